Source: an optimization exercise on an open RTL-to-GDS flow (aim: small area and a short achievable clock period). Production flows keep margins and buffers that such runs may drop.
At most, simulation tests tie the RTL to the original design; equivalence was not proved.
Order is by start time. A run may have started before the one above it ended, and the first run may already hold edits.
The series may have gaps, and a smaller design here may also do less where the tests do not look.
Function not checked in runs 2, 3 and 19: the RTL went through the layout flow alone.
The clock port is modelled as an ideal driver; clocking choices that lean on that would not hold on a real chip.

[run.sh]
#!/bin/bash
# synth_recipe.tcl (not shown) runs the flow's synth.tcl, then flattens the netlist and writes it again
# the make line also repeats each setting of config.mk as NAME=value (left out here)
make -C /OpenROAD-flow-scripts/flow DESIGN_CONFIG=/design/flow/config.mk WORK_HOME=/design/flow/orfs CLKGATE_MAP_FILE= SYNTH_SCRIPT=/design/flow/synth_recipe.tcl finish
[config.mk]
export PLATFORM = sky130hd
export DESIGN_NAME = tpu
export DESIGN_NICKNAME = tpu
export VERILOG_FILES = /design/flow/design.v
export SDC_FILE = /design/flow/constraint.sdc
export NUM_CORES = 4
export LEC_CHECK = 0
export CAP_MARGIN = 20
export CORE_MARGIN = 2
export CORE_UTILIZATION = 40
export PLACE_DENSITY = 0.55
export SLEW_MARGIN = 20
[constraint.sdc]
create_clock -name core_clock -period 6.0 [get_ports {clk}]
set_input_delay 1.2000 -clock core_clock [delete_from_list [all_inputs] [get_ports {clk}]]
set_output_delay 1.2000 -clock core_clock [all_outputs]
set_load 0.01 [all_outputs]
[design.v]
`timescale 1 ns / 1ns
module multSigned #(parameter size = 8) (x,y,po);
	input signed [size - 1:0] x;
	input signed [size - 1:0] y;
	output signed [(size * 2) - 1:0] po;
	assign po = x * y;
endmodule
`timescale 1 ns / 1ns
module adder(a, b, o);
	parameter firstInpSize = 16;
	parameter secondInpSize = 16;
	parameter outputSize = 24;
	input signed [firstInpSize - 1:0] a;
	input signed [secondInpSize - 1:0] b;
	output signed [outputSize - 1:0] o;
	assign o = a + b;
endmodule 
`timescale 1 ns / 1ns
module mac(so, si, di, wi);
	parameter inputWeightSize = 8;
	parameter parSumSize = 24;
	parameter outputSize = 24;
	input [inputWeightSize - 1:0] di;
	input [inputWeightSize - 1:0] wi;
	input [parSumSize - 1:0] si;
	output [outputSize - 1:0] so;
	wire [(inputWeightSize * 2) - 1:0] multOut;
	multSigned#(inputWeightSize) MUL(di, wi, multOut);
	adder#((inputWeightSize * 2), parSumSize, outputSize) ADD(multOut,si,so);
endmodule
`timescale 1 ns / 1ns
module PE(
	so, wo, dout, si, di, wi, clk, rst
);
	input clk, rst;
	input [7:0] di;
	input [7:0] wi;
	input [23:0] si;
	output [7:0] dout;
	output [7:0] wo;
	output [23:0] so;
	reg [7:0] diReg;
	reg [7:0] wiReg;
	reg [23:0] soReg;
	wire [23:0] soReg_input;
	mac#(8, 24, 24) MAC_UNIT(soReg_input, si, diReg, wiReg);
	always @(posedge clk, posedge rst) begin
		if (rst) begin
			diReg <= 0;
			wiReg <= 0;
			soReg <= 0;
		end
		else begin
			diReg <= di;
			wiReg <= wi;
			soReg <= soReg_input;
		end
	end
	assign dout = diReg;
	assign wo = wiReg;
	assign so = soReg;
endmodule
`timescale 1ns/1ns
module tpu(
    o, d, w, clk, rst
);
    parameter arraySize = 8;
    output wire [24*arraySize-1:0] o;
    input  wire [8*arraySize-1:0] d;
    input  wire [8*arraySize-1:0] w;
    input   clk, rst;
    reg [2:0] age;
    always @(posedge clk, posedge rst)
        if (rst) age <= 3'd0;
        else if (age != 3'd7) age <= age + 3'd1;
    wire wvalid = (age == 3'd7);
    reg signed [10:0] p [1:8];
    integer k;
    always @(posedge clk, posedge rst)
        if (rst) begin
            for (k = 1; k <= 8; k = k + 1) p[k] <= 11'sd0;
        end else begin
            p[1] <= {{3{d[7]}}, d[7:0]};
            for (k = 2; k <= 8; k = k + 1)
                p[k] <= p[k-1] + {{3{d[8*k-1]}}, d[8*k-1 -: 8]};
        end
    reg signed [10:0] x [2:8];
    always @(posedge clk) begin
        x[2] <= p[8];
        for (k = 3; k <= 8; k = k + 1) x[k] <= x[k-1];
    end
    genvar i;
    generate
        for (i = 1; i <= arraySize; i = i + 1) begin : COL
            reg [7:0] wd [1:7];
            integer s;
            always @(posedge clk) begin
                wd[1] <= w[8*i-1 -: 8];
                for (s = 2; s <= 7; s = s + 1) wd[s] <= wd[s-1];
            end
            reg signed [7:0] w8;
            always @(posedge clk, posedge rst)
                if (rst) w8 <= 8'd0;
                else w8 <= wvalid ? wd[7] : 8'd0;
            wire signed [10:0] xi;
            if (i == 1) begin : X1
                assign xi = p[8];
            end else begin : XN
                assign xi = x[i];
            end
            reg signed [18:0] oreg;
            always @(posedge clk, posedge rst)
                if (rst) oreg <= 19'sd0;
                else oreg <= w8 * xi;
            assign o[24*i-1 -: 24] = {{5{oreg[18]}}, oreg};
        end
    endgenerate
endmodule
==> impl_metrics.prom, run 1 <==
# TYPE chip_impl_metric gauge
chip_impl_info{name="status",value="finished clean"} 1
chip_impl_metric{name="num_vias",unit=""} 28159
chip_impl_metric{name="post_synth_instance_area",unit="sq um"} 47300
chip_impl_metric{name="synthDistinctLibCells",unit=""} 58
chip_impl_metric{name="setup-tns-final",unit="ns"} 0
chip_impl_info{name="reg2reg_to",value="COL[6].oreg[18]"} 1
chip_impl_metric{name="final_critical_path_share_of_the_clock_period",unit=""} 0.809
chip_impl_info{name="layout.cells.most_common",value="sky130_fd_sc_hd__inv_1"} 1
chip_impl_metric{name="drv.max_cap_violation_count",unit=""} 0
chip_impl_metric{name="detail_route.first_pass.iterations",unit=""} 7
chip_impl_metric{name="synth_enable_flop_cells",unit=""} 0
chip_impl_metric{name="cts.path.max_buffers",unit=""} 3
chip_impl_metric{name="fp.dieArea",unit="sq um"} 121000
chip_impl_metric{name="pin_count",unit=""} 322
chip_impl_metric{name="dp_hpwl",unit="um"} 73600
chip_impl_metric{name="routed_wire_length_per_instance",unit="um"} 15.6
chip_impl_info{name="critPathLaunchType",value="flip-flop"} 1
chip_impl_metric{name="grt_max_degree",unit=""} 113
chip_impl_metric{name="cts-resized-gates",unit=""} 0
chip_impl_metric{name="achievable-frequency",unit="GHz"} 0.206
chip_impl_metric{name="wire_length_of_the_first_global_routing_pass",unit="um"} 160000
chip_impl_metric{name="remaining_drc_errors",unit=""} 0
chip_impl_metric{name="cts.repair_timing.setup_buffer_count",unit=""} 0
chip_impl_metric{name="cts_hold_buffers",unit=""} 0
chip_impl_metric{name="dp_worst_setup_slack",unit="ns"} 1.18
chip_impl_info{name="top_library_cells_by_usage_in_the_layout_fill_and_taps_aside",value="sky130_fd_sc_hd__inv_1 (780), sky130_fd_sc_hd__fa_1 (591), sky130_fd_sc_hd__dfxtp_1 (525), sky130_fd_sc_hd__and2_1 (478), sky130_fd_sc_hd__ha_1 (348)"} 1
chip_impl_info{name="cts.root.buffer_cell",value="sky130_fd_sc_hd__clkbuf_16"} 1
chip_impl_info{name="timing.hold.worst.class",value="flip-flop to flip-flop"} 1
chip_impl_info{name="timing_endpoint_of_the_critical_path",value="COL[6].oreg[18]"} 1
chip_impl_metric{name="ys_async_sr_fraction",unit=""} 0.365
chip_impl_metric{name="grt_overflow",unit=""} 0
chip_impl_metric{name="slew_violations",unit=""} 0
chip_impl_metric{name="postSynthRegisterBits",unit=""} 827
chip_impl_info{name="critical-path-slowest-cell",value="sky130_fd_sc_hd__dfrtp_1"} 1
chip_impl_info{name="grt_setup_unrepaired",value="no"} 1
chip_impl_metric{name="final_antenna_net_count",unit=""} 0
chip_impl_metric{name="max_stage_delay",unit="ns"} 0.59
chip_impl_metric{name="layout.core_utilization",unit=""} 0.469
chip_impl_metric{name="cp_data_arrival_time",unit="ns"} 5.41
chip_impl_metric{name="portBuffers",unit=""} 321
chip_impl_metric{name="reg2reg_setup_slack",unit="ns"} 1.15
chip_impl_info{name="timing_worst_setup_path_type",value="flip-flop to flip-flop"} 1
chip_impl_metric{name="number_of_instances_in_the_synthesized_netlist",unit=""} 4251
chip_impl_info{name="synth_ff_type",value="sky130_fd_sc_hd__dfxtp_1"} 1
chip_impl_metric{name="dieHeight",unit="um"} 348
chip_impl_metric{name="report.final.setup_viol",unit=""} 0
chip_impl_metric{name="cts_made_buffers",unit=""} 92
chip_impl_info{name="cp_cell_sequence",value="nand2_1 -> fa_1 -> fa_1 -> inv_1 -> fa_1 -> inv_1 -> fa_1 -> inv_1 -> ha_1 -> o21a_1 -> o31a_1 -> o2111ai_1 -> a21boi_0 -> a21oi_1 -> a311o_1"} 1
chip_impl_metric{name="design.final.nets",unit=""} 5635
chip_impl_metric{name="drt-initial-drc-count",unit=""} 1108
chip_impl_metric{name="clk-insertion-delay-late",unit="ns"} 0.70
chip_impl_metric{name="area_delta_synth_final",unit="%"} 16.8
chip_impl_info{name="synthTopCellsByArea",value="sky130_fd_sc_hd__fa_1 (25%), sky130_fd_sc_hd__dfxtp_1 (22%), sky130_fd_sc_hd__dfrtp_1 (16%), sky130_fd_sc_hd__ha_1 (9.2%), sky130_fd_sc_hd__and2_1 (6.3%)"} 1
chip_impl_metric{name="first_global_vias",unit=""} 30230
chip_impl_metric{name="cts_htree_levels",unit=""} 3
chip_impl_metric{name="normalized_max_slew_margin",unit=""} 0.368
chip_impl_metric{name="synth_fp_nets",unit=""} 5321
chip_impl_metric{name="floorplan.rows",unit=""} 126
chip_impl_info{name="worstSetupEndpointType",value="flip-flop"} 1
chip_impl_metric{name="finalHoldViolations",unit=""} 0
chip_impl_metric{name="sequential_cell_area_fraction_in_the_yosys_report",unit=""} 0.382
chip_impl_metric{name="ys_warnings",unit=""} 11
chip_impl_metric{name="vias_per_cell",unit=""} 4.55
chip_impl_metric{name="antenna_found_initial",unit=""} 11
chip_impl_metric{name="synth_top_area_share",unit=""} 0.250
chip_impl_metric{name="grtUsageTotal",unit=""} 0.166
chip_impl_info{name="cpMostUsedCell",value="sky130_fd_sc_hd__fa_1"} 1
chip_impl_metric{name="wl",unit="um"} 96200
chip_impl_metric{name="drive_gt1_frac",unit=""} 0.0396
chip_impl_info{name="reg_to_reg_startpoint",value="COL[6].w8[3]"} 1
chip_impl_info{name="tritoncts_clock_tree",value="yes"} 1
chip_impl_metric{name="coreArea",unit="sq um"} 118000
chip_impl_metric{name="crit_fanout",unit=""} 11
chip_impl_metric{name="floorplan.initialDensity",unit=""} 0.402
chip_impl_metric{name="cts_sinks",unit=""} 827
chip_impl_metric{name="holdPathStages",unit=""} 0
chip_impl_metric{name="worst_endpoint_required_time",unit="ns"} 6.55
chip_impl_metric{name="setup_slack",unit="ns"} 1.15
chip_impl_metric{name="synthesis.area_per_instance",unit="sq um"} 11.1
chip_impl_metric{name="worst_reg_to_reg_cells",unit=""} 15
chip_impl_metric{name="minimum_clock_period_after_layout",unit="ns"} 4.85
chip_impl_metric{name="place.gp.congestion",unit=""} 0.837
chip_impl_metric{name="die_w",unit="um"} 348
chip_impl_info{name="synth_top_area_cell",value="sky130_fd_sc_hd__fa_1"} 1
chip_impl_metric{name="cts.clk_slew.worst_paths",unit="ns"} 0.06
chip_impl_metric{name="finalClockSkew",unit="ns"} 0.0299
chip_impl_metric{name="worst_pin_slew",unit="ns"} 0.948
chip_impl_info{name="crit_start",value="COL[6].w8[3]"} 1
layer usage:
metal,GRT usage,up-vias,wire length (um)
met2,0.263,519,43700
met3,0.0308,111,4940
met4,0.0506,2,2100
li1,-,13602,-
met5,0,-,13
met1,0.231,13925,45500
sequential cells by signal, indices dropped and copies added (netlist names):
register,count
COL.w8,64
p,83
COL.oreg,152
x,77
COL.wd,448
age,3
cells by family after synthesis:
kind of cell	synth area share
XOR/XNOR	0.0365
AO/OA/AOI/OAI	0.0466
AND/OR/NAND/NOR	0.117
buffers and inverters	0.0742
adder cells (fa/ha/maj)	0.343
flip-flops	0.382
multiplexers	0.000688
how the worst min path moves through the flow:
stage,from,end
5_1_grt,COL[3].wd[3][0],COL[3].wd[4][0]
6_report,COL[5].wd[5][7],COL[5].wd[6][7]
4_1_cts,COL[5].wd[5][7],COL[5].wd[6][7]
2_1_floorplan,COL[1].wd[1][0],COL[1].wd[2][0]
3_3_place_gp,COL[5].wd[6][6],COL[5].wd[7][6]
3_5_place_dp,COL[2].wd[4][6],COL[2].wd[5][6]
stage by stage:
step,hold slack [ns],instances,area (sq um)
finish,0.296,6185,55200
CTS,0.307,6180,55200
global placement,0.310,6007,51900
detailed placement,0.312,6007,51900
global route,0.321,6184,55200
floorplan,0.310,4251,47300
synth_stat cells (8+ instances only):
master / count
sky130_fd_sc_hd__o21ai_0: 81
sky130_fd_sc_hd__inv_1: 781
sky130_fd_sc_hd__dfrtp_1: 302
sky130_fd_sc_hd__o21bai_1: 13
sky130_fd_sc_hd__xor2_1: 44
sky130_fd_sc_hd__nor2b_1: 33
sky130_fd_sc_hd__nand3_1: 15
sky130_fd_sc_hd__nor2_1: 154
sky130_fd_sc_hd__nand2b_1: 38
sky130_fd_sc_hd__xnor2_1: 153
sky130_fd_sc_hd__a21oi_1: 91
sky130_fd_sc_hd__buf_4: 40
sky130_fd_sc_hd__clkbuf_1: 64
sky130_fd_sc_hd__nor3_1: 32
sky130_fd_sc_hd__nand2_1: 252
sky130_fd_sc_hd__o311ai_0: 10
sky130_fd_sc_hd__a211oi_1: 14
sky130_fd_sc_hd__and2_1: 478
sky130_fd_sc_hd__fa_1: 591
sky130_fd_sc_hd__or2_2: 8
sky130_fd_sc_hd__a21o_1: 29
sky130_fd_sc_hd__o21a_1: 30
sky130_fd_sc_hd__o31a_1: 8
sky130_fd_sc_hd__dfxtp_1: 525
sky130_fd_sc_hd__ha_1: 349
area by class of cell:
type                       instances  area (sq um)
fill                           10913         62400
multi-input combinational       2530         25700
sequential                       827         18100
timing repair buffer             325          3270
inverter                         789          2970
clock buffer                     121          2720
tap                             1536          1920
clock inverter                    52           554
antenna                            5          12.5
critical path, delay by kind of cell, from the launching register on:
family / cells / cell delay [ns]
compound gates: 6 / 1.53
buf+inv: 3 / 0.14
simple gates: 1 / 0.14
fa+ha+maj: 5 / 2.34
flops: 1 / 0.59
Power of run 1 is not shown: default switching activity piles up to over one toggle a cycle in this logic, so the estimate is an artifact.
==> run 2: changes to the inputs <==
--- a/design.v
+++ b/design.v
@@ -1,9 +1,430 @@
-`timescale 1 ns / 1ns
-module multSigned #(parameter size = 8) (x,y,po);
-	input signed [size - 1:0] x;
-	input signed [size - 1:0] y;
-	output signed [(size * 2) - 1:0] po;
-	assign po = x * y;
+module mul8x11(a, b, p);
+    input [7:0] a;
+    input [10:0] b;
+    output [18:0] p;
+    wire pp1;
+    assign pp1 = a[0] & b[0];
+    wire pp2;
+    assign pp2 = a[0] & b[1];
+    wire pp3;
+    assign pp3 = a[0] & b[2];
+    wire pp4;
+    assign pp4 = a[0] & b[3];
+    wire pp5;
+    assign pp5 = a[0] & b[4];
+    wire pp6;
+    assign pp6 = a[0] & b[5];
+    wire pp7;
+    assign pp7 = a[0] & b[6];
+    wire pp8;
+    assign pp8 = a[0] & b[7];
+    wire pp9;
+    assign pp9 = a[0] & b[8];
+    wire pp10;
+    assign pp10 = a[0] & b[9];
+    wire pp11;
+    assign pp11 = ~(a[0] & b[10]);
+    wire pp12;
+    assign pp12 = a[1] & b[0];
+    wire pp13;
+    assign pp13 = a[1] & b[1];
+    wire pp14;
+    assign pp14 = a[1] & b[2];
+    wire pp15;
+    assign pp15 = a[1] & b[3];
+    wire pp16;
+    assign pp16 = a[1] & b[4];
+    wire pp17;
+    assign pp17 = a[1] & b[5];
+    wire pp18;
+    assign pp18 = a[1] & b[6];
+    wire pp19;
+    assign pp19 = a[1] & b[7];
+    wire pp20;
+    assign pp20 = a[1] & b[8];
+    wire pp21;
+    assign pp21 = a[1] & b[9];
+    wire pp22;
+    assign pp22 = ~(a[1] & b[10]);
+    wire pp23;
+    assign pp23 = a[2] & b[0];
+    wire pp24;
+    assign pp24 = a[2] & b[1];
+    wire pp25;
+    assign pp25 = a[2] & b[2];
+    wire pp26;
+    assign pp26 = a[2] & b[3];
+    wire pp27;
+    assign pp27 = a[2] & b[4];
+    wire pp28;
+    assign pp28 = a[2] & b[5];
+    wire pp29;
+    assign pp29 = a[2] & b[6];
+    wire pp30;
+    assign pp30 = a[2] & b[7];
+    wire pp31;
+    assign pp31 = a[2] & b[8];
+    wire pp32;
+    assign pp32 = a[2] & b[9];
+    wire pp33;
+    assign pp33 = ~(a[2] & b[10]);
+    wire pp34;
+    assign pp34 = a[3] & b[0];
+    wire pp35;
+    assign pp35 = a[3] & b[1];
+    wire pp36;
+    assign pp36 = a[3] & b[2];
+    wire pp37;
+    assign pp37 = a[3] & b[3];
+    wire pp38;
+    assign pp38 = a[3] & b[4];
+    wire pp39;
+    assign pp39 = a[3] & b[5];
+    wire pp40;
+    assign pp40 = a[3] & b[6];
+    wire pp41;
+    assign pp41 = a[3] & b[7];
+    wire pp42;
+    assign pp42 = a[3] & b[8];
+    wire pp43;
+    assign pp43 = a[3] & b[9];
+    wire pp44;
+    assign pp44 = ~(a[3] & b[10]);
+    wire pp45;
+    assign pp45 = a[4] & b[0];
+    wire pp46;
+    assign pp46 = a[4] & b[1];
+    wire pp47;
+    assign pp47 = a[4] & b[2];
+    wire pp48;
+    assign pp48 = a[4] & b[3];
+    wire pp49;
+    assign pp49 = a[4] & b[4];
+    wire pp50;
+    assign pp50 = a[4] & b[5];
+    wire pp51;
+    assign pp51 = a[4] & b[6];
+    wire pp52;
+    assign pp52 = a[4] & b[7];
+    wire pp53;
+    assign pp53 = a[4] & b[8];
+    wire pp54;
+    assign pp54 = a[4] & b[9];
+    wire pp55;
+    assign pp55 = ~(a[4] & b[10]);
+    wire pp56;
+    assign pp56 = a[5] & b[0];
+    wire pp57;
+    assign pp57 = a[5] & b[1];
+    wire pp58;
+    assign pp58 = a[5] & b[2];
+    wire pp59;
+    assign pp59 = a[5] & b[3];
+    wire pp60;
+    assign pp60 = a[5] & b[4];
+    wire pp61;
+    assign pp61 = a[5] & b[5];
+    wire pp62;
+    assign pp62 = a[5] & b[6];
+    wire pp63;
+    assign pp63 = a[5] & b[7];
+    wire pp64;
+    assign pp64 = a[5] & b[8];
+    wire pp65;
+    assign pp65 = a[5] & b[9];
+    wire pp66;
+    assign pp66 = ~(a[5] & b[10]);
+    wire pp67;
+    assign pp67 = a[6] & b[0];
+    wire pp68;
+    assign pp68 = a[6] & b[1];
+    wire pp69;
+    assign pp69 = a[6] & b[2];
+    wire pp70;
+    assign pp70 = a[6] & b[3];
+    wire pp71;
+    assign pp71 = a[6] & b[4];
+    wire pp72;
+    assign pp72 = a[6] & b[5];
+    wire pp73;
+    assign pp73 = a[6] & b[6];
+    wire pp74;
+    assign pp74 = a[6] & b[7];
+    wire pp75;
+    assign pp75 = a[6] & b[8];
+    wire pp76;
+    assign pp76 = a[6] & b[9];
+    wire pp77;
+    assign pp77 = ~(a[6] & b[10]);
+    wire pp78;
+    assign pp78 = ~(a[7] & b[0]);
+    wire pp79;
+    assign pp79 = ~(a[7] & b[1]);
+    wire pp80;
+    assign pp80 = ~(a[7] & b[2]);
+    wire pp81;
+    assign pp81 = ~(a[7] & b[3]);
+    wire pp82;
+    assign pp82 = ~(a[7] & b[4]);
+    wire pp83;
+    assign pp83 = ~(a[7] & b[5]);
+    wire pp84;
+    assign pp84 = ~(a[7] & b[6]);
+    wire pp85;
+    assign pp85 = ~(a[7] & b[7]);
+    wire pp86;
+    assign pp86 = ~(a[7] & b[8]);
+    wire pp87;
+    assign pp87 = ~(a[7] & b[9]);
+    wire pp88;
+    assign pp88 = a[7] & b[10];
+    wire s89;
+    wire c90;
+    assign s89 = pp7 ^ pp17;
+    assign c90 = pp7 & pp17;
+    wire s91;
+    wire c92;
+    assign s91 = pp8 ^ pp18 ^ pp28;
+    assign c92 = (pp8 & pp18) | (pp8 & pp28) | (pp18 & pp28);
+    wire s93;
+    wire c94;
+    assign s93 = pp38 ^ pp48 ^ pp58;
+    assign c94 = (pp38 & pp48) | (pp38 & pp58) | (pp48 & pp58);
+    wire s95;
+    wire c96;
+    assign s95 = pp9 ^ pp19 ^ pp29;
+    assign c96 = (pp9 & pp19) | (pp9 & pp29) | (pp19 & pp29);
+    wire s97;
+    wire c98;
+    assign s97 = pp39 ^ pp49 ^ pp59;
+    assign c98 = (pp39 & pp49) | (pp39 & pp59) | (pp49 & pp59);
+    wire s99;
+    wire c100;
+    assign s99 = pp10 ^ pp20 ^ pp30;
+    assign c100 = (pp10 & pp20) | (pp10 & pp30) | (pp20 & pp30);
+    wire s101;
+    wire c102;
+    assign s101 = pp40 ^ pp50 ^ pp60;
+    assign c102 = (pp40 & pp50) | (pp40 & pp60) | (pp50 & pp60);
+    wire s103;
+    wire c104;
+    assign s103 = pp11 ^ pp21 ^ pp31;
+    assign c104 = (pp11 & pp21) | (pp11 & pp31) | (pp21 & pp31);
+    wire s105;
+    wire c106;
+    assign s105 = pp41 ^ pp51 ^ pp61;
+    assign c106 = (pp41 & pp51) | (pp41 & pp61) | (pp51 & pp61);
+    wire s107;
+    wire c108;
+    assign s107 = pp71 ^ pp81;
+    assign c108 = pp71 & pp81;
+    wire s109;
+    wire c110;
+    assign s109 = pp22 ^ pp32 ^ pp42;
+    assign c110 = (pp22 & pp32) | (pp22 & pp42) | (pp32 & pp42);
+    wire s111;
+    wire c112;
+    assign s111 = pp52 ^ pp62 ^ pp72;
+    assign c112 = (pp52 & pp62) | (pp52 & pp72) | (pp62 & pp72);
+    wire s113;
+    wire c114;
+    assign s113 = pp33 ^ pp43 ^ pp53;
+    assign c114 = (pp33 & pp43) | (pp33 & pp53) | (pp43 & pp53);
+    wire s115;
+    wire c116;
+    assign s115 = pp5 ^ pp15;
+    assign c116 = pp5 & pp15;
+    wire s117;
+    wire c118;
+    assign s117 = pp6 ^ pp16 ^ pp26;
+    assign c118 = (pp6 & pp16) | (pp6 & pp26) | (pp16 & pp26);
+    wire s119;
+    wire c120;
+    assign s119 = pp36 ^ pp46;
+    assign c120 = pp36 & pp46;
+    wire s121;
+    wire c122;
+    assign s121 = pp27 ^ pp37 ^ pp47;
+    assign c122 = (pp27 & pp37) | (pp27 & pp47) | (pp37 & pp47);
+    wire s123;
+    wire c124;
+    assign s123 = pp57 ^ pp67 ^ s89;
+    assign c124 = (pp57 & pp67) | (pp57 & s89) | (pp67 & s89);
+    wire s125;
+    wire c126;
+    assign s125 = pp68 ^ pp78 ^ 1'b1;
+    assign c126 = (pp68 & pp78) | (pp68 & 1'b1) | (pp78 & 1'b1);
+    wire s127;
+    wire c128;
+    assign s127 = s91 ^ s93 ^ c90;
+    assign c128 = (s91 & s93) | (s91 & c90) | (s93 & c90);
+    wire s129;
+    wire c130;
+    assign s129 = pp69 ^ pp79 ^ s95;
+    assign c130 = (pp69 & pp79) | (pp69 & s95) | (pp79 & s95);
+    wire s131;
+    wire c132;
+    assign s131 = s97 ^ c92 ^ c94;
+    assign c132 = (s97 & c92) | (s97 & c94) | (c92 & c94);
+    wire s133;
+    wire c134;
+    assign s133 = pp70 ^ pp80 ^ s99;
+    assign c134 = (pp70 & pp80) | (pp70 & s99) | (pp80 & s99);
+    wire s135;
+    wire c136;
+    assign s135 = s101 ^ c96 ^ c98;
+    assign c136 = (s101 & c96) | (s101 & c98) | (c96 & c98);
+    wire s137;
+    wire c138;
+    assign s137 = 1'b1 ^ s103 ^ s105;
+    assign c138 = (1'b1 & s103) | (1'b1 & s105) | (s103 & s105);
+    wire s139;
+    wire c140;
+    assign s139 = s107 ^ c100 ^ c102;
+    assign c140 = (s107 & c100) | (s107 & c102) | (c100 & c102);
+    wire s141;
+    wire c142;
+    assign s141 = pp82 ^ s109 ^ s111;
+    assign c142 = (pp82 & s109) | (pp82 & s111) | (s109 & s111);
+    wire s143;
+    wire c144;
+    assign s143 = c104 ^ c106 ^ c108;
+    assign c144 = (c104 & c106) | (c104 & c108) | (c106 & c108);
+    wire s145;
+    wire c146;
+    assign s145 = pp63 ^ pp73 ^ pp83;
+    assign c146 = (pp63 & pp73) | (pp63 & pp83) | (pp73 & pp83);
+    wire s147;
+    wire c148;
+    assign s147 = s113 ^ c110 ^ c112;
+    assign c148 = (s113 & c110) | (s113 & c112) | (c110 & c112);
+    wire s149;
+    wire c150;
+    assign s149 = pp44 ^ pp54 ^ pp64;
+    assign c150 = (pp44 & pp54) | (pp44 & pp64) | (pp54 & pp64);
+    wire s151;
+    wire c152;
+    assign s151 = pp74 ^ pp84 ^ c114;
+    assign c152 = (pp74 & pp84) | (pp74 & c114) | (pp84 & c114);
+    wire s153;
+    wire c154;
+    assign s153 = pp55 ^ pp65 ^ pp75;
+    assign c154 = (pp55 & pp65) | (pp55 & pp75) | (pp65 & pp75);
+    wire s155;
+    wire c156;
+    assign s155 = pp4 ^ pp14;
+    assign c156 = pp4 & pp14;
+    wire s157;
+    wire c158;
+    assign s157 = pp25 ^ pp35 ^ pp45;
+    assign c158 = (pp25 & pp35) | (pp25 & pp45) | (pp35 & pp45);
+    wire s159;
+    wire c160;
+    assign s159 = pp56 ^ s117 ^ s119;
+    assign c160 = (pp56 & s117) | (pp56 & s119) | (s117 & s119);
+    wire s161;
+    wire c162;
+    assign s161 = s121 ^ s123 ^ c118;
+    assign c162 = (s121 & s123) | (s121 & c118) | (s123 & c118);
+    wire s163;
+    wire c164;
+    assign s163 = s125 ^ s127 ^ c122;
+    assign c164 = (s125 & s127) | (s125 & c122) | (s127 & c122);
+    wire s165;
+    wire c166;
+    assign s165 = s129 ^ s131 ^ c126;
+    assign c166 = (s129 & s131) | (s129 & c126) | (s131 & c126);
+    wire s167;
+    wire c168;
+    assign s167 = s133 ^ s135 ^ c130;
+    assign c168 = (s133 & s135) | (s133 & c130) | (s135 & c130);
+    wire s169;
+    wire c170;
+    assign s169 = s137 ^ s139 ^ c134;
+    assign c170 = (s137 & s139) | (s137 & c134) | (s139 & c134);
+    wire s171;
+    wire c172;
+    assign s171 = s141 ^ s143 ^ c138;
+    assign c172 = (s141 & s143) | (s141 & c138) | (s143 & c138);
+    wire s173;
+    wire c174;
+    assign s173 = s145 ^ s147 ^ c142;
+    assign c174 = (s145 & s147) | (s145 & c142) | (s147 & c142);
+    wire s175;
+    wire c176;
+    assign s175 = s149 ^ s151 ^ c146;
+    assign c176 = (s149 & s151) | (s149 & c146) | (s151 & c146);
+    wire s177;
+    wire c178;
+    assign s177 = pp85 ^ s153 ^ c150;
+    assign c178 = (pp85 & s153) | (pp85 & c150) | (s153 & c150);
+    wire s179;
+    wire c180;
+    assign s179 = pp66 ^ pp76 ^ pp86;
+    assign c180 = (pp66 & pp76) | (pp66 & pp86) | (pp76 & pp86);
+    wire s181;
+    wire c182;
+    assign s181 = pp3 ^ pp13;
+    assign c182 = pp3 & pp13;
+    wire s183;
+    wire c184;
+    assign s183 = pp24 ^ pp34 ^ s155;
+    assign c184 = (pp24 & pp34) | (pp24 & s155) | (pp34 & s155);
+    wire s185;
+    wire c186;
+    assign s185 = s115 ^ s157 ^ c156;
+    assign c186 = (s115 & s157) | (s115 & c156) | (s157 & c156);
+    wire s187;
+    wire c188;
+    assign s187 = c116 ^ s159 ^ c158;
+    assign c188 = (c116 & s159) | (c116 & c158) | (s159 & c158);
+    wire s189;
+    wire c190;
+    assign s189 = c120 ^ s161 ^ c160;
+    assign c190 = (c120 & s161) | (c120 & c160) | (s161 & c160);
+    wire s191;
+    wire c192;
+    assign s191 = c124 ^ s163 ^ c162;
+    assign c192 = (c124 & s163) | (c124 & c162) | (s163 & c162);
+    wire s193;
+    wire c194;
+    assign s193 = c128 ^ s165 ^ c164;
+    assign c194 = (c128 & s165) | (c128 & c164) | (s165 & c164);
+    wire s195;
+    wire c196;
+    assign s195 = c132 ^ s167 ^ c166;
+    assign c196 = (c132 & s167) | (c132 & c166) | (s167 & c166);
+    wire s197;
+    wire c198;
+    assign s197 = c136 ^ s169 ^ c168;
+    assign c198 = (c136 & s169) | (c136 & c168) | (s169 & c168);
+    wire s199;
+    wire c200;
+    assign s199 = c140 ^ s171 ^ c170;
+    assign c200 = (c140 & s171) | (c140 & c170) | (s171 & c170);
+    wire s201;
+    wire c202;
+    assign s201 = c144 ^ s173 ^ c172;
+    assign c202 = (c144 & s173) | (c144 & c172) | (s173 & c172);
+    wire s203;
+    wire c204;
+    assign s203 = c148 ^ s175 ^ c174;
+    assign c204 = (c148 & s175) | (c148 & c174) | (s175 & c174);
+    wire s205;
+    wire c206;
+    assign s205 = c152 ^ s177 ^ c176;
+    assign c206 = (c152 & s177) | (c152 & c176) | (s177 & c176);
+    wire s207;
+    wire c208;
+    assign s207 = c154 ^ s179 ^ c178;
+    assign c208 = (c154 & s179) | (c154 & c178) | (s179 & c178);
+    wire s209;
+    wire c210;
+    assign s209 = pp77 ^ pp87 ^ c180;
+    assign c210 = (pp77 & pp87) | (pp77 & c180) | (pp87 & c180);
+    wire [18:0] ra = {1'b1, pp88, s209, s207, s205, s203, s201, s199, s197, s195, s193, s191, s189, s187, s185, s183, pp23, pp2, pp1};
+    wire [18:0] rb = {1'b0, c210, c208, c206, c204, c202, c200, c198, c196, c194, c192, c190, c188, c186, c184, c182, s181, pp12, 1'b0};
+    assign p = ra + rb;
 endmodule
 `timescale 1 ns / 1ns
 module adder(a, b, o);
@@ -108,10 +529,12 @@
             end else begin : XN
                 assign xi = x[i];
             end
-            reg signed [18:0] oreg;
+            wire [18:0] prod;
+            mul8x11 MUL(w8, xi, prod);
+            reg [18:0] oreg;
             always @(posedge clk, posedge rst)
-                if (rst) oreg <= 19'sd0;
-                else oreg <= w8 * xi;
+                if (rst) oreg <= 19'd0;
+                else oreg <= prod;
             assign o[24*i-1 -: 24] = {{5{oreg[18]}}, oreg};
         end
     endgenerate
==> impl_metrics.prom, run 2 <==
# TYPE chip_impl_metric gauge
chip_impl_metric{name="drt-initial-drc-count",unit=""} 1019
chip_impl_metric{name="dieHeight",unit="um"} 329
chip_impl_metric{name="slew_violations",unit=""} 0
chip_impl_metric{name="pin_count",unit=""} 322
chip_impl_metric{name="clk-insertion-delay-late",unit="ns"} 0.67
chip_impl_metric{name="synth.mux.area_fraction",unit=""} 0.00104
chip_impl_metric{name="ys_async_sr_fraction",unit=""} 0.365
chip_impl_metric{name="max_stage_delay",unit="ns"} 0.54
chip_impl_metric{name="cts_sinks",unit=""} 827
chip_impl_info{name="synthTopCellsByArea",value="sky130_fd_sc_hd__dfxtp_1 (25%), sky130_fd_sc_hd__fa_1 (21%), sky130_fd_sc_hd__dfrtp_1 (18%), sky130_fd_sc_hd__ha_1 (8.0%), sky130_fd_sc_hd__and2_1 (6.9%)"} 1
chip_impl_metric{name="final_critical_path_share_of_the_clock_period",unit=""} 0.804
chip_impl_metric{name="path_buf_inv",unit=""} 2
chip_impl_metric{name="num_vias",unit=""} 25505
chip_impl_info{name="most_frequent_cell_after_synthesis",value="sky130_fd_sc_hd__dfxtp_1"} 1
chip_impl_metric{name="cts.clk_slew.worst_paths",unit="ns"} 0.06
chip_impl_metric{name="grt_max_degree",unit=""} 112
chip_impl_info{name="worstSetupEndpointType",value="flip-flop"} 1
chip_impl_info{name="synth_top_area_cell",value="sky130_fd_sc_hd__dfxtp_1"} 1
chip_impl_metric{name="cts.path.max_buffers",unit=""} 3
chip_impl_info{name="reg2reg_to",value="COL[4].oreg[18]"} 1
chip_impl_metric{name="detail_route.first_pass.iterations",unit=""} 5
chip_impl_metric{name="achievable-frequency",unit="GHz"} 0.207
chip_impl_metric{name="cp_data_arrival_time",unit="ns"} 5.41
chip_impl_metric{name="setup-tns-final",unit="ns"} 0
chip_impl_metric{name="sequential_cell_area_fraction_in_the_yosys_report",unit=""} 0.428
chip_impl_info{name="tritoncts_clock_tree",value="yes"} 1
chip_impl_info{name="grt_setup_unrepaired",value="no"} 1
chip_impl_info{name="hold_path_end",value="COL[1].wd[3][7]"} 1
chip_impl_metric{name="synth_enable_flop_cells",unit=""} 0
chip_impl_info{name="layout.cells.most_common",value="sky130_fd_sc_hd__dfxtp_1"} 1
chip_impl_metric{name="worst_reg_to_reg_cells",unit=""} 15
chip_impl_metric{name="worst_endpoint_required_time",unit="ns"} 6.59
chip_impl_metric{name="place.gp.congestion",unit=""} 0.831
chip_impl_metric{name="floorplan.initialDensity",unit=""} 0.402
chip_impl_info{name="regMostFlops",value="COL.wd"} 1
chip_impl_info{name="reg_to_reg_startpoint",value="COL[4].w8[2]"} 1
chip_impl_metric{name="vias_per_cell",unit=""} 4.63
chip_impl_metric{name="normalized_max_slew_margin",unit=""} 0.439
chip_impl_metric{name="post_synth_instance_area",unit="sq um"} 42200
chip_impl_metric{name="design.final.nets",unit=""} 4877
chip_impl_info{name="synthTopCellsByCount",value="sky130_fd_sc_hd__dfxtp_1 (525), sky130_fd_sc_hd__inv_1 (468), sky130_fd_sc_hd__and2_1 (462), sky130_fd_sc_hd__fa_1 (439), sky130_fd_sc_hd__nand2_1 (372)"} 1
chip_impl_metric{name="cts_htree_levels",unit=""} 3
chip_impl_metric{name="holdPathStages",unit=""} 0
chip_impl_metric{name="synthesized_area_fraction_occupied_by_and_or_nand_nor_cells",unit=""} 0.131
chip_impl_metric{name="synth_compound_gate_area_share",unit=""} 0.0636
chip_impl_metric{name="synth_adder_area_share",unit=""} 0.288
chip_impl_metric{name="wire_length_of_the_first_global_routing_pass",unit="um"} 143000
chip_impl_metric{name="synthDistinctLibCells",unit=""} 70
chip_impl_metric{name="wl",unit="um"} 87500
chip_impl_info{name="timing.hold.worst.class",value="flip-flop to flip-flop"} 1
chip_impl_metric{name="cts.repair_timing.setup_buffer_count",unit=""} 0
chip_impl_metric{name="finalClockSkew",unit="ns"} 0.0182
chip_impl_info{name="cpMostUsedCell",value="sky130_fd_sc_hd__fa_1"} 1
chip_impl_metric{name="fp.dieArea",unit="sq um"} 108000
chip_impl_metric{name="portBuffers",unit=""} 321
chip_impl_info{name="cp_cell_sequence",value="and2_1 -> fa_1 -> fa_1 -> inv_1 -> fa_1 -> fa_1 -> inv_1 -> ha_1 -> nand4_1 -> nor4_1 -> or2_2 -> o41ai_2 -> o21ai_1 -> a221o_1 -> a21oi_1"} 1
chip_impl_metric{name="drive_gt1_frac",unit=""} 0.0459
chip_impl_info{name="crit_family",value="adder cells"} 1
chip_impl_metric{name="synth_top_area_share",unit=""} 0.249
chip_impl_metric{name="routed_wire_length_per_instance",unit="um"} 15.9
chip_impl_metric{name="dp_hpwl",unit="um"} 65400
chip_impl_info{name="synth_top_family_by_area",value="adder cells"} 1
chip_impl_info{name="timing_worst_setup_path_type",value="flip-flop to flip-flop"} 1
chip_impl_info{name="holdCritStartpoint",value="COL[1].wd[2][7]"} 1
chip_impl_metric{name="reg2reg_setup_slack",unit="ns"} 1.18
chip_impl_info{name="largest_registers",value="COL.wd: 448 flops, COL.oreg: 152 flops, p: 83 flops"} 1
chip_impl_metric{name="postSynthRegisterBits",unit=""} 827
chip_impl_metric{name="first_global_vias",unit=""} 26628
chip_impl_info{name="cts.root.buffer_cell",value="sky130_fd_sc_hd__clkbuf_16"} 1
chip_impl_metric{name="coreArea",unit="sq um"} 105000
chip_impl_metric{name="drv.max_cap_violation_count",unit=""} 0
chip_impl_metric{name="die_w",unit="um"} 329
chip_impl_metric{name="grtUsageTotal",unit=""} 0.166
chip_impl_metric{name="number_of_instances_in_the_synthesized_netlist",unit=""} 3736
chip_impl_metric{name="synth_fp_nets",unit=""} 4574
chip_impl_metric{name="finalHoldViolations",unit=""} 0
chip_impl_metric{name="floorplan.rows",unit=""} 119
chip_impl_metric{name="antenna_found_initial",unit=""} 2
chip_impl_metric{name="synthesis.area_per_instance",unit="sq um"} 11.3
chip_impl_metric{name="ys_warnings",unit=""} 11
chip_impl_info{name="status",value="finished clean"} 1
chip_impl_metric{name="remaining_drc_errors",unit=""} 0
chip_impl_metric{name="minimum_clock_period_after_layout",unit="ns"} 4.82
chip_impl_metric{name="synth-xor-area-share",unit=""} 0.0324
chip_impl_metric{name="cts_hold_buffers",unit=""} 0
chip_impl_metric{name="final_antenna_net_count",unit=""} 0
chip_impl_info{name="critical-path-slowest-cell",value="sky130_fd_sc_hd__fa_1"} 1
chip_impl_metric{name="worst-path-stages",unit=""} 15
chip_impl_metric{name="largest_register_ff_count",unit=""} 448
chip_impl_metric{name="area_delta_synth_final",unit="%"} 17.7
chip_impl_metric{name="crit_fanout",unit=""} 11
chip_impl_info{name="top_library_cells_by_usage_in_the_layout_fill_and_taps_aside",value="sky130_fd_sc_hd__dfxtp_1 (525), sky130_fd_sc_hd__inv_1 (467), sky130_fd_sc_hd__and2_1 (462), sky130_fd_sc_hd__fa_1 (439), sky130_fd_sc_hd__nand2_1 (372)"} 1
chip_impl_metric{name="cts-resized-gates",unit=""} 0
chip_impl_info{name="synth_ff_type",value="sky130_fd_sc_hd__dfxtp_1"} 1
chip_impl_metric{name="cts_made_buffers",unit=""} 88
chip_impl_metric{name="report.final.setup_viol",unit=""} 0
chip_impl_metric{name="worst_pin_slew",unit="ns"} 0.841
chip_impl_metric{name="grt_overflow",unit=""} 0
chip_impl_info{name="critPathLaunchType",value="flip-flop"} 1
==> run 2: cell types whose count changed in the layout (fill, tap and decap cells not counted), moves of 13 or more <==
cell,change
sky130_fd_sc_hd__a21o_1,+27
sky130_fd_sc_hd__a21oi_1,+13
sky130_fd_sc_hd__and2_1,-16
sky130_fd_sc_hd__fa_1,-152
sky130_fd_sc_hd__ha_1,-80
sky130_fd_sc_hd__inv_1,-313
sky130_fd_sc_hd__nand2_1,+120
sky130_fd_sc_hd__nand2b_1,-24
sky130_fd_sc_hd__nor2_1,-79
sky130_fd_sc_hd__o21ai_0,-13
sky130_fd_sc_hd__xnor2_1,-49
==> run 2: through the flow <==
step                instance area [sq um]  std cells  utilization  hold WS (ns)  setup slack, ns
floorplan                           42200       3736            -         0.310            0.785
global placement                    46600       5340        0.444         0.310             1.23
detailed placement                  46600       5340        0.444         0.312             1.21
CTS                                 49600       5505        0.473         0.314             1.17
global route                        49600       5506        0.473         0.319            0.915
finish                              49600       5506        0.473         0.315             1.18
==> run 2: layer usage <==
layer | wire length [um] | track usage
met1 | 39500 | 0.219
met5 | 0 | 0
met4 | 2810 | 0.0576
met3 | 3640 | 0.0300
met2 | 41500 | 0.274
==> run 2: how the worst max path moves through the flow <==
stage                       startpoint         endpoint  slack (ns)
after CTS                      x[3][4]  COL[3].oreg[15]        1.17
after floorplan                    rst   COL[1].oreg[0]        0.78
after detailed placement  COL[1].w8[5]  COL[1].oreg[16]        1.21
final                     COL[4].w8[2]  COL[4].oreg[18]        1.18
after global placement         x[3][3]  COL[3].oreg[15]        1.23
after global routing           x[3][4]  COL[3].oreg[15]        0.91
==> run 2: kinds of logic after synthesis <==
logic type,after synthesis
XOR/XNOR,156
flip-flops,827
AND/OR/NAND/NOR,1064
buffers and inverters,583
adder cells (fa/ha/maj),708
AO/OA/AOI/OAI,394
multiplexers,4
==> run 2: area by class of cell <==
cell class / instances / area, sq um
flip-flops and latches: 827 / 18100
fillers: 9614 / 55300
repair buffers: 328 / 3300
clock buffers: 125 / 2600
multi-input cells: 2326 / 21800
clock inverters: 40 / 398
diodes: 1 / 2.50
well taps: 1391 / 1740
inverters: 468 / 1760
Power of run 2 is left out for the same reason.
==> run 3: changes to the inputs <==
--- a/config.mk
+++ b/config.mk
@@ -9,4 +9,5 @@
 export CORE_MARGIN = 2
 export CORE_UTILIZATION = 40
 export PLACE_DENSITY = 0.55
+export SETUP_SLACK_MARGIN = 2.5
 export SLEW_MARGIN = 20
==> impl_metrics.prom, run 3 <==
# TYPE chip_impl_metric gauge
chip_impl_metric{name="achievable-frequency",unit="GHz"} 0.228
chip_impl_metric{name="die_w",unit="um"} 329
chip_impl_metric{name="postSynthRegisterBits",unit=""} 827
chip_impl_info{name="critPathLaunchType",value="flip-flop"} 1
chip_impl_metric{name="clk-insertion-delay-late",unit="ns"} 0.66
chip_impl_metric{name="floorplan.rows",unit=""} 119
chip_impl_info{name="largest_registers",value="COL.wd: 448 flops, COL.oreg: 152 flops, p: 83 flops"} 1
chip_impl_info{name="layout.cells.most_common",value="sky130_fd_sc_hd__dfxtp_1"} 1
chip_impl_metric{name="drive_gt1_frac",unit=""} 0.221
chip_impl_metric{name="slew_violations",unit=""} 0
chip_impl_metric{name="ys_async_sr_fraction",unit=""} 0.365
chip_impl_info{name="cts.root.buffer_cell",value="sky130_fd_sc_hd__clkbuf_16"} 1
chip_impl_metric{name="floorplan.initialDensity",unit=""} 0.402
chip_impl_metric{name="synthDistinctLibCells",unit=""} 70
chip_impl_metric{name="minimum_clock_period_after_layout",unit="ns"} 4.39
chip_impl_metric{name="wl",unit="um"} 92500
chip_impl_metric{name="max_stage_delay",unit="ns"} 0.52
chip_impl_metric{name="worst_endpoint_required_time",unit="ns"} 6.59
chip_impl_info{name="crit_start",value="COL[4].w8[0]"} 1
chip_impl_metric{name="routed_wire_length_per_instance",unit="um"} 16.0
chip_impl_metric{name="cts_htree_levels",unit=""} 3
chip_impl_metric{name="cts.path.max_buffers",unit=""} 3
chip_impl_metric{name="cts.clk_slew.worst_paths",unit="ns"} 0.07
chip_impl_metric{name="synth_fp_nets",unit=""} 4574
chip_impl_info{name="worstSetupEndpointType",value="flip-flop"} 1
chip_impl_metric{name="cts_made_buffers",unit=""} 92
chip_impl_metric{name="worst_pin_slew",unit="ns"} 0.817
chip_impl_metric{name="portBuffers",unit=""} 321
chip_impl_info{name="timing.hold.worst.class",value="flip-flop to flip-flop"} 1
chip_impl_metric{name="setup-tns-final",unit="ns"} 0
chip_impl_info{name="status",value="finished clean"} 1
chip_impl_metric{name="remaining_drc_errors",unit=""} 0
chip_impl_info{name="timing_worst_setup_path_type",value="flip-flop to flip-flop"} 1
chip_impl_metric{name="grt_max_degree",unit=""} 123
chip_impl_metric{name="vias_per_cell",unit=""} 4.62
chip_impl_info{name="cpMostUsedCell",value="sky130_fd_sc_hd__fa_1"} 1
chip_impl_metric{name="report.final.setup_viol",unit=""} 0
chip_impl_metric{name="pin_count",unit=""} 322
chip_impl_metric{name="crit_fanout",unit=""} 6
chip_impl_metric{name="setup_slack",unit="ns"} 1.61
chip_impl_metric{name="normalized_max_slew_margin",unit=""} 0.456
chip_impl_metric{name="largest_register_ff_count",unit=""} 448
chip_impl_metric{name="grt_overflow",unit=""} 0
chip_impl_metric{name="fp.dieArea",unit="sq um"} 108000
chip_impl_metric{name="first_global_vias",unit=""} 28272
chip_impl_metric{name="num_vias",unit=""} 26724
chip_impl_info{name="synthTopCellsByArea",value="sky130_fd_sc_hd__dfxtp_1 (25%), sky130_fd_sc_hd__fa_1 (21%), sky130_fd_sc_hd__dfrtp_1 (18%), sky130_fd_sc_hd__ha_1 (8.0%), sky130_fd_sc_hd__and2_1 (6.9%)"} 1
chip_impl_metric{name="area_delta_synth_final",unit="%"} 29.6
chip_impl_info{name="holdCritStartpoint",value="COL[3].wd[5][0]"} 1
chip_impl_metric{name="design.final.nets",unit=""} 5150
chip_impl_metric{name="synth_top_area_share",unit=""} 0.249
chip_impl_metric{name="dp_hpwl",unit="um"} 66000
chip_impl_metric{name="number_of_instances_in_the_synthesized_netlist",unit=""} 3736
chip_impl_info{name="grt_setup_unrepaired",value="yes"} 1
chip_impl_metric{name="post_synth_instance_area",unit="sq um"} 42200
chip_impl_metric{name="layout.core_utilization",unit=""} 0.521
chip_impl_metric{name="synth_enable_flop_cells",unit=""} 0
chip_impl_metric{name="drv.max_cap_violation_count",unit=""} 0
chip_impl_metric{name="final_critical_path_share_of_the_clock_period",unit=""} 0.731
chip_impl_metric{name="wire_length_of_the_first_global_routing_pass",unit="um"} 150000
chip_impl_metric{name="finalClockSkew",unit="ns"} 0.0372
chip_impl_info{name="crit_family",value="adder cells"} 1
chip_impl_info{name="top_library_cells_by_usage_in_the_layout_fill_and_taps_aside",value="sky130_fd_sc_hd__dfxtp_1 (465), sky130_fd_sc_hd__inv_1 (434), sky130_fd_sc_hd__fa_1 (408), sky130_fd_sc_hd__and2_1 (404), sky130_fd_sc_hd__nand2_1 (333)"} 1
chip_impl_metric{name="coreArea",unit="sq um"} 105000
chip_impl_metric{name="cp_data_arrival_time",unit="ns"} 4.97
chip_impl_info{name="synth_ff_type",value="sky130_fd_sc_hd__dfxtp_1"} 1
chip_impl_metric{name="dieHeight",unit="um"} 329
chip_impl_info{name="regMostFlops",value="COL.wd"} 1
chip_impl_metric{name="dp_worst_setup_slack",unit="ns"} 1.40
chip_impl_metric{name="detail_route.first_pass.iterations",unit=""} 7
chip_impl_metric{name="sequential_cell_area_fraction_in_the_yosys_report",unit=""} 0.428
chip_impl_metric{name="place.gp.congestion",unit=""} 0.836
chip_impl_metric{name="grtUsageTotal",unit=""} 0.175
chip_impl_info{name="critical-path-slowest-cell",value="sky130_fd_sc_hd__fa_1"} 1
chip_impl_metric{name="placed_cells",unit=""} 5339
chip_impl_info{name="tritoncts_clock_tree",value="yes"} 1
chip_impl_metric{name="post_layout_nonfiller_instances",unit=""} 5787
chip_impl_info{name="most_frequent_cell_after_synthesis",value="sky130_fd_sc_hd__dfxtp_1"} 1
chip_impl_info{name="cp_cell_sequence",value="and2_4 -> fa_1 -> fa_1 -> inv_2 -> fa_1 -> fa_1 -> inv_2 -> ha_4 -> nand4_1 -> nor4_2 -> or2_4 -> o41ai_4 -> o21ai_2 -> a221o_1 -> a21oi_1"} 1
chip_impl_info{name="synthTopCellsByCount",value="sky130_fd_sc_hd__dfxtp_1 (525), sky130_fd_sc_hd__inv_1 (468), sky130_fd_sc_hd__and2_1 (462), sky130_fd_sc_hd__fa_1 (439), sky130_fd_sc_hd__nand2_1 (372)"} 1
chip_impl_metric{name="finalHoldViolations",unit=""} 0
chip_impl_metric{name="final_antenna_net_count",unit=""} 0
chip_impl_metric{name="ys_warnings",unit=""} 11
chip_impl_metric{name="path_buf_inv",unit=""} 2
chip_impl_info{name="reg_to_reg_startpoint",value="COL[4].w8[0]"} 1
chip_impl_metric{name="cts_sinks",unit=""} 827
chip_impl_metric{name="drt-initial-drc-count",unit=""} 1035
chip_impl_metric{name="antenna_found_initial",unit=""} 10
chip_impl_metric{name="synthesis.area_per_instance",unit="sq um"} 11.3
chip_impl_info{name="synth_top_area_cell",value="sky130_fd_sc_hd__dfxtp_1"} 1
-- run 3: cell counts after synthesis --
No cell type changed its count.
-- run 3: metrics by stage --
stage               hold slack [ns]  instance area [sq um]
floorplan                     0.310                  43500
global placement              0.310                  47600
finish                        0.316                  54600
CTS                           0.319                  53500
detailed placement            0.312                  47600
global route                  0.321                  54600
-- run 3: worst reg2reg max path, delay by kind of cell, from the launching register on --
kind / cells / cell delay [ns]
simple gates: 4 / 0.63
buf+inv: 2 / 0.09
flops: 1 / 0.46
compound gates: 4 / 0.90
fa+ha+maj: 5 / 2.22
-- run 3: worst paths after layout --
path                       cells after the start  slack (ns)         endpoint
min in group asynchronous                      2        0.93   COL[2].oreg[5]
max                                           15        1.61  COL[4].oreg[18]
min                                            0        0.32  COL[3].wd[6][0]
min reg2reg                                    0        0.32  COL[3].wd[6][0]
max in group asynchronous                      3        3.87     COL[6].w8[1]
max reg2reg                                   15        1.61  COL[4].oreg[18]
-- run 3: cell families (layout without fill, tap and decap cells) --
logic type,after synthesis,after routing,share of synthesized area
compound gates,394,394,0.0636
other cells,0,6,0
simple gates,1064,1064,0.131
xor+xnor,156,156,0.0324
mux,4,4,0.00104
flops,827,827,0.428
fa+ha+maj,708,708,0.288
buf+inv,583,1237,0.0554
-- run 3: area by class of cell --
cell class	count	area [sq um]
antenna	6	15.0
clock inverter	40	470
sequential	827	18300
tap	1391	1740
multi-input combinational	2326	24100
fill	9230	50300
timing repair buffer	597	5540
clock buffer	132	2720
inverter	468	1760
-- run 3: what timing repair did --
item	in CTS	in global routing
hold buffers	0	0
pin swaps	137	166
gates resized for setup	327	173
endpoints found under the setup margin	91	94
buffers inserted	215	55
-- run 3: layer usage --
layer,GRT usage,wire length (um),vias to the layer above
li1,-,-,12912
met1,0.233,41500,13180
met2,0.290,44700,505
met3,0.0298,4120,125
met4,0.0580,2190,2
met5,0,12,-
Power of run 3 is left out for the same reason.
==> run 4: changes to the inputs <==
==> design.v (replaced) <==
module mul8x11(neg, one, two, b, p);
    input [3:0] neg, one, two;
    input [10:0] b;
    output [18:0] p;
    wire [11:0] bx = {b[10], b};
    wire [11:0] b2 = {b, 1'b0};
    wire pp1;
    assign pp1 = (((one[0] & bx[0]) | (two[0] & b2[0])) ^ neg[0]);
    wire pp2;
    assign pp2 = (((one[0] & bx[1]) | (two[0] & b2[1])) ^ neg[0]);
    wire pp3;
    assign pp3 = (((one[0] & bx[2]) | (two[0] & b2[2])) ^ neg[0]);
    wire pp4;
    assign pp4 = (((one[0] & bx[3]) | (two[0] & b2[3])) ^ neg[0]);
    wire pp5;
    assign pp5 = (((one[0] & bx[4]) | (two[0] & b2[4])) ^ neg[0]);
    wire pp6;
    assign pp6 = (((one[0] & bx[5]) | (two[0] & b2[5])) ^ neg[0]);
    wire pp7;
    assign pp7 = (((one[0] & bx[6]) | (two[0] & b2[6])) ^ neg[0]);
    wire pp8;
    assign pp8 = (((one[0] & bx[7]) | (two[0] & b2[7])) ^ neg[0]);
    wire pp9;
    assign pp9 = (((one[0] & bx[8]) | (two[0] & b2[8])) ^ neg[0]);
    wire pp10;
    assign pp10 = (((one[0] & bx[9]) | (two[0] & b2[9])) ^ neg[0]);
    wire pp11;
    assign pp11 = (((one[0] & bx[10]) | (two[0] & b2[10])) ^ neg[0]);
    wire pp12;
    assign pp12 = ~(((one[0] & bx[11]) | (two[0] & b2[11])) ^ neg[0]);
    wire pp13;
    assign pp13 = (((one[1] & bx[0]) | (two[1] & b2[0])) ^ neg[1]);
    wire pp14;
    assign pp14 = (((one[1] & bx[1]) | (two[1] & b2[1])) ^ neg[1]);
    wire pp15;
    assign pp15 = (((one[1] & bx[2]) | (two[1] & b2[2])) ^ neg[1]);
    wire pp16;
    assign pp16 = (((one[1] & bx[3]) | (two[1] & b2[3])) ^ neg[1]);
    wire pp17;
    assign pp17 = (((one[1] & bx[4]) | (two[1] & b2[4])) ^ neg[1]);
    wire pp18;
    assign pp18 = (((one[1] & bx[5]) | (two[1] & b2[5])) ^ neg[1]);
    wire pp19;
    assign pp19 = (((one[1] & bx[6]) | (two[1] & b2[6])) ^ neg[1]);
    wire pp20;
    assign pp20 = (((one[1] & bx[7]) | (two[1] & b2[7])) ^ neg[1]);
    wire pp21;
    assign pp21 = (((one[1] & bx[8]) | (two[1] & b2[8])) ^ neg[1]);
    wire pp22;
    assign pp22 = (((one[1] & bx[9]) | (two[1] & b2[9])) ^ neg[1]);
    wire pp23;
    assign pp23 = (((one[1] & bx[10]) | (two[1] & b2[10])) ^ neg[1]);
    wire pp24;
    assign pp24 = ~(((one[1] & bx[11]) | (two[1] & b2[11])) ^ neg[1]);
    wire pp25;
    assign pp25 = (((one[2] & bx[0]) | (two[2] & b2[0])) ^ neg[2]);
    wire pp26;
    assign pp26 = (((one[2] & bx[1]) | (two[2] & b2[1])) ^ neg[2]);
    wire pp27;
    assign pp27 = (((one[2] & bx[2]) | (two[2] & b2[2])) ^ neg[2]);
    wire pp28;
    assign pp28 = (((one[2] & bx[3]) | (two[2] & b2[3])) ^ neg[2]);
    wire pp29;
    assign pp29 = (((one[2] & bx[4]) | (two[2] & b2[4])) ^ neg[2]);
    wire pp30;
    assign pp30 = (((one[2] & bx[5]) | (two[2] & b2[5])) ^ neg[2]);
    wire pp31;
    assign pp31 = (((one[2] & bx[6]) | (two[2] & b2[6])) ^ neg[2]);
    wire pp32;
    assign pp32 = (((one[2] & bx[7]) | (two[2] & b2[7])) ^ neg[2]);
    wire pp33;
    assign pp33 = (((one[2] & bx[8]) | (two[2] & b2[8])) ^ neg[2]);
    wire pp34;
    assign pp34 = (((one[2] & bx[9]) | (two[2] & b2[9])) ^ neg[2]);
    wire pp35;
    assign pp35 = (((one[2] & bx[10]) | (two[2] & b2[10])) ^ neg[2]);
    wire pp36;
    assign pp36 = ~(((one[2] & bx[11]) | (two[2] & b2[11])) ^ neg[2]);
    wire pp37;
    assign pp37 = (((one[3] & bx[0]) | (two[3] & b2[0])) ^ neg[3]);
    wire pp38;
    assign pp38 = (((one[3] & bx[1]) | (two[3] & b2[1])) ^ neg[3]);
    wire pp39;
    assign pp39 = (((one[3] & bx[2]) | (two[3] & b2[2])) ^ neg[3]);
    wire pp40;
    assign pp40 = (((one[3] & bx[3]) | (two[3] & b2[3])) ^ neg[3]);
    wire pp41;
    assign pp41 = (((one[3] & bx[4]) | (two[3] & b2[4])) ^ neg[3]);
    wire pp42;
    assign pp42 = (((one[3] & bx[5]) | (two[3] & b2[5])) ^ neg[3]);
    wire pp43;
    assign pp43 = (((one[3] & bx[6]) | (two[3] & b2[6])) ^ neg[3]);
    wire pp44;
    assign pp44 = (((one[3] & bx[7]) | (two[3] & b2[7])) ^ neg[3]);
    wire pp45;
    assign pp45 = (((one[3] & bx[8]) | (two[3] & b2[8])) ^ neg[3]);
    wire pp46;
    assign pp46 = (((one[3] & bx[9]) | (two[3] & b2[9])) ^ neg[3]);
    wire pp47;
    assign pp47 = (((one[3] & bx[10]) | (two[3] & b2[10])) ^ neg[3]);
    wire pp48;
    assign pp48 = ~(((one[3] & bx[11]) | (two[3] & b2[11])) ^ neg[3]);
    wire s49;
    assign s49 = ~pp12;
    wire s50;
    assign s50 = ~pp12;
    wire s51;
    assign s51 = ~pp35;
    wire s52;
    assign s52 = ~pp47;
    wire s53;
    wire c54;
    HA us53(neg[3], pp17, s53, c54);
    wire s55;
    wire c56;
    HA us55(pp18, pp28, s55, c56);
    wire s57;
    wire c58;
    HA us57(pp19, pp29, s57, c58);
    wire s59;
    wire c60;
    HA us59(pp10, pp20, s59, c60);
    wire s61;
    wire c62;
    HA us61(pp11, pp21, s61, c62);
    wire s63;
    wire c64;
    HA us63(pp22, pp32, s63, c64);
    wire s65;
    wire c66;
    HA us65(pp23, pp33, s65, c66);
    wire s67;
    wire c68;
    HA us67(pp12, pp24, s67, c68);
    wire s69;
    wire c70;
    HA us69(neg[2], pp15, s69, c70);
    wire s71;
    wire c72;
    HA us71(pp16, pp26, s71, c72);
    wire s73;
    wire c74;
    FA us73(pp27, pp37, pp7, s73, c74);
    wire s75;
    wire c76;
    FA us75(pp38, pp8, c54, s75, c76);
    wire s77;
    wire c78;
    FA us77(pp39, pp9, c56, s77, c78);
    wire s79;
    wire c80;
    FA us79(pp30, pp40, c58, s79, c80);
    wire s81;
    wire c82;
    FA us81(pp31, pp41, c60, s81, c82);
    wire s83;
    wire c84;
    FA us83(pp42, s49, c62, s83, c84);
    wire s85;
    wire c86;
    FA us85(pp43, s50, c64, s85, c86);
    wire s87;
    wire c88;
    FA us87(pp34, pp44, c66, s87, c88);
    wire s89;
    wire c90;
    HA us89(pp45, s51, s89, c90);
    wire s91;
    wire c92;
    HA us91(pp35, pp36, s91, c92);
    wire s93;
    wire c94;
    HA us93(neg[1], pp13, s93, c94);
    wire s95;
    wire c96;
    HA us95(pp14, pp4, s95, c96);
    wire s97;
    wire c98;
    FA us97(pp25, pp5, s69, s97, c98);
    wire s99;
    wire c100;
    FA us99(pp6, c70, s71, s99, c100);
    wire s101;
    wire c102;
    FA us101(c72, s53, s73, s101, c102);
    wire s103;
    wire c104;
    FA us103(s55, c74, s75, s103, c104);
    wire s105;
    wire c106;
    FA us105(s57, c76, s77, s105, c106);
    wire s107;
    wire c108;
    FA us107(s59, c78, s79, s107, c108);
    wire s109;
    wire c110;
    FA us109(s61, c80, s81, s109, c110);
    wire s111;
    wire c112;
    FA us111(s63, c82, s83, s111, c112);
    wire s113;
    wire c114;
    FA us113(s65, c84, s85, s113, c114);
    wire s115;
    wire c116;
    FA us115(s67, c86, s87, s115, c116);
    wire s117;
    wire c118;
    FA us117(c68, s89, c88, s117, c118);
    wire s119;
    wire c120;
    FA us119(pp46, c90, s91, s119, c120);
    wire s121;
    wire c122;
    HA us121(s52, c92, s121, c122);
    wire s123;
    wire c124;
    HA us123(pp47, pp48, s123, c124);
    wire [18:0] ra = {1'b1, s123, s121, s119, s117, s115, s113, s111, s109, s107, s105, s103, s101, s99, s97, s95, pp3, pp2, neg[0]};
    wire [18:0] rb = {c124, c122, c120, c118, c116, c114, c112, c110, c108, c106, c104, c102, c100, c98, c96, c94, s93, 1'b0, pp1};
    assign p = ra + rb;
endmodule
module FA(a, b, c, s, co);
    input a, b, c;
    output s, co;
    assign s = a ^ b ^ c;
    assign co = (a & b) | (a & c) | (b & c);
endmodule
module HA(a, b, s, co);
    input a, b;
    output s, co;
    assign s = a ^ b;
    assign co = a & b;
endmodule
`timescale 1ns/1ns
module tpu(
    o, d, w, clk, rst
);
    parameter arraySize = 8;
    output wire [24*arraySize-1:0] o;
    input  wire [8*arraySize-1:0] d;
    input  wire [8*arraySize-1:0] w;
    input   clk, rst;
    reg [2:0] age;
    always @(posedge clk, posedge rst)
        if (rst) age <= 3'd0;
        else if (age != 3'd7) age <= age + 3'd1;
    wire wvalid = (age == 3'd7);
    reg signed [10:0] p [1:8];
    integer k;
    always @(posedge clk, posedge rst)
        if (rst) begin
            for (k = 1; k <= 8; k = k + 1) p[k] <= 11'sd0;
        end else begin
            p[1] <= {{3{d[7]}}, d[7:0]};
            for (k = 2; k <= 8; k = k + 1)
                p[k] <= p[k-1] + {{3{d[8*k-1]}}, d[8*k-1 -: 8]};
        end
    reg signed [10:0] x [2:8];
    always @(posedge clk) begin
        x[2] <= p[8];
        for (k = 3; k <= 8; k = k + 1) x[k] <= x[k-1];
    end
    genvar i;
    generate
        for (i = 1; i <= arraySize; i = i + 1) begin : COL
            reg [7:0] wd [1:7];
            integer s;
            always @(posedge clk) begin
                wd[1] <= w[8*i-1 -: 8];
                for (s = 2; s <= 7; s = s + 1) wd[s] <= wd[s-1];
            end
            wire [7:0] wm = wvalid ? wd[7] : 8'd0;
            wire [8:0] we = {wm, 1'b0};
            reg [3:0] neg, one, two;
            integer q;
            always @(posedge clk, posedge rst)
                if (rst) begin
                    neg <= 4'd0; one <= 4'd0; two <= 4'd0;
                end else begin
                    for (q = 0; q < 4; q = q + 1) begin
                        neg[q] <= we[2*q+2];
                        one[q] <= we[2*q+1] ^ we[2*q];
                        two[q] <= (we[2*q+2] & ~we[2*q+1] & ~we[2*q]) |
                                  (~we[2*q+2] & we[2*q+1] & we[2*q]);
                    end
                end
            wire signed [10:0] xi;
            if (i == 1) begin : X1
                assign xi = p[8];
            end else begin : XN
                assign xi = x[i];
            end
            wire [18:0] prod;
            mul8x11 MUL(neg, one, two, xi, prod);
            reg [18:0] oreg;
            always @(posedge clk, posedge rst)
                if (rst) oreg <= 19'd0;
                else oreg <= prod;
            assign o[24*i-1 -: 24] = {{5{oreg[18]}}, oreg};
        end
    endgenerate
endmodule
==> config.mk (replaced) <==
export PLATFORM = sky130hd
export DESIGN_NAME = tpu
export DESIGN_NICKNAME = tpu
export VERILOG_FILES = /design/flow/design.v
export SDC_FILE = /design/flow/constraint.sdc
export NUM_CORES = 4
export LEC_CHECK = 0
export ABC_AREA = 1
export CAP_MARGIN = 20
export CORE_MARGIN = 2
export CORE_UTILIZATION = 60
export CTS_BUF_LIST = sky130_fd_sc_hd__clkbuf_4 sky130_fd_sc_hd__clkbuf_8
export PLACE_DENSITY = 0.7
export SLEW_MARGIN = 20
export SYNTH_HIERARCHICAL = 1
export SYNTH_MINIMUM_KEEP_SIZE = 0
==> impl_metrics.prom, run 4 <==
# TYPE chip_impl_metric gauge
chip_impl_metric{name="normalized_max_slew_margin",unit=""} 0.298
chip_impl_info{name="critPathLaunchType",value="flip-flop"} 1
chip_impl_info{name="cts.root.buffer_cell",value="sky130_fd_sc_hd__clkbuf_8"} 1
chip_impl_metric{name="routed_wire_length_per_instance",unit="um"} 15.8
chip_impl_info{name="critical-path-slowest-cell",value="sky130_fd_sc_hd__dfrtp_1"} 1
chip_impl_info{name="reg2reg_to",value="COL[5].oreg[18]"} 1
chip_impl_metric{name="minimum_clock_period_after_layout",unit="ns"} 3.69
chip_impl_metric{name="antenna_found_initial",unit=""} 3
chip_impl_info{name="synth_ff_type",value="sky130_fd_sc_hd__dfxtp_1"} 1
chip_impl_metric{name="ys_async_sr_fraction",unit=""} 0.389
chip_impl_metric{name="cts_htree_levels",unit=""} 4
chip_impl_metric{name="synth_enable_flop_cells",unit=""} 0
chip_impl_metric{name="slew_violations",unit=""} 0
chip_impl_info{name="timing_worst_setup_path_type",value="flip-flop to flip-flop"} 1
chip_impl_metric{name="finalClockSkew",unit="ns"} 0.0377
chip_impl_info{name="cp_cell_sequence",value="inv_1 -> xor2_1 -> inv_1 -> fa_1 -> fa_1 -> ha_1 -> nand2_1 -> inv_1 -> a21oi_1 -> nor2_1 -> nor2_1 -> nand2_1 -> nand2_1 -> nand2_1"} 1
chip_impl_metric{name="finalHoldViolations",unit=""} 0
chip_impl_metric{name="number_of_instances_in_the_synthesized_netlist",unit=""} 4573
chip_impl_info{name="synthTopCellsByArea",value="sky130_fd_sc_hd__dfxtp_1 (24%), sky130_fd_sc_hd__dfrtp_1 (19%), sky130_fd_sc_hd__ha_1 (9.8%), sky130_fd_sc_hd__xor2_1 (9.1%), sky130_fd_sc_hd__fa_1 (7.7%)"} 1
chip_impl_info{name="cpMostUsedCell",value="sky130_fd_sc_hd__nand2_1"} 1
chip_impl_metric{name="drv.max_cap_violation_count",unit=""} 0
chip_impl_metric{name="setup-tns-final",unit="ns"} 0
chip_impl_metric{name="largest_register_ff_count",unit=""} 448
chip_impl_metric{name="design.final.nets",unit=""} 5594
chip_impl_metric{name="cts_made_buffers",unit=""} 137
chip_impl_metric{name="achievable-frequency",unit="GHz"} 0.271
chip_impl_metric{name="final_critical_path_share_of_the_clock_period",unit=""} 0.615
chip_impl_metric{name="wire_length_of_the_first_global_routing_pass",unit="um"} 154000
chip_impl_metric{name="cts_sinks",unit=""} 859
chip_impl_metric{name="portBuffers",unit=""} 321
chip_impl_metric{name="ys_warnings",unit=""} 17
chip_impl_metric{name="cts_hold_buffers",unit=""} 0
chip_impl_metric{name="coreArea",unit="sq um"} 71600
chip_impl_info{name="reg_to_reg_startpoint",value="COL[5].neg[0]"} 1
chip_impl_metric{name="post_synth_instance_area",unit="sq um"} 43500
chip_impl_info{name="timing_endpoint_of_the_critical_path",value="COL[5].oreg[18]"} 1
chip_impl_metric{name="area_delta_synth_final",unit="%"} 16.2
chip_impl_metric{name="clk-insertion-delay-late",unit="ns"} 0.81
chip_impl_metric{name="cts.path.max_buffers",unit=""} 3
chip_impl_info{name="crit_family",value="adder cells"} 1
chip_impl_metric{name="hold-worst-slack",unit="ns"} 0.305
chip_impl_info{name="worstSetupEndpointType",value="flip-flop"} 1
chip_impl_metric{name="sequential_cell_area_fraction_in_the_yosys_report",unit=""} 0.434
chip_impl_info{name="crit_start",value="COL[5].neg[0]"} 1
chip_impl_metric{name="grtUsageTotal",unit=""} 0.256
chip_impl_metric{name="postSynthRegisterBits",unit=""} 859
chip_impl_info{name="synth_top_area_cell",value="sky130_fd_sc_hd__dfxtp_1"} 1
chip_impl_metric{name="grt_overflow",unit=""} 0
chip_impl_metric{name="synth_top_area_share",unit=""} 0.242
chip_impl_info{name="layout.cells.most_common",value="sky130_fd_sc_hd__nand2_1"} 1
chip_impl_metric{name="dp_hpwl",unit="um"} 73000
chip_impl_metric{name="final_antenna_net_count",unit=""} 0
chip_impl_metric{name="remaining_drc_errors",unit=""} 0
chip_impl_metric{name="num_vias",unit=""} 31684
chip_impl_info{name="synthTopCellsByCount",value="sky130_fd_sc_hd__nand2_1 (829), sky130_fd_sc_hd__dfxtp_1 (525), sky130_fd_sc_hd__inv_1 (460), sky130_fd_sc_hd__xor2_1 (451), sky130_fd_sc_hd__ha_1 (341)"} 1
chip_impl_metric{name="worst_pin_slew",unit="ns"} 1.05
chip_impl_info{name="top_library_cells_by_usage_in_the_layout_fill_and_taps_aside",value="sky130_fd_sc_hd__nand2_1 (829), sky130_fd_sc_hd__dfxtp_1 (525), sky130_fd_sc_hd__inv_1 (459), sky130_fd_sc_hd__xor2_1 (451), sky130_fd_sc_hd__ha_1 (340)"} 1
chip_impl_metric{name="synthDistinctLibCells",unit=""} 37
chip_impl_metric{name="cts-resized-gates",unit=""} 0
chip_impl_info{name="most_frequent_cell_after_synthesis",value="sky130_fd_sc_hd__nand2_1"} 1
chip_impl_metric{name="cts.clk_slew.worst_paths",unit="ns"} 0.07
chip_impl_metric{name="path_buf_inv",unit=""} 3
chip_impl_metric{name="fp.dieArea",unit="sq um"} 74700
chip_impl_metric{name="dieHeight",unit="um"} 273
chip_impl_metric{name="floorplan.rows",unit=""} 98
chip_impl_metric{name="max_stage_delay",unit="ns"} 0.81
chip_impl_metric{name="reg2reg_setup_slack",unit="ns"} 2.31
chip_impl_info{name="grt_setup_unrepaired",value="no"} 1
chip_impl_metric{name="floorplan.initialDensity",unit=""} 0.608
chip_impl_info{name="regMostFlops",value="COL.wd"} 1
chip_impl_metric{name="detail_route.first_pass.iterations",unit=""} 6
chip_impl_info{name="timing.hold.worst.class",value="flip-flop to flip-flop"} 1
chip_impl_metric{name="grt_max_degree",unit=""} 150
chip_impl_metric{name="place.gp.congestion",unit=""} 0.975
chip_impl_metric{name="worst-path-stages",unit=""} 14
chip_impl_metric{name="vias_per_cell",unit=""} 5.26
chip_impl_metric{name="drive_gt1_frac",unit=""} 0.0832
chip_impl_info{name="tritoncts_clock_tree",value="yes"} 1
chip_impl_metric{name="die_w",unit="um"} 273
chip_impl_metric{name="worst_reg_to_reg_cells",unit=""} 14
chip_impl_metric{name="crit_fanout",unit=""} 14
chip_impl_metric{name="cp_data_arrival_time",unit="ns"} 4.38
chip_impl_metric{name="synthesis.area_per_instance",unit="sq um"} 9.51
chip_impl_metric{name="wl",unit="um"} 95100
chip_impl_metric{name="pin_count",unit=""} 322
chip_impl_metric{name="drt-initial-drc-count",unit=""} 2073
chip_impl_metric{name="synth_fp_nets",unit=""} 5211
chip_impl_metric{name="cts.repair_timing.setup_buffer_count",unit=""} 0
chip_impl_metric{name="report.final.setup_viol",unit=""} 0
chip_impl_info{name="status",value="finished clean"} 1
chip_impl_info{name="largest_registers",value="COL.wd: 448 flops, COL.oreg: 152 flops, p: 83 flops"} 1
chip_impl_metric{name="first_global_vias",unit=""} 30958
chip_impl_metric{name="worst_endpoint_required_time",unit="ns"} 6.69
## run 4: changes by cell type after synthesis, sizes merged, moves of 246 or more
cell | previous run | this run
fa | 439 | 167
xor2 | 52 | 451
o22ai | 2 | 312
and2 | 462 | 0
nand2 | 372 | 897
nand3 | 15 | 261
## run 4: layout make-up
class,count,area (sq um)
multi-input cells,3085,22000
fillers,5665,21100
flip-flops and latches,859,18900
repair buffers,326,3280
clock buffers,213,2670
inverters,547,2060
well taps,950,1190
clock inverters,42,462
diodes,1,2.50
## run 4: logic make-up (layout without fill, tap and decap cells)
kind of cell	count (synthesis)	after routing	synth area share
AO/OA/AOI/OAI	610	610	0.0854
buffers and inverters	629	1128	0.0603
XOR/XNOR	490	490	0.0986
adder cells (fa/ha/maj)	508	508	0.175
other	0	1	0
flip-flops	859	859	0.434
AND/OR/NAND/NOR	1475	1475	0.147
multiplexers	2	2	0.000518
## run 4: how the worst min path moves through the flow
stage,start,to,slack [ns],depth (start not counted)
2_1_floorplan,COL[1].wd[1][0],COL[1].wd[2][0],0.31,0
3_3_place_gp,COL[3].wd[3][1],COL[3].wd[4][1],0.31,0
3_5_place_dp,COL[1].wd[4][7],COL[1].wd[5][7],0.31,0
4_1_cts,COL[4].wd[3][2],COL[4].wd[4][2],0.31,0
5_1_grt,COL[4].wd[3][2],COL[4].wd[4][2],0.32,0
6_report,COL[4].wd[6][0],COL[4].wd[7][0],0.31,0
## run 4: through the flow
| step | worst slack [ns] | instance area [sq um] | util | cells |
|---|---|---|---|---|
| after floorplan | 0.337 | 43500 | - | 4573 |
| after global placement | 2.46 | 47400 | 0.662 | 5767 |
| after detailed placement | 2.37 | 47400 | 0.662 | 5767 |
| after CTS | 2.35 | 50500 | 0.706 | 6022 |
| after global routing | 2.05 | 50500 | 0.706 | 6023 |
| final | 2.31 | 50500 | 0.706 | 6023 |
## run 4: per-layer routing
layer  share of wire  track usage  vias to the layer above
met1            0.44        0.340                    14804
met3           0.053       0.0423                      188
li1                -            -                    15782
met4           0.027       0.0917                        2
met5         0.00012            0                        -
met2            0.48        0.422                      908
## run 4: per-module statistics from Yosys (local to each module, per instance)
module	times used	cells inside	area [sq um]	flip-flops and latches
mul8x11	8	313	1840	0
tpu	1	1781	24000	859
FA	160	1	20.0	0
HA	128	1	12.5	0
Power of run 4 is left out for the same reason.
==> run 5: changes to the inputs <==
--- a/config.mk
+++ b/config.mk
@@ -8,9 +8,9 @@
 export ABC_AREA = 1
 export CAP_MARGIN = 20
 export CORE_MARGIN = 2
-export CORE_UTILIZATION = 60
-export CTS_BUF_LIST = sky130_fd_sc_hd__clkbuf_4 sky130_fd_sc_hd__clkbuf_8
-export PLACE_DENSITY = 0.7
+export CORE_UTILIZATION = 40
+export PLACE_DENSITY = 0.55
+export SETUP_SLACK_MARGIN = 3.3
 export SLEW_MARGIN = 20
 export SYNTH_HIERARCHICAL = 1
 export SYNTH_MINIMUM_KEEP_SIZE = 0
==> impl_metrics.prom, run 5 <==
# TYPE chip_impl_metric gauge
chip_impl_metric{name="grt_overflow",unit=""} 0
chip_impl_info{name="crit_family",value="adder cells"} 1
chip_impl_metric{name="synthDistinctLibCells",unit=""} 37
chip_impl_metric{name="largest_register_ff_count",unit=""} 448
chip_impl_info{name="largest_registers",value="COL.wd: 448 flops, COL.oreg: 152 flops, p: 83 flops"} 1
chip_impl_metric{name="cts.clk_slew.worst_paths",unit="ns"} 0.06
chip_impl_metric{name="path_buf_inv",unit=""} 2
chip_impl_info{name="synthTopCellsByCount",value="sky130_fd_sc_hd__nand2_1 (829), sky130_fd_sc_hd__dfxtp_1 (525), sky130_fd_sc_hd__inv_1 (460), sky130_fd_sc_hd__xor2_1 (451), sky130_fd_sc_hd__ha_1 (341)"} 1
chip_impl_info{name="top_library_cells_by_usage_in_the_layout_fill_and_taps_aside",value="sky130_fd_sc_hd__nand2_1 (678), sky130_fd_sc_hd__dfxtp_1 (484), sky130_fd_sc_hd__xor2_1 (422), sky130_fd_sc_hd__inv_1 (373), sky130_fd_sc_hd__dfrtp_1 (282)"} 1
chip_impl_info{name="critical-path-slowest-cell",value="sky130_fd_sc_hd__fa_1"} 1
chip_impl_metric{name="ys_async_sr_fraction",unit=""} 0.389
chip_impl_metric{name="die_w",unit="um"} 334
chip_impl_info{name="grt_setup_unrepaired",value="yes"} 1
chip_impl_metric{name="floorplan.initialDensity",unit=""} 0.405
chip_impl_metric{name="storage_cell_area",unit="sq um"} 19000
chip_impl_info{name="critPathLaunchType",value="flip-flop"} 1
chip_impl_metric{name="sequential_cell_area_fraction_in_the_yosys_report",unit=""} 0.434
chip_impl_metric{name="synth_top_area_share",unit=""} 0.242
chip_impl_metric{name="cts_htree_levels",unit=""} 3
chip_impl_info{name="cpMostUsedCell",value="sky130_fd_sc_hd__nand2_1"} 1
chip_impl_metric{name="max_stage_delay",unit="ns"} 0.54
chip_impl_metric{name="multi_input_comb_area",unit="sq um"} 26400
chip_impl_metric{name="normalized_max_slew_margin",unit=""} 0.484
chip_impl_metric{name="synth.mux.area_fraction",unit=""} 0.000518
chip_impl_metric{name="antenna_found_initial",unit=""} 6
chip_impl_metric{name="setup-tns-final",unit="ns"} 0
chip_impl_metric{name="finalClockSkew",unit="ns"} 0.0392
chip_impl_metric{name="drt-initial-drc-count",unit=""} 1595
chip_impl_metric{name="final_antenna_net_count",unit=""} 0
chip_impl_metric{name="achievable-frequency",unit="GHz"} 0.298
chip_impl_metric{name="final_critical_path_share_of_the_clock_period",unit=""} 0.559
chip_impl_metric{name="cts_hold_buffers",unit=""} 0
chip_impl_metric{name="cp_data_arrival_time",unit="ns"} 3.94
chip_impl_metric{name="area_delta_synth_final",unit="%"} 33.7
chip_impl_metric{name="worst_pin_slew",unit="ns"} 0.775
chip_impl_info{name="timing.hold.worst.class",value="flip-flop to flip-flop"} 1
chip_impl_metric{name="grtUsageTotal",unit=""} 0.196
chip_impl_info{name="synth_top_area_cell",value="sky130_fd_sc_hd__dfxtp_1"} 1
chip_impl_metric{name="cts_sinks",unit=""} 859
chip_impl_metric{name="crit_fanout",unit=""} 8
chip_impl_info{name="regMostFlops",value="COL.wd"} 1
chip_impl_metric{name="dp_hpwl",unit="um"} 82800
chip_impl_metric{name="synthesis.area_per_instance",unit="sq um"} 9.51
chip_impl_metric{name="synth-xor-area-share",unit=""} 0.0986
chip_impl_metric{name="finalHoldViolations",unit=""} 0
chip_impl_metric{name="num_vias",unit=""} 32698
chip_impl_metric{name="remaining_drc_errors",unit=""} 0
chip_impl_info{name="cp_cell_sequence",value="clkinv_4 -> buf_6 -> o22ai_2 -> xor2_1 -> ha_2 -> fa_1 -> fa_1 -> ha_4 -> a21oi_4 -> nand2_2 -> nor2_1 -> nand2_1 -> nand3b_1 -> nand2_1 -> nand2_1 -> nand2_1"} 1
chip_impl_metric{name="minimum_clock_period_after_layout",unit="ns"} 3.35
chip_impl_metric{name="slew_violations",unit=""} 0
chip_impl_info{name="synthTopCellsByArea",value="sky130_fd_sc_hd__dfxtp_1 (24%), sky130_fd_sc_hd__dfrtp_1 (19%), sky130_fd_sc_hd__ha_1 (9.8%), sky130_fd_sc_hd__xor2_1 (9.1%), sky130_fd_sc_hd__fa_1 (7.7%)"} 1
chip_impl_info{name="most_frequent_cell_after_synthesis",value="sky130_fd_sc_hd__nand2_1"} 1
chip_impl_metric{name="synthesized_area_fraction_occupied_by_and_or_nand_nor_cells",unit=""} 0.147
chip_impl_metric{name="number_of_instances_in_the_synthesized_netlist",unit=""} 4573
chip_impl_metric{name="fill_cells",unit=""} 9653
chip_impl_metric{name="portBuffers",unit=""} 321
chip_impl_metric{name="clk-insertion-delay-late",unit="ns"} 0.69
chip_impl_metric{name="synth_enable_flop_cells",unit=""} 0
chip_impl_metric{name="cts.path.max_buffers",unit=""} 3
chip_impl_metric{name="worst_endpoint_required_time",unit="ns"} 6.58
chip_impl_info{name="tritoncts_clock_tree",value="yes"} 1
chip_impl_metric{name="synth_compound_gate_area_share",unit=""} 0.0854
chip_impl_metric{name="dieHeight",unit="um"} 334
chip_impl_info{name="cts.root.buffer_cell",value="sky130_fd_sc_hd__clkbuf_16"} 1
chip_impl_metric{name="post_synth_instance_area",unit="sq um"} 43500
chip_impl_info{name="synth_ff_type",value="sky130_fd_sc_hd__dfxtp_1"} 1
chip_impl_metric{name="synth_adder_area_share",unit=""} 0.175
chip_impl_metric{name="first_global_vias",unit=""} 32875
chip_impl_info{name="status",value="finished clean"} 1
chip_impl_metric{name="drv.max_cap_violation_count",unit=""} 0
chip_impl_metric{name="detail_route.first_pass.iterations",unit=""} 5
chip_impl_info{name="layout.cells.most_common",value="sky130_fd_sc_hd__nand2_1"} 1
chip_impl_metric{name="design.final.nets",unit=""} 5809
chip_impl_metric{name="report.final.setup_viol",unit=""} 0
chip_impl_metric{name="vias_per_cell",unit=""} 4.91
chip_impl_info{name="worstSetupEndpointType",value="flip-flop"} 1
chip_impl_metric{name="pin_count",unit=""} 322
chip_impl_metric{name="ys_warnings",unit=""} 17
chip_impl_metric{name="floorplan.rows",unit=""} 120
chip_impl_metric{name="wl",unit="um"} 112000
chip_impl_info{name="synth_top_family_by_area",value="adder cells"} 1
chip_impl_metric{name="coreArea",unit="sq um"} 108000
chip_impl_metric{name="place.gp.congestion",unit=""} 0.904
chip_impl_metric{name="grt_max_degree",unit=""} 118
chip_impl_metric{name="cts_made_buffers",unit=""} 92
chip_impl_metric{name="routed_wire_length_per_instance",unit="um"} 16.8
chip_impl_metric{name="wire_length_of_the_first_global_routing_pass",unit="um"} 175000
chip_impl_metric{name="synth_fp_nets",unit=""} 5211
chip_impl_metric{name="drive_gt1_frac",unit=""} 0.281
chip_impl_metric{name="postSynthRegisterBits",unit=""} 859
chip_impl_info{name="timing_worst_setup_path_type",value="flip-flop to flip-flop"} 1
chip_impl_metric{name="fp.dieArea",unit="sq um"} 111000
## run 5: cell count changes in the layout (fill, tap and decap cells not counted), moves of 86 or more
cell | previous run | this run
sky130_fd_sc_hd__ha_4 | 1 | 88
sky130_fd_sc_hd__clkbuf_16 | 0 | 102
sky130_fd_sc_hd__dlygate4sd2_1 | 0 | 169
sky130_fd_sc_hd__buf_4 | 3 | 192
sky130_fd_sc_hd__clkdlybuf4s50_1 | 321 | 129
sky130_fd_sc_hd__o22ai_2 | 0 | 86
sky130_fd_sc_hd__clkbuf_8 | 171 | 12
sky130_fd_sc_hd__ha_1 | 340 | 208
sky130_fd_sc_hd__nand2_2 | 68 | 162
sky130_fd_sc_hd__inv_1 | 459 | 373
sky130_fd_sc_hd__nand2_1 | 829 | 678
sky130_fd_sc_hd__o22ai_1 | 312 | 195
## run 5: stage by stage
stage | cells | instance area [sq um] | setup slack, ns | utilization | hold slack (ns)
after floorplan | 4573 | 45000 | 0.337 | - | 0.310
final | 6654 | 58200 | 2.65 | 0.541 | 0.303
after global placement | 6220 | 49400 | 2.42 | 0.460 | 0.310
after detailed placement | 6220 | 49400 | 2.42 | 0.460 | 0.312
after CTS | 6565 | 55900 | 2.76 | 0.520 | 0.307
after global routing | 6654 | 58200 | 2.46 | 0.541 | 0.316
## run 5: cell type report
type | count | share of cell area
multi-input combinational | 3085 | 0.454
antenna | 1 | 0.0000430
sequential | 859 | 0.327
clock buffer | 133 | 0.0479
timing repair inverter | 5 | 0.000624
clock inverter | 40 | 0.00906
tap | 1403 | 0.0302
timing repair buffer | 581 | 0.0903
inverter | 547 | 0.0406
## run 5: path summary, 6_finish.rpt
check / from / to / slack, ns / depth (start not counted)
worst max-delay path: COL[2].one[1] / COL[2].oreg[17] / 2.65 / 16
worst min-delay path: COL[1].wd[6][5] / COL[1].wd[7][5] / 0.30 / 0
worst max register to register: COL[2].one[1] / COL[2].oreg[17] / 2.65 / 16
worst min register to register: COL[1].wd[6][5] / COL[1].wd[7][5] / 0.30 / 0
max in group asynchronous: rst / COL[4].neg[0] / 3.90 / 3
min in group asynchronous: rst / COL[1].oreg[1] / 0.92 / 2
## run 5: Yosys stat by module (local to each module, per instance)
module / flops+latches / cells inside
FA: 0 / 1
HA: 0 / 1
mul8x11: 0 / 313
tpu: 859 / 1781
## run 5: per-layer routing
layer  up-vias  part of all wire  GRT usage
met4         6             0.034     0.0671
li1      16158                 -          -
met5         -           0.00033          0
met2       729              0.48      0.330
met1     15612              0.43      0.250
met3       193             0.050     0.0401
## run 5: cells by family after synthesis
group / Yosys count
xor gates and xnor gates: 490
AOI/OAI and AO/OA: 610
DFF: 859
muxes: 2
adders and majority gates: 508
buffers and inverters: 629
and+or+nand+nor: 1475
## run 5: what timing repair did
item                                   CTS  global route
endpoints found under the hold margin    0             0
setup buffers                          169            86
resized for setup                      786           412
cloned                                   3             2
pin swaps                              293           285
setup endpoints to repair              304           135
Power of run 5 is left out for the same reason.
==> run 6: changes to the inputs <==
--- a/config.mk
+++ b/config.mk
@@ -10,7 +10,7 @@
 export CORE_MARGIN = 2
 export CORE_UTILIZATION = 40
 export PLACE_DENSITY = 0.55
-export SETUP_SLACK_MARGIN = 3.3
+export SETUP_SLACK_MARGIN = 2.8
 export SLEW_MARGIN = 20
 export SYNTH_HIERARCHICAL = 1
 export SYNTH_MINIMUM_KEEP_SIZE = 0
==> impl_metrics.prom, run 6 <==
# TYPE chip_impl_metric gauge
chip_impl_metric{name="report.final.setup_viol",unit=""} 0
chip_impl_metric{name="postSynthRegisterBits",unit=""} 859
chip_impl_info{name="largest_registers",value="COL.wd: 448 flops, COL.oreg: 152 flops, p: 83 flops"} 1
chip_impl_metric{name="dp_hpwl",unit="um"} 80100
chip_impl_metric{name="pin_count",unit=""} 322
chip_impl_info{name="critPathLaunchType",value="flip-flop"} 1
chip_impl_info{name="synth_top_area_cell",value="sky130_fd_sc_hd__dfxtp_1"} 1
chip_impl_info{name="timing.hold.worst.class",value="flip-flop to flip-flop"} 1
chip_impl_metric{name="portBuffers",unit=""} 321
chip_impl_metric{name="synth_fp_nets",unit=""} 5211
chip_impl_metric{name="largest_register_ff_count",unit=""} 448
chip_impl_metric{name="finalClockSkew",unit="ns"} 0.0247
chip_impl_info{name="synthTopCellsByArea",value="sky130_fd_sc_hd__dfxtp_1 (24%), sky130_fd_sc_hd__dfrtp_1 (19%), sky130_fd_sc_hd__ha_1 (9.8%), sky130_fd_sc_hd__xor2_1 (9.1%), sky130_fd_sc_hd__fa_1 (7.7%)"} 1
chip_impl_info{name="regMostFlops",value="COL.wd"} 1
chip_impl_metric{name="remaining_drc_errors",unit=""} 0
chip_impl_metric{name="cts_made_buffers",unit=""} 93
chip_impl_metric{name="clk-insertion-delay-late",unit="ns"} 0.68
chip_impl_info{name="synthTopCellsByCount",value="sky130_fd_sc_hd__nand2_1 (829), sky130_fd_sc_hd__dfxtp_1 (525), sky130_fd_sc_hd__inv_1 (460), sky130_fd_sc_hd__xor2_1 (451), sky130_fd_sc_hd__ha_1 (341)"} 1
chip_impl_metric{name="area_delta_synth_final",unit="%"} 29.1
chip_impl_metric{name="worst_endpoint_required_time",unit="ns"} 6.56
chip_impl_metric{name="cp_data_arrival_time",unit="ns"} 3.87
chip_impl_metric{name="first_global_vias",unit=""} 31659
chip_impl_metric{name="minimum_clock_period_after_layout",unit="ns"} 3.31
chip_impl_metric{name="vias_per_cell",unit=""} 4.95
chip_impl_metric{name="wl",unit="um"} 107000
chip_impl_metric{name="ys_warnings",unit=""} 17
chip_impl_metric{name="finalHoldViolations",unit=""} 0
chip_impl_metric{name="cts_hold_buffers",unit=""} 0
chip_impl_metric{name="place.gp.congestion",unit=""} 0.901
chip_impl_info{name="timing_worst_setup_path_type",value="flip-flop to flip-flop"} 1
chip_impl_metric{name="drt-initial-drc-count",unit=""} 1619
chip_impl_metric{name="synthDistinctLibCells",unit=""} 37
chip_impl_metric{name="floorplan.initialDensity",unit=""} 0.405
chip_impl_metric{name="final_antenna_net_count",unit=""} 0
chip_impl_metric{name="detail_route.first_pass.iterations",unit=""} 5
chip_impl_info{name="grt_setup_unrepaired",value="yes"} 1
chip_impl_metric{name="fin_area",unit="sq um"} 56200
chip_impl_metric{name="cts.path.max_buffers",unit=""} 3
chip_impl_metric{name="final_critical_path_share_of_the_clock_period",unit=""} 0.551
chip_impl_metric{name="crit_fanout",unit=""} 8
chip_impl_metric{name="synth_top_area_share",unit=""} 0.242
chip_impl_metric{name="sequential_cell_area_fraction_in_the_yosys_report",unit=""} 0.434
chip_impl_metric{name="die_w",unit="um"} 334
chip_impl_metric{name="antenna_found_initial",unit=""} 7
chip_impl_metric{name="routed_wire_length_per_instance",unit="um"} 16.3
chip_impl_metric{name="detailed_place.area",unit="sq um"} 48000
chip_impl_metric{name="achievable-frequency",unit="GHz"} 0.303
chip_impl_info{name="layout.cells.most_common",value="sky130_fd_sc_hd__nand2_1"} 1
chip_impl_metric{name="synthesis.area_per_instance",unit="sq um"} 9.51
chip_impl_metric{name="cts_sinks",unit=""} 859
chip_impl_info{name="worstSetupEndpointType",value="flip-flop"} 1
chip_impl_metric{name="cts_htree_levels",unit=""} 3
chip_impl_metric{name="drv.max_cap_violation_count",unit=""} 0
chip_impl_info{name="most_frequent_cell_after_synthesis",value="sky130_fd_sc_hd__nand2_1"} 1
chip_impl_info{name="cts.root.buffer_cell",value="sky130_fd_sc_hd__clkbuf_16"} 1
chip_impl_metric{name="coreArea",unit="sq um"} 108000
chip_impl_metric{name="post_synth_instance_area",unit="sq um"} 43500
chip_impl_metric{name="worst_pin_slew",unit="ns"} 0.792
chip_impl_metric{name="number_of_instances_in_the_synthesized_netlist",unit=""} 4573
chip_impl_metric{name="grt_overflow",unit=""} 0
chip_impl_metric{name="num_vias",unit=""} 32507
chip_impl_info{name="tritoncts_clock_tree",value="yes"} 1
chip_impl_info{name="synth_ff_type",value="sky130_fd_sc_hd__dfxtp_1"} 1
chip_impl_metric{name="slew_violations",unit=""} 0
chip_impl_metric{name="floorplan.rows",unit=""} 120
chip_impl_metric{name="grt_max_degree",unit=""} 131
chip_impl_metric{name="ys_async_sr_fraction",unit=""} 0.389
chip_impl_metric{name="drive_gt1_frac",unit=""} 0.235
chip_impl_metric{name="fp.dieArea",unit="sq um"} 111000
chip_impl_metric{name="dieHeight",unit="um"} 334
chip_impl_metric{name="setup-tns-final",unit="ns"} 0
chip_impl_metric{name="layout.core_utilization",unit=""} 0.523
chip_impl_metric{name="wire_length_of_the_first_global_routing_pass",unit="um"} 168000
chip_impl_metric{name="design.final.nets",unit=""} 5722
chip_impl_info{name="status",value="finished clean"} 1
chip_impl_metric{name="normalized_max_slew_margin",unit=""} 0.472
chip_impl_metric{name="grtUsageTotal",unit=""} 0.186
chip_impl_metric{name="synth_enable_flop_cells",unit=""} 0
chip_impl_info{name="top_library_cells_by_usage_in_the_layout_fill_and_taps_aside",value="sky130_fd_sc_hd__nand2_1 (718), sky130_fd_sc_hd__dfxtp_1 (487), sky130_fd_sc_hd__xor2_1 (425), sky130_fd_sc_hd__inv_1 (377), sky130_fd_sc_hd__clkdlybuf4s50_1 (321)"} 1
chip_impl_metric{name="cts.clk_slew.worst_paths",unit="ns"} 0.06
run 6: cell counts after synthesis:
No cell type changed its count.
run 6: final timing paths:
path	start	endpoint	slack (ns)	cells after the start
max in group asynchronous	rst	COL[4].neg[0]	3.92	3
worst max-delay path	x[4][6]	COL[4].oreg[14]	2.69	14
worst max register to register	x[4][6]	COL[4].oreg[14]	2.69	14
worst min register to register	COL[2].wd[3][3]	COL[2].wd[4][3]	0.32	0
worst min-delay path	COL[2].wd[3][3]	COL[2].wd[4][3]	0.32	0
min in group asynchronous	rst	COL[8].neg[1]	0.93	2
run 6: cell type report:
type / instances / area (sq um)
repair inverters: 5 / 28.8
diodes: 1 / 2.50
flip-flops and latches: 859 / 19000
well taps: 1403 / 1760
multi-input cells: 3085 / 25200
clock inverters: 46 / 478
fillers: 9692 / 51300
inverters: 547 / 2300
clock buffers: 129 / 2810
repair buffers: 493 / 4580
run 6: cell families after synthesis:
family | after synthesis | synth area share
XOR/XNOR | 490 | 0.0986
flip-flops | 859 | 0.434
adder cells (fa/ha/maj) | 508 | 0.175
AO/OA/AOI/OAI | 610 | 0.0854
AND/OR/NAND/NOR | 1475 | 0.147
multiplexers | 2 | 0.000518
buffers and inverters | 629 | 0.0603
run 6: per-module statistics from Yosys (local to each module, per instance):
module,cells,flops+latches
HA,1,0
FA,1,0
mul8x11,313,0
tpu,1781,859
run 6: repair_timing:
item                                    in CTS  in global routing
buffers inserted                            69                 99
pin swaps                                   57                266
endpoints found under the setup margin      95                 90
resized for setup                          372                556
gates cloned                                 0                  5
run 6: per-layer routing:
metal,routed length [um],up-vias,global-route usage
met2,51600,818,0.314
met1,47100,15487,0.241
met4,3120,6,0.0588
met5,39,-,0
li1,-,16004,-
met3,5450,192,0.0353
run 6: metrics by stage:
step	cells	hold WS (ns)	setup slack (ns)
6_report	6568	0.316	2.69
2_1_floorplan	4573	0.310	0.337
5_1_grt	6567	0.316	2.56
3_3_place_gp	6219	0.310	2.36
3_5_place_dp	6219	0.312	2.33
4_1_cts	6463	0.317	2.75
run 6: worst max-delay path: stages (launching register included):
cell,delay [ns]
sky130_fd_sc_hd__dfxtp_4,0.38
sky130_fd_sc_hd__clkinvlp_4,0.20
sky130_fd_sc_hd__o22ai_2,0.23
sky130_fd_sc_hd__xor2_1,0.18
sky130_fd_sc_hd__ha_2,0.21
sky130_fd_sc_hd__fa_1,0.45
sky130_fd_sc_hd__fa_2,0.58
sky130_fd_sc_hd__ha_4,0.23
sky130_fd_sc_hd__a21o_1,0.20
sky130_fd_sc_hd__nor2_1,0.13
sky130_fd_sc_hd__nand3_2,0.14
sky130_fd_sc_hd__nand2_2,0.11
sky130_fd_sc_hd__nand2_1,0.06
sky130_fd_sc_hd__nand2_1,0.06
sky130_fd_sc_hd__nand2_1,0.05
Power of run 6 is left out for the same reason.
==> run 7: changes to the inputs <==
--- a/config.mk
+++ b/config.mk
@@ -10,7 +10,6 @@
 export CORE_MARGIN = 2
 export CORE_UTILIZATION = 40
 export PLACE_DENSITY = 0.55
-export SETUP_SLACK_MARGIN = 2.8
 export SLEW_MARGIN = 20
 export SYNTH_HIERARCHICAL = 1
 export SYNTH_MINIMUM_KEEP_SIZE = 0
==> impl_metrics.prom, run 7 <==
# TYPE chip_impl_metric gauge
chip_impl_info{name="status",value="finished clean"} 1
chip_impl_metric{name="cts.clk_slew.worst_paths",unit="ns"} 0.06
chip_impl_metric{name="postSynthRegisterBits",unit=""} 859
chip_impl_metric{name="coreArea",unit="sq um"} 108000
chip_impl_metric{name="slew_violations",unit=""} 0
chip_impl_metric{name="ys_async_sr_fraction",unit=""} 0.389
chip_impl_metric{name="place.gp.congestion",unit=""} 0.901
chip_impl_metric{name="report.final.setup_viol",unit=""} 0
chip_impl_metric{name="cts.path.max_buffers",unit=""} 3
chip_impl_metric{name="setup-tns-final",unit="ns"} 0
chip_impl_metric{name="reg2reg_setup_slack",unit="ns"} 2.34
chip_impl_metric{name="number_of_instances_in_the_synthesized_netlist",unit=""} 4573
chip_impl_metric{name="synth_fp_nets",unit=""} 5211
chip_impl_metric{name="minimum_clock_period_after_layout",unit="ns"} 3.66
chip_impl_metric{name="cts.repair_timing.setup_buffer_count",unit=""} 0
chip_impl_metric{name="achievable-frequency",unit="GHz"} 0.273
chip_impl_info{name="crit_family",value="adder cells"} 1
chip_impl_metric{name="post_synth_instance_area",unit="sq um"} 43500
chip_impl_metric{name="crit_fanout",unit=""} 14
chip_impl_metric{name="floorplan.rows",unit=""} 120
chip_impl_metric{name="cts_htree_levels",unit=""} 3
chip_impl_metric{name="finalClockSkew",unit="ns"} 0.0217
chip_impl_info{name="largest_registers",value="COL.wd: 448 flops, COL.oreg: 152 flops, p: 83 flops"} 1
chip_impl_info{name="tritoncts_clock_tree",value="yes"} 1
chip_impl_metric{name="ys_warnings",unit=""} 17
chip_impl_metric{name="cts-resized-gates",unit=""} 0
chip_impl_info{name="synth_top_area_cell",value="sky130_fd_sc_hd__dfxtp_1"} 1
chip_impl_metric{name="remaining_drc_errors",unit=""} 0
chip_impl_metric{name="drv.max_cap_violation_count",unit=""} 0
chip_impl_info{name="synthTopCellsByCount",value="sky130_fd_sc_hd__nand2_1 (829), sky130_fd_sc_hd__dfxtp_1 (525), sky130_fd_sc_hd__inv_1 (460), sky130_fd_sc_hd__xor2_1 (451), sky130_fd_sc_hd__ha_1 (341)"} 1
chip_impl_metric{name="path_buf_inv",unit=""} 3
chip_impl_info{name="synth_ff_type",value="sky130_fd_sc_hd__dfxtp_1"} 1
chip_impl_metric{name="normalized_max_slew_margin",unit=""} 0.449
chip_impl_metric{name="holdPathStages",unit=""} 0
chip_impl_metric{name="first_global_vias",unit=""} 31034
chip_impl_metric{name="fp.dieArea",unit="sq um"} 111000
chip_impl_metric{name="sequential_cell_area_fraction_in_the_yosys_report",unit=""} 0.434
chip_impl_info{name="layout.cells.most_common",value="sky130_fd_sc_hd__nand2_1"} 1
chip_impl_metric{name="final_antenna_net_count",unit=""} 0
chip_impl_metric{name="final_critical_path_share_of_the_clock_period",unit=""} 0.610
chip_impl_metric{name="num_vias",unit=""} 31382
chip_impl_info{name="worstSetupEndpointType",value="flip-flop"} 1
chip_impl_info{name="reg2reg_to",value="COL[6].oreg[18]"} 1
chip_impl_metric{name="vias_per_cell",unit=""} 4.91
chip_impl_info{name="grt_setup_unrepaired",value="no"} 1
chip_impl_info{name="reg_to_reg_startpoint",value="COL[6].neg[0]"} 1
chip_impl_metric{name="detailed_place.area",unit="sq um"} 48000
chip_impl_info{name="timing_worst_setup_path_type",value="flip-flop to flip-flop"} 1
chip_impl_metric{name="cts_sinks",unit=""} 859
chip_impl_info{name="most_frequent_cell_after_synthesis",value="sky130_fd_sc_hd__nand2_1"} 1
chip_impl_info{name="cp_cell_sequence",value="inv_1 -> xor2_1 -> inv_1 -> fa_1 -> fa_1 -> ha_1 -> inv_1 -> o21ai_0 -> a21oi_1 -> nor2_1 -> nor2_1 -> nand2_1 -> nand2_1 -> nand2_1"} 1
chip_impl_metric{name="wire_length_of_the_first_global_routing_pass",unit="um"} 165000
chip_impl_metric{name="synthDistinctLibCells",unit=""} 37
chip_impl_metric{name="cts_made_buffers",unit=""} 93
chip_impl_metric{name="cts_hold_buffers",unit=""} 0
chip_impl_metric{name="max_stage_delay",unit="ns"} 0.77
chip_impl_metric{name="fin_area",unit="sq um"} 51300
chip_impl_metric{name="dieHeight",unit="um"} 334
chip_impl_info{name="top_library_cells_by_usage_in_the_layout_fill_and_taps_aside",value="sky130_fd_sc_hd__nand2_1 (829), sky130_fd_sc_hd__dfxtp_1 (525), sky130_fd_sc_hd__inv_1 (459), sky130_fd_sc_hd__xor2_1 (451), sky130_fd_sc_hd__ha_1 (340)"} 1
chip_impl_info{name="regMostFlops",value="COL.wd"} 1
chip_impl_metric{name="worst_reg_to_reg_cells",unit=""} 14
chip_impl_metric{name="drive_gt1_frac",unit=""} 0.0661
chip_impl_metric{name="routed_wire_length_per_instance",unit="um"} 16.0
chip_impl_metric{name="synth_top_area_share",unit=""} 0.242
chip_impl_info{name="timing.hold.worst.class",value="flip-flop to flip-flop"} 1
chip_impl_info{name="cts.root.buffer_cell",value="sky130_fd_sc_hd__clkbuf_16"} 1
chip_impl_metric{name="synthesis.area_per_instance",unit="sq um"} 9.51
chip_impl_metric{name="layout.core_utilization",unit=""} 0.477
chip_impl_info{name="hold_path_end",value="COL[2].wd[4][3]"} 1
chip_impl_metric{name="dp_hpwl",unit="um"} 80100
chip_impl_metric{name="drt-initial-drc-count",unit=""} 1709
chip_impl_metric{name="area_delta_synth_final",unit="%"} 17.9
chip_impl_metric{name="worst_endpoint_required_time",unit="ns"} 6.55
chip_impl_metric{name="worst_pin_slew",unit="ns"} 0.827
chip_impl_metric{name="largest_register_ff_count",unit=""} 448
chip_impl_metric{name="grt_max_degree",unit=""} 131
chip_impl_metric{name="synth_enable_flop_cells",unit=""} 0
chip_impl_info{name="holdCritStartpoint",value="COL[2].wd[3][3]"} 1
chip_impl_metric{name="wl",unit="um"} 102000
chip_impl_metric{name="finalHoldViolations",unit=""} 0
chip_impl_info{name="critical-path-slowest-cell",value="sky130_fd_sc_hd__dfrtp_1"} 1
chip_impl_metric{name="die_w",unit="um"} 334
chip_impl_metric{name="design.final.nets",unit=""} 5549
chip_impl_metric{name="cp_data_arrival_time",unit="ns"} 4.21
chip_impl_metric{name="floorplan.initialDensity",unit=""} 0.405
chip_impl_info{name="synthTopCellsByArea",value="sky130_fd_sc_hd__dfxtp_1 (24%), sky130_fd_sc_hd__dfrtp_1 (19%), sky130_fd_sc_hd__ha_1 (9.8%), sky130_fd_sc_hd__xor2_1 (9.1%), sky130_fd_sc_hd__fa_1 (7.7%)"} 1
chip_impl_metric{name="grt_overflow",unit=""} 0
chip_impl_metric{name="portBuffers",unit=""} 321
chip_impl_metric{name="detail_route.first_pass.iterations",unit=""} 5
chip_impl_metric{name="grtUsageTotal",unit=""} 0.183
chip_impl_metric{name="pin_count",unit=""} 322
chip_impl_metric{name="antenna_found_initial",unit=""} 6
chip_impl_metric{name="clk-insertion-delay-late",unit="ns"} 0.67
chip_impl_info{name="critPathLaunchType",value="flip-flop"} 1
run 7: cell types whose count changed in the layout (fill, tap and decap cells not counted), sizes merged:
| cell | delta |
|---|---|
| inv | -10 |
| clkinv | +9 |
| clkinvlp | -4 |
| buf | -168 |
run 7: metal layers:
metal | part of all wire | up-vias | wire length [um] | GRT usage
met5 | 0.00052 | - | 53 | 0
met4 | 0.030 | 8 | 3110 | 0.0576
met3 | 0.055 | 175 | 5650 | 0.0375
met2 | 0.47 | 776 | 48000 | 0.305
met1 | 0.44 | 14757 | 45400 | 0.238
li1 | - | 15666 | - | -
run 7: area by class of cell:
class                   instances  area (sq um)
repair buffers                325          3280
multi-input cells            3085         22000
clock buffers                 129          2810
flip-flops and latches        859         18900
diodes                          1          2.50
fillers                     10168         56200
inverters                     547          2060
clock inverters                46           478
well taps                    1403          1760
run 7: Yosys stat by module, one instance, submodules excluded:
module   flops+latches  cells  copies in the design  area, sq um
FA                   0      1                   160         20.0
HA                   0      1                   128         12.5
tpu                859   1781                     1        24000
mul8x11              0    313                     8         1840
run 7: logic make-up after synthesis:
logic type      after synthesis  synth area share
simple gates               1475             0.147
mux                           2          0.000518
buf+inv                     629            0.0603
xor+xnor                    490            0.0986
fa+ha+maj                   508             0.175
flops                       859             0.434
compound gates              610            0.0854
run 7: how the worst max path moves through the flow:
| stage | startpoint | endpoint | slack [ns] | depth (start not counted) |
|---|---|---|---|---|
| final | COL[6].neg[0] | COL[6].oreg[18] | 2.34 | 14 |
| after global routing | COL[6].neg[0] | COL[6].oreg[18] | 2.05 | 14 |
| after CTS | COL[6].neg[0] | COL[6].oreg[18] | 2.32 | 14 |
| after detailed placement | COL[6].neg[0] | COL[6].oreg[18] | 2.33 | 14 |
| after global placement | COL[6].neg[0] | COL[6].oreg[18] | 2.36 | 14 |
| after floorplan | rst | COL[1].neg[0] | 0.34 | 1 |
run 7: worst reg2reg max path: stages (launching register included):
cell and delay (ns):
sky130_fd_sc_hd__dfrtp_1 0.77, sky130_fd_sc_hd__inv_1 0.25, sky130_fd_sc_hd__xor2_1 0.28, sky130_fd_sc_hd__inv_1 0.12
sky130_fd_sc_hd__fa_1 0.43, sky130_fd_sc_hd__fa_1 0.47, sky130_fd_sc_hd__ha_1 0.37, sky130_fd_sc_hd__inv_1 0.12
sky130_fd_sc_hd__o21ai_0 0.13, sky130_fd_sc_hd__a21oi_1 0.26, sky130_fd_sc_hd__nor2_1 0.07, sky130_fd_sc_hd__nor2_1 0.13
sky130_fd_sc_hd__nand2_1 0.07, sky130_fd_sc_hd__nand2_1 0.05, sky130_fd_sc_hd__nand2_1 0.06
run 7: stage by stage:
step	hold slack [ns]	std cells	setup WS (ns)
2_1_floorplan	0.310	4573	0.337
3_3_place_gp	0.310	6219	2.36
3_5_place_dp	0.312	6219	2.33
4_1_cts	0.317	6394	2.32
5_1_grt	0.316	6394	2.05
6_report	0.317	6395	2.34
Power of run 7 is left out for the same reason.
==> run 8: changes to the inputs <==
--- a/config.mk
+++ b/config.mk
@@ -8,8 +8,11 @@
 export ABC_AREA = 1
 export CAP_MARGIN = 20
 export CORE_MARGIN = 2
-export CORE_UTILIZATION = 40
-export PLACE_DENSITY = 0.55
+export CORE_UTILIZATION = 60
+export CTS_BUF_LIST = sky130_fd_sc_hd__clkbuf_4 sky130_fd_sc_hd__clkbuf_8
+export CTS_CLUSTER_DIAMETER = 60
+export CTS_CLUSTER_SIZE = 20
+export PLACE_DENSITY = 0.7
 export SLEW_MARGIN = 20
 export SYNTH_HIERARCHICAL = 1
 export SYNTH_MINIMUM_KEEP_SIZE = 0
==> impl_metrics.prom, run 8 <==
# TYPE chip_impl_metric gauge
chip_impl_info{name="worstSetupEndpointType",value="flip-flop"} 1
chip_impl_metric{name="reg2reg_setup_slack",unit="ns"} 2.32
chip_impl_info{name="regMostFlops",value="COL.wd"} 1
chip_impl_metric{name="place.gp.congestion",unit=""} 0.975
chip_impl_metric{name="die_w",unit="um"} 273
chip_impl_metric{name="setup-tns-final",unit="ns"} 0
chip_impl_metric{name="synth_enable_flop_cells",unit=""} 0
chip_impl_metric{name="synth-xor-area-share",unit=""} 0.0986
chip_impl_metric{name="worst-path-stages",unit=""} 14
chip_impl_metric{name="grt_max_degree",unit=""} 150
chip_impl_info{name="hold_path_end",value="COL[2].wd[5][1]"} 1
chip_impl_metric{name="number_of_instances_in_the_synthesized_netlist",unit=""} 4573
chip_impl_info{name="cp_cell_sequence",value="inv_1 -> xor2_1 -> inv_1 -> fa_1 -> fa_1 -> ha_1 -> nand2_1 -> inv_1 -> nand2_1 -> nand3_1 -> a21oi_1 -> nand2_1 -> nand2_1 -> nand2_1"} 1
chip_impl_metric{name="post_layout_nonfiller_instances",unit=""} 5891
chip_impl_metric{name="path_buf_inv",unit=""} 3
chip_impl_info{name="routed.top_layer",value="met5"} 1
chip_impl_metric{name="sequential_cell_area_fraction_in_the_yosys_report",unit=""} 0.434
chip_impl_info{name="synthTopCellsByCount",value="sky130_fd_sc_hd__nand2_1 (829), sky130_fd_sc_hd__dfxtp_1 (525), sky130_fd_sc_hd__inv_1 (460), sky130_fd_sc_hd__xor2_1 (451), sky130_fd_sc_hd__ha_1 (341)"} 1
chip_impl_info{name="synth_top_area_cell",value="sky130_fd_sc_hd__dfxtp_1"} 1
chip_impl_info{name="status",value="finished clean"} 1
chip_impl_metric{name="cts_htree_levels",unit=""} 3
chip_impl_metric{name="floorplan.initialDensity",unit=""} 0.608
chip_impl_metric{name="fin_area",unit="sq um"} 48900
chip_impl_info{name="synth_top_family_by_area",value="adder cells"} 1
chip_impl_metric{name="num_vias",unit=""} 31098
chip_impl_metric{name="remaining_drc_errors",unit=""} 0
chip_impl_info{name="layout.cells.most_common",value="sky130_fd_sc_hd__nand2_1"} 1
chip_impl_info{name="critical-path-slowest-cell",value="sky130_fd_sc_hd__dfrtp_1"} 1
chip_impl_metric{name="met3RoutedLength",unit="um"} 4510
chip_impl_metric{name="synthDistinctLibCells",unit=""} 37
chip_impl_metric{name="dp_worst_setup_slack",unit="ns"} 2.37
chip_impl_metric{name="minimum_clock_period_after_layout",unit="ns"} 3.68
chip_impl_metric{name="clk-insertion-delay-late",unit="ns"} 0.69
chip_impl_metric{name="area_delta_synth_final",unit="%"} 12.5
chip_impl_info{name="reg_to_reg_startpoint",value="COL[5].neg[0]"} 1
chip_impl_info{name="holdCritStartpoint",value="COL[2].wd[4][1]"} 1
chip_impl_metric{name="first_global_vias",unit=""} 30046
chip_impl_metric{name="synth.mux.area_fraction",unit=""} 0.000518
chip_impl_info{name="timing.hold.worst.class",value="flip-flop to flip-flop"} 1
chip_impl_metric{name="dp_hpwl",unit="um"} 73000
chip_impl_metric{name="drive_gt1_frac",unit=""} 0.0583
chip_impl_info{name="reg2reg_to",value="COL[5].oreg[13]"} 1
chip_impl_metric{name="design.final.nets",unit=""} 5524
chip_impl_info{name="top_library_cells_by_usage_in_the_layout_fill_and_taps_aside",value="sky130_fd_sc_hd__nand2_1 (829), sky130_fd_sc_hd__dfxtp_1 (525), sky130_fd_sc_hd__inv_1 (459), sky130_fd_sc_hd__xor2_1 (451), sky130_fd_sc_hd__ha_1 (340)"} 1
chip_impl_metric{name="routed_wire_length_per_instance",unit="um"} 15.8
chip_impl_info{name="most_frequent_cell_after_synthesis",value="sky130_fd_sc_hd__nand2_1"} 1
chip_impl_metric{name="synthesized_area_fraction_occupied_by_and_or_nand_nor_cells",unit=""} 0.147
chip_impl_metric{name="holdPathStages",unit=""} 0
chip_impl_metric{name="setup_slack",unit="ns"} 2.32
chip_impl_metric{name="report.final.setup_viol",unit=""} 0
chip_impl_metric{name="cts_sinks",unit=""} 859
chip_impl_metric{name="worst_endpoint_required_time",unit="ns"} 6.57
chip_impl_metric{name="synth_fp_nets",unit=""} 5211
chip_impl_metric{name="drv.max_cap_violation_count",unit=""} 0
chip_impl_metric{name="floorplan.rows",unit=""} 98
chip_impl_metric{name="largest_register_ff_count",unit=""} 448
chip_impl_info{name="timing_worst_setup_path_type",value="flip-flop to flip-flop"} 1
chip_impl_info{name="tritoncts_clock_tree",value="yes"} 1
chip_impl_metric{name="post_synth_instance_area",unit="sq um"} 43500
chip_impl_metric{name="cts.repair_timing.setup_buffer_count",unit=""} 0
chip_impl_metric{name="cp_data_arrival_time",unit="ns"} 4.25
chip_impl_metric{name="cts_hold_buffers",unit=""} 0
chip_impl_metric{name="fp.dieArea",unit="sq um"} 74700
chip_impl_info{name="grt_setup_unrepaired",value="no"} 1
chip_impl_info{name="crit_family",value="adder cells"} 1
chip_impl_info{name="critPathLaunchType",value="flip-flop"} 1
chip_impl_metric{name="dieHeight",unit="um"} 273
chip_impl_metric{name="slew_violations",unit=""} 0
chip_impl_info{name="cpMostUsedCell",value="sky130_fd_sc_hd__nand2_1"} 1
chip_impl_metric{name="cts.path.max_buffers",unit=""} 3
chip_impl_metric{name="max_stage_delay",unit="ns"} 0.81
chip_impl_metric{name="ys_warnings",unit=""} 17
chip_impl_metric{name="detail_route.first_pass.iterations",unit=""} 6
chip_impl_metric{name="synth_top_area_share",unit=""} 0.242
chip_impl_metric{name="synthesis.area_per_instance",unit="sq um"} 9.51
chip_impl_metric{name="synth_adder_area_share",unit=""} 0.175
chip_impl_metric{name="route.met2.wl",unit="um"} 44200
chip_impl_metric{name="crit_fanout",unit=""} 14
chip_impl_metric{name="normalized_max_slew_margin",unit=""} 0.293
chip_impl_metric{name="coreArea",unit="sq um"} 71600
chip_impl_metric{name="postSynthRegisterBits",unit=""} 859
chip_impl_metric{name="cts-resized-gates",unit=""} 0
chip_impl_metric{name="worst_pin_slew",unit="ns"} 1.06
chip_impl_metric{name="vias_per_cell",unit=""} 5.28
chip_impl_info{name="cts.root.buffer_cell",value="sky130_fd_sc_hd__clkbuf_8"} 1
chip_impl_metric{name="synth_compound_gate_area_share",unit=""} 0.0854
chip_impl_metric{name="wire_length_of_the_first_global_routing_pass",unit="um"} 151000
chip_impl_metric{name="detailed_place.area",unit="sq um"} 47400
chip_impl_metric{name="grt_overflow",unit=""} 0
chip_impl_metric{name="achievable-frequency",unit="GHz"} 0.272
chip_impl_metric{name="ys_async_sr_fraction",unit=""} 0.389
chip_impl_metric{name="cts.clk_slew.worst_paths",unit="ns"} 0.12
chip_impl_metric{name="grtUsageTotal",unit=""} 0.248
chip_impl_metric{name="worst_reg_to_reg_cells",unit=""} 14
chip_impl_info{name="largest_registers",value="COL.wd: 448 flops, COL.oreg: 152 flops, p: 83 flops"} 1
chip_impl_metric{name="finalClockSkew",unit="ns"} 0.0353
chip_impl_metric{name="final_critical_path_share_of_the_clock_period",unit=""} 0.613
chip_impl_metric{name="portBuffers",unit=""} 321
chip_impl_metric{name="met1_length",unit="um"} 41900
chip_impl_metric{name="pin_count",unit=""} 322
chip_impl_metric{name="antenna_found_initial",unit=""} 3
chip_impl_metric{name="drt-initial-drc-count",unit=""} 2119
chip_impl_metric{name="finalHoldViolations",unit=""} 0
chip_impl_metric{name="final_antenna_net_count",unit=""} 0
chip_impl_metric{name="placed_cells",unit=""} 5767
chip_impl_info{name="synthTopCellsByArea",value="sky130_fd_sc_hd__dfxtp_1 (24%), sky130_fd_sc_hd__dfrtp_1 (19%), sky130_fd_sc_hd__ha_1 (9.8%), sky130_fd_sc_hd__xor2_1 (9.1%), sky130_fd_sc_hd__fa_1 (7.7%)"} 1
chip_impl_metric{name="cts_made_buffers",unit=""} 67
chip_impl_info{name="synth_ff_type",value="sky130_fd_sc_hd__dfxtp_1"} 1
chip_impl_metric{name="wl",unit="um"} 93100
==> run 8: cell types whose count changed in the layout (fill, tap and decap cells not counted), moves of 4 or more <==
cell / delta
sky130_fd_sc_hd__inv_12: +4
sky130_fd_sc_hd__inv_6: -5
sky130_fd_sc_hd__clkbuf_16: -102
sky130_fd_sc_hd__clkbuf_1: -11
sky130_fd_sc_hd__clkinv_4: -9
sky130_fd_sc_hd__clkinv_2: -9
sky130_fd_sc_hd__clkbuf_8: +56
sky130_fd_sc_hd__clkbuf_4: +15
sky130_fd_sc_hd__inv_8: +5
==> run 8: worst max-delay path by stage <==
stage,endpoint,from,slack (ns)
finish,COL[5].oreg[13],COL[5].neg[0],2.32
global route,COL[5].oreg[18],COL[5].neg[0],2.05
CTS,COL[6].oreg[18],COL[6].neg[0],2.32
detailed placement,COL[5].oreg[18],COL[5].neg[0],2.37
global placement,COL[6].oreg[18],COL[6].neg[0],2.46
floorplan,COL[1].neg[0],rst,0.34
==> run 8: cell families after synthesis <==
family                     Yosys count
AOI/OAI and AO/OA                  610
xor gates and xnor gates           490
adders and majority gates          508
buffers and inverters              629
DFF                                859
muxes                                2
and+or+nand+nor                   1475
==> run 8: layout make-up <==
cell class                 instances  area (sq um)
tap                              950          1190
multi-input combinational       3085         22000
fill                            5832         22700
antenna                            3          7.51
timing repair buffer             326          3280
clock buffer                      87          1100
inverter                         547          2060
sequential                       859         18900
clock inverter                    34           422
==> run 8: worst register-to-register path, delay by kind of cell, from the launching register on <==
| kind | cells | cell delay [ns] |
|---|---|---|
| AO/OA/AOI/OAI | 1 | 0.21 |
| XOR/XNOR | 1 | 0.28 |
| adder cells (fa/ha/maj) | 3 | 1.30 |
| buffers and inverters | 3 | 0.44 |
| flip-flops | 1 | 0.81 |
| AND/OR/NAND/NOR | 6 | 0.50 |
==> run 8: metrics by stage <==
stage                util  hold slack [ns]
global placement    0.662            0.310
finish              0.684            0.313
floorplan               -            0.310
detailed placement  0.662            0.312
CTS                 0.683            0.312
global route        0.683            0.314
==> run 8: metal layers <==
layer | GRT usage | vias up
met1 | 0.339 | 14543
met4 | 0.0772 | 2
met2 | 0.415 | 811
li1 | - | 15580
met5 | 0 | -
met3 | 0.0303 | 162
==> run 8: per-module statistics from Yosys, one instance, submodules excluded <==
module	times used	cells
FA	160	1
HA	128	1
mul8x11	8	313
tpu	1	1781
Power of run 8 is left out for the same reason.
==> run 9: changes to the inputs <==
==> flow/run.sh (new file) <==
#!/bin/bash
# The standard layout, with the port buffers made of the smallest buffer cell
# instead of the delay buffer buffer_ports picks by default.
set -euo pipefail
bash standard.sh BUFFER_PORTS_ARGS="-buffer_cell sky130_fd_sc_hd__buf_1" finish > standard_flow.log 2>&1
==> standard.sh (new file) <==
#!/bin/bash
# synth_recipe.tcl (not shown) runs the flow's synth.tcl, then flattens the netlist and writes it again
# the make line also repeats each setting of config.mk as NAME=value (left out here)
make -C /OpenROAD-flow-scripts/flow DESIGN_CONFIG=/design/flow/config.mk WORK_HOME=/design/flow/orfs CLKGATE_MAP_FILE= SYNTH_SCRIPT=/design/flow/synth_recipe.tcl "${@:-finish}"
==> config.mk (replaced) <==
export PLATFORM = sky130hd
export DESIGN_NAME = tpu
export DESIGN_NICKNAME = tpu
export VERILOG_FILES = /design/flow/design.v
export SDC_FILE = /design/flow/constraint.sdc
export NUM_CORES = 4
export LEC_CHECK = 0
export ABC_AREA = 1
export CAP_MARGIN = 20
export CORE_MARGIN = 2
export CORE_UTILIZATION = 40
export PLACE_DENSITY = 0.55
export SLEW_MARGIN = 20
export SYNTH_HIERARCHICAL = 1
export SYNTH_MINIMUM_KEEP_SIZE = 0
removed: run.sh
==> impl_metrics.prom, run 9 <==
# TYPE chip_impl_metric gauge
chip_impl_info{name="status",value="finished clean"} 1
chip_impl_metric{name="worst_pin_slew",unit="ns"} 0.879
chip_impl_metric{name="reg2reg_setup_slack",unit="ns"} 2.29
chip_impl_metric{name="synthesis.area_per_instance",unit="sq um"} 9.51
chip_impl_info{name="worstSetupEndpointType",value="flip-flop"} 1
chip_impl_info{name="layout.cells.most_common",value="sky130_fd_sc_hd__nand2_1"} 1
chip_impl_metric{name="drv.max_cap_violation_count",unit=""} 0
chip_impl_metric{name="drive_gt1_frac",unit=""} 0.0634
chip_impl_info{name="crit_start",value="COL[6].neg[0]"} 1
chip_impl_metric{name="cts-resized-gates",unit=""} 0
chip_impl_metric{name="remaining_drc_errors",unit=""} 0
chip_impl_info{name="most_frequent_cell_after_synthesis",value="sky130_fd_sc_hd__nand2_1"} 1
chip_impl_metric{name="routed_wire_length_per_instance",unit="um"} 15.9
chip_impl_info{name="grt_setup_unrepaired",value="no"} 1
chip_impl_metric{name="cts_made_buffers",unit=""} 91
chip_impl_metric{name="grt_max_degree",unit=""} 138
chip_impl_metric{name="wl",unit="um"} 101000
chip_impl_metric{name="number_of_instances_in_the_synthesized_netlist",unit=""} 4573
chip_impl_metric{name="place.gp.congestion",unit=""} 0.927
chip_impl_metric{name="ys_warnings",unit=""} 17
chip_impl_metric{name="worst_endpoint_required_time",unit="ns"} 6.55
chip_impl_metric{name="design.final.nets",unit=""} 5548
chip_impl_metric{name="synth_adder_area_share",unit=""} 0.175
chip_impl_metric{name="cp_data_arrival_time",unit="ns"} 4.26
chip_impl_info{name="synthTopCellsByCount",value="sky130_fd_sc_hd__nand2_1 (829), sky130_fd_sc_hd__dfxtp_1 (525), sky130_fd_sc_hd__inv_1 (460), sky130_fd_sc_hd__xor2_1 (451), sky130_fd_sc_hd__ha_1 (341)"} 1
chip_impl_metric{name="setup-tns-final",unit="ns"} 0
chip_impl_metric{name="first_global_vias",unit=""} 31014
chip_impl_metric{name="grt_overflow",unit=""} 0
chip_impl_metric{name="detail_route.first_pass.iterations",unit=""} 5
chip_impl_info{name="critPathLaunchType",value="flip-flop"} 1
chip_impl_metric{name="vias_per_cell",unit=""} 4.89
chip_impl_metric{name="finalClockSkew",unit="ns"} 0.0247
chip_impl_metric{name="grtUsageTotal",unit=""} 0.181
chip_impl_metric{name="worst_reg_to_reg_cells",unit=""} 14
chip_impl_info{name="largest_registers",value="COL.wd: 448 flops, COL.oreg: 152 flops, p: 83 flops"} 1
chip_impl_metric{name="ys_async_sr_fraction",unit=""} 0.389
chip_impl_metric{name="cts.path.max_buffers",unit=""} 3
chip_impl_metric{name="floorplan.initialDensity",unit=""} 0.405
chip_impl_metric{name="synth.mux.area_fraction",unit=""} 0.000518
chip_impl_metric{name="synth_top_area_share",unit=""} 0.242
chip_impl_metric{name="clk-insertion-delay-late",unit="ns"} 0.67
chip_impl_metric{name="normalized_max_slew_margin",unit=""} 0.414
chip_impl_metric{name="num_vias",unit=""} 31236
chip_impl_metric{name="finalHoldViolations",unit=""} 0
chip_impl_metric{name="cts.repair_timing.setup_buffer_count",unit=""} 0
chip_impl_metric{name="drt-initial-drc-count",unit=""} 1612
chip_impl_info{name="tritoncts_clock_tree",value="yes"} 1
chip_impl_info{name="reg_to_reg_startpoint",value="COL[6].neg[0]"} 1
chip_impl_metric{name="sequential_cell_area_fraction_in_the_yosys_report",unit=""} 0.434
chip_impl_metric{name="holdPathStages",unit=""} 0
chip_impl_info{name="regMostFlops",value="COL.wd"} 1
chip_impl_info{name="synthTopCellsByArea",value="sky130_fd_sc_hd__dfxtp_1 (24%), sky130_fd_sc_hd__dfrtp_1 (19%), sky130_fd_sc_hd__ha_1 (9.8%), sky130_fd_sc_hd__xor2_1 (9.1%), sky130_fd_sc_hd__fa_1 (7.7%)"} 1
chip_impl_metric{name="pin_count",unit=""} 322
chip_impl_metric{name="synthDistinctLibCells",unit=""} 37
chip_impl_metric{name="detailed_place.area",unit="sq um"} 46000
chip_impl_metric{name="coreArea",unit="sq um"} 108000
chip_impl_metric{name="synthesized_area_fraction_occupied_by_and_or_nand_nor_cells",unit=""} 0.147
chip_impl_metric{name="synth-xor-area-share",unit=""} 0.0986
chip_impl_info{name="timing_worst_setup_path_type",value="flip-flop to flip-flop"} 1
chip_impl_metric{name="largest_register_ff_count",unit=""} 448
chip_impl_metric{name="crit_fanout",unit=""} 14
chip_impl_metric{name="minimum_clock_period_after_layout",unit="ns"} 3.71
chip_impl_metric{name="final_antenna_net_count",unit=""} 0
chip_impl_metric{name="dp_hpwl",unit="um"} 79300
chip_impl_metric{name="synth_enable_flop_cells",unit=""} 0
chip_impl_info{name="cts.root.buffer_cell",value="sky130_fd_sc_hd__clkbuf_16"} 1
chip_impl_info{name="top_library_cells_by_usage_in_the_layout_fill_and_taps_aside",value="sky130_fd_sc_hd__nand2_1 (829), sky130_fd_sc_hd__dfxtp_1 (525), sky130_fd_sc_hd__inv_1 (459), sky130_fd_sc_hd__xor2_1 (451), sky130_fd_sc_hd__ha_1 (340)"} 1
chip_impl_metric{name="report.final.setup_viol",unit=""} 0
chip_impl_metric{name="synth_fp_nets",unit=""} 5211
chip_impl_metric{name="cts_hold_buffers",unit=""} 0
chip_impl_metric{name="antenna_found_initial",unit=""} 6
chip_impl_metric{name="cts.clk_slew.worst_paths",unit="ns"} 0.07
chip_impl_metric{name="area_delta_synth_final",unit="%"} 12.8
chip_impl_metric{name="postSynthRegisterBits",unit=""} 859
chip_impl_metric{name="fin_area",unit="sq um"} 49100
chip_impl_metric{name="layout.core_utilization",unit=""} 0.457
chip_impl_metric{name="slew_violations",unit=""} 0
chip_impl_metric{name="achievable-frequency",unit="GHz"} 0.270
chip_impl_metric{name="floorplan.rows",unit=""} 120
chip_impl_metric{name="dieHeight",unit="um"} 334
chip_impl_metric{name="wire_length_of_the_first_global_routing_pass",unit="um"} 162000
chip_impl_metric{name="post_synth_instance_area",unit="sq um"} 43500
chip_impl_info{name="synth_top_area_cell",value="sky130_fd_sc_hd__dfxtp_1"} 1
chip_impl_metric{name="final_critical_path_share_of_the_clock_period",unit=""} 0.618
chip_impl_info{name="timing_endpoint_of_the_critical_path",value="COL[6].oreg[18]"} 1
chip_impl_metric{name="synth_compound_gate_area_share",unit=""} 0.0854
chip_impl_info{name="reg2reg_to",value="COL[6].oreg[18]"} 1
chip_impl_metric{name="cts_sinks",unit=""} 859
chip_impl_info{name="timing.hold.worst.class",value="flip-flop to flip-flop"} 1
chip_impl_info{name="synth_top_family_by_area",value="adder cells"} 1
chip_impl_info{name="synth_ff_type",value="sky130_fd_sc_hd__dfxtp_1"} 1
chip_impl_metric{name="die_w",unit="um"} 334
chip_impl_metric{name="cts_htree_levels",unit=""} 3
chip_impl_metric{name="portBuffers",unit=""} 321
chip_impl_metric{name="fp.dieArea",unit="sq um"} 111000
==> run 9: cell counts after synthesis <==
No cell type changed its count.
==> run 9: worst min-delay path by stage <==
stage	from	end	slack, ns
6_report	COL[4].wd[6][0]	COL[4].wd[7][0]	0.31
5_1_grt	COL[4].wd[6][0]	COL[4].wd[7][0]	0.32
4_1_cts	COL[4].wd[6][0]	COL[4].wd[7][0]	0.31
3_5_place_dp	COL[1].wd[4][5]	COL[1].wd[5][5]	0.31
3_3_place_gp	COL[6].wd[5][3]	COL[6].wd[6][3]	0.31
2_1_floorplan	COL[1].wd[1][0]	COL[1].wd[2][0]	0.31
==> run 9: metrics by stage <==
step / instances / hold slack (ns) / worst slack, ns
3_3_place_gp: 6220 / 0.310 / 2.32
3_5_place_dp: 6220 / 0.312 / 2.30
5_1_grt: 6390 / 0.317 / 1.96
6_report: 6391 / 0.307 / 2.29
2_1_floorplan: 4573 / 0.310 / 0.337
4_1_cts: 6390 / 0.311 / 2.26
==> run 9: cell type report <==
class,instances,area (sq um)
repair buffers,326,1270
well taps,1403,1760
flip-flops and latches,859,18900
fillers,10506,58400
multi-input cells,3085,22000
inverters,547,2060
clock buffers,133,2710
clock inverters,37,394
diodes,1,2.50
==> run 9: worst max-delay path, stage by stage (launching register included) <==
cell and delay (ns):
sky130_fd_sc_hd__dfrtp_1 0.78, sky130_fd_sc_hd__inv_1 0.23, sky130_fd_sc_hd__xor2_1 0.27, sky130_fd_sc_hd__inv_1 0.12
sky130_fd_sc_hd__fa_1 0.53, sky130_fd_sc_hd__fa_1 0.41, sky130_fd_sc_hd__ha_1 0.36, sky130_fd_sc_hd__nand2_1 0.17
sky130_fd_sc_hd__inv_1 0.05, sky130_fd_sc_hd__a21oi_1 0.28, sky130_fd_sc_hd__nor2_1 0.07, sky130_fd_sc_hd__nor2_1 0.13
sky130_fd_sc_hd__nand2_1 0.07, sky130_fd_sc_hd__nand2_1 0.05, sky130_fd_sc_hd__nand2_1 0.05
==> run 9: cells by family (layout without fill, tap and decap cells) <==
family                     count (synthesis)  in the layout
and+or+nand+nor                         1475           1475
DFF                                      859            859
AOI/OAI and AO/OA                        610            610
other                                      0              1
buffers and inverters                    629           1043
xor gates and xnor gates                 490            490
adders and majority gates                508            508
muxes                                      2              2
==> run 9: per-layer routing <==
layer	vias to the layer above	part of all wire	global-route usage	wire length (um)
met3	186	0.053	0.0388	5420
met5	-	0.00070	0	71
met1	14693	0.44	0.230	45100
li1	15659	-	-	-
met4	10	0.027	0.0532	2700
met2	688	0.48	0.309	48200
==> run 9: modules after synthesis (local to each module, per instance) <==
module / copies in the design / flops+latches / cells inside
tpu: 1 / 859 / 1781
mul8x11: 8 / 0 / 313
FA: 160 / 0 / 1
HA: 128 / 0 / 1
Power of run 9 is left out for the same reason.
==> run 10: changes to the inputs <==
--- a/config.mk
+++ b/config.mk
@@ -8,8 +8,11 @@
 export ABC_AREA = 1
 export CAP_MARGIN = 20
 export CORE_MARGIN = 2
-export CORE_UTILIZATION = 40
-export PLACE_DENSITY = 0.55
+export CORE_UTILIZATION = 60
+export CTS_BUF_LIST = sky130_fd_sc_hd__clkbuf_4 sky130_fd_sc_hd__clkbuf_8
+export CTS_CLUSTER_DIAMETER = 60
+export CTS_CLUSTER_SIZE = 18
+export PLACE_DENSITY = 0.7
 export SLEW_MARGIN = 20
 export SYNTH_HIERARCHICAL = 1
 export SYNTH_MINIMUM_KEEP_SIZE = 0
==> impl_metrics.prom, run 10 <==
# TYPE chip_impl_metric gauge
chip_impl_metric{name="die_w",unit="um"} 273
chip_impl_metric{name="cts_made_buffers",unit=""} 67
chip_impl_info{name="synth_ff_type",value="sky130_fd_sc_hd__dfxtp_1"} 1
chip_impl_metric{name="first_global_vias",unit=""} 29836
chip_impl_metric{name="remaining_drc_errors",unit=""} 0
chip_impl_info{name="grt_setup_unrepaired",value="no"} 1
chip_impl_metric{name="synth_fp_nets",unit=""} 5211
chip_impl_metric{name="cts.repair_timing.setup_buffer_count",unit=""} 0
chip_impl_info{name="synthTopCellsByArea",value="sky130_fd_sc_hd__dfxtp_1 (24%), sky130_fd_sc_hd__dfrtp_1 (19%), sky130_fd_sc_hd__ha_1 (9.8%), sky130_fd_sc_hd__xor2_1 (9.1%), sky130_fd_sc_hd__fa_1 (7.7%)"} 1
chip_impl_metric{name="normalized_max_slew_margin",unit=""} 0.431
chip_impl_metric{name="number_of_instances_in_the_synthesized_netlist",unit=""} 4573
chip_impl_metric{name="dieHeight",unit="um"} 273
chip_impl_metric{name="num_vias",unit=""} 31058
chip_impl_metric{name="detailed_place.area",unit="sq um"} 45400
chip_impl_metric{name="cts_hold_buffers",unit=""} 0
chip_impl_metric{name="worst_pin_slew",unit="ns"} 0.853
chip_impl_info{name="most_frequent_cell_after_synthesis",value="sky130_fd_sc_hd__nand2_1"} 1
chip_impl_info{name="cts.root.buffer_cell",value="sky130_fd_sc_hd__clkbuf_8"} 1
chip_impl_metric{name="grtUsageTotal",unit=""} 0.249
chip_impl_metric{name="dp_hpwl",unit="um"} 73000
chip_impl_metric{name="floorplan.rows",unit=""} 98
chip_impl_metric{name="storage_cell_area",unit="sq um"} 18900
chip_impl_metric{name="achievable-frequency",unit="GHz"} 0.273
chip_impl_info{name="top_library_cells_by_usage_in_the_layout_fill_and_taps_aside",value="sky130_fd_sc_hd__nand2_1 (829), sky130_fd_sc_hd__dfxtp_1 (525), sky130_fd_sc_hd__inv_1 (459), sky130_fd_sc_hd__xor2_1 (451), sky130_fd_sc_hd__ha_1 (340)"} 1
chip_impl_metric{name="antenna_found_initial",unit=""} 4
chip_impl_metric{name="cts.clk_slew.worst_paths",unit="ns"} 0.11
chip_impl_metric{name="grt_max_degree",unit=""} 138
chip_impl_metric{name="synthDistinctLibCells",unit=""} 37
chip_impl_metric{name="cts.path.max_buffers",unit=""} 3
chip_impl_metric{name="fp.dieArea",unit="sq um"} 74700
chip_impl_info{name="timing_worst_setup_path_type",value="flip-flop to flip-flop"} 1
chip_impl_metric{name="crit_fanout",unit=""} 14
chip_impl_metric{name="setup-tns-final",unit="ns"} 0
chip_impl_info{name="timing.hold.worst.class",value="flip-flop to flip-flop"} 1
chip_impl_metric{name="finalHoldViolations",unit=""} 0
chip_impl_metric{name="final_antenna_net_count",unit=""} 0
chip_impl_metric{name="drv.max_cap_violation_count",unit=""} 0
chip_impl_metric{name="largest_register_ff_count",unit=""} 448
chip_impl_metric{name="floorplan.initialDensity",unit=""} 0.608
chip_impl_metric{name="drive_gt1_frac",unit=""} 0.0587
chip_impl_metric{name="fin_area",unit="sq um"} 46900
chip_impl_metric{name="post_synth_instance_area",unit="sq um"} 43500
chip_impl_metric{name="routed_wire_length_per_instance",unit="um"} 15.8
chip_impl_metric{name="worst_endpoint_required_time",unit="ns"} 6.57
chip_impl_metric{name="sequential_cell_area_fraction_in_the_yosys_report",unit=""} 0.434
chip_impl_metric{name="drt-initial-drc-count",unit=""} 1932
chip_impl_info{name="synth_top_area_cell",value="sky130_fd_sc_hd__dfxtp_1"} 1
chip_impl_metric{name="detail_route.first_pass.iterations",unit=""} 6
chip_impl_metric{name="synthesis.area_per_instance",unit="sq um"} 9.51
chip_impl_metric{name="area_delta_synth_final",unit="%"} 7.71
chip_impl_info{name="status",value="finished clean"} 1
chip_impl_info{name="regMostFlops",value="COL.wd"} 1
chip_impl_metric{name="pin_count",unit=""} 322
chip_impl_metric{name="finalClockSkew",unit="ns"} 0.0269
chip_impl_metric{name="minimum_clock_period_after_layout",unit="ns"} 3.66
chip_impl_info{name="worstSetupEndpointType",value="flip-flop"} 1
chip_impl_metric{name="ys_warnings",unit=""} 17
chip_impl_metric{name="postSynthRegisterBits",unit=""} 859
chip_impl_metric{name="cts_htree_levels",unit=""} 3
chip_impl_metric{name="synth_enable_flop_cells",unit=""} 0
chip_impl_info{name="critPathLaunchType",value="flip-flop"} 1
chip_impl_info{name="tritoncts_clock_tree",value="yes"} 1
chip_impl_metric{name="wire_length_of_the_first_global_routing_pass",unit="um"} 150000
chip_impl_metric{name="setup_slack",unit="ns"} 2.34
chip_impl_metric{name="placed_cells",unit=""} 5767
chip_impl_metric{name="post_layout_nonfiller_instances",unit=""} 5891
chip_impl_metric{name="dp_worst_setup_slack",unit="ns"} 2.33
chip_impl_metric{name="synth_top_area_share",unit=""} 0.242
chip_impl_metric{name="coreArea",unit="sq um"} 71600
chip_impl_metric{name="cts_sinks",unit=""} 859
chip_impl_metric{name="grt_overflow",unit=""} 0
chip_impl_metric{name="portBuffers",unit=""} 321
chip_impl_metric{name="fill_cells",unit=""} 6080
chip_impl_metric{name="clk-insertion-delay-late",unit="ns"} 0.69
chip_impl_metric{name="vias_per_cell",unit=""} 5.27
chip_impl_info{name="synthTopCellsByCount",value="sky130_fd_sc_hd__nand2_1 (829), sky130_fd_sc_hd__dfxtp_1 (525), sky130_fd_sc_hd__inv_1 (460), sky130_fd_sc_hd__xor2_1 (451), sky130_fd_sc_hd__ha_1 (341)"} 1
chip_impl_metric{name="ys_async_sr_fraction",unit=""} 0.389
chip_impl_metric{name="place.gp.congestion",unit=""} 0.971
chip_impl_metric{name="slew_violations",unit=""} 0
chip_impl_info{name="largest_registers",value="COL.wd: 448 flops, COL.oreg: 152 flops, p: 83 flops"} 1
chip_impl_metric{name="multi_input_comb_area",unit="sq um"} 22000
chip_impl_metric{name="cts-resized-gates",unit=""} 0
chip_impl_info{name="layout.cells.most_common",value="sky130_fd_sc_hd__nand2_1"} 1
chip_impl_metric{name="wl",unit="um"} 93200
chip_impl_metric{name="report.final.setup_viol",unit=""} 0
chip_impl_metric{name="final_critical_path_share_of_the_clock_period",unit=""} 0.610
chip_impl_metric{name="design.final.nets",unit=""} 5524
chip_impl_metric{name="cp_data_arrival_time",unit="ns"} 4.23
run 10: critical path, cell delays in order, from the launching register on:
cell and delay [ns]:
sky130_fd_sc_hd__dfrtp_1 0.71, sky130_fd_sc_hd__inv_1 0.19, sky130_fd_sc_hd__xor2_1 0.33, sky130_fd_sc_hd__inv_1 0.15
sky130_fd_sc_hd__fa_1 0.44, sky130_fd_sc_hd__fa_1 0.46, sky130_fd_sc_hd__ha_1 0.38, sky130_fd_sc_hd__nand2_1 0.10
sky130_fd_sc_hd__nor3_1 0.31, sky130_fd_sc_hd__nand2_1 0.10, sky130_fd_sc_hd__nand3b_1 0.23, sky130_fd_sc_hd__nand3_1 0.10
sky130_fd_sc_hd__nand2_1 0.05
run 10: final cells by class:
| cell class | instances | area share |
|---|---|---|
| diodes | 1 | 0.0000534 |
| clock inverters | 29 | 0.00652 |
| inverters | 547 | 0.0439 |
| well taps | 950 | 0.0254 |
| multi-input cells | 3085 | 0.470 |
| clock buffers | 94 | 0.0244 |
| flip-flops and latches | 859 | 0.403 |
| repair buffers | 326 | 0.0270 |
run 10: final timing paths:
check | startpoint | end | slack (ns) | depth (start not counted)
max | COL[3].neg[0] | COL[3].oreg[17] | 2.34 | 12
min | COL[5].wd[5][4] | COL[5].wd[6][4] | 0.32 | 0
max reg2reg | COL[3].neg[0] | COL[3].oreg[17] | 2.34 | 12
min reg2reg | COL[5].wd[5][4] | COL[5].wd[6][4] | 0.32 | 0
max in group asynchronous | rst | COL[7].oreg[18] | 4.28 | 4
min in group asynchronous | rst | COL[2].oreg[15] | 0.70 | 3
run 10: cell families (layout without fill, tap and decap cells):
logic type,count (synthesis),count (layout),share of synthesized area
AOI/OAI and AO/OA,610,610,0.0854
other,0,1,0
DFF,859,859,0.434
muxes,2,2,0.000518
buffers and inverters,629,996,0.0603
adders and majority gates,508,508,0.175
and+or+nand+nor,1475,1475,0.147
xor gates and xnor gates,490,490,0.0986
run 10: through the flow:
| stage | utilization | hold WS (ns) |
|---|---|---|
| 3_5_place_dp | 0.634 | 0.312 |
| 3_3_place_gp | 0.634 | 0.310 |
| 2_1_floorplan | - | 0.310 |
| 4_1_cts | 0.654 | 0.325 |
| 5_1_grt | 0.654 | 0.329 |
| 6_report | 0.654 | 0.321 |
run 10: Yosys stat by module (local to each module, per instance):
| module | cell area, sq um | flip-flops and latches | cells |
|---|---|---|---|
| HA | 12.5 | 0 | 1 |
| FA | 20.0 | 0 | 1 |
| mul8x11 | 1840 | 0 | 313 |
| tpu | 24000 | 859 | 1781 |
run 10: metal layers:
metal  GRT usage  part of all wire  up-vias  wire (um)
met3      0.0369             0.047      179       4360
met1       0.340              0.45    14491      42200
li1            -                 -    15559          -
met4      0.0828             0.032        6       3010
met2       0.406              0.47      823      43600
met5           0           0.00043        -         40
Power of run 10 is left out for the same reason.
==> run 11: changes to the inputs <==
--- a/config.mk
+++ b/config.mk
@@ -13,6 +13,7 @@
 export CTS_CLUSTER_DIAMETER = 60
 export CTS_CLUSTER_SIZE = 18
 export PLACE_DENSITY = 0.7
+export SETUP_SLACK_MARGIN = 2.45
 export SLEW_MARGIN = 20
 export SYNTH_HIERARCHICAL = 1
 export SYNTH_MINIMUM_KEEP_SIZE = 0
==> impl_metrics.prom, run 11 <==
# TYPE chip_impl_metric gauge
chip_impl_metric{name="cts.path.max_buffers",unit=""} 3
chip_impl_metric{name="cts_made_buffers",unit=""} 67
chip_impl_metric{name="cts.clk_slew.worst_paths",unit="ns"} 0.11
chip_impl_info{name="synthTopCellsByCount",value="sky130_fd_sc_hd__nand2_1 (829), sky130_fd_sc_hd__dfxtp_1 (525), sky130_fd_sc_hd__inv_1 (460), sky130_fd_sc_hd__xor2_1 (451), sky130_fd_sc_hd__ha_1 (341)"} 1
chip_impl_metric{name="drt-initial-drc-count",unit=""} 1841
chip_impl_metric{name="crit_fanout",unit=""} 7
chip_impl_metric{name="grt_overflow",unit=""} 0
chip_impl_info{name="critPathLaunchType",value="flip-flop"} 1
chip_impl_metric{name="remaining_drc_errors",unit=""} 0
chip_impl_metric{name="detail_route.first_pass.iterations",unit=""} 6
chip_impl_metric{name="largest_register_ff_count",unit=""} 448
chip_impl_info{name="critical-path-slowest-cell",value="sky130_fd_sc_hd__fa_1"} 1
chip_impl_info{name="status",value="finished clean"} 1
chip_impl_info{name="synthTopCellsByArea",value="sky130_fd_sc_hd__dfxtp_1 (24%), sky130_fd_sc_hd__dfrtp_1 (19%), sky130_fd_sc_hd__ha_1 (9.8%), sky130_fd_sc_hd__xor2_1 (9.1%), sky130_fd_sc_hd__fa_1 (7.7%)"} 1
chip_impl_metric{name="floorplan.rows",unit=""} 98
chip_impl_metric{name="ys_warnings",unit=""} 17
chip_impl_info{name="synth_top_area_cell",value="sky130_fd_sc_hd__dfxtp_1"} 1
chip_impl_metric{name="post_synth_instance_area",unit="sq um"} 43500
chip_impl_metric{name="slew_violations",unit=""} 0
chip_impl_metric{name="vias_per_cell",unit=""} 5.30
chip_impl_metric{name="area_delta_synth_final",unit="%"} 10.8
chip_impl_metric{name="dieHeight",unit="um"} 273
chip_impl_metric{name="grt.met3_usage",unit=""} 0.0372
chip_impl_info{name="grt_most_used_layer",value="met2"} 1
chip_impl_metric{name="wl",unit="um"} 95200
chip_impl_metric{name="worst_pin_slew",unit="ns"} 0.857
chip_impl_metric{name="achievable-frequency",unit="GHz"} 0.292
chip_impl_metric{name="portBuffers",unit=""} 321
chip_impl_metric{name="first_global_vias",unit=""} 29835
chip_impl_metric{name="clk-insertion-delay-late",unit="ns"} 0.69
chip_impl_metric{name="postSynthRegisterBits",unit=""} 859
chip_impl_metric{name="grt_max_degree",unit=""} 138
chip_impl_metric{name="finalHoldViolations",unit=""} 0
chip_impl_metric{name="cts_sinks",unit=""} 859
chip_impl_metric{name="normalized_max_slew_margin",unit=""} 0.429
chip_impl_metric{name="synth_compound_gate_area_share",unit=""} 0.0854
chip_impl_metric{name="synth_enable_flop_cells",unit=""} 0
chip_impl_metric{name="pin_count",unit=""} 322
chip_impl_info{name="cts.root.buffer_cell",value="sky130_fd_sc_hd__clkbuf_8"} 1
chip_impl_metric{name="cp_data_arrival_time",unit="ns"} 4.02
chip_impl_metric{name="report.final.setup_viol",unit=""} 0
chip_impl_info{name="layout.cells.most_common",value="sky130_fd_sc_hd__nand2_1"} 1
chip_impl_metric{name="sequential_cell_area_fraction_in_the_yosys_report",unit=""} 0.434
chip_impl_info{name="regMostFlops",value="COL.wd"} 1
chip_impl_metric{name="coreArea",unit="sq um"} 71600
chip_impl_info{name="most_frequent_cell_after_synthesis",value="sky130_fd_sc_hd__nand2_1"} 1
chip_impl_info{name="worstSetupEndpointType",value="flip-flop"} 1
chip_impl_metric{name="synth_adder_area_share",unit=""} 0.175
chip_impl_metric{name="synthDistinctLibCells",unit=""} 37
chip_impl_metric{name="synth_top_area_share",unit=""} 0.242
chip_impl_metric{name="synth-xor-area-share",unit=""} 0.0986
chip_impl_info{name="timing_worst_setup_path_type",value="flip-flop to flip-flop"} 1
chip_impl_metric{name="drive_gt1_frac",unit=""} 0.110
chip_impl_metric{name="cts_htree_levels",unit=""} 3
chip_impl_metric{name="design.final.nets",unit=""} 5599
chip_impl_metric{name="dp_hpwl",unit="um"} 73000
chip_impl_metric{name="minimum_clock_period_after_layout",unit="ns"} 3.43
chip_impl_info{name="cpMostUsedCell",value="sky130_fd_sc_hd__nand2_1"} 1
chip_impl_info{name="synth_top_family_by_area",value="adder cells"} 1
chip_impl_info{name="largest_registers",value="COL.wd: 448 flops, COL.oreg: 152 flops, p: 83 flops"} 1
chip_impl_metric{name="floorplan.initialDensity",unit=""} 0.608
chip_impl_metric{name="max_stage_delay",unit="ns"} 0.47
chip_impl_metric{name="final_antenna_net_count",unit=""} 0
chip_impl_metric{name="place.gp.congestion",unit=""} 0.971
chip_impl_metric{name="synthesis.area_per_instance",unit="sq um"} 9.51
chip_impl_metric{name="cts_hold_buffers",unit=""} 0
chip_impl_metric{name="num_vias",unit=""} 31637
chip_impl_metric{name="synth.mux.area_fraction",unit=""} 0.000518
chip_impl_metric{name="final_critical_path_share_of_the_clock_period",unit=""} 0.571
chip_impl_info{name="synth_ff_type",value="sky130_fd_sc_hd__dfxtp_1"} 1
chip_impl_info{name="grt_setup_unrepaired",value="yes"} 1
chip_impl_metric{name="die_w",unit="um"} 273
chip_impl_metric{name="synth_fp_nets",unit=""} 5211
chip_impl_info{name="timing.hold.worst.class",value="flip-flop to flip-flop"} 1
chip_impl_info{name="top_library_cells_by_usage_in_the_layout_fill_and_taps_aside",value="sky130_fd_sc_hd__nand2_1 (821), sky130_fd_sc_hd__dfxtp_1 (519), sky130_fd_sc_hd__inv_1 (453), sky130_fd_sc_hd__xor2_1 (449), sky130_fd_sc_hd__buf_1 (321)"} 1
chip_impl_metric{name="routed_wire_length_per_instance",unit="um"} 15.9
chip_impl_metric{name="groute.layer.met1.usage",unit=""} 0.340
chip_impl_metric{name="worst_endpoint_required_time",unit="ns"} 6.59
chip_impl_metric{name="setup-tns-final",unit="ns"} 0
chip_impl_metric{name="antenna_found_initial",unit=""} 4
chip_impl_metric{name="grtUsageTotal",unit=""} 0.249
chip_impl_info{name="cp_cell_sequence",value="clkinvlp_4 -> buf_4 -> o22ai_1 -> xor2_1 -> ha_1 -> fa_1 -> fa_1 -> ha_1 -> nand2_1 -> nor2_1 -> nand2_1 -> nand3b_1 -> nand3_1 -> nand2_1"} 1
chip_impl_metric{name="finalClockSkew",unit="ns"} 0.0260
chip_impl_metric{name="synthesized_area_fraction_occupied_by_and_or_nand_nor_cells",unit=""} 0.147
chip_impl_metric{name="ys_async_sr_fraction",unit=""} 0.389
chip_impl_metric{name="grt.met2_usage",unit=""} 0.407
chip_impl_metric{name="drv.max_cap_violation_count",unit=""} 0
chip_impl_metric{name="fp.dieArea",unit="sq um"} 74700
chip_impl_info{name="tritoncts_clock_tree",value="yes"} 1
chip_impl_metric{name="number_of_instances_in_the_synthesized_netlist",unit=""} 4573
chip_impl_metric{name="wire_length_of_the_first_global_routing_pass",unit="um"} 151000
## run 11: worst paths after layout
path                            startpoint              end  slack (ns)  cells after the start
setup / recovery             COL[1].two[0]  COL[1].oreg[17]        2.57                     14
hold / removal             COL[5].wd[5][4]  COL[5].wd[6][4]        0.32                      0
setup reg to reg             COL[1].two[0]  COL[1].oreg[17]        2.57                     14
hold reg to reg            COL[5].wd[5][4]  COL[5].wd[6][4]        0.32                      0
max in group asynchronous              rst    COL[7].neg[3]        4.24                      4
min in group asynchronous              rst  COL[2].oreg[15]        0.70                      3
## run 11: cell families after synthesis
family	count (synthesis)
DFF	859
AOI/OAI and AO/OA	610
xor gates and xnor gates	490
buffers and inverters	629
adders and majority gates	508
and+or+nand+nor	1475
muxes	2
## run 11: area by class of cell
class,count,area [sq um]
diodes,1,2.50
clock buffers,94,1140
clock inverters,29,305
fillers,5923,23400
inverters,547,2210
multi-input cells,3085,22600
flip-flops and latches,859,18900
well taps,950,1190
repair buffers,390,1750
repair inverters,11,60.1
## run 11: timing repair
item / CTS / global route
endpoints found under the hold margin: 0 / 0
setup buffers: 0 / 64
cloned: 0 / 11
pin swaps: 0 / 7
resized for setup: 9 / 198
endpoints found under the setup margin: 12 / 77
## run 11: metal layers
layer,wire [um],vias to the layer above
met5,40,-
met4,3160,6
met3,4970,204
met2,44800,915
met1,42200,14790
li1,-,15722
## run 11: Yosys stat by module (local to each module, per instance)
module	flip-flops and latches	cell area, sq um	copies in the design
HA	0	12.5	128
mul8x11	0	1840	8
tpu	859	24000	1
FA	0	20.0	160
## run 11: worst max-delay path, delay by kind of cell (launching register included)
kind                       cells  cell delay, ns
buffers and inverters          2            0.28
and+or+nand+nor                6            0.79
AOI/OAI and AO/OA              1            0.17
xor gates and xnor gates       1            0.18
adders and majority gates      4            1.46
DFF                            1            0.45
## run 11: stage by stage
stage | instance area [sq um] | cells | worst slack (ns) | util | hold WS [ns]
detailed placement | 45400 | 5767 | 2.33 | 0.634 | 0.312
floorplan | 43500 | 4573 | 0.337 | - | 0.310
CTS | 46900 | 5890 | 2.39 | 0.654 | 0.325
global placement | 45400 | 5767 | 2.39 | 0.634 | 0.310
finish | 48200 | 5966 | 2.57 | 0.673 | 0.320
global route | 48200 | 5966 | 2.39 | 0.673 | 0.329
Power of run 11 is left out for the same reason.
==> run 12: changes to the inputs <==
==> flow/run.sh (replaced) <==
#!/bin/bash
# The standard layout with two changes:
#  - the port buffers are the smallest buffer cell instead of the delay buffer
#    buffer_ports picks by default;
#  - after clock tree synthesis, the clock of the output registers is delayed a
#    little (flow/skew.tcl): they end the multiplier paths, the longest
#    register-to-register paths, and start only the paths to the outputs, which
#    have time to spare.
set -euo pipefail
PORTBUF='BUFFER_PORTS_ARGS=-buffer_cell sky130_fd_sc_hd__buf_1'
bash standard.sh "$PORTBUF" cts > 1_standard_to_cts.log 2>&1
R=$(pwd)/orfs/results/$FLOW_PLATFORM/tpu/base
IN_ODB=$R/4_cts.odb OUT_ODB=$R/4_cts_skew.odb SDC=$R/4_cts.sdc \
  DLY_CELL=sky130_fd_sc_hd__clkdlybuf4s15_1 BUF_CELL=sky130_fd_sc_hd__clkbuf_8 CHUNK=6 \
  openroad -no_init -exit flow/skew.tcl > 2_skew.log 2>&1
cp $R/4_cts_skew.odb $R/4_cts.odb
bash standard.sh "$PORTBUF" finish > 3_standard_finish.log 2>&1
==> flow/skew.tcl (new file) <==
# Delays the clock of the output registers (COL[*].oreg[*]): they capture the
# multiplier, the design's longest register-to-register path, and launch only
# to the outputs, which have time to spare. Each column's output registers get
# one delay cell, fed from the leaf clock net most of them are on, driving one
# clock buffer per group of at most CHUNK nearby registers.
# env: IN_ODB OUT_ODB SDC DLY_CELL BUF_CELL CHUNK
set plat $::env(FLOW_HOME)/platforms/$::env(FLOW_PLATFORM)
read_lib $plat/lib/sky130_fd_sc_hd__tt_025C_1v80.lib
read_db $::env(IN_ODB)
read_sdc $::env(SDC)
source $plat/setRC.tcl
set_propagated_clock [all_clocks]
estimate_parasitics -placement
puts "before:"
report_worst_slack -max
report_worst_slack -min

set db [ord::get_db]
set block [ord::get_db_block]
set dly_m [$db findMaster $::env(DLY_CELL)]
set buf_m [$db findMaster $::env(BUF_CELL)]
array set groups {}
foreach inst [$block getInsts] {
  set n [$inst getName]
  if {![string match {COL*oreg*} $n]} continue
  if {![regexp {COL[^0-9]*([0-9]+)} $n -> col]} { error "no column in $n" }
  lappend groups($col) $inst
}
proc centroid { regs } {
  set sx 0; set sy 0
  foreach r $regs { set loc [$r getLocation]; incr sx [lindex $loc 0]; incr sy [lindex $loc 1] }
  return [list [expr {$sx / [llength $regs]}] [expr {$sy / [llength $regs]}]]
}
set k 0
set nb 0
foreach grp [lsort [array names groups]] {
  set regs $groups($grp)
  # source: the leaf clock net that most of the column's registers are on
  array unset votes
  foreach r $regs { set nn [[[$r findITerm CLK] getNet] getName]; if {[info exists votes($nn)]} {incr votes($nn)} else {set votes($nn) 1} }
  set best ""; set bv 0
  foreach nn [array names votes] { if {$votes($nn) > $bv} { set bv $votes($nn); set best $nn } }
  set net [$block findNet $best]
  # one delay cell per column
  set dly [odb::dbInst_create $block $dly_m "oskew_dly_$k"]
  set n1 [odb::dbNet_create $block "oskew_n1_$k"]
  $n1 setSigType CLOCK
  [$dly findITerm A] connect $net
  [$dly findITerm X] connect $n1
  set c [centroid $regs]
  $dly setLocation [lindex $c 0] [lindex $c 1]
  $dly setPlacementStatus PLACED
  # the column's registers split along their longer spread into chunks, one
  # clock buffer each
  set xs {}; set ys {}
  foreach r $regs { set l [$r getLocation]; lappend xs [lindex $l 0]; lappend ys [lindex $l 1] }
  set xs [lsort -integer $xs]; set ys [lsort -integer $ys]
  set axis [expr {([lindex $xs end] - [lindex $xs 0]) > ([lindex $ys end] - [lindex $ys 0]) ? 0 : 1}]
  set keyed {}
  foreach r $regs { lappend keyed [list [lindex [$r getLocation] $axis] $r] }
  set sorted {}
  foreach p [lsort -integer -index 0 $keyed] { lappend sorted [lindex $p 1] }
  set nchunks [expr {([llength $sorted] + $::env(CHUNK) - 1) / $::env(CHUNK)}]
  set per [expr {([llength $sorted] + $nchunks - 1) / $nchunks}]
  for {set i 0} {$i < [llength $sorted]} {incr i $per} {
    set chunk [lrange $sorted $i [expr {$i + $per - 1}]]
    set buf [odb::dbInst_create $block $buf_m "oskew_buf_$nb"]
    set n2 [odb::dbNet_create $block "oskew_n2_$nb"]
    $n2 setSigType CLOCK
    [$buf findITerm A] connect $n1
    [$buf findITerm X] connect $n2
    foreach r $chunk { set ck [$r findITerm CLK]; $ck disconnect; $ck connect $n2 }
    set c [centroid $chunk]
    $buf setLocation [lindex $c 0] [lindex $c 1]
    $buf setPlacementStatus PLACED
    incr nb
  }
  puts "column $grp: [llength $regs] registers from $best, $nchunks buffers"
  incr k
}
puts "inserted $k delay cells and $nb buffers"
global_connect
detailed_placement
check_placement -verbose
estimate_parasitics -placement
puts "after:"
report_worst_slack -max
report_worst_slack -min
report_checks -from [all_registers] -to [all_registers] -format end -group_path_count 2
report_checks -to [all_outputs] -format end -group_path_count 2
report_checks -path_delay min -format end -group_path_count 5
set worst 0
foreach inst [$block getInsts] {
  if {![string match {COL*oreg*} [$inst getName]]} continue
  set pin [get_pins -of_objects [get_cells [$inst getName]] -filter "name == CLK"]
  foreach s [list [get_property $pin slew_max_rise] [get_property $pin slew_max_fall]] {
    if {$s > $worst} { set worst $s }
  }
}
puts "worst output-register clock slew: $worst"
write_db $::env(OUT_ODB)
--- a/config.mk
+++ b/config.mk
@@ -13,7 +13,6 @@
 export CTS_CLUSTER_DIAMETER = 60
 export CTS_CLUSTER_SIZE = 18
 export PLACE_DENSITY = 0.7
-export SETUP_SLACK_MARGIN = 2.45
 export SLEW_MARGIN = 20
 export SYNTH_HIERARCHICAL = 1
 export SYNTH_MINIMUM_KEEP_SIZE = 0
==> impl_metrics.prom, run 12 <==
# TYPE chip_impl_metric gauge
chip_impl_info{name="status",value="finished clean"} 1
chip_impl_info{name="synthTopCellsByCount",value="sky130_fd_sc_hd__nand2_1 (829), sky130_fd_sc_hd__dfxtp_1 (525), sky130_fd_sc_hd__inv_1 (460), sky130_fd_sc_hd__xor2_1 (451), sky130_fd_sc_hd__ha_1 (341)"} 1
chip_impl_metric{name="grt_max_degree",unit=""} 138
chip_impl_metric{name="layout.core_utilization",unit=""} 0.662
chip_impl_metric{name="place.gp.congestion",unit=""} 0.971
chip_impl_metric{name="final_critical_path_share_of_the_clock_period",unit=""} 0.524
chip_impl_metric{name="ys_async_sr_fraction",unit=""} 0.389
chip_impl_metric{name="first_global_vias",unit=""} 30270
chip_impl_info{name="tritoncts_clock_tree",value="yes"} 1
chip_impl_metric{name="ys_warnings",unit=""} 17
chip_impl_info{name="crit_start",value="COL[3].oreg[18]"} 1
chip_impl_metric{name="synthesis.area_per_instance",unit="sq um"} 9.51
chip_impl_metric{name="grtUsageTotal",unit=""} 0.253
chip_impl_metric{name="worst_endpoint_required_time",unit="ns"} 4.80
chip_impl_metric{name="num_vias",unit=""} 31281
chip_impl_info{name="reg_to_reg_startpoint",value="COL[5].neg[0]"} 1
chip_impl_metric{name="area_delta_synth_final",unit="%"} 8.91
chip_impl_metric{name="drt-initial-drc-count",unit=""} 1893
chip_impl_info{name="synth_top_area_cell",value="sky130_fd_sc_hd__dfxtp_1"} 1
chip_impl_metric{name="cts_sinks",unit=""} 859
chip_impl_metric{name="cts.path.max_buffers",unit=""} 3
chip_impl_metric{name="minimum_clock_period_after_layout",unit="ns"} 3.14
chip_impl_metric{name="cts.repair_timing.setup_buffer_count",unit=""} 0
chip_impl_metric{name="coreArea",unit="sq um"} 71600
chip_impl_metric{name="cts.clk_slew.worst_paths",unit="ns"} 0.09
chip_impl_metric{name="fp.dieArea",unit="sq um"} 74700
chip_impl_metric{name="wire_length_of_the_first_global_routing_pass",unit="um"} 153000
chip_impl_info{name="crit_family",value="flip-flops"} 1
chip_impl_metric{name="hold-worst-slack",unit="ns"} 0.0937
chip_impl_info{name="critPathLaunchType",value="flip-flop"} 1
chip_impl_metric{name="achievable-frequency",unit="GHz"} 0.318
chip_impl_info{name="holdCritStartpoint",value="COL[7].one[0]"} 1
chip_impl_metric{name="dieHeight",unit="um"} 273
chip_impl_metric{name="synth_enable_flop_cells",unit=""} 0
chip_impl_metric{name="clk-insertion-delay-late",unit="ns"} 1.28
chip_impl_metric{name="crit_fanout",unit=""} 6
chip_impl_metric{name="routed_wire_length_per_instance",unit="um"} 16.0
chip_impl_info{name="synthTopCellsByArea",value="sky130_fd_sc_hd__dfxtp_1 (24%), sky130_fd_sc_hd__dfrtp_1 (19%), sky130_fd_sc_hd__ha_1 (9.8%), sky130_fd_sc_hd__xor2_1 (9.1%), sky130_fd_sc_hd__fa_1 (7.7%)"} 1
chip_impl_metric{name="post_synth_instance_area",unit="sq um"} 43500
chip_impl_metric{name="pin_count",unit=""} 322
chip_impl_metric{name="grt_overflow",unit=""} 0
chip_impl_info{name="synth_ff_type",value="sky130_fd_sc_hd__dfxtp_1"} 1
chip_impl_metric{name="cp_data_arrival_time",unit="ns"} 1.94
chip_impl_info{name="timing_worst_setup_path_type",value="flip-flop to output pin"} 1
chip_impl_info{name="regMostFlops",value="COL.wd"} 1
chip_impl_metric{name="detail_route.first_pass.iterations",unit=""} 5
chip_impl_info{name="worstSetupEndpointType",value="output pin"} 1
chip_impl_metric{name="worst_pin_slew",unit="ns"} 0.844
chip_impl_metric{name="synthDistinctLibCells",unit=""} 37
chip_impl_metric{name="cts-resized-gates",unit=""} 0
chip_impl_metric{name="cts_htree_levels",unit=""} 3
chip_impl_metric{name="drv.max_cap_violation_count",unit=""} 0
chip_impl_metric{name="vias_per_cell",unit=""} 5.27
chip_impl_metric{name="max_stage_delay",unit="ns"} 0.50
chip_impl_metric{name="wl",unit="um"} 94600
chip_impl_metric{name="die_w",unit="um"} 273
chip_impl_metric{name="remaining_drc_errors",unit=""} 0
chip_impl_metric{name="finalHoldViolations",unit=""} 0
chip_impl_metric{name="path_buf_inv",unit=""} 1
chip_impl_info{name="top_library_cells_by_usage_in_the_layout_fill_and_taps_aside",value="sky130_fd_sc_hd__nand2_1 (829), sky130_fd_sc_hd__dfxtp_1 (525), sky130_fd_sc_hd__inv_1 (459), sky130_fd_sc_hd__xor2_1 (451), sky130_fd_sc_hd__ha_1 (340)"} 1
chip_impl_metric{name="floorplan.initialDensity",unit=""} 0.608
chip_impl_metric{name="drive_gt1_frac",unit=""} 0.0647
chip_impl_metric{name="synth_top_area_share",unit=""} 0.242
chip_impl_metric{name="largest_register_ff_count",unit=""} 448
chip_impl_metric{name="number_of_instances_in_the_synthesized_netlist",unit=""} 4573
chip_impl_info{name="layout.cells.most_common",value="sky130_fd_sc_hd__nand2_1"} 1
chip_impl_metric{name="report.final.setup_viol",unit=""} 0
chip_impl_info{name="cp_cell_sequence",value="buf_1"} 1
chip_impl_metric{name="setup-tns-final",unit="ns"} 0
chip_impl_metric{name="synth_fp_nets",unit=""} 5211
chip_impl_metric{name="dp_hpwl",unit="um"} 73000
chip_impl_metric{name="final_antenna_net_count",unit=""} 0
chip_impl_info{name="cts.root.buffer_cell",value="sky130_fd_sc_hd__clkbuf_8"} 1
chip_impl_metric{name="floorplan.rows",unit=""} 98
chip_impl_info{name="most_frequent_cell_after_synthesis",value="sky130_fd_sc_hd__nand2_1"} 1
chip_impl_metric{name="portBuffers",unit=""} 321
chip_impl_metric{name="cts_made_buffers",unit=""} 67
chip_impl_metric{name="postSynthRegisterBits",unit=""} 859
chip_impl_info{name="grt_setup_unrepaired",value="no"} 1
chip_impl_metric{name="design.final.nets",unit=""} 5564
chip_impl_metric{name="slew_violations",unit=""} 0
chip_impl_info{name="largest_registers",value="COL.wd: 448 flops, COL.oreg: 152 flops, p: 83 flops"} 1
chip_impl_metric{name="cts_hold_buffers",unit=""} 0
chip_impl_info{name="timing.hold.worst.class",value="flip-flop to flip-flop"} 1
chip_impl_metric{name="finalClockSkew",unit="ns"} 0.623
chip_impl_metric{name="normalized_max_slew_margin",unit=""} 0.437
chip_impl_info{name="critical-path-slowest-cell",value="sky130_fd_sc_hd__dfrtp_1"} 1
chip_impl_metric{name="sequential_cell_area_fraction_in_the_yosys_report",unit=""} 0.434
chip_impl_metric{name="antenna_found_initial",unit=""} 4
-- run 12: cell counts after synthesis --
Identical to the previous run, type by type.
-- run 12: area by class of cell --
cell class	count	area [sq um]
Buffer	40	520
Multi-Input combinational cell	3085	22000
Timing Repair Buffer	326	1270
Clock inverter	29	305
Sequential cell	859	18900
Clock buffer	94	1140
Fill cell	6033	24200
Tap cell	950	1190
Antenna cell	2	5.00
Inverter	547	2060
-- run 12: worst paths after layout --
kind	slack, ns	end	cells past startpoint
worst max-delay path	2.86	o[68]	1
worst min-delay path	0.09	COL[7].oreg[0]	3
worst max register to register	2.86	COL[5].oreg[18]	14
worst min register to register	0.09	COL[7].oreg[0]	3
max in group asynchronous	4.25	COL[7].neg[3]	4
min in group asynchronous	0.18	COL[6].oreg[14]	3
-- run 12: per-module statistics from Yosys, one instance, submodules excluded --
module   cells inside  copies in the design
FA                  1                   160
tpu              1781                     1
HA                  1                   128
mul8x11           313                     8
-- run 12: kinds of logic after synthesis --
group                    share of synthesized area
AND/OR/NAND/NOR                              0.147
XOR/XNOR                                    0.0986
AO/OA/AOI/OAI                               0.0854
flip-flops                                   0.434
adder cells (fa/ha/maj)                      0.175
buffers and inverters                       0.0603
multiplexers                              0.000518
-- run 12: through the flow --
stage,cells,setup WS [ns],area (sq um)
global placement,5767,2.39,45400
finish,5932,2.86,47400
detailed placement,5767,2.33,45400
floorplan,4573,0.337,43500
CTS,5890,2.30,46900
global route,5931,2.67,47400
-- run 12: routing by layer --
| layer | up-vias | track usage | part of all wire |
|---|---|---|---|
| met5 | - | 0 | 0.00042 |
| met4 | 6 | 0.0886 | 0.034 |
| met3 | 208 | 0.0412 | 0.050 |
| met2 | 853 | 0.413 | 0.47 |
| met1 | 14557 | 0.343 | 0.45 |
| li1 | 15657 | - | - |
-- run 12: tightest hold or removal path: stages (launching register included) --
cell                      delay, ns
sky130_fd_sc_hd__dfrtp_1       0.41
sky130_fd_sc_hd__nand2_1       0.07
sky130_fd_sc_hd__ha_1          0.13
sky130_fd_sc_hd__xnor2_1       0.06
Power of run 12 is left out for the same reason.
==> run 13: changes to the inputs <==
--- a/flow/run.sh
+++ b/flow/run.sh
@@ -14,4 +14,4 @@
   DLY_CELL=sky130_fd_sc_hd__clkdlybuf4s15_1 BUF_CELL=sky130_fd_sc_hd__clkbuf_8 CHUNK=6 \
   openroad -no_init -exit flow/skew.tcl > 2_skew.log 2>&1
 cp $R/4_cts_skew.odb $R/4_cts.odb
-bash standard.sh "$PORTBUF" finish > 3_standard_finish.log 2>&1
+bash standard.sh "$PORTBUF" SETUP_SLACK_MARGIN=3.0 finish > 3_standard_finish.log 2>&1
==> impl_metrics.prom, run 13 <==
# TYPE chip_impl_metric gauge
chip_impl_info{name="synthTopCellsByCount",value="sky130_fd_sc_hd__nand2_1 (829), sky130_fd_sc_hd__dfxtp_1 (525), sky130_fd_sc_hd__inv_1 (460), sky130_fd_sc_hd__xor2_1 (451), sky130_fd_sc_hd__ha_1 (341)"} 1
chip_impl_info{name="largest_registers",value="COL.wd: 448 flops, COL.oreg: 152 flops, p: 83 flops"} 1
chip_impl_metric{name="postSynthRegisterBits",unit=""} 859
chip_impl_metric{name="path_buf_inv",unit=""} 1
chip_impl_metric{name="floorplan.rows",unit=""} 98
chip_impl_metric{name="finalHoldViolations",unit=""} 0
chip_impl_metric{name="dieHeight",unit="um"} 273
chip_impl_metric{name="final_antenna_net_count",unit=""} 0
chip_impl_info{name="crit_family",value="flip-flops"} 1
chip_impl_info{name="reg2reg_to",value="COL[2].oreg[18]"} 1
chip_impl_metric{name="floorplan.initialDensity",unit=""} 0.608
chip_impl_metric{name="grt_overflow",unit=""} 0
chip_impl_metric{name="fill_cells",unit=""} 5874
chip_impl_metric{name="cts_htree_levels",unit=""} 3
chip_impl_metric{name="worst_reg_to_reg_cells",unit=""} 15
chip_impl_metric{name="drt-initial-drc-count",unit=""} 1902
chip_impl_metric{name="cts_sinks",unit=""} 859
chip_impl_metric{name="post_synth_instance_area",unit="sq um"} 43500
chip_impl_metric{name="cts.path.max_buffers",unit=""} 3
chip_impl_metric{name="crit_fanout",unit=""} 6
chip_impl_metric{name="max_stage_delay",unit="ns"} 0.49
chip_impl_metric{name="slew_violations",unit=""} 0
chip_impl_metric{name="setup-tns-final",unit="ns"} 0
chip_impl_info{name="most_frequent_cell_after_synthesis",value="sky130_fd_sc_hd__nand2_1"} 1
chip_impl_info{name="timing.hold.worst.class",value="flip-flop to flip-flop"} 1
chip_impl_metric{name="grtUsageTotal",unit=""} 0.253
chip_impl_info{name="reg_to_reg_startpoint",value="COL[2].one[1]"} 1
chip_impl_info{name="holdCritStartpoint",value="COL[7].neg[0]"} 1
chip_impl_metric{name="dp_hpwl",unit="um"} 73000
chip_impl_metric{name="achievable-frequency",unit="GHz"} 0.322
chip_impl_metric{name="detail_route.first_pass.iterations",unit=""} 5
chip_impl_metric{name="design.final.nets",unit=""} 5636
chip_impl_info{name="regMostFlops",value="COL.wd"} 1
chip_impl_info{name="timing_worst_setup_path_type",value="flip-flop to output pin"} 1
chip_impl_info{name="critical-path-slowest-cell",value="sky130_fd_sc_hd__dfrtp_2"} 1
chip_impl_metric{name="pin_count",unit=""} 322
chip_impl_metric{name="reg2reg_setup_slack",unit="ns"} 3.08
chip_impl_info{name="synthTopCellsByArea",value="sky130_fd_sc_hd__dfxtp_1 (24%), sky130_fd_sc_hd__dfrtp_1 (19%), sky130_fd_sc_hd__ha_1 (9.8%), sky130_fd_sc_hd__xor2_1 (9.1%), sky130_fd_sc_hd__fa_1 (7.7%)"} 1
chip_impl_metric{name="number_of_instances_in_the_synthesized_netlist",unit=""} 4573
chip_impl_metric{name="fp.dieArea",unit="sq um"} 74700
chip_impl_metric{name="cts.clk_slew.worst_paths",unit="ns"} 0.09
chip_impl_metric{name="cts_hold_buffers",unit=""} 0
chip_impl_metric{name="vias_per_cell",unit=""} 5.29
chip_impl_info{name="cp_cell_sequence",value="buf_2"} 1
chip_impl_metric{name="sequential_cell_area_fraction_in_the_yosys_report",unit=""} 0.434
chip_impl_metric{name="cts_made_buffers",unit=""} 67
chip_impl_metric{name="synth_fp_nets",unit=""} 5211
chip_impl_info{name="crit_start",value="COL[6].oreg[18]"} 1
chip_impl_metric{name="multi_input_comb_area",unit="sq um"} 22300
chip_impl_info{name="synth_top_area_cell",value="sky130_fd_sc_hd__dfxtp_1"} 1
chip_impl_metric{name="coreArea",unit="sq um"} 71600
chip_impl_metric{name="ys_async_sr_fraction",unit=""} 0.389
chip_impl_metric{name="num_vias",unit=""} 31768
chip_impl_info{name="grt_setup_unrepaired",value="yes"} 1
chip_impl_metric{name="minimum_clock_period_after_layout",unit="ns"} 3.10
chip_impl_metric{name="area_delta_synth_final",unit="%"} 12.1
chip_impl_metric{name="die_w",unit="um"} 273
chip_impl_metric{name="synthDistinctLibCells",unit=""} 37
chip_impl_metric{name="routed_wire_length_per_instance",unit="um"} 16.1
chip_impl_info{name="synth_ff_type",value="sky130_fd_sc_hd__dfxtp_1"} 1
chip_impl_metric{name="drive_gt1_frac",unit=""} 0.138
chip_impl_metric{name="place.gp.congestion",unit=""} 0.971
chip_impl_metric{name="finalClockSkew",unit="ns"} 0.637
chip_impl_metric{name="holdPathStages",unit=""} 1
chip_impl_info{name="worstSetupEndpointType",value="output pin"} 1
chip_impl_metric{name="worst_endpoint_required_time",unit="ns"} 4.80
chip_impl_info{name="tritoncts_clock_tree",value="yes"} 1
chip_impl_metric{name="grt_max_degree",unit=""} 138
chip_impl_metric{name="largest_register_ff_count",unit=""} 448
chip_impl_metric{name="synth_enable_flop_cells",unit=""} 0
chip_impl_metric{name="synthesis.area_per_instance",unit="sq um"} 9.51
chip_impl_metric{name="remaining_drc_errors",unit=""} 0
chip_impl_metric{name="wl",unit="um"} 96400
chip_impl_metric{name="worst_pin_slew",unit="ns"} 0.861
chip_impl_metric{name="antenna_found_initial",unit=""} 4
chip_impl_metric{name="first_global_vias",unit=""} 30270
chip_impl_metric{name="wire_length_of_the_first_global_routing_pass",unit="um"} 153000
chip_impl_metric{name="report.final.setup_viol",unit=""} 0
chip_impl_metric{name="drv.max_cap_violation_count",unit=""} 0
chip_impl_metric{name="clk-insertion-delay-late",unit="ns"} 1.29
chip_impl_metric{name="ys_warnings",unit=""} 17
chip_impl_info{name="top_library_cells_by_usage_in_the_layout_fill_and_taps_aside",value="sky130_fd_sc_hd__nand2_1 (827), sky130_fd_sc_hd__dfxtp_1 (518), sky130_fd_sc_hd__inv_1 (452), sky130_fd_sc_hd__xor2_1 (451), sky130_fd_sc_hd__ha_1 (324)"} 1
chip_impl_metric{name="cp_data_arrival_time",unit="ns"} 1.90
chip_impl_info{name="cts.root.buffer_cell",value="sky130_fd_sc_hd__clkbuf_8"} 1
chip_impl_metric{name="synth_top_area_share",unit=""} 0.242
chip_impl_metric{name="final_critical_path_share_of_the_clock_period",unit=""} 0.517
chip_impl_info{name="status",value="finished clean"} 1
chip_impl_metric{name="portBuffers",unit=""} 321
chip_impl_info{name="hold_path_end",value="COL[7].oreg[0]"} 1
chip_impl_info{name="critPathLaunchType",value="flip-flop"} 1
chip_impl_info{name="layout.cells.most_common",value="sky130_fd_sc_hd__nand2_1"} 1
chip_impl_metric{name="normalized_max_slew_margin",unit=""} 0.426
chip_impl_metric{name="storage_cell_area",unit="sq um"} 18900
==> run 13: per-module statistics from Yosys (local to each module, per instance) <==
| module | flops+latches | copies in the design | cells |
|---|---|---|---|
| tpu | 859 | 1 | 1781 |
| mul8x11 | 0 | 8 | 313 |
| FA | 0 | 160 | 1 |
| HA | 0 | 128 | 1 |
==> run 13: final cells by class <==
cell class,count,area share
sequential,859,0.388
antenna,1,0.0000513
buffer,40,0.0107
timing repair inverter,8,0.000924
timing repair buffer,390,0.0431
inverter,547,0.0453
multi-input combinational,3085,0.458
clock buffer,94,0.0234
clock inverter,29,0.00626
tap,950,0.0244
==> run 13: how the worst max path moves through the flow <==
stage | end | slack [ns] | cells past startpoint
5_1_grt | o[138] | 2.81 | 1
2_1_floorplan | COL[1].neg[0] | 0.34 | 1
3_5_place_dp | COL[3].oreg[17] | 2.33 | 12
6_report | o[138] | 2.90 | 1
3_3_place_gp | COL[4].oreg[18] | 2.39 | 14
4_1_cts | COL[3].oreg[17] | 2.30 | 12
==> run 13: logic make-up after synthesis <==
kind of cell             synth area share
adder cells (fa/ha/maj)             0.175
AND/OR/NAND/NOR                     0.147
buffers and inverters              0.0603
multiplexers                     0.000518
AO/OA/AOI/OAI                      0.0854
XOR/XNOR                           0.0986
flip-flops                          0.434
==> run 13: through the flow <==
stage / util / hold slack, ns / setup WS, ns / cells / area [sq um]
after floorplan: - / 0.310 / 0.337 / 4573 / 43500
after global placement: 0.634 / 0.310 / 2.39 / 5767 / 45400
after detailed placement: 0.634 / 0.312 / 2.33 / 5767 / 45400
after CTS: 0.654 / 0.325 / 2.30 / 5890 / 46900
after global routing: 0.681 / 0.151 / 2.81 / 6003 / 48800
final: 0.681 / 0.125 / 2.90 / 6003 / 48800
==> run 13: worst register-to-register path: stages, from the launching register on <==
cell,delay (ns)
sky130_fd_sc_hd__dfrtp_1,0.44
sky130_fd_sc_hd__clkinvlp_4,0.22
sky130_fd_sc_hd__buf_4,0.20
sky130_fd_sc_hd__o22ai_1,0.18
sky130_fd_sc_hd__xor2_1,0.18
sky130_fd_sc_hd__ha_1,0.18
sky130_fd_sc_hd__fa_1,0.43
sky130_fd_sc_hd__fa_1,0.44
sky130_fd_sc_hd__ha_4,0.31
sky130_fd_sc_hd__inv_1,0.05
sky130_fd_sc_hd__o21bai_1,0.31
sky130_fd_sc_hd__a21oi_2,0.12
sky130_fd_sc_hd__nor2_1,0.10
sky130_fd_sc_hd__nor2_1,0.06
sky130_fd_sc_hd__nand3b_1,0.08
sky130_fd_sc_hd__nand2_1,0.05
==> run 13: timing repair <==
item                                    in CTS  in global routing
endpoints found under the setup margin       0                234
endpoints found under the hold margin        0                  0
buffers inserted                             0                 64
gates resized for setup                      0                383
==> run 13: metal layers <==
metal | global-route usage | up-vias | part of all wire
li1 | - | 15783 | -
met1 | 0.343 | 14862 | 0.44
met2 | 0.413 | 900 | 0.47
met3 | 0.0412 | 217 | 0.052
met4 | 0.0886 | 6 | 0.035
met5 | 0 | - | 0.00041
Power of run 13 is left out for the same reason.
==> run 14: changes to the inputs <==
--- a/design.v
+++ b/design.v
@@ -246,19 +246,30 @@
         if (rst) age <= 3'd0;
         else if (age != 3'd7) age <= age + 3'd1;
     wire wvalid = (age == 3'd7);
-    reg signed [10:0] p [1:8];
-    integer k;
+    wire signed [7:0] d1 = d[7:0],   d2 = d[15:8],  d3 = d[23:16], d4 = d[31:24];
+    wire signed [7:0] d5 = d[39:32], d6 = d[47:40], d7 = d[55:48], d8 = d[63:56];
+    reg signed [7:0]  p1;
+    reg signed [8:0]  p2;
+    reg signed [9:0]  p3, p4;
+    reg signed [10:0] p5, p6, p7, p8;
     always @(posedge clk, posedge rst)
         if (rst) begin
-            for (k = 1; k <= 8; k = k + 1) p[k] <= 11'sd0;
+            p1 <= 8'sd0;  p2 <= 9'sd0;  p3 <= 10'sd0; p4 <= 10'sd0;
+            p5 <= 11'sd0; p6 <= 11'sd0; p7 <= 11'sd0; p8 <= 11'sd0;
         end else begin
-            p[1] <= {{3{d[7]}}, d[7:0]};
-            for (k = 2; k <= 8; k = k + 1)
-                p[k] <= p[k-1] + {{3{d[8*k-1]}}, d[8*k-1 -: 8]};
+            p1 <= d1;
+            p2 <= p1 + d2;
+            p3 <= p2 + d3;
+            p4 <= p3 + d4;
+            p5 <= p4 + d5;
+            p6 <= p5 + d6;
+            p7 <= p6 + d7;
+            p8 <= p7 + d8;
         end
+    integer k;
     reg signed [10:0] x [2:8];
     always @(posedge clk) begin
-        x[2] <= p[8];
+        x[2] <= p8;
         for (k = 3; k <= 8; k = k + 1) x[k] <= x[k-1];
     end
     genvar i;
@@ -287,7 +298,7 @@
                 end
             wire signed [10:0] xi;
             if (i == 1) begin : X1
-                assign xi = p[8];
+                assign xi = p8;
             end else begin : XN
                 assign xi = x[i];
             end
--- a/config.mk
+++ b/config.mk
@@ -8,11 +8,11 @@
 export ABC_AREA = 1
 export CAP_MARGIN = 20
 export CORE_MARGIN = 2
-export CORE_UTILIZATION = 60
+export CORE_UTILIZATION = 70
 export CTS_BUF_LIST = sky130_fd_sc_hd__clkbuf_4 sky130_fd_sc_hd__clkbuf_8
 export CTS_CLUSTER_DIAMETER = 60
 export CTS_CLUSTER_SIZE = 18
-export PLACE_DENSITY = 0.7
+export PLACE_DENSITY = 0.75
 export SLEW_MARGIN = 20
 export SYNTH_HIERARCHICAL = 1
 export SYNTH_MINIMUM_KEEP_SIZE = 0
==> impl_metrics.prom, run 14 <==
# TYPE chip_impl_metric gauge
chip_impl_info{name="status",value="finished clean"} 1
chip_impl_metric{name="cp_data_arrival_time",unit="ns"} 1.93
chip_impl_info{name="layout.cells.most_common",value="sky130_fd_sc_hd__nand2_1"} 1
chip_impl_metric{name="portBuffers",unit=""} 321
chip_impl_metric{name="normalized_max_slew_margin",unit=""} 0.368
chip_impl_info{name="critPathLaunchType",value="flip-flop"} 1
chip_impl_info{name="timing_worst_setup_path_type",value="flip-flop to output pin"} 1
chip_impl_metric{name="pin_count",unit=""} 322
chip_impl_metric{name="achievable-frequency",unit="GHz"} 0.320
chip_impl_metric{name="worst_pin_slew",unit="ns"} 0.948
chip_impl_metric{name="place.gp.congestion",unit=""} 0.981
chip_impl_metric{name="cts_made_buffers",unit=""} 61
chip_impl_metric{name="area_delta_synth_final",unit="%"} 12.0
chip_impl_info{name="regMostFlops",value="COL.wd"} 1
chip_impl_metric{name="ys_async_sr_fraction",unit=""} 0.387
chip_impl_info{name="most_frequent_cell_after_synthesis",value="sky130_fd_sc_hd__nand2_1"} 1
chip_impl_info{name="synthTopCellsByArea",value="sky130_fd_sc_hd__dfxtp_1 (24%), sky130_fd_sc_hd__dfrtp_1 (19%), sky130_fd_sc_hd__ha_1 (9.8%), sky130_fd_sc_hd__xor2_1 (9.1%), sky130_fd_sc_hd__fa_1 (7.7%)"} 1
chip_impl_metric{name="detail_route.first_pass.iterations",unit=""} 8
chip_impl_metric{name="largest_register_ff_count",unit=""} 448
chip_impl_metric{name="vias_per_cell",unit=""} 5.60
chip_impl_metric{name="dp_worst_setup_slack",unit="ns"} 2.35
chip_impl_metric{name="hold-worst-slack",unit="ns"} 0.147
chip_impl_metric{name="worst_reg_to_reg_cells",unit=""} 15
chip_impl_metric{name="finalClockSkew",unit="ns"} 0.633
chip_impl_metric{name="floorplan.rows",unit=""} 91
chip_impl_info{name="cp_cell_sequence",value="buf_6"} 1
chip_impl_metric{name="synth_fp_nets",unit=""} 5184
chip_impl_info{name="worstSetupEndpointType",value="output pin"} 1
chip_impl_metric{name="cts_htree_levels",unit=""} 2
chip_impl_metric{name="detailed_place.area",unit="sq um"} 45000
chip_impl_metric{name="wire_length_of_the_first_global_routing_pass",unit="um"} 151000
chip_impl_metric{name="design.final.nets",unit=""} 5606
chip_impl_metric{name="synthesis.area_per_instance",unit="sq um"} 9.53
chip_impl_info{name="synth_top_area_cell",value="sky130_fd_sc_hd__dfxtp_1"} 1
chip_impl_metric{name="setup_slack",unit="ns"} 2.87
chip_impl_metric{name="final_critical_path_share_of_the_clock_period",unit=""} 0.521
chip_impl_metric{name="dieHeight",unit="um"} 253
chip_impl_metric{name="floorplan.initialDensity",unit=""} 0.705
chip_impl_metric{name="final_antenna_net_count",unit=""} 0
chip_impl_metric{name="sequential_cell_area_fraction_in_the_yosys_report",unit=""} 0.434
chip_impl_info{name="cts.root.buffer_cell",value="sky130_fd_sc_hd__clkbuf_8"} 1
chip_impl_metric{name="worst_endpoint_required_time",unit="ns"} 4.80
chip_impl_info{name="top_library_cells_by_usage_in_the_layout_fill_and_taps_aside",value="sky130_fd_sc_hd__nand2_1 (810), sky130_fd_sc_hd__dfxtp_1 (522), sky130_fd_sc_hd__xor2_1 (448), sky130_fd_sc_hd__inv_1 (444), sky130_fd_sc_hd__ha_1 (318)"} 1
chip_impl_info{name="synthTopCellsByCount",value="sky130_fd_sc_hd__nand2_1 (821), sky130_fd_sc_hd__dfxtp_1 (525), sky130_fd_sc_hd__inv_1 (457), sky130_fd_sc_hd__xor2_1 (450), sky130_fd_sc_hd__ha_1 (340)"} 1
chip_impl_info{name="largest_registers",value="COL.wd: 448 flops, COL.oreg: 152 flops, x: 77 flops"} 1
chip_impl_metric{name="worst-path-stages",unit=""} 1
chip_impl_metric{name="drt-initial-drc-count",unit=""} 2896
chip_impl_metric{name="slew_violations",unit=""} 0
chip_impl_metric{name="cts_sinks",unit=""} 857
chip_impl_info{name="critical-path-slowest-cell",value="sky130_fd_sc_hd__dfrtp_2"} 1
chip_impl_metric{name="fp.dieArea",unit="sq um"} 63900
chip_impl_metric{name="report.final.setup_viol",unit=""} 0
chip_impl_info{name="tritoncts_clock_tree",value="yes"} 1
chip_impl_metric{name="dp_hpwl",unit="um"} 73400
chip_impl_metric{name="grt_overflow",unit=""} 0
chip_impl_metric{name="cts.clk_slew.worst_paths",unit="ns"} 0.10
chip_impl_metric{name="ys_warnings",unit=""} 16
chip_impl_metric{name="synth_top_area_share",unit=""} 0.243
chip_impl_info{name="synth_ff_type",value="sky130_fd_sc_hd__dfxtp_1"} 1
chip_impl_metric{name="synth_enable_flop_cells",unit=""} 0
chip_impl_info{name="grt_setup_unrepaired",value="yes"} 1
chip_impl_metric{name="clk-insertion-delay-late",unit="ns"} 1.33
chip_impl_metric{name="cts.path.max_buffers",unit=""} 3
chip_impl_info{name="crit_family",value="flip-flops"} 1
chip_impl_info{name="timing.hold.worst.class",value="flip-flop to flip-flop"} 1
chip_impl_metric{name="post_synth_instance_area",unit="sq um"} 43300
chip_impl_metric{name="postSynthRegisterBits",unit=""} 857
chip_impl_metric{name="drv.max_cap_violation_count",unit=""} 0
chip_impl_metric{name="synthDistinctLibCells",unit=""} 35
chip_impl_metric{name="crit_fanout",unit=""} 6
chip_impl_metric{name="drive_gt1_frac",unit=""} 0.140
chip_impl_metric{name="fin_area",unit="sq um"} 48500
chip_impl_metric{name="remaining_drc_errors",unit=""} 0
chip_impl_metric{name="minimum_clock_period_after_layout",unit="ns"} 3.13
chip_impl_metric{name="grtUsageTotal",unit=""} 0.295
chip_impl_metric{name="antenna_found_initial",unit=""} 4
chip_impl_metric{name="die_w",unit="um"} 253
chip_impl_metric{name="holdPathStages",unit=""} 1
chip_impl_metric{name="max_stage_delay",unit="ns"} 0.52
chip_impl_metric{name="routed_wire_length_per_instance",unit="um"} 17.0
chip_impl_metric{name="path_buf_inv",unit=""} 1
chip_impl_metric{name="first_global_vias",unit=""} 30431
chip_impl_metric{name="number_of_instances_in_the_synthesized_netlist",unit=""} 4547
chip_impl_metric{name="finalHoldViolations",unit=""} 0
chip_impl_metric{name="wl",unit="um"} 99000
chip_impl_metric{name="setup-tns-final",unit="ns"} 0
chip_impl_metric{name="num_vias",unit=""} 32557
chip_impl_metric{name="coreArea",unit="sq um"} 61500
chip_impl_metric{name="grt_max_degree",unit=""} 154
[run 14: cell count changes after synthesis, sizes merged, moves of 3 or more]
cell	before	now
inv	499	495
nand2	897	889
nand3	261	258
nor2	230	223
[run 14: through the flow]
step	std cells	util
CTS	5694	0.755
detailed placement	5580	0.732
global placement	5580	0.732
finish	5811	0.789
global route	5811	0.789
floorplan	4547	-
[run 14: final cells by class]
type                       count  area (sq um)
fill                        4125         12900
buffer                        40           520
clock buffer                  96          1130
timing repair inverter        12          70.1
clock inverter                18           268
timing repair buffer         389          2160
tap                          790           988
multi-input combinational   3065         22300
antenna                        1          2.50
inverter                     543          2210
sequential                   857         18900
[run 14: logic make-up after synthesis]
kind of cell,count (synthesis),synth area share
AOI/OAI and AO/OA,611,0.0858
buffers and inverters,625,0.0598
and+or+nand+nor,1456,0.145
muxes,2,0.000520
DFF,857,0.434
adders and majority gates,507,0.175
xor gates and xnor gates,489,0.0989
[run 14: path summary, 6_finish.rpt]
check / startpoint / to / slack [ns]
max: COL[3].oreg[18] / o[67] / 2.87
min: COL[1].neg[0] / COL[1].oreg[0] / 0.15
max reg2reg: COL[1].two[1] / COL[1].oreg[18] / 3.03
min reg2reg: COL[1].neg[0] / COL[1].oreg[0] / 0.15
max in group asynchronous: rst / p1[5] / 3.68
min in group asynchronous: rst / COL[3].oreg[14] / 0.56
[run 14: what timing repair did]
action / in CTS / in global routing
endpoints found under the hold margin: 0 / 2
setup endpoints to repair: 0 / 217
hold buffers: 0 / 1
resized for setup: 0 / 417
setup buffers: 0 / 63
[run 14: modules after synthesis (local to each module, per instance)]
module	flops+latches	times used
FA	0	160
HA	0	128
mul8x11	0	8
tpu	857	1
[run 14: layer usage]
metal	vias up	GRT usage	wire (um)
met1	15321	0.388	41000
li1	15728	-	-
met2	1250	0.499	48400
met4	6	0.103	3440
met5	-	0	36
met3	252	0.0422	6130
Power of run 14 is left out for the same reason.
==> run 15: changes to the inputs <==
--- a/config.mk
+++ b/config.mk
@@ -8,11 +8,11 @@
 export ABC_AREA = 1
 export CAP_MARGIN = 20
 export CORE_MARGIN = 2
-export CORE_UTILIZATION = 70
+export CORE_UTILIZATION = 60
 export CTS_BUF_LIST = sky130_fd_sc_hd__clkbuf_4 sky130_fd_sc_hd__clkbuf_8
 export CTS_CLUSTER_DIAMETER = 60
 export CTS_CLUSTER_SIZE = 18
-export PLACE_DENSITY = 0.75
+export PLACE_DENSITY = 0.7
 export SLEW_MARGIN = 20
 export SYNTH_HIERARCHICAL = 1
 export SYNTH_MINIMUM_KEEP_SIZE = 0
==> impl_metrics.prom, run 15 <==
# TYPE chip_impl_metric gauge
chip_impl_info{name="most_frequent_cell_after_synthesis",value="sky130_fd_sc_hd__nand2_1"} 1
chip_impl_metric{name="portBuffers",unit=""} 321
chip_impl_metric{name="cts_made_buffers",unit=""} 67
chip_impl_info{name="regMostFlops",value="COL.wd"} 1
chip_impl_info{name="tritoncts_clock_tree",value="yes"} 1
chip_impl_metric{name="finalClockSkew",unit="ns"} 0.636
chip_impl_metric{name="synth_fp_nets",unit=""} 5184
chip_impl_metric{name="final_antenna_net_count",unit=""} 0
chip_impl_metric{name="drive_gt1_frac",unit=""} 0.137
chip_impl_metric{name="placed_cells",unit=""} 5740
chip_impl_metric{name="design.final.nets",unit=""} 5611
chip_impl_metric{name="worst_endpoint_required_time",unit="ns"} 4.80
chip_impl_metric{name="path_buf_inv",unit=""} 1
chip_impl_metric{name="max_stage_delay",unit="ns"} 0.45
chip_impl_metric{name="dp_hpwl",unit="um"} 72400
chip_impl_metric{name="coreArea",unit="sq um"} 71500
chip_impl_metric{name="grt.met2_usage",unit=""} 0.420
chip_impl_metric{name="synth_top_area_share",unit=""} 0.243
chip_impl_metric{name="postSynthRegisterBits",unit=""} 857
chip_impl_metric{name="report.final.setup_viol",unit=""} 0
chip_impl_metric{name="synth_enable_flop_cells",unit=""} 0
chip_impl_info{name="status",value="finished clean"} 1
chip_impl_metric{name="crit_fanout",unit=""} 6
chip_impl_metric{name="clk-insertion-delay-late",unit="ns"} 1.32
chip_impl_metric{name="fp.dieArea",unit="sq um"} 74400
chip_impl_metric{name="groute.layer.met1.usage",unit=""} 0.345
chip_impl_info{name="largest_registers",value="COL.wd: 448 flops, COL.oreg: 152 flops, x: 77 flops"} 1
chip_impl_metric{name="synthesis.area_per_instance",unit="sq um"} 9.53
chip_impl_metric{name="cp_data_arrival_time",unit="ns"} 1.91
chip_impl_info{name="critical-path-slowest-cell",value="sky130_fd_sc_hd__dfrtp_2"} 1
chip_impl_metric{name="dieHeight",unit="um"} 273
chip_impl_metric{name="antenna_found_initial",unit=""} 3
chip_impl_info{name="cts.root.buffer_cell",value="sky130_fd_sc_hd__clkbuf_8"} 1
chip_impl_metric{name="worst_pin_slew",unit="ns"} 1.08
chip_impl_metric{name="ys_warnings",unit=""} 16
chip_impl_metric{name="routed_wire_length_per_instance",unit="um"} 16.0
chip_impl_metric{name="setup-tns-final",unit="ns"} 0
chip_impl_metric{name="wl",unit="um"} 95700
chip_impl_metric{name="area_delta_synth_final",unit="%"} 12.0
chip_impl_metric{name="cts.clk_slew.worst_paths",unit="ns"} 0.10
chip_impl_metric{name="achievable-frequency",unit="GHz"} 0.322
chip_impl_metric{name="cts.path.max_buffers",unit=""} 3
chip_impl_metric{name="place.gp.congestion",unit=""} 0.955
chip_impl_metric{name="grt_max_degree",unit=""} 144
chip_impl_info{name="grt_most_used_layer",value="met2"} 1
chip_impl_metric{name="number_of_instances_in_the_synthesized_netlist",unit=""} 4547
chip_impl_info{name="synth_top_area_cell",value="sky130_fd_sc_hd__dfxtp_1"} 1
chip_impl_metric{name="drv.max_cap_violation_count",unit=""} 0
chip_impl_metric{name="cts_htree_levels",unit=""} 3
chip_impl_info{name="timing.hold.worst.class",value="flip-flop to flip-flop"} 1
chip_impl_metric{name="drt-initial-drc-count",unit=""} 2437
chip_impl_metric{name="final_critical_path_share_of_the_clock_period",unit=""} 0.518
chip_impl_metric{name="vias_per_cell",unit=""} 5.29
chip_impl_metric{name="normalized_max_slew_margin",unit=""} 0.280
chip_impl_metric{name="num_vias",unit=""} 31634
chip_impl_metric{name="detail_route.first_pass.iterations",unit=""} 8
chip_impl_info{name="grt_setup_unrepaired",value="yes"} 1
chip_impl_metric{name="grtUsageTotal",unit=""} 0.255
chip_impl_metric{name="slew_violations",unit=""} 0
chip_impl_metric{name="pin_count",unit=""} 322
chip_impl_metric{name="ys_async_sr_fraction",unit=""} 0.387
chip_impl_metric{name="cts_sinks",unit=""} 857
chip_impl_metric{name="die_w",unit="um"} 273
chip_impl_metric{name="floorplan.initialDensity",unit=""} 0.606
chip_impl_metric{name="post_layout_nonfiller_instances",unit=""} 5978
chip_impl_metric{name="remaining_drc_errors",unit=""} 0
chip_impl_metric{name="reg2reg_setup_slack",unit="ns"} 3.05
chip_impl_info{name="critPathLaunchType",value="flip-flop"} 1
chip_impl_info{name="top_library_cells_by_usage_in_the_layout_fill_and_taps_aside",value="sky130_fd_sc_hd__nand2_1 (817), sky130_fd_sc_hd__dfxtp_1 (519), sky130_fd_sc_hd__xor2_1 (448), sky130_fd_sc_hd__inv_1 (447), sky130_fd_sc_hd__ha_1 (328)"} 1
chip_impl_info{name="timing_worst_setup_path_type",value="flip-flop to output pin"} 1
chip_impl_metric{name="grt_overflow",unit=""} 0
chip_impl_metric{name="post_synth_instance_area",unit="sq um"} 43300
chip_impl_metric{name="minimum_clock_period_after_layout",unit="ns"} 3.11
chip_impl_info{name="synthTopCellsByArea",value="sky130_fd_sc_hd__dfxtp_1 (24%), sky130_fd_sc_hd__dfrtp_1 (19%), sky130_fd_sc_hd__ha_1 (9.8%), sky130_fd_sc_hd__xor2_1 (9.1%), sky130_fd_sc_hd__fa_1 (7.7%)"} 1
chip_impl_metric{name="finalHoldViolations",unit=""} 0
chip_impl_metric{name="grt.met3_usage",unit=""} 0.0409
chip_impl_metric{name="largest_register_ff_count",unit=""} 448
chip_impl_metric{name="synthDistinctLibCells",unit=""} 35
chip_impl_info{name="layout.cells.most_common",value="sky130_fd_sc_hd__nand2_1"} 1
chip_impl_info{name="synth_ff_type",value="sky130_fd_sc_hd__dfxtp_1"} 1
chip_impl_metric{name="sequential_cell_area_fraction_in_the_yosys_report",unit=""} 0.434
chip_impl_metric{name="wire_length_of_the_first_global_routing_pass",unit="um"} 154000
chip_impl_info{name="cp_cell_sequence",value="buf_1"} 1
chip_impl_metric{name="floorplan.rows",unit=""} 98
chip_impl_metric{name="first_global_vias",unit=""} 30424
chip_impl_info{name="synthTopCellsByCount",value="sky130_fd_sc_hd__nand2_1 (821), sky130_fd_sc_hd__dfxtp_1 (525), sky130_fd_sc_hd__inv_1 (457), sky130_fd_sc_hd__xor2_1 (450), sky130_fd_sc_hd__ha_1 (340)"} 1
chip_impl_info{name="worstSetupEndpointType",value="output pin"} 1
chip_impl_info{name="crit_family",value="flip-flops"} 1
-- run 15: final timing paths --
check / start / to / cells after the start
setup / recovery: COL[4].oreg[18] / o[92] / 1
hold / removal: COL[3].neg[0] / COL[3].oreg[0] / 1
setup reg to reg: COL[2].one[1] / COL[2].oreg[18] / 14
hold reg to reg: COL[3].neg[0] / COL[3].oreg[0] / 1
max in group asynchronous: rst / COL[5].two[1] / 4
min in group asynchronous: rst / COL[2].oreg[12] / 3
-- run 15: layer usage --
| metal | wire length (um) | vias up |
|---|---|---|
| met5 | 30 | - |
| met4 | 2930 | 4 |
| met3 | 5280 | 175 |
| met2 | 45300 | 934 |
| met1 | 42200 | 14806 |
| li1 | - | 15715 |
-- run 15: area by class of cell --
class	count	area, sq um
Antenna cell	1	2.50
Buffer	40	520
Clock buffer	99	1210
Clock inverter	23	278
Fill cell	5843	22900
Inverter	543	2200
Multi-Input combinational cell	3065	22200
Sequential cell	857	18900
Tap cell	950	1190
Timing Repair Buffer	391	2060
Timing Repair inverter	9	52.6
-- run 15: metrics by stage --
stage | instance area [sq um] | hold slack, ns | setup WS (ns) | utilization
global route | 48500 | 0.143 | 2.79 | 0.679
finish | 48500 | 0.117 | 2.89 | 0.679
CTS | 46700 | 0.311 | 2.34 | 0.654
detailed placement | 45200 | 0.312 | 2.36 | 0.633
global placement | 45200 | 0.310 | 2.38 | 0.633
floorplan | 43300 | 0.310 | 0.365 | -
-- run 15: kinds of logic after synthesis --
group / Yosys count / synth area share
compound gates: 611 / 0.0858
xor+xnor: 489 / 0.0989
fa+ha+maj: 507 / 0.175
buf+inv: 625 / 0.0598
flops: 857 / 0.434
mux: 2 / 0.000520
simple gates: 1456 / 0.145
-- run 15: per-module statistics from Yosys, one instance, submodules excluded --
module	cells	area, sq um	flip-flops and latches
HA	1	12.5	0
mul8x11	313	1840	0
tpu	1755	23800	857
FA	1	20.0	0
-- run 15: repair_timing --
item / CTS / global route
setup buffers: 0 / 65
endpoints found under the hold margin: 0 / 15
hold buffers: 0 / 1
resized for setup: 0 / 355
setup endpoints to repair: 0 / 225
Power of run 15 is left out for the same reason.
==> run 16: changes to the inputs <==
--- a/flow/run.sh
+++ b/flow/run.sh
@@ -14,4 +14,4 @@
   DLY_CELL=sky130_fd_sc_hd__clkdlybuf4s15_1 BUF_CELL=sky130_fd_sc_hd__clkbuf_8 CHUNK=6 \
   openroad -no_init -exit flow/skew.tcl > 2_skew.log 2>&1
 cp $R/4_cts_skew.odb $R/4_cts.odb
-bash standard.sh "$PORTBUF" SETUP_SLACK_MARGIN=3.0 finish > 3_standard_finish.log 2>&1
+bash standard.sh "$PORTBUF" SETUP_SLACK_MARGIN=3.2 finish > 3_standard_finish.log 2>&1
==> impl_metrics.prom, run 16 <==
# TYPE chip_impl_metric gauge
chip_impl_metric{name="worst_reg_to_reg_cells",unit=""} 16
chip_impl_info{name="cts.root.buffer_cell",value="sky130_fd_sc_hd__clkbuf_8"} 1
chip_impl_info{name="holdCritStartpoint",value="COL[4].one[0]"} 1
chip_impl_metric{name="wl",unit="um"} 102000
chip_impl_metric{name="finalClockSkew",unit="ns"} 0.662
chip_impl_metric{name="antenna_found_initial",unit=""} 4
chip_impl_metric{name="detail_route.first_pass.iterations",unit=""} 5
chip_impl_metric{name="synth_enable_flop_cells",unit=""} 0
chip_impl_metric{name="slew_violations",unit=""} 0
chip_impl_metric{name="fill_cells",unit=""} 5261
chip_impl_info{name="timing.hold.worst.class",value="flip-flop to flip-flop"} 1
chip_impl_metric{name="setup-tns-final",unit="ns"} 0
chip_impl_metric{name="final_critical_path_share_of_the_clock_period",unit=""} 0.523
chip_impl_metric{name="drt-initial-drc-count",unit=""} 2316
chip_impl_metric{name="holdPathStages",unit=""} 3
chip_impl_metric{name="routed_wire_length_per_instance",unit="um"} 16.7
chip_impl_info{name="status",value="finished clean"} 1
chip_impl_metric{name="coreArea",unit="sq um"} 71500
chip_impl_metric{name="floorplan.initialDensity",unit=""} 0.606
chip_impl_metric{name="path_buf_inv",unit=""} 1
chip_impl_info{name="tritoncts_clock_tree",value="yes"} 1
chip_impl_metric{name="grt_max_degree",unit=""} 144
chip_impl_metric{name="design.final.nets",unit=""} 5721
chip_impl_metric{name="synth_fp_nets",unit=""} 5184
chip_impl_metric{name="normalized_max_slew_margin",unit=""} 0.289
chip_impl_metric{name="ys_warnings",unit=""} 16
chip_impl_info{name="largest_registers",value="COL.wd: 448 flops, COL.oreg: 152 flops, x: 77 flops"} 1
chip_impl_metric{name="finalHoldViolations",unit=""} 0
chip_impl_info{name="crit_family",value="flip-flops"} 1
chip_impl_metric{name="fp.dieArea",unit="sq um"} 74400
chip_impl_metric{name="pin_count",unit=""} 322
chip_impl_metric{name="reg2reg_setup_slack",unit="ns"} 3.03
chip_impl_metric{name="post_synth_instance_area",unit="sq um"} 43300
chip_impl_metric{name="achievable-frequency",unit="GHz"} 0.319
chip_impl_metric{name="dp_hpwl",unit="um"} 72400
chip_impl_metric{name="cts_sinks",unit=""} 857
chip_impl_metric{name="placed_cells",unit=""} 5740
chip_impl_metric{name="final_antenna_net_count",unit=""} 0
chip_impl_info{name="timing_worst_setup_path_type",value="flip-flop to output pin"} 1
chip_impl_metric{name="wire_length_of_the_first_global_routing_pass",unit="um"} 154000
chip_impl_info{name="synth_top_area_cell",value="sky130_fd_sc_hd__dfxtp_1"} 1
chip_impl_metric{name="drv.max_cap_violation_count",unit=""} 0
chip_impl_metric{name="max_stage_delay",unit="ns"} 0.45
chip_impl_metric{name="cts_htree_levels",unit=""} 3
chip_impl_metric{name="post_layout_nonfiller_instances",unit=""} 6089
chip_impl_info{name="regMostFlops",value="COL.wd"} 1
chip_impl_metric{name="cts_made_buffers",unit=""} 67
chip_impl_metric{name="minimum_clock_period_after_layout",unit="ns"} 3.14
chip_impl_metric{name="die_w",unit="um"} 273
chip_impl_info{name="critical-path-slowest-cell",value="sky130_fd_sc_hd__dfrtp_2"} 1
chip_impl_metric{name="cts.path.max_buffers",unit=""} 3
chip_impl_metric{name="floorplan.rows",unit=""} 98
chip_impl_metric{name="first_global_vias",unit=""} 30424
chip_impl_info{name="synthTopCellsByArea",value="sky130_fd_sc_hd__dfxtp_1 (24%), sky130_fd_sc_hd__dfrtp_1 (19%), sky130_fd_sc_hd__ha_1 (9.8%), sky130_fd_sc_hd__xor2_1 (9.1%), sky130_fd_sc_hd__fa_1 (7.7%)"} 1
chip_impl_metric{name="place.gp.congestion",unit=""} 0.955
chip_impl_metric{name="layout.core_utilization",unit=""} 0.730
chip_impl_metric{name="clk-insertion-delay-late",unit="ns"} 1.34
chip_impl_metric{name="ys_async_sr_fraction",unit=""} 0.387
chip_impl_metric{name="cts.clk_slew.worst_paths",unit="ns"} 0.10
chip_impl_info{name="cp_cell_sequence",value="buf_1"} 1
chip_impl_metric{name="synth_top_area_share",unit=""} 0.243
chip_impl_metric{name="sequential_cell_area_fraction_in_the_yosys_report",unit=""} 0.434
chip_impl_info{name="hold_path_end",value="COL[4].oreg[0]"} 1
chip_impl_metric{name="grt_overflow",unit=""} 0
chip_impl_metric{name="worst_pin_slew",unit="ns"} 1.07
chip_impl_metric{name="synthDistinctLibCells",unit=""} 35
chip_impl_metric{name="report.final.setup_viol",unit=""} 0
chip_impl_info{name="synth_ff_type",value="sky130_fd_sc_hd__dfxtp_1"} 1
chip_impl_metric{name="portBuffers",unit=""} 321
chip_impl_metric{name="grtUsageTotal",unit=""} 0.255
chip_impl_info{name="most_frequent_cell_after_synthesis",value="sky130_fd_sc_hd__nand2_1"} 1
chip_impl_metric{name="remaining_drc_errors",unit=""} 0
chip_impl_metric{name="vias_per_cell",unit=""} 5.38
chip_impl_metric{name="synthesis.area_per_instance",unit="sq um"} 9.53
chip_impl_info{name="reg_to_reg_startpoint",value="COL[5].one[1]"} 1
chip_impl_info{name="layout.cells.most_common",value="sky130_fd_sc_hd__nand2_1"} 1
chip_impl_metric{name="dieHeight",unit="um"} 273
chip_impl_info{name="synthTopCellsByCount",value="sky130_fd_sc_hd__nand2_1 (821), sky130_fd_sc_hd__dfxtp_1 (525), sky130_fd_sc_hd__inv_1 (457), sky130_fd_sc_hd__xor2_1 (450), sky130_fd_sc_hd__ha_1 (340)"} 1
chip_impl_metric{name="worst_endpoint_required_time",unit="ns"} 4.80
chip_impl_info{name="grt_setup_unrepaired",value="yes"} 1
chip_impl_info{name="worstSetupEndpointType",value="output pin"} 1
chip_impl_info{name="top_library_cells_by_usage_in_the_layout_fill_and_taps_aside",value="sky130_fd_sc_hd__nand2_1 (716), sky130_fd_sc_hd__dfxtp_1 (512), sky130_fd_sc_hd__xor2_1 (433), sky130_fd_sc_hd__inv_1 (424), sky130_fd_sc_hd__dfrtp_1 (288)"} 1
chip_impl_metric{name="area_delta_synth_final",unit="%"} 20.5
chip_impl_metric{name="number_of_instances_in_the_synthesized_netlist",unit=""} 4547
chip_impl_metric{name="num_vias",unit=""} 32747
chip_impl_info{name="critPathLaunchType",value="flip-flop"} 1
chip_impl_metric{name="cp_data_arrival_time",unit="ns"} 1.94
chip_impl_metric{name="largest_register_ff_count",unit=""} 448
chip_impl_metric{name="hold-worst-slack",unit="ns"} 0.118
chip_impl_metric{name="crit_fanout",unit=""} 6
chip_impl_metric{name="drive_gt1_frac",unit=""} 0.247
chip_impl_info{name="reg2reg_to",value="COL[5].oreg[18]"} 1
chip_impl_metric{name="postSynthRegisterBits",unit=""} 857
run 16: per-layer routing:
| metal | vias to the layer above | wire length [um] | GRT usage |
|---|---|---|---|
| met4 | 4 | 3140 | 0.0817 |
| met2 | 1042 | 49400 | 0.420 |
| met3 | 204 | 5450 | 0.0409 |
| met5 | - | 25 | 0 |
| li1 | 15931 | - | - |
| met1 | 15566 | 43600 | 0.345 |
run 16: area by class of cell:
type / count / area [sq um] / share of cell area
multi-input combinational: 3065 / 24800 / 0.474
sequential: 857 / 18900 / 0.362
timing repair buffer: 500 / 3060 / 0.0587
inverter: 543 / 2230 / 0.0428
clock buffer: 99 / 1210 / 0.0231
tap: 950 / 1190 / 0.0228
buffer: 40 / 520 / 0.00997
clock inverter: 23 / 278 / 0.00532
timing repair inverter: 10 / 62.6 / 0.00120
antenna: 2 / 5.00 / 0.0000959
run 16: modules after synthesis (local to each module, per instance):
module / times used / cells / flops+latches / cell area [sq um]
FA: 160 / 1 / 0 / 20.0
mul8x11: 8 / 313 / 0 / 1840
tpu: 1 / 1755 / 857 / 23800
HA: 128 / 1 / 0 / 12.5
run 16: kinds of logic (layout without fill, tap and decap cells):
| logic type | count (synthesis) | count (layout) | share of synthesized area |
|---|---|---|---|
| XOR/XNOR | 489 | 489 | 0.0989 |
| adder cells (fa/ha/maj) | 507 | 507 | 0.175 |
| AND/OR/NAND/NOR | 1456 | 1456 | 0.145 |
| flip-flops | 857 | 857 | 0.434 |
| AO/OA/AOI/OAI | 611 | 611 | 0.0858 |
| other | 0 | 2 | 0 |
| multiplexers | 2 | 2 | 0.000520 |
| buffers and inverters | 625 | 1215 | 0.0598 |
run 16: worst max path at each step:
stage	startpoint	to	depth (start not counted)
finish	COL[4].oreg[18]	o[92]	1
CTS	COL[4].neg[0]	COL[4].oreg[18]	14
global route	COL[4].oreg[18]	o[95]	1
floorplan	rst	COL[1].neg[0]	1
detailed placement	COL[4].neg[0]	COL[4].oreg[18]	14
global placement	COL[3].neg[0]	COL[3].oreg[17]	12
run 16: through the flow:
step | setup WS (ns) | area, sq um
finish | 2.86 | 52200
global route | 2.79 | 52200
CTS | 2.34 | 46700
detailed placement | 2.36 | 45200
global placement | 2.38 | 45200
floorplan | 0.365 | 43300
run 16: repair_timing:
action,CTS,global route
resized for setup,0,992
hold endpoints to repair,0,15
setup endpoints to repair,0,283
hold buffers,0,1
setup buffers,0,174
Power of run 16 is left out for the same reason.
==> run 17: changes to the inputs <==
==> flow/run.sh (replaced) <==
#!/bin/bash
# The standard layout with three changes:
#  - the port buffers are the smallest buffer cell instead of the delay buffer
#    buffer_ports picks by default;
#  - after clock tree synthesis, the clock of the output registers is delayed a
#    little (flow/skew.tcl): they end the multiplier paths, the longest
#    register-to-register paths, and start only the paths to the outputs, which
#    have time to spare;
#  - the steps after clock tree synthesis repair setup timing to a margin
#    (SETUP_SLACK_MARGIN), so that resizing works on the paths the delayed
#    clock leaves critical.
set -euo pipefail
PORTBUF='BUFFER_PORTS_ARGS=-buffer_cell sky130_fd_sc_hd__buf_1'
bash standard.sh "$PORTBUF" cts > 1_standard_to_cts.log 2>&1
R=$(pwd)/orfs/results/$FLOW_PLATFORM/tpu/base
IN_ODB=$R/4_cts.odb OUT_ODB=$R/4_cts_skew.odb SDC=$R/4_cts.sdc \
  DLY_CELL=sky130_fd_sc_hd__clkdlybuf4s15_1 BUF_CELL=sky130_fd_sc_hd__clkbuf_8 CHUNK=6 \
  openroad -no_init -exit flow/skew.tcl > 2_skew.log 2>&1
cp $R/4_cts_skew.odb $R/4_cts.odb
bash standard.sh "$PORTBUF" SETUP_SLACK_MARGIN=3.0 finish > 3_standard_finish.log 2>&1
==> impl_metrics.prom, run 17 <==
# TYPE chip_impl_metric gauge
chip_impl_metric{name="setup_slack",unit="ns"} 2.89
chip_impl_info{name="synth_ff_type",value="sky130_fd_sc_hd__dfxtp_1"} 1
chip_impl_metric{name="setup-tns-final",unit="ns"} 0
chip_impl_metric{name="number_of_instances_in_the_synthesized_netlist",unit=""} 4547
chip_impl_metric{name="design.final.nets",unit=""} 5611
chip_impl_metric{name="minimum_clock_period_after_layout",unit="ns"} 3.11
chip_impl_metric{name="detail_route.first_pass.iterations",unit=""} 8
chip_impl_info{name="synthTopCellsByCount",value="sky130_fd_sc_hd__nand2_1 (821), sky130_fd_sc_hd__dfxtp_1 (525), sky130_fd_sc_hd__inv_1 (457), sky130_fd_sc_hd__xor2_1 (450), sky130_fd_sc_hd__ha_1 (340)"} 1
chip_impl_metric{name="reg2reg_setup_slack",unit="ns"} 3.05
chip_impl_info{name="regMostFlops",value="COL.wd"} 1
chip_impl_metric{name="grt_overflow",unit=""} 0
chip_impl_metric{name="synth_top_area_share",unit=""} 0.243
chip_impl_metric{name="routed_wire_length_per_instance",unit="um"} 16.0
chip_impl_metric{name="drt-initial-drc-count",unit=""} 2437
chip_impl_metric{name="sequential_cell_area_fraction_in_the_yosys_report",unit=""} 0.434
chip_impl_metric{name="final_critical_path_share_of_the_clock_period",unit=""} 0.518
chip_impl_info{name="timing.hold.worst.class",value="flip-flop to flip-flop"} 1
chip_impl_metric{name="area_delta_synth_final",unit="%"} 12.0
chip_impl_metric{name="grtUsageTotal",unit=""} 0.255
chip_impl_metric{name="achievable-frequency",unit="GHz"} 0.322
chip_impl_metric{name="normalized_max_slew_margin",unit=""} 0.280
chip_impl_metric{name="vias_per_cell",unit=""} 5.29
chip_impl_info{name="most_frequent_cell_after_synthesis",value="sky130_fd_sc_hd__nand2_1"} 1
chip_impl_metric{name="ys_warnings",unit=""} 16
chip_impl_info{name="worstSetupEndpointType",value="output pin"} 1
chip_impl_metric{name="wl",unit="um"} 95700
chip_impl_info{name="largest_registers",value="COL.wd: 448 flops, COL.oreg: 152 flops, x: 77 flops"} 1
chip_impl_metric{name="num_vias",unit=""} 31634
chip_impl_info{name="critPathLaunchType",value="flip-flop"} 1
chip_impl_info{name="critical-path-slowest-cell",value="sky130_fd_sc_hd__dfrtp_2"} 1
chip_impl_metric{name="post_synth_instance_area",unit="sq um"} 43300
chip_impl_metric{name="cts.clk_slew.worst_paths",unit="ns"} 0.10
chip_impl_info{name="cp_cell_sequence",value="buf_1"} 1
chip_impl_info{name="timing_worst_setup_path_type",value="flip-flop to output pin"} 1
chip_impl_metric{name="path_buf_inv",unit=""} 1
chip_impl_info{name="synth_top_area_cell",value="sky130_fd_sc_hd__dfxtp_1"} 1
chip_impl_metric{name="cts_made_buffers",unit=""} 67
chip_impl_metric{name="max_stage_delay",unit="ns"} 0.45
chip_impl_info{name="grt_setup_unrepaired",value="yes"} 1
chip_impl_metric{name="cts_htree_levels",unit=""} 3
chip_impl_info{name="hold_path_end",value="COL[3].oreg[0]"} 1
chip_impl_metric{name="cts.path.max_buffers",unit=""} 3
chip_impl_metric{name="dieHeight",unit="um"} 273
chip_impl_metric{name="remaining_drc_errors",unit=""} 0
chip_impl_info{name="top_library_cells_by_usage_in_the_layout_fill_and_taps_aside",value="sky130_fd_sc_hd__nand2_1 (817), sky130_fd_sc_hd__dfxtp_1 (519), sky130_fd_sc_hd__xor2_1 (448), sky130_fd_sc_hd__inv_1 (447), sky130_fd_sc_hd__ha_1 (328)"} 1
chip_impl_metric{name="dp_hpwl",unit="um"} 72400
chip_impl_metric{name="largest_register_ff_count",unit=""} 448
chip_impl_info{name="synthTopCellsByArea",value="sky130_fd_sc_hd__dfxtp_1 (24%), sky130_fd_sc_hd__dfrtp_1 (19%), sky130_fd_sc_hd__ha_1 (9.8%), sky130_fd_sc_hd__xor2_1 (9.1%), sky130_fd_sc_hd__fa_1 (7.7%)"} 1
chip_impl_metric{name="place.gp.congestion",unit=""} 0.955
chip_impl_metric{name="clk-insertion-delay-late",unit="ns"} 1.32
chip_impl_metric{name="synth_enable_flop_cells",unit=""} 0
chip_impl_metric{name="crit_fanout",unit=""} 6
chip_impl_info{name="cts.root.buffer_cell",value="sky130_fd_sc_hd__clkbuf_8"} 1
chip_impl_metric{name="drv.max_cap_violation_count",unit=""} 0
chip_impl_metric{name="worst_pin_slew",unit="ns"} 1.08
chip_impl_metric{name="cts_sinks",unit=""} 857
chip_impl_metric{name="finalClockSkew",unit="ns"} 0.636
chip_impl_info{name="holdCritStartpoint",value="COL[3].neg[0]"} 1
chip_impl_info{name="reg2reg_to",value="COL[2].oreg[18]"} 1
chip_impl_metric{name="grt_max_degree",unit=""} 144
chip_impl_metric{name="synthDistinctLibCells",unit=""} 35
chip_impl_metric{name="drive_gt1_frac",unit=""} 0.137
chip_impl_metric{name="wire_length_of_the_first_global_routing_pass",unit="um"} 154000
chip_impl_metric{name="fill_cells",unit=""} 5843
chip_impl_metric{name="dp_worst_setup_slack",unit="ns"} 2.36
chip_impl_info{name="layout.cells.most_common",value="sky130_fd_sc_hd__nand2_1"} 1
chip_impl_metric{name="slew_violations",unit=""} 0
chip_impl_info{name="tritoncts_clock_tree",value="yes"} 1
chip_impl_metric{name="portBuffers",unit=""} 321
chip_impl_info{name="crit_family",value="flip-flops"} 1
chip_impl_metric{name="pin_count",unit=""} 322
chip_impl_metric{name="postSynthRegisterBits",unit=""} 857
chip_impl_metric{name="cp_data_arrival_time",unit="ns"} 1.91
chip_impl_metric{name="final_antenna_net_count",unit=""} 0
chip_impl_metric{name="antenna_found_initial",unit=""} 3
chip_impl_metric{name="finalHoldViolations",unit=""} 0
chip_impl_metric{name="ys_async_sr_fraction",unit=""} 0.387
chip_impl_metric{name="first_global_vias",unit=""} 30424
chip_impl_metric{name="floorplan.rows",unit=""} 98
chip_impl_metric{name="fp.dieArea",unit="sq um"} 74400
chip_impl_metric{name="floorplan.initialDensity",unit=""} 0.606
chip_impl_metric{name="synth_fp_nets",unit=""} 5184
chip_impl_info{name="status",value="finished clean"} 1
chip_impl_metric{name="report.final.setup_viol",unit=""} 0
chip_impl_metric{name="worst_reg_to_reg_cells",unit=""} 14
chip_impl_metric{name="die_w",unit="um"} 273
chip_impl_metric{name="synthesis.area_per_instance",unit="sq um"} 9.53
chip_impl_metric{name="holdPathStages",unit=""} 1
chip_impl_metric{name="coreArea",unit="sq um"} 71500
chip_impl_metric{name="worst_endpoint_required_time",unit="ns"} 4.80
chip_impl_info{name="reg_to_reg_startpoint",value="COL[2].one[1]"} 1
[run 17: cell counts after synthesis]
Identical to the previous run, type by type.
[run 17: logic make-up after synthesis]
family,Yosys count,share of synthesized area
mux,2,0.000520
fa+ha+maj,507,0.175
buf+inv,625,0.0598
flops,857,0.434
compound gates,611,0.0858
xor+xnor,489,0.0989
simple gates,1456,0.145
[run 17: cell type report]
cell class              instances  area [sq um]  area share
multi-input cells            3065         22200       0.456
flip-flops and latches        857         18900       0.389
inverters                     543          2200      0.0452
repair buffers                391          2060      0.0425
clock buffers                  99          1210      0.0248
well taps                     950          1190      0.0245
plain buffers                  40           520      0.0107
clock inverters                23           278     0.00572
repair inverters                9          52.6     0.00108
diodes                          1          2.50   0.0000516
[run 17: worst max path at each step]
stage,from,end,slack (ns),depth (start not counted)
after floorplan,rst,COL[1].neg[0],0.37,1
after CTS,COL[4].neg[0],COL[4].oreg[18],2.34,14
after global placement,COL[3].neg[0],COL[3].oreg[17],2.38,12
after detailed placement,COL[4].neg[0],COL[4].oreg[18],2.36,14
after global routing,COL[4].oreg[18],o[95],2.79,1
final,COL[4].oreg[18],o[92],2.89,1
[run 17: what timing repair did]
action | CTS | global route
endpoints found under the hold margin | 0 | 15
hold buffers | 0 | 1
gates resized for setup | 0 | 355
setup buffers | 0 | 65
endpoints found under the setup margin | 0 | 225
[run 17: routing by layer]
metal | wire length, um | GRT usage | vias up
met2 | 45300 | 0.420 | 934
met5 | 30 | 0 | -
met4 | 2930 | 0.0817 | 4
met3 | 5280 | 0.0409 | 175
met1 | 42200 | 0.345 | 14806
li1 | - | - | 15715
[run 17: modules after synthesis, one instance, submodules excluded]
module   area [sq um]  flops+latches  copies in the design  cells
HA               12.5              0                   128      1
FA               20.0              0                   160      1
tpu             23800            857                     1   1755
mul8x11          1840              0                     8    313
[run 17: worst reg2reg max path, delay by kind of cell (launching register included)]
| kind | cells | cell delay (ns) |
|---|---|---|
| and+or+nand+nor | 7 | 0.76 |
| DFF | 1 | 0.43 |
| AOI/OAI and AO/OA | 1 | 0.26 |
| adders and majority gates | 4 | 1.52 |
| xor gates and xnor gates | 1 | 0.21 |
| buffers and inverters | 1 | 0.20 |
[run 17: per-stage QoR]
step | instance area, sq um | hold slack (ns) | instances | utilization
2_1_floorplan | 43300 | 0.310 | 4547 | -
3_3_place_gp | 45200 | 0.310 | 5740 | 0.633
3_5_place_dp | 45200 | 0.312 | 5740 | 0.633
4_1_cts | 46700 | 0.311 | 5862 | 0.654
5_1_grt | 48500 | 0.143 | 5978 | 0.679
6_report | 48500 | 0.117 | 5978 | 0.679
Power of run 17 is left out for the same reason.
==> run 18: changes to the inputs <==
--- a/flow/run.sh
+++ b/flow/run.sh
@@ -14,7 +14,7 @@
 bash standard.sh "$PORTBUF" cts > 1_standard_to_cts.log 2>&1
 R=$(pwd)/orfs/results/$FLOW_PLATFORM/tpu/base
 IN_ODB=$R/4_cts.odb OUT_ODB=$R/4_cts_skew.odb SDC=$R/4_cts.sdc \
-  DLY_CELL=sky130_fd_sc_hd__clkdlybuf4s15_1 BUF_CELL=sky130_fd_sc_hd__clkbuf_8 CHUNK=6 \
+  DLY_CELL=sky130_fd_sc_hd__clkdlybuf4s15_1 BUF_CELL=sky130_fd_sc_hd__clkbuf_8 CHUNK=8 \
   openroad -no_init -exit flow/skew.tcl > 2_skew.log 2>&1
 cp $R/4_cts_skew.odb $R/4_cts.odb
-bash standard.sh "$PORTBUF" SETUP_SLACK_MARGIN=3.0 finish > 3_standard_finish.log 2>&1
+bash standard.sh "$PORTBUF" SETUP_SLACK_MARGIN=2.9 finish > 3_standard_finish.log 2>&1
--- a/config.mk
+++ b/config.mk
@@ -8,11 +8,11 @@
 export ABC_AREA = 1
 export CAP_MARGIN = 20
 export CORE_MARGIN = 2
-export CORE_UTILIZATION = 60
+export CORE_UTILIZATION = 65
 export CTS_BUF_LIST = sky130_fd_sc_hd__clkbuf_4 sky130_fd_sc_hd__clkbuf_8
 export CTS_CLUSTER_DIAMETER = 60
 export CTS_CLUSTER_SIZE = 18
-export PLACE_DENSITY = 0.7
+export PLACE_DENSITY = 0.72
 export SLEW_MARGIN = 20
 export SYNTH_HIERARCHICAL = 1
 export SYNTH_MINIMUM_KEEP_SIZE = 0
==> impl_metrics.prom, run 18 <==
# TYPE chip_impl_metric gauge
chip_impl_metric{name="antenna_found_initial",unit=""} 4
chip_impl_metric{name="num_vias",unit=""} 32172
chip_impl_info{name="critical-path-slowest-cell",value="sky130_fd_sc_hd__dfrtp_1"} 1
chip_impl_metric{name="floorplan.initialDensity",unit=""} 0.658
chip_impl_metric{name="largest_register_ff_count",unit=""} 448
chip_impl_info{name="regMostFlops",value="COL.wd"} 1
chip_impl_metric{name="final_critical_path_share_of_the_clock_period",unit=""} 0.510
chip_impl_metric{name="finalClockSkew",unit="ns"} 0.582
chip_impl_metric{name="pin_count",unit=""} 322
chip_impl_info{name="synth_ff_type",value="sky130_fd_sc_hd__dfxtp_1"} 1
chip_impl_metric{name="minimum_clock_period_after_layout",unit="ns"} 3.06
chip_impl_info{name="grt_setup_unrepaired",value="yes"} 1
chip_impl_info{name="synthTopCellsByArea",value="sky130_fd_sc_hd__dfxtp_1 (24%), sky130_fd_sc_hd__dfrtp_1 (19%), sky130_fd_sc_hd__ha_1 (9.8%), sky130_fd_sc_hd__xor2_1 (9.1%), sky130_fd_sc_hd__fa_1 (7.7%)"} 1
chip_impl_info{name="critPathLaunchType",value="flip-flop"} 1
chip_impl_metric{name="max_stage_delay",unit="ns"} 0.42
chip_impl_metric{name="synthDistinctLibCells",unit=""} 35
chip_impl_metric{name="cts_htree_levels",unit=""} 3
chip_impl_metric{name="cp_data_arrival_time",unit="ns"} 1.86
chip_impl_metric{name="grt_overflow",unit=""} 0
chip_impl_metric{name="post_synth_instance_area",unit="sq um"} 43300
chip_impl_metric{name="first_global_vias",unit=""} 30267
chip_impl_info{name="cp_cell_sequence",value="buf_1"} 1
chip_impl_metric{name="synth_top_area_share",unit=""} 0.243
chip_impl_metric{name="normalized_max_slew_margin",unit=""} 0.367
chip_impl_metric{name="drt-initial-drc-count",unit=""} 2453
chip_impl_metric{name="drive_gt1_frac",unit=""} 0.105
chip_impl_metric{name="dieHeight",unit="um"} 262
chip_impl_metric{name="crit_fanout",unit=""} 6
chip_impl_info{name="tritoncts_clock_tree",value="yes"} 1
chip_impl_metric{name="finalHoldViolations",unit=""} 0
chip_impl_metric{name="coreArea",unit="sq um"} 65900
chip_impl_metric{name="worst_endpoint_required_time",unit="ns"} 4.80
chip_impl_metric{name="drv.max_cap_violation_count",unit=""} 0
chip_impl_metric{name="wl",unit="um"} 96400
chip_impl_metric{name="die_w",unit="um"} 262
chip_impl_info{name="top_library_cells_by_usage_in_the_layout_fill_and_taps_aside",value="sky130_fd_sc_hd__nand2_1 (820), sky130_fd_sc_hd__dfxtp_1 (523), sky130_fd_sc_hd__xor2_1 (449), sky130_fd_sc_hd__inv_1 (448), sky130_fd_sc_hd__ha_1 (332)"} 1
chip_impl_info{name="synth_top_area_cell",value="sky130_fd_sc_hd__dfxtp_1"} 1
chip_impl_metric{name="grt_max_degree",unit=""} 149
chip_impl_metric{name="grtUsageTotal",unit=""} 0.273
chip_impl_info{name="synthTopCellsByCount",value="sky130_fd_sc_hd__nand2_1 (821), sky130_fd_sc_hd__dfxtp_1 (525), sky130_fd_sc_hd__inv_1 (457), sky130_fd_sc_hd__xor2_1 (450), sky130_fd_sc_hd__ha_1 (340)"} 1
chip_impl_info{name="most_frequent_cell_after_synthesis",value="sky130_fd_sc_hd__nand2_1"} 1
chip_impl_metric{name="ys_async_sr_fraction",unit=""} 0.387
chip_impl_metric{name="fp.dieArea",unit="sq um"} 68700
chip_impl_metric{name="cts.path.max_buffers",unit=""} 3
chip_impl_metric{name="cts.clk_slew.worst_paths",unit="ns"} 0.06
chip_impl_metric{name="slew_violations",unit=""} 0
chip_impl_metric{name="synth_enable_flop_cells",unit=""} 0
chip_impl_metric{name="floorplan.rows",unit=""} 94
chip_impl_metric{name="routed_wire_length_per_instance",unit="um"} 16.4
chip_impl_info{name="layout.cells.most_common",value="sky130_fd_sc_hd__nand2_1"} 1
chip_impl_metric{name="area_delta_synth_final",unit="%"} 10.9
chip_impl_info{name="timing.hold.worst.class",value="input port to async pin"} 1
chip_impl_info{name="worstSetupEndpointType",value="output pin"} 1
chip_impl_info{name="crit_family",value="flip-flops"} 1
chip_impl_metric{name="setup-tns-final",unit="ns"} 0
chip_impl_metric{name="number_of_instances_in_the_synthesized_netlist",unit=""} 4547
chip_impl_metric{name="worst_pin_slew",unit="ns"} 0.949
chip_impl_metric{name="report.final.setup_viol",unit=""} 0
chip_impl_metric{name="postSynthRegisterBits",unit=""} 857
chip_impl_metric{name="place.gp.congestion",unit=""} 0.989
chip_impl_metric{name="achievable-frequency",unit="GHz"} 0.327
chip_impl_metric{name="final_antenna_net_count",unit=""} 0
chip_impl_metric{name="synth_fp_nets",unit=""} 5184
chip_impl_metric{name="synthesis.area_per_instance",unit="sq um"} 9.53
chip_impl_metric{name="ys_warnings",unit=""} 16
chip_impl_metric{name="portBuffers",unit=""} 321
chip_impl_metric{name="cts_made_buffers",unit=""} 69
chip_impl_info{name="status",value="finished clean"} 1
chip_impl_info{name="cts.root.buffer_cell",value="sky130_fd_sc_hd__clkbuf_8"} 1
chip_impl_info{name="timing_worst_setup_path_type",value="flip-flop to output pin"} 1
chip_impl_metric{name="dp_hpwl",unit="um"} 73100
chip_impl_metric{name="clk-insertion-delay-late",unit="ns"} 1.24
chip_impl_metric{name="cts_sinks",unit=""} 857
chip_impl_metric{name="detail_route.first_pass.iterations",unit=""} 6
chip_impl_metric{name="sequential_cell_area_fraction_in_the_yosys_report",unit=""} 0.434
chip_impl_metric{name="wire_length_of_the_first_global_routing_pass",unit="um"} 151000
chip_impl_info{name="largest_registers",value="COL.wd: 448 flops, COL.oreg: 152 flops, x: 77 flops"} 1
chip_impl_metric{name="vias_per_cell",unit=""} 5.47
chip_impl_metric{name="remaining_drc_errors",unit=""} 0
chip_impl_metric{name="path_buf_inv",unit=""} 1
chip_impl_metric{name="design.final.nets",unit=""} 5594
[run 18: cell type report]
| type | instances | area (sq um) |
|---|---|---|
| Inverter | 543 | 2200 |
| Multi-Input combinational cell | 3065 | 22100 |
| Timing Repair inverter | 10 | 55.1 |
| Fill cell | 5085 | 17800 |
| Sequential cell | 857 | 18900 |
| Buffer | 32 | 410 |
| Clock inverter | 31 | 378 |
| Tap cell | 864 | 1080 |
| Timing Repair Buffer | 379 | 1760 |
| Clock buffer | 97 | 1170 |
| Antenna cell | 3 | 7.51 |
[run 18: path summary, 6_finish.rpt]
check                                 from  slack, ns  cells past startpoint               to
hold reg to reg              COL[4].neg[0]       0.20                      1   COL[4].oreg[0]
min in group core_clock      COL[4].neg[0]       0.20                      1   COL[4].oreg[0]
setup / recovery           COL[7].oreg[18]       2.94                      1           o[164]
setup reg to reg                  x[8][10]       2.97                     15  COL[8].oreg[18]
max in group asynchronous              rst       4.11                      3    COL[4].one[2]
hold / removal                         rst       0.17                      2   COL[8].oreg[6]
[run 18: per-stage QoR]
stage | hold WS, ns | std cells | area [sq um] | utilization | setup WS [ns]
2_1_floorplan | 0.310 | 4547 | 43300 | - | 0.365
5_1_grt | 0.156 | 5879 | 48000 | 0.729 | 2.83
6_report | 0.166 | 5881 | 48000 | 0.729 | 2.94
3_3_place_gp | 0.310 | 5655 | 45100 | 0.685 | 2.45
3_5_place_dp | 0.312 | 5655 | 45100 | 0.685 | 2.41
4_1_cts | 0.318 | 5783 | 46700 | 0.709 | 2.35
[run 18: per-layer routing]
metal  up-vias  GRT usage  part of all wire
met2      1131      0.454              0.47
met1     15120      0.368              0.43
li1      15713          -                 -
met4         6     0.0824             0.030
met3       202     0.0469             0.065
met5         -          0           0.00043
[run 18: cell families after synthesis]
| logic type | after synthesis | synth area share |
|---|---|---|
| simple gates | 1456 | 0.145 |
| flops | 857 | 0.434 |
| buf+inv | 625 | 0.0598 |
| compound gates | 611 | 0.0858 |
| fa+ha+maj | 507 | 0.175 |
| xor+xnor | 489 | 0.0989 |
| mux | 2 | 0.000520 |
[run 18: Yosys stat by module, one instance, submodules excluded]
module	cells inside	flip-flops and latches	copies in the design	cell area, sq um
FA	1	0	160	20.0
mul8x11	313	0	8	1840
tpu	1755	857	1	23800
HA	1	0	128	12.5
[run 18: repair_timing]
action | 4_1_cts | 5_1_grt
endpoints found under the setup margin | 0 | 90
buffers inserted | 0 | 53
gates resized for setup | 0 | 170
hold buffers | 0 | 0
Power of run 18 is left out for the same reason.
==> run 19: changes to the inputs <==
--- a/design.v
+++ b/design.v
@@ -2,8 +2,22 @@
     input [3:0] neg, one, two;
     input [10:0] b;
     output [18:0] p;
-    wire [11:0] bx = {b[10], b};
-    wire [11:0] b2 = {b, 1'b0};
+    wire [12:0] bx = {b[10], b[10], b};
+    wire [12:0] b2 = {b[10], b, 1'b0};
+    wire [12:0] po;
+    assign po[0] = 1'b0;
+    assign po[1] = po[0] | bx[0];
+    assign po[2] = po[1] | bx[1];
+    assign po[3] = po[2] | bx[2];
+    assign po[4] = po[3] | bx[3];
+    assign po[5] = po[4] | bx[4];
+    assign po[6] = po[5] | bx[5];
+    assign po[7] = po[6] | bx[6];
+    assign po[8] = po[7] | bx[7];
+    assign po[9] = po[8] | bx[8];
+    assign po[10] = po[9] | bx[9];
+    assign po[11] = po[10] | bx[10];
+    assign po[12] = po[11] | bx[11];
     wire pp1;
     assign pp1 = (((one[0] & bx[0]) | (two[0] & b2[0])) ^ neg[0]);
     wire pp2;
@@ -77,147 +91,115 @@
     wire pp36;
     assign pp36 = ~(((one[2] & bx[11]) | (two[2] & b2[11])) ^ neg[2]);
     wire pp37;
-    assign pp37 = (((one[3] & bx[0]) | (two[3] & b2[0])) ^ neg[3]);
+    assign pp37 = (((one[3] & bx[0]) | (two[3] & b2[0])) ^ (neg[3] & ((one[3] & po[0]) | (two[3] & 1'b0))));
     wire pp38;
-    assign pp38 = (((one[3] & bx[1]) | (two[3] & b2[1])) ^ neg[3]);
+    assign pp38 = (((one[3] & bx[1]) | (two[3] & b2[1])) ^ (neg[3] & ((one[3] & po[1]) | (two[3] & po[0]))));
     wire pp39;
-    assign pp39 = (((one[3] & bx[2]) | (two[3] & b2[2])) ^ neg[3]);
+    assign pp39 = (((one[3] & bx[2]) | (two[3] & b2[2])) ^ (neg[3] & ((one[3] & po[2]) | (two[3] & po[1]))));
     wire pp40;
-    assign pp40 = (((one[3] & bx[3]) | (two[3] & b2[3])) ^ neg[3]);
+    assign pp40 = (((one[3] & bx[3]) | (two[3] & b2[3])) ^ (neg[3] & ((one[3] & po[3]) | (two[3] & po[2]))));
     wire pp41;
-    assign pp41 = (((one[3] & bx[4]) | (two[3] & b2[4])) ^ neg[3]);
+    assign pp41 = (((one[3] & bx[4]) | (two[3] & b2[4])) ^ (neg[3] & ((one[3] & po[4]) | (two[3] & po[3]))));
     wire pp42;
-    assign pp42 = (((one[3] & bx[5]) | (two[3] & b2[5])) ^ neg[3]);
+    assign pp42 = (((one[3] & bx[5]) | (two[3] & b2[5])) ^ (neg[3] & ((one[3] & po[5]) | (two[3] & po[4]))));
     wire pp43;
-    assign pp43 = (((one[3] & bx[6]) | (two[3] & b2[6])) ^ neg[3]);
+    assign pp43 = (((one[3] & bx[6]) | (two[3] & b2[6])) ^ (neg[3] & ((one[3] & po[6]) | (two[3] & po[5]))));
     wire pp44;
-    assign pp44 = (((one[3] & bx[7]) | (two[3] & b2[7])) ^ neg[3]);
+    assign pp44 = (((one[3] & bx[7]) | (two[3] & b2[7])) ^ (neg[3] & ((one[3] & po[7]) | (two[3] & po[6]))));
     wire pp45;
-    assign pp45 = (((one[3] & bx[8]) | (two[3] & b2[8])) ^ neg[3]);
+    assign pp45 = (((one[3] & bx[8]) | (two[3] & b2[8])) ^ (neg[3] & ((one[3] & po[8]) | (two[3] & po[7]))));
     wire pp46;
-    assign pp46 = (((one[3] & bx[9]) | (two[3] & b2[9])) ^ neg[3]);
+    assign pp46 = (((one[3] & bx[9]) | (two[3] & b2[9])) ^ (neg[3] & ((one[3] & po[9]) | (two[3] & po[8]))));
     wire pp47;
-    assign pp47 = (((one[3] & bx[10]) | (two[3] & b2[10])) ^ neg[3]);
+    assign pp47 = (((one[3] & bx[10]) | (two[3] & b2[10])) ^ (neg[3] & ((one[3] & po[10]) | (two[3] & po[9]))));
     wire pp48;
-    assign pp48 = ~(((one[3] & bx[11]) | (two[3] & b2[11])) ^ neg[3]);
-    wire s49;
-    assign s49 = ~pp12;
+    assign pp48 = (((one[3] & bx[11]) | (two[3] & b2[11])) ^ (neg[3] & ((one[3] & po[11]) | (two[3] & po[10]))));
+    wire pp49;
+    assign pp49 = ~(((one[3] & bx[12]) | (two[3] & b2[12])) ^ (neg[3] & ((one[3] & po[12]) | (two[3] & po[11]))));
     wire s50;
     assign s50 = ~pp12;
     wire s51;
-    assign s51 = ~pp35;
+    assign s51 = ~pp23;
     wire s52;
-    assign s52 = ~pp47;
-    wire s53;
-    wire c54;
-    HA us53(neg[3], pp17, s53, c54);
-    wire s55;
-    wire c56;
-    HA us55(pp18, pp28, s55, c56);
-    wire s57;
-    wire c58;
-    HA us57(pp19, pp29, s57, c58);
-    wire s59;
-    wire c60;
-    HA us59(pp10, pp20, s59, c60);
-    wire s61;
-    wire c62;
-    HA us61(pp11, pp21, s61, c62);
-    wire s63;
-    wire c64;
-    HA us63(pp22, pp32, s63, c64);
-    wire s65;
-    wire c66;
-    HA us65(pp23, pp33, s65, c66);
-    wire s67;
-    wire c68;
-    HA us67(pp12, pp24, s67, c68);
-    wire s69;
-    wire c70;
-    HA us69(neg[2], pp15, s69, c70);
-    wire s71;
-    wire c72;
-    HA us71(pp16, pp26, s71, c72);
+    wire c53;
+    HA us52(neg[2], pp15, s52, c53);
+    wire s54;
+    wire c55;
+    HA us54(pp16, pp26, s54, c55);
+    wire s56;
+    wire c57;
+    FA us56(pp17, pp27, pp7, s56, c57);
+    wire s58;
+    wire c59;
+    FA us58(pp18, pp28, pp8, s58, c59);
+    wire s60;
+    wire c61;
+    FA us60(pp19, pp29, pp9, s60, c61);
+    wire s62;
+    wire c63;
+    FA us62(pp10, pp20, pp30, s62, c63);
+    wire s64;
+    wire c65;
+    FA us64(pp11, pp21, pp31, s64, c65);
+    wire s66;
+    wire c67;
+    FA us66(pp22, pp32, s50, s66, c67);
+    wire s68;
+    wire c69;
+    FA us68(pp12, pp33, s51, s68, c69);
+    wire s70;
+    wire c71;
+    FA us70(pp23, pp24, pp34, s70, c71);
+    wire s72;
+    assign s72 = ~pp35;
     wire s73;
     wire c74;
-    FA us73(pp27, pp37, pp7, s73, c74);
+    HA us73(neg[1], pp13, s73, c74);
     wire s75;
     wire c76;
-    FA us75(pp38, pp8, c54, s75, c76);
+    HA us75(pp14, pp4, s75, c76);
     wire s77;
     wire c78;
-    FA us77(pp39, pp9, c56, s77, c78);
+    FA us77(pp25, pp5, s52, s77, c78);
     wire s79;
     wire c80;
-    FA us79(pp30, pp40, c58, s79, c80);
+    FA us79(pp6, c53, s54, s79, c80);
     wire s81;
     wire c82;
-    FA us81(pp31, pp41, c60, s81, c82);
+    FA us81(c55, pp37, s56, s81, c82);
     wire s83;
     wire c84;
-    FA us83(pp42, s49, c62, s83, c84);
+    FA us83(pp38, c57, s58, s83, c84);
     wire s85;
     wire c86;
-    FA us85(pp43, s50, c64, s85, c86);
+    FA us85(pp39, c59, s60, s85, c86);
     wire s87;
     wire c88;
-    FA us87(pp34, pp44, c66, s87, c88);
+    FA us87(pp40, c61, s62, s87, c88);
     wire s89;
     wire c90;
-    HA us89(pp45, s51, s89, c90);
+    FA us89(pp41, c63, s64, s89, c90);
     wire s91;
     wire c92;
-    HA us91(pp35, pp36, s91, c92);
+    FA us91(pp42, c65, s66, s91, c92);
     wire s93;
     wire c94;
-    HA us93(neg[1], pp13, s93, c94);
+    FA us93(pp43, c67, s68, s93, c94);
     wire s95;
     wire c96;
-    HA us95(pp14, pp4, s95, c96);
+    FA us95(pp44, c69, s70, s95, c96);
     wire s97;
     wire c98;
-    FA us97(pp25, pp5, s69, s97, c98);
+    FA us97(s72, pp45, c71, s97, c98);
     wire s99;
     wire c100;
-    FA us99(pp6, c70, s71, s99, c100);
+    FA us99(pp35, pp36, pp46, s99, c100);
     wire s101;
-    wire c102;
-    FA us101(c72, s53, s73, s101, c102);
-    wire s103;
-    wire c104;
-    FA us103(s55, c74, s75, s103, c104);
-    wire s105;
-    wire c106;
-    FA us105(s57, c76, s77, s105, c106);
-    wire s107;
-    wire c108;
-    FA us107(s59, c78, s79, s107, c108);
-    wire s109;
-    wire c110;
-    FA us109(s61, c80, s81, s109, c110);
-    wire s111;
-    wire c112;
-    FA us111(s63, c82, s83, s111, c112);
-    wire s113;
-    wire c114;
-    FA us113(s65, c84, s85, s113, c114);
-    wire s115;
-    wire c116;
-    FA us115(s67, c86, s87, s115, c116);
-    wire s117;
-    wire c118;
-    FA us117(c68, s89, c88, s117, c118);
-    wire s119;
-    wire c120;
-    FA us119(pp46, c90, s91, s119, c120);
-    wire s121;
-    wire c122;
-    HA us121(s52, c92, s121, c122);
-    wire s123;
-    wire c124;
-    HA us123(pp47, pp48, s123, c124);
-    wire [18:0] ra = {1'b1, s123, s121, s119, s117, s115, s113, s111, s109, s107, s105, s103, s101, s99, s97, s95, pp3, pp2, neg[0]};
-    wire [18:0] rb = {c124, c122, c120, c118, c116, c114, c112, c110, c108, c106, c104, c102, c100, c98, c96, c94, s93, 1'b0, pp1};
+    assign s101 = ~pp47;
+    wire s102;
+    assign s102 = ~pp48;
+    wire [18:0] ra = {pp49, s102, s101, s99, s97, s95, s93, s91, s89, s87, s85, s83, s81, s79, s77, s75, pp3, pp2, neg[0]};
+    wire [18:0] rb = {pp48, pp47, c100, c98, c96, c94, c92, c90, c88, c86, c84, c82, c80, c78, c76, c74, s73, 1'b0, pp1};
     assign p = ra + rb;
 endmodule
 module FA(a, b, c, s, co);
==> impl_metrics.prom, run 19 <==
# TYPE chip_impl_metric gauge
chip_impl_metric{name="cts_made_buffers",unit=""} 61
chip_impl_info{name="crit_start",value="COL[2].oreg[18]"} 1
chip_impl_metric{name="dp_hpwl",unit="um"} 76900
chip_impl_metric{name="grt_overflow",unit=""} 0
chip_impl_info{name="crit_family",value="flip-flops"} 1
chip_impl_metric{name="normalized_max_slew_margin",unit=""} 0.388
chip_impl_metric{name="synth_enable_flop_cells",unit=""} 0
chip_impl_info{name="synth_ff_type",value="sky130_fd_sc_hd__dfxtp_1"} 1
chip_impl_info{name="timing_worst_setup_path_type",value="flip-flop to output pin"} 1
chip_impl_metric{name="pin_count",unit=""} 322
chip_impl_metric{name="portBuffers",unit=""} 321
chip_impl_metric{name="setup-tns-final",unit="ns"} 0
chip_impl_metric{name="detail_route.first_pass.iterations",unit=""} 6
chip_impl_metric{name="first_global_vias",unit=""} 32513
chip_impl_metric{name="routed_wire_length_per_instance",unit="um"} 15.9
chip_impl_metric{name="post_synth_instance_area",unit="sq um"} 44400
chip_impl_metric{name="ys_async_sr_fraction",unit=""} 0.387
chip_impl_info{name="status",value="finished clean"} 1
chip_impl_info{name="synthTopCellsByCount",value="sky130_fd_sc_hd__nand2_1 (1163), sky130_fd_sc_hd__dfxtp_1 (525), sky130_fd_sc_hd__inv_1 (503), sky130_fd_sc_hd__xor2_1 (394), sky130_fd_sc_hd__dfrtp_1 (332)"} 1
chip_impl_metric{name="synth_fp_nets",unit=""} 5536
chip_impl_info{name="top_library_cells_by_usage_in_the_layout_fill_and_taps_aside",value="sky130_fd_sc_hd__nand2_1 (1163), sky130_fd_sc_hd__dfxtp_1 (506), sky130_fd_sc_hd__inv_1 (501), sky130_fd_sc_hd__xor2_1 (390), sky130_fd_sc_hd__dfrtp_1 (304)"} 1
chip_impl_metric{name="wl",unit="um"} 101000
chip_impl_metric{name="fill_cells",unit=""} 5214
chip_impl_metric{name="drt-initial-drc-count",unit=""} 2894
chip_impl_metric{name="area_delta_synth_final",unit="%"} 11.4
chip_impl_metric{name="number_of_instances_in_the_synthesized_netlist",unit=""} 4995
chip_impl_metric{name="cp_data_arrival_time",unit="ns"} 1.91
chip_impl_metric{name="worst_pin_slew",unit="ns"} 0.919
chip_impl_metric{name="die_w",unit="um"} 265
chip_impl_metric{name="cts_hold_buffers",unit=""} 0
chip_impl_metric{name="setup_slack",unit="ns"} 2.89
chip_impl_info{name="synthTopCellsByArea",value="sky130_fd_sc_hd__dfxtp_1 (24%), sky130_fd_sc_hd__dfrtp_1 (19%), sky130_fd_sc_hd__nand2_1 (9.8%), sky130_fd_sc_hd__xor2_1 (7.8%), sky130_fd_sc_hd__fa_1 (7.5%)"} 1
chip_impl_info{name="critical-path-slowest-cell",value="sky130_fd_sc_hd__dfrtp_2"} 1
chip_impl_metric{name="cts_sinks",unit=""} 857
chip_impl_info{name="grt_setup_unrepaired",value="yes"} 1
chip_impl_metric{name="drive_gt1_frac",unit=""} 0.116
chip_impl_metric{name="wire_length_of_the_first_global_routing_pass",unit="um"} 161000
chip_impl_info{name="cts.root.buffer_cell",value="sky130_fd_sc_hd__clkbuf_8"} 1
chip_impl_metric{name="worst_endpoint_required_time",unit="ns"} 4.80
chip_impl_metric{name="drv.max_cap_violation_count",unit=""} 0
chip_impl_metric{name="postSynthRegisterBits",unit=""} 857
chip_impl_info{name="tritoncts_clock_tree",value="yes"} 1
chip_impl_info{name="cp_cell_sequence",value="clkbuf_2"} 1
chip_impl_info{name="largest_registers",value="COL.wd: 448 flops, COL.oreg: 152 flops, x: 77 flops"} 1
chip_impl_info{name="most_frequent_cell_after_synthesis",value="sky130_fd_sc_hd__nand2_1"} 1
chip_impl_metric{name="synth_top_area_share",unit=""} 0.237
chip_impl_metric{name="clk-insertion-delay-late",unit="ns"} 1.29
chip_impl_metric{name="place.gp.congestion",unit=""} 0.961
chip_impl_metric{name="cts.path.max_buffers",unit=""} 3
chip_impl_metric{name="remaining_drc_errors",unit=""} 0
chip_impl_info{name="worstSetupEndpointType",value="output pin"} 1
chip_impl_metric{name="worst-path-stages",unit=""} 1
chip_impl_metric{name="crit_fanout",unit=""} 6
chip_impl_metric{name="design.final.nets",unit=""} 5964
chip_impl_metric{name="report.final.setup_viol",unit=""} 0
chip_impl_metric{name="largest_register_ff_count",unit=""} 448
chip_impl_metric{name="antenna_found_initial",unit=""} 5
chip_impl_metric{name="slew_violations",unit=""} 0
chip_impl_metric{name="cts.clk_slew.worst_paths",unit="ns"} 0.06
chip_impl_metric{name="final_critical_path_share_of_the_clock_period",unit=""} 0.518
chip_impl_metric{name="dieHeight",unit="um"} 265
chip_impl_info{name="synth_top_area_cell",value="sky130_fd_sc_hd__dfxtp_1"} 1
chip_impl_metric{name="fp.dieArea",unit="sq um"} 70400
chip_impl_metric{name="path_buf_inv",unit=""} 1
chip_impl_metric{name="finalClockSkew",unit="ns"} 0.580
chip_impl_metric{name="grt_max_degree",unit=""} 148
chip_impl_metric{name="ys_warnings",unit=""} 16
chip_impl_metric{name="final_antenna_net_count",unit=""} 0
chip_impl_metric{name="dp_worst_setup_slack",unit="ns"} 2.27
chip_impl_metric{name="sequential_cell_area_fraction_in_the_yosys_report",unit=""} 0.424
chip_impl_info{name="reg_to_reg_startpoint",value="COL[4].one[0]"} 1
chip_impl_metric{name="floorplan.initialDensity",unit=""} 0.658
chip_impl_metric{name="finalHoldViolations",unit=""} 0
chip_impl_metric{name="worst_reg_to_reg_cells",unit=""} 14
chip_impl_metric{name="num_vias",unit=""} 34690
chip_impl_info{name="critPathLaunchType",value="flip-flop"} 1
chip_impl_info{name="layout.cells.most_common",value="sky130_fd_sc_hd__nand2_1"} 1
chip_impl_metric{name="synthDistinctLibCells",unit=""} 38
chip_impl_metric{name="synthesis.area_per_instance",unit="sq um"} 8.88
chip_impl_metric{name="minimum_clock_period_after_layout",unit="ns"} 3.11
chip_impl_metric{name="max_stage_delay",unit="ns"} 0.46
chip_impl_metric{name="floorplan.rows",unit=""} 95
chip_impl_metric{name="achievable-frequency",unit="GHz"} 0.322
chip_impl_metric{name="coreArea",unit="sq um"} 67400
chip_impl_info{name="regMostFlops",value="COL.wd"} 1
chip_impl_metric{name="vias_per_cell",unit=""} 5.47
chip_impl_metric{name="cts_htree_levels",unit=""} 2
chip_impl_metric{name="grtUsageTotal",unit=""} 0.281
chip_impl_info{name="timing.hold.worst.class",value="input port to async pin"} 1
run 19: cells by family after synthesis:
| kind of cell | after synthesis | share of synthesized area |
|---|---|---|
| multiplexers | 2 | 0.000508 |
| buffers and inverters | 689 | 0.0648 |
| XOR/XNOR | 457 | 0.0902 |
| flip-flops | 857 | 0.424 |
| adder cells (fa/ha/maj) | 411 | 0.144 |
| AO/OA/AOI/OAI | 603 | 0.0816 |
| AND/OR/NAND/NOR | 1976 | 0.195 |
run 19: final timing paths:
path,end,slack [ns]
min reg2reg,COL[2].oreg[0],0.20
min,COL[2].oreg[10],0.06
max in group asynchronous,COL[4].neg[0],4.47
min in group core_clock,COL[2].oreg[0],0.20
max,o[46],2.89
max reg2reg,COL[4].oreg[17],2.97
run 19: cell type report:
cell class | count | area, sq um | share of cell area
diodes | 1 | 2.50 | 0.0000506
repair buffers | 419 | 2130 | 0.0431
multi-input cells | 3449 | 23100 | 0.467
inverters | 599 | 2510 | 0.0508
flip-flops and latches | 857 | 18900 | 0.382
clock inverters | 22 | 249 | 0.00504
repair inverters | 4 | 22.5 | 0.000456
clock buffers | 90 | 1070 | 0.0216
well taps | 873 | 1090 | 0.0221
plain buffers | 32 | 410 | 0.00830
run 19: routing by layer:
layer,up-vias,part of all wire,track usage,wire (um)
li1,17025,-,-,-
met1,16138,0.43,0.382,43700
met2,1284,0.46,0.457,47000
met3,235,0.073,0.0520,7410
met4,8,0.029,0.0904,2970
met5,-,0.00050,0,51
run 19: Yosys stat by module (local to each module, per instance):
module   cells inside  area [sq um]
FA                  1          20.0
HA                  1          12.5
mul8x11           381          2120
tpu              1755         23800
run 19: worst min-delay path: cells and delay by family:
family | cells | cell delay [ns]
buf+inv | 3 | 0.60
run 19: stage by stage:
| stage | utilization | instance area (sq um) | instances | hold slack, ns |
|---|---|---|---|---|
| floorplan | - | 44400 | 4995 | 0.310 |
| global placement | 0.684 | 46100 | 6103 | 0.309 |
| detailed placement | 0.684 | 46100 | 6103 | 0.312 |
| CTS | 0.704 | 47400 | 6215 | 0.312 |
| global route | 0.734 | 49400 | 6346 | 0.0978 |
| finish | 0.734 | 49400 | 6346 | 0.0603 |
run 19: what timing repair did:
| action | 4_1_cts | 5_1_grt |
|---|---|---|
| setup buffers | 0 | 94 |
| endpoints found under the setup margin | 0 | 98 |
| gates resized for setup | 0 | 256 |
Power of run 19 is left out for the same reason.
==> run 20: changes to the inputs <==
==> design.v: back to that of run 14 <==
--- a/flow/run.sh
+++ b/flow/run.sh
@@ -14,7 +14,7 @@
 bash standard.sh "$PORTBUF" cts > 1_standard_to_cts.log 2>&1
 R=$(pwd)/orfs/results/$FLOW_PLATFORM/tpu/base
 IN_ODB=$R/4_cts.odb OUT_ODB=$R/4_cts_skew.odb SDC=$R/4_cts.sdc \
-  DLY_CELL=sky130_fd_sc_hd__clkdlybuf4s15_1 BUF_CELL=sky130_fd_sc_hd__clkbuf_8 CHUNK=8 \
+  DLY_CELL=sky130_fd_sc_hd__clkdlybuf4s15_1 BUF_CELL=sky130_fd_sc_hd__clkbuf_8 CHUNK=6 \
   openroad -no_init -exit flow/skew.tcl > 2_skew.log 2>&1
 cp $R/4_cts_skew.odb $R/4_cts.odb
-bash standard.sh "$PORTBUF" SETUP_SLACK_MARGIN=2.9 finish > 3_standard_finish.log 2>&1
+bash standard.sh "$PORTBUF" SETUP_SLACK_MARGIN=3.0 finish > 3_standard_finish.log 2>&1
--- a/config.mk
+++ b/config.mk
@@ -9,9 +9,9 @@
 export CAP_MARGIN = 20
 export CORE_MARGIN = 2
 export CORE_UTILIZATION = 65
-export CTS_BUF_LIST = sky130_fd_sc_hd__clkbuf_4 sky130_fd_sc_hd__clkbuf_8
-export CTS_CLUSTER_DIAMETER = 60
-export CTS_CLUSTER_SIZE = 18
+export CTS_BUF_LIST = sky130_fd_sc_hd__clkbuf_16
+export CTS_CLUSTER_DIAMETER = 80
+export CTS_CLUSTER_SIZE = 30
 export PLACE_DENSITY = 0.72
 export SLEW_MARGIN = 20
 export SYNTH_HIERARCHICAL = 1
==> impl_metrics.prom, run 20 <==
# TYPE chip_impl_metric gauge
chip_impl_info{name="status",value="finished clean"} 1
chip_impl_metric{name="place.gp.congestion",unit=""} 0.989
chip_impl_metric{name="first_global_vias",unit=""} 30327
chip_impl_metric{name="fill_cells",unit=""} 5005
chip_impl_metric{name="cts_htree_levels",unit=""} 2
chip_impl_metric{name="cts_hold_buffers",unit=""} 0
chip_impl_info{name="cts.root.buffer_cell",value="sky130_fd_sc_hd__clkbuf_16"} 1
chip_impl_metric{name="final_antenna_net_count",unit=""} 0
chip_impl_info{name="synthTopCellsByArea",value="sky130_fd_sc_hd__dfxtp_1 (24%), sky130_fd_sc_hd__dfrtp_1 (19%), sky130_fd_sc_hd__ha_1 (9.8%), sky130_fd_sc_hd__xor2_1 (9.1%), sky130_fd_sc_hd__fa_1 (7.7%)"} 1
chip_impl_metric{name="detail_route.first_pass.iterations",unit=""} 6
chip_impl_metric{name="crit_fanout",unit=""} 6
chip_impl_metric{name="remaining_drc_errors",unit=""} 0
chip_impl_metric{name="grt_max_degree",unit=""} 149
chip_impl_metric{name="post_synth_instance_area",unit="sq um"} 43300
chip_impl_metric{name="cp_data_arrival_time",unit="ns"} 1.85
chip_impl_metric{name="dp_hpwl",unit="um"} 73100
chip_impl_info{name="synth_ff_type",value="sky130_fd_sc_hd__dfxtp_1"} 1
chip_impl_metric{name="wire_length_of_the_first_global_routing_pass",unit="um"} 152000
chip_impl_metric{name="cts.clk_slew.worst_paths",unit="ns"} 0.10
chip_impl_metric{name="finalHoldViolations",unit=""} 0
chip_impl_metric{name="met3RoutedLength",unit="um"} 6130
chip_impl_info{name="worstSetupEndpointType",value="output pin"} 1
chip_impl_metric{name="minimum_clock_period_after_layout",unit="ns"} 3.05
chip_impl_info{name="synthTopCellsByCount",value="sky130_fd_sc_hd__nand2_1 (821), sky130_fd_sc_hd__dfxtp_1 (525), sky130_fd_sc_hd__inv_1 (457), sky130_fd_sc_hd__xor2_1 (450), sky130_fd_sc_hd__ha_1 (340)"} 1
chip_impl_info{name="largest_registers",value="COL.wd: 448 flops, COL.oreg: 152 flops, x: 77 flops"} 1
chip_impl_metric{name="synth_top_area_share",unit=""} 0.243
chip_impl_info{name="crit_start",value="COL[3].oreg[18]"} 1
chip_impl_metric{name="normalized_max_slew_margin",unit=""} 0.405
chip_impl_info{name="cp_cell_sequence",value="clkbuf_2"} 1
chip_impl_metric{name="final_critical_path_share_of_the_clock_period",unit=""} 0.508
chip_impl_metric{name="ys_warnings",unit=""} 16
chip_impl_metric{name="dieHeight",unit="um"} 262
chip_impl_info{name="most_frequent_cell_after_synthesis",value="sky130_fd_sc_hd__nand2_1"} 1
chip_impl_metric{name="vias_per_cell",unit=""} 5.49
chip_impl_metric{name="num_vias",unit=""} 32141
chip_impl_metric{name="post_layout_nonfiller_instances",unit=""} 5854
chip_impl_metric{name="floorplan.rows",unit=""} 94
chip_impl_info{name="synth_top_area_cell",value="sky130_fd_sc_hd__dfxtp_1"} 1
chip_impl_metric{name="area_delta_synth_final",unit="%"} 12.2
chip_impl_metric{name="die_w",unit="um"} 262
chip_impl_metric{name="largest_register_ff_count",unit=""} 448
chip_impl_info{name="tritoncts_clock_tree",value="yes"} 1
chip_impl_metric{name="ys_async_sr_fraction",unit=""} 0.387
chip_impl_metric{name="cts_sinks",unit=""} 857
chip_impl_info{name="regMostFlops",value="COL.wd"} 1
chip_impl_metric{name="finalClockSkew",unit="ns"} 0.617
chip_impl_metric{name="fp.dieArea",unit="sq um"} 68700
chip_impl_info{name="timing.hold.worst.class",value="flip-flop to flip-flop"} 1
chip_impl_info{name="routed.top_layer",value="met5"} 1
chip_impl_metric{name="achievable-frequency",unit="GHz"} 0.328
chip_impl_metric{name="grt_overflow",unit=""} 0
chip_impl_info{name="crit_family",value="flip-flops"} 1
chip_impl_metric{name="met1_length",unit="um"} 41800
chip_impl_metric{name="portBuffers",unit=""} 321
chip_impl_metric{name="worst_pin_slew",unit="ns"} 0.892
chip_impl_metric{name="synth_fp_nets",unit=""} 5184
chip_impl_info{name="top_library_cells_by_usage_in_the_layout_fill_and_taps_aside",value="sky130_fd_sc_hd__nand2_1 (814), sky130_fd_sc_hd__dfxtp_1 (519), sky130_fd_sc_hd__inv_1 (455), sky130_fd_sc_hd__xor2_1 (448), sky130_fd_sc_hd__ha_1 (323)"} 1
chip_impl_metric{name="grtUsageTotal",unit=""} 0.275
chip_impl_metric{name="postSynthRegisterBits",unit=""} 857
chip_impl_metric{name="synthDistinctLibCells",unit=""} 35
chip_impl_metric{name="antenna_found_initial",unit=""} 3
chip_impl_metric{name="sequential_cell_area_fraction_in_the_yosys_report",unit=""} 0.434
chip_impl_metric{name="drive_gt1_frac",unit=""} 0.119
chip_impl_metric{name="wl",unit="um"} 97800
chip_impl_info{name="timing_worst_setup_path_type",value="flip-flop to output pin"} 1
chip_impl_info{name="critical-path-slowest-cell",value="sky130_fd_sc_hd__dfrtp_2"} 1
chip_impl_metric{name="worst_endpoint_required_time",unit="ns"} 4.80
chip_impl_info{name="reg_to_reg_startpoint",value="COL[5].two[1]"} 1
chip_impl_info{name="critPathLaunchType",value="flip-flop"} 1
chip_impl_metric{name="synthesis.area_per_instance",unit="sq um"} 9.53
chip_impl_metric{name="report.final.setup_viol",unit=""} 0
chip_impl_metric{name="design.final.nets",unit=""} 5591
chip_impl_metric{name="coreArea",unit="sq um"} 65900
chip_impl_info{name="holdCritStartpoint",value="COL[3].neg[0]"} 1
chip_impl_info{name="layout.cells.most_common",value="sky130_fd_sc_hd__nand2_1"} 1
chip_impl_metric{name="routed_wire_length_per_instance",unit="um"} 16.7
chip_impl_metric{name="floorplan.initialDensity",unit=""} 0.658
chip_impl_info{name="grt_setup_unrepaired",value="yes"} 1
chip_impl_metric{name="max_stage_delay",unit="ns"} 0.49
chip_impl_metric{name="pin_count",unit=""} 322
chip_impl_metric{name="path_buf_inv",unit=""} 1
chip_impl_metric{name="placed_cells",unit=""} 5655
chip_impl_metric{name="clk-insertion-delay-late",unit="ns"} 1.23
chip_impl_metric{name="route.met2.wl",unit="um"} 47100
chip_impl_metric{name="setup-tns-final",unit="ns"} 0
chip_impl_metric{name="cts_made_buffers",unit=""} 43
chip_impl_metric{name="synth_enable_flop_cells",unit=""} 0
chip_impl_metric{name="hold-worst-slack",unit="ns"} 0.149
chip_impl_metric{name="drv.max_cap_violation_count",unit=""} 0
chip_impl_metric{name="cts.path.max_buffers",unit=""} 3
chip_impl_metric{name="number_of_instances_in_the_synthesized_netlist",unit=""} 4547
chip_impl_metric{name="drt-initial-drc-count",unit=""} 2466
chip_impl_metric{name="slew_violations",unit=""} 0
run 20: cell types whose count changed in the layout (fill, tap and decap cells not counted), moves of 30 or more:
| cell | change |
|---|---|
| sky130_fd_sc_hd__ha_1 | +96 |
| sky130_fd_sc_hd__clkinvlp_4 | -30 |
| sky130_fd_sc_hd__clkbuf_8 | -55 |
| sky130_fd_sc_hd__o22ai_1 | +46 |
| sky130_fd_sc_hd__nand3_1 | -56 |
| sky130_fd_sc_hd__nor2_1 | -36 |
| sky130_fd_sc_hd__inv_1 | -46 |
| sky130_fd_sc_hd__xor2_1 | +58 |
| sky130_fd_sc_hd__clkbuf_16 | +46 |
| sky130_fd_sc_hd__nand4_1 | -56 |
| sky130_fd_sc_hd__o21ai_0 | -83 |
| sky130_fd_sc_hd__buf_1 | -39 |
| sky130_fd_sc_hd__inv_2 | +42 |
| sky130_fd_sc_hd__nand2_1 | -349 |
run 20: metal layers:
| layer | vias to the layer above | GRT usage |
|---|---|---|
| met5 | - | 0 |
| met4 | 6 | 0.0753 |
| met3 | 207 | 0.0412 |
| met2 | 1154 | 0.465 |
| met1 | 15091 | 0.369 |
| li1 | 15683 | - |
run 20: kinds of logic (layout without fill, tap and decap cells):
kind of cell | count (synthesis) | in the layout | share of synthesized area
adders and majority gates | 507 | 507 | 0.175
muxes | 2 | 2 | 0.000520
DFF | 857 | 857 | 0.434
and+or+nand+nor | 1456 | 1456 | 0.145
other | 0 | 1 | 0
xor gates and xnor gates | 489 | 489 | 0.0989
buffers and inverters | 625 | 1067 | 0.0598
AOI/OAI and AO/OA | 611 | 611 | 0.0858
run 20: Yosys stat by module, one instance, submodules excluded:
module | cell area [sq um] | copies in the design
mul8x11 | 1840 | 8
FA | 20.0 | 160
tpu | 23800 | 1
HA | 12.5 | 128
run 20: final cells by class:
cell class	instances	area (sq um)	area share
multi-input cells	3065	22300	0.459
flip-flops and latches	857	18900	0.389
inverters	543	2200	0.0452
repair buffers	390	1950	0.0401
clock buffers	46	1150	0.0237
well taps	864	1080	0.0222
plain buffers	40	520	0.0107
clock inverters	34	398	0.00819
repair inverters	14	75.1	0.00154
diodes	1	2.50	0.0000515
run 20: worst paths after layout:
path / end / slack (ns) / depth (start not counted)
worst max register to register: COL[5].oreg[18] / 3.10 / 16
min in group asynchronous: COL[8].oreg[7] / 0.17 / 2
max in group asynchronous: p1[4] / 4.08 / 3
worst min-delay path: COL[3].oreg[0] / 0.15 / 1
worst min register to register: COL[3].oreg[0] / 0.15 / 1
worst max-delay path: o[71] / 2.95 / 1
run 20: worst register-to-register path: cells and delay by family (launching register included):
family	cells	cell delay, ns
fa+ha+maj	4	1.44
compound gates	2	0.33
flops	1	0.42
simple gates	6	0.50
xor+xnor	1	0.20
buf+inv	3	0.44
run 20: what timing repair did:
item	in CTS	in global routing
setup buffers	0	64
gates resized for setup	0	303
endpoints found under the setup margin	0	146
run 20: through the flow:
step | cell area [sq um] | utilization | setup WS [ns]
2_1_floorplan | 43300 | - | 0.365
3_3_place_gp | 45100 | 0.685 | 2.45
3_5_place_dp | 45100 | 0.685 | 2.41
4_1_cts | 46700 | 0.709 | 2.34
5_1_grt | 48600 | 0.738 | 2.88
6_report | 48600 | 0.738 | 2.95
Power of run 20 is left out for the same reason.
==> run 21: changes to the inputs <==
--- a/config.mk
+++ b/config.mk
@@ -8,11 +8,11 @@
 export ABC_AREA = 1
 export CAP_MARGIN = 20
 export CORE_MARGIN = 2
-export CORE_UTILIZATION = 65
+export CORE_UTILIZATION = 60
 export CTS_BUF_LIST = sky130_fd_sc_hd__clkbuf_16
 export CTS_CLUSTER_DIAMETER = 80
 export CTS_CLUSTER_SIZE = 30
-export PLACE_DENSITY = 0.72
+export PLACE_DENSITY = 0.7
 export SLEW_MARGIN = 20
 export SYNTH_HIERARCHICAL = 1
 export SYNTH_MINIMUM_KEEP_SIZE = 0
==> impl_metrics.prom, run 21 <==
# TYPE chip_impl_metric gauge
chip_impl_metric{name="first_global_vias",unit=""} 30345
chip_impl_info{name="grt_setup_unrepaired",value="yes"} 1
chip_impl_info{name="most_frequent_cell_after_synthesis",value="sky130_fd_sc_hd__nand2_1"} 1
chip_impl_metric{name="normalized_max_slew_margin",unit=""} 0.273
chip_impl_info{name="timing_worst_setup_path_type",value="flip-flop to output pin"} 1
chip_impl_metric{name="crit_fanout",unit=""} 1
chip_impl_metric{name="post_synth_instance_area",unit="sq um"} 43300
chip_impl_metric{name="floorplan.rows",unit=""} 98
chip_impl_metric{name="cts_made_buffers",unit=""} 43
chip_impl_metric{name="cp_data_arrival_time",unit="ns"} 1.83
chip_impl_info{name="synth_top_family_by_area",value="adder cells"} 1
chip_impl_metric{name="finalClockSkew",unit="ns"} 0.626
chip_impl_metric{name="ys_warnings",unit=""} 16
chip_impl_info{name="synth_top_area_cell",value="sky130_fd_sc_hd__dfxtp_1"} 1
chip_impl_metric{name="layout.core_utilization",unit=""} 0.677
chip_impl_metric{name="grt.met2_usage",unit=""} 0.424
chip_impl_info{name="grt_most_used_layer",value="met2"} 1
chip_impl_info{name="regMostFlops",value="COL.wd"} 1
chip_impl_metric{name="worst-path-stages",unit=""} 1
chip_impl_metric{name="cts_sinks",unit=""} 857
chip_impl_metric{name="finalHoldViolations",unit=""} 0
chip_impl_metric{name="coreArea",unit="sq um"} 71500
chip_impl_metric{name="drv.max_cap_violation_count",unit=""} 0
chip_impl_metric{name="number_of_instances_in_the_synthesized_netlist",unit=""} 4547
chip_impl_metric{name="postSynthRegisterBits",unit=""} 857
chip_impl_metric{name="grtUsageTotal",unit=""} 0.254
chip_impl_metric{name="portBuffers",unit=""} 321
chip_impl_info{name="largest_registers",value="COL.wd: 448 flops, COL.oreg: 152 flops, x: 77 flops"} 1
chip_impl_metric{name="max_stage_delay",unit="ns"} 0.44
chip_impl_info{name="layout.cells.most_common",value="sky130_fd_sc_hd__nand2_1"} 1
chip_impl_metric{name="ys_async_sr_fraction",unit=""} 0.387
chip_impl_metric{name="clk-insertion-delay-late",unit="ns"} 1.24
chip_impl_metric{name="detail_route.first_pass.iterations",unit=""} 7
chip_impl_metric{name="cts_htree_levels",unit=""} 2
chip_impl_metric{name="grt_max_degree",unit=""} 144
chip_impl_metric{name="setup-tns-final",unit="ns"} 0
chip_impl_metric{name="synthDistinctLibCells",unit=""} 35
chip_impl_metric{name="num_vias",unit=""} 31528
chip_impl_metric{name="cts_hold_buffers",unit=""} 0
chip_impl_metric{name="vias_per_cell",unit=""} 5.32
chip_impl_metric{name="design.final.nets",unit=""} 5581
chip_impl_metric{name="dp_hpwl",unit="um"} 72400
chip_impl_info{name="tritoncts_clock_tree",value="yes"} 1
chip_impl_metric{name="detailed_place.area",unit="sq um"} 45200
chip_impl_metric{name="path_buf_inv",unit=""} 1
chip_impl_metric{name="groute.layer.met1.usage",unit=""} 0.345
chip_impl_metric{name="worst_endpoint_required_time",unit="ns"} 4.80
chip_impl_metric{name="worst_pin_slew",unit="ns"} 1.09
chip_impl_metric{name="cts.clk_slew.worst_paths",unit="ns"} 0.07
chip_impl_metric{name="drive_gt1_frac",unit=""} 0.107
chip_impl_metric{name="largest_register_ff_count",unit=""} 448
chip_impl_metric{name="synth_enable_flop_cells",unit=""} 0
chip_impl_metric{name="drt-initial-drc-count",unit=""} 2144
chip_impl_metric{name="dieHeight",unit="um"} 273
chip_impl_info{name="critPathLaunchType",value="flip-flop"} 1
chip_impl_metric{name="sequential_cell_area_fraction_in_the_yosys_report",unit=""} 0.434
chip_impl_metric{name="synth_compound_gate_area_share",unit=""} 0.0858
chip_impl_info{name="synth_ff_type",value="sky130_fd_sc_hd__dfxtp_1"} 1
chip_impl_info{name="cp_cell_sequence",value="clkbuf_2"} 1
chip_impl_metric{name="worst_reg_to_reg_cells",unit=""} 13
chip_impl_metric{name="slew_violations",unit=""} 0
chip_impl_metric{name="synth.mux.area_fraction",unit=""} 0.000520
chip_impl_metric{name="synth_top_area_share",unit=""} 0.243
chip_impl_info{name="critical-path-slowest-cell",value="sky130_fd_sc_hd__dfrtp_1"} 1
chip_impl_metric{name="routed_wire_length_per_instance",unit="um"} 16.1
chip_impl_metric{name="grt.met3_usage",unit=""} 0.0316
chip_impl_metric{name="fp.dieArea",unit="sq um"} 74400
chip_impl_info{name="status",value="finished clean"} 1
chip_impl_metric{name="report.final.setup_viol",unit=""} 0
chip_impl_metric{name="minimum_clock_period_after_layout",unit="ns"} 3.03
chip_impl_metric{name="grt_overflow",unit=""} 0
chip_impl_metric{name="final_antenna_net_count",unit=""} 0
chip_impl_metric{name="reg2reg_setup_slack",unit="ns"} 3.10
chip_impl_metric{name="place.gp.congestion",unit=""} 0.955
chip_impl_metric{name="pin_count",unit=""} 322
chip_impl_metric{name="synth-xor-area-share",unit=""} 0.0989
chip_impl_info{name="synthTopCellsByCount",value="sky130_fd_sc_hd__nand2_1 (821), sky130_fd_sc_hd__dfxtp_1 (525), sky130_fd_sc_hd__inv_1 (457), sky130_fd_sc_hd__xor2_1 (450), sky130_fd_sc_hd__ha_1 (340)"} 1
chip_impl_info{name="timing.hold.worst.class",value="input port to async pin"} 1
chip_impl_metric{name="achievable-frequency",unit="GHz"} 0.330
chip_impl_info{name="crit_family",value="flip-flops"} 1
chip_impl_metric{name="remaining_drc_errors",unit=""} 0
chip_impl_metric{name="synth_fp_nets",unit=""} 5184
chip_impl_metric{name="die_w",unit="um"} 273
chip_impl_metric{name="area_delta_synth_final",unit="%"} 11.7
chip_impl_metric{name="cts.path.max_buffers",unit=""} 3
chip_impl_metric{name="wire_length_of_the_first_global_routing_pass",unit="um"} 154000
chip_impl_metric{name="synthesized_area_fraction_occupied_by_and_or_nand_nor_cells",unit=""} 0.145
chip_impl_info{name="reg_to_reg_startpoint",value="COL[1].one[1]"} 1
chip_impl_metric{name="synthesis.area_per_instance",unit="sq um"} 9.53
chip_impl_info{name="worstSetupEndpointType",value="output pin"} 1
chip_impl_info{name="reg2reg_to",value="COL[1].oreg[16]"} 1
chip_impl_info{name="cts.root.buffer_cell",value="sky130_fd_sc_hd__clkbuf_16"} 1
chip_impl_metric{name="final_critical_path_share_of_the_clock_period",unit=""} 0.505
chip_impl_info{name="top_library_cells_by_usage_in_the_layout_fill_and_taps_aside",value="sky130_fd_sc_hd__nand2_1 (816), sky130_fd_sc_hd__dfxtp_1 (520), sky130_fd_sc_hd__inv_1 (459), sky130_fd_sc_hd__xor2_1 (448), sky130_fd_sc_hd__ha_1 (328)"} 1
chip_impl_metric{name="fin_area",unit="sq um"} 48400
chip_impl_info{name="synthTopCellsByArea",value="sky130_fd_sc_hd__dfxtp_1 (24%), sky130_fd_sc_hd__dfrtp_1 (19%), sky130_fd_sc_hd__ha_1 (9.8%), sky130_fd_sc_hd__xor2_1 (9.1%), sky130_fd_sc_hd__fa_1 (7.7%)"} 1
chip_impl_metric{name="synth_adder_area_share",unit=""} 0.175
chip_impl_metric{name="antenna_found_initial",unit=""} 2
chip_impl_metric{name="floorplan.initialDensity",unit=""} 0.606
chip_impl_metric{name="wl",unit="um"} 95400
==> run 21: cell counts after synthesis <==
No cell type changed its count.
==> run 21: cell families (layout without fill, tap and decap cells) <==
| logic type | count (synthesis) | after routing |
|---|---|---|
| simple gates | 1456 | 1456 |
| flops | 857 | 857 |
| buf+inv | 625 | 1057 |
| other cells | 0 | 1 |
| compound gates | 611 | 611 |
| mux | 2 | 2 |
| fa+ha+maj | 507 | 507 |
| xor+xnor | 489 | 489 |
==> run 21: worst max-delay path by stage <==
stage | from | endpoint
floorplan | rst | COL[1].neg[0]
global placement | COL[3].neg[0] | COL[3].oreg[17]
detailed placement | COL[4].neg[0] | COL[4].oreg[18]
CTS | COL[4].neg[0] | COL[4].oreg[18]
global route | COL[4].oreg[18] | o[95]
finish | COL[3].oreg[3] | o[51]
==> run 21: repair_timing <==
item	in CTS	in global routing
resized for setup	0	252
buffers inserted	0	61
endpoints found under the setup margin	0	145
==> run 21: Yosys stat by module, one instance, submodules excluded <==
module / flip-flops and latches / cells inside / copies in the design
HA: 0 / 1 / 128
mul8x11: 0 / 313 / 8
FA: 0 / 1 / 160
tpu: 857 / 1755 / 1
==> run 21: area by class of cell <==
cell class	count	area, sq um
plain buffers	40	520
clock buffers	46	1150
flip-flops and latches	857	18900
inverters	543	2200
diodes	1	2.50
well taps	950	1190
multi-input cells	3065	22100
repair buffers	386	1910
fillers	5849	23100
repair inverters	8	47.5
clock inverters	34	397
==> run 21: routing by layer <==
layer | part of all wire | vias up
met5 | 0.00026 | -
met4 | 0.032 | 4
met3 | 0.050 | 177
met2 | 0.47 | 949
met1 | 0.44 | 14740
li1 | - | 15658
==> run 21: metrics by stage <==
step / instances / setup slack (ns) / hold slack, ns
after floorplan: 4547 / 0.365 / 0.310
after global placement: 5740 / 2.38 / 0.310
after detailed placement: 5740 / 2.36 / 0.312
after CTS: 5820 / 2.34 / 0.324
after global routing: 5929 / 2.89 / 0.0351
final: 5930 / 2.97 / 0.0631
==> run 21: worst register-to-register path, cell delays in order (launching register included) <==
cell,delay (ns)
sky130_fd_sc_hd__dfrtp_1,0.43
sky130_fd_sc_hd__clkinvlp_4,0.22
sky130_fd_sc_hd__o22ai_1,0.24
sky130_fd_sc_hd__xor2_1,0.09
sky130_fd_sc_hd__ha_1,0.24
sky130_fd_sc_hd__fa_1,0.50
sky130_fd_sc_hd__fa_1,0.42
sky130_fd_sc_hd__ha_1,0.36
sky130_fd_sc_hd__a21o_1,0.25
sky130_fd_sc_hd__a21oi_1,0.26
sky130_fd_sc_hd__o21a_1,0.18
sky130_fd_sc_hd__nand2_1,0.07
sky130_fd_sc_hd__nand2_1,0.06
sky130_fd_sc_hd__nand2_1,0.05
Power of run 21 is left out for the same reason.
==> run 22: changes to the inputs <==
--- a/design.v
+++ b/design.v
@@ -268,10 +268,13 @@
         end
     integer k;
     reg signed [10:0] x [2:8];
-    always @(posedge clk) begin
-        x[2] <= p8;
-        for (k = 3; k <= 8; k = k + 1) x[k] <= x[k-1];
-    end
+    always @(posedge clk, posedge rst)
+        if (rst) begin
+            for (k = 2; k <= 8; k = k + 1) x[k] <= 11'sd0;
+        end else begin
+            x[2] <= p8;
+            for (k = 3; k <= 8; k = k + 1) x[k] <= x[k-1];
+        end
     genvar i;
     generate
         for (i = 1; i <= arraySize; i = i + 1) begin : COL
@@ -285,10 +288,8 @@
             wire [8:0] we = {wm, 1'b0};
             reg [3:0] neg, one, two;
             integer q;
-            always @(posedge clk, posedge rst)
-                if (rst) begin
-                    neg <= 4'd0; one <= 4'd0; two <= 4'd0;
-                end else begin
+            always @(posedge clk)
+                begin
                     for (q = 0; q < 4; q = q + 1) begin
                         neg[q] <= we[2*q+2];
                         one[q] <= we[2*q+1] ^ we[2*q];
==> impl_metrics.prom, run 22 <==
# TYPE chip_impl_metric gauge
chip_impl_info{name="status",value="finished clean"} 1
chip_impl_metric{name="grt_overflow",unit=""} 0
chip_impl_metric{name="postSynthRegisterBits",unit=""} 857
chip_impl_info{name="top_library_cells_by_usage_in_the_layout_fill_and_taps_aside",value="sky130_fd_sc_hd__nand2_1 (816), sky130_fd_sc_hd__dfxtp_1 (492), sky130_fd_sc_hd__xor2_1 (448), sky130_fd_sc_hd__inv_1 (421), sky130_fd_sc_hd__ha_1 (324)"} 1
chip_impl_metric{name="normalized_max_slew_margin",unit=""} 0.313
chip_impl_metric{name="wire_length_of_the_first_global_routing_pass",unit="um"} 155000
chip_impl_metric{name="cts_htree_levels",unit=""} 2
chip_impl_metric{name="drv.max_cap_violation_count",unit=""} 0
chip_impl_metric{name="finalHoldViolations",unit=""} 0
chip_impl_metric{name="cts.clk_slew.worst_paths",unit="ns"} 0.08
chip_impl_metric{name="cp_data_arrival_time",unit="ns"} 1.80
chip_impl_metric{name="num_vias",unit=""} 31562
chip_impl_metric{name="synth-xor-area-share",unit=""} 0.0991
chip_impl_metric{name="drt-initial-drc-count",unit=""} 2285
chip_impl_info{name="most_frequent_cell_after_synthesis",value="sky130_fd_sc_hd__nand2_1"} 1
chip_impl_metric{name="place.gp.congestion",unit=""} 0.951
chip_impl_metric{name="worst_pin_slew",unit="ns"} 1.03
chip_impl_metric{name="synthDistinctLibCells",unit=""} 35
chip_impl_info{name="synthTopCellsByArea",value="sky130_fd_sc_hd__dfxtp_1 (25%), sky130_fd_sc_hd__dfrtp_1 (18%), sky130_fd_sc_hd__ha_1 (9.8%), sky130_fd_sc_hd__xor2_1 (9.1%), sky130_fd_sc_hd__fa_1 (7.7%)"} 1
chip_impl_info{name="critPathLaunchType",value="flip-flop"} 1
chip_impl_metric{name="setup-tns-final",unit="ns"} 0
chip_impl_info{name="layout.cells.most_common",value="sky130_fd_sc_hd__nand2_1"} 1
chip_impl_metric{name="finalClockSkew",unit="ns"} 0.607
chip_impl_metric{name="synthesized_area_fraction_occupied_by_and_or_nand_nor_cells",unit=""} 0.146
chip_impl_metric{name="minimum_clock_period_after_layout",unit="ns"} 3.00
chip_impl_metric{name="final_antenna_net_count",unit=""} 0
chip_impl_metric{name="pin_count",unit=""} 322
chip_impl_info{name="crit_start",value="COL[1].oreg[18]"} 1
chip_impl_metric{name="cts_made_buffers",unit=""} 46
chip_impl_info{name="synthTopCellsByCount",value="sky130_fd_sc_hd__nand2_1 (821), sky130_fd_sc_hd__dfxtp_1 (544), sky130_fd_sc_hd__inv_1 (457), sky130_fd_sc_hd__xor2_1 (450), sky130_fd_sc_hd__ha_1 (340)"} 1
chip_impl_metric{name="crit_fanout",unit=""} 6
chip_impl_info{name="timing.hold.worst.class",value="flip-flop to flip-flop"} 1
chip_impl_metric{name="die_w",unit="um"} 272
chip_impl_metric{name="wl",unit="um"} 97300
chip_impl_metric{name="worst-path-stages",unit=""} 1
chip_impl_metric{name="antenna_found_initial",unit=""} 26
chip_impl_metric{name="fin_area",unit="sq um"} 48600
chip_impl_info{name="critical-path-slowest-cell",value="sky130_fd_sc_hd__dfrtp_2"} 1
chip_impl_info{name="synth_ff_type",value="sky130_fd_sc_hd__dfxtp_1"} 1
chip_impl_info{name="tritoncts_clock_tree",value="yes"} 1
chip_impl_metric{name="holdPathStages",unit=""} 1
chip_impl_info{name="holdCritStartpoint",value="COL[1].neg[0]"} 1
chip_impl_info{name="cts.root.buffer_cell",value="sky130_fd_sc_hd__clkbuf_16"} 1
chip_impl_metric{name="detailed_place.area",unit="sq um"} 45100
chip_impl_metric{name="design.final.nets",unit=""} 5597
chip_impl_metric{name="sequential_cell_area_fraction_in_the_yosys_report",unit=""} 0.433
chip_impl_metric{name="synth_top_area_share",unit=""} 0.252
chip_impl_info{name="reg_to_reg_startpoint",value="COL[1].one[1]"} 1
chip_impl_metric{name="achievable-frequency",unit="GHz"} 0.333
chip_impl_metric{name="largest_register_ff_count",unit=""} 448
chip_impl_metric{name="dp_hpwl",unit="um"} 73500
chip_impl_metric{name="floorplan.rows",unit=""} 98
chip_impl_info{name="worstSetupEndpointType",value="output pin"} 1
chip_impl_metric{name="cts_hold_buffers",unit=""} 0
chip_impl_metric{name="grt_max_degree",unit=""} 136
chip_impl_metric{name="number_of_instances_in_the_synthesized_netlist",unit=""} 4547
chip_impl_metric{name="cts.path.max_buffers",unit=""} 3
chip_impl_metric{name="first_global_vias",unit=""} 30375
chip_impl_metric{name="post_synth_instance_area",unit="sq um"} 43200
chip_impl_metric{name="synth_fp_nets",unit=""} 5184
chip_impl_metric{name="fill_cells",unit=""} 5826
chip_impl_info{name="synth_top_family_by_area",value="adder cells"} 1
chip_impl_info{name="crit_family",value="flip-flops"} 1
chip_impl_metric{name="synth_compound_gate_area_share",unit=""} 0.0860
chip_impl_info{name="synth_top_area_cell",value="sky130_fd_sc_hd__dfxtp_1"} 1
chip_impl_metric{name="final_critical_path_share_of_the_clock_period",unit=""} 0.500
chip_impl_info{name="regMostFlops",value="COL.wd"} 1
chip_impl_metric{name="detail_route.first_pass.iterations",unit=""} 7
chip_impl_metric{name="grtUsageTotal",unit=""} 0.258
chip_impl_metric{name="path_buf_inv",unit=""} 1
chip_impl_metric{name="max_stage_delay",unit="ns"} 0.44
chip_impl_metric{name="dieHeight",unit="um"} 272
chip_impl_metric{name="synthesis.area_per_instance",unit="sq um"} 9.51
chip_impl_metric{name="ys_warnings",unit=""} 16
chip_impl_metric{name="synth.mux.area_fraction",unit=""} 0.000521
chip_impl_metric{name="portBuffers",unit=""} 321
chip_impl_info{name="timing_worst_setup_path_type",value="flip-flop to output pin"} 1
chip_impl_metric{name="area_delta_synth_final",unit="%"} 12.4
chip_impl_metric{name="slew_violations",unit=""} 0
chip_impl_info{name="grt_setup_unrepaired",value="yes"} 1
chip_impl_metric{name="routed_wire_length_per_instance",unit="um"} 16.4
chip_impl_metric{name="worst_endpoint_required_time",unit="ns"} 4.80
chip_impl_metric{name="synth_enable_flop_cells",unit=""} 0
chip_impl_metric{name="coreArea",unit="sq um"} 71400
chip_impl_info{name="cp_cell_sequence",value="clkbuf_2"} 1
chip_impl_info{name="largest_registers",value="COL.wd: 448 flops, COL.oreg: 152 flops, x: 77 flops"} 1
chip_impl_metric{name="vias_per_cell",unit=""} 5.31
chip_impl_metric{name="floorplan.initialDensity",unit=""} 0.606
chip_impl_metric{name="worst_reg_to_reg_cells",unit=""} 17
chip_impl_metric{name="cts_sinks",unit=""} 857
chip_impl_metric{name="clk-insertion-delay-late",unit="ns"} 1.21
chip_impl_metric{name="drive_gt1_frac",unit=""} 0.125
chip_impl_metric{name="fp.dieArea",unit="sq um"} 74200
chip_impl_metric{name="ys_async_sr_fraction",unit=""} 0.365
chip_impl_metric{name="remaining_drc_errors",unit=""} 0
chip_impl_metric{name="report.final.setup_viol",unit=""} 0
chip_impl_metric{name="synth_adder_area_share",unit=""} 0.176
[run 22: changes by cell type after synthesis, sizes merged]
cell / previous run / this run
dfxtp: 525 / 544
dfrtp: 332 / 313
[run 22: modules after synthesis, one instance, submodules excluded]
module / cells inside / copies in the design / flops+latches / area (sq um)
mul8x11: 313 / 8 / 0 / 1840
HA: 1 / 128 / 0 / 12.5
tpu: 1755 / 1 / 857 / 23700
FA: 1 / 160 / 0 / 20.0
[run 22: cells by family after synthesis]
group | after synthesis
and+or+nand+nor | 1456
DFF | 857
buffers and inverters | 625
AOI/OAI and AO/OA | 611
adders and majority gates | 507
xor gates and xnor gates | 489
muxes | 2
[run 22: path summary, 6_finish.rpt]
check	endpoint	slack [ns]
worst max-delay path	o[21]	3.00
worst min-delay path	COL[1].oreg[0]	0.07
worst max register to register	COL[1].oreg[17]	3.12
worst min register to register	COL[1].oreg[0]	0.07
max in group asynchronous	x[3][10]	4.07
min in group asynchronous	COL[7].oreg[9]	0.13
[run 22: what timing repair did]
item	4_1_cts	5_1_grt
setup buffers	0	71
setup endpoints to repair	0	145
gates resized for setup	0	297
[run 22: layer usage]
layer / global-route usage / part of all wire / up-vias
met5: 0 / 0.0026 / -
met4: 0.0613 / 0.021 / 42
met3: 0.0651 / 0.079 / 202
met2: 0.406 / 0.45 / 1024
met1: 0.358 / 0.45 / 14609
li1: - / - / 15685
[run 22: area by class of cell]
type                       count  area, sq um  share of cell area
inverter                     543         2210              0.0455
clock inverter                38          546              0.0112
tap                          950         1190              0.0245
buffer                        40          520              0.0107
clock buffer                  46         1150              0.0237
antenna                        3         7.51            0.000155
multi-input combinational   3065        22200               0.457
sequential                   857        18800               0.387
timing repair buffer         395         1870              0.0384
timing repair inverter        12         65.1             0.00134
[run 22: per-stage QoR]
stage | hold slack (ns) | utilization | setup slack [ns] | std cells
final | 0.0705 | 0.681 | 3.00 | 5949
after global placement | 0.310 | 0.632 | 2.32 | 5739
after floorplan | 0.310 | - | 0.631 | 4547
after CTS | 0.324 | 0.656 | 2.30 | 5823
after detailed placement | 0.312 | 0.632 | 2.32 | 5739
after global routing | 0.0384 | 0.681 | 2.89 | 5947
Power of run 22 is left out for the same reason.

-- separate check: timing with driven ports --
How much do the figures lean on ideal ports? The routed layouts below were timed once more, with nothing changed but the port constraints. Step 1: set_driving_cell puts a clkbuf_16 on clk and a buf_2 on each other input, an assumption about the parent block. Step 2, shift: input delay + t, output delay - t, t = (earliest + latest rising clock arrival at the registers) / 2. This alone moves slack from input paths to output paths. Slacks: ideal / step 1 / step 2; pairs: ideal / step 1.
run	shift t [ns]	setup WS [ns]	worst hold slack (ns)	latest minus earliest clock arrival (ns)
run 1	0.753	1.145 / 1.145 / 1.145	0.296 / 0.296 / 0.296	0.032 / 0.032
run 2	0.732	1.176 / 1.176 / 1.176	0.315 / 0.315 / 0.315	0.022 / 0.022
run 3	0.709	1.611 / 1.611 / 1.611	0.316 / 0.316 / 0.316	0.044 / 0.044
run 4	0.849	2.312 / 2.312 / 2.312	0.305 / 0.305 / 0.305	0.044 / 0.045
run 5	0.746	2.647 / 2.647 / 2.647	0.303 / 0.303 / 0.303	0.048 / 0.049
run 6	0.732	2.695 / 2.695 / 2.695	0.316 / 0.316 / 0.316	0.026 / 0.026
run 7	0.729	2.338 / 2.338 / 2.338	0.317 / 0.317 / 0.317	0.025 / 0.024
run 8	0.741	2.319 / 2.319 / 2.319	0.313 / 0.313 / 0.313	0.045 / 0.044
run 9	0.730	2.290 / 2.290 / 2.290	0.307 / 0.307 / 0.307	0.027 / 0.027
run 10	0.746	2.340 / 2.340 / 2.340	0.321 / 0.321 / 0.321	0.033 / 0.033
run 11	0.746	2.573 / 2.573 / 2.573	0.320 / 0.320 / 0.320	0.035 / 0.035
run 12	1.031	2.855 / 2.785 / 2.864	0.094 / 0.094 / 0.094	0.630 / 0.630
run 13	1.036	2.898 / 2.829 / 3.078	0.125 / 0.125 / 0.125	0.644 / 0.643
run 14	1.061	2.874 / 2.810 / 2.659	0.147 / 0.147 / 0.147	0.673 / 0.674
run 15	1.036	2.891 / 2.827 / 2.710	0.117 / 0.117 / 0.117	0.691 / 0.691
run 16	1.048	2.865 / 2.802 / 2.688	0.118 / 0.118 / 0.118	0.718 / 0.717
run 17	1.036	2.891 / 2.827 / 2.710	0.117 / 0.117 / 0.117	0.691 / 0.691
run 18	1.016	2.941 / 2.875 / 2.966	0.166 / 0.121 / 0.204	0.620 / 0.620
run 19	1.047	2.893 / 2.831 / 2.975	0.060 / 0.019 / 0.198	0.615 / 0.615
run 20	0.967	2.951 / 2.884 / 3.090	0.149 / 0.126 / 0.149	0.660 / 0.659
run 21	0.975	2.969 / 2.901 / 3.080	0.063 / 0.017 / 0.122	0.664 / 0.664
run 22	0.969	2.999 / 2.933 / 3.099	0.070 / 0.070 / 0.070	0.627 / 0.628
In 11 of these runs the clock reaches the registers at very different times; t lies between them, and the last value is a rough guide only. For run 14, which loses most, drivers alone change the setup slack by -0.064 ns; drivers and shift together by -0.215 ns. The worst setup slack also covers recovery checks on asynchronous resets.
